Source: an optimization exercise on an open RTL-to-GDS flow (aim: small area and a short achievable clock period). Production flows keep margins and buffers that such runs may drop.
RTL that was checked went through simulation tests only; none was proved equivalent to the original.
Runs are listed by start time; runs that overlapped did not see each other's results, and the first one shown may already differ from the original design.
Some runs may be left out. An edit can pass the tests and still lose a function that they never use.
For runs 2 to 8, 14 to 16, 33 to 46, 50 to 52, 57, 61 to 63, 66, 67, 69 and 73, only the layout was checked, not whether the RTL still works.
Power figures rest on the tool's default switching activity, not on a simulated workload.

--- config.mk ---
export PLATFORM = sky130hd
export DESIGN_NAME = multiplier_logic
export DESIGN_NICKNAME = multiplier_logic
export VERILOG_FILES = /design/flow/design.v
export SDC_FILE = /design/flow/constraint.sdc
export NUM_CORES = 4
export LEC_CHECK = 0
export CAP_MARGIN = 20
export CORE_MARGIN = 2
export CORE_UTILIZATION = 40
export SLEW_MARGIN = 20
--- constraint.sdc ---
create_clock -name core_clock -period 4.5 [get_ports {clk}]
set_input_delay 0.9000 -clock core_clock [delete_from_list [all_inputs] [get_ports {clk}]]
set_output_delay 0.9000 -clock core_clock [all_outputs]
set_load 0.01 [all_outputs]
--- design.v ---
module multiplier_logic (
    input  wire        clk,
    input  wire        rst_n,
    input  wire [15:0] a,
    input  wire [15:0] b,
    output reg  [31:0] y
);
     reg[15:0] a_r1,a_r2,a_r3;
     reg[15:0] b_r1,b_r2,b_r3;
    wire [31:0] pp [0:15];
    assign pp[0] = b[0] ? (a << 0) : 32'd0;
    assign pp[1] = b[1] ? (a << 1) : 32'd0;
    assign pp[2] = b[2] ? (a << 2) : 32'd0;
    assign pp[3] = b[3] ? (a << 3) : 32'd0;
    assign pp[4] = b[4] ? (a << 4) : 32'd0;
    assign pp[5] = b[5] ? (a << 5) : 32'd0;
    assign pp[6] = b[6] ? (a << 6) : 32'd0;
    assign pp[7] = b[7] ? (a << 7) : 32'd0;
	 assign pp[8] = b[8] ? (a << 8) : 32'd0;
    assign pp[9] = b[9] ? (a << 9) : 32'd0;
    assign pp[10] = b[10] ? (a << 10) : 32'd0;
    assign pp[11] = b[11] ? (a << 11) : 32'd0;
    assign pp[12] = b[12] ? (a << 12) : 32'd0;
	 assign pp[13] = b[13] ? (a << 13) : 32'd0;
    assign pp[14] = b[14] ? (a << 14) : 32'd0;
    assign pp[15] = b[15] ? (a << 15) : 32'd0;
	 reg [31:0] s1_0, s1_1, s1_2, s1_3, s1_4, s1_5, s1_6, s1_7;
    reg [31:0] s2_0, s2_1, s2_2, s2_3;
    reg [31:0] s3_0, s3_1;
    reg [31:0] s4;
    always @(posedge clk) begin
        if (!rst_n) begin
		  a_r1 <= 32'd0;a_r2 <= 32'd0;a_r3<= 32'd0;
		  b_r1 <= 32'd0;b_r2 <= 32'd0;b_r3<= 32'd0;
		      s1_0 <= 32'd0;
				s1_1 <= 32'd0;
				s1_2 <= 32'd0;
				s1_3 <= 32'd0;
				s1_4 <= 32'd0;
				s1_5 <= 32'd0;
				s1_6 <= 32'd0;
				s1_7 <= 32'd0;
				s2_0 <= 32'd0;
				s2_1 <= 32'd0;
				s2_2 <= 32'd0;
				s2_3 <= 32'd0;
				s3_0 <= 32'd0;
				s3_1 <= 32'd0;
            y  <= 32'd0;
            s4 <= 32'd0;
        end else begin
		     a_r1<=a;
           a_r2<=a_r1; 
           a_r3<=a_r2; 
			  b_r1<=b;
			  b_r2<=b_r1;
			  b_r3<=b_r2;
            s1_0 <= pp[0] + pp[1];
            s1_1 <= pp[2] + pp[3];
            s1_2 <= pp[4] + pp[5];
            s1_3 <= pp[6] + pp[7];
            s1_4 <= pp[8] + pp[9];
            s1_5 <= pp[10] + pp[11];
            s1_6 <= pp[12] + pp[13];
            s1_7 <= pp[14] + pp[15];
            s2_0 <= s1_0 + s1_1;
            s2_1 <= s1_2 + s1_3;
            s2_2 <= s1_4 + s1_5;
            s2_3 <= s1_6 + s1_7;
				s3_0  <= s2_0 + s2_1;
				s3_1  <= s2_2 + s2_3;
				s4    <= s3_0 + s3_1; 
            y  <= s4;
        end
    end
endmodule
--- run.sh ---
#!/bin/bash
# synth_recipe.tcl (not shown) runs the flow's synth.tcl, then flattens the netlist and writes it again
# the make line also repeats each setting of config.mk as NAME=value (left out here)
make -C /OpenROAD-flow-scripts/flow DESIGN_CONFIG=/design/flow/config.mk WORK_HOME=/design/flow/orfs CLKGATE_MAP_FILE= SYNTH_SCRIPT=/design/flow/synth_recipe.tcl finish
==> flow_metrics.env, run 1 <==
export IMPL_finClkSkew_ns=0.0156
export IMPL_nets=2830
export IMPL_dr_pass1_iters=5
export IMPL_p_comb_share_pct=21.8
export IMPL_power_density_nw_per_um2=361
export IMPL_numCtsBuffers=39
export IMPL_antenna_found_initial=5
export IMPL_clk_latency_ns=0.56
export IMPL_syn_area_um2=21000
export IMPL_synth_top_area_share_pct=32.5
export IMPL_grt_pass1_vias=17148
export IMPL_cp_max_fo=10
export IMPL_p_clk_share_pct=38.2
export IMPL_vias=17168
export IMPL_wl_per_cell_um=16.2
export IMPL_postCtsSetupRepairBufs=0
export IMPL_hold_buffers=0
export IMPL_finalSetupTns_ns=0
export IMPL_clock_root_buffer="clkbuf_16"
export IMPL_dieArea_um2=54400
export IMPL_seqPwrFrac_pct=39.9
export IMPL_die_x_um=233
export IMPL_gr_total_overflow=0
export IMPL_yosys_register_bits=341
export IMPL_final_max_slew_viol_count=0
export IMPL_drc=0
export IMPL_leakagePower_nw=10.7
export IMPL_synth_cell_type_count=76
export IMPL_path_clk_slew_ns=0.06
export IMPL_track_usage_pct=19.9
export IMPL_status="finished clean"
export IMPL_die_y_um=233
export IMPL_end_kind="flop"
export IMPL_setup_violations=0
export IMPL_worstMarginPinSlew_ns=1.01
export IMPL_slew_headroom_pct=32.6
export IMPL_rsz0062_at_grt="false"
export IMPL_synth_warnings=1
export IMPL_async_flop_share_pct=0
export IMPL_dpl_hpwl_mm=40.3
export IMPL_grt_max_degree=123
export IMPL_grt_pass1_wl_mm=87.0
export IMPL_ios=66
export IMPL_cts_max_level=2
export IMPL_min_period_ns=3.72
export IMPL_rows=84
export IMPL_clock_path_buffers=3
export IMPL_synth_edff_count=0
export IMPL_dpl_cell_area_um2=22500
export IMPL_setup_slack_ns=0.776
export IMPL_arrival_ns=4.12
export IMPL_netlist_instances=2475
export IMPL_critical_path_class="primary input to flop"
export IMPL_ys_top_cells_by_area="dfxtp_1, ha_1, and2_1, nor2_1, a21oi_1"
export IMPL_drtIter0Drc=977
export IMPL_max_freq_ghz=0.268
export IMPL_utilization_pct=45.8
export IMPL_switching_share_pct=28.5
export IMPL_start_util_pct=40.2
export IMPL_synth_area_leader_cell="dfxtp_1"
export IMPL_hp_class="flop to flop"
export IMPL_intPower_mw=6.16
export IMPL_vias_per_cell=5.26
export IMPL_gp_congestion=0.884
export IMPL_power_mw=8.62
export IMPL_cts_sinks=341
export IMPL_required_ns=4.89
export IMPL_area_growth_pct=13.8
export IMPL_cts_resized=0
export IMPL_drive_gt1_share_pct=5.09
export IMPL_p_switching_mw=2.46
export IMPL_period_share_pct=82.8
export IMPL_syn_avg_cell_area_um2=8.49
export IMPL_finalHoldViolCount=0
export IMPL_ir_drop_uv=240
export IMPL_dp_worst_setup_slack_ns=0.260
export IMPL_drt_total_wl_mm=52.9
export IMPL_maxCapViolCount=0
export IMPL_worstSetupStartpointType="primary input"
export IMPL_yosysSeqAreaShare_pct=32.5
export IMPL_postRouteAntennaNets=0
export IMPL_port_buffers=65
export IMPL_fp_coreArea_um2=52200
export IMPL_yosys_most_used_dff="dfxtp_1"
export IMPL_cts_tree="yes"
export IMPL_fin_area_um2=23900
cells in the mapped netlist, types with 5 or more instances:
| master | count |
|---|---|
| dfxtp_1 | 341 |
| and2_1 | 335 |
| nor2_1 | 271 |
| ha_1 | 236 |
| a21oi_1 | 179 |
| nand2_1 | 131 |
| o21ai_0 | 118 |
| xnor2_1 | 91 |
| xor2_1 | 82 |
| a21o_1 | 71 |
| inv_1 | 70 |
| clkbuf_1 | 69 |
| a211oi_1 | 42 |
| nor3_1 | 40 |
| nand2b_1 | 37 |
| nand3_1 | 37 |
| and3_1 | 29 |
| o21bai_1 | 25 |
| o21a_1 | 23 |
| nor2b_1 | 20 |
| nand4_1 | 17 |
| o211ai_1 | 17 |
| a31oi_1 | 15 |
| fa_1 | 15 |
| mux2i_1 | 13 |
| o31ai_1 | 12 |
| nor3b_1 | 11 |
| or2_2 | 8 |
| o2111ai_1 | 7 |
| a41oi_1 | 6 |
| o22ai_1 | 6 |
| o31a_1 | 6 |
| a211o_1 | 5 |
| a21boi_0 | 5 |
| a221oi_1 | 5 |
| a31o_2 | 5 |
| or3_1 | 5 |
through the flow:
stage	std cells	hold WS, ns
floorplan	2475	0.412
global placement	3192	0.414
detailed placement	3192	0.418
CTS	3262	0.425
global route	3262	0.440
finish	3263	0.425
cells in the final DEF (no fill, tap or decap), types with 42 or more instances in the layout:
master,count
clkdlybuf4s50_1,64
a211oi_1,42
nand2_1,131
and2_1,335
a21oi_1,179
a21o_1,71
xor2_1,82
inv_1,69
o21ai_0,118
nor2_1,271
dfxtp_1,341
ha_1,236
xnor2_1,91
path summary, 6_finish.rpt:
path / startpoint / end / slack [ns] / depth (start not counted)
max: a[0] / s1_3[21] / 0.78 / 12
min: s4[25] / y[25] / 0.43 / 1
max reg2reg: s2_0[7] / s3_0[23] / 1.93 / 8
min reg2reg: s4[25] / y[25] / 0.43 / 1
worst max-delay path, cell delays in order:
cell and delay [ns]:
clkdlybuf4s50_1 0.64, buf_4 0.29, and2_1 0.14, ha_1 0.20, fa_1 0.41, a21o_1 0.22
a211oi_1 0.31, o21ai_0 0.20, a41oi_1 0.36, o21ai_0 0.21, xnor2_1 0.17, nor2_1 0.05
sequential cells by signal (all words and copies together), names as in the netlist, 20 cells and up:
signal,count
y,32
s2_3,20
s2_0,21
s2_2,21
s3_0,26
s2_1,21
s4,32
s3_1,24
cells by family (layout without fill, tap and decap cells):
kind of cell	Yosys count	count (layout)	synth area share, %
AND/OR/NAND/NOR	960	960	23.5
XOR/XNOR	173	173	7.21
buffers and inverters	146	245	2.69
flip-flops	341	341	32.5
other	0	1	0
adder cells (fa/ha/maj)	251	251	15.5
multiplexers	13	13	0.619
AO/OA/AOI/OAI	591	591	18.0
power by group through the flow:
stage,Sequential (mW),Clock (mW),Combinational (mW)
after floorplan,3.46,0,1.39
after global placement,3.51,0,1.84
after detailed placement,3.52,0,1.87
after CTS,3.45,3.40,1.88
after global routing,3.47,3.50,2.13
final,3.44,3.30,1.88
layer usage:
metal	global-route usage, %	vias up	part of all wire, %
li1	-	8770	-
met1	24.0	7968	45
met2	35.7	323	48
met3	3.26	101	4.1
met4	6.41	6	3.1
met5	0	-	0.064
cell type report:
type / count / area, um^2
antenna: 1 / 2.50
timing repair buffer: 105 / 961
sequential: 341 / 6830
clock inverter: 14 / 194
fill: 5127 / 28300
tap: 688 / 861
clock buffer: 56 / 1170
multi-input combinational: 1988 / 13600
inverter: 70 / 268
==> run 2: too many edits to list; what changed since run 1 <==
design.v: 76 -> 1085 lines; modules unchanged: 0
  multiplier_logic: edited, 76 -> 1085 lines, not shown
==> run 2 against run 1 <==
  * Fmax is 37% higher
  * Register-to-register slack worse by 0.14 ns
  * First-iteration DRC count is 65% lower
  * Non-clock buffer count is 40 lower
  * Critical path type is now flop to flop
  * Critical endpoint is now r2_s441
  * Highest routed layer is now met4
==> flow_metrics.env, run 2 <==
export IMPL_clock_path_buffers=3
export IMPL_grt_pass1_vias=7970
export IMPL_cpMaxStageDelayCell="dfxtp_1"
export IMPL_rsz0062_at_grt="false"
export IMPL_postRouteAntennaNets=0
export IMPL_yosys_most_used_dff="dfxtp_1"
export IMPL_setup_violations=0
export IMPL_reg_largest_list="q4 x32, y x32, v x4"
export IMPL_period_share_pct=60.2
export IMPL_slew_headroom_pct=35.5
export IMPL_fp_coreArea_um2=31600
export IMPL_synth_area_leader_cell="dfxtp_1"
export IMPL_syn_avg_cell_area_um2=11.1
export IMPL_placed_cells=1578
export IMPL_hold_buffers=0
export IMPL_cts_tree="yes"
export IMPL_rows=65
export IMPL_required_ns=4.89
export IMPL_worstSetupStartpointType="flop"
export IMPL_instances_no_fill=1625
export IMPL_synth_top_area_share_pct=39.4
export IMPL_gr_total_overflow=0
export IMPL_dr_pass1_iters=5
export IMPL_die_y_um=183
export IMPL_critical_path_class="flop to flop"
export IMPL_intPower_mw=5.57
export IMPL_powerComb_mw=2.99
export IMPL_max_freq_ghz=0.369
export IMPL_dieArea_um2=33600
export IMPL_die_x_um=183
export IMPL_synth_common_cells="dfxtp_1, fa_1, inv_1, nand2_1, and2_1"
export IMPL_ios=66
export IMPL_worstMarginPinSlew_ns=0.965
export IMPL_final_cell_mix="dfxtp_1, inv_1, fa_1"
export IMPL_ir_drop_uv=294
export IMPL_finalSetupTns_ns=0
export IMPL_n_antenna_cell=0
export IMPL_path_delay_family="adder cells"
export IMPL_grt_pass1_wl_mm=42.6
export IMPL_drt_total_wl_mm=25.7
export IMPL_p_clk_share_pct=25.8
export IMPL_cts_sinks=253
export IMPL_switching_share_pct=33.5
export IMPL_hp_class="flop to flop"
export IMPL_end_kind="flop"
export IMPL_p_switching_mw=2.81
export IMPL_netlist_instances=1152
export IMPL_p_comb_share_pct=35.7
export IMPL_wl_per_cell_um=15.8
export IMPL_synth_edff_count=0
export IMPL_arrival_ns=3.10
export IMPL_vias=7381
export IMPL_p_clk_mw=2.16
export IMPL_async_flop_share_pct=0
export IMPL_pg_seq_mw=3.23
export IMPL_clk_latency_ns=0.52
export IMPL_area_growth_pct=14.7
export IMPL_port_buffers=65
export IMPL_status="finished clean"
export IMPL_cp_max_fo=16
export IMPL_min_period_ns=2.71
export IMPL_syn_area_um2=12800
export IMPL_yosysMostFrequentCell="dfxtp_1"
export IMPL_final_max_slew_viol_count=0
export IMPL_worstPathBufferInverterCount=1
export IMPL_final_common_cell="dfxtp_1"
export IMPL_synth_cell_type_count=43
export IMPL_finalHoldViolCount=0
export IMPL_path_clk_slew_ns=0.06
export IMPL_track_usage_pct=16.1
export IMPL_crit_top_cell="fa_1"
==> run 2: routing by layer <==
metal | wire, um | track usage [%] | share of wire, % | up-vias
met4 | 486 | 4.19 | 1.9 | 0
met1 | 12700 | 24.0 | 49 | 3563
li1 | - | - | - | 3529
met5 | 0 | 0 | 0 | -
met3 | 1820 | 2.60 | 7.1 | 36
met2 | 10700 | 24.3 | 42 | 253
==> run 2: layout make-up <==
type / count / area (um^2)
inverters: 203 / 762
multi-input cells: 655 / 6850
repair buffers: 65 / 651
clock inverters: 11 / 120
clock buffers: 36 / 769
fillers: 2868 / 16800
flip-flops and latches: 253 / 5060
well taps: 402 / 503
==> run 2: logic make-up (layout without fill, tap and decap cells) <==
family,after synthesis,count (layout),synth area share [%]
fa+ha+maj,241,241,35.4
compound gates,64,64,3.53
buf+inv,244,315,7.19
simple gates,332,332,13.3
xor+xnor,18,18,1.23
flops,253,253,39.4
==> run 2: final timing paths <==
path	cells after the start	startpoint	to
setup / recovery	5	r1_b8	r2_s441
hold / removal	0	r3_r2_s267	q4[3]
setup reg to reg	5	r1_b8	r2_s441
hold reg to reg	0	r3_r2_s267	q4[3]
==> run 2: per-stage QoR <==
step	area, um^2	power (mW)	hold slack, ns	setup slack, ns
after floorplan	12800	5.43	0.310	2.09
after global placement	13800	6.24	0.313	1.82
after detailed placement	13800	6.29	0.312	1.78
after CTS	14700	8.49	0.324	1.76
after global routing	14700	9.14	0.327	1.64
final	14700	8.38	0.324	1.79
==> run 3, diff against run 2 <==
--- a/config.mk
+++ b/config.mk
@@ -5,7 +5,9 @@
 export SDC_FILE = /design/flow/constraint.sdc
 export NUM_CORES = 4
 export LEC_CHECK = 0
+export ABC_CLOCK_PERIOD_IN_PS = 1600
 export CAP_MARGIN = 20
 export CORE_MARGIN = 2
 export CORE_UTILIZATION = 40
+export SETUP_SLACK_MARGIN = 2.5
 export SLEW_MARGIN = 20
==> run 3 against run 2 <==
  * Combinational power rose by 42%
  * Clock power grew 21%
  * Hold slack lost 0.00058 ns
  * Sequential power hardly changed
  * Clock skew rose by 0.0039 ns
  * Critical endpoint is now r2_s477
==> flow_metrics.env, run 3 <==
export IMPL_rows=65
export IMPL_max_freq_ghz=0.434
export IMPL_hp_class="flop to flop"
export IMPL_use_met3_pct=3.91
export IMPL_clockBufferCount=33
export IMPL_postRouteAntennaNets=0
export IMPL_fillCellCount=2662
export IMPL_fin_area_um2=16900
export IMPL_yosysSeqAreaShare_pct=39.4
export IMPL_clock_root_buffer="clkbuf_16"
export IMPL_maxCapViolCount=0
export IMPL_die_y_um=183
export IMPL_area_growth_pct=31.5
export IMPL_yosys_register_bits=253
export IMPL_async_flop_share_pct=0
export IMPL_reg_largest_list="q4 x32, y x32, v x4"
export IMPL_p_clk_share_pct=25.9
export IMPL_end_kind="flop"
export IMPL_finalSetupTns_ns=0
export IMPL_hold_buffers=0
export IMPL_power_density_nw_per_um2=600
export IMPL_multi_input_area_share_pct=45.5
export IMPL_synth_common_cells="dfxtp_1, fa_1, inv_1, nand2_1, and2_1"
export IMPL_ys_top_cells_by_area="dfxtp_1, fa_1, and2_1, inv_1, nand2_1"
export IMPL_synth_edff_count=0
export IMPL_gr_total_overflow=0
export IMPL_grt_max_degree=37
export IMPL_inv_count=203
export IMPL_worstMarginPinSlew_ns=0.948
export IMPL_multi_input_cells=655
export IMPL_non_clock_buffer_area_share_pct=9.73
export IMPL_drc=0
export IMPL_synth_cell_type_count=43
export IMPL_clock_path_buffers=3
export IMPL_setup_violations=0
export IMPL_final_max_slew_viol_count=0
export IMPL_grt_busiest_layer="met2"
export IMPL_ios=66
export IMPL_dp_worst_setup_slack_ns=2.08
export IMPL_finalHoldViolCount=0
export IMPL_cts_tree="yes"
export IMPL_seqCellArea_um2=5190
export IMPL_wl_per_cell_um=16.6
export IMPL_clkCellAreaFrac_pct=6.50
export IMPL_path_clk_slew_ns=0.07
export IMPL_synth_top_area_share_pct=39.4
export IMPL_ir_drop_uv=390
export IMPL_seqPwrFrac_pct=32.0
export IMPL_leakagePower_nw=7.83
export IMPL_num_nonclk_buffers=191
export IMPL_cp_max_fo=8
export IMPL_grt_pass1_vias=8649
export IMPL_vias_per_cell=4.59
export IMPL_synth_area_leader_cell="dfxtp_1"
export IMPL_final_cell_mix="dfxtp_1, inv_1, fa_1"
export IMPL_multi_input_area_um2=7680
export IMPL_seq_area_share_pct=30.8
export IMPL_setup_slack_ns=2.20
export IMPL_period_share_pct=51.2
export IMPL_n_antenna_cell=0
export IMPL_gr_usage_met2_pct=26.6
export IMPL_dpl_hpwl_mm=19.1
export IMPL_gp_congestion=0.875
export IMPL_numCtsBuffers=28
export IMPL_status="finished clean"
export IMPL_cts_max_level=1
export IMPL_drt_total_wl_mm=29.2
export IMPL_die_x_um=183
export IMPL_finClkSkew_ns=0.0155
export IMPL_drtIter0Drc=577
export IMPL_dpl_cell_area_um2=14100
## run 3: logic make-up after synthesis
logic type	share of synthesized area (%)
XOR/XNOR	1.23
AND/OR/NAND/NOR	13.3
adder cells (fa/ha/maj)	35.4
flip-flops	39.4
AO/OA/AOI/OAI	3.53
buffers and inverters	7.19
## run 3: power by group through the flow
stage / combinational [mW] / clock [mW] / sequential (mW)
global route: 4.78 / 2.80 / 3.30
CTS: 3.84 / 2.70 / 3.21
finish: 4.26 / 2.62 / 3.24
floorplan: 2.45 / 0 / 3.15
detailed placement: 3.20 / 0 / 3.29
global placement: 3.16 / 0 / 3.28
## run 3: final timing paths
| kind | startpoint | to | slack (ns) | depth (start not counted) |
|---|---|---|---|---|
| worst max-delay path | r1_a12 | r2_s477 | 2.20 | 6 |
| worst min register to register | r3_r2_s261 | q4[2] | 0.32 | 0 |
| worst max register to register | r1_a12 | r2_s477 | 2.20 | 6 |
| worst min-delay path | r3_r2_s261 | q4[2] | 0.32 | 0 |
## run 3: timing repair
item,CTS,global route
gates resized for setup,262,115
setup endpoints to repair,108,87
setup buffers,108,18
pin swaps,47,54
## run 3: metal layers
metal	part of all wire (%)	vias to the layer above
met5	0.082	-
li1	-	3787
met3	7.6	69
met4	3.3	4
met2	43	273
met1	46	3927
## run 3: worst max-delay path, cell delays in order (launching register included)
cell and delay (ns):
dfxtp_4 0.40, and2_4 0.18, fa_2 0.55, inv_1 0.05, fa_1 0.50, inv_2 0.05
fa_1 0.44
## Run 4: large edit since run 3, in outline
design.v: 1085 -> 1089 lines; modules unchanged: 0
  multiplier_logic: edited, 1085 -> 1085 lines, not shown
  mult_fa: new, 4 lines
==> module mult_fa as of run 4 <==
module mult_fa (input wire x, input wire y, input wire z, output wire s, output wire c);
  assign s = x ^ y ^ z;
  assign c = (x & y) | (x & z) | (y & z);
endmodule
--- a/config.mk
+++ b/config.mk
@@ -5,9 +5,9 @@
 export SDC_FILE = /design/flow/constraint.sdc
 export NUM_CORES = 4
 export LEC_CHECK = 0
-export ABC_CLOCK_PERIOD_IN_PS = 1600
 export CAP_MARGIN = 20
 export CORE_MARGIN = 2
 export CORE_UTILIZATION = 40
-export SETUP_SLACK_MARGIN = 2.5
 export SLEW_MARGIN = 20
+export SYNTH_HIERARCHICAL = 1
+export SYNTH_MINIMUM_KEEP_SIZE = 0
==> run 4 against run 3 <==
  * Still clean
  * Register-to-register slack got worse by 0.36 ns
  * Worst setup slack got worse by 0.36 ns
  * Die area fell by 3.2%
  * Sequential share of layout area rose by 4.5 points
  * Cell count fell by 19%
  * Critical path depth decreased by 2
  * Area after synthesis decreased by 3.3%
  * Critical endpoint is now r2_c478
  * Largest power group is now registers
  * Highest routed layer is now met4
==> flow_metrics.env, run 4 <==
export IMPL_synth_area_leader_cell="dfxtp_1"
export IMPL_synth_warnings=7
export IMPL_synth_cell_type_count=37
export IMPL_dpl_hpwl_mm=17.7
export IMPL_instances_no_fill=1425
export IMPL_utilization_pct=46.9
export IMPL_finalSetupTns_ns=0
export IMPL_async_flop_share_pct=0
export IMPL_final_cell_mix="and2_1, dfxtp_1, fa_1"
export IMPL_yosys_most_used_dff="dfxtp_1"
export IMPL_period_share_pct=59.1
export IMPL_reg_largest_list="q4 x32, y x32, v x4"
export IMPL_worstMarginPinSlew_ns=0.920
export IMPL_synth_top_area_share_pct=40.8
export IMPL_dpl_cell_area_um2=13400
export IMPL_maxCapViolCount=0
export IMPL_synth_edff_count=0
export IMPL_critical_path_class="flop to flop"
export IMPL_synth_compound_area_share_pct=3.35
export IMPL_nets=1283
export IMPL_dieArea_um2=32500
export IMPL_yosysMostFrequentCell="and2_1"
export IMPL_setup_violations=0
export IMPL_worstRegToRegCells=4
export IMPL_min_period_ns=2.66
export IMPL_drive_gt1_share_pct=5.64
export IMPL_vias_per_cell=4.75
export IMPL_max_freq_ghz=0.376
export IMPL_grt_pass1_wl_mm=41.5
export IMPL_syn_area_um2=12400
export IMPL_synth_xor_area_share_pct=1.34
export IMPL_placed_cells=1375
export IMPL_cts_sinks=253
export IMPL_gr_total_overflow=0
export IMPL_wl_per_cell_um=18.0
export IMPL_dp_worst_setup_slack_ns=1.82
export IMPL_power_density_nw_per_um2=588
export IMPL_ios=66
export IMPL_yosys_register_bits=253
export IMPL_synthAdderAreaFrac_pct=36.6
export IMPL_synthSimpleGateAreaFrac_pct=16.5
export IMPL_postRouteAntennaNets=0
export IMPL_status="finished clean"
export IMPL_rsz0062_at_grt="false"
export IMPL_synth_mux_area_share_pct=0
export IMPL_n_antenna_cell=0
export IMPL_clock_path_buffers=3
export IMPL_finalHoldViolCount=0
export IMPL_antenna_found_initial=0
export IMPL_cts_resized=0
export IMPL_rows=64
export IMPL_dr_pass1_iters=4
export IMPL_required_ns=4.89
export IMPL_synth_top_family_by_area="adder cells"
export IMPL_fin_area_um2=14400
export IMPL_drc=0
export IMPL_hold_depth=0
export IMPL_syn_avg_cell_area_um2=13.0
export IMPL_drt_total_wl_mm=25.6
export IMPL_setup_slack_ns=1.84
export IMPL_worstSetupStartpointType="flop"
export IMPL_postCtsSetupRepairBufs=0
export IMPL_vias=6768
export IMPL_clk_latency_ns=0.54
export IMPL_cp_max_fo=16
export IMPL_grt_pass1_vias=7619
export IMPL_ir_drop_uv=291
export IMPL_cts_max_level=1
export IMPL_final_common_cell="and2_1"
export IMPL_leakagePower_nw=6.15
export IMPL_finClkSkew_ns=0.0187
-- run 4: cell families after synthesis --
family / after synthesis
AOI/OAI and AO/OA: 56
xor gates and xnor gates: 19
adders and majority gates: 241
buffers and inverters: 48
DFF: 253
and+or+nand+nor: 337
-- run 4: worst paths after layout --
| path | startpoint | end | slack, ns |
|---|---|---|---|
| min | r3_r2_s257 | q4[1] | 0.33 |
| max reg2reg | r1_b8 | r2_c478 | 1.84 |
| min reg2reg | r3_r2_s257 | q4[1] | 0.33 |
| max | r1_b8 | r2_c478 | 1.84 |
-- run 4: metal layers --
layer / GRT usage [%] / wire (um)
met5: 0 / 0
met4: 5.29 / 609
met3: 3.15 / 1610
met2: 24.9 / 11200
met1: 23.0 / 12200
-- run 4: worst max-delay path, cell delays in order (launching register included) --
cell and delay, ns:
dfxtp_1 0.83, and2_1 0.25, fa_1 0.45, fa_1 0.51
fa_1 0.48
-- run 4: cell type report --
class / instances / area (um^2)
inverter: 8 / 30.0
timing repair buffer: 65 / 651
clock inverter: 16 / 186
clock buffer: 34 / 752
tap: 396 / 495
fill: 2769 / 16200
sequential: 253 / 5060
multi-input combinational: 653 / 7170
-- run 4: modules after synthesis (local to each module, per instance) --
module	cells inside	area (um^2)	times used	flops+latches
mult_fa	1	20.0	202	0
multiplier_logic	752	8370	1	253
-- run 4: power breakdown --
group	switching [mW]	internal (mW)	leakage, nW
Combinational	1.55	1.35	3.58
Sequential	0.329	2.94	2.11
Clock	0.901	1.37	0.459
--- run 5: outline of the changes from run 4 ---
design.v: 1089 -> 841 lines; modules unchanged: 0
  multiplier_logic: edited, 1085 -> 841 lines, not shown
  removed: mult_fa
--- a/config.mk
+++ b/config.mk
@@ -9,5 +9,3 @@
 export CORE_MARGIN = 2
 export CORE_UTILIZATION = 40
 export SLEW_MARGIN = 20
-export SYNTH_HIERARCHICAL = 1
-export SYNTH_MINIMUM_KEEP_SIZE = 0
==> run 5 against run 4 <==
  * Still clean
  * Global-route usage rose by 0.88 points
  * Via count rose by 8.7%
  * Routed wire length fell by 0.39%
  * Hold slack barely moved
  * Sequential share of layout area fell by 0.37 points
  * First-iteration DRC count rose by 30%
  * Non-clock buffer count rose by 9
  * Clock skew rose by 0.0064 ns
  * Combinational power rose by 17%
  * Power rose by 3.3%
  * Worst setup slack got worse by 0.30 ns
  * Sequential cell count fell by 16
  * Critical path type unchanged
  * Critical endpoint is now r2_s229
==> flow_metrics.env, run 5 <==
export IMPL_status="finished clean"
export IMPL_p_clk_share_pct=23.2
export IMPL_drive_gt1_share_pct=5.46
export IMPL_grt_busiest_layer="met2"
export IMPL_seq_area_share_pct=34.9
export IMPL_grt_pass1_vias=7527
export IMPL_cpMaxStageDelayCell="dfxtp_1"
export IMPL_postCtsSetupRepairBufs=0
export IMPL_power_density_nw_per_um2=642
export IMPL_gr_total_overflow=0
export IMPL_synth_area_leader_cell="dfxtp_1"
export IMPL_cp_startpoint="r1_neg6"
export IMPL_max_freq_ghz=0.338
export IMPL_ir_drop_uv=238
export IMPL_port_buffers=65
export IMPL_clockBufferCount=32
export IMPL_nets=1306
export IMPL_ys_top_cells_by_area="dfxtp_1, fa_1, xnor2_1, a22oi_1, inv_1"
export IMPL_grt_max_degree=37
export IMPL_area_growth_pct=14.3
export IMPL_utilization_pct=46.1
export IMPL_clkCellAreaFrac_pct=6.01
export IMPL_end_kind="flop"
export IMPL_timing_hold_ws_ns=0.326
export IMPL_crit_top_cell="fa_1"
export IMPL_leakagePower_nw=5.86
export IMPL_seqPwrFrac_pct=37.8
export IMPL_reg_largest_list="q4 x32, y x32, v x4"
export IMPL_switching_share_pct=36.0
export IMPL_worstSetupStartpointType="flop"
export IMPL_cts_sinks=237
export IMPL_cts_tree="yes"
export IMPL_inv_count=152
export IMPL_start_util_pct=40.3
export IMPL_fillCellCount=2769
export IMPL_p_switching_mw=3.14
export IMPL_gp_congestion=0.878
export IMPL_die_x_um=176
export IMPL_track_usage_pct=17.0
export IMPL_clock_path_buffers=3
export IMPL_seqCellArea_um2=4740
export IMPL_async_flop_share_pct=0
export IMPL_hp_start="r3_r2_s203"
export IMPL_multi_input_area_um2=6250
export IMPL_wl_per_cell_um=16.7
export IMPL_met3_length_mm=1.97
export IMPL_maxCapViolCount=0
export IMPL_dieArea_um2=31100
export IMPL_drtIter0Drc=500
## run 5: changes by cell type in the layout (fill, tap and decap cells not counted), sizes merged, moves of 12 or more
cell / delta
xor2: +47
nand2: +34
a22oi: +121
a21oi: -12
xnor2: +97
and2: -253
fa: -87
inv: +143
dfxtp: -16
## run 5: metrics by stage
stage	worst slack [ns]	power, mW	instance area [um^2]
6_report	1.54	8.72	13600
5_1_grt	1.38	9.54	13600
4_1_cts	1.54	8.84	13600
3_5_place_dp	1.55	6.79	12800
3_3_place_gp	1.61	6.67	12800
2_1_floorplan	1.81	5.72	11900
## run 5: power by group through the flow
stage               registers, mW  clock network [mW]  logic, mW
finish                       3.29                2.02       3.40
global route                 3.38                2.18       3.98
CTS                          3.30                2.09       3.45
detailed placement           3.34                   0       3.45
global placement             3.32                   0       3.35
floorplan                    3.14                   0       2.59
## run 5: kinds of logic (layout without fill, tap and decap cells)
| family | count (synthesis) | in the layout | synth area share (%) |
|---|---|---|---|
| AOI/OAI and AO/OA | 179 | 179 | 11.2 |
| xor gates and xnor gates | 163 | 163 | 12.0 |
| adders and majority gates | 153 | 153 | 23.4 |
| buffers and inverters | 237 | 270 | 7.54 |
| DFF | 237 | 237 | 39.9 |
| muxes | 3 | 3 | 0.274 |
| and+or+nand+nor | 131 | 131 | 5.61 |
## run 5: worst paths after layout
check,to,slack [ns],depth (start not counted)
worst max-delay path,r2_s229,1.54,6
worst min-delay path,q4[3],0.33,0
worst max register to register,r2_s229,1.54,6
worst min register to register,q4[3],0.33,0
==> run 6: too many edits to list; what changed since run 5 <==
design.v: 841 -> 845 lines; modules unchanged: 0
  multiplier_logic: edited, 841 -> 841 lines, not shown
  mult_fa: new, 4 lines
==> module mult_fa as of run 6 <==
module mult_fa (input wire x, input wire y, input wire z, output wire s, output wire c);
  assign s = x ^ y ^ z;
  assign c = (x & y) | (x & z) | (y & z);
endmodule
--- a/config.mk
+++ b/config.mk
@@ -8,4 +8,7 @@
 export CAP_MARGIN = 20
 export CORE_MARGIN = 2
 export CORE_UTILIZATION = 40
+export SETUP_SLACK_MARGIN = 2.1
 export SLEW_MARGIN = 20
+export SYNTH_HIERARCHICAL = 1
+export SYNTH_MINIMUM_KEEP_SIZE = 0
==> run 6 against run 5 <==
  * Still clean on timing, DRC and antenna
  * First-iteration DRC count fell by 12%
  * Non-clock buffer count rose by 44
  * Utilization rose by 3.2 points
  * Cell area rose by 3.3%
  * Worst setup slack improved by 0.55 ns
  * Largest cell class unchanged
  * Highest routed layer unchanged
==> flow_metrics.env, run 6 <==
export IMPL_cts_max_level=1
export IMPL_final_cell_mix="dfxtp_1, xnor2_1, fa_1"
export IMPL_finalHoldViolCount=0
export IMPL_die_x_um=173
export IMPL_p_switching_mw=2.92
export IMPL_finalSetupTns_ns=0
export IMPL_drive_gt1_share_pct=16.8
export IMPL_required_ns=4.88
export IMPL_synth_top_area_share_pct=41.3
export IMPL_cts_sinks=237
export IMPL_dpl_hpwl_mm=17.1
export IMPL_synth_area_leader_cell="dfxtp_1"
export IMPL_postRouteAntennaNets=0
export IMPL_cp_max_fo=16
export IMPL_worstSetupStartpointType="flop"
export IMPL_netlist_instances=957
export IMPL_yosysSeqAreaShare_pct=41.3
export IMPL_clk_latency_ns=0.52
export IMPL_synth_compound_area_share_pct=11.3
export IMPL_syn_area_um2=11500
export IMPL_port_buffers=65
export IMPL_end_kind="flop"
export IMPL_wirelength_met1_mm=12.1
export IMPL_cts_tree="yes"
export IMPL_synthSimpleGateAreaFrac_pct=6.03
export IMPL_nets=1213
export IMPL_vias=7102
export IMPL_status="finished clean"
export IMPL_synth_top_family_by_area="adder cells"
export IMPL_reg2reg_from="r1_one19"
export IMPL_clock_path_buffers=3
export IMPL_cp_startpoint="r1_one19"
export IMPL_synth_xor_area_share_pct=12.4
export IMPL_yosys_most_used_dff="dfxtp_1"
export IMPL_wl_per_cell_um=17.8
export IMPL_period_share_pct=53.5
export IMPL_vias_per_cell=4.98
export IMPL_leakagePower_nw=5.49
export IMPL_ys_top_cells_by_area="dfxtp_1, fa_1, xnor2_1, a22oi_1, ha_1"
export IMPL_clock_root_buffer="clkbuf_16"
export IMPL_slew_headroom_pct=40.7
export IMPL_critical_path_class="flop to flop"
export IMPL_async_flop_share_pct=0
export IMPL_drt_total_wl_mm=25.4
export IMPL_finClkSkew_ns=0.0170
export IMPL_drc=0
export IMPL_seqPwrFrac_pct=37.6
export IMPL_arrival_ns=2.79
export IMPL_start_util_pct=40.3
export IMPL_hp_class="flop to flop"
export IMPL_worstRegToRegCells=5
export IMPL_maxCapViolCount=0
export IMPL_fp_coreArea_um2=28500
export IMPL_synth_mux_area_share_pct=0
export IMPL_utilization_pct=49.3
export IMPL_reg_largest_list="q4 x32, y x32, v x4"
export IMPL_timing_rr_end="r2_s321"
export IMPL_yosys_register_bits=237
export IMPL_gp_congestion=0.879
export IMPL_hold_depth=0
export IMPL_synth_warnings=7
export IMPL_path_clk_slew_ns=0.06
export IMPL_yosysMostFrequentCell="dfxtp_1"
export IMPL_synth_cell_type_count=47
export IMPL_ir_drop_uv=316
export IMPL_numCtsBuffers=26
export IMPL_top_layer="met4"
export IMPL_track_usage_pct=16.3
export IMPL_timing_hold_ws_ns=0.324
export IMPL_gr_total_overflow=0
export IMPL_final_max_slew_viol_count=0
[run 6: cell type report]
class,instances,area [um^2]
sequential,237,4890
timing repair buffer,118,1130
multi-input combinational,624,6490
clock inverter,17,255
tap,384,480
clock buffer,31,731
fill,2555,14400
inverter,15,56.3
[run 6: power groups by stage]
stage	Clock (mW)	Sequential (mW)	Combinational, mW
floorplan	0	3.19	2.37
global placement	0	3.39	2.99
detailed placement	0	3.41	3.07
CTS	2.41	3.36	3.10
global route	2.50	3.44	3.66
finish	2.35	3.35	3.19
[run 6: per-layer routing]
| layer | up-vias | track usage [%] |
|---|---|---|
| met5 | - | 0 |
| met4 | 0 | 4.80 |
| met3 | 45 | 2.30 |
| met2 | 275 | 24.5 |
| met1 | 3458 | 24.5 |
| li1 | 3324 | - |
[run 6: worst max-delay path: stages (launching register included)]
cell     delay [ns]
dfxtp_4        0.51
a22oi_2        0.13
xnor2_1        0.16
fa_1           0.53
fa_2           0.41
fa_1           0.51
[run 6: what timing repair did]
action,4_1_cts,5_1_grt
endpoints found under the setup margin,58,20
buffers inserted,3,43
gates resized for setup,76,26
pin swaps,0,4
hold buffers,0,0
cloned,0,1
[run 6: metrics by stage]
step	instances	total power [mW]	cell area (um^2)	setup slack [ns]
2_1_floorplan	964	5.55	11700	2.08
3_3_place_gp	1331	6.37	12400	1.49
3_5_place_dp	1331	6.48	12400	1.51
4_1_cts	1382	8.88	13500	2.07
5_1_grt	1426	9.59	14000	2.06
6_report	1426	8.89	14000	2.09
==> run 7, diff against run 6 <==
==> design.v: back to that of run 4 <==
==> run 7 against run 6 <==
  * Worst setup slack improved by 0.038 ns
  * Count of clock-buffer cells in the layout increased by 3
  * Combinational power fell by 5%
  * Critical path depth up 5
  * Die area is 7.9% higher
  * Power fell by 3.5%
  * Highest routed layer unchanged
==> flow_metrics.env, run 7 <==
export IMPL_power_density_nw_per_um2=590
export IMPL_p_clk_mw=2.27
export IMPL_crit_top_cell="o31ai_4"
export IMPL_syn_area_um2=12400
export IMPL_arrival_ns=2.78
export IMPL_die_x_um=180
export IMPL_synth_area_leader_cell="dfxtp_1"
export IMPL_synth_cell_type_count=37
export IMPL_yosysMostFrequentCell="and2_1"
export IMPL_async_flop_share_pct=0
export IMPL_powerComb_mw=3.04
export IMPL_syn_avg_cell_area_um2=13.0
export IMPL_finClkSkew_ns=0.0187
export IMPL_finalSetupTns_ns=0
export IMPL_drtIter0Drc=317
export IMPL_cts_sinks=253
export IMPL_postRouteAntennaNets=0
export IMPL_grt_pass1_vias=7640
export IMPL_fp_coreArea_um2=30600
export IMPL_wl_per_cell_um=18.0
export IMPL_grt_max_degree=37
export IMPL_dieArea_um2=32500
export IMPL_min_period_ns=2.37
export IMPL_rows=64
export IMPL_final_cell_mix="and2_1, dfxtp_1, fa_1"
export IMPL_synth_edff_count=0
export IMPL_drive_gt1_share_pct=10.3
export IMPL_die_y_um=180
export IMPL_path_depth=10
export IMPL_worstPathBufferInverterCount=1
export IMPL_gr_total_overflow=0
export IMPL_slew_headroom_pct=38.3
export IMPL_regToRegSetupSlack_ns=2.13
export IMPL_leakagePower_nw=6.17
export IMPL_period_share_pct=52.7
export IMPL_port_buffers=65
export IMPL_synth_warnings=7
export IMPL_p_comb_share_pct=35.4
export IMPL_cts_tree="yes"
export IMPL_worstMarginPinSlew_ns=0.922
export IMPL_cp_max_fo=3
export IMPL_nets=1287
export IMPL_end_kind="flop"
export IMPL_synth_common_cells="and2_1, dfxtp_1, fa_1, clkbuf_1, ha_1"
export IMPL_status="finished clean"
export IMPL_numCtsBuffers=27
export IMPL_power_leader="registers"
export IMPL_start_util_pct=40.6
export IMPL_setup_violations=0
export IMPL_intPower_mw=5.75
export IMPL_cts_max_level=1
export IMPL_antenna_found_initial=0
export IMPL_dr_pass1_iters=4
export IMPL_ir_drop_uv=292
export IMPL_worstRegToRegCells=10
export IMPL_synth_top_area_share_pct=40.8
export IMPL_n_antenna_cell=0
export IMPL_required_ns=4.91
export IMPL_pg_seq_mw=3.27
export IMPL_holdPathEnd="q4[3]"
export IMPL_track_usage_pct=16.2
export IMPL_hp_start="r3_r2_s267"
export IMPL_path_clk_slew_ns=0.06
export IMPL_dpl_hpwl_mm=17.7
export IMPL_hold_buffers=0
export IMPL_p_clk_share_pct=26.5
export IMPL_switching_share_pct=33.0
export IMPL_postCtsSetupRepairBufs=2
export IMPL_p_switching_mw=2.83
export IMPL_maxCapViolCount=0
export IMPL_worstSetupStartpointType="flop"
==> run 7: area by class of cell <==
cell class	count	area, um^2
well taps	396	495
clock buffers	34	752
flip-flops and latches	253	5150
repair buffers	69	681
inverters	8	30.0
clock inverters	16	186
multi-input cells	653	7230
fillers	2765	16100
==> run 7: worst register-to-register path, cell delays in order (launching register included) <==
cell	delay, ns
dfxtp_2	0.33
ha_4	0.27
inv_2	0.04
fa_2	0.38
nor2b_4	0.16
o31ai_4	0.08
a31oi_4	0.22
a41oi_4	0.17
o31ai_4	0.32
a31oi_1	0.14
xnor2_1	0.14
==> run 7: modules after synthesis, one instance, submodules excluded <==
module,flip-flops and latches,cells inside,copies in the design,cell area [um^2]
mult_fa,0,1,202,20.0
multiplier_logic,253,752,1,8370
==> run 7: stage by stage <==
step	instance area, um^2	cells	utilization (%)	worst slack [ns]
after floorplan	12400	954	-	2.23
after global placement	13400	1375	43.8	1.88
after detailed placement	13400	1375	43.8	1.82
after CTS	14400	1427	47.1	2.11
after global routing	14500	1429	47.5	2.02
final	14500	1429	47.5	2.13
==> run 7: cells by family (layout without fill, tap and decap cells) <==
group | Yosys count | count (layout) | share of synthesized area (%)
simple gates | 337 | 337 | 16.5
flops | 253 | 253 | 40.8
fa+ha+maj | 241 | 241 | 36.6
compound gates | 56 | 56 | 3.35
buf+inv | 48 | 127 | 1.46
xor+xnor | 19 | 19 | 1.34
==> run 7: layer usage <==
metal  wire [um]  global-route usage (%)
met1       12000                    23.0
met2       11300                    25.1
met3        1750                    3.15
met4         598                    5.29
met5           0                       0
## Run 8: large edit since run 7, in outline
design.v: 1089 -> 890 lines; modules unchanged: 1
  multiplier_logic: edited, 1085 -> 886 lines, not shown
--- a/config.mk
+++ b/config.mk
@@ -8,7 +8,7 @@
 export CAP_MARGIN = 20
 export CORE_MARGIN = 2
 export CORE_UTILIZATION = 40
-export SETUP_SLACK_MARGIN = 2.1
+export SETUP_SLACK_MARGIN = 2.3
 export SLEW_MARGIN = 20
 export SYNTH_HIERARCHICAL = 1
 export SYNTH_MINIMUM_KEEP_SIZE = 0
==> run 8 against run 7 <==
  * Still clean on timing, DRC and antenna
  * Combinational power increased by 11%
  * Sequential power increased by 14%
  * Critical path depth decreased by 1
  * Critical path type unchanged
  * Critical endpoint is now r4_plo[19]
==> flow_metrics.env, run 8 <==
export IMPL_fillCellCount=2725
export IMPL_status="finished clean"
export IMPL_hp_start="r3_c438"
export IMPL_intPower_mw=6.18
export IMPL_numCtsBuffers=28
export IMPL_finalHoldViolCount=0
export IMPL_wl_per_cell_um=17.3
export IMPL_seqCellArea_um2=5410
export IMPL_slew_headroom_pct=47.4
export IMPL_vias_per_cell=4.98
export IMPL_endpoint="r4_plo[19]"
export IMPL_postRouteAntennaNets=0
export IMPL_required_ns=4.92
export IMPL_netlist_instances=985
export IMPL_ios=66
export IMPL_dpl_hpwl_mm=17.2
export IMPL_cpMaxStageDelayCell="fa_1"
export IMPL_reg2reg_from="r3_c368"
export IMPL_p_clk_share_pct=24.1
export IMPL_die_x_um=177
export IMPL_p_switching_mw=3.17
export IMPL_largest_register="y"
export IMPL_setup_slack_ns=2.14
export IMPL_final_common_cell="dfxtp_1"
export IMPL_met2_length_mm=10.8
export IMPL_crit_chain="fa_1 -> ha_2 -> inv_2 -> fa_2 -> nor2b_4 -> o2111ai_4 -> nand4b_1 -> mux2i_1 -> nand2_1"
export IMPL_drive_gt1_share_pct=10.9
export IMPL_wirelength_met1_mm=11.4
export IMPL_cp_startpoint="r3_c368"
export IMPL_worstMarginPinSlew_ns=0.788
export IMPL_synth_warnings=7
export IMPL_cts_tree="yes"
export IMPL_nets=1203
export IMPL_finClkSkew_ns=0.0102
export IMPL_cp_max_fo=2
export IMPL_holdPathEnd="r4_ha[7]"
export IMPL_drt_total_wl_mm=24.6
export IMPL_final_max_slew_viol_count=0
export IMPL_finalSetupTns_ns=0
export IMPL_path_depth=9
export IMPL_max_freq_ghz=0.424
export IMPL_antenna_found_initial=0
export IMPL_setup_violations=0
export IMPL_min_period_ns=2.36
export IMPL_syn_avg_cell_area_um2=12.2
export IMPL_synth_cell_type_count=44
export IMPL_gr_total_overflow=0
export IMPL_power_density_nw_per_um2=670
export IMPL_maxCapViolCount=0
export IMPL_synth_top_family_by_area="adder cells"
export IMPL_area_growth_pct=15.9
export IMPL_critical_path_class="flop to flop"
export IMPL_synth_xor_area_share_pct=11.6
export IMPL_synthSimpleGateAreaFrac_pct=5.94
export IMPL_seqPwrFrac_pct=39.8
export IMPL_synth_top_area_share_pct=44.3
export IMPL_cts_sinks=266
export IMPL_path_clk_slew_ns=0.06
export IMPL_clk_latency_ns=0.53
export IMPL_start_util_pct=40.6
export IMPL_yosysMostFrequentCell="dfxtp_1"
export IMPL_fin_area_um2=13900
export IMPL_p_comb_share_pct=36.1
export IMPL_n_antenna_cell=0
export IMPL_drc=0
export IMPL_path_delay_family="adder cells"
export IMPL_async_flop_share_pct=0
export IMPL_drtIter0Drc=524
export IMPL_fp_coreArea_um2=29600
export IMPL_hold_depth=0
export IMPL_clock_root_buffer="clkbuf_16"
run 8: changes by cell type after synthesis, sizes merged, moves of 16 or more:
cell / before / now
a21oi: 25 / 7
a22oi: 0 / 121
and2: 261 / 20
buf: 1 / 17
clkbuf: 39 / 71
fa: 203 / 127
xnor2: 14 / 147
run 8: through the flow:
step           cells  hold slack (ns)
2_1_floorplan    992            0.310
3_3_place_gp    1366            0.310
3_5_place_dp    1366            0.312
4_1_cts         1419            0.325
5_1_grt         1420            0.330
6_report        1420            0.324
run 8: final cells by class:
class | count | area share, %
clock buffer | 38 | 5.88
clock inverter | 13 | 0.781
inverter | 16 | 0.431
multi-input combinational | 622 | 45.6
sequential | 266 | 38.8
tap | 390 | 3.50
timing repair buffer | 75 | 4.96
run 8: power groups by stage:
stage / registers (mW) / clock network (mW) / logic (mW)
floorplan: 3.54 / 0 / 2.60
global placement: 3.75 / 0 / 3.22
detailed placement: 3.78 / 0 / 3.30
CTS: 3.73 / 2.32 / 3.38
global route: 3.81 / 2.41 / 3.95
finish: 3.72 / 2.25 / 3.37
run 8: cells by family after synthesis:
| logic type | Yosys count |
|---|---|
| DFF | 266 |
| adders and majority gates | 160 |
| xor gates and xnor gates | 160 |
| AOI/OAI and AO/OA | 158 |
| and+or+nand+nor | 133 |
| buffers and inverters | 104 |
| muxes | 3 |
| other | 1 |
run 8: per-module statistics from Yosys (local to each module, per instance):
module | copies in the design | flip-flops and latches | area, um^2 | cells inside
multiplier_logic | 1 | 266 | 9530 | 860
mult_fa | 125 | 0 | 20.0 | 1
--- run 9: outline of the changes from run 8 ---
design.v: 890 -> 888 lines; modules unchanged: 1
  multiplier_logic: edited, 886 -> 884 lines, not shown
--- a/config.mk
+++ b/config.mk
@@ -7,8 +7,10 @@
 export LEC_CHECK = 0
 export CAP_MARGIN = 20
 export CORE_MARGIN = 2
-export CORE_UTILIZATION = 40
-export SETUP_SLACK_MARGIN = 2.3
+export CORE_UTILIZATION = 60
+export CTS_BUF_LIST = sky130_fd_sc_hd__clkbuf_4 sky130_fd_sc_hd__clkbuf_8
+export PLACE_DENSITY = 0.7
+export SETUP_SLACK_MARGIN = 2.5
 export SLEW_MARGIN = 20
 export SYNTH_HIERARCHICAL = 1
 export SYNTH_MINIMUM_KEEP_SIZE = 0
==> run 9 against run 8 <==
  * Sequential share of layout area decreased by 0.50 points
  * Hold slack lost 0.0031 ns
  * Register-to-register slack better by 0.34 ns
  * Critical path depth shrank 4
  * Largest cell class unchanged
  * Highest routed layer is now met5
  * Utilization is 25 points higher
  * Die area decreased by 32%
  * Power grew 2.1%
  * Clock skew grew 0.0070 ns
  * First-iteration DRC count is 9.9% higher
==> flow_metrics.env, run 9 <==
export IMPL_synth_compound_area_share_pct=10.9
export IMPL_maxCapViolCount=0
export IMPL_status="finished clean"
export IMPL_synth_edff_count=0
export IMPL_power_density_nw_per_um2=661
export IMPL_p_comb_share_pct=37.8
export IMPL_fp_coreArea_um2=20000
export IMPL_track_usage_pct=23.8
export IMPL_postCtsSetupRepairBufs=2
export IMPL_largest_register="y"
export IMPL_syn_area_um2=12200
export IMPL_n_antenna_cell=0
export IMPL_start_util_pct=60.7
export IMPL_critical_path_class="flop to flop"
export IMPL_ys_top_cells_by_area="dfxtp_1, fa_1, xnor2_1, a22oi_1, ha_1"
export IMPL_synth_top_area_share_pct=44.2
export IMPL_multi_input_area_um2=6630
export IMPL_cpMaxStageDelayCell="fa_1"
export IMPL_yosys_register_bits=269
export IMPL_dp_worst_setup_slack_ns=2.03
export IMPL_yosys_most_used_dff="dfxtp_1"
export IMPL_postRouteAntennaNets=0
export IMPL_ir_drop_uv=304
export IMPL_dpl_hpwl_mm=16.2
export IMPL_synth_warnings=7
export IMPL_multi_input_area_share_pct=45.9
export IMPL_arrival_ns=2.45
export IMPL_clock_root_buffer="clkbuf_8"
export IMPL_gr_total_overflow=0
export IMPL_vias_per_cell=5.49
export IMPL_cp_startpoint="r1_a11"
export IMPL_finClkSkew_ns=0.0172
export IMPL_hold_buffers=0
export IMPL_hp_class="flop to flop"
export IMPL_port_buffers=65
export IMPL_clockBufferCount=71
export IMPL_taps=270
export IMPL_drive_gt1_share_pct=22.2
export IMPL_grt_pass1_wl_mm=40.1
export IMPL_num_nonclk_buffers=113
export IMPL_clk_latency_ns=0.55
export IMPL_yosysSeqAreaShare_pct=44.2
export IMPL_p_clk_share_pct=22.8
export IMPL_path_clk_slew_ns=0.06
export IMPL_synth_area_leader_cell="dfxtp_1"
export IMPL_clkCellAreaFrac_pct=6.46
export IMPL_p_switching_mw=3.22
export IMPL_worstSetupStartpointType="flop"
export IMPL_final_common_cell="dfxtp_1"
[run 9: cell types whose count changed after synthesis, moves of 4 or more]
cell and change:
fa_1 -4, o21ai_0 +5, buf_1 +4, xnor2_1 -7
nor2_1 -8, a21oi_1 +10, a31oi_1 -6, ha_1 +7
[run 9: through the flow]
step / cells / area, um^2 / power, mW / hold WS [ns]
2_1_floorplan: 1012 / 12300 / 6.07 / 0.310
6_report: 1385 / 14400 / 9.54 / 0.321
5_1_grt: 1385 / 14400 / 10.3 / 0.315
3_3_place_gp: 1266 / 12900 / 6.85 / 0.311
3_5_place_dp: 1266 / 12900 / 7.01 / 0.312
4_1_cts: 1345 / 14100 / 9.41 / 0.321
[run 9: per-layer routing]
metal	vias up	GRT usage (%)	wire (um)
li1	3532	-	-
met1	3647	34.0	11100
met2	371	36.1	11700
met3	51	5.41	2460
met4	2	8.40	470
met5	-	0	13
[run 9: power groups by stage]
stage	registers, mW	logic (mW)	clock network, mW
3_3_place_gp	3.78	3.07	0
3_5_place_dp	3.81	3.20	0
4_1_cts	3.76	3.41	2.23
6_report	3.76	3.61	2.18
2_1_floorplan	3.55	2.52	0
5_1_grt	3.84	4.13	2.35
[run 9: path summary, 6_finish.rpt]
kind	slack (ns)	end
max	2.49	r2_s345
min	0.32	r4_ha[2]
max reg2reg	2.49	r2_s345
min reg2reg	0.32	r4_ha[2]
[run 9: critical path: cells and delay by family, from the launching register on]
kind                       cells  cell delay [ns]
DFF                            1             0.39
adders and majority gates      2             0.99
and+or+nand+nor                1             0.17
buffers and inverters          2             0.35
==> run 10, diff against run 9 <==
==> config.mk (replaced) <==
export PLATFORM = sky130hd
export DESIGN_NAME = multiplier_logic
export DESIGN_NICKNAME = multiplier_logic
export VERILOG_FILES = /design/flow/design.v
export SDC_FILE = /design/flow/constraint.sdc
export NUM_CORES = 4
export LEC_CHECK = 0
export CAP_MARGIN = 20
export CORE_MARGIN = 2
export CORE_UTILIZATION = 40
export SETUP_SLACK_MARGIN = 2.65
export SLEW_MARGIN = 20
export SYNTH_HIERARCHICAL = 1
export SYNTH_MINIMUM_KEEP_SIZE = 0
==> run 10 against run 9 <==
  * Synthesized cell count stayed put
  * Via count is 4.4% higher
  * Power is 9.1% higher
  * Area after synthesis stayed put
  * Critical path depth stayed put
  * Critical endpoint is now r2_s301
  * Still clean on timing, DRC and antenna
  * Die area is 49% higher
  * Clock skew is 0.0050 ns lower
  * Cell count is 14% higher
  * Sequential power hardly changed
==> flow_metrics.env, run 10 <==
export IMPL_status="finished clean"
export IMPL_hp_start="r3_s365"
export IMPL_final_max_slew_viol_count=0
export IMPL_numCtsBuffers=28
export IMPL_postRouteAntennaNets=0
export IMPL_die_x_um=178
export IMPL_rows=63
export IMPL_syn_area_um2=12200
export IMPL_finalSetupTns_ns=0
export IMPL_timing_rr_end="r2_s301"
export IMPL_timing_hold_ws_ns=0.323
export IMPL_worstMarginPinSlew_ns=0.658
export IMPL_dpl_cell_area_um2=13300
export IMPL_synth_edff_count=0
export IMPL_largest_register="y"
export IMPL_ios=66
export IMPL_synth_common_cells="dfxtp_1, xnor2_1, fa_1, a22oi_1, clkbuf_1"
export IMPL_cts_tree="yes"
export IMPL_nets=1362
export IMPL_gr_total_overflow=0
export IMPL_end_kind="flop"
export IMPL_powerComb_mw=4.25
export IMPL_track_usage_pct=17.4
export IMPL_area_growth_pct=33.6
export IMPL_power_mw=10.4
export IMPL_power_density_nw_per_um2=640
export IMPL_critical_path_class="flop to flop"
export IMPL_p_comb_share_pct=40.8
export IMPL_required_ns=4.98
export IMPL_cp_max_fo=8
export IMPL_grt_pass1_wl_mm=43.1
export IMPL_p_clk_share_pct=23.2
export IMPL_vias=7941
export IMPL_reg2reg_from="r1_a10"
export IMPL_cts_sinks=269
export IMPL_pg_seq_mw=3.75
export IMPL_dpl_hpwl_mm=17.3
export IMPL_start_util_pct=40.9
export IMPL_vias_per_cell=5.05
export IMPL_synth_cell_type_count=48
export IMPL_gr_usage_met2_pct=27.0
export IMPL_dr_pass1_iters=5
export IMPL_utilization_pct=54.6
export IMPL_max_freq_ghz=0.505
export IMPL_drt_total_wl_mm=30.0
export IMPL_fin_area_um2=16300
export IMPL_hp_class="flop to flop"
export IMPL_cp_startpoint="r1_a10"
export IMPL_p_switching_mw=3.46
export IMPL_reg_largest_list="y x32, r4_plo x21, r4_ha x12"
export IMPL_slew_headroom_pct=56.0
export IMPL_hold_buffers=0
export IMPL_yosysSeqAreaShare_pct=44.2
export IMPL_clock_path_buffers=3
export IMPL_seqPwrFrac_pct=36.0
export IMPL_synth_area_leader_cell="dfxtp_1"
export IMPL_antenna_found_initial=1
export IMPL_switching_share_pct=33.2
export IMPL_grt_busiest_layer="met2"
export IMPL_yosys_most_used_dff="dfxtp_1"
export IMPL_ir_drop_uv=362
export IMPL_dieArea_um2=31800
export IMPL_final_common_cell="dfxtp_1"
export IMPL_yosys_register_bits=269
export IMPL_drtIter0Drc=557
export IMPL_n_antenna_cell=0
export IMPL_maxCapViolCount=0
export IMPL_drive_gt1_share_pct=38.6
export IMPL_regToRegSetupSlack_ns=2.52
export IMPL_clock_root_buffer="clkbuf_16"
export IMPL_drc=0
==> run 10: layer usage <==
layer  part of all wire, %  routed length [um]
met4                   3.6                1090
met2                    45               13500
met1                    43               13100
met5                 0.043                  13
met3                   7.9                2380
==> run 10: what timing repair did <==
item	CTS	global route
resized for setup	265	117
cloned	0	1
pin swaps	26	61
setup endpoints to repair	136	108
buffers inserted	61	76
==> run 10: cell families after synthesis <==
logic type	count (synthesis)	synth area share, %
buffers and inverters	104	3.35
adder cells (fa/ha/maj)	163	24.3
flip-flops	269	44.2
AND/OR/NAND/NOR	130	5.89
AO/OA/AOI/OAI	182	10.9
other	1	0.0308
XOR/XNOR	153	11.0
multiplexers	3	0.288
==> run 10: per-stage QoR <==
| step | instances | setup WS, ns |
|---|---|---|
| 6_report | 1572 | 2.52 |
| 4_1_cts | 1495 | 2.55 |
| 5_1_grt | 1572 | 2.44 |
| 3_5_place_dp | 1387 | 2.01 |
| 3_3_place_gp | 1387 | 2.03 |
| 2_1_floorplan | 1012 | 2.54 |
==> run 10: cell type report <==
cell class | instances | area [um^2]
inverter | 17 | 63.8
tap | 390 | 488
multi-input combinational | 639 | 7290
clock inverter | 9 | 155
clock buffer | 38 | 820
fill | 2481 | 13500
timing repair buffer | 210 | 1890
sequential | 269 | 5550
==> run 10: worst max-delay path, cell delays in order (launching register included) <==
cell and delay [ns]:
dfxtp_4 0.42, buf_12 0.18, a22oi_2 0.17, xnor2_1 0.16
fa_2 0.47, fa_2 0.53
==> run 11, diff against run 10 <==
--- a/config.mk
+++ b/config.mk
@@ -8,7 +8,7 @@
 export CAP_MARGIN = 20
 export CORE_MARGIN = 2
 export CORE_UTILIZATION = 40
-export SETUP_SLACK_MARGIN = 2.65
+export SETUP_SLACK_MARGIN = 2.3
 export SLEW_MARGIN = 20
 export SYNTH_HIERARCHICAL = 1
 export SYNTH_MINIMUM_KEEP_SIZE = 0
==> run 11 against run 10 <==
  * Utilization decreased by 7.5 points
  * Fmax fell by 7.4%
  * Largest cell class unchanged
  * Routed wire length fell by 16%
  * First-iteration DRC count decreased by 3.4%
  * Largest power group is now registers
  * Register-to-register slack worse by 0.16 ns
  * Hold slack about the same
  * Sequential cell count stayed put
  * Synthesized cell count did not move
  * Highest routed layer is now met4
  * Clock skew is 0.00075 ns lower
  * Critical endpoint unchanged
==> flow_metrics.env, run 11 <==
export IMPL_track_usage_pct=16.2
export IMPL_die_x_um=178
export IMPL_clock_path_buffers=3
export IMPL_power_leader="registers"
export IMPL_fp_coreArea_um2=29800
export IMPL_cts_sinks=269
export IMPL_regToRegSetupSlack_ns=2.36
export IMPL_hp_class="flop to flop"
export IMPL_numCtsBuffers=28
export IMPL_setup_slack_ns=2.36
export IMPL_leakagePower_nw=5.59
export IMPL_maxCapViolCount=0
export IMPL_reg_largest_list="y x32, r4_plo x21, r4_ha x12"
export IMPL_dp_worst_setup_slack_ns=1.99
export IMPL_seqPwrFrac_pct=40.7
export IMPL_utilization_pct=47.1
export IMPL_synth_top_area_share_pct=44.2
export IMPL_ir_drop_uv=282
export IMPL_drt_total_wl_mm=25.1
export IMPL_synth_cell_type_count=48
export IMPL_finalSetupTns_ns=0
export IMPL_cts_tree="yes"
export IMPL_hold_depth=0
export IMPL_endpoint="r2_s301"
export IMPL_synthSimpleGateAreaFrac_pct=5.89
export IMPL_start_util_pct=40.9
export IMPL_setup_violations=0
export IMPL_path_clk_slew_ns=0.06
export IMPL_status="finished clean"
export IMPL_final_common_cell="dfxtp_1"
export IMPL_required_ns=4.90
export IMPL_fin_area_um2=14000
export IMPL_postRouteAntennaNets=0
export IMPL_drc=0
export IMPL_synthAdderAreaFrac_pct=24.3
export IMPL_intPower_mw=6.16
export IMPL_vias=7197
export IMPL_ios=66
export IMPL_antenna_found_initial=1
export IMPL_dpl_hpwl_mm=16.9
export IMPL_hp_start="r3_s417"
export IMPL_drive_gt1_share_pct=10.0
export IMPL_async_flop_share_pct=0
export IMPL_worstRegToRegCells=4
export IMPL_p_comb_share_pct=34.4
export IMPL_min_period_ns=2.14
export IMPL_max_freq_ghz=0.467
export IMPL_gp_congestion=0.843
export IMPL_power_mw=9.21
[run 11: changes by cell type in the layout (fill, tap and decap cells not counted), sizes merged]
cell         before  now
dlygate4sd2       0   32
clkinvlp          1    3
bufinv            4    2
clkinv            3    8
inv              18   17
clkbuf           39   37
buf             176    6
[run 11: worst min-delay path by stage]
stage | to | slack (ns)
2_1_floorplan | r3_r2_c210 | 0.31
3_3_place_gp | r4_plo[3] | 0.31
3_5_place_dp | r3_r2_s355 | 0.31
4_1_cts | r4_ha[1] | 0.33
5_1_grt | r4_ha[6] | 0.33
6_report | r4_ha[1] | 0.32
[run 11: worst max-delay path, cell delays in order (launching register included)]
cell	delay, ns
dfxtp_2	0.62
a22oi_1	0.19
xnor2_1	0.24
fa_1	0.48
fa_1	0.47
[run 11: metal layers]
metal  part of all wire, %  track usage (%)  wire, um  vias up
met4                   2.6             5.08       657        0
li1                      -                -         -     3397
met5                     0                0         0        -
met2                    43             25.3     10900      265
met3                   7.4             2.75      1870       48
met1                    46             23.0     11700     3487
[run 11: what timing repair did]
action,in CTS,in global routing
pin swaps,0,1
hold buffers,0,0
setup buffers,0,1
setup endpoints to repair,90,8
resized for setup,69,16
[run 11: cell type report]
class	count	area [um^2]
clock buffers	37	806
clock inverters	13	134
fillers	2693	15800
inverters	17	63.8
multi-input cells	639	6420
flip-flops and latches	269	5460
well taps	390	488
repair buffers	71	656
[run 11: per-module statistics from Yosys, one instance, submodules excluded]
module	copies in the design	flip-flops and latches	cells
mult_fa	120	0	1
multiplier_logic	1	269	885
==> run 12, diff against run 11 <==
--- a/config.mk
+++ b/config.mk
@@ -8,7 +8,7 @@
 export CAP_MARGIN = 20
 export CORE_MARGIN = 2
 export CORE_UTILIZATION = 40
-export SETUP_SLACK_MARGIN = 2.3
+export SETUP_SLACK_MARGIN = 2.4
 export SLEW_MARGIN = 20
 export SYNTH_HIERARCHICAL = 1
 export SYNTH_MINIMUM_KEEP_SIZE = 0
==> run 12 against run 11 <==
  * Worst setup slack improved by 0.091 ns
  * Critical path depth increased by 4
  * Power up 4.4%
  * Die area unchanged
  * Cell count increased by 1.1%
  * Utilization up 1.3 points
  * Register-to-register slack improved by 0.09 ns
  * Non-clock buffer count grew 14
  * Sequential power is essentially flat
  * Via count is 0.96% higher
  * Clock power is 7% higher
  * Largest cell class unchanged
  * Highest routed layer unchanged
==> flow_metrics.env, run 12 <==
export IMPL_status="finished clean"
export IMPL_worstMarginPinSlew_ns=0.565
export IMPL_finClkSkew_ns=0.0116
export IMPL_yosys_register_bits=269
export IMPL_path_delay_family="compound AO/OA/AOI/OAI gates"
export IMPL_arrival_ns=2.50
export IMPL_seqPwrFrac_pct=39.0
export IMPL_power_mw=9.62
export IMPL_switching_share_pct=32.6
export IMPL_postRouteAntennaNets=0
export IMPL_worstSetupStartpointType="flop"
export IMPL_wl_per_cell_um=17.5
export IMPL_max_freq_ghz=0.488
export IMPL_dpl_cell_area_um2=13000
export IMPL_setup_violations=0
export IMPL_worstPathBufferInverterCount=1
export IMPL_p_comb_share_pct=35.5
export IMPL_die_y_um=178
export IMPL_drt_total_wl_mm=25.4
export IMPL_setup_slack_ns=2.45
export IMPL_leakagePower_nw=5.72
export IMPL_dieArea_um2=31800
export IMPL_port_buffers=65
export IMPL_drtIter0Drc=456
export IMPL_required_ns=4.95
export IMPL_gr_total_overflow=0
export IMPL_critical_path_class="flop to flop"
export IMPL_power_leader="registers"
export IMPL_gp_congestion=0.824
export IMPL_drc=0
export IMPL_path_depth=8
export IMPL_final_cell_mix="dfxtp_1, xnor2_1, fa_1"
export IMPL_timing_hold_ws_ns=0.325
export IMPL_hold_buffers=0
export IMPL_cts_tree="yes"
export IMPL_hold_depth=0
export IMPL_synth_area_leader_cell="dfxtp_1"
export IMPL_pg_seq_mw=3.75
export IMPL_rows=63
export IMPL_worstRegToRegCells=8
export IMPL_fin_area_um2=14400
export IMPL_utilization_pct=48.4
export IMPL_largest_reg_flops=32
export IMPL_clk_latency_ns=0.53
export IMPL_rsz0062_at_grt="true"
export IMPL_ios=66
export IMPL_largest_register="y"
export IMPL_numCtsBuffers=28
export IMPL_hp_class="flop to flop"
export IMPL_crit_chain="fa_2 -> inv_2 -> fa_2 -> nor2b_2 -> o31a_1 -> o31a_1 -> o21a_1 -> nor3_2"
export IMPL_start_util_pct=40.9
export IMPL_maxCapViolCount=0
export IMPL_instances_no_fill=1452
export IMPL_syn_area_um2=12200
export IMPL_crit_path_max_incr_delay_ns=0.39
export IMPL_ir_drop_uv=344
export IMPL_yosysMostFrequentCell="dfxtp_1"
export IMPL_grt_pass1_vias=7575
export IMPL_dr_pass1_iters=6
export IMPL_track_usage_pct=16.3
export IMPL_p_clk_mw=2.45
export IMPL_fillCellCount=2700
export IMPL_path_clk_slew_ns=0.06
export IMPL_reg_largest_list="y x32, r4_plo x21, r4_ha x12"
export IMPL_cts_sinks=269
export IMPL_vias_per_cell=5.00
export IMPL_power_density_nw_per_um2=667
export IMPL_nets=1237
export IMPL_min_period_ns=2.05
export IMPL_finalHoldViolCount=0
export IMPL_netlist_instances=1005
==> run 12: cell counts after synthesis <==
No cell type changed its count.
==> run 12: per-layer routing <==
layer,vias up,wire (um),part of all wire [%],track usage [%]
met1,3524,12000,47,23.1
met5,-,0,0,0
li1,3436,-,-,-
met4,0,584,2.3,5.62
met3,53,1710,6.7,2.75
met2,253,11100,44,25.1
==> run 12: layout make-up <==
type,instances,area share [%]
Tap cell,390,3.38
Inverter,17,0.442
Timing Repair Buffer,85,5.48
Multi-Input combinational cell,639,45.3
Clock buffer,40,5.87
Clock inverter,12,1.20
Sequential cell,269,38.3
==> run 12: logic make-up (layout without fill, tap and decap cells) <==
group                      after synthesis  count (layout)  synth area share [%]
AOI/OAI and AO/OA                      182             182                  10.9
and+or+nand+nor                        130             130                  5.89
other                                    1               8                0.0308
buffers and inverters                  104             154                  3.35
adders and majority gates              163             163                  24.3
xor gates and xnor gates               153             153                  11.0
DFF                                    269             269                  44.2
muxes                                    3               3                 0.288
==> run 12: path summary, 6_finish.rpt <==
path              end  startpoint  slack, ns
min reg2reg  r4_ha[1]     r3_s417       0.33
max             y[30]    r4_hb[0]       2.45
min          r4_ha[1]     r3_s417       0.33
max reg2reg     y[30]    r4_hb[0]       2.45
==> run 12: what timing repair did <==
action                                  in CTS  in global routing
pin swaps                                    1                  7
endpoints found under the hold margin        0                  0
resized for setup                           84                 56
endpoints found under the setup margin     100                 38
buffers inserted                             0                 14
==> run 13, diff against run 12 <==
==> flow/run.sh (new file) <==
#!/bin/bash
# Layout: the standard flow (standard.sh), with the port buffers that
# global placement inserts made from plain buf_1 cells instead of the tool's
# default pick; repair_timing still resizes them where timing needs it.
set -euo pipefail
export BUFFER_PORTS_ARGS="-buffer_cell sky130_fd_sc_hd__buf_1"
bash standard.sh > standard_flow.log 2>&1
==> standard.sh (new file) <==
#!/bin/bash
# synth_recipe.tcl (not shown) runs the flow's synth.tcl, then flattens the netlist and writes it again
# the make line also repeats each setting of config.mk as NAME=value (left out here)
make -C /OpenROAD-flow-scripts/flow DESIGN_CONFIG=/design/flow/config.mk WORK_HOME=/design/flow/orfs CLKGATE_MAP_FILE= SYNTH_SCRIPT=/design/flow/synth_recipe.tcl "${@:-finish}"
--- a/config.mk
+++ b/config.mk
@@ -8,7 +8,7 @@
 export CAP_MARGIN = 20
 export CORE_MARGIN = 2
 export CORE_UTILIZATION = 40
-export SETUP_SLACK_MARGIN = 2.4
+export SETUP_SLACK_MARGIN = 2.5
 export SLEW_MARGIN = 20
 export SYNTH_HIERARCHICAL = 1
 export SYNTH_MINIMUM_KEEP_SIZE = 0
removed: run.sh
==> run 13 against run 12 <==
  * Still clean on timing, DRC and antenna
  * Clock power rose by 3%
  * Synthesized cell count did not move
  * Area after synthesis did not move
  * Cell area rose by 0.30%
  * First-iteration DRC count rose by 23%
  * Sequential power barely moved
  * Count of clock-buffer cells in the layout fell by 2
  * Die area did not move
  * Combinational power rose by 5%
  * Fmax fell by 0.15%
==> flow_metrics.env, run 13 <==
export IMPL_instances_no_fill=1480
export IMPL_leakagePower_nw=5.59
export IMPL_rsz0062_at_grt="true"
export IMPL_yosys_register_bits=269
export IMPL_min_period_ns=2.05
export IMPL_final_cell_mix="dfxtp_1, xnor2_1, fa_1"
export IMPL_crit_top_cell="fa_1"
export IMPL_synth_edff_count=0
export IMPL_synth_cell_type_count=48
export IMPL_cts_tree="yes"
export IMPL_finalHoldViolCount=0
export IMPL_syn_area_um2=12200
export IMPL_synth_area_leader_cell="dfxtp_1"
export IMPL_dpl_hpwl_mm=17.0
export IMPL_area_growth_pct=18.8
export IMPL_timing_hold_ws_ns=0.324
export IMPL_clk_latency_ns=0.54
export IMPL_crit_path_max_incr_delay_ns=0.50
export IMPL_yosysMostFrequentCell="dfxtp_1"
export IMPL_wl_per_cell_um=18.1
export IMPL_cts_sinks=269
export IMPL_dieArea_um2=31800
export IMPL_port_buffers=65
export IMPL_fp_coreArea_um2=29800
export IMPL_cts_max_level=1
export IMPL_wirelength_met1_mm=12.2
export IMPL_largest_register="y"
export IMPL_largest_reg_flops=32
export IMPL_start_util_pct=40.9
export IMPL_fin_area_um2=14500
export IMPL_n_antenna_cell=0
export IMPL_yosysSeqAreaShare_pct=44.2
export IMPL_finalSetupTns_ns=0
export IMPL_hold_buffers=0
export IMPL_dr_pass1_iters=6
export IMPL_utilization_pct=48.5
export IMPL_vias=7431
export IMPL_met3_length_mm=2.47
export IMPL_status="finished clean"
export IMPL_final_common_cell="dfxtp_1"
export IMPL_grt_max_degree=36
export IMPL_end_kind="flop"
export IMPL_drt_total_wl_mm=26.8
export IMPL_setup_slack_ns=2.45
export IMPL_drtIter0Drc=562
export IMPL_grt_pass1_vias=7593
export IMPL_antenna_found_initial=0
export IMPL_yosys_most_used_dff="dfxtp_1"
export IMPL_nets=1267
-- run 13: cell counts after synthesis --
No cell type changed its count.
-- run 13: routing by layer --
layer  up-vias  track usage, %
li1       3484               -
met1      3579            23.9
met2       316            25.4
met3        52            3.50
met4         0            5.01
met5         -               0
-- run 13: final timing paths --
path / from / cells past startpoint / to / slack, ns
max: r1_a7 / 5 / r2_s327 / 2.45
min: r3_s417 / 0 / r4_ha[1] / 0.32
max reg2reg: r1_a7 / 5 / r2_s327 / 2.45
min reg2reg: r3_s417 / 0 / r4_ha[1] / 0.32
-- run 13: what timing repair did --
action	in CTS	in global routing
buffers inserted	4	40
setup endpoints to repair	83	32
resized for setup	94	38
pin swaps	10	15
-- run 13: where the power goes --
group / internal [mW] / switching, mW / total [mW]
sequential: 3.26 / 0.495 / 3.76
clock: 1.60 / 0.920 / 2.52
combinational: 1.77 / 1.80 / 3.58
-- run 13: final cells by class --
cell class / count / share of cell area (%)
Timing Repair Buffer: 115 / 5.01
Inverter: 17 / 0.441
Multi-Input combinational cell: 639 / 45.8
Clock buffer: 38 / 5.60
Sequential cell: 269 / 38.3
Tap cell: 390 / 3.37
Clock inverter: 12 / 1.53
-- run 13: cells by family (layout without fill, tap and decap cells) --
logic type                 after synthesis  in the layout  share of synthesized area (%)
buffers and inverters                  104            182                           3.35
other                                    1              8                         0.0308
adders and majority gates              163            163                           24.3
and+or+nand+nor                        130            130                           5.89
AOI/OAI and AO/OA                      182            182                           10.9
DFF                                    269            269                           44.2
xor gates and xnor gates               153            153                           11.0
muxes                                    3              3                          0.288
==> run 14, diff against run 13 <==
--- a/design.v
+++ b/design.v
@@ -671,12 +671,9 @@
   wire c472 = r3_c424 & r3_c426;
   wire [31:0] ra = {r3_c444, r3_s443, r3_c440, r3_s439, r3_c436, r3_s435, r3_s431, r3_s427, r3_s425, r3_s421, r3_s417, r3_s411, r3_s407, c464, r3_s397, r3_s393, c460, c458, c456, c454, c452, c450, c448, c446, r3_r2_s213, r3_c366, r3_s365, r3_s361, r3_s357, r3_r2_s199, r3_r2_s195, r3_r2_s193};
   wire [31:0] rb = {r3_r2_s355, 1'b0, r3_s441, 1'b0, r3_s437, 1'b0, c472, s471, c470, s469, c468, s467, c466, s465, s463, c462, s461, s459, s457, s455, s453, s451, s449, s447, s445, r3_s367, 1'b0, 1'b0, 1'b0, 1'b0, 1'b0, 1'b0};
-  wire [20:0] plo = ra[19:0] + rb[19:0];
-  reg [20:0] r4_plo;
-  reg [11:0] r4_ha, r4_hb;
-  always @(posedge clk) begin r4_plo <= plo; r4_ha <= ra[31:20]; r4_hb <= rb[31:20]; end
-  wire [11:0] phi = r4_ha + r4_hb + r4_plo[20];
-  wire [31:0] prod = {phi, r4_plo[19:0]};
+  wire [31:0] prod = ra + rb;
+  reg [31:0] q4;
+  always @(posedge clk) q4 <= prod;
   always @(posedge clk) begin
     r1_a0 <= a[0];
     r1_a1 <= a[1];
@@ -878,7 +875,7 @@
       y <= 32'd0;
     end else begin
       v <= {v[2:0], 1'b1};
-      y <= v[3] ? prod : 32'd0;
+      y <= v[3] ? q4 : 32'd0;
     end
   end
 endmodule
==> run.sh (new file) <==
#!/bin/bash
# synth_recipe.tcl (not shown) runs the flow's synth.tcl, then flattens the netlist and writes it again
# the make line also repeats each setting of config.mk as NAME=value (left out here)
make -C /OpenROAD-flow-scripts/flow DESIGN_CONFIG=/design/flow/config.mk WORK_HOME=/design/flow/orfs CLKGATE_MAP_FILE= SYNTH_SCRIPT=/design/flow/synth_recipe.tcl finish
removed: flow/run.sh
removed: standard.sh
==> run 14 against run 13 <==
  * Still clean
  * Fmax shrank 12%
  * Sequential share of layout area down 2.6 points
  * Global-route usage barely moved
  * Largest power group is now combinational logic
==> flow_metrics.env, run 14 <==
export IMPL_start_util_pct=40.9
export IMPL_multi_input_area_share_pct=47.3
export IMPL_wl_per_cell_um=18.0
export IMPL_syn_avg_cell_area_um2=11.8
export IMPL_largest_cell_class="multi-input gates"
export IMPL_finalSetupTns_ns=0
export IMPL_seqPwrFrac_pct=34.1
export IMPL_clockBufferCount=38
export IMPL_taps=390
export IMPL_syn_area_um2=12200
export IMPL_maxCapViolCount=0
export IMPL_finalHoldViolCount=0
export IMPL_final_common_cell="dfxtp_1"
export IMPL_synth_top_area_share_pct=42.5
export IMPL_ir_drop_uv=351
export IMPL_arrival_ns=2.73
export IMPL_fillCellCount=2606
export IMPL_placed_cells=1413
export IMPL_cts_max_level=1
export IMPL_grt_pass1_wl_mm=41.8
export IMPL_die_y_um=179
export IMPL_required_ns=4.90
export IMPL_timing_hold_ws_ns=0.325
export IMPL_die_x_um=179
export IMPL_utilization_pct=50.0
export IMPL_antenna_found_initial=0
export IMPL_clock_root_buffer="clkbuf_16"
export IMPL_fp_coreArea_um2=29900
export IMPL_ys_top_cells_by_area="dfxtp_1, fa_1, xnor2_1, a22oi_1, ha_1"
export IMPL_gr_usage_met2_pct=24.7
export IMPL_cts_tree="yes"
export IMPL_seq_area_share_pct=35.7
export IMPL_rsz0062_at_grt="true"
export IMPL_dpl_hpwl_mm=17.8
export IMPL_async_flop_share_pct=0
export IMPL_synth_common_cells="dfxtp_1, xnor2_1, fa_1, a22oi_1, clkbuf_1"
export IMPL_worstMarginPinSlew_ns=0.946
export IMPL_met1_usage_pct=24.7
export IMPL_netlist_instances=1038
export IMPL_instances_no_fill=1521
export IMPL_cts_sinks=259
export IMPL_clkCellAreaFrac_pct=6.29
export IMPL_p_comb_share_pct=44.7
export IMPL_final_max_slew_viol_count=0
export IMPL_gr_total_overflow=0
export IMPL_synth_cell_type_count=55
export IMPL_numCtsBuffers=28
export IMPL_met3_length_mm=2.13
export IMPL_p_switching_mw=3.79
export IMPL_met2_length_mm=11.7
export IMPL_switching_share_pct=35.5
export IMPL_non_clock_buffer_area_share_pct=6.96
export IMPL_end_kind="flop"
export IMPL_yosysSeqAreaShare_pct=42.5
export IMPL_slew_headroom_pct=36.7
export IMPL_wirelength_met1_mm=12.9
export IMPL_yosys_register_bits=259
export IMPL_synth_warnings=7
export IMPL_use_met3_pct=3.12
export IMPL_postRouteAntennaNets=0
export IMPL_top_layer="met4"
export IMPL_path_clk_slew_ns=0.06
export IMPL_crit_path_max_incr_delay_ns=0.37
export IMPL_dieArea_um2=31900
export IMPL_yosysMostFrequentCell="dfxtp_1"
export IMPL_yosys_most_used_dff="dfxtp_1"
export IMPL_status="finished clean"
export IMPL_critical_path_class="flop to flop"
export IMPL_postCtsSetupRepairBufs=5
export IMPL_multi_input_cells=675
export IMPL_synth_edff_count=0
[run 14: cell count changes in the layout (fill, tap and decap cells not counted), moves of 6 or more]
| cell | change |
|---|---|
| a22oi_1 | -9 |
| buf_2 | +9 |
| and3_1 | +14 |
| buf_1 | -65 |
| buf_4 | +13 |
| a21oi_1 | +8 |
| dfxtp_1 | -13 |
| a22oi_2 | +9 |
| clkdlybuf4s50_1 | +33 |
| clkbuf_2 | +17 |
| clkdlybuf4s15_2 | +6 |
| a21oi_2 | -8 |
| ha_4 | +6 |
[run 14: kinds of logic (layout without fill, tap and decap cells)]
kind of cell,after synthesis,count (layout),synth area share (%)
other,1,8,0.0307
flip-flops,259,259,42.5
XOR/XNOR,159,159,11.4
AO/OA/AOI/OAI,196,196,11.8
adder cells (fa/ha/maj),162,162,24.0
AND/OR/NAND/NOR,150,150,6.75
buffers and inverters,111,197,3.51
[run 14: final timing paths]
check,from,endpoint,slack [ns],cells after the start
hold / removal,r2_s199,r3_r2_s199,0.33,0
setup reg to reg,r3_c368,q4[24],2.17,9
hold reg to reg,r2_s199,r3_r2_s199,0.33,0
setup / recovery,r3_c368,q4[24],2.17,9
[run 14: worst max-delay path, delay by kind of cell (launching register included)]
family                     cells  cell delay (ns)
AOI/OAI and AO/OA              5             1.08
adders and majority gates      2             0.61
buffers and inverters          1             0.03
DFF                            1             0.33
and+or+nand+nor                1             0.15
[run 14: Yosys stat by module (local to each module, per instance)]
module / copies in the design / cells inside / area, um^2
multiplier_logic: 1 / 918 / 9810
mult_fa: 120 / 1 / 20.0
==> run 15, diff against run 14 <==
--- a/design.v
+++ b/design.v
@@ -671,9 +671,12 @@
   wire c472 = r3_c424 & r3_c426;
   wire [31:0] ra = {r3_c444, r3_s443, r3_c440, r3_s439, r3_c436, r3_s435, r3_s431, r3_s427, r3_s425, r3_s421, r3_s417, r3_s411, r3_s407, c464, r3_s397, r3_s393, c460, c458, c456, c454, c452, c450, c448, c446, r3_r2_s213, r3_c366, r3_s365, r3_s361, r3_s357, r3_r2_s199, r3_r2_s195, r3_r2_s193};
   wire [31:0] rb = {r3_r2_s355, 1'b0, r3_s441, 1'b0, r3_s437, 1'b0, c472, s471, c470, s469, c468, s467, c466, s465, s463, c462, s461, s459, s457, s455, s453, s451, s449, s447, s445, r3_s367, 1'b0, 1'b0, 1'b0, 1'b0, 1'b0, 1'b0};
-  wire [31:0] prod = ra + rb;
-  reg [31:0] q4;
-  always @(posedge clk) q4 <= prod;
+  wire [18:0] plo = ra[17:0] + rb[17:0];
+  reg [18:0] r4_plo;
+  reg [13:0] r4_ha, r4_hb;
+  always @(posedge clk) begin r4_plo <= plo; r4_ha <= ra[31:18]; r4_hb <= rb[31:18]; end
+  wire [13:0] phi = r4_ha + r4_hb + r4_plo[18];
+  wire [31:0] prod = {phi, r4_plo[17:0]};
   always @(posedge clk) begin
     r1_a0 <= a[0];
     r1_a1 <= a[1];
@@ -875,7 +878,7 @@
       y <= 32'd0;
     end else begin
       v <= {v[2:0], 1'b1};
-      y <= v[3] ? q4 : 32'd0;
+      y <= v[3] ? prod : 32'd0;
     end
   end
 endmodule
==> run 15 against run 14 <==
  * Sequential power up 4%
  * Register-to-register slack better by 0.26 ns
  * Non-clock buffer count increased by 15
  * Power down 8.4%
  * Clock power increased by 3%
  * Worst setup slack better by 0.26 ns
  * Utilization up 0.25 points
  * Critical path depth is the same
  * Fmax up 13%
  * Still clean on timing, DRC and antenna
  * Area after synthesis decreased by 0.33%
  * Combinational power down 23%
  * Cell count is 1.6% lower
==> flow_metrics.env, run 15 <==
export IMPL_dpl_cell_area_um2=13100
export IMPL_drc=0
export IMPL_cpMaxStageDelayCell="fa_2"
export IMPL_area_growth_pct=23.1
export IMPL_placed_cells=1378
export IMPL_setup_slack_ns=2.43
export IMPL_arrival_ns=2.49
export IMPL_pg_seq_mw=3.77
export IMPL_die_y_um=178
export IMPL_cts_max_level=1
export IMPL_yosysSeqAreaShare_pct=44.6
export IMPL_switching_share_pct=33.0
export IMPL_clockBufferCount=36
export IMPL_required_ns=4.92
export IMPL_wl_per_cell_um=18.2
export IMPL_finalSetupTns_ns=0
export IMPL_rsz0062_at_grt="true"
export IMPL_multi_input_area_share_pct=45.1
export IMPL_n_antenna_cell=0
export IMPL_synth_area_leader_cell="dfxtp_1"
export IMPL_status="finished clean"
export IMPL_grt_pass1_vias=7492
export IMPL_end_kind="flop"
export IMPL_dr_pass1_iters=5
export IMPL_gr_total_overflow=0
export IMPL_seq_area_share_pct=37.2
export IMPL_p_comb_share_pct=37.4
export IMPL_fin_area_um2=15000
export IMPL_slew_headroom_pct=59.9
export IMPL_p_clk_share_pct=24.0
export IMPL_rows=63
export IMPL_nets=1284
export IMPL_vias=7536
export IMPL_clock_root_buffer="clkbuf_16"
export IMPL_finalHoldViolCount=0
export IMPL_gp_congestion=0.824
export IMPL_p_switching_mw=3.22
export IMPL_leakagePower_nw=5.97
export IMPL_ir_drop_uv=391
export IMPL_crit_chain="fa_2 -> fa_2 -> a21oi_4 -> o21bai_2 -> buf_4 -> buf_4 -> buf_4 -> xnor2_1 -> nor2_1"
export IMPL_numCtsBuffers=28
export IMPL_clkCellAreaFrac_pct=6.40
export IMPL_seqPwrFrac_pct=38.6
export IMPL_hp_class="flop to flop"
export IMPL_path_clk_slew_ns=0.06
export IMPL_multi_input_cells=634
export IMPL_synth_cell_type_count=47
export IMPL_final_cell_mix="dfxtp_1, xnor2_1, fa_1"
export IMPL_seqCellArea_um2=5570
run 15: final timing paths:
| check | from | to | slack (ns) | depth (start not counted) |
|---|---|---|---|---|
| setup / recovery | r4_hb[0] | y[22] | 2.43 | 9 |
| hold / removal | r2_c210 | r3_r2_c210 | 0.32 | 0 |
| setup reg to reg | r4_hb[0] | y[22] | 2.43 | 9 |
| hold reg to reg | r2_c210 | r3_r2_c210 | 0.32 | 0 |
run 15: repair_timing:
| action | CTS | global route |
|---|---|---|
| endpoints found under the hold margin | 0 | 0 |
| resized for setup | 177 | 107 |
| setup endpoints to repair | 107 | 65 |
| buffers inserted | 6 | 63 |
| hold buffers | 0 | 0 |
| pin swaps | 7 | 43 |
| cloned | 0 | 0 |
run 15: per-module statistics from Yosys (local to each module, per instance):
module / cell area (um^2) / times used / cells / flops+latches
multiplier_logic: 9770 / 1 / 877 / 271
mult_fa: 20.0 / 120 / 1 / 0
run 15: logic make-up after synthesis:
family	after synthesis	synth area share (%)
AOI/OAI and AO/OA	178	10.7
xor gates and xnor gates	157	11.3
and+or+nand+nor	124	5.57
muxes	4	0.329
adders and majority gates	163	24.3
other	1	0.0308
DFF	271	44.6
buffers and inverters	99	3.13
run 15: worst max-delay path, delay by kind of cell, from the launching register on:
family | cells | cell delay (ns)
XOR/XNOR | 1 | 0.13
adder cells (fa/ha/maj) | 2 | 0.78
AND/OR/NAND/NOR | 1 | 0.05
buffers and inverters | 3 | 0.38
flip-flops | 1 | 0.32
AO/OA/AOI/OAI | 2 | 0.28
==> run 16, diff against run 15 <==
--- a/design.v
+++ b/design.v
@@ -671,12 +671,12 @@
   wire c472 = r3_c424 & r3_c426;
   wire [31:0] ra = {r3_c444, r3_s443, r3_c440, r3_s439, r3_c436, r3_s435, r3_s431, r3_s427, r3_s425, r3_s421, r3_s417, r3_s411, r3_s407, c464, r3_s397, r3_s393, c460, c458, c456, c454, c452, c450, c448, c446, r3_r2_s213, r3_c366, r3_s365, r3_s361, r3_s357, r3_r2_s199, r3_r2_s195, r3_r2_s193};
   wire [31:0] rb = {r3_r2_s355, 1'b0, r3_s441, 1'b0, r3_s437, 1'b0, c472, s471, c470, s469, c468, s467, c466, s465, s463, c462, s461, s459, s457, s455, s453, s451, s449, s447, s445, r3_s367, 1'b0, 1'b0, 1'b0, 1'b0, 1'b0, 1'b0};
-  wire [18:0] plo = ra[17:0] + rb[17:0];
-  reg [18:0] r4_plo;
-  reg [13:0] r4_ha, r4_hb;
-  always @(posedge clk) begin r4_plo <= plo; r4_ha <= ra[31:18]; r4_hb <= rb[31:18]; end
-  wire [13:0] phi = r4_ha + r4_hb + r4_plo[18];
-  wire [31:0] prod = {phi, r4_plo[17:0]};
+  wire [22:0] plo = ra[21:0] + rb[21:0];
+  reg [22:0] r4_plo;
+  reg [9:0] r4_ha, r4_hb;
+  always @(posedge clk) begin r4_plo <= plo; r4_ha <= ra[31:22]; r4_hb <= rb[31:22]; end
+  wire [9:0] phi = r4_ha + r4_hb + r4_plo[22];
+  wire [31:0] prod = {phi, r4_plo[21:0]};
   always @(posedge clk) begin
     r1_a0 <= a[0];
     r1_a1 <= a[1];
==> run 16 against run 15 <==
  * Still clean on timing, DRC and antenna
  * Worst setup slack improved by 0.035 ns
  * Die area rose by 0.75%
  * Fmax rose by 1.7%
  * Highest routed layer unchanged
==> flow_metrics.env, run 16 <==
export IMPL_status="finished clean"
export IMPL_reg2reg_from="r1_a8"
export IMPL_port_buffers=65
export IMPL_setup_violations=0
export IMPL_cts_tree="yes"
export IMPL_drtIter0Drc=608
export IMPL_drive_gt1_share_pct=17.4
export IMPL_end_kind="flop"
export IMPL_clock_path_buffers=3
export IMPL_p_clk_share_pct=23.4
export IMPL_power_density_nw_per_um2=690
export IMPL_met3_length_mm=2.08
export IMPL_final_common_cell="dfxtp_1"
export IMPL_synth_compound_area_share_pct=11.2
export IMPL_netlist_instances=1030
export IMPL_synth_top_family_by_area="adder cells"
export IMPL_synth_cell_type_count=48
export IMPL_dpl_hpwl_mm=16.9
export IMPL_dp_worst_setup_slack_ns=1.51
export IMPL_maxCapViolCount=0
export IMPL_grt_max_degree=36
export IMPL_clk_latency_ns=0.55
export IMPL_largest_reg_flops=32
export IMPL_seq_cell_count=267
export IMPL_synth_edff_count=0
export IMPL_yosys_register_bits=267
export IMPL_taps=396
export IMPL_hp_start="r3_s439"
export IMPL_inv_count=24
export IMPL_holdPathEnd="r4_ha[6]"
export IMPL_multi_input_area_um2=6700
export IMPL_cts_max_level=1
export IMPL_timing_rr_end="r2_c284"
export IMPL_synth_common_cells="dfxtp_1, xnor2_1, fa_1, a22oi_1, clkbuf_1"
export IMPL_final_cell_mix="dfxtp_1, xnor2_1, a22oi_1"
export IMPL_worstRegToRegCells=5
export IMPL_required_ns=4.90
export IMPL_power_mw=10.1
export IMPL_hp_class="flop to flop"
export IMPL_max_freq_ghz=0.492
export IMPL_dieArea_um2=32100
export IMPL_num_nonclk_buffers=104
export IMPL_clockBufferCount=36
export IMPL_critical_path_class="flop to flop"
export IMPL_finalHoldViolCount=0
export IMPL_seqCellArea_um2=5490
export IMPL_worstSetupStartpointType="flop"
export IMPL_antenna_found_initial=0
export IMPL_gp_congestion=0.844
export IMPL_fp_coreArea_um2=30400
export IMPL_syn_area_um2=12300
export IMPL_n_antenna_cell=0
export IMPL_start_util_pct=40.3
export IMPL_synthAdderAreaFrac_pct=24.2
export IMPL_largest_register="y"
export IMPL_min_period_ns=2.03
export IMPL_timing_hold_ws_ns=0.325
export IMPL_rsz0062_at_grt="true"
export IMPL_intPower_mw=6.64
export IMPL_area_growth_pct=19.0
export IMPL_path_clk_slew_ns=0.06
export IMPL_die_x_um=179
export IMPL_met1_usage_pct=22.8
export IMPL_ys_top_cells_by_area="dfxtp_1, fa_1, xnor2_1, a22oi_1, ha_1"
export IMPL_regToRegSetupSlack_ns=2.47
export IMPL_vias_per_cell=5.04
export IMPL_postRouteAntennaNets=0
export IMPL_syn_avg_cell_area_um2=11.9
export IMPL_die_y_um=179
export IMPL_hold_buffers=0
export IMPL_wl_per_cell_um=17.5
[run 16: cell types whose count changed after synthesis, sizes merged, moves of 5 or more]
cell	previous run	this run
o211ai	1	6
buf	8	17
xnor2	147	140
inv	12	24
nor3	3	12
[run 16: power by group through the flow]
stage | registers (mW) | clock network [mW] | logic (mW)
after floorplan | 3.52 | 0 | 2.79
after global placement | 3.75 | 0 | 3.43
after detailed placement | 3.77 | 0 | 3.47
after CTS | 3.71 | 2.43 | 3.81
after global routing | 3.80 | 2.52 | 4.60
final | 3.71 | 2.36 | 4.00
[run 16: Yosys stat by module (local to each module, per instance)]
module | flops+latches | cell area [um^2] | cells inside | times used
multiplier_logic | 267 | 9860 | 910 | 1
mult_fa | 0 | 20.0 | 1 | 120
[run 16: worst max path at each step]
stage	slack, ns	end	startpoint
4_1_cts	2.48	r2_s293	r1_a6
5_1_grt	2.45	r4_plo[20]	r3_s377
3_5_place_dp	1.51	y[29]	rst_n
2_1_floorplan	2.46	r2_s219	r1_one1
6_report	2.47	r2_c284	r1_a8
3_3_place_gp	1.60	y[29]	rst_n
[run 16: worst max-delay path, stage by stage, from the launching register on]
cell     delay [ns]
dfxtp_4        0.46
buf_6          0.21
a22oi_1        0.10
xnor2_1        0.20
fa_1           0.46
fa_1           0.45
[run 16: repair_timing]
item                                    4_1_cts  5_1_grt
endpoints found under the setup margin      119       68
resized for setup                           195       39
setup buffers                                 8       27
pin swaps                                     8        7
==> run 17, diff against run 16 <==
--- a/design.v
+++ b/design.v
@@ -671,12 +671,12 @@
   wire c472 = r3_c424 & r3_c426;
   wire [31:0] ra = {r3_c444, r3_s443, r3_c440, r3_s439, r3_c436, r3_s435, r3_s431, r3_s427, r3_s425, r3_s421, r3_s417, r3_s411, r3_s407, c464, r3_s397, r3_s393, c460, c458, c456, c454, c452, c450, c448, c446, r3_r2_s213, r3_c366, r3_s365, r3_s361, r3_s357, r3_r2_s199, r3_r2_s195, r3_r2_s193};
   wire [31:0] rb = {r3_r2_s355, 1'b0, r3_s441, 1'b0, r3_s437, 1'b0, c472, s471, c470, s469, c468, s467, c466, s465, s463, c462, s461, s459, s457, s455, s453, s451, s449, s447, s445, r3_s367, 1'b0, 1'b0, 1'b0, 1'b0, 1'b0, 1'b0};
-  wire [22:0] plo = ra[21:0] + rb[21:0];
-  reg [22:0] r4_plo;
-  reg [9:0] r4_ha, r4_hb;
-  always @(posedge clk) begin r4_plo <= plo; r4_ha <= ra[31:22]; r4_hb <= rb[31:22]; end
-  wire [9:0] phi = r4_ha + r4_hb + r4_plo[22];
-  wire [31:0] prod = {phi, r4_plo[21:0]};
+  wire [16:0] plo = ra[15:0] + rb[15:0];
+  reg [16:0] r4_plo;
+  reg [15:0] r4_ha, r4_hb;
+  always @(posedge clk) begin r4_plo <= plo; r4_ha <= ra[31:16]; r4_hb <= rb[31:16]; end
+  wire [15:0] phi = r4_ha + r4_hb + r4_plo[16];
+  wire [31:0] prod = {phi, r4_plo[15:0]};
   always @(posedge clk) begin
     r1_a0 <= a[0];
     r1_a1 <= a[1];
==> run 17 against run 16 <==
  * Non-clock buffer count fell by 16
  * Via count fell by 0.86%
  * Clock power fell by 5%
  * Sequential share of layout area rose by 1.4 points
  * Hold slack got worse by 0.0065 ns
  * Cell count fell by 2.1%
  * Critical endpoint is now r2_s309
  * Sequential cell count rose by 6
  * Critical path type unchanged
  * Power fell by 7.1%
==> flow_metrics.env, run 17 <==
export IMPL_finClkSkew_ns=0.0147
export IMPL_synth_xor_area_share_pct=11.0
export IMPL_synth_common_cells="dfxtp_1, xnor2_1, fa_1, a22oi_1, clkbuf_1"
export IMPL_yosys_register_bits=273
export IMPL_path_clk_slew_ns=0.07
export IMPL_worstSetupStartpointType="flop"
export IMPL_top_layer="met4"
export IMPL_fillCellCount=2782
export IMPL_synthAdderAreaFrac_pct=24.1
export IMPL_dp_worst_setup_slack_ns=1.89
export IMPL_slew_headroom_pct=62.1
export IMPL_rsz0062_at_grt="true"
export IMPL_ir_drop_uv=329
export IMPL_n_antenna_cell=0
export IMPL_status="finished clean"
export IMPL_worstMarginPinSlew_ns=0.567
export IMPL_die_y_um=179
export IMPL_drc=0
export IMPL_port_buffers=65
export IMPL_area_growth_pct=17.0
export IMPL_cts_max_level=1
export IMPL_finalHoldViolCount=0
export IMPL_dpl_hpwl_mm=17.2
export IMPL_hp_class="flop to flop"
export IMPL_maxCapViolCount=0
export IMPL_finalSetupTns_ns=0
export IMPL_drt_total_wl_mm=26.6
export IMPL_crit_top_cell="fa_1"
export IMPL_timing_rr_end="r2_s309"
export IMPL_min_period_ns=2.00
export IMPL_ios=66
export IMPL_synth_area_leader_cell="dfxtp_1"
export IMPL_synth_edff_count=0
export IMPL_synth_compound_area_share_pct=11.3
export IMPL_setup_violations=0
export IMPL_clock_root_buffer="clkbuf_16"
export IMPL_crit_path_max_incr_delay_ns=0.51
export IMPL_path_delay_family="adder cells"
export IMPL_required_ns=4.91
export IMPL_dr_pass1_iters=6
export IMPL_yosys_most_used_dff="dfxtp_1"
export IMPL_end_kind="flop"
export IMPL_hold_depth=0
export IMPL_synth_cell_type_count=47
export IMPL_postRouteAntennaNets=0
export IMPL_hold_buffers=0
export IMPL_yosysSeqAreaShare_pct=44.5
export IMPL_max_freq_ghz=0.499
export IMPL_cts_tree="yes"
## run 17: cell count changes after synthesis, moves of 4 or more
cell | previous run | this run
and2_1 | 21 | 25
nor2_1 | 12 | 19
inv_1 | 24 | 15
o21ai_0 | 20 | 16
and3_1 | 25 | 20
nand2_1 | 29 | 25
a21oi_1 | 13 | 20
dfxtp_1 | 267 | 273
nor3_1 | 11 | 3
clkbuf_1 | 74 | 70
## run 17: report_power, final
group	internal [mW]	leakage [nW]	switching, mW
sequential	3.31	2.30	0.484
clock	1.34	0.447	0.900
combinational	1.61	2.89	1.72
## run 17: worst max-delay path by stage
stage | to | cells after the start | slack, ns | start
floorplan | r2_s219 | 6 | 2.46 | r1_one1
global placement | r2_s283 | 4 | 1.93 | r1_a9
detailed placement | r2_s283 | 4 | 1.89 | r1_a9
CTS | r2_s283 | 4 | 2.47 | r1_a9
global route | r2_c258 | 4 | 2.42 | r1_one16
finish | r2_s309 | 4 | 2.50 | r1_one13
## run 17: cell type report
type	count	area (um^2)	share of cell area [%]
Inverter	15	56.3	0.392
Sequential cell	273	5610	39.0
Multi-Input combinational cell	644	6600	46.0
Clock buffer	37	753	5.25
Tap cell	396	495	3.45
Timing Repair Buffer	88	707	4.92
Clock inverter	12	139	0.967
## run 17: metal layers
layer	track usage, %	up-vias
li1	-	3465
met1	23.3	3638
met2	25.8	328
met3	3.24	52
met4	5.17	0
met5	0	-
## run 17: repair_timing
action,CTS,global route
setup buffers,1,17
pin swaps,11,5
setup endpoints to repair,110,63
resized for setup,162,47
==> run 18, diff against run 17 <==
--- a/design.v
+++ b/design.v
@@ -671,12 +671,12 @@
   wire c472 = r3_c424 & r3_c426;
   wire [31:0] ra = {r3_c444, r3_s443, r3_c440, r3_s439, r3_c436, r3_s435, r3_s431, r3_s427, r3_s425, r3_s421, r3_s417, r3_s411, r3_s407, c464, r3_s397, r3_s393, c460, c458, c456, c454, c452, c450, c448, c446, r3_r2_s213, r3_c366, r3_s365, r3_s361, r3_s357, r3_r2_s199, r3_r2_s195, r3_r2_s193};
   wire [31:0] rb = {r3_r2_s355, 1'b0, r3_s441, 1'b0, r3_s437, 1'b0, c472, s471, c470, s469, c468, s467, c466, s465, s463, c462, s461, s459, s457, s455, s453, s451, s449, s447, s445, r3_s367, 1'b0, 1'b0, 1'b0, 1'b0, 1'b0, 1'b0};
-  wire [16:0] plo = ra[15:0] + rb[15:0];
-  reg [16:0] r4_plo;
-  reg [15:0] r4_ha, r4_hb;
-  always @(posedge clk) begin r4_plo <= plo; r4_ha <= ra[31:16]; r4_hb <= rb[31:16]; end
-  wire [15:0] phi = r4_ha + r4_hb + r4_plo[16];
-  wire [31:0] prod = {phi, r4_plo[15:0]};
+  wire [20:0] plo = ra[19:0] + rb[19:0];
+  reg [20:0] r4_plo;
+  reg [11:0] r4_ha, r4_hb;
+  always @(posedge clk) begin r4_plo <= plo; r4_ha <= ra[31:20]; r4_hb <= rb[31:20]; end
+  wire [11:0] phi = r4_ha + r4_hb + r4_plo[20];
+  wire [31:0] prod = {phi, r4_plo[19:0]};
   always @(posedge clk) begin
     r1_a0 <= a[0];
     r1_a1 <= a[1];
--- a/config.mk
+++ b/config.mk
@@ -8,6 +8,8 @@
 export CAP_MARGIN = 20
 export CORE_MARGIN = 2
 export CORE_UTILIZATION = 40
+export CTS_CLUSTER_DIAMETER = 60
+export CTS_CLUSTER_SIZE = 40
 export SETUP_SLACK_MARGIN = 2.5
 export SLEW_MARGIN = 20
 export SYNTH_HIERARCHICAL = 1
==> run 18 against run 17 <==
  * Still clean on timing, DRC and antenna
  * Register-to-register slack about the same
  * Sequential share of layout area decreased by 0.61 points
  * Global-route usage decreased by 0.71 points
  * Hold slack improved by 0.0027 ns
  * Area after synthesis decreased by 0.81%
  * Die area decreased by 0.79%
  * Utilization increased by 1.1 points
  * Critical path type unchanged
==> flow_metrics.env, run 18 <==
export IMPL_path_clk_slew_ns=0.08
export IMPL_cts_sinks=269
export IMPL_largest_reg_flops=32
export IMPL_synth_common_cells="dfxtp_1, xnor2_1, fa_1, a22oi_1, clkbuf_1"
export IMPL_end_kind="flop"
export IMPL_utilization_pct=48.3
export IMPL_instances_no_fill=1459
export IMPL_crit_chain="buf_4 -> a22oi_1 -> xnor2_1 -> fa_1 -> fa_1"
export IMPL_setup_violations=0
export IMPL_top_layer="met4"
export IMPL_crit_top_cell="fa_1"
export IMPL_dp_worst_setup_slack_ns=2.01
export IMPL_final_common_cell="dfxtp_1"
export IMPL_grt_pass1_vias=7327
export IMPL_n_antenna_cell=0
export IMPL_drive_gt1_share_pct=18.3
export IMPL_worstMarginPinSlew_ns=0.687
export IMPL_wl_per_cell_um=17.2
export IMPL_drtIter0Drc=497
export IMPL_yosysSeqAreaShare_pct=44.2
export IMPL_synth_warnings=7
export IMPL_met3_length_mm=1.68
export IMPL_gp_congestion=0.815
export IMPL_cts_resized=163
export IMPL_clk_latency_ns=0.52
export IMPL_clock_path_buffers=3
export IMPL_yosys_register_bits=269
export IMPL_required_ns=4.89
export IMPL_leakagePower_nw=5.62
export IMPL_start_util_pct=40.9
export IMPL_synth_top_area_share_pct=44.2
export IMPL_power_density_nw_per_um2=654
export IMPL_largest_register="y"
export IMPL_worstPathBufferInverterCount=1
export IMPL_status="finished clean"
export IMPL_met2_length_mm=11.0
export IMPL_postRouteAntennaNets=0
export IMPL_drc=0
export IMPL_critical_path_class="flop to flop"
export IMPL_area_growth_pct=18.3
export IMPL_postCtsSetupRepairBufs=2
export IMPL_synth_cell_type_count=48
export IMPL_path_delay_family="adder cells"
export IMPL_syn_area_um2=12200
export IMPL_gr_total_overflow=0
export IMPL_async_flop_share_pct=0
export IMPL_power_mw=9.41
export IMPL_cts_tree="yes"
export IMPL_cts_max_level=1
[run 18: cell count changes after synthesis, sizes merged, moves of 3 or more]
cell / before / now
nor2: 19 / 12
o21bai: 0 / 3
o211ai: 5 / 2
dfxtp: 273 / 269
a21oi: 20 / 16
buf: 16 / 19
nor2b: 4 / 7
nand2: 26 / 29
[run 18: report_power, final]
group	switching (mW)	internal [mW]
Combinational	1.77	1.77
Clock	1.00	1.13
Sequential	0.486	3.26
Total	3.26	6.16
[run 18: cells by family (layout without fill, tap and decap cells)]
kind of cell,after synthesis,count (layout),synth area share (%)
compound gates,182,182,10.9
xor+xnor,153,153,11.0
fa+ha+maj,163,163,24.3
buf+inv,104,161,3.35
flops,269,269,44.2
mux,3,3,0.288
other cells,1,8,0.0308
simple gates,130,130,5.89
[run 18: path summary, 6_finish.rpt]
check | from | to | slack [ns] | cells past startpoint
worst max-delay path | r1_a8 | r2_c220 | 2.50 | 5
worst min-delay path | r3_s437 | r4_hb[7] | 0.32 | 0
worst max register to register | r1_a8 | r2_c220 | 2.50 | 5
worst min register to register | r3_s437 | r4_hb[7] | 0.32 | 0
[run 18: modules after synthesis, one instance, submodules excluded]
module	cells	area (um^2)	copies in the design	flip-flops and latches
mult_fa	1	20.0	120	0
multiplier_logic	885	9770	1	269
[run 18: layout make-up]
class,count,area share [%]
clock buffer,23,4.00
clock inverter,16,1.81
inverter,17,0.443
multi-input combinational,639,45.9
sequential,269,38.4
tap,390,3.39
timing repair buffer,105,6.03
==> run 19, diff against run 18 <==
--- a/config.mk
+++ b/config.mk
@@ -8,8 +8,6 @@
 export CAP_MARGIN = 20
 export CORE_MARGIN = 2
 export CORE_UTILIZATION = 40
-export CTS_CLUSTER_DIAMETER = 60
-export CTS_CLUSTER_SIZE = 40
 export SETUP_SLACK_MARGIN = 2.5
 export SLEW_MARGIN = 20
 export SYNTH_HIERARCHICAL = 1
==> run 19 against run 18 <==
  * Still clean
  * Die area unchanged
  * Power increased by 3.6%
  * Sequential share of layout area decreased by 0.39 points
  * Critical path type unchanged
  * Largest power group unchanged
==> flow_metrics.env, run 19 <==
export IMPL_yosys_most_used_dff="dfxtp_1"
export IMPL_start_util_pct=40.9
export IMPL_grt_pass1_vias=7425
export IMPL_utilization_pct=48.8
export IMPL_status="finished clean"
export IMPL_end_kind="flop"
export IMPL_dpl_hpwl_mm=16.7
export IMPL_path_delay_family="adder cells"
export IMPL_synth_area_leader_cell="dfxtp_1"
export IMPL_nets=1256
export IMPL_power_mw=9.75
export IMPL_cpMaxStageDelayCell="fa_1"
export IMPL_synth_top_family_by_area="adder cells"
export IMPL_seqPwrFrac_pct=38.4
export IMPL_syn_area_um2=12200
export IMPL_finClkSkew_ns=0.0283
export IMPL_synth_edff_count=0
export IMPL_dr_pass1_iters=5
export IMPL_multi_input_area_um2=6610
export IMPL_seqCellArea_um2=5530
export IMPL_slew_headroom_pct=53.8
export IMPL_track_usage_pct=15.9
export IMPL_gr_total_overflow=0
export IMPL_yosys_register_bits=269
export IMPL_pg_seq_mw=3.75
export IMPL_postCtsSetupRepairBufs=1
export IMPL_cts_sinks=269
export IMPL_clock_path_buffers=3
export IMPL_synth_warnings=7
export IMPL_p_clk_share_pct=25.4
export IMPL_min_period_ns=2.02
export IMPL_synth_common_cells="dfxtp_1, xnor2_1, fa_1, a22oi_1, clkbuf_1"
export IMPL_hold_buffers=0
export IMPL_port_buffers=65
export IMPL_fp_coreArea_um2=29800
export IMPL_max_freq_ghz=0.494
export IMPL_clk_latency_ns=0.55
export IMPL_synthSimpleGateAreaFrac_pct=5.89
export IMPL_clock_root_buffer="clkbuf_16"
export IMPL_hp_class="flop to flop"
export IMPL_n_antenna_cell=0
export IMPL_p_clk_mw=2.47
export IMPL_dieArea_um2=31800
export IMPL_power_density_nw_per_um2=671
export IMPL_powerComb_mw=3.53
export IMPL_area_growth_pct=19.4
export IMPL_die_y_um=178
export IMPL_cts_resized=180
export IMPL_synth_top_area_share_pct=44.2
export IMPL_drc=0
export IMPL_switching_share_pct=32.7
export IMPL_ir_drop_uv=336
export IMPL_arrival_ns=2.45
export IMPL_cts_max_level=1
export IMPL_antenna_found_initial=0
export IMPL_path_clk_slew_ns=0.06
export IMPL_placed_cells=1386
export IMPL_grt_pass1_wl_mm=40.0
export IMPL_drive_gt1_share_pct=19.0
export IMPL_synth_mux_area_share_pct=0.288
export IMPL_p_switching_mw=3.19
export IMPL_wl_per_cell_um=17.3
export IMPL_numCtsBuffers=28
export IMPL_ys_top_cells_by_area="dfxtp_1, fa_1, xnor2_1, a22oi_1, ha_1"
export IMPL_maxCapViolCount=0
export IMPL_intPower_mw=6.57
export IMPL_cts_tree="yes"
export IMPL_synth_xor_area_share_pct=11.0
export IMPL_fillCellCount=2655
export IMPL_final_max_slew_viol_count=0
export IMPL_period_share_pct=45.0
## run 19: final timing paths
check	start	end	slack (ns)	depth (start not counted)
max	r1_a8	r2_s265	2.48	5
min	r3_s437	r4_hb[7]	0.32	0
max reg2reg	r1_a8	r2_s265	2.48	5
min reg2reg	r3_s437	r4_hb[7]	0.32	0
## run 19: metrics by stage
step                area, um^2  worst slack [ns]  hold slack [ns]
finish                   14500              2.48            0.325
global placement         13000              2.01            0.312
CTS                      14300              2.50            0.326
detailed placement       13000              2.01            0.312
floorplan                12300              2.49            0.310
global route             14500              2.41            0.328
## run 19: cell type report
class / instances / area share [%]
clock buffers: 32 / 5.13
clock inverters: 16 / 1.84
inverters: 17 / 0.439
multi-input cells: 639 / 45.5
flip-flops and latches: 269 / 38.1
well taps: 390 / 3.36
repair buffers: 104 / 5.69
## run 19: per-module statistics from Yosys (local to each module, per instance)
| module | copies in the design | flip-flops and latches | cells inside | cell area [um^2] |
|---|---|---|---|---|
| multiplier_logic | 1 | 269 | 885 | 9770 |
| mult_fa | 120 | 0 | 1 | 20.0 |
## run 19: cell families after synthesis
logic type,after synthesis
flip-flops,269
AO/OA/AOI/OAI,182
adder cells (fa/ha/maj),163
XOR/XNOR,153
AND/OR/NAND/NOR,130
buffers and inverters,104
multiplexers,3
other,1
## run 19: per-layer routing
layer  wire length, um  global-route usage, %  up-vias  part of all wire [%]
met1             11800                   22.8     3546                    47
met4               524                   4.23        0                   2.1
met5                 0                      0        -                     0
met3              1940                   2.86       40                   7.6
li1                  -                      -     3464                     -
met2             11100                   24.6      262                    44
==> run 20, diff against run 19 <==
--- a/config.mk
+++ b/config.mk
@@ -7,7 +7,8 @@
 export LEC_CHECK = 0
 export CAP_MARGIN = 20
 export CORE_MARGIN = 2
-export CORE_UTILIZATION = 40
+export CORE_UTILIZATION = 55
+export PLACE_DENSITY = 0.75
 export SETUP_SLACK_MARGIN = 2.5
 export SLEW_MARGIN = 20
 export SYNTH_HIERARCHICAL = 1
==> run 20 against run 19 <==
  * Hold slack better by 0.0033 ns
  * Routed wire length up 1.1%
  * Sequential share of layout area up 0.36 points
  * Non-clock buffer count unchanged
  * Combinational power up 3%
  * Highest routed layer unchanged
  * Cell area down 0.97%
  * Clock skew down 0.016 ns
  * Register-to-register slack better by 0.03 ns
  * Power down 0.27%
==> flow_metrics.env, run 20 <==
export IMPL_cp_max_fo=3
export IMPL_clk_latency_ns=0.54
export IMPL_hold_buffers=0
export IMPL_antenna_found_initial=0
export IMPL_hold_depth=0
export IMPL_vias=7578
export IMPL_leakagePower_nw=5.66
export IMPL_drc=0
export IMPL_power_mw=9.73
export IMPL_grt_busiest_layer="met2"
export IMPL_crit_chain="fa_2 -> inv_2 -> fa_2 -> nor2b_1 -> o31a_1 -> o31a_1 -> o21a_1 -> nor3_2"
export IMPL_yosys_register_bits=269
export IMPL_regToRegSetupSlack_ns=2.51
export IMPL_reg_largest_list="y x32, r4_plo x21, r4_ha x12"
export IMPL_required_ns=4.96
export IMPL_holdPathEnd="r4_plo[1]"
export IMPL_gr_total_overflow=0
export IMPL_rows=54
export IMPL_syn_area_um2=12200
export IMPL_dieArea_um2=23300
export IMPL_n_antenna_cell=0
export IMPL_utilization_pct=66.2
export IMPL_largest_register="y"
export IMPL_reg2reg_from="r4_plo[20]"
export IMPL_critical_path_class="flop to flop"
export IMPL_final_common_cell="dfxtp_1"
export IMPL_area_growth_pct=18.2
export IMPL_instances_no_fill=1359
export IMPL_synth_warnings=7
export IMPL_synth_edff_count=0
export IMPL_ys_top_cells_by_area="dfxtp_1, fa_1, xnor2_1, a22oi_1, ha_1"
export IMPL_netlist_instances=1005
export IMPL_met2_length_mm=11.8
export IMPL_die_x_um=153
export IMPL_path_clk_slew_ns=0.06
export IMPL_async_flop_share_pct=0
export IMPL_nets=1255
export IMPL_status="finished clean"
export IMPL_gp_congestion=0.892
export IMPL_die_y_um=153
export IMPL_met3_length_mm=2.42
export IMPL_numCtsBuffers=27
export IMPL_period_share_pct=44.2
export IMPL_yosysMostFrequentCell="dfxtp_1"
export IMPL_track_usage_pct=21.3
export IMPL_setup_violations=0
export IMPL_met1_usage_pct=30.4
export IMPL_crit_path_max_incr_delay_ns=0.40
export IMPL_cp_startpoint="r4_plo[20]"
-- run 20: cell count changes in the layout (fill, tap and decap cells not counted), moves of 3 or more --
cell and delta:
inv_6 +3, buf_2 -21, dfxtp_2 -4, buf_4 +4
clkdlybuf4s15_1 +11, bufinv_16 -3, clkbuf_2 +8, dfxtp_1 +3
-- run 20: logic make-up after synthesis --
logic type               count (synthesis)  share of synthesized area [%]
flip-flops                             269                           44.2
AO/OA/AOI/OAI                          182                           10.9
adder cells (fa/ha/maj)                163                           24.3
XOR/XNOR                               153                           11.0
AND/OR/NAND/NOR                        130                           5.89
buffers and inverters                  104                           3.35
multiplexers                             3                          0.288
other                                    1                         0.0308
-- run 20: layout make-up --
class                      instances  area share, %
tap                              280           2.43
timing repair buffer             104           5.99
clock buffer                      34           5.22
clock inverter                    16           1.30
multi-input combinational        639           46.2
inverter                          17          0.443
sequential                       269           38.4
-- run 20: where the power goes --
| part | switching (mW) | internal (mW) | total [mW] |
|---|---|---|---|
| clock network | 0.936 | 1.37 | 2.31 |
| registers | 0.523 | 3.26 | 3.78 |
| logic | 1.83 | 1.81 | 3.63 |
-- run 20: worst max-delay path: cells and delay by family (launching register included) --
family | cells | cell delay, ns
and+or+nand+nor | 2 | 0.16
adders and majority gates | 2 | 0.58
DFF | 1 | 0.32
AOI/OAI and AO/OA | 3 | 0.81
buffers and inverters | 1 | 0.06
-- run 20: per-module statistics from Yosys (local to each module, per instance) --
| module | times used | cells inside |
|---|---|---|
| multiplier_logic | 1 | 885 |
| mult_fa | 120 | 1 |
==> run 21, diff against run 20 <==
--- a/config.mk
+++ b/config.mk
@@ -7,9 +7,8 @@
 export LEC_CHECK = 0
 export CAP_MARGIN = 20
 export CORE_MARGIN = 2
-export CORE_UTILIZATION = 55
-export PLACE_DENSITY = 0.75
-export SETUP_SLACK_MARGIN = 2.5
+export CORE_UTILIZATION = 40
+export SETUP_SLACK_MARGIN = 2.45
 export SLEW_MARGIN = 20
 export SYNTH_HIERARCHICAL = 1
 export SYNTH_MINIMUM_KEEP_SIZE = 0
==> run 21 against run 20 <==
  * Still clean on timing, DRC and antenna
  * Highest routed layer unchanged
  * Critical path depth fell by 4
  * Sequential cell count is the same
  * Register-to-register slack lost 0.02 ns
  * Hold slack got worse by 0.0073 ns
  * Area after synthesis did not move
  * Count of clock-buffer cells in the layout is 6 higher
  * Clock skew increased by 0.0015 ns
  * Non-clock buffer count is 11 lower
  * Utilization decreased by 18 points
==> flow_metrics.env, run 21 <==
export IMPL_status="finished clean"
export IMPL_synth_common_cells="dfxtp_1, xnor2_1, fa_1, a22oi_1, clkbuf_1"
export IMPL_placed_cells=1385
export IMPL_cpMaxStageDelayCell="fa_1"
export IMPL_grt_pass1_vias=7449
export IMPL_area_growth_pct=18.4
export IMPL_cts_max_level=1
export IMPL_numCtsBuffers=28
export IMPL_synth_area_leader_cell="dfxtp_1"
export IMPL_rsz0062_at_grt="true"
export IMPL_finalSetupTns_ns=0
export IMPL_antenna_found_initial=1
export IMPL_hold_buffers=0
export IMPL_n_antenna_cell=0
export IMPL_yosys_most_used_dff="dfxtp_1"
export IMPL_ys_top_cells_by_area="dfxtp_1, fa_1, xnor2_1, a22oi_1, ha_1"
export IMPL_power_mw=9.42
export IMPL_power_density_nw_per_um2=653
export IMPL_crit_top_cell="fa_1"
export IMPL_timing_hold_ws_ns=0.321
export IMPL_grt_pass1_wl_mm=41.0
export IMPL_reg_largest_list="y x32, r4_plo x21, r4_ha x12"
export IMPL_drive_gt1_share_pct=13.3
export IMPL_async_flop_share_pct=0
export IMPL_drt_total_wl_mm=26.0
export IMPL_intPower_mw=6.27
export IMPL_drtIter0Drc=482
export IMPL_met2_length_mm=11.3
export IMPL_nets=1245
export IMPL_synth_warnings=7
export IMPL_finalHoldViolCount=0
export IMPL_die_y_um=178
export IMPL_p_switching_mw=3.14
export IMPL_clock_path_buffers=3
export IMPL_clock_root_buffer="clkbuf_16"
export IMPL_vias=7340
export IMPL_final_max_slew_viol_count=0
export IMPL_required_ns=4.91
export IMPL_setup_slack_ns=2.49
export IMPL_gr_total_overflow=0
export IMPL_end_kind="flop"
export IMPL_final_cell_mix="dfxtp_1, xnor2_1, fa_1"
export IMPL_switching_share_pct=33.4
export IMPL_maxCapViolCount=0
export IMPL_track_usage_pct=16.4
export IMPL_largest_reg_flops=32
export IMPL_cts_sinks=269
export IMPL_pg_seq_mw=3.76
export IMPL_path_delay_family="adder cells"
-- run 21: path summary, 6_finish.rpt --
| check | start | end | slack (ns) | depth (start not counted) |
|---|---|---|---|---|
| setup / recovery | r1_a3 | r2_s219 | 2.49 | 4 |
| setup reg to reg | r1_a3 | r2_s219 | 2.49 | 4 |
| hold reg to reg | r3_s417 | r4_ha[1] | 0.32 | 0 |
| hold / removal | r3_s417 | r4_ha[1] | 0.32 | 0 |
-- run 21: kinds of logic (layout without fill, tap and decap cells) --
kind of cell,after synthesis,in the layout,synth area share (%)
XOR/XNOR,153,153,11.0
AND/OR/NAND/NOR,130,130,5.89
flip-flops,269,269,44.2
other,1,8,0.0308
buffers and inverters,104,160,3.35
multiplexers,3,3,0.288
AO/OA/AOI/OAI,182,182,10.9
adder cells (fa/ha/maj),163,163,24.3
-- run 21: routing by layer --
layer,up-vias,global-route usage (%)
li1,3453,-
met1,3577,23.7
met2,265,25.0
met3,45,3.20
met4,0,4.44
met5,-,0
-- run 21: cell type report --
cell class | instances | area [um^2] | area share, %
multi-input combinational | 639 | 6560 | 45.5
sequential | 269 | 5530 | 38.4
timing repair buffer | 93 | 872 | 6.05
clock buffer | 40 | 807 | 5.60
tap | 390 | 488 | 3.39
clock inverter | 10 | 87.6 | 0.608
inverter | 17 | 63.8 | 0.443
-- run 21: worst register-to-register path, cell delays in order, from the launching register on --
cell     delay (ns)
dfxtp_4        0.51
a22oi_1        0.14
xnor2_1        0.17
fa_1           0.64
fa_1           0.44
==> run 22, diff against run 21 <==
--- a/config.mk
+++ b/config.mk
@@ -8,7 +8,7 @@
 export CAP_MARGIN = 20
 export CORE_MARGIN = 2
 export CORE_UTILIZATION = 40
-export SETUP_SLACK_MARGIN = 2.45
+export SETUP_SLACK_MARGIN = 2.55
 export SLEW_MARGIN = 20
 export SYNTH_HIERARCHICAL = 1
 export SYNTH_MINIMUM_KEEP_SIZE = 0
==> run 22 against run 21 <==
  * Still clean
  * Hold slack improved by 0.0025 ns
  * Count of clock-buffer cells in the layout did not move
  * Routed wire length rose by 7.1%
  * Utilization rose by 4.0 points
  * Register-to-register slack improved by 0.02 ns
  * Die area did not move
  * First-iteration DRC count rose by 36%
  * Worst setup slack improved by 0.016 ns
==> flow_metrics.env, run 22 <==
export IMPL_dr_pass1_iters=7
export IMPL_cp_max_fo=6
export IMPL_synth_warnings=7
export IMPL_final_cell_mix="dfxtp_1, xnor2_1, fa_1"
export IMPL_largest_register="y"
export IMPL_drt_total_wl_mm=27.8
export IMPL_crit_top_cell="fa_1"
export IMPL_nets=1314
export IMPL_rows=63
export IMPL_die_x_um=178
export IMPL_cts_tree="yes"
export IMPL_drc=0
export IMPL_fin_area_um2=15600
export IMPL_finClkSkew_ns=0.0190
export IMPL_end_kind="flop"
export IMPL_hold_buffers=0
export IMPL_syn_avg_cell_area_um2=12.1
export IMPL_seqPwrFrac_pct=36.7
export IMPL_gp_congestion=0.814
export IMPL_setup_violations=0
export IMPL_dieArea_um2=31800
export IMPL_critical_path_class="flop to flop"
export IMPL_synth_top_area_share_pct=44.2
export IMPL_clk_latency_ns=0.54
export IMPL_power_leader="combinational logic"
export IMPL_hp_class="flop to flop"
export IMPL_numCtsBuffers=28
export IMPL_min_period_ns=2.00
export IMPL_yosysMostFrequentCell="dfxtp_1"
export IMPL_slew_headroom_pct=58.7
export IMPL_p_comb_share_pct=40.2
export IMPL_power_mw=10.1
export IMPL_p_switching_mw=3.37
export IMPL_path_clk_slew_ns=0.06
export IMPL_intPower_mw=6.77
export IMPL_drive_gt1_share_pct=29.7
export IMPL_synth_common_cells="dfxtp_1, xnor2_1, fa_1, a22oi_1, clkbuf_1"
export IMPL_hp_start="r3_s439"
export IMPL_async_flop_share_pct=0
export IMPL_grt_pass1_wl_mm=42.4
export IMPL_n_antenna_cell=0
export IMPL_area_growth_pct=28.1
export IMPL_yosys_most_used_dff="dfxtp_1"
export IMPL_p_clk_share_pct=23.1
export IMPL_synth_edff_count=0
export IMPL_finalHoldViolCount=0
export IMPL_cpMaxStageDelayCell="fa_1"
export IMPL_dpl_cell_area_um2=13200
export IMPL_timing_hold_ws_ns=0.323
export IMPL_crit_path_max_incr_delay_ns=0.56
export IMPL_syn_area_um2=12200
export IMPL_synth_area_leader_cell="dfxtp_1"
export IMPL_p_clk_mw=2.34
export IMPL_rsz0062_at_grt="true"
export IMPL_switching_share_pct=33.2
export IMPL_leakagePower_nw=6.13
export IMPL_cts_sinks=269
export IMPL_antenna_found_initial=0
export IMPL_cts_max_level=1
export IMPL_fp_coreArea_um2=29800
export IMPL_max_freq_ghz=0.501
export IMPL_power_density_nw_per_um2=651
export IMPL_clock_root_buffer="clkbuf_16"
export IMPL_grt_pass1_vias=7668
export IMPL_start_util_pct=40.9
export IMPL_pg_seq_mw=3.72
export IMPL_dpl_hpwl_mm=16.7
export IMPL_status="finished clean"
export IMPL_utilization_pct=52.3
export IMPL_postRouteAntennaNets=0
export IMPL_period_share_pct=44.4
==> run 22: metal layers <==
metal / GRT usage, % / up-vias / routed length, um
met5: 0 / - / 0
met4: 6.23 / 0 / 758
met3: 3.13 / 56 / 1960
met2: 26.3 / 292 / 12400
met1: 24.3 / 3745 / 12700
li1: - / 3594 / -
==> run 22: final cells by class <==
class / count / area share, %
clock buffers: 40 / 5.18
clock inverters: 11 / 0.955
inverters: 17 / 0.409
multi-input cells: 639 / 45.1
flip-flops and latches: 269 / 35.5
well taps: 390 / 3.13
repair buffers: 162 / 9.73
==> run 22: path summary, 6_finish.rpt <==
kind                            endpoint  slack (ns)  cells past startpoint
worst min-delay path            r4_ha[8]        0.32                      0
worst min register to register  r4_ha[8]        0.32                      0
worst max-delay path             r2_s349        2.50                      5
worst max register to register   r2_s349        2.50                      5
==> run 22: cells by family after synthesis <==
family	after synthesis	share of synthesized area, %
flops	269	44.2
compound gates	182	10.9
fa+ha+maj	163	24.3
xor+xnor	153	11.0
simple gates	130	5.89
buf+inv	104	3.35
mux	3	0.288
other cells	1	0.0308
==> run 22: per-module statistics from Yosys (local to each module, per instance) <==
| module | cell area, um^2 | copies in the design | cells |
|---|---|---|---|
| multiplier_logic | 9770 | 1 | 885 |
| mult_fa | 20.0 | 120 | 1 |
==> run 22: repair_timing <==
action | CTS | global route
setup endpoints to repair | 133 | 47
resized for setup | 241 | 81
pin swaps | 5 | 43
buffers inserted | 42 | 49
==> run 23, diff against run 22 <==
--- a/config.mk
+++ b/config.mk
@@ -5,10 +5,11 @@
 export SDC_FILE = /design/flow/constraint.sdc
 export NUM_CORES = 4
 export LEC_CHECK = 0
+export ABC_AREA = 1
 export CAP_MARGIN = 20
 export CORE_MARGIN = 2
 export CORE_UTILIZATION = 40
-export SETUP_SLACK_MARGIN = 2.55
+export SETUP_SLACK_MARGIN = 2.5
 export SLEW_MARGIN = 20
 export SYNTH_HIERARCHICAL = 1
 export SYNTH_MINIMUM_KEEP_SIZE = 0
==> run 23 against run 22 <==
  * Still clean
  * Via count grew 5.4%
  * Sequential power shrank 3%
  * Critical path depth is the same
  * Non-clock buffer count shrank 14
  * Die area grew 0.58%
  * Area after synthesis grew 0.60%
  * Clock skew shrank 0.0027 ns
  * Cell count grew 10%
  * Cell area grew 1.5%
  * Synthesized cell count grew 13%
  * Highest routed layer unchanged
==> flow_metrics.env, run 23 <==
export IMPL_status="finished clean"
export IMPL_largest_register="y"
export IMPL_dpl_hpwl_mm=18.4
export IMPL_hold_depth=0
export IMPL_postRouteAntennaNets=0
export IMPL_port_buffers=65
export IMPL_async_flop_share_pct=0
export IMPL_met1_usage_pct=23.6
export IMPL_multi_input_area_share_pct=43.7
export IMPL_rsz0062_at_grt="true"
export IMPL_finalSetupTns_ns=0
export IMPL_yosys_register_bits=269
export IMPL_gr_total_overflow=0
export IMPL_final_common_cell="dfxtp_1"
export IMPL_power_leader="registers"
export IMPL_switching_share_pct=35.0
export IMPL_wl_per_cell_um=16.6
export IMPL_largest_reg_flops=32
export IMPL_yosysMostFrequentCell="dfxtp_1"
export IMPL_synth_warnings=7
export IMPL_p_switching_mw=3.34
export IMPL_multi_input_area_um2=6910
export IMPL_synth_common_cells="dfxtp_1, xor2_1, nand2_1, fa_1, o22ai_1"
export IMPL_path_clk_slew_ns=0.06
export IMPL_num_nonclk_buffers=148
export IMPL_required_ns=4.98
export IMPL_finClkSkew_ns=0.0162
export IMPL_cts_max_level=1
export IMPL_dpl_cell_area_um2=13200
export IMPL_hp_class="flop to flop"
export IMPL_yosysSeqAreaShare_pct=44.0
export IMPL_gp_congestion=0.895
export IMPL_vias_per_cell=4.81
export IMPL_dr_pass1_iters=5
export IMPL_antenna_found_initial=0
export IMPL_clkCellAreaFrac_pct=6.06
export IMPL_met3_length_mm=2.14
export IMPL_powerComb_mw=3.60
export IMPL_track_usage_pct=17.3
export IMPL_fillCellCount=2547
export IMPL_multi_input_cells=695
export IMPL_clock_path_buffers=3
export IMPL_grt_max_degree=34
export IMPL_taps=396
export IMPL_die_y_um=179
export IMPL_area_growth_pct=29.2
export IMPL_leakagePower_nw=6.91
export IMPL_end_kind="flop"
export IMPL_clk_latency_ns=0.54
export IMPL_drive_gt1_share_pct=28.5
export IMPL_worstRegToRegCells=5
export IMPL_inv_count=126
export IMPL_final_max_slew_viol_count=0
export IMPL_numCtsBuffers=27
export IMPL_synth_cell_type_count=31
export IMPL_min_period_ns=2.17
export IMPL_rows=64
export IMPL_n_antenna_cell=0
export IMPL_grt_pass1_vias=8189
export IMPL_clock_root_buffer="clkbuf_16"
export IMPL_p_clk_mw=2.34
export IMPL_use_met3_pct=3.77
export IMPL_non_clock_buffer_area_share_pct=9.00
export IMPL_regToRegSetupSlack_ns=2.33
export IMPL_grt_pass1_wl_mm=43.2
export IMPL_seq_cell_count=269
export IMPL_period_share_pct=48.2
export IMPL_start_util_pct=40.3
export IMPL_vias=8105
export IMPL_netlist_instances=1134
export IMPL_seqCellArea_um2=5430
-- run 23: how the worst max path moves through the flow --
stage | slack, ns | to | from | cells past startpoint
finish | 2.33 | r2_s265 | r1_one1 | 5
global route | 2.27 | r2_s243 | r1_two2 | 6
CTS | 2.37 | r2_s293 | r1_two14 | 6
detailed placement | 1.73 | y[23] | rst_n | 5
global placement | 1.76 | y[23] | rst_n | 5
floorplan | 2.51 | r2_s243 | r1_neg18 | 5
-- run 23: what timing repair did --
action                                  4_1_cts  5_1_grt
buffers inserted                             61       15
endpoints found under the setup margin      103       82
pin swaps                                    48       53
gates cloned                                  1        1
gates resized for setup                     220      131
-- run 23: logic make-up after synthesis --
kind of cell / count (synthesis) / share of synthesized area (%)
muxes: 7 / 0.644
other: 1 / 0.0306
xor gates and xnor gates: 144 / 10.3
and+or+nand+nor: 227 / 7.49
DFF: 269 / 44.0
buffers and inverters: 177 / 6.07
adders and majority gates: 163 / 24.2
AOI/OAI and AO/OA: 146 / 7.30
-- run 23: critical path, cell delays in order (launching register included) --
cell	delay, ns
dfxtp_4	0.38
clkinvlp_2	0.32
o22ai_1	0.31
xor2_1	0.15
fa_2	0.42
fa_2	0.54
-- run 23: per-stage QoR --
step | hold slack (ns) | setup slack (ns) | total power, mW
after floorplan | 0.310 | 2.51 | 6.05
after global placement | 0.311 | 1.76 | 6.94
after detailed placement | 0.312 | 1.73 | 7.02
after CTS | 0.325 | 2.37 | 9.57
after global routing | 0.331 | 2.27 | 10.4
final | 0.323 | 2.33 | 9.54
==> run 24, diff against run 23 <==
--- a/config.mk
+++ b/config.mk
@@ -5,7 +5,7 @@
 export SDC_FILE = /design/flow/constraint.sdc
 export NUM_CORES = 4
 export LEC_CHECK = 0
-export ABC_AREA = 1
+export ABC_CLOCK_PERIOD_IN_PS = 1500
 export CAP_MARGIN = 20
 export CORE_MARGIN = 2
 export CORE_UTILIZATION = 40
==> run 24 against run 23 <==
  * Still clean on timing, DRC and antenna
  * Count of clock-buffer cells in the layout increased by 1
  * Synthesized cell count decreased by 11%
  * Sequential cell count unchanged
  * Via count decreased by 9.8%
  * Critical path type unchanged
  * Highest routed layer unchanged
==> flow_metrics.env, run 24 <==
export IMPL_seqPwrFrac_pct=38.4
export IMPL_powerComb_mw=3.53
export IMPL_instances_no_fill=1467
export IMPL_status="finished clean"
export IMPL_clk_latency_ns=0.55
export IMPL_end_kind="flop"
export IMPL_cp_max_fo=10
export IMPL_dieArea_um2=31800
export IMPL_clock_root_buffer="clkbuf_16"
export IMPL_cp_startpoint="r1_a8"
export IMPL_die_y_um=178
export IMPL_synth_cell_type_count=48
export IMPL_yosysSeqAreaShare_pct=44.2
export IMPL_clock_path_buffers=3
export IMPL_fp_coreArea_um2=29800
export IMPL_grt_max_degree=36
export IMPL_max_freq_ghz=0.494
export IMPL_dpl_cell_area_um2=13000
export IMPL_worstRegToRegCells=5
export IMPL_cpMaxStageDelayCell="fa_1"
export IMPL_grt_pass1_wl_mm=40.0
export IMPL_postRouteAntennaNets=0
export IMPL_largest_register="y"
export IMPL_p_clk_share_pct=25.4
export IMPL_dpl_hpwl_mm=16.7
export IMPL_ios=66
export IMPL_cts_resized=180
export IMPL_worstSetupStartpointType="flop"
export IMPL_drive_gt1_share_pct=19.0
export IMPL_synth_warnings=7
export IMPL_rows=63
export IMPL_synth_common_cells="dfxtp_1, xnor2_1, fa_1, a22oi_1, clkbuf_1"
export IMPL_utilization_pct=48.8
export IMPL_ir_drop_uv=336
export IMPL_power_mw=9.75
export IMPL_reg_largest_list="y x32, r4_plo x21, r4_ha x12"
export IMPL_fin_area_um2=14500
export IMPL_hold_buffers=0
export IMPL_endpoint="r2_s265"
export IMPL_die_x_um=178
export IMPL_finClkSkew_ns=0.0283
export IMPL_timing_rr_end="r2_s265"
export IMPL_dr_pass1_iters=5
export IMPL_antenna_found_initial=0
export IMPL_finalSetupTns_ns=0
export IMPL_final_cell_mix="dfxtp_1, xnor2_1, fa_1"
export IMPL_netlist_instances=1005
export IMPL_crit_top_cell="fa_1"
export IMPL_final_max_slew_viol_count=0
## run 24: cell types whose count changed after synthesis, moves of 65 or more
cell / before / now
xor2_1: 142 / 13
a22oi_1: 0 / 120
inv_1: 103 / 17
xnor2_1: 2 / 140
o22ai_1: 120 / 0
nand2_1: 128 / 29
clkbuf_1: 3 / 68
## run 24: logic make-up (layout without fill, tap and decap cells)
kind of cell / after synthesis / after routing / synth area share, %
other: 1 / 8 / 0.0308
adders and majority gates: 163 / 163 / 24.3
DFF: 269 / 269 / 44.2
buffers and inverters: 104 / 169 / 3.35
xor gates and xnor gates: 153 / 153 / 11.0
AOI/OAI and AO/OA: 182 / 182 / 10.9
muxes: 3 / 3 / 0.288
and+or+nand+nor: 130 / 130 / 5.89
## run 24: area by class of cell
class                      count  area, um^2
clock buffer                  32         746
clock inverter                16         268
fill                        2655       15300
inverter                      17        63.8
multi-input combinational    639        6610
sequential                   269        5530
tap                          390         488
timing repair buffer         104         827
## run 24: per-module statistics from Yosys, one instance, submodules excluded
module	times used	cell area, um^2	cells	flip-flops and latches
multiplier_logic	1	9770	885	269
mult_fa	120	20.0	1	0
## run 24: per-layer routing
layer  track usage (%)  vias up  share of wire [%]
li1                  -     3464                  -
met1              22.8     3546                 47
met2              24.6      262                 44
met3              2.86       40                7.6
met4              4.23        0                2.1
met5                 0        -                  0
## run 24: worst register-to-register path: stages (launching register included)
cell     delay (ns)
dfxtp_4        0.47
buf_6          0.20
a22oi_1        0.11
xnor2_1        0.16
fa_1           0.46
fa_1           0.49
==> run 25, diff against run 24 <==
--- a/design.v
+++ b/design.v
@@ -671,12 +671,12 @@
   wire c472 = r3_c424 & r3_c426;
   wire [31:0] ra = {r3_c444, r3_s443, r3_c440, r3_s439, r3_c436, r3_s435, r3_s431, r3_s427, r3_s425, r3_s421, r3_s417, r3_s411, r3_s407, c464, r3_s397, r3_s393, c460, c458, c456, c454, c452, c450, c448, c446, r3_r2_s213, r3_c366, r3_s365, r3_s361, r3_s357, r3_r2_s199, r3_r2_s195, r3_r2_s193};
   wire [31:0] rb = {r3_r2_s355, 1'b0, r3_s441, 1'b0, r3_s437, 1'b0, c472, s471, c470, s469, c468, s467, c466, s465, s463, c462, s461, s459, s457, s455, s453, s451, s449, s447, s445, r3_s367, 1'b0, 1'b0, 1'b0, 1'b0, 1'b0, 1'b0};
-  wire [20:0] plo = ra[19:0] + rb[19:0];
-  reg [20:0] r4_plo;
-  reg [11:0] r4_ha, r4_hb;
-  always @(posedge clk) begin r4_plo <= plo; r4_ha <= ra[31:20]; r4_hb <= rb[31:20]; end
-  wire [11:0] phi = r4_ha + r4_hb + r4_plo[20];
-  wire [31:0] prod = {phi, r4_plo[19:0]};
+  wire [16:0] plo = ra[15:0] + rb[15:0];
+  reg [16:0] r4_plo;
+  reg [15:0] r4_ha, r4_hb;
+  always @(posedge clk) begin r4_plo <= plo; r4_ha <= ra[31:16]; r4_hb <= rb[31:16]; end
+  wire [15:0] phi = r4_ha + r4_hb + r4_plo[16];
+  wire [31:0] prod = {phi, r4_plo[15:0]};
   always @(posedge clk) begin
     r1_a0 <= a[0];
     r1_a1 <= a[1];
--- a/config.mk
+++ b/config.mk
@@ -5,10 +5,12 @@
 export SDC_FILE = /design/flow/constraint.sdc
 export NUM_CORES = 4
 export LEC_CHECK = 0
-export ABC_CLOCK_PERIOD_IN_PS = 1500
 export CAP_MARGIN = 20
 export CORE_MARGIN = 2
 export CORE_UTILIZATION = 40
+export CTS_BUF_LIST = sky130_fd_sc_hd__clkbuf_16 sky130_fd_sc_hd__clkbuf_8
+export CTS_CLUSTER_DIAMETER = 60
+export CTS_CLUSTER_SIZE = 40
 export SETUP_SLACK_MARGIN = 2.5
 export SLEW_MARGIN = 20
 export SYNTH_HIERARCHICAL = 1
==> run 25 against run 24 <==
  * Count of clock-buffer cells in the layout shrank 10
  * Highest routed layer unchanged
  * Critical path depth shrank 1
  * Cell area shrank 2.3%
  * Sequential cell count grew 4
  * Combinational power shrank 6.5%
  * Global-route usage grew 0.72 points
  * Fmax shrank 0.34%
  * Largest power group unchanged
  * Worst setup slack lost 0.0069 ns
  * Clock skew shrank 0.017 ns
  * First-iteration DRC count grew 7.3%
  * Sequential share of layout area grew 1.5 points
==> flow_metrics.env, run 25 <==
export IMPL_status="finished clean"
export IMPL_gr_total_overflow=0
export IMPL_ios=66
export IMPL_required_ns=4.90
export IMPL_postRouteAntennaNets=0
export IMPL_synth_top_area_share_pct=44.5
export IMPL_use_met3_pct=3.16
export IMPL_die_x_um=179
export IMPL_drive_gt1_share_pct=14.6
export IMPL_slew_headroom_pct=62.5
export IMPL_final_common_cell="dfxtp_1"
export IMPL_antenna_found_initial=0
export IMPL_crit_top_cell="fa_1"
export IMPL_vias_per_cell=5.08
export IMPL_clock_path_buffers=3
export IMPL_dr_pass1_iters=5
export IMPL_path_delay_family="adder cells"
export IMPL_gp_congestion=0.826
export IMPL_yosysMostFrequentCell="dfxtp_1"
export IMPL_synth_cell_type_count=47
export IMPL_met3_length_mm=2.14
export IMPL_cpMaxStageDelayCell="dfxtp_4"
export IMPL_syn_area_um2=12300
export IMPL_largest_register="y"
export IMPL_path_clk_slew_ns=0.08
export IMPL_finClkSkew_ns=0.0110
export IMPL_crit_chain="a22oi_1 -> xnor2_2 -> fa_1 -> fa_1"
export IMPL_start_util_pct=40.3
export IMPL_port_buffers=65
export IMPL_dieArea_um2=32100
export IMPL_drc=0
export IMPL_setup_violations=0
export IMPL_clock_root_buffer="clkbuf_16"
export IMPL_nets=1241
export IMPL_netlist_instances=1011
export IMPL_power_mw=9.02
export IMPL_crit_path_max_incr_delay_ns=0.53
export IMPL_yosys_most_used_dff="dfxtp_1"
export IMPL_reg_largest_list="y x32, r4_plo x17, r4_ha x16"
export IMPL_drtIter0Drc=562
export IMPL_rows=64
export IMPL_maxCapViolCount=0
export IMPL_gr_usage_met2_pct=25.9
export IMPL_largest_reg_flops=32
export IMPL_synth_area_leader_cell="dfxtp_1"
export IMPL_met2_length_mm=11.5
export IMPL_grt_max_degree=36
export IMPL_min_period_ns=2.03
export IMPL_rsz0062_at_grt="true"
## run 25: path summary, 6_finish.rpt
kind                endpoint  cells past startpoint  slack (ns)     from
setup reg to reg     r2_s283                      4        2.47    r1_a8
hold / removal    r3_r2_s355                      0        0.33  r2_s355
hold reg to reg   r3_r2_s355                      0        0.33  r2_s355
setup / recovery     r2_s283                      4        2.47    r1_a8
## run 25: cells by family after synthesis
family	after synthesis	synth area share [%]
adders and majority gates	163	24.1
DFF	273	44.5
xor gates and xnor gates	154	11.0
muxes	1	0.0816
buffers and inverters	101	3.24
AOI/OAI and AO/OA	190	11.3
other	1	0.0306
and+or+nand+nor	128	5.69
## run 25: repair_timing
action	CTS	global route
gates resized for setup	148	47
pin swaps	12	7
buffers inserted	2	18
setup endpoints to repair	111	65
## run 25: final cells by class
type / count / area (um^2) / share of cell area [%]
multi-input combinational: 644 / 6570 / 46.3
sequential: 273 / 5610 / 39.5
timing repair buffer: 90 / 747 / 5.26
clock buffer: 22 / 539 / 3.80
tap: 396 / 495 / 3.49
clock inverter: 14 / 176 / 1.24
inverter: 15 / 56.3 / 0.397
## run 25: power by group
part	internal [mW]	switching, mW	leakage [nW]
Sequential	3.31	0.485	2.30
Clock	1.02	0.901	0.356
Combinational	1.60	1.71	2.90
## run 25: per-stage QoR
step	setup slack, ns	std cells
floorplan	2.46	1018
global placement	1.93	1398
detailed placement	1.89	1398
CTS	2.46	1436
global route	2.41	1454
finish	2.47	1454
==> run 26, diff against run 25 <==
--- a/config.mk
+++ b/config.mk
@@ -8,9 +8,8 @@
 export CAP_MARGIN = 20
 export CORE_MARGIN = 2
 export CORE_UTILIZATION = 40
-export CTS_BUF_LIST = sky130_fd_sc_hd__clkbuf_16 sky130_fd_sc_hd__clkbuf_8
-export CTS_CLUSTER_DIAMETER = 60
-export CTS_CLUSTER_SIZE = 40
+export CTS_CLUSTER_DIAMETER = 40
+export CTS_CLUSTER_SIZE = 30
 export SETUP_SLACK_MARGIN = 2.5
 export SLEW_MARGIN = 20
 export SYNTH_HIERARCHICAL = 1
==> run 26 against run 25 <==
  * Global-route usage grew 0.34 points
  * Cell count grew 2.9%
  * Power increased by 13%
  * Cell area is 6.1% higher
  * Non-clock buffer count is 8 higher
  * Critical endpoint is now r2_s243
==> flow_metrics.env, run 26 <==
export IMPL_status="finished clean"
export IMPL_n_antenna_cell=0
export IMPL_top_layer="met4"
export IMPL_track_usage_pct=16.9
export IMPL_synth_xor_area_share_pct=11.0
export IMPL_finalSetupTns_ns=0
export IMPL_cts_tree="yes"
export IMPL_reg_largest_list="y x32, r4_plo x17, r4_ha x16"
export IMPL_clock_root_buffer="clkbuf_16"
export IMPL_synth_top_family_by_area="adder cells"
export IMPL_maxCapViolCount=0
export IMPL_numCtsBuffers=39
export IMPL_cts_sinks=273
export IMPL_synth_common_cells="dfxtp_1, xnor2_1, fa_1, a22oi_1, clkbuf_1"
export IMPL_drtIter0Drc=715
export IMPL_synth_top_area_share_pct=44.5
export IMPL_final_common_cell="dfxtp_1"
export IMPL_worstSetupStartpointType="flop"
export IMPL_final_max_slew_viol_count=0
export IMPL_ys_top_cells_by_area="dfxtp_1, fa_1, xnor2_1, a22oi_1, ha_1"
export IMPL_timing_rr_end="r2_s243"
export IMPL_start_util_pct=40.3
export IMPL_vias_per_cell=5.06
export IMPL_reg2reg_from="r1_one7"
export IMPL_synth_warnings=7
export IMPL_vias=7565
export IMPL_power_density_nw_per_um2=678
export IMPL_met2_length_mm=11.9
export IMPL_end_kind="flop"
export IMPL_synth_compound_area_share_pct=11.3
export IMPL_met3_length_mm=2.35
export IMPL_dpl_hpwl_mm=17.2
export IMPL_worstMarginPinSlew_ns=0.586
export IMPL_hp_class="flop to flop"
export IMPL_final_cell_mix="dfxtp_1, xnor2_1, fa_1"
export IMPL_synthAdderAreaFrac_pct=24.1
export IMPL_cts_max_level=2
export IMPL_clock_path_buffers=3
export IMPL_dieArea_um2=32100
export IMPL_met1_usage_pct=23.3
export IMPL_crit_chain="buf_4 -> a22oi_1 -> xnor2_1 -> fa_1 -> fa_1"
export IMPL_slew_headroom_pct=60.9
export IMPL_wirelength_met1_mm=11.9
export IMPL_placed_cells=1398
export IMPL_arrival_ns=2.39
export IMPL_rows=64
export IMPL_worstRegToRegCells=5
export IMPL_rsz0062_at_grt="true"
export IMPL_power_mw=10.2
export IMPL_clk_latency_ns=0.52
export IMPL_synth_cell_type_count=47
export IMPL_crit_path_max_incr_delay_ns=0.46
export IMPL_synthSimpleGateAreaFrac_pct=5.69
export IMPL_die_x_um=179
export IMPL_hold_depth=0
export IMPL_netlist_instances=1011
export IMPL_crit_top_cell="fa_1"
export IMPL_period_share_pct=44.5
export IMPL_largest_reg_flops=32
export IMPL_utilization_pct=49.5
export IMPL_postRouteAntennaNets=0
export IMPL_syn_area_um2=12300
export IMPL_gp_congestion=0.826
export IMPL_fp_coreArea_um2=30400
export IMPL_cp_max_fo=9
export IMPL_synth_area_leader_cell="dfxtp_1"
export IMPL_yosys_most_used_dff="dfxtp_1"
export IMPL_wl_per_cell_um=17.9
export IMPL_grt_busiest_layer="met2"
export IMPL_required_ns=4.89
export IMPL_timing_hold_ws_ns=0.308
## run 26: changes by cell type in the layout (fill, tap and decap cells not counted), moves of 4 or more
cell,before,now
clkbuf_16,21,41
clkdlybuf4s15_1,9,20
clkbuf_2,20,11
inv_6,1,6
buf_12,1,5
dfxtp_1,230,234
dfxtp_2,6,2
## run 26: Yosys stat by module (local to each module, per instance)
module | area [um^2] | flip-flops and latches | times used | cells inside
mult_fa | 20.0 | 0 | 120 | 1
multiplier_logic | 9870 | 273 | 1 | 891
## run 26: power breakdown
group          switching, mW  internal [mW]
logic                   1.72           1.62
clock network           1.17           1.92
registers              0.477           3.31
total                   3.36           6.85
## run 26: how the worst max path moves through the flow
stage / slack [ns] / cells after the start / to
after floorplan: 2.46 / 6 / r2_s219
after global placement: 1.93 / 4 / r2_s283
after detailed placement: 1.89 / 4 / r2_s283
after CTS: 2.47 / 8 / y[28]
after global routing: 2.42 / 8 / y[30]
final: 2.50 / 5 / r2_s243
## run 26: final cells by class
class / instances / area [um^2]
Clock buffer: 45 / 1060
Clock inverter: 25 / 319
Timing Repair Buffer: 98 / 920
Inverter: 15 / 56.3
Multi-Input combinational cell: 644 / 6600
Sequential cell: 273 / 5610
Fill cell: 2721 / 15400
Tap cell: 396 / 495
## run 26: timing repair
action / in CTS / in global routing
setup buffers: 3 / 25
gates resized for setup: 142 / 45
setup endpoints to repair: 110 / 56
pin swaps: 12 / 11
hold buffers: 0 / 0
==> run 27, diff against run 26 <==
--- a/config.mk
+++ b/config.mk
@@ -8,9 +8,8 @@
 export CAP_MARGIN = 20
 export CORE_MARGIN = 2
 export CORE_UTILIZATION = 40
-export CTS_CLUSTER_DIAMETER = 40
-export CTS_CLUSTER_SIZE = 30
 export SETUP_SLACK_MARGIN = 2.5
 export SLEW_MARGIN = 20
 export SYNTH_HIERARCHICAL = 1
 export SYNTH_MINIMUM_KEEP_SIZE = 0
+export TNS_END_PERCENT = 5
==> run 27 against run 26 <==
  * Sequential share of layout area grew 1.9 points
  * Hold slack gained 0.014 ns
  * Worst setup slack lost 0.028 ns
  * Critical path type unchanged
  * Routed wire length shrank 4.9%
  * Combinational power shrank 4%
  * Highest routed layer unchanged
==> flow_metrics.env, run 27 <==
export IMPL_maxCapViolCount=0
export IMPL_synth_cell_type_count=47
export IMPL_hold_depth=0
export IMPL_cts_max_level=1
export IMPL_numCtsBuffers=29
export IMPL_vias_per_cell=5.01
export IMPL_seq_area_share_pct=39.1
export IMPL_dpl_cell_area_um2=13200
export IMPL_largest_reg_flops=32
export IMPL_clkCellAreaFrac_pct=6.67
export IMPL_synth_edff_count=0
export IMPL_num_nonclk_buffers=73
export IMPL_clock_root_buffer="clkbuf_16"
export IMPL_reg_largest_list="y x32, r4_plo x17, r4_ha x16"
export IMPL_start_util_pct=40.3
export IMPL_yosys_most_used_dff="dfxtp_1"
export IMPL_syn_avg_cell_area_um2=12.1
export IMPL_track_usage_pct=16.6
export IMPL_setup_slack_ns=2.47
export IMPL_cts_tree="yes"
export IMPL_port_buffers=65
export IMPL_async_flop_share_pct=0
export IMPL_power_mw=9.30
export IMPL_synth_common_cells="dfxtp_1, xnor2_1, fa_1, a22oi_1, clkbuf_1"
export IMPL_worstMarginPinSlew_ns=0.596
export IMPL_required_ns=4.91
export IMPL_critical_path_class="flop to flop"
export IMPL_die_y_um=179
export IMPL_finClkSkew_ns=0.0223
export IMPL_yosys_register_bits=273
export IMPL_clockBufferCount=38
export IMPL_met1_usage_pct=23.2
export IMPL_placed_cells=1400
export IMPL_met3_length_mm=2.10
export IMPL_finalSetupTns_ns=0
export IMPL_cp_max_fo=19
export IMPL_grt_max_degree=36
export IMPL_multi_input_cells=644
export IMPL_rsz0062_at_grt="true"
export IMPL_largest_register="y"
export IMPL_vias=7281
export IMPL_fp_coreArea_um2=30400
export IMPL_yosysSeqAreaShare_pct=44.5
export IMPL_grt_pass1_wl_mm=41.4
export IMPL_final_cell_mix="dfxtp_1, xnor2_1, a22oi_1, fa_1, ha_1"
export IMPL_hold_buffers=0
export IMPL_worstRegToRegCells=3
export IMPL_wl_per_cell_um=17.5
export IMPL_antenna_found_initial=0
export IMPL_wirelength_met1_mm=11.6
export IMPL_drc=0
export IMPL_final_max_slew_viol_count=0
export IMPL_end_kind="flop"
export IMPL_crit_chain="xnor2_1 -> fa_1 -> fa_1"
export IMPL_multi_input_area_share_pct=45.5
export IMPL_gr_usage_met2_pct=26.0
export IMPL_met2_length_mm=11.4
export IMPL_gr_total_overflow=0
export IMPL_rows=64
export IMPL_netlist_instances=1011
export IMPL_period_share_pct=45.1
export IMPL_instances_no_fill=1454
export IMPL_top_layer="met4"
export IMPL_status="finished clean"
export IMPL_clock_path_buffers=3
export IMPL_worstSetupStartpointType="flop"
export IMPL_synth_top_area_share_pct=44.5
export IMPL_timing_hold_ws_ns=0.323
export IMPL_largest_cell_class="multi-input gates"
export IMPL_path_clk_slew_ns=0.06
export IMPL_clk_latency_ns=0.55
==> run 27: cell counts after synthesis <==
Identical to the previous run, type by type.
==> run 27: logic make-up after synthesis <==
family	Yosys count	share of synthesized area, %
DFF	273	44.5
AOI/OAI and AO/OA	190	11.3
adders and majority gates	163	24.1
xor gates and xnor gates	154	11.0
and+or+nand+nor	128	5.69
buffers and inverters	101	3.24
other	1	0.0306
muxes	1	0.0816
==> run 27: where the power goes <==
group	switching [mW]	leakage, nW	internal (mW)
sequential	0.477	2.30	3.31
clock	0.949	0.458	1.37
combinational	1.66	2.86	1.53
==> run 27: final timing paths <==
| path | start | end | slack, ns |
|---|---|---|---|
| setup / recovery | r1_neg6 | r2_s273 | 2.47 |
| setup reg to reg | r1_neg6 | r2_s273 | 2.47 |
| hold / removal | r3_s435 | r4_ha[10] | 0.32 |
| hold reg to reg | r3_s435 | r4_ha[10] | 0.32 |
==> run 27: repair_timing <==
action / 4_1_cts / 5_1_grt
setup endpoints to repair: 107 / 73
gates resized for setup: 128 / 5
setup buffers: 1 / 0
hold endpoints to repair: 0 / 0
pin swaps: 7 / 1
==> run 27: per-module statistics from Yosys, one instance, submodules excluded <==
module	copies in the design	cells inside	flip-flops and latches
multiplier_logic	1	891	273
mult_fa	120	1	0
==> run 27: worst max-delay path, delay by kind of cell (launching register included) <==
kind,cells,cell delay (ns)
xor gates and xnor gates,1,0.20
adders and majority gates,2,1.00
DFF,1,0.71
==> run 28, diff against run 27 <==
--- a/config.mk
+++ b/config.mk
@@ -12,4 +12,4 @@
 export SLEW_MARGIN = 20
 export SYNTH_HIERARCHICAL = 1
 export SYNTH_MINIMUM_KEEP_SIZE = 0
-export TNS_END_PERCENT = 5
+export TNS_END_PERCENT = 20
==> run 28 against run 27 <==
  * Sequential share of layout area down 0.13 points
  * Via count up 3.1%
  * Register-to-register slack about the same
  * Hold slack worse by 0.0035 ns
  * Clock power down 4%
  * Sequential power about the same
  * Non-clock buffer count up 11
  * First-iteration DRC count up 77%
  * Critical path depth up 2
  * Synthesized cell count unchanged
  * Largest power group unchanged
  * Still clean
==> flow_metrics.env, run 28 <==
export IMPL_cts_sinks=273
export IMPL_clk_latency_ns=0.54
export IMPL_final_common_cell="dfxtp_1"
export IMPL_synth_warnings=7
export IMPL_gp_congestion=0.826
export IMPL_status="finished clean"
export IMPL_ys_top_cells_by_area="dfxtp_1, fa_1, xnor2_1, a22oi_1, ha_1"
export IMPL_vias=7510
export IMPL_drc=0
export IMPL_clock_root_buffer="clkbuf_16"
export IMPL_final_max_slew_viol_count=0
export IMPL_crit_chain="buf_6 -> a22oi_1 -> xnor2_1 -> fa_1 -> fa_1"
export IMPL_timing_rr_end="r2_s309"
export IMPL_rows=64
export IMPL_cpMaxStageDelayCell="fa_1"
export IMPL_path_clk_slew_ns=0.07
export IMPL_holdPathEnd="r4_plo[1]"
export IMPL_postRouteAntennaNets=0
export IMPL_fp_coreArea_um2=30400
export IMPL_numCtsBuffers=27
export IMPL_syn_avg_cell_area_um2=12.1
export IMPL_netlist_instances=1011
export IMPL_reg2reg_from="r1_a5"
export IMPL_antenna_found_initial=0
export IMPL_intPower_mw=6.24
export IMPL_fillCellCount=2790
export IMPL_yosys_register_bits=273
export IMPL_vias_per_cell=5.14
export IMPL_timing_hold_ws_ns=0.319
export IMPL_power_mw=9.33
export IMPL_seqPwrFrac_pct=40.7
export IMPL_yosysSeqAreaShare_pct=44.5
export IMPL_ir_drop_uv=327
export IMPL_p_switching_mw=3.09
export IMPL_syn_area_um2=12300
export IMPL_wl_per_cell_um=18.0
export IMPL_fin_area_um2=14400
export IMPL_critical_path_class="flop to flop"
export IMPL_track_usage_pct=16.5
export IMPL_worstPathBufferInverterCount=1
export IMPL_path_depth=5
export IMPL_regToRegSetupSlack_ns=2.47
export IMPL_rsz0062_at_grt="true"
export IMPL_synth_top_area_share_pct=44.5
export IMPL_maxCapViolCount=0
export IMPL_worstMarginPinSlew_ns=0.559
export IMPL_required_ns=4.91
export IMPL_yosys_most_used_dff="dfxtp_1"
export IMPL_synth_edff_count=0
[run 28: cell counts after synthesis]
No cell type changed its count.
[run 28: area by class of cell]
type / instances / area, um^2 / area share [%]
multi-input combinational: 644 / 6580 / 45.8
sequential: 273 / 5610 / 39.0
clock buffer: 37 / 753 / 5.24
timing repair buffer: 84 / 749 / 5.21
tap: 396 / 495 / 3.45
clock inverter: 12 / 139 / 0.966
inverter: 15 / 56.3 / 0.392
[run 28: worst reg2reg max path, cell delays in order, from the launching register on]
cell and delay, ns:
dfxtp_4 0.45, buf_6 0.19, a22oi_1 0.10, xnor2_1 0.21, fa_1 0.47, fa_1 0.48
[run 28: cells by family after synthesis]
group / synth area share (%)
AOI/OAI and AO/OA: 11.3
xor gates and xnor gates: 11.0
adders and majority gates: 24.1
buffers and inverters: 3.24
DFF: 44.5
muxes: 0.0816
other: 0.0306
and+or+nand+nor: 5.69
[run 28: metal layers]
layer | track usage (%) | wire, um | up-vias | part of all wire [%]
li1 | - | - | 3456 | -
met1 | 23.3 | 11700 | 3655 | 44
met2 | 25.7 | 11600 | 343 | 44
met3 | 3.27 | 2380 | 56 | 9.1
met4 | 5.17 | 655 | 0 | 2.5
met5 | 0 | 0 | - | 0
[run 28: Yosys stat by module (local to each module, per instance)]
module	area [um^2]	flip-flops and latches
mult_fa	20.0	0
multiplier_logic	9870	273
[run 28: timing repair]
action / CTS / global route
gates resized for setup: 115 / 23
setup buffers: 1 / 13
cloned: 0 / 0
pin swaps: 7 / 8
endpoints found under the setup margin: 110 / 67
hold buffers: 0 / 0
==> run 29, diff against run 28 <==
--- a/config.mk
+++ b/config.mk
@@ -8,8 +8,8 @@
 export CAP_MARGIN = 20
 export CORE_MARGIN = 2
 export CORE_UTILIZATION = 40
-export SETUP_SLACK_MARGIN = 2.5
+export SETUP_SLACK_MARGIN = 2.6
 export SLEW_MARGIN = 20
 export SYNTH_HIERARCHICAL = 1
 export SYNTH_MINIMUM_KEEP_SIZE = 0
-export TNS_END_PERCENT = 20
+export TNS_END_PERCENT = 5
==> run 29 against run 28 <==
  * Global-route usage increased by 1.0 points
  * Synthesized cell count unchanged
  * Critical path depth decreased by 1
  * Via count decreased by 1.6%
==> flow_metrics.env, run 29 <==
export IMPL_status="finished clean"
export IMPL_ios=66
export IMPL_synth_edff_count=0
export IMPL_switching_share_pct=33.1
export IMPL_grt_pass1_wl_mm=43.4
export IMPL_grt_max_degree=30
export IMPL_power_mw=9.46
export IMPL_synth_common_cells="dfxtp_1, xnor2_1, fa_1, a22oi_1, clkbuf_1"
export IMPL_synth_top_family_by_area="adder cells"
export IMPL_vias=7390
export IMPL_dpl_hpwl_mm=17.5
export IMPL_drc=0
export IMPL_cp_max_fo=16
export IMPL_start_util_pct=40.3
export IMPL_end_kind="flop"
export IMPL_cts_sinks=273
export IMPL_maxCapViolCount=0
export IMPL_cts_tree="yes"
export IMPL_dpl_cell_area_um2=13300
export IMPL_yosys_register_bits=273
export IMPL_drtIter0Drc=485
export IMPL_grt_pass1_vias=7795
export IMPL_wl_per_cell_um=18.3
export IMPL_worstSetupStartpointType="flop"
export IMPL_instances_no_fill=1489
export IMPL_reg2reg_from="r1_two8"
export IMPL_track_usage_pct=17.6
export IMPL_hp_class="flop to flop"
export IMPL_synth_xor_area_share_pct=11.0
export IMPL_setup_slack_ns=2.46
export IMPL_placed_cells=1400
export IMPL_numCtsBuffers=28
export IMPL_largest_reg_flops=32
export IMPL_async_flop_share_pct=0
export IMPL_setup_violations=0
export IMPL_worstPathBufferInverterCount=0
export IMPL_synth_compound_area_share_pct=11.3
export IMPL_period_share_pct=45.4
export IMPL_fp_coreArea_um2=30400
export IMPL_synth_warnings=7
export IMPL_yosysSeqAreaShare_pct=44.5
export IMPL_final_max_slew_viol_count=0
export IMPL_crit_chain="a22oi_2 -> xnor2_1 -> fa_1 -> fa_1"
export IMPL_final_common_cell="dfxtp_1"
export IMPL_synth_cell_type_count=47
export IMPL_die_x_um=179
export IMPL_finalHoldViolCount=0
export IMPL_dp_worst_setup_slack_ns=1.97
export IMPL_min_period_ns=2.04
export IMPL_path_depth=4
export IMPL_finalSetupTns_ns=0
export IMPL_p_comb_share_pct=34.7
export IMPL_use_met3_pct=3.24
export IMPL_n_antenna_cell=0
export IMPL_finClkSkew_ns=0.00745
export IMPL_fin_area_um2=14900
export IMPL_worstMarginPinSlew_ns=0.561
export IMPL_synth_top_area_share_pct=44.5
export IMPL_clk_latency_ns=0.54
export IMPL_crit_top_cell="fa_1"
export IMPL_power_density_nw_per_um2=635
export IMPL_endpoint="r2_s293"
export IMPL_rows=64
export IMPL_area_growth_pct=21.4
export IMPL_drt_total_wl_mm=27.2
export IMPL_largest_register="y"
export IMPL_cpMaxStageDelayCell="fa_1"
export IMPL_syn_area_um2=12300
export IMPL_ir_drop_uv=310
export IMPL_met2_length_mm=11.6
export IMPL_synthAdderAreaFrac_pct=24.1
==> run 29: cell counts after synthesis <==
No cell type changed its count.
==> run 29: repair_timing <==
action	in CTS	in global routing
pin swaps	8	5
setup endpoints to repair	131	99
buffers inserted	32	6
hold buffers	0	0
endpoints found under the hold margin	0	0
resized for setup	138	12
==> run 29: cell type report <==
type	count	area, um^2
Fill cell	2748	15500
Multi-Input combinational cell	644	6680
Sequential cell	273	5610
Timing Repair Buffer	110	1060
Clock buffer	36	802
Tap cell	396	495
Clock inverter	15	180
Inverter	15	56.3
==> run 29: Yosys stat by module (local to each module, per instance) <==
module,cells,flip-flops and latches
mult_fa,1,0
multiplier_logic,891,273
==> run 29: worst reg2reg max path, stage by stage, from the launching register on <==
cell and delay (ns):
dfxtp_4 0.52, a22oi_2 0.09, xnor2_1 0.17, fa_1 0.66
fa_1 0.46
==> run 29: cell families (layout without fill, tap and decap cells) <==
family / count (synthesis) / after routing
buf+inv: 101 / 176
fa+ha+maj: 163 / 163
compound gates: 190 / 190
simple gates: 128 / 128
xor+xnor: 154 / 154
mux: 1 / 1
flops: 273 / 273
other cells: 1 / 8
==> run 29: power by group through the flow <==
| stage | Combinational (mW) | Clock (mW) | Sequential [mW] |
|---|---|---|---|
| 2_1_floorplan | 2.51 | 0 | 3.61 |
| 3_3_place_gp | 3.07 | 0 | 3.84 |
| 3_5_place_dp | 3.13 | 0 | 3.86 |
| 5_1_grt | 3.83 | 2.56 | 3.86 |
| 6_report | 3.29 | 2.40 | 3.77 |
| 4_1_cts | 3.25 | 2.46 | 3.79 |
==> run 30, diff against run 29 <==
--- a/config.mk
+++ b/config.mk
@@ -8,7 +8,7 @@
 export CAP_MARGIN = 20
 export CORE_MARGIN = 2
 export CORE_UTILIZATION = 40
-export SETUP_SLACK_MARGIN = 2.6
+export SETUP_SLACK_MARGIN = 2.4
 export SLEW_MARGIN = 20
 export SYNTH_HIERARCHICAL = 1
 export SYNTH_MINIMUM_KEEP_SIZE = 0
==> run 30 against run 29 <==
  * Clock power up 5%
  * Hold slack better by 0.00091 ns
  * Cell area down 4.1%
  * Cell count down 2.5%
  * Critical path depth down 3
  * Combinational power down 6%
  * Utilization down 2.0 points
  * Power down 0.60%
==> flow_metrics.env, run 30 <==
export IMPL_status="finished clean"
export IMPL_antenna_found_initial=0
export IMPL_cp_max_fo=1
export IMPL_gr_usage_met2_pct=24.9
export IMPL_grt_max_degree=36
export IMPL_grt_pass1_wl_mm=41.4
export IMPL_crit_path_max_incr_delay_ns=0.53
export IMPL_postRouteAntennaNets=0
export IMPL_worstPathBufferInverterCount=1
export IMPL_start_util_pct=40.3
export IMPL_area_growth_pct=16.3
export IMPL_placed_cells=1399
export IMPL_arrival_ns=1.38
export IMPL_yosysMostFrequentCell="dfxtp_1"
export IMPL_netlist_instances=1011
export IMPL_worstSetupStartpointType="flop"
export IMPL_largest_register="y"
export IMPL_use_met3_pct=3.37
export IMPL_cts_tree="yes"
export IMPL_path_delay_family="buffers and inverters"
export IMPL_maxCapViolCount=0
export IMPL_die_y_um=179
export IMPL_setup_slack_ns=2.22
export IMPL_ios=66
export IMPL_max_freq_ghz=0.438
export IMPL_utilization_pct=46.9
export IMPL_gp_congestion=0.847
export IMPL_drtIter0Drc=492
export IMPL_cts_sinks=273
export IMPL_clock_root_buffer="clkbuf_16"
export IMPL_hp_class="flop to flop"
export IMPL_vias=7250
export IMPL_synth_cell_type_count=47
export IMPL_instances_no_fill=1452
export IMPL_synth_compound_area_share_pct=11.3
export IMPL_final_cell_mix="dfxtp_1, xnor2_1, fa_1"
export IMPL_synth_mux_area_share_pct=0.0816
export IMPL_finClkSkew_ns=0.0123
export IMPL_finalHoldViolCount=0
export IMPL_regToRegSetupSlack_ns=2.34
export IMPL_period_share_pct=50.7
export IMPL_dpl_cell_area_um2=13100
export IMPL_intPower_mw=6.34
export IMPL_async_flop_share_pct=0
export IMPL_synthAdderAreaFrac_pct=24.1
export IMPL_reg_largest_list="y x32, r4_plo x17, r4_ha x16"
export IMPL_dieArea_um2=32100
export IMPL_setup_violations=0
export IMPL_clk_latency_ns=0.54
export IMPL_synthSimpleGateAreaFrac_pct=5.69
export IMPL_yosys_most_used_dff="dfxtp_1"
export IMPL_leakagePower_nw=5.55
export IMPL_finalSetupTns_ns=0
export IMPL_vias_per_cell=4.99
export IMPL_syn_avg_cell_area_um2=12.1
export IMPL_rows=64
export IMPL_port_buffers=65
export IMPL_gr_total_overflow=0
export IMPL_track_usage_pct=16.5
export IMPL_ys_top_cells_by_area="dfxtp_1, fa_1, xnor2_1, a22oi_1, ha_1"
export IMPL_top_layer="met4"
export IMPL_dp_worst_setup_slack_ns=1.94
export IMPL_power_density_nw_per_um2=658
export IMPL_synth_top_area_share_pct=44.5
export IMPL_switching_share_pct=32.6
export IMPL_cts_max_level=1
export IMPL_wirelength_met1_mm=12.1
export IMPL_fp_coreArea_um2=30400
export IMPL_dpl_hpwl_mm=17.1
export IMPL_n_antenna_cell=0
export IMPL_clock_path_buffers=3
## run 30: cell counts after synthesis
No cell type changed its count.
## run 30: kinds of logic (layout without fill, tap and decap cells)
kind of cell / after synthesis / in the layout
mux: 1 / 1
fa+ha+maj: 163 / 163
buf+inv: 101 / 139
flops: 273 / 273
simple gates: 128 / 128
other cells: 1 / 8
compound gates: 190 / 190
xor+xnor: 154 / 154
## run 30: Yosys stat by module, one instance, submodules excluded
module | flip-flops and latches | copies in the design
mult_fa | 0 | 120
multiplier_logic | 273 | 1
## run 30: layout make-up
| class | instances | area (um^2) |
|---|---|---|
| fill | 2744 | 16200 |
| multi-input combinational | 644 | 6450 |
| sequential | 273 | 5540 |
| clock buffer | 35 | 798 |
| timing repair buffer | 71 | 701 |
| tap | 396 | 495 |
| clock inverter | 18 | 238 |
| inverter | 15 | 56.3 |
## run 30: final timing paths
kind,from,cells past startpoint,to
setup / recovery,y[24],1,y[24]
setup reg to reg,r3_r2_c210,7,r4_plo[13]
hold reg to reg,r3_s361,0,r4_plo[4]
hold / removal,r3_s361,0,r4_plo[4]
## run 30: power by group through the flow
stage	Combinational (mW)	Sequential [mW]	Clock, mW
final	3.10	3.80	2.51
after global routing	3.61	3.89	2.69
after CTS	3.12	3.80	2.58
after detailed placement	3.09	3.85	0
after global placement	3.04	3.84	0
after floorplan	2.44	3.61	0
## run 30: what timing repair did
item	in CTS	in global routing
pin swaps	0	1
setup endpoints to repair	102	65
resized for setup	49	6
hold buffers	0	0
==> run 31, diff against run 30 <==
--- a/config.mk
+++ b/config.mk
@@ -8,8 +8,9 @@
 export CAP_MARGIN = 20
 export CORE_MARGIN = 2
 export CORE_UTILIZATION = 40
-export SETUP_SLACK_MARGIN = 2.4
+export CTS_CLUSTER_DIAMETER = 50
+export CTS_CLUSTER_SIZE = 60
+export SETUP_SLACK_MARGIN = 2.5
 export SLEW_MARGIN = 20
 export SYNTH_HIERARCHICAL = 1
 export SYNTH_MINIMUM_KEEP_SIZE = 0
-export TNS_END_PERCENT = 5
==> run 31 against run 30 <==
  * Clock skew shrank 0.0016 ns
  * Cell count grew 0.83%
  * Sequential share of layout area is essentially flat
  * Worst setup slack gained 0.27 ns
  * First-iteration DRC count grew 44%
  * Sequential power is essentially flat
  * Cell area grew 1.2%
  * Critical path type is now flop to flop
  * Power grew 1.3%
  * Still clean
  * Register-to-register slack gained 0.15 ns
  * Clock power shrank 4%
==> flow_metrics.env, run 31 <==
export IMPL_die_y_um=179
export IMPL_end_kind="flop"
export IMPL_required_ns=4.97
export IMPL_yosysSeqAreaShare_pct=44.5
export IMPL_cts_max_level=1
export IMPL_drtIter0Drc=710
export IMPL_p_clk_mw=2.42
export IMPL_synth_common_cells="dfxtp_1, xnor2_1, fa_1, a22oi_1, clkbuf_1"
export IMPL_postRouteAntennaNets=0
export IMPL_synth_top_family_by_area="adder cells"
export IMPL_path_clk_slew_ns=0.07
export IMPL_power_leader="registers"
export IMPL_yosysMostFrequentCell="dfxtp_1"
export IMPL_area_growth_pct=17.8
export IMPL_final_max_slew_viol_count=0
export IMPL_die_x_um=179
export IMPL_synthAdderAreaFrac_pct=24.1
export IMPL_arrival_ns=2.48
export IMPL_path_delay_family="compound AO/OA/AOI/OAI gates"
export IMPL_rows=64
export IMPL_synth_cell_type_count=47
export IMPL_numCtsBuffers=27
export IMPL_setup_violations=0
export IMPL_crit_top_cell="fa_2"
export IMPL_power_density_nw_per_um2=659
export IMPL_syn_avg_cell_area_um2=12.1
export IMPL_synth_compound_area_share_pct=11.3
export IMPL_status="finished clean"
export IMPL_gr_total_overflow=0
export IMPL_slew_headroom_pct=62.6
export IMPL_worstSetupStartpointType="flop"
export IMPL_clock_root_buffer="clkbuf_16"
export IMPL_crit_chain="fa_2 -> inv_2 -> fa_2 -> nor2b_4 -> o31ai_2 -> a211oi_2 -> o31ai_1 -> nor3b_2"
export IMPL_rsz0062_at_grt="true"
export IMPL_maxCapViolCount=0
export IMPL_track_usage_pct=16.8
export IMPL_clk_latency_ns=0.54
export IMPL_synth_top_area_share_pct=44.5
export IMPL_gp_congestion=0.826
export IMPL_final_cell_mix="dfxtp_1, xnor2_1, fa_1"
export IMPL_synth_warnings=7
export IMPL_p_comb_share_pct=34.7
export IMPL_largest_register="y"
export IMPL_hold_buffers=0
export IMPL_syn_area_um2=12300
export IMPL_nets=1244
export IMPL_instances_no_fill=1464
export IMPL_dpl_hpwl_mm=17.2
export IMPL_leakagePower_nw=5.67
run 31: cell counts after synthesis:
No cell type changed its count.
run 31: Yosys stat by module (local to each module, per instance):
module            cells inside  copies in the design
multiplier_logic           891                     1
mult_fa                      1                   120
run 31: layout make-up:
cell class / instances / area [um^2] / share of cell area (%)
Clock buffer: 30 / 717 / 4.96
Clock inverter: 20 / 277 / 1.91
Inverter: 15 / 56.3 / 0.390
Multi-Input combinational cell: 644 / 6600 / 45.7
Sequential cell: 273 / 5610 / 38.8
Tap cell: 396 / 495 / 3.43
Timing Repair Buffer: 86 / 701 / 4.85
run 31: stage by stage:
stage	setup WS [ns]	util, %
5_1_grt	2.40	47.5
3_3_place_gp	1.93	43.2
4_1_cts	2.49	47.3
3_5_place_dp	1.89	43.2
2_1_floorplan	2.46	-
6_report	2.49	47.5
run 31: worst paths after layout:
| path | start | endpoint | slack, ns | cells after the start |
|---|---|---|---|---|
| setup reg to reg | r4_hb[0] | y[30] | 2.49 | 8 |
| hold reg to reg | r2_s355 | r3_r2_s355 | 0.32 | 0 |
| setup / recovery | r4_hb[0] | y[30] | 2.49 | 8 |
| hold / removal | r2_s355 | r3_r2_s355 | 0.32 | 0 |
run 31: routing by layer:
metal  share of wire (%)  track usage (%)
met5                   0                0
met2                  44             26.1
met3                 8.0             3.41
met1                  45             23.5
met4                 2.1             5.28
run 31: timing repair:
item / in CTS / in global routing
setup endpoints to repair: 111 / 56
gates resized for setup: 179 / 42
setup buffers: 3 / 13
gates cloned: 0 / 0
pin swaps: 11 / 5
==> run 32, diff against run 31 <==
--- a/config.mk
+++ b/config.mk
@@ -8,8 +8,8 @@
 export CAP_MARGIN = 20
 export CORE_MARGIN = 2
 export CORE_UTILIZATION = 40
-export CTS_CLUSTER_DIAMETER = 50
-export CTS_CLUSTER_SIZE = 60
+export CTS_CLUSTER_DIAMETER = 60
+export CTS_CLUSTER_SIZE = 50
 export SETUP_SLACK_MARGIN = 2.5
 export SLEW_MARGIN = 20
 export SYNTH_HIERARCHICAL = 1
==> run 32 against run 31 <==
  * Sequential cell count did not move
  * Power decreased by 5.2%
  * Die area is the same
  * Highest routed layer unchanged
==> flow_metrics.env, run 32 <==
export IMPL_min_period_ns=2.02
export IMPL_crit_chain="a22oi_1 -> xnor2_2 -> fa_1 -> fa_1"
export IMPL_critical_path_class="flop to flop"
export IMPL_met1_usage_pct=23.5
export IMPL_num_nonclk_buffers=90
export IMPL_ys_top_cells_by_area="dfxtp_1, fa_1, xnor2_1, a22oi_1, ha_1"
export IMPL_synth_edff_count=0
export IMPL_die_x_um=179
export IMPL_power_density_nw_per_um2=635
export IMPL_hold_buffers=0
export IMPL_required_ns=4.90
export IMPL_cts_sinks=273
export IMPL_die_y_um=179
export IMPL_non_clock_buffer_area_share_pct=5.26
export IMPL_worstSetupStartpointType="flop"
export IMPL_port_buffers=65
export IMPL_setup_violations=0
export IMPL_worstPathBufferInverterCount=0
export IMPL_yosys_register_bits=273
export IMPL_path_delay_family="adder cells"
export IMPL_switching_share_pct=34.3
export IMPL_finalHoldViolCount=0
export IMPL_start_util_pct=40.3
export IMPL_synth_area_leader_cell="dfxtp_1"
export IMPL_multi_input_area_um2=6570
export IMPL_cpMaxStageDelayCell="dfxtp_4"
export IMPL_pg_seq_mw=3.79
export IMPL_drc=0
export IMPL_multi_input_area_share_pct=46.3
export IMPL_clkCellAreaFrac_pct=5.04
export IMPL_synth_compound_area_share_pct=11.3
export IMPL_drtIter0Drc=639
export IMPL_status="finished clean"
export IMPL_vias_per_cell=5.09
export IMPL_worstMarginPinSlew_ns=0.561
export IMPL_clockBufferCount=25
export IMPL_grt_max_degree=36
export IMPL_numCtsBuffers=20
export IMPL_cts_tree="yes"
export IMPL_netlist_instances=1011
export IMPL_yosys_most_used_dff="dfxtp_1"
export IMPL_area_growth_pct=15.7
export IMPL_postRouteAntennaNets=0
export IMPL_clock_path_buffers=3
export IMPL_nets=1241
export IMPL_track_usage_pct=16.6
export IMPL_final_cell_mix="dfxtp_1, xnor2_1, fa_1"
export IMPL_synth_top_family_by_area="adder cells"
export IMPL_clk_latency_ns=0.51
export IMPL_synth_top_area_share_pct=44.5
export IMPL_async_flop_share_pct=0
export IMPL_synth_common_cells="dfxtp_1, xnor2_1, fa_1, a22oi_1, clkbuf_1"
export IMPL_seq_cell_count=273
export IMPL_fillCellCount=2799
export IMPL_end_kind="flop"
export IMPL_p_comb_share_pct=36.6
export IMPL_rsz0062_at_grt="true"
export IMPL_final_max_slew_viol_count=0
export IMPL_dr_pass1_iters=5
export IMPL_gr_usage_met2_pct=25.9
export IMPL_antenna_found_initial=0
export IMPL_inv_count=15
export IMPL_powerComb_mw=3.30
export IMPL_multi_input_cells=644
export IMPL_synth_cell_type_count=47
export IMPL_utilization_pct=46.7
export IMPL_vias=7395
export IMPL_grt_busiest_layer="met2"
export IMPL_ios=66
export IMPL_clock_root_buffer="clkbuf_16"
export IMPL_p_switching_mw=3.09
## run 32: cell count changes in the layout (fill, tap and decap cells not counted), moves of 5 or more
cell	change
clkbuf_16	-6
clkdlybuf4s15_2	-6
clkbuf_2	+10
clkdlybuf4s15_1	+9
buf_2	-13
dfxtp_2	+5
dfxtp_1	-5
## run 32: through the flow
| stage | instance area [um^2] | setup slack [ns] |
|---|---|---|
| final | 14200 | 2.48 |
| after CTS | 14100 | 2.46 |
| after detailed placement | 13100 | 1.89 |
| after global placement | 13100 | 1.93 |
| after global routing | 14200 | 2.41 |
| after floorplan | 12400 | 2.46 |
## run 32: worst paths after layout
check	startpoint	end	slack (ns)	depth (start not counted)
worst max-delay path	r1_a8	r2_s283	2.48	4
worst min-delay path	r2_s355	r3_r2_s355	0.33	0
worst max register to register	r1_a8	r2_s283	2.48	4
worst min register to register	r2_s355	r3_r2_s355	0.33	0
## run 32: metal layers
layer  up-vias  share of wire, %  routed length (um)
met5         -                 0                   0
li1       3448                 -                   -
met1      3595                46               12100
met4         0               2.1                 561
met2       301                44               11500
met3        51               8.1                2140
## run 32: repair_timing
| item | CTS | global route |
|---|---|---|
| endpoints found under the setup margin | 111 | 65 |
| gates resized for setup | 148 | 47 |
| gates cloned | 0 | 0 |
| pin swaps | 12 | 7 |
| endpoints found under the hold margin | 0 | 0 |
| buffers inserted | 2 | 18 |
## run 32: Yosys stat by module (local to each module, per instance)
module            area, um^2  flip-flops and latches
multiplier_logic        9870                     273
mult_fa                 20.0                       0
--- run 33: outline of the changes from run 32 ---
design.v: 888 -> 891 lines; modules unchanged: 1
  multiplier_logic: edited, 884 -> 887 lines, not shown
==> run 33 against run 32 <==
  * Cell area grew 7.3%
  * Utilization grew 3.4 points
  * Combinational power grew 29%
  * Clock skew grew 0.0066 ns
  * Critical endpoint is now q4[28]
  * Hold slack lost 0.013 ns
  * Register-to-register slack lost 0.20 ns
  * Synthesized cell count grew 3.4%
  * Fmax shrank 9.1%
  * Non-clock buffer count grew 73
  * Die area is essentially flat
  * Via count grew 8.3%
  * Largest power group is now combinational logic
  * Worst setup slack lost 0.20 ns
==> flow_metrics.env, run 33 <==
export IMPL_ir_drop_uv=236
export IMPL_use_met3_pct=3.33
export IMPL_path_delay_family="compound AO/OA/AOI/OAI gates"
export IMPL_synth_warnings=7
export IMPL_wl_per_cell_um=18.7
export IMPL_gp_congestion=0.841
export IMPL_gr_total_overflow=0
export IMPL_utilization_pct=50.1
export IMPL_start_util_pct=40.3
export IMPL_seqPwrFrac_pct=36.6
export IMPL_required_ns=4.92
export IMPL_synth_area_leader_cell="dfxtp_1"
export IMPL_final_max_slew_viol_count=0
export IMPL_yosysMostFrequentCell="dfxtp_1"
export IMPL_dpl_hpwl_mm=18.2
export IMPL_status="finished clean"
export IMPL_cp_max_fo=3
export IMPL_nets=1343
export IMPL_fp_coreArea_um2=30400
export IMPL_path_clk_slew_ns=0.09
export IMPL_critical_path_class="flop to flop"
export IMPL_worstPathBufferInverterCount=0
export IMPL_dp_worst_setup_slack_ns=2.04
export IMPL_yosys_register_bits=265
export IMPL_instances_no_fill=1554
export IMPL_antenna_found_initial=0
export IMPL_area_growth_pct=24.1
export IMPL_numCtsBuffers=21
export IMPL_dieArea_um2=32100
export IMPL_min_period_ns=2.22
export IMPL_drc=0
export IMPL_worstMarginPinSlew_ns=0.899
export IMPL_met1_usage_pct=24.4
export IMPL_end_kind="flop"
export IMPL_cts_sinks=265
export IMPL_cpMaxStageDelayCell="dfxtp_4"
export IMPL_grt_busiest_layer="met2"
export IMPL_met3_length_mm=2.16
export IMPL_grt_max_degree=37
export IMPL_netlist_instances=1045
export IMPL_crit_path_max_incr_delay_ns=0.37
export IMPL_port_buffers=65
export IMPL_rsz0062_at_grt="true"
export IMPL_async_flop_share_pct=0
export IMPL_leakagePower_nw=6.16
export IMPL_syn_area_um2=12300
export IMPL_die_y_um=179
export IMPL_period_share_pct=49.3
export IMPL_fillCellCount=2648
run 33: power groups by stage:
stage | sequential (mW) | clock (mW) | combinational, mW
finish | 3.63 | 2.03 | 4.26
global route | 3.71 | 2.19 | 4.79
CTS | 3.66 | 2.10 | 3.92
detailed placement | 3.71 | 0 | 3.64
global placement | 3.70 | 0 | 3.58
floorplan | 3.47 | 0 | 2.85
run 33: repair_timing:
item,in CTS,in global routing
endpoints found under the setup margin,109,73
cloned,0,0
pin swaps,9,32
resized for setup,167,106
setup buffers,10,81
run 33: logic make-up (layout without fill, tap and decap cells):
family                     after synthesis  after routing  share of synthesized area (%)
AOI/OAI and AO/OA                      206            206                           11.8
xor gates and xnor gates               170            170                           12.1
adders and majority gates              165            165                           23.8
buffers and inverters                  105            211                           3.22
DFF                                    265            265                           43.2
other                                    1              8                         0.0305
and+or+nand+nor                        133            133                           5.80
run 33: final timing paths:
| kind | start | endpoint | slack, ns | cells after the start |
|---|---|---|---|---|
| worst max-delay path | r3_s413 | q4[28] | 2.28 | 8 |
| worst min-delay path | r2_s195 | r3_r2_s195 | 0.31 | 0 |
| worst max register to register | r3_s413 | q4[28] | 2.28 | 8 |
| worst min register to register | r2_s195 | r3_r2_s195 | 0.31 | 0 |
run 33: layout make-up:
cell class	count	area, um^2	area share, %
Clock buffer	22	529	3.47
Clock inverter	15	249	1.63
Inverter	11	41.3	0.271
Multi-Input combinational cell	682	7070	46.4
Sequential cell	265	5460	35.8
Tap cell	396	495	3.25
Timing Repair Buffer	163	1400	9.16
==> run 34, diff against run 33 <==
--- a/design.v
+++ b/design.v
@@ -671,9 +671,12 @@
   wire c466 = r2_c286 & r2_s287;
   wire [31:0] ra = {r3_c466, r3_c464, r3_c462, r3_c460, r3_c458, r3_c456, r3_c454, r3_c452, r3_c450, r3_c448, r3_c446, r3_c444, r3_c442, r3_c440, r3_c438, r3_c436, r3_c434, r3_c432, r3_c430, r3_c428, r3_c426, r3_c424, r3_c422, r3_c420, r3_c418, r3_c416, r3_c414, r3_r2_s195, r3_r2_c356, r3_r2_s355, r3_r2_s353, r3_r2_s351};
   wire [31:0] rb = {r3_r2_s349, r3_s465, r3_s463, r3_s461, r3_s459, r3_s457, r3_s455, r3_s453, r3_s451, r3_s449, r3_s447, r3_s445, r3_s443, r3_s441, r3_s439, r3_s437, r3_s435, r3_s433, r3_s431, r3_s429, r3_s427, r3_s425, r3_s423, r3_s421, r3_s419, r3_s417, r3_s415, r3_s413, r3_r2_s289, 1'b0, 1'b0, 1'b0};
-  wire [31:0] prod = ra + rb;
-  reg [31:0] q4;
-  always @(posedge clk) q4 <= prod;
+  wire [24:0] plo = ra[23:0] + rb[23:0];
+  reg [24:0] r4_plo;
+  reg [7:0] r4_ha, r4_hb;
+  always @(posedge clk) begin r4_plo <= plo; r4_ha <= ra[31:24]; r4_hb <= rb[31:24]; end
+  wire [7:0] phi = r4_ha + r4_hb + r4_plo[24];
+  wire [31:0] prod = {phi, r4_plo[23:0]};
   always @(posedge clk) begin
     r1_a0 <= a[0];
     r1_a1 <= a[1];
@@ -881,7 +884,7 @@
       y <= 32'd0;
     end else begin
       v <= {v[2:0], 1'b1};
-      y <= v[3] ? q4 : 32'd0;
+      y <= v[3] ? prod : 32'd0;
     end
   end
 endmodule
==> run 34 against run 33 <==
  * Still clean on timing, DRC and antenna
  * Clock skew grew 0.0016 ns
  * Global-route usage down 0.91 points
  * Sequential power rose by 3%
  * First-iteration DRC count rose by 4.9%
  * Count of clock-buffer cells in the layout rose by 3
  * Cell area fell by 1.0%
  * Critical endpoint is now r2_s301
  * Largest cell class unchanged
  * Largest power group unchanged
==> flow_metrics.env, run 34 <==
export IMPL_track_usage_pct=16.4
export IMPL_dpl_hpwl_mm=17.7
export IMPL_clk_latency_ns=0.52
export IMPL_largest_cell_class="multi-input gates"
export IMPL_synth_common_cells="dfxtp_1, xnor2_1, a22oi_1, fa_1, clkbuf_1"
export IMPL_gr_usage_met2_pct=25.1
export IMPL_crit_top_cell="fa_1"
export IMPL_min_period_ns=2.09
export IMPL_powerComb_mw=3.80
export IMPL_largest_register="y"
export IMPL_yosysSeqAreaShare_pct=44.0
export IMPL_grt_pass1_wl_mm=43.3
export IMPL_met3_length_mm=2.46
export IMPL_final_cell_mix="dfxtp_1, xnor2_1, fa_1"
export IMPL_power_leader="combinational logic"
export IMPL_cts_tree="yes"
export IMPL_gr_total_overflow=0
export IMPL_max_freq_ghz=0.477
export IMPL_drive_gt1_share_pct=20.9
export IMPL_multi_input_area_um2=6790
export IMPL_async_flop_share_pct=0
export IMPL_num_nonclk_buffers=145
export IMPL_ir_drop_uv=327
export IMPL_p_clk_mw=2.10
export IMPL_rsz0062_at_grt="true"
export IMPL_end_kind="flop"
export IMPL_seqPwrFrac_pct=38.8
export IMPL_setup_violations=0
export IMPL_largest_reg_flops=32
export IMPL_status="finished clean"
export IMPL_synth_cell_type_count=48
export IMPL_yosys_most_used_dff="dfxtp_1"
export IMPL_worstMarginPinSlew_ns=0.664
export IMPL_maxCapViolCount=0
export IMPL_synthSimpleGateAreaFrac_pct=6.10
export IMPL_synth_compound_area_share_pct=10.9
export IMPL_cp_max_fo=9
export IMPL_synth_top_area_share_pct=44.0
export IMPL_crit_chain="buf_4 -> a22oi_2 -> xnor2_1 -> fa_1 -> fa_1"
export IMPL_cts_sinks=274
export IMPL_synth_top_family_by_area="adder cells"
export IMPL_gp_congestion=0.830
export IMPL_non_clock_buffer_area_share_pct=8.38
export IMPL_syn_area_um2=12500
export IMPL_seq_area_share_pct=37.4
export IMPL_wirelength_met1_mm=13.2
export IMPL_dr_pass1_iters=6
export IMPL_cpMaxStageDelayCell="fa_1"
export IMPL_clkCellAreaFrac_pct=5.43
run 34: changes by cell type in the layout (fill, tap and decap cells not counted), moves of 7 or more:
cell / previous run / this run
nor2_1: 13 / 23
dfxtp_1: 219 / 231
buf_6: 8 / 15
and3_1: 34 / 25
a22oi_1: 92 / 102
a22oi_2: 29 / 18
buf_4: 78 / 55
inv_1: 11 / 18
run 34: logic make-up after synthesis:
kind of cell,Yosys count
flops,274
simple gates,141
fa+ha+maj,166
other cells,1
buf+inv,112
compound gates,189
xor+xnor,165
run 34: timing repair:
| item | 4_1_cts | 5_1_grt |
|---|---|---|
| gates resized for setup | 164 | 86 |
| hold buffers | 0 | 0 |
| pin swaps | 6 | 31 |
| setup endpoints to repair | 117 | 61 |
| buffers inserted | 9 | 66 |
run 34: path summary, 6_finish.rpt:
path	slack, ns	end	depth (start not counted)	start
setup / recovery	2.41	r2_s301	5	r1_two14
hold / removal	0.33	r3_r2_s289	0	r2_s289
setup reg to reg	2.41	r2_s301	5	r1_two14
hold reg to reg	0.33	r3_r2_s289	0	r2_s289
run 34: stage by stage:
stage	instances	util [%]	power (mW)	instance area, um^2
finish	1545	49.3	9.63	15100
global route	1545	49.3	10.4	15100
CTS	1479	47.1	9.44	14400
detailed placement	1430	43.5	7.20	13300
global placement	1430	43.5	7.10	13300
floorplan	1055	-	6.25	12600
run 34: per-module statistics from Yosys, one instance, submodules excluded:
module	cells	cell area, um^2	copies in the design	flops+latches
multiplier_logic	934	10200	1	274
mult_fa	1	20.0	114	0
--- run 35: outline of the changes from run 34 ---
design.v: 894 -> 889 lines; modules unchanged: 1
  multiplier_logic: edited, 890 -> 885 lines, not shown
==> run 35 against run 34 <==
  * Die area shrank 1.7%
  * Count of clock-buffer cells in the layout shrank 4
  * Cell count is 4.9% lower
  * Still clean
  * Routed wire length fell by 10%
  * Global-route usage down 0.19 points
  * Critical path depth decreased by 1
  * Power is 6.2% lower
  * Critical path type unchanged
==> flow_metrics.env, run 35 <==
export IMPL_cts_tree="yes"
export IMPL_gr_usage_met2_pct=24.6
export IMPL_area_growth_pct=18.7
export IMPL_hold_buffers=0
export IMPL_syn_avg_cell_area_um2=12.3
export IMPL_yosys_most_used_dff="dfxtp_1"
export IMPL_intPower_mw=5.91
export IMPL_rows=64
export IMPL_async_flop_share_pct=0
export IMPL_rsz0062_at_grt="true"
export IMPL_yosysSeqAreaShare_pct=44.6
export IMPL_final_cell_mix="dfxtp_1, xnor2_1, fa_1"
export IMPL_seqPwrFrac_pct=41.9
export IMPL_instances_no_fill=1470
export IMPL_fin_area_um2=14500
export IMPL_power_density_nw_per_um2=622
export IMPL_postRouteAntennaNets=0
export IMPL_yosys_register_bits=273
export IMPL_num_nonclk_buffers=121
export IMPL_seq_cell_count=273
export IMPL_die_x_um=179
export IMPL_p_comb_share_pct=36.6
export IMPL_inv_count=11
export IMPL_required_ns=4.90
export IMPL_final_max_slew_viol_count=0
export IMPL_drive_gt1_share_pct=17.7
export IMPL_multi_input_area_share_pct=45.1
export IMPL_power_mw=9.04
export IMPL_numCtsBuffers=21
export IMPL_largest_cell_class="multi-input gates"
export IMPL_vias_per_cell=5.06
export IMPL_synth_edff_count=0
export IMPL_worstMarginPinSlew_ns=0.633
export IMPL_cp_max_fo=16
export IMPL_drt_total_wl_mm=26.2
export IMPL_clock_root_buffer="clkbuf_16"
export IMPL_status="finished clean"
export IMPL_met1_usage_pct=24.0
export IMPL_maxCapViolCount=0
export IMPL_dieArea_um2=32000
export IMPL_multi_input_area_um2=6550
export IMPL_grt_pass1_wl_mm=40.7
export IMPL_path_clk_slew_ns=0.08
export IMPL_antenna_found_initial=0
export IMPL_ys_top_cells_by_area="dfxtp_1, fa_1, xnor2_1, a22oi_1, ha_1"
export IMPL_postCtsSetupRepairBufs=16
export IMPL_reg2reg_from="r1_a6"
export IMPL_drtIter0Drc=624
export IMPL_ios=66
[run 35: changes by cell type in the layout (fill, tap and decap cells not counted), sizes merged, moves of 8 or more]
cell,delta
ha,-8
nor2,-12
buf,-30
inv,-11
[run 35: logic make-up after synthesis]
logic type,count (synthesis),synth area share [%]
mux,5,0.409
buf+inv,98,3.15
xor+xnor,154,11.0
compound gates,183,11.3
flops,273,44.6
simple gates,121,5.35
fa+ha+maj,163,24.1
other cells,1,0.0306
[run 35: worst paths after layout]
| kind | end | slack, ns | cells past startpoint |
|---|---|---|---|
| min | r4_hb[11] | 0.32 | 0 |
| max | r2_s293 | 2.49 | 4 |
| max reg2reg | r2_s293 | 2.49 | 4 |
| min reg2reg | r4_hb[11] | 0.32 | 0 |
[run 35: critical path: stages, from the launching register on]
cell	delay, ns
dfxtp_4	0.51
a22oi_1	0.16
xnor2_1	0.17
fa_1	0.56
fa_1	0.49
[run 35: modules after synthesis (local to each module, per instance)]
module | area [um^2] | times used
multiplier_logic | 9840 | 1
mult_fa | 20.0 | 120
[run 35: power groups by stage]
| stage | clock network (mW) | registers, mW | logic, mW |
|---|---|---|---|
| floorplan | 0 | 3.61 | 2.49 |
| global placement | 0 | 3.84 | 3.03 |
| detailed placement | 0 | 3.86 | 3.11 |
| CTS | 2.01 | 3.79 | 3.23 |
| global route | 2.11 | 3.88 | 3.80 |
| finish | 1.94 | 3.79 | 3.31 |
[run 35: routing by layer]
layer	part of all wire, %	up-vias
li1	-	3475
met1	47	3630
met2	44	293
met3	7.5	36
met4	1.8	0
met5	0	-
==> run 36, diff against run 35 <==
--- a/design.v
+++ b/design.v
@@ -671,13 +671,13 @@
   wire c472 = r3_c424 & r3_c426;
   wire [31:0] ra = {r3_c444, r3_s443, r3_c440, r3_s439, r3_c436, r3_s435, r3_s431, r3_s427, r3_s425, r3_s421, r3_s417, r3_s411, r3_s407, c464, r3_s397, r3_s393, c460, c458, c456, c454, c452, c450, c448, c446, r3_r2_s213, r3_c366, r3_s365, r3_s361, r3_s357, r3_r2_s199, r3_r2_s195, r3_r2_s193};
   wire [31:0] rb = {r3_r2_s355, 1'b0, r3_s441, 1'b0, r3_s437, 1'b0, c472, s471, c470, s469, c468, s467, c466, s465, s463, c462, s461, s459, s457, s455, s453, s451, s449, s447, s445, r3_s367, 1'b0, 1'b0, 1'b0, 1'b0, 1'b0, 1'b0};
-  wire [16:0] plo = ra[15:0] + rb[15:0];
-  reg [16:0] r4_plo;
-  reg [15:0] r4_ha, r4_hb;
-  always @(posedge clk) begin r4_plo <= plo; r4_ha <= ra[31:16]; r4_hb <= rb[31:16]; end
-  wire [16:0] phs = {r4_ha, r4_plo[16]} + {r4_hb, r4_plo[16]};
-  wire [15:0] phi = phs[16:1];
-  wire [31:0] prod = {phi, r4_plo[15:0]};
+  wire [20:0] plo = ra[19:0] + rb[19:0];
+  reg [20:0] r4_plo;
+  reg [11:0] r4_ha, r4_hb;
+  always @(posedge clk) begin r4_plo <= plo; r4_ha <= ra[31:20]; r4_hb <= rb[31:20]; end
+  wire [12:0] phs = {r4_ha, r4_plo[20]} + {r4_hb, r4_plo[20]};
+  wire [11:0] phi = phs[12:1];
+  wire [31:0] prod = {phi, r4_plo[19:0]};
   always @(posedge clk) begin
     r1_a0 <= a[0];
     r1_a1 <= a[1];
==> run 36 against run 35 <==
  * Clock skew fell by 0.0024 ns
  * Hold slack gained 0.0065 ns
  * Via count increased by 0.75%
  * Critical endpoint is now r2_s327
  * Largest cell class unchanged
  * Register-to-register slack better by 0.03 ns
==> flow_metrics.env, run 36 <==
export IMPL_wl_per_cell_um=17.9
export IMPL_min_period_ns=1.98
export IMPL_power_density_nw_per_um2=686
export IMPL_cts_max_level=1
export IMPL_gr_usage_met2_pct=25.2
export IMPL_ir_drop_uv=391
export IMPL_final_cell_mix="dfxtp_1, xnor2_1, fa_1"
export IMPL_syn_avg_cell_area_um2=12.1
export IMPL_dieArea_um2=32200
export IMPL_gr_total_overflow=0
export IMPL_regToRegSetupSlack_ns=2.52
export IMPL_vias=7490
export IMPL_fillCellCount=2735
export IMPL_timing_hold_ws_ns=0.330
export IMPL_setup_violations=0
export IMPL_drive_gt1_share_pct=17.1
export IMPL_die_x_um=179
export IMPL_ios=66
export IMPL_met3_length_mm=1.86
export IMPL_grt_pass1_vias=7462
export IMPL_grt_max_degree=36
export IMPL_hp_class="flop to flop"
export IMPL_die_y_um=179
export IMPL_maxCapViolCount=0
export IMPL_vias_per_cell=5.13
export IMPL_dp_worst_setup_slack_ns=1.94
export IMPL_hold_buffers=0
export IMPL_async_flop_share_pct=0
export IMPL_final_common_cell="dfxtp_1"
export IMPL_port_buffers=65
export IMPL_antenna_found_initial=0
export IMPL_multi_input_area_um2=6790
export IMPL_cp_max_fo=10
export IMPL_synth_cell_type_count=55
export IMPL_synth_area_leader_cell="dfxtp_1"
export IMPL_largest_register="y"
export IMPL_yosys_most_used_dff="dfxtp_1"
export IMPL_cts_sinks=269
export IMPL_end_kind="flop"
export IMPL_yosysSeqAreaShare_pct=43.8
export IMPL_leakagePower_nw=5.60
export IMPL_cpMaxStageDelayCell="fa_1"
export IMPL_drc=0
export IMPL_crit_path_max_incr_delay_ns=0.48
export IMPL_postRouteAntennaNets=0
export IMPL_worstMarginPinSlew_ns=0.641
export IMPL_seqCellArea_um2=5530
export IMPL_dr_pass1_iters=6
export IMPL_wirelength_met1_mm=12.0
export IMPL_yosysMostFrequentCell="dfxtp_1"
export IMPL_rows=64
export IMPL_worstSetupStartpointType="flop"
export IMPL_drt_total_wl_mm=26.1
export IMPL_status="finished clean"
export IMPL_instances_no_fill=1461
export IMPL_synth_warnings=7
export IMPL_finalHoldViolCount=0
export IMPL_crit_top_cell="fa_1"
export IMPL_syn_area_um2=12300
export IMPL_track_usage_pct=16.1
export IMPL_grt_pass1_wl_mm=40.5
export IMPL_max_freq_ghz=0.505
export IMPL_dpl_cell_area_um2=13200
export IMPL_slew_headroom_pct=57.2
export IMPL_n_antenna_cell=0
export IMPL_power_mw=9.92
export IMPL_cts_tree="yes"
export IMPL_rsz0062_at_grt="true"
export IMPL_finClkSkew_ns=0.0171
export IMPL_clock_root_buffer="clkbuf_16"
export IMPL_nets=1246
## run 36: cell count changes after synthesis, moves of 4 or more
cell / delta
and3_1: +9
nand2_1: -7
a2111oi_0: +4
a21oi_1: +4
dfxtp_1: -4
mux2i_1: -4
nand2b_1: -4
nor3_1: +4
## run 36: layout make-up
cell class                 count  area share, %
multi-input combinational    653           46.9
sequential                   269           38.2
timing repair buffer          92           5.32
clock buffer                  24           4.07
tap                          396           3.43
clock inverter                17           1.76
inverter                      10          0.259
## run 36: power by group
| group | switching, mW | leakage (nW) | internal (mW) |
|---|---|---|---|
| clock | 1.08 | 0.403 | 1.07 |
| sequential | 0.481 | 2.27 | 3.26 |
| combinational | 2.05 | 2.93 | 1.98 |
| total | 3.61 | 5.60 | 6.31 |
## run 36: cell families (layout without fill, tap and decap cells)
family | Yosys count | count (layout) | share of synthesized area, %
compound gates | 194 | 194 | 11.6
xor+xnor | 157 | 157 | 11.2
fa+ha+maj | 163 | 163 | 24.0
buf+inv | 101 | 143 | 3.31
flops | 269 | 269 | 43.8
mux | 1 | 1 | 0.0813
other cells | 1 | 8 | 0.0305
simple gates | 130 | 130 | 5.98
## run 36: repair_timing
action                     in CTS  in global routing
resized for setup             167                 63
pin swaps                       4                  7
setup endpoints to repair     107                 63
buffers inserted                2                 20
## run 36: path summary, 6_finish.rpt
check	to	startpoint	cells after the start
worst max-delay path	r2_s327	r1_a7	5
worst min-delay path	r3_r2_s195	r2_s195	0
worst max register to register	r2_s327	r1_a7	5
worst min register to register	r3_r2_s195	r2_s195	0
==> run 37, diff against run 36 <==
--- a/config.mk
+++ b/config.mk
@@ -10,7 +10,7 @@
 export CORE_UTILIZATION = 40
 export CTS_CLUSTER_DIAMETER = 60
 export CTS_CLUSTER_SIZE = 50
-export SETUP_SLACK_MARGIN = 2.5
+export SETUP_SLACK_MARGIN = 2.45
 export SLEW_MARGIN = 20
 export SYNTH_HIERARCHICAL = 1
 export SYNTH_MINIMUM_KEEP_SIZE = 0
==> run 37 against run 36 <==
  * Still clean
  * Fmax shrank 0.89%
  * Hold slack gained 0.0025 ns
  * Synthesized cell count is the same
  * Combinational power shrank 5.5%
  * Routed wire length shrank 4.0%
  * Largest cell class unchanged
  * Highest routed layer unchanged
==> flow_metrics.env, run 37 <==
export IMPL_status="finished clean"
export IMPL_critical_path_class="flop to flop"
export IMPL_hold_depth=0
export IMPL_fillCellCount=2781
export IMPL_clkCellAreaFrac_pct=5.39
export IMPL_period_share_pct=44.4
export IMPL_seq_cell_count=269
export IMPL_finalSetupTns_ns=0
export IMPL_multi_input_area_share_pct=46.9
export IMPL_clk_latency_ns=0.52
export IMPL_rows=64
export IMPL_grt_pass1_vias=7404
export IMPL_synth_area_leader_cell="dfxtp_1"
export IMPL_end_kind="flop"
export IMPL_timing_hold_ws_ns=0.332
export IMPL_drtIter0Drc=528
export IMPL_hp_class="flop to flop"
export IMPL_track_usage_pct=16.0
export IMPL_drive_gt1_share_pct=10.4
export IMPL_postRouteAntennaNets=0
export IMPL_num_nonclk_buffers=73
export IMPL_port_buffers=65
export IMPL_die_y_um=179
export IMPL_non_clock_buffer_area_share_pct=4.95
export IMPL_wl_per_cell_um=17.5
export IMPL_yosysSeqAreaShare_pct=43.8
export IMPL_regToRegSetupSlack_ns=2.50
export IMPL_hp_start="r2_s213"
export IMPL_setup_slack_ns=2.50
export IMPL_max_freq_ghz=0.500
export IMPL_reg2reg_from="r1_a5"
export IMPL_grt_pass1_wl_mm=40.5
export IMPL_syn_avg_cell_area_um2=12.1
export IMPL_clockBufferCount=22
export IMPL_dp_worst_setup_slack_ns=1.51
export IMPL_arrival_ns=2.38
export IMPL_final_cell_mix="dfxtp_1, xnor2_1, a22oi_1"
export IMPL_synth_common_cells="dfxtp_1, xnor2_1, a22oi_1, fa_1, clkbuf_1"
export IMPL_largest_register="y"
export IMPL_start_util_pct=40.4
export IMPL_fin_area_um2=14200
export IMPL_slew_headroom_pct=58.0
export IMPL_cts_max_level=1
export IMPL_drc=0
export IMPL_netlist_instances=1016
export IMPL_synth_edff_count=0
export IMPL_rsz0062_at_grt="false"
export IMPL_finalHoldViolCount=0
export IMPL_inv_count=10
export IMPL_instances_no_fill=1437
export IMPL_cts_sinks=269
export IMPL_ir_drop_uv=346
export IMPL_vias_per_cell=5.13
export IMPL_syn_area_um2=12300
export IMPL_clock_root_buffer="clkbuf_16"
export IMPL_multi_input_area_um2=6660
export IMPL_setup_violations=0
export IMPL_ios=66
export IMPL_final_common_cell="dfxtp_1"
export IMPL_area_growth_pct=15.3
export IMPL_largest_cell_class="multi-input gates"
export IMPL_path_clk_slew_ns=0.08
export IMPL_async_flop_share_pct=0
export IMPL_min_period_ns=2.00
export IMPL_dpl_hpwl_mm=17.1
export IMPL_final_max_slew_viol_count=0
export IMPL_utilization_pct=46.6
export IMPL_worstSetupStartpointType="flop"
export IMPL_cp_max_fo=17
export IMPL_gr_total_overflow=0
export IMPL_synth_cell_type_count=55
run 37: cells by family after synthesis:
kind of cell,synth area share (%)
AO/OA/AOI/OAI,11.6
XOR/XNOR,11.2
adder cells (fa/ha/maj),24.0
buffers and inverters,3.31
flip-flops,43.8
multiplexers,0.0813
other,0.0305
AND/OR/NAND/NOR,5.98
run 37: worst max-delay path by stage:
stage	end	cells past startpoint	slack, ns	from
floorplan	r2_s219	6	2.42	r1_a8
global placement	y[27]	4	1.56	rst_n
detailed placement	y[27]	4	1.51	rst_n
CTS	r2_s273	4	2.45	r1_a8
global route	r4_plo[16]	6	2.44	r3_c374
finish	r2_s213	4	2.50	r1_a5
run 37: critical path, cell delays in order, from the launching register on:
cell and delay [ns]:
dfxtp_4 0.51, a22oi_1 0.15, xnor2_1 0.17, fa_1 0.58, fa_1 0.46
run 37: per-module statistics from Yosys (local to each module, per instance):
module | copies in the design | cells
multiplier_logic | 1 | 896
mult_fa | 120 | 1
run 37: layer usage:
layer,share of wire (%),track usage (%)
met5,0,0
met4,1.9,4.44
met3,7.1,2.81
met2,44,24.5
met1,47,23.2
run 37: what timing repair did:
action | in CTS | in global routing
hold buffers | 0 | 0
endpoints found under the hold margin | 0 | 0
buffers inserted | 2 | 2
pin swaps | 2 | 3
resized for setup | 106 | 47
endpoints found under the setup margin | 104 | 55
run 37: power breakdown:
part	internal [mW]	switching, mW	total, mW
clock	1.02	0.999	2.02
sequential	3.25	0.477	3.73
combinational	1.86	1.96	3.81
==> run 38, diff against run 37 <==
==> flow/run.sh (new file) <==
#!/bin/bash
# Layout: the standard flow (standard.sh), with the port buffers that
# global placement inserts made from plain buf_1 cells instead of the tool's
# default pick; repair_timing still resizes them where timing needs it.
set -euo pipefail
export BUFFER_PORTS_ARGS="-buffer_cell sky130_fd_sc_hd__buf_1"
bash standard.sh > standard_flow.log 2>&1
==> standard.sh (new file) <==
#!/bin/bash
# synth_recipe.tcl (not shown) runs the flow's synth.tcl, then flattens the netlist and writes it again
# the make line also repeats each setting of config.mk as NAME=value (left out here)
make -C /OpenROAD-flow-scripts/flow DESIGN_CONFIG=/design/flow/config.mk WORK_HOME=/design/flow/orfs CLKGATE_MAP_FILE= SYNTH_SCRIPT=/design/flow/synth_recipe.tcl "${@:-finish}"
--- a/config.mk
+++ b/config.mk
@@ -10,7 +10,7 @@
 export CORE_UTILIZATION = 40
 export CTS_CLUSTER_DIAMETER = 60
 export CTS_CLUSTER_SIZE = 50
-export SETUP_SLACK_MARGIN = 2.45
+export SETUP_SLACK_MARGIN = 2.5
 export SLEW_MARGIN = 20
 export SYNTH_HIERARCHICAL = 1
 export SYNTH_MINIMUM_KEEP_SIZE = 0
removed: run.sh
==> run 38 against run 37 <==
  * Via count increased by 0.34%
  * Clock skew increased by 0.0025 ns
  * Synthesized cell count unchanged
  * Sequential share of layout area increased by 0.10 points
  * Critical endpoint is now r2_s219
  * Still clean
==> flow_metrics.env, run 38 <==
export IMPL_synth_common_cells="dfxtp_1, xnor2_1, a22oi_1, fa_1, clkbuf_1"
export IMPL_drt_total_wl_mm=25.9
export IMPL_maxCapViolCount=0
export IMPL_finalHoldViolCount=0
export IMPL_synthSimpleGateAreaFrac_pct=5.98
export IMPL_regToRegSetupSlack_ns=2.48
export IMPL_final_cell_mix="dfxtp_1, xnor2_1, fa_1"
export IMPL_crit_chain="buf_4 -> a22oi_1 -> xnor2_1 -> fa_1 -> fa_1"
export IMPL_largest_reg_flops=32
export IMPL_finalSetupTns_ns=0
export IMPL_hp_start="r2_c210"
export IMPL_arrival_ns=2.42
export IMPL_grt_pass1_wl_mm=41.1
export IMPL_hp_class="flop to flop"
export IMPL_finClkSkew_ns=0.0168
export IMPL_synthAdderAreaFrac_pct=24.0
export IMPL_cts_sinks=269
export IMPL_drc=0
export IMPL_die_y_um=179
export IMPL_start_util_pct=40.4
export IMPL_wirelength_met1_mm=12.3
export IMPL_power_density_nw_per_um2=689
export IMPL_synth_cell_type_count=55
export IMPL_vias=7395
export IMPL_met1_usage_pct=22.6
export IMPL_met2_length_mm=11.4
export IMPL_postRouteAntennaNets=0
export IMPL_clk_latency_ns=0.52
export IMPL_area_growth_pct=15.1
export IMPL_grt_max_degree=36
export IMPL_gr_usage_met2_pct=24.4
export IMPL_critical_path_class="flop to flop"
export IMPL_numCtsBuffers=20
export IMPL_timing_hold_ws_ns=0.330
export IMPL_ir_drop_uv=338
export IMPL_grt_pass1_vias=7610
export IMPL_clock_root_buffer="clkbuf_16"
export IMPL_antenna_found_initial=1
export IMPL_required_ns=4.90
export IMPL_hold_buffers=0
export IMPL_ios=66
export IMPL_final_max_slew_viol_count=0
export IMPL_dpl_hpwl_mm=17.1
export IMPL_fp_coreArea_um2=30400
export IMPL_drive_gt1_share_pct=14.5
export IMPL_dr_pass1_iters=6
export IMPL_setup_slack_ns=2.48
export IMPL_crit_top_cell="fa_1"
export IMPL_status="finished clean"
export IMPL_path_delay_family="adder cells"
export IMPL_cpMaxStageDelayCell="fa_1"
export IMPL_ys_top_cells_by_area="dfxtp_1, fa_1, xnor2_1, a22oi_1, ha_1"
export IMPL_syn_area_um2=12300
export IMPL_yosys_register_bits=269
export IMPL_grt_busiest_layer="met2"
export IMPL_met3_length_mm=1.84
export IMPL_nets=1252
export IMPL_clock_path_buffers=3
export IMPL_yosysSeqAreaShare_pct=43.8
export IMPL_yosys_most_used_dff="dfxtp_1"
export IMPL_synth_mux_area_share_pct=0.0813
export IMPL_crit_path_max_incr_delay_ns=0.57
export IMPL_largest_register="y"
export IMPL_syn_avg_cell_area_um2=12.1
export IMPL_leakagePower_nw=5.38
export IMPL_worstPathBufferInverterCount=1
export IMPL_port_buffers=65
export IMPL_track_usage_pct=16.1
export IMPL_rows=64
export IMPL_cp_max_fo=8
export IMPL_synth_xor_area_share_pct=11.2
## run 38: cell counts after synthesis
No cell type changed its count.
## run 38: timing repair
item                       in CTS  in global routing
setup buffers                   2                 29
gates resized for setup        93                 39
pin swaps                       7                  9
setup endpoints to repair      74                 33
## run 38: through the flow
step	cell area, um^2	total power, mW	instances
final	14200	9.76	1465
after global routing	14200	10.6	1464
after CTS	13700	9.38	1435
after detailed placement	12700	7.23	1398
after global placement	12700	7.16	1398
after floorplan	12500	6.37	1023
## run 38: layout make-up
| type | instances | area [um^2] | area share [%] |
|---|---|---|---|
| well taps | 396 | 495 | 3.50 |
| flip-flops and latches | 269 | 5530 | 39.0 |
| multi-input cells | 653 | 6850 | 48.4 |
| clock buffers | 22 | 529 | 3.74 |
| repair buffers | 101 | 537 | 3.79 |
| clock inverters | 13 | 183 | 1.29 |
| inverters | 10 | 37.5 | 0.265 |
| diodes | 1 | 2.50 | 0.0177 |
## run 38: where the power goes
part | internal (mW) | total [mW] | switching [mW]
Combinational | 2.07 | 4.11 | 2.04
Sequential | 3.26 | 3.76 | 0.500
Clock | 0.935 | 1.90 | 0.963
Total | 6.26 | 9.76 | 3.50
## run 38: worst reg2reg max path: cells and delay by family, from the launching register on
| family | cells | cell delay [ns] |
|---|---|---|
| compound gates | 1 | 0.22 |
| xor+xnor | 1 | 0.12 |
| fa+ha+maj | 2 | 0.98 |
| buf+inv | 1 | 0.19 |
| flops | 1 | 0.40 |
==> run 39, diff against run 38 <==
==> run.sh (new file) <==
#!/bin/bash
# synth_recipe.tcl (not shown) runs the flow's synth.tcl, then flattens the netlist and writes it again
# the make line also repeats each setting of config.mk as NAME=value (left out here)
make -C /OpenROAD-flow-scripts/flow DESIGN_CONFIG=/design/flow/config.mk WORK_HOME=/design/flow/orfs CLKGATE_MAP_FILE= SYNTH_SCRIPT=/design/flow/synth_recipe.tcl finish
--- a/config.mk
+++ b/config.mk
@@ -10,7 +10,7 @@
 export CORE_UTILIZATION = 40
 export CTS_CLUSTER_DIAMETER = 60
 export CTS_CLUSTER_SIZE = 50
-export SETUP_SLACK_MARGIN = 2.5
+export SETUP_SLACK_MARGIN = 2.55
 export SLEW_MARGIN = 20
 export SYNTH_HIERARCHICAL = 1
 export SYNTH_MINIMUM_KEEP_SIZE = 0
removed: flow/run.sh
removed: standard.sh
==> run 39 against run 38 <==
  * Global-route usage rose by 0.57 points
  * Combinational power rose by 3%
  * Sequential cell count did not move
  * Clock skew rose by 0.0087 ns
  * Clock power rose by 8%
  * Largest cell class unchanged
  * Highest routed layer unchanged
==> flow_metrics.env, run 39 <==
export IMPL_status="finished clean"
export IMPL_power_mw=10.0
export IMPL_syn_avg_cell_area_um2=12.1
export IMPL_gr_total_overflow=0
export IMPL_placed_cells=1399
export IMPL_hp_class="flop to flop"
export IMPL_synth_top_family_by_area="adder cells"
export IMPL_track_usage_pct=16.7
export IMPL_synth_compound_area_share_pct=11.6
export IMPL_ios=66
export IMPL_die_y_um=179
export IMPL_port_buffers=65
export IMPL_drt_total_wl_mm=26.5
export IMPL_grt_pass1_vias=7694
export IMPL_clock_root_buffer="clkbuf_16"
export IMPL_fp_coreArea_um2=30400
export IMPL_min_period_ns=2.01
export IMPL_multi_input_area_um2=6990
export IMPL_seqCellArea_um2=5530
export IMPL_max_freq_ghz=0.499
export IMPL_netlist_instances=1016
export IMPL_path_delay_family="adder cells"
export IMPL_worstSetupStartpointType="flop"
export IMPL_crit_chain="buf_6 -> a22oi_2 -> xnor2_2 -> fa_1 -> fa_1"
export IMPL_yosys_register_bits=269
export IMPL_maxCapViolCount=0
export IMPL_setup_slack_ns=2.49
export IMPL_dp_worst_setup_slack_ns=1.93
export IMPL_vias=7509
export IMPL_power_density_nw_per_um2=683
export IMPL_antenna_found_initial=0
export IMPL_reg_largest_list="y x32, r4_plo x21, r4_ha x12"
export IMPL_crit_top_cell="fa_1"
export IMPL_final_cell_mix="dfxtp_1, xnor2_1, fa_1"
export IMPL_synth_warnings=7
export IMPL_cts_sinks=269
export IMPL_ir_drop_uv=321
export IMPL_met2_length_mm=11.6
export IMPL_syn_area_um2=12300
export IMPL_ys_top_cells_by_area="dfxtp_1, fa_1, xnor2_1, a22oi_1, ha_1"
export IMPL_setup_violations=0
export IMPL_worstPathBufferInverterCount=1
export IMPL_wirelength_met1_mm=12.4
export IMPL_dpl_hpwl_mm=17.4
export IMPL_drc=0
export IMPL_leakagePower_nw=5.72
export IMPL_synth_top_area_share_pct=43.8
export IMPL_postRouteAntennaNets=0
export IMPL_final_common_cell="dfxtp_1"
export IMPL_required_ns=4.91
export IMPL_grt_max_degree=30
export IMPL_vias_per_cell=5.10
export IMPL_synth_area_leader_cell="dfxtp_1"
export IMPL_yosysMostFrequentCell="dfxtp_1"
export IMPL_crit_path_max_incr_delay_ns=0.57
export IMPL_synth_mux_area_share_pct=0.0813
export IMPL_drive_gt1_share_pct=20.8
export IMPL_synth_edff_count=0
export IMPL_start_util_pct=40.4
export IMPL_top_layer="met4"
export IMPL_rsz0062_at_grt="true"
export IMPL_clk_latency_ns=0.53
export IMPL_arrival_ns=2.42
export IMPL_n_antenna_cell=0
export IMPL_end_kind="flop"
export IMPL_largest_reg_flops=32
export IMPL_final_max_slew_viol_count=0
export IMPL_numCtsBuffers=20
export IMPL_dpl_cell_area_um2=13300
export IMPL_area_growth_pct=19.5
export IMPL_synthSimpleGateAreaFrac_pct=5.98
run 39: power by group:
| part | switching (mW) | internal, mW | total (mW) |
|---|---|---|---|
| registers | 0.499 | 3.26 | 3.76 |
| logic | 2.12 | 2.11 | 4.23 |
| clock network | 1.00 | 1.06 | 2.06 |
| total | 3.62 | 6.42 | 10.0 |
run 39: metal layers:
layer	vias up	GRT usage (%)
met5	-	0
met4	0	5.07
met3	49	3.40
met2	285	25.4
met1	3640	24.0
li1	3535	-
run 39: timing repair:
action / 4_1_cts / 5_1_grt
endpoints found under the setup margin: 126 / 43
gates resized for setup: 231 / 36
pin swaps: 6 / 14
cloned: 0 / 0
buffers inserted: 16 / 22
hold endpoints to repair: 0 / 0
run 39: final cells by class:
cell class	instances	share of cell area, %
flip-flops and latches	269	37.6
clock buffers	21	3.57
inverters	10	0.255
clock inverters	15	1.87
repair buffers	109	5.84
multi-input cells	653	47.5
well taps	396	3.37
run 39: path summary, 6_finish.rpt:
path / from / end / slack [ns] / depth (start not counted)
hold reg to reg: r2_s199 / r3_r2_s199 / 0.33 / 0
setup reg to reg: r1_a7 / r2_s273 / 2.49 / 5
setup / recovery: r1_a7 / r2_s273 / 2.49 / 5
hold / removal: r2_s199 / r3_r2_s199 / 0.33 / 0
run 39: per-module statistics from Yosys (local to each module, per instance):
| module | times used | cells | flops+latches | area [um^2] |
|---|---|---|---|---|
| mult_fa | 120 | 1 | 0 | 20.0 |
| multiplier_logic | 1 | 896 | 269 | 9900 |
==> run 40, diff against run 39 <==
--- a/config.mk
+++ b/config.mk
@@ -10,7 +10,8 @@
 export CORE_UTILIZATION = 40
 export CTS_CLUSTER_DIAMETER = 60
 export CTS_CLUSTER_SIZE = 50
-export SETUP_SLACK_MARGIN = 2.55
+export PLACE_DENSITY = 0.7
+export SETUP_SLACK_MARGIN = 2.5
 export SLEW_MARGIN = 20
 export SYNTH_HIERARCHICAL = 1
 export SYNTH_MINIMUM_KEEP_SIZE = 0
==> run 40 against run 39 <==
  * Die area did not move
  * Power fell by 4.6%
  * Largest power group unchanged
  * Highest routed layer unchanged
  * Critical path type unchanged
  * Synthesized cell count did not move
==> flow_metrics.env, run 40 <==
export IMPL_status="finished clean"
export IMPL_netlist_instances=1016
export IMPL_syn_avg_cell_area_um2=12.1
export IMPL_drive_gt1_share_pct=14.9
export IMPL_cts_max_level=1
export IMPL_power_leader="combinational logic"
export IMPL_period_share_pct=44.0
export IMPL_antenna_found_initial=0
export IMPL_numCtsBuffers=17
export IMPL_vias=7366
export IMPL_n_antenna_cell=0
export IMPL_maxCapViolCount=0
export IMPL_hp_class="flop to flop"
export IMPL_pg_seq_mw=3.73
export IMPL_clock_root_buffer="clkbuf_16"
export IMPL_largest_reg_flops=32
export IMPL_max_freq_ghz=0.505
export IMPL_finalSetupTns_ns=0
export IMPL_placed_cells=1397
export IMPL_instances_no_fill=1439
export IMPL_seqPwrFrac_pct=38.9
export IMPL_min_period_ns=1.98
export IMPL_path_delay_family="adder cells"
export IMPL_postCtsSetupRepairBufs=3
export IMPL_dpl_cell_area_um2=13100
export IMPL_cts_tree="yes"
export IMPL_grt_max_degree=37
export IMPL_worstRegToRegCells=4
export IMPL_grt_pass1_wl_mm=40.1
export IMPL_seqCellArea_um2=5540
export IMPL_dieArea_um2=32200
export IMPL_timing_hold_ws_ns=0.324
export IMPL_end_kind="flop"
export IMPL_drt_total_wl_mm=25.3
export IMPL_dr_pass1_iters=6
export IMPL_drtIter0Drc=550
export IMPL_crit_top_cell="fa_1"
export IMPL_final_common_cell="dfxtp_1"
export IMPL_setup_violations=0
export IMPL_yosys_register_bits=269
export IMPL_power_density_nw_per_um2=676
export IMPL_rows=64
export IMPL_required_ns=4.89
export IMPL_rsz0062_at_grt="true"
export IMPL_async_flop_share_pct=0
export IMPL_largest_register="y"
export IMPL_dp_worst_setup_slack_ns=1.85
export IMPL_syn_area_um2=12300
export IMPL_dpl_hpwl_mm=17.0
export IMPL_port_buffers=65
export IMPL_hold_depth=0
export IMPL_clk_latency_ns=0.51
export IMPL_arrival_ns=2.36
export IMPL_synthAdderAreaFrac_pct=24.0
export IMPL_synth_warnings=7
export IMPL_cts_sinks=269
export IMPL_critical_path_class="flop to flop"
export IMPL_synth_common_cells="dfxtp_1, xnor2_1, a22oi_1, fa_1, clkbuf_1"
export IMPL_synth_compound_area_share_pct=11.6
export IMPL_cp_max_fo=17
export IMPL_power_mw=9.58
export IMPL_reg_largest_list="y x32, r4_plo x21, r4_ha x12"
export IMPL_worstPathBufferInverterCount=0
export IMPL_yosys_most_used_dff="dfxtp_1"
export IMPL_fillCellCount=2745
export IMPL_die_x_um=179
export IMPL_die_y_um=179
export IMPL_intPower_mw=6.08
export IMPL_gp_congestion=0.862
export IMPL_utilization_pct=46.6
export IMPL_wl_per_cell_um=17.6
[run 40: cell count changes in the layout (fill, tap and decap cells not counted), moves of 3 or more]
cell             previous run  this run
xnor2_2                     3         0
buf_6                       5         0
buf_4                      37        15
dfxtp_1                   228       225
a22oi_1                    95       118
clkinv_16                   2         5
clkdlybuf4s15_1             0         6
xnor2_1                   139       142
a22oi_2                    27         4
clkinv_8                    3         0
clkbuf_16                  21        17
buf_2                      32         7
clkbuf_2                    0        19
[run 40: Yosys stat by module (local to each module, per instance)]
| module | times used | area [um^2] |
|---|---|---|
| mult_fa | 120 | 20.0 |
| multiplier_logic | 1 | 9900 |
[run 40: layer usage]
| metal | up-vias | share of wire (%) | track usage [%] |
|---|---|---|---|
| li1 | 3462 | - | - |
| met1 | 3617 | 46 | 21.9 |
| met2 | 263 | 46 | 25.1 |
| met3 | 24 | 7.0 | 3.16 |
| met4 | 0 | 1.4 | 4.64 |
| met5 | - | 0 | 0 |
[run 40: cell type report]
cell class                 instances  area share (%)
tap                              396            3.49
clock buffer                      17            3.00
timing repair buffer              81            4.56
clock inverter                    13            1.76
sequential                       269            39.1
multi-input combinational        653            47.9
inverter                          10           0.265
[run 40: path summary, 6_finish.rpt]
kind	endpoint	slack (ns)	startpoint
hold reg to reg	r3_r2_s199	0.32	r2_s199
setup / recovery	r2_s293	2.52	r1_a14
hold / removal	r3_r2_s199	0.32	r2_s199
setup reg to reg	r2_s293	2.52	r1_a14
==> run 41, diff against run 40 <==
--- a/config.mk
+++ b/config.mk
@@ -10,7 +10,7 @@
 export CORE_UTILIZATION = 40
 export CTS_CLUSTER_DIAMETER = 60
 export CTS_CLUSTER_SIZE = 50
-export PLACE_DENSITY = 0.7
+export GPL_ROUTABILITY_DRIVEN = 0
 export SETUP_SLACK_MARGIN = 2.5
 export SLEW_MARGIN = 20
 export SYNTH_HIERARCHICAL = 1
==> run 41 against run 40 <==
  * Critical path depth is 1 higher
  * Cell count is 1.7% higher
  * Clock power is 21% higher
  * Routed wire length is 2.8% higher
  * Critical endpoint is now r2_s321
  * Sequential cell count stayed put
  * Largest cell class unchanged
  * Area after synthesis stayed put
  * Worst setup slack worse by 0.019 ns
  * Die area stayed put
  * Global-route usage is 0.22 points higher
  * Synthesized cell count stayed put
  * Count of clock-buffer cells in the layout is 6 higher
  * Power is 2.9% higher
==> flow_metrics.env, run 41 <==
export IMPL_arrival_ns=2.40
export IMPL_p_comb_share_pct=40.3
export IMPL_cts_resized=164
export IMPL_drt_total_wl_mm=26.0
export IMPL_area_growth_pct=17.9
export IMPL_hp_class="flop to flop"
export IMPL_yosysSeqAreaShare_pct=43.8
export IMPL_syn_avg_cell_area_um2=12.1
export IMPL_utilization_pct=47.7
export IMPL_status="finished clean"
export IMPL_setup_slack_ns=2.50
export IMPL_finalSetupTns_ns=0
export IMPL_drtIter0Drc=650
export IMPL_ir_drop_uv=294
export IMPL_seqPwrFrac_pct=37.9
export IMPL_slew_headroom_pct=56.9
export IMPL_syn_area_um2=12300
export IMPL_crit_path_max_incr_delay_ns=0.50
export IMPL_nets=1249
export IMPL_vias_per_cell=5.09
export IMPL_numCtsBuffers=22
export IMPL_fin_area_um2=14500
export IMPL_final_common_cell="dfxtp_1"
export IMPL_power_density_nw_per_um2=679
export IMPL_intPower_mw=6.29
export IMPL_dieArea_um2=32200
export IMPL_netlist_instances=1016
export IMPL_end_kind="flop"
export IMPL_cts_tree="yes"
export IMPL_cts_sinks=269
export IMPL_synth_cell_type_count=55
export IMPL_dp_worst_setup_slack_ns=1.95
export IMPL_path_clk_slew_ns=0.09
export IMPL_grt_max_degree=36
export IMPL_period_share_pct=44.4
export IMPL_power_mw=9.86
export IMPL_min_period_ns=2.00
export IMPL_vias=7459
export IMPL_synth_top_area_share_pct=43.8
export IMPL_final_cell_mix="dfxtp_1, xnor2_1, fa_1"
export IMPL_wl_per_cell_um=17.7
export IMPL_pg_seq_mw=3.74
export IMPL_rsz0062_at_grt="true"
export IMPL_p_clk_mw=2.15
export IMPL_setup_violations=0
export IMPL_ios=66
export IMPL_maxCapViolCount=0
export IMPL_largest_register="y"
export IMPL_cts_max_level=1
-- run 41: worst paths after layout --
check | cells after the start | to | slack (ns) | start
setup reg to reg | 5 | r2_s321 | 2.50 | r1_a8
hold / removal | 0 | r3_r2_s199 | 0.33 | r2_s199
setup / recovery | 5 | r2_s321 | 2.50 | r1_a8
hold reg to reg | 0 | r3_r2_s199 | 0.33 | r2_s199
-- run 41: modules after synthesis, one instance, submodules excluded --
module,area [um^2],flops+latches,times used
multiplier_logic,9900,269,1
mult_fa,20.0,0,120
-- run 41: routing by layer --
| layer | global-route usage [%] | share of wire [%] | vias to the layer above |
|---|---|---|---|
| met2 | 25.1 | 44 | 316 |
| met4 | 4.37 | 2.2 | 0 |
| met3 | 2.76 | 8.2 | 48 |
| li1 | - | - | 3514 |
| met5 | 0 | 0 | - |
| met1 | 22.9 | 46 | 3581 |
-- run 41: cells by family (layout without fill, tap and decap cells) --
logic type	Yosys count	in the layout	share of synthesized area, %
adders and majority gates	163	163	24.0
other	1	8	0.0305
DFF	269	269	43.8
xor gates and xnor gates	157	157	11.2
buffers and inverters	101	146	3.31
muxes	1	1	0.0813
AOI/OAI and AO/OA	194	194	11.6
and+or+nand+nor	130	130	5.98
-- run 41: cell type report --
type                            count  area (um^2)
Tap cell                          396          495
Fill cell                        2772        15900
Multi-Input combinational cell    653         6780
Clock buffer                       23          576
Inverter                           10         37.5
Sequential cell                   269         5530
Timing Repair Buffer               96          798
Clock inverter                     17          298
## Run 42: large edit since run 41, in outline
design.v: 889 -> 927 lines; modules unchanged: 1
  multiplier_logic: edited, 885 -> 923 lines, not shown
--- a/config.mk
+++ b/config.mk
@@ -10,8 +10,7 @@
 export CORE_UTILIZATION = 40
 export CTS_CLUSTER_DIAMETER = 60
 export CTS_CLUSTER_SIZE = 50
-export GPL_ROUTABILITY_DRIVEN = 0
-export SETUP_SLACK_MARGIN = 2.5
+export SETUP_SLACK_MARGIN = 2.6
 export SLEW_MARGIN = 20
 export SYNTH_HIERARCHICAL = 1
 export SYNTH_MINIMUM_KEEP_SIZE = 0
==> run 42 against run 41 <==
  * Die area rose by 4.9%
  * Count of clock-buffer cells in the layout did not move
  * Critical path depth rose by 3
  * Non-clock buffer count rose by 24
  * Utilization rose by 2.7 points
  * Via count rose by 6.1%
  * Power rose by 2.4%
  * Fmax fell by 2.1%
  * Synthesized cell count rose by 6.9%
  * Global-route usage rose by 0.43 points
  * Critical path type unchanged
  * Largest power group is now registers
==> flow_metrics.env, run 42 <==
export IMPL_grt_pass1_wl_mm=44.0
export IMPL_cts_tree="yes"
export IMPL_gp_congestion=0.870
export IMPL_ir_drop_uv=301
export IMPL_dp_worst_setup_slack_ns=1.78
export IMPL_wl_per_cell_um=17.7
export IMPL_synth_top_area_share_pct=46.1
export IMPL_worstMarginPinSlew_ns=0.518
export IMPL_holdPathEnd="r3_r2_s289"
export IMPL_fin_area_um2=16000
export IMPL_final_cell_mix="dfxtp_1, xnor2_1, fa_1"
export IMPL_fillCellCount=2744
export IMPL_top_layer="met4"
export IMPL_period_share_pct=45.4
export IMPL_yosysSeqAreaShare_pct=46.1
export IMPL_numCtsBuffers=21
export IMPL_multi_input_area_um2=7210
export IMPL_nets=1363
export IMPL_timing_hold_ws_ns=0.322
export IMPL_dpl_hpwl_mm=19.0
export IMPL_utilization_pct=50.4
export IMPL_reg2reg_from="r1_one13"
export IMPL_drt_total_wl_mm=28.0
export IMPL_grt_pass1_vias=7970
export IMPL_clk_latency_ns=0.54
export IMPL_final_common_cell="dfxtp_1"
export IMPL_gr_total_overflow=0
export IMPL_rsz0062_at_grt="true"
export IMPL_status="finished clean"
export IMPL_worstPathBufferInverterCount=4
export IMPL_cp_max_fo=6
export IMPL_endpoint="r2_s309"
export IMPL_path_depth=8
export IMPL_vias_per_cell=5.01
export IMPL_min_period_ns=2.04
export IMPL_async_flop_share_pct=0
export IMPL_end_kind="flop"
export IMPL_finClkSkew_ns=0.0222
export IMPL_yosys_register_bits=298
export IMPL_critical_path_class="flop to flop"
export IMPL_wirelength_met1_mm=13.5
export IMPL_crit_path_max_incr_delay_ns=0.53
export IMPL_die_x_um=184
export IMPL_synth_warnings=7
export IMPL_drtIter0Drc=673
export IMPL_dieArea_um2=33800
export IMPL_largest_reg_flops=32
export IMPL_fp_coreArea_um2=31700
export IMPL_vias=7911
export IMPL_syn_avg_cell_area_um2=11.9
export IMPL_worstSetupStartpointType="flop"
export IMPL_clock_root_buffer="clkbuf_16"
export IMPL_dr_pass1_iters=5
export IMPL_postCtsSetupRepairBufs=40
export IMPL_grt_max_degree=35
export IMPL_hold_buffers=0
export IMPL_synth_cell_type_count=54
export IMPL_rows=65
export IMPL_cpMaxStageDelayCell="fa_2"
export IMPL_instances_no_fill=1580
export IMPL_leakagePower_nw=6.31
export IMPL_dpl_cell_area_um2=13900
export IMPL_slew_headroom_pct=65.4
export IMPL_cp_startpoint="r1_one13"
export IMPL_maxCapViolCount=0
export IMPL_postRouteAntennaNets=0
export IMPL_max_freq_ghz=0.490
export IMPL_clock_path_buffers=3
export IMPL_cts_sinks=298
export IMPL_power_mw=10.1
export IMPL_reg_largest_list="y x32, r4_plo x17"
run 42: layout make-up:
type	count	share of cell area [%]
multi-input combinational	679	45.1
sequential	298	38.4
timing repair buffer	120	6.68
clock buffer	23	3.40
tap	402	3.14
clock inverter	15	1.76
inverter	40	1.38
timing repair inverter	3	0.110
run 42: Yosys stat by module, one instance, submodules excluded:
module | cell area, um^2 | flip-flops and latches | times used
mult_fa | 20.0 | 0 | 114
multiplier_logic | 10600 | 298 | 1
run 42: per-layer routing:
layer	track usage [%]	up-vias
met5	0	-
met1	24.4	3790
met4	4.54	0
li1	-	3794
met2	24.8	279
met3	2.63	48
run 42: logic make-up after synthesis:
| logic type | share of synthesized area, % |
|---|---|
| AOI/OAI and AO/OA | 10.7 |
| adders and majority gates | 22.8 |
| other | 0.0290 |
| buffers and inverters | 3.51 |
| and+or+nand+nor | 5.71 |
| xor gates and xnor gates | 10.7 |
| muxes | 0.387 |
| DFF | 46.1 |
run 42: worst register-to-register path: stages, from the launching register on:
cell and delay, ns:
dfxtp_4 0.39, clkinvlp_4 0.12, buf_12 0.16, buf_6 0.12
buf_6 0.11, o22ai_4 0.11, xnor2_2 0.08, fa_2 0.38
fa_2 0.53
run 42: power breakdown:
group / switching [mW] / total, mW / internal, mW
sequential: 0.417 / 3.97 / 3.55
clock: 1.10 / 2.15 / 1.05
combinational: 2.07 / 3.97 / 1.89
==> run 43, diff against run 42 <==
--- a/design.v
+++ b/design.v
@@ -21,22 +21,6 @@
   reg r1_a13;
   reg r1_a14;
   reg r1_a15;
-  reg r1_an0;
-  reg r1_an1;
-  reg r1_an2;
-  reg r1_an3;
-  reg r1_an4;
-  reg r1_an5;
-  reg r1_an6;
-  reg r1_an7;
-  reg r1_an8;
-  reg r1_an9;
-  reg r1_an10;
-  reg r1_an11;
-  reg r1_an12;
-  reg r1_an13;
-  reg r1_an14;
-  reg r1_an15;
   reg r1_b15;
   reg r1_one1;
   reg r1_two2;
@@ -319,80 +303,80 @@
   wire p98 = ((r1_one10 & 1'b0) | (r1_two11 & r1_a15)) ^ r1_neg12;
   wire ns99 = ~r1_neg12;
   wire ng100 = r1_neg12;
-  wire p101 = ((r1_one13 & ~r1_an0) | (r1_two14 & 1'b0)) ^ r1_neg15;
-  wire p102 = ((r1_one13 & ~r1_an1) | (r1_two14 & ~r1_an0)) ^ r1_neg15;
-  wire p103 = ((r1_one13 & ~r1_an2) | (r1_two14 & ~r1_an1)) ^ r1_neg15;
-  wire p104 = ((r1_one13 & ~r1_an3) | (r1_two14 & ~r1_an2)) ^ r1_neg15;
-  wire p105 = ((r1_one13 & ~r1_an4) | (r1_two14 & ~r1_an3)) ^ r1_neg15;
-  wire p106 = ((r1_one13 & ~r1_an5) | (r1_two14 & ~r1_an4)) ^ r1_neg15;
-  wire p107 = ((r1_one13 & ~r1_an6) | (r1_two14 & ~r1_an5)) ^ r1_neg15;
-  wire p108 = ((r1_one13 & ~r1_an7) | (r1_two14 & ~r1_an6)) ^ r1_neg15;
-  wire p109 = ((r1_one13 & ~r1_an8) | (r1_two14 & ~r1_an7)) ^ r1_neg15;
-  wire p110 = ((r1_one13 & ~r1_an9) | (r1_two14 & ~r1_an8)) ^ r1_neg15;
-  wire p111 = ((r1_one13 & ~r1_an10) | (r1_two14 & ~r1_an9)) ^ r1_neg15;
-  wire p112 = ((r1_one13 & ~r1_an11) | (r1_two14 & ~r1_an10)) ^ r1_neg15;
-  wire p113 = ((r1_one13 & ~r1_an12) | (r1_two14 & ~r1_an11)) ^ r1_neg15;
-  wire p114 = ((r1_one13 & ~r1_an13) | (r1_two14 & ~r1_an12)) ^ r1_neg15;
-  wire p115 = ((r1_one13 & ~r1_an14) | (r1_two14 & ~r1_an13)) ^ r1_neg15;
-  wire p116 = ((r1_one13 & ~r1_an15) | (r1_two14 & ~r1_an14)) ^ r1_neg15;
-  wire p117 = ((r1_one13 & 1'b0) | (r1_two14 & ~r1_an15)) ^ r1_neg15;
+  wire p101 = ((r1_one13 & r1_a0) | (r1_two14 & 1'b0)) ^ r1_neg15;
+  wire p102 = ((r1_one13 & r1_a1) | (r1_two14 & r1_a0)) ^ r1_neg15;
+  wire p103 = ((r1_one13 & r1_a2) | (r1_two14 & r1_a1)) ^ r1_neg15;
+  wire p104 = ((r1_one13 & r1_a3) | (r1_two14 & r1_a2)) ^ r1_neg15;
+  wire p105 = ((r1_one13 & r1_a4) | (r1_two14 & r1_a3)) ^ r1_neg15;
+  wire p106 = ((r1_one13 & r1_a5) | (r1_two14 & r1_a4)) ^ r1_neg15;
+  wire p107 = ((r1_one13 & r1_a6) | (r1_two14 & r1_a5)) ^ r1_neg15;
+  wire p108 = ((r1_one13 & r1_a7) | (r1_two14 & r1_a6)) ^ r1_neg15;
+  wire p109 = ((r1_one13 & r1_a8) | (r1_two14 & r1_a7)) ^ r1_neg15;
+  wire p110 = ((r1_one13 & r1_a9) | (r1_two14 & r1_a8)) ^ r1_neg15;
+  wire p111 = ((r1_one13 & r1_a10) | (r1_two14 & r1_a9)) ^ r1_neg15;
+  wire p112 = ((r1_one13 & r1_a11) | (r1_two14 & r1_a10)) ^ r1_neg15;
+  wire p113 = ((r1_one13 & r1_a12) | (r1_two14 & r1_a11)) ^ r1_neg15;
+  wire p114 = ((r1_one13 & r1_a13) | (r1_two14 & r1_a12)) ^ r1_neg15;
+  wire p115 = ((r1_one13 & r1_a14) | (r1_two14 & r1_a13)) ^ r1_neg15;
+  wire p116 = ((r1_one13 & r1_a15) | (r1_two14 & r1_a14)) ^ r1_neg15;
+  wire p117 = ((r1_one13 & 1'b0) | (r1_two14 & r1_a15)) ^ r1_neg15;
   wire ns118 = ~r1_neg15;
   wire ng119 = r1_neg15;
-  wire p120 = ((r1_one16 & ~r1_an0) | (r1_two17 & 1'b0)) ^ r1_neg18;
-  wire p121 = ((r1_one16 & ~r1_an1) | (r1_two17 & ~r1_an0)) ^ r1_neg18;
-  wire p122 = ((r1_one16 & ~r1_an2) | (r1_two17 & ~r1_an1)) ^ r1_neg18;
-  wire p123 = ((r1_one16 & ~r1_an3) | (r1_two17 & ~r1_an2)) ^ r1_neg18;
-  wire p124 = ((r1_one16 & ~r1_an4) | (r1_two17 & ~r1_an3)) ^ r1_neg18;
-  wire p125 = ((r1_one16 & ~r1_an5) | (r1_two17 & ~r1_an4)) ^ r1_neg18;
-  wire p126 = ((r1_one16 & ~r1_an6) | (r1_two17 & ~r1_an5)) ^ r1_neg18;
-  wire p127 = ((r1_one16 & ~r1_an7) | (r1_two17 & ~r1_an6)) ^ r1_neg18;
-  wire p128 = ((r1_one16 & ~r1_an8) | (r1_two17 & ~r1_an7)) ^ r1_neg18;
-  wire p129 = ((r1_one16 & ~r1_an9) | (r1_two17 & ~r1_an8)) ^ r1_neg18;
-  wire p130 = ((r1_one16 & ~r1_an10) | (r1_two17 & ~r1_an9)) ^ r1_neg18;
-  wire p131 = ((r1_one16 & ~r1_an11) | (r1_two17 & ~r1_an10)) ^ r1_neg18;
-  wire p132 = ((r1_one16 & ~r1_an12) | (r1_two17 & ~r1_an11)) ^ r1_neg18;
-  wire p133 = ((r1_one16 & ~r1_an13) | (r1_two17 & ~r1_an12)) ^ r1_neg18;
-  wire p134 = ((r1_one16 & ~r1_an14) | (r1_two17 & ~r1_an13)) ^ r1_neg18;
-  wire p135 = ((r1_one16 & ~r1_an15) | (r1_two17 & ~r1_an14)) ^ r1_neg18;
-  wire p136 = ((r1_one16 & 1'b0) | (r1_two17 & ~r1_an15)) ^ r1_neg18;
+  wire p120 = ((r1_one16 & r1_a0) | (r1_two17 & 1'b0)) ^ r1_neg18;
+  wire p121 = ((r1_one16 & r1_a1) | (r1_two17 & r1_a0)) ^ r1_neg18;
+  wire p122 = ((r1_one16 & r1_a2) | (r1_two17 & r1_a1)) ^ r1_neg18;
+  wire p123 = ((r1_one16 & r1_a3) | (r1_two17 & r1_a2)) ^ r1_neg18;
+  wire p124 = ((r1_one16 & r1_a4) | (r1_two17 & r1_a3)) ^ r1_neg18;
+  wire p125 = ((r1_one16 & r1_a5) | (r1_two17 & r1_a4)) ^ r1_neg18;
+  wire p126 = ((r1_one16 & r1_a6) | (r1_two17 & r1_a5)) ^ r1_neg18;
+  wire p127 = ((r1_one16 & r1_a7) | (r1_two17 & r1_a6)) ^ r1_neg18;
+  wire p128 = ((r1_one16 & r1_a8) | (r1_two17 & r1_a7)) ^ r1_neg18;
+  wire p129 = ((r1_one16 & r1_a9) | (r1_two17 & r1_a8)) ^ r1_neg18;
+  wire p130 = ((r1_one16 & r1_a10) | (r1_two17 & r1_a9)) ^ r1_neg18;
+  wire p131 = ((r1_one16 & r1_a11) | (r1_two17 & r1_a10)) ^ r1_neg18;
+  wire p132 = ((r1_one16 & r1_a12) | (r1_two17 & r1_a11)) ^ r1_neg18;
+  wire p133 = ((r1_one16 & r1_a13) | (r1_two17 & r1_a12)) ^ r1_neg18;
+  wire p134 = ((r1_one16 & r1_a14) | (r1_two17 & r1_a13)) ^ r1_neg18;
+  wire p135 = ((r1_one16 & r1_a15) | (r1_two17 & r1_a14)) ^ r1_neg18;
+  wire p136 = ((r1_one16 & 1'b0) | (r1_two17 & r1_a15)) ^ r1_neg18;
   wire ns137 = ~r1_neg18;
   wire ng138 = r1_neg18;
-  wire p139 = ((r1_one19 & ~r1_an0) | (r1_two20 & 1'b0)) ^ r1_neg21;
-  wire p140 = ((r1_one19 & ~r1_an1) | (r1_two20 & ~r1_an0)) ^ r1_neg21;
-  wire p141 = ((r1_one19 & ~r1_an2) | (r1_two20 & ~r1_an1)) ^ r1_neg21;
-  wire p142 = ((r1_one19 & ~r1_an3) | (r1_two20 & ~r1_an2)) ^ r1_neg21;
-  wire p143 = ((r1_one19 & ~r1_an4) | (r1_two20 & ~r1_an3)) ^ r1_neg21;
-  wire p144 = ((r1_one19 & ~r1_an5) | (r1_two20 & ~r1_an4)) ^ r1_neg21;
-  wire p145 = ((r1_one19 & ~r1_an6) | (r1_two20 & ~r1_an5)) ^ r1_neg21;
-  wire p146 = ((r1_one19 & ~r1_an7) | (r1_two20 & ~r1_an6)) ^ r1_neg21;
-  wire p147 = ((r1_one19 & ~r1_an8) | (r1_two20 & ~r1_an7)) ^ r1_neg21;
-  wire p148 = ((r1_one19 & ~r1_an9) | (r1_two20 & ~r1_an8)) ^ r1_neg21;
-  wire p149 = ((r1_one19 & ~r1_an10) | (r1_two20 & ~r1_an9)) ^ r1_neg21;
-  wire p150 = ((r1_one19 & ~r1_an11) | (r1_two20 & ~r1_an10)) ^ r1_neg21;
-  wire p151 = ((r1_one19 & ~r1_an12) | (r1_two20 & ~r1_an11)) ^ r1_neg21;
-  wire p152 = ((r1_one19 & ~r1_an13) | (r1_two20 & ~r1_an12)) ^ r1_neg21;
-  wire p153 = ((r1_one19 & ~r1_an14) | (r1_two20 & ~r1_an13)) ^ r1_neg21;
-  wire p154 = ((r1_one19 & ~r1_an15) | (r1_two20 & ~r1_an14)) ^ r1_neg21;
-  wire p155 = ((r1_one19 & 1'b0) | (r1_two20 & ~r1_an15)) ^ r1_neg21;
+  wire p139 = ((r1_one19 & r1_a0) | (r1_two20 & 1'b0)) ^ r1_neg21;
+  wire p140 = ((r1_one19 & r1_a1) | (r1_two20 & r1_a0)) ^ r1_neg21;
+  wire p141 = ((r1_one19 & r1_a2) | (r1_two20 & r1_a1)) ^ r1_neg21;
+  wire p142 = ((r1_one19 & r1_a3) | (r1_two20 & r1_a2)) ^ r1_neg21;
+  wire p143 = ((r1_one19 & r1_a4) | (r1_two20 & r1_a3)) ^ r1_neg21;
+  wire p144 = ((r1_one19 & r1_a5) | (r1_two20 & r1_a4)) ^ r1_neg21;
+  wire p145 = ((r1_one19 & r1_a6) | (r1_two20 & r1_a5)) ^ r1_neg21;
+  wire p146 = ((r1_one19 & r1_a7) | (r1_two20 & r1_a6)) ^ r1_neg21;
+  wire p147 = ((r1_one19 & r1_a8) | (r1_two20 & r1_a7)) ^ r1_neg21;
+  wire p148 = ((r1_one19 & r1_a9) | (r1_two20 & r1_a8)) ^ r1_neg21;
+  wire p149 = ((r1_one19 & r1_a10) | (r1_two20 & r1_a9)) ^ r1_neg21;
+  wire p150 = ((r1_one19 & r1_a11) | (r1_two20 & r1_a10)) ^ r1_neg21;
+  wire p151 = ((r1_one19 & r1_a12) | (r1_two20 & r1_a11)) ^ r1_neg21;
+  wire p152 = ((r1_one19 & r1_a13) | (r1_two20 & r1_a12)) ^ r1_neg21;
+  wire p153 = ((r1_one19 & r1_a14) | (r1_two20 & r1_a13)) ^ r1_neg21;
+  wire p154 = ((r1_one19 & r1_a15) | (r1_two20 & r1_a14)) ^ r1_neg21;
+  wire p155 = ((r1_one19 & 1'b0) | (r1_two20 & r1_a15)) ^ r1_neg21;
   wire ns156 = ~r1_neg21;
   wire ng157 = r1_neg21;
-  wire p158 = ((r1_one22 & ~r1_an0) | (r1_two23 & 1'b0)) ^ r1_neg24;
-  wire p159 = ((r1_one22 & ~r1_an1) | (r1_two23 & ~r1_an0)) ^ r1_neg24;
-  wire p160 = ((r1_one22 & ~r1_an2) | (r1_two23 & ~r1_an1)) ^ r1_neg24;
-  wire p161 = ((r1_one22 & ~r1_an3) | (r1_two23 & ~r1_an2)) ^ r1_neg24;
-  wire p162 = ((r1_one22 & ~r1_an4) | (r1_two23 & ~r1_an3)) ^ r1_neg24;
-  wire p163 = ((r1_one22 & ~r1_an5) | (r1_two23 & ~r1_an4)) ^ r1_neg24;
-  wire p164 = ((r1_one22 & ~r1_an6) | (r1_two23 & ~r1_an5)) ^ r1_neg24;
-  wire p165 = ((r1_one22 & ~r1_an7) | (r1_two23 & ~r1_an6)) ^ r1_neg24;
-  wire p166 = ((r1_one22 & ~r1_an8) | (r1_two23 & ~r1_an7)) ^ r1_neg24;
-  wire p167 = ((r1_one22 & ~r1_an9) | (r1_two23 & ~r1_an8)) ^ r1_neg24;
-  wire p168 = ((r1_one22 & ~r1_an10) | (r1_two23 & ~r1_an9)) ^ r1_neg24;
-  wire p169 = ((r1_one22 & ~r1_an11) | (r1_two23 & ~r1_an10)) ^ r1_neg24;
-  wire p170 = ((r1_one22 & ~r1_an12) | (r1_two23 & ~r1_an11)) ^ r1_neg24;
-  wire p171 = ((r1_one22 & ~r1_an13) | (r1_two23 & ~r1_an12)) ^ r1_neg24;
-  wire p172 = ((r1_one22 & ~r1_an14) | (r1_two23 & ~r1_an13)) ^ r1_neg24;
-  wire p173 = ((r1_one22 & ~r1_an15) | (r1_two23 & ~r1_an14)) ^ r1_neg24;
-  wire p174 = ((r1_one22 & 1'b0) | (r1_two23 & ~r1_an15)) ^ r1_neg24;
+  wire p158 = ((r1_one22 & r1_a0) | (r1_two23 & 1'b0)) ^ r1_neg24;
+  wire p159 = ((r1_one22 & r1_a1) | (r1_two23 & r1_a0)) ^ r1_neg24;
+  wire p160 = ((r1_one22 & r1_a2) | (r1_two23 & r1_a1)) ^ r1_neg24;
+  wire p161 = ((r1_one22 & r1_a3) | (r1_two23 & r1_a2)) ^ r1_neg24;
+  wire p162 = ((r1_one22 & r1_a4) | (r1_two23 & r1_a3)) ^ r1_neg24;
+  wire p163 = ((r1_one22 & r1_a5) | (r1_two23 & r1_a4)) ^ r1_neg24;
+  wire p164 = ((r1_one22 & r1_a6) | (r1_two23 & r1_a5)) ^ r1_neg24;
+  wire p165 = ((r1_one22 & r1_a7) | (r1_two23 & r1_a6)) ^ r1_neg24;
+  wire p166 = ((r1_one22 & r1_a8) | (r1_two23 & r1_a7)) ^ r1_neg24;
+  wire p167 = ((r1_one22 & r1_a9) | (r1_two23 & r1_a8)) ^ r1_neg24;
+  wire p168 = ((r1_one22 & r1_a10) | (r1_two23 & r1_a9)) ^ r1_neg24;
+  wire p169 = ((r1_one22 & r1_a11) | (r1_two23 & r1_a10)) ^ r1_neg24;
+  wire p170 = ((r1_one22 & r1_a12) | (r1_two23 & r1_a11)) ^ r1_neg24;
+  wire p171 = ((r1_one22 & r1_a13) | (r1_two23 & r1_a12)) ^ r1_neg24;
+  wire p172 = ((r1_one22 & r1_a14) | (r1_two23 & r1_a13)) ^ r1_neg24;
+  wire p173 = ((r1_one22 & r1_a15) | (r1_two23 & r1_a14)) ^ r1_neg24;
+  wire p174 = ((r1_one22 & 1'b0) | (r1_two23 & r1_a15)) ^ r1_neg24;
   wire ns175 = ~r1_neg24;
   wire ng176 = r1_neg24;
   wire p177 = r1_a0 & r1_b15;
@@ -711,22 +695,6 @@
     r1_a13 <= a[13];
     r1_a14 <= a[14];
     r1_a15 <= a[15];
-    r1_an0 <= ~a[0];
-    r1_an1 <= ~a[1];
-    r1_an2 <= ~a[2];
-    r1_an3 <= ~a[3];
-    r1_an4 <= ~a[4];
-    r1_an5 <= ~a[5];
-    r1_an6 <= ~a[6];
-    r1_an7 <= ~a[7];
-    r1_an8 <= ~a[8];
-    r1_an9 <= ~a[9];
-    r1_an10 <= ~a[10];
-    r1_an11 <= ~a[11];
-    r1_an12 <= ~a[12];
-    r1_an13 <= ~a[13];
-    r1_an14 <= ~a[14];
-    r1_an15 <= ~a[15];
     r1_b15 <= b[15];
     r1_one1 <= one1;
     r1_two2 <= two2;
--- a/config.mk
+++ b/config.mk
@@ -10,7 +10,7 @@
 export CORE_UTILIZATION = 40
 export CTS_CLUSTER_DIAMETER = 60
 export CTS_CLUSTER_SIZE = 50
-export SETUP_SLACK_MARGIN = 2.6
+export SETUP_SLACK_MARGIN = 2.55
 export SLEW_MARGIN = 20
 export SYNTH_HIERARCHICAL = 1
 export SYNTH_MINIMUM_KEEP_SIZE = 0
==> run 43 against run 42 <==
  * Non-clock buffer count up 21
  * Largest cell class unchanged
  * Largest power group unchanged
  * Sequential cell count down 16
  * Global-route usage increased by 0.71 points
  * Combinational power fell by 5%
  * Still clean on timing, DRC and antenna
==> flow_metrics.env, run 43 <==
export IMPL_status="finished clean"
export IMPL_yosys_most_used_dff="dfxtp_1"
export IMPL_track_usage_pct=17.1
export IMPL_synthSimpleGateAreaFrac_pct=5.42
export IMPL_numCtsBuffers=23
export IMPL_period_share_pct=44.5
export IMPL_met3_length_mm=2.19
export IMPL_cts_max_level=1
export IMPL_vias_per_cell=5.13
export IMPL_grt_pass1_wl_mm=44.9
export IMPL_multi_input_area_um2=7000
export IMPL_syn_area_um2=12700
export IMPL_grt_pass1_vias=8196
export IMPL_rows=65
export IMPL_die_x_um=182
export IMPL_ios=66
export IMPL_finalHoldViolCount=0
export IMPL_netlist_instances=1068
export IMPL_largest_reg_flops=32
export IMPL_utilization_pct=49.6
export IMPL_fin_area_um2=15600
export IMPL_power_density_nw_per_um2=634
export IMPL_start_util_pct=40.3
export IMPL_cp_max_fo=5
export IMPL_nets=1352
export IMPL_synth_top_area_share_pct=44.6
export IMPL_drt_total_wl_mm=29.0
export IMPL_met2_length_mm=12.7
export IMPL_final_common_cell="dfxtp_1"
export IMPL_final_max_slew_viol_count=0
export IMPL_fillCellCount=2835
export IMPL_yosysSeqAreaShare_pct=44.6
export IMPL_postRouteAntennaNets=0
export IMPL_clock_path_buffers=3
export IMPL_reg_largest_list="y x32, r4_plo x17"
export IMPL_reg2reg_from="r1_one16"
export IMPL_synth_compound_area_share_pct=12.2
export IMPL_worstMarginPinSlew_ns=0.517
export IMPL_critical_path_class="flop to flop"
export IMPL_regToRegSetupSlack_ns=2.50
export IMPL_vias=8059
export IMPL_synth_cell_type_count=49
export IMPL_gr_total_overflow=0
export IMPL_hp_class="flop to flop"
export IMPL_gp_congestion=0.811
export IMPL_required_ns=4.91
export IMPL_die_y_um=182
export IMPL_leakagePower_nw=6.23
export IMPL_seqCellArea_um2=5810
export IMPL_largest_register="y"
export IMPL_dpl_cell_area_um2=13600
export IMPL_min_period_ns=2.00
export IMPL_gr_usage_met2_pct=26.5
export IMPL_worstPathBufferInverterCount=1
export IMPL_ir_drop_uv=341
export IMPL_instances_no_fill=1572
export IMPL_synth_warnings=7
export IMPL_worstRegToRegCells=5
export IMPL_antenna_found_initial=1
export IMPL_clock_root_buffer="clkbuf_16"
export IMPL_cpMaxStageDelayCell="fa_1"
export IMPL_synth_xor_area_share_pct=11.1
export IMPL_arrival_ns=2.41
export IMPL_power_mw=9.87
export IMPL_final_cell_mix="dfxtp_1, xnor2_1, fa_1"
export IMPL_dp_worst_setup_slack_ns=1.86
export IMPL_wirelength_met1_mm=13.5
export IMPL_dr_pass1_iters=5
export IMPL_slew_headroom_pct=65.5
export IMPL_synth_common_cells="dfxtp_1, xnor2_1, a22oi_1, fa_1, clkbuf_1"
export IMPL_timing_rr_end="r2_s301"
## run 43: cell types whose count changed after synthesis, moves of 5 or more
cell and delta:
a21oi_1 +9, a22oi_1 +61, buf_1 -8, buf_2 -6
clkbuf_1 +28, dfxtp_1 -16, inv_1 -19, nand2_1 +11
nor2_1 -17, o22ai_1 -60, xor2_1 +5
## run 43: layout make-up
type / count / area share [%]
clock inverter: 19 / 2.16
timing repair buffer: 141 / 8.27
antenna: 1 / 0.0161
tap: 402 / 3.23
multi-input combinational: 687 / 44.9
sequential: 282 / 37.3
inverter: 17 / 0.410
clock buffer: 23 / 3.70
## run 43: how the worst max path moves through the flow
| stage | from | end | slack, ns | cells after the start |
|---|---|---|---|---|
| 2_1_floorplan | r1_one16 | r2_s301 | 2.51 | 6 |
| 3_3_place_gp | rst_n | y[31] | 1.83 | 5 |
| 3_5_place_dp | rst_n | y[18] | 1.86 | 3 |
| 4_1_cts | r3_r2_c356 | r4_plo[15] | 2.48 | 7 |
| 5_1_grt | r3_r2_c356 | r4_plo[15] | 2.42 | 7 |
| 6_report | r1_one16 | r2_s301 | 2.50 | 5 |
## run 43: power by group
part           internal [mW]  total [mW]  switching (mW)
clock network           1.08        2.25            1.17
registers               3.40        3.84           0.445
logic                   1.77        3.78            2.01
total                   6.25        9.87            3.63
## run 43: what timing repair did
item                                   4_1_cts  5_1_grt
setup buffers                               25       46
setup endpoints to repair                  124       47
endpoints found under the hold margin        0        0
gates resized for setup                    232       66
pin swaps                                    1       29
==> run 44, diff against run 43 <==
==> design.v: back to that of run 42 <==
--- a/config.mk
+++ b/config.mk
@@ -10,7 +10,7 @@
 export CORE_UTILIZATION = 40
 export CTS_CLUSTER_DIAMETER = 60
 export CTS_CLUSTER_SIZE = 50
-export SETUP_SLACK_MARGIN = 2.55
+export SETUP_SLACK_MARGIN = 2.5
 export SLEW_MARGIN = 20
 export SYNTH_HIERARCHICAL = 1
 export SYNTH_MINIMUM_KEEP_SIZE = 0
==> run 44 against run 43 <==
  * Highest routed layer unchanged
  * Non-clock buffer count shrank 53
  * Count of clock-buffer cells in the layout rose by 2
  * Die area up 2.1%
  * Sequential cell count grew 16
  * Sequential share of layout area is 2.4 points higher
  * Still clean
  * Combinational power about the same
  * Largest power group unchanged
  * Sequential power is 3% higher
  * Synthesized cell count rose by 1.7%
  * Register-to-register slack lost 0.20 ns
  * Area after synthesis grew 2.1%
==> flow_metrics.env, run 44 <==
export IMPL_hp_start="r3_c466"
export IMPL_worstRegToRegCells=5
export IMPL_seqPwrFrac_pct=40.2
export IMPL_cp_max_fo=6
export IMPL_vias=7832
export IMPL_power_leader="registers"
export IMPL_p_clk_mw=2.16
export IMPL_dr_pass1_iters=7
export IMPL_synth_cell_type_count=54
export IMPL_hold_buffers=0
export IMPL_final_cell_mix="dfxtp_1, xnor2_1, fa_1"
export IMPL_hold_depth=0
export IMPL_n_antenna_cell=0
export IMPL_clock_path_buffers=3
export IMPL_switching_share_pct=34.9
export IMPL_clk_latency_ns=0.54
export IMPL_finalSetupTns_ns=0
export IMPL_ir_drop_uv=284
export IMPL_power_mw=9.88
export IMPL_finalHoldViolCount=0
export IMPL_cpMaxStageDelayCell="fa_2"
export IMPL_grt_max_degree=26
export IMPL_p_switching_mw=3.45
export IMPL_worstSetupStartpointType="flop"
export IMPL_antenna_found_initial=0
export IMPL_p_comb_share_pct=38.0
export IMPL_maxCapViolCount=0
export IMPL_drive_gt1_share_pct=21.4
export IMPL_port_buffers=65
export IMPL_gr_total_overflow=0
export IMPL_yosys_most_used_dff="dfxtp_1"
export IMPL_largest_register="y"
export IMPL_area_growth_pct=18.5
export IMPL_path_depth=5
export IMPL_max_freq_ghz=0.454
export IMPL_ios=66
export IMPL_dieArea_um2=33800
export IMPL_min_period_ns=2.20
export IMPL_clock_root_buffer="clkbuf_16"
export IMPL_instances_no_fill=1553
export IMPL_path_clk_slew_ns=0.09
export IMPL_synth_area_leader_cell="dfxtp_1"
export IMPL_crit_chain="clkinvlp_4 -> o22ai_1 -> xnor2_1 -> fa_2 -> fa_1"
export IMPL_async_flop_share_pct=0
export IMPL_drc=0
export IMPL_status="finished clean"
export IMPL_grt_pass1_vias=8010
export IMPL_dpl_hpwl_mm=19.1
export IMPL_fp_coreArea_um2=31700
## run 44: cell count changes in the layout (fill, tap and decap cells not counted), moves of 13 or more
cell	delta
a22oi_2	-40
nor2_1	+14
clkinvlp_4	+14
o22ai_1	+31
dfxtp_1	+13
dfxtp_2	+24
buf_4	-34
dfxtp_4	-21
a22oi_1	-21
o22ai_2	+25
## run 44: logic make-up after synthesis
group,count (synthesis),synth area share [%]
AOI/OAI and AO/OA,200,10.7
adders and majority gates,166,22.8
other,1,0.0290
and+or+nand+nor,142,5.71
xor gates and xnor gates,158,10.7
DFF,298,46.1
muxes,5,0.387
buffers and inverters,116,3.51
## run 44: per-stage QoR
step | util [%] | worst slack, ns
floorplan | - | 2.45
global placement | 43.5 | 1.80
detailed placement | 43.6 | 1.78
CTS | 47.8 | 2.42
global route | 48.3 | 2.21
finish | 48.3 | 2.30
## run 44: cell type report
cell class | instances | area [um^2]
Clock buffer | 25 | 593
Clock inverter | 15 | 220
Fill cell | 2846 | 16400
Inverter | 40 | 193
Multi-Input combinational cell | 679 | 6970
Sequential cell | 298 | 6080
Tap cell | 402 | 503
Timing Repair Buffer | 88 | 726
Timing Repair inverter | 6 | 42.5
## run 44: modules after synthesis, one instance, submodules excluded
module            flops+latches  copies in the design
mult_fa                       0                   114
multiplier_logic            298                     1
## run 44: routing by layer
layer,track usage [%],up-vias,part of all wire (%)
met5,0,-,0
met4,4.74,0,2.4
met3,2.73,52,6.6
met2,25.0,264,43
met1,23.7,3782,48
li1,-,3734,-
==> run 45, diff against run 44 <==
==> design.v: back to that of run 36 <==
--- a/config.mk
+++ b/config.mk
@@ -10,6 +10,7 @@
 export CORE_UTILIZATION = 40
 export CTS_CLUSTER_DIAMETER = 60
 export CTS_CLUSTER_SIZE = 50
+export PLACE_DENSITY = 0.8
 export SETUP_SLACK_MARGIN = 2.5
 export SLEW_MARGIN = 20
 export SYNTH_HIERARCHICAL = 1
==> run 45 against run 44 <==
  * Register-to-register slack gained 0.15 ns
  * First-iteration DRC count fell by 17%
  * Count of clock-buffer cells in the layout down 7
  * Largest power group is now combinational logic
  * Largest cell class unchanged
  * Cell count decreased by 6.2%
  * Area after synthesis shrank 4.8%
  * Critical path type unchanged
  * Fmax grew 7.5%
  * Synthesized cell count down 6.4%
  * Non-clock buffer count grew 12
==> flow_metrics.env, run 45 <==
export IMPL_port_buffers=65
export IMPL_async_flop_share_pct=0
export IMPL_ios=66
export IMPL_cts_resized=159
export IMPL_critical_path_class="flop to flop"
export IMPL_cpMaxStageDelayCell="fa_1"
export IMPL_synth_warnings=7
export IMPL_seqPwrFrac_pct=39.3
export IMPL_grt_pass1_vias=7990
export IMPL_timing_hold_ws_ns=0.311
export IMPL_start_util_pct=40.4
export IMPL_wl_per_cell_um=18.3
export IMPL_ir_drop_uv=336
export IMPL_synth_top_area_share_pct=43.8
export IMPL_die_y_um=179
export IMPL_rsz0062_at_grt="true"
export IMPL_power_mw=9.55
export IMPL_placed_cells=1398
export IMPL_clk_latency_ns=0.52
export IMPL_p_clk_share_pct=18.2
export IMPL_final_cell_mix="dfxtp_1, xnor2_1, fa_1"
export IMPL_gr_total_overflow=0
export IMPL_maxCapViolCount=0
export IMPL_drtIter0Drc=545
export IMPL_power_density_nw_per_um2=668
export IMPL_dieArea_um2=32200
export IMPL_synth_common_cells="dfxtp_1, xnor2_1, a22oi_1, fa_1, clkbuf_1"
export IMPL_yosys_most_used_dff="dfxtp_1"
export IMPL_dr_pass1_iters=5
export IMPL_final_common_cell="dfxtp_1"
export IMPL_instances_no_fill=1456
export IMPL_yosysSeqAreaShare_pct=43.8
export IMPL_cts_tree="yes"
export IMPL_period_share_pct=45.6
export IMPL_utilization_pct=47.0
export IMPL_p_comb_share_pct=42.5
export IMPL_worstMarginPinSlew_ns=0.501
export IMPL_status="finished clean"
export IMPL_multi_input_area_um2=6760
export IMPL_setup_slack_ns=2.45
export IMPL_track_usage_pct=16.6
export IMPL_cp_max_fo=14
export IMPL_finClkSkew_ns=0.0281
export IMPL_fin_area_um2=14300
export IMPL_crit_top_cell="fa_1"
export IMPL_ys_top_cells_by_area="dfxtp_1, fa_1, xnor2_1, a22oi_1, ha_1"
export IMPL_crit_chain="buf_4 -> a22oi_1 -> xnor2_1 -> fa_1 -> fa_1"
export IMPL_finalSetupTns_ns=0
export IMPL_setup_violations=0
## run 45: path summary, 6_finish.rpt
path,slack (ns),from,endpoint,cells past startpoint
worst max-delay path,2.45,r1_a5,r2_s219,5
worst min-delay path,0.31,r2_s195,r3_r2_s195,0
worst max register to register,2.45,r1_a5,r2_s219,5
worst min register to register,0.31,r2_s195,r3_r2_s195,0
## run 45: final cells by class
class / count / area share [%]
clock buffer: 18 / 3.00
clock inverter: 10 / 1.30
inverter: 10 / 0.262
multi-input combinational: 653 / 47.3
sequential: 269 / 38.7
tap: 396 / 3.46
timing repair buffer: 100 / 5.95
## run 45: power by group through the flow
stage / logic [mW] / clock network (mW) / registers (mW)
after floorplan: 2.81 / 0 / 3.56
after global placement: 3.32 / 0 / 3.77
after detailed placement: 3.54 / 0 / 3.81
after CTS: 3.81 / 1.78 / 3.76
after global routing: 4.53 / 1.87 / 3.84
final: 4.06 / 1.74 / 3.75
## run 45: logic make-up (layout without fill, tap and decap cells)
group           count (synthesis)  in the layout  share of synthesized area (%)
other cells                     1              8                         0.0305
flops                         269            269                           43.8
mux                             1              1                         0.0813
fa+ha+maj                     163            163                           24.0
compound gates                194            194                           11.6
xor+xnor                      157            157                           11.2
simple gates                  130            130                           5.98
buf+inv                       101            138                           3.31
## run 45: layer usage
layer	vias to the layer above	wire, um	share of wire, %	global-route usage, %
met4	0	599	2.3	4.70
met3	45	2010	7.6	2.85
met5	-	0	0	0
met2	307	12900	48	28.4
met1	3732	11100	42	21.9
li1	3504	-	-	-
==> run 46, diff against run 45 <==
--- a/config.mk
+++ b/config.mk
@@ -10,8 +10,8 @@
 export CORE_UTILIZATION = 40
 export CTS_CLUSTER_DIAMETER = 60
 export CTS_CLUSTER_SIZE = 50
-export PLACE_DENSITY = 0.8
-export SETUP_SLACK_MARGIN = 2.5
+export PLACE_DENSITY = 0.7
+export SETUP_SLACK_MARGIN = 2.45
 export SLEW_MARGIN = 20
 export SYNTH_HIERARCHICAL = 1
 export SYNTH_MINIMUM_KEEP_SIZE = 0
==> run 46 against run 45 <==
  * Still clean
  * Count of clock-buffer cells in the layout increased by 2
  * Clock skew increased by 0.0051 ns
  * Non-clock buffer count fell by 27
  * Power shrank 0.85%
  * Utilization decreased by 0.42 points
  * Register-to-register slack gained 0.05 ns
  * Area after synthesis unchanged
  * Sequential power hardly changed
  * Worst setup slack improved by 0.044 ns
  * Combinational power is 6.2% lower
  * Critical path type is now flop to output port
  * Largest cell class unchanged
  * Largest power group unchanged
==> flow_metrics.env, run 46 <==
export IMPL_period_share_pct=44.6
export IMPL_slew_headroom_pct=60.8
export IMPL_final_cell_mix="dfxtp_1, xnor2_1, a22oi_1, fa_1, dfxtp_4"
export IMPL_top_layer="met4"
export IMPL_start_util_pct=40.4
export IMPL_yosys_most_used_dff="dfxtp_1"
export IMPL_clock_root_buffer="clkbuf_16"
export IMPL_finalHoldViolCount=0
export IMPL_worstSetupStartpointType="flop"
export IMPL_power_mw=9.47
export IMPL_drtIter0Drc=661
export IMPL_area_growth_pct=15.2
export IMPL_port_buffers=65
export IMPL_path_clk_slew_ns=0.11
export IMPL_leakagePower_nw=5.50
export IMPL_hp_class="flop to flop"
export IMPL_synth_edff_count=0
export IMPL_synth_cell_type_count=55
export IMPL_netlist_instances=1016
export IMPL_cts_sinks=269
export IMPL_dp_worst_setup_slack_ns=2.00
export IMPL_antenna_found_initial=0
export IMPL_hp_start="r2_s195"
export IMPL_status="finished clean"
export IMPL_critical_path_class="flop to output port"
export IMPL_ys_top_cells_by_area="dfxtp_1, fa_1, xnor2_1, a22oi_1, ha_1"
export IMPL_met2_length_mm=11.2
export IMPL_met3_length_mm=2.02
export IMPL_largest_reg_flops=32
export IMPL_cts_max_level=1
export IMPL_instances_no_fill=1434
export IMPL_path_depth=1
export IMPL_vias=7325
export IMPL_wl_per_cell_um=17.3
export IMPL_hold_depth=0
export IMPL_worstRegToRegCells=6
export IMPL_synth_top_area_share_pct=43.8
export IMPL_endpoint="y[0]"
export IMPL_cpMaxStageDelayCell="dfxtp_1"
export IMPL_power_density_nw_per_um2=668
export IMPL_finalSetupTns_ns=0
export IMPL_regToRegSetupSlack_ns=2.50
export IMPL_holdPathEnd="r3_r2_s195"
export IMPL_die_x_um=179
export IMPL_largest_register="y"
export IMPL_reg_largest_list="y x32, r4_plo x21, r4_ha x12"
export IMPL_synth_area_leader_cell="dfxtp_1"
export IMPL_utilization_pct=46.6
export IMPL_min_period_ns=2.01
==> run 46: cell counts after synthesis <==
Identical to the previous run, type by type.
==> run 46: power by group <==
part / total, mW / internal, mW / leakage (nW) / switching [mW]
Clock: 1.92 / 0.899 / 0.350 / 1.02
Sequential: 3.73 / 3.25 / 2.27 / 0.480
Combinational: 3.81 / 1.86 / 2.88 / 1.95
==> run 46: final cells by class <==
cell class / count / area, um^2 / share of cell area, %
multi-input combinational: 653 / 6680 / 47.2
tap: 396 / 495 / 3.50
timing repair buffer: 73 / 688 / 4.86
clock buffer: 20 / 479 / 3.38
clock inverter: 13 / 260 / 1.84
inverter: 10 / 37.5 / 0.265
sequential: 269 / 5530 / 39.0
==> run 46: cell families (layout without fill, tap and decap cells) <==
kind of cell	after synthesis	after routing	synth area share, %
DFF	269	269	43.8
AOI/OAI and AO/OA	194	194	11.6
adders and majority gates	163	163	24.0
xor gates and xnor gates	157	157	11.2
and+or+nand+nor	130	130	5.98
buffers and inverters	101	116	3.31
other	1	8	0.0305
muxes	1	1	0.0813
==> run 46: timing repair <==
| action | 4_1_cts | 5_1_grt |
|---|---|---|
| setup endpoints to repair | 99 | 48 |
| pin swaps | 2 | 6 |
| setup buffers | 1 | 3 |
| gates resized for setup | 98 | 52 |
==> run 46: Yosys stat by module (local to each module, per instance) <==
module,copies in the design,cells,cell area [um^2]
multiplier_logic,1,896,9900
mult_fa,120,1,20.0
==> run 47, diff against run 46 <==
--- a/design.v
+++ b/design.v
@@ -394,253 +394,253 @@
   wire s195 = p26 ^ c194;
   wire c196 = p26 & c194;
   wire s197, c198;
-  mult_fa u_s197 (.x(ng62), .y(p27), .z(p44), .s(s197), .c(c198));
+  mult_fa u_s197 (.x(p44), .y(ng62), .z(p27), .s(s197), .c(c198));
   wire s199 = c196 ^ s197;
   wire c200 = c196 & s197;
   wire s201, c202;
-  mult_fa u_s201 (.x(p28), .y(p45), .z(c198), .s(s201), .c(c202));
+  mult_fa u_s201 (.x(c198), .y(p28), .z(p45), .s(s201), .c(c202));
   wire s203, c204;
-  mult_fa u_s203 (.x(ng81), .y(p29), .z(p46), .s(s203), .c(c204));
+  mult_fa u_s203 (.x(p46), .y(ng81), .z(p29), .s(s203), .c(c204));
   wire s205, c206;
-  mult_fa u_s205 (.x(p30), .y(p47), .z(p64), .s(s205), .c(c206));
+  mult_fa u_s205 (.x(p64), .y(p30), .z(p47), .s(s205), .c(c206));
   wire s207, c208;
-  mult_fa u_s207 (.x(ng100), .y(p31), .z(p48), .s(s207), .c(c208));
+  mult_fa u_s207 (.x(p48), .y(ng100), .z(p31), .s(s207), .c(c208));
   wire s209, c210;
-  mult_fa u_s209 (.x(p65), .y(p82), .z(c206), .s(s209), .c(c210));
+  mult_fa u_s209 (.x(c206), .y(p65), .z(p82), .s(s209), .c(c210));
   wire s211, c212;
-  mult_fa u_s211 (.x(p32), .y(p49), .z(p66), .s(s211), .c(c212));
+  mult_fa u_s211 (.x(p66), .y(p32), .z(p49), .s(s211), .c(c212));
   wire s213, c214;
-  mult_fa u_s213 (.x(p83), .y(c208), .z(s211), .s(s213), .c(c214));
+  mult_fa u_s213 (.x(s211), .y(p83), .z(c208), .s(s213), .c(c214));
   wire s215, c216;
-  mult_fa u_s215 (.x(ng119), .y(p101), .z(p33), .s(s215), .c(c216));
+  mult_fa u_s215 (.x(p33), .y(ng119), .z(p101), .s(s215), .c(c216));
   wire s217, c218;
-  mult_fa u_s217 (.x(p50), .y(p67), .z(p84), .s(s217), .c(c218));
+  mult_fa u_s217 (.x(p84), .y(p50), .z(p67), .s(s217), .c(c218));
   wire s219, c220;
-  mult_fa u_s219 (.x(c212), .y(s215), .z(s217), .s(s219), .c(c220));
+  mult_fa u_s219 (.x(s217), .y(c212), .z(s215), .s(s219), .c(c220));
   wire s221, c222;
-  mult_fa u_s221 (.x(p102), .y(p34), .z(p51), .s(s221), .c(c222));
+  mult_fa u_s221 (.x(p51), .y(p102), .z(p34), .s(s221), .c(c222));
   wire s223, c224;
-  mult_fa u_s223 (.x(p68), .y(p85), .z(c216), .s(s223), .c(c224));
+  mult_fa u_s223 (.x(c216), .y(p68), .z(p85), .s(s223), .c(c224));
   wire s225, c226;
-  mult_fa u_s225 (.x(ng138), .y(p103), .z(p120), .s(s225), .c(c226));
+  mult_fa u_s225 (.x(p120), .y(ng138), .z(p103), .s(s225), .c(c226));
   wire s227, c228;
-  mult_fa u_s227 (.x(p35), .y(p52), .z(p69), .s(s227), .c(c228));
+  mult_fa u_s227 (.x(p69), .y(p35), .z(p52), .s(s227), .c(c228));
   wire s229, c230;
-  mult_fa u_s229 (.x(p86), .y(c222), .z(s225), .s(s229), .c(c230));
+  mult_fa u_s229 (.x(s225), .y(p86), .z(c222), .s(s229), .c(c230));
   wire s231, c232;
-  mult_fa u_s231 (.x(p104), .y(p121), .z(p36), .s(s231), .c(c232));
+  mult_fa u_s231 (.x(p36), .y(p104), .z(p121), .s(s231), .c(c232));
   wire s233, c234;
-  mult_fa u_s233 (.x(p53), .y(p70), .z(p87), .s(s233), .c(c234));
+  mult_fa u_s233 (.x(p87), .y(p53), .z(p70), .s(s233), .c(c234));
   wire s235, c236;
-  mult_fa u_s235 (.x(c226), .y(c228), .z(s231), .s(s235), .c(c236));
+  mult_fa u_s235 (.x(s231), .y(c226), .z(c228), .s(s235), .c(c236));
   wire s237, c238;
-  mult_fa u_s237 (.x(ng157), .y(p105), .z(p122), .s(s237), .c(c238));
+  mult_fa u_s237 (.x(p122), .y(ng157), .z(p105), .s(s237), .c(c238));
   wire s239, c240;
-  mult_fa u_s239 (.x(p139), .y(p37), .z(p54), .s(s239), .c(c240));
+  mult_fa u_s239 (.x(p54), .y(p139), .z(p37), .s(s239), .c(c240));
   wire s241, c242;
-  mult_fa u_s241 (.x(p71), .y(p88), .z(c232), .s(s241), .c(c242));
+  mult_fa u_s241 (.x(c232), .y(p71), .z(p88), .s(s241), .c(c242));
   wire s243, c244;
-  mult_fa u_s243 (.x(c234), .y(s237), .z(s239), .s(s243), .c(c244));
+  mult_fa u_s243 (.x(s239), .y(c234), .z(s237), .s(s243), .c(c244));
   wire s245, c246;
-  mult_fa u_s245 (.x(p106), .y(p123), .z(p140), .s(s245), .c(c246));
+  mult_fa u_s245 (.x(p140), .y(p106), .z(p123), .s(s245), .c(c246));
   wire s247, c248;
-  mult_fa u_s247 (.x(p38), .y(p55), .z(p72), .s(s247), .c(c248));
+  mult_fa u_s247 (.x(p72), .y(p38), .z(p55), .s(s247), .c(c248));
   wire s249, c250;
-  mult_fa u_s249 (.x(p89), .y(c238), .z(c240), .s(s249), .c(c250));
+  mult_fa u_s249 (.x(c240), .y(p89), .z(c238), .s(s249), .c(c250));
   wire s251, c252;
-  mult_fa u_s251 (.x(ng176), .y(p107), .z(p124), .s(s251), .c(c252));
+  mult_fa u_s251 (.x(p124), .y(ng176), .z(p107), .s(s251), .c(c252));
   wire s253, c254;
-  mult_fa u_s253 (.x(p141), .y(p158), .z(p39), .s(s253), .c(c254));
+  mult_fa u_s253 (.x(p39), .y(p141), .z(p158), .s(s253), .c(c254));
   wire s255, c256;
-  mult_fa u_s255 (.x(p56), .y(p73), .z(p90), .s(s255), .c(c256));
+  mult_fa u_s255 (.x(p90), .y(p56), .z(p73), .s(s255), .c(c256));
   wire s257, c258;
-  mult_fa u_s257 (.x(c246), .y(c248), .z(s251), .s(s257), .c(c258));
+  mult_fa u_s257 (.x(s251), .y(c246), .z(c248), .s(s257), .c(c258));
   wire s259, c260;
-  mult_fa u_s259 (.x(p108), .y(p125), .z(p142), .s(s259), .c(c260));
+  mult_fa u_s259 (.x(p142), .y(p108), .z(p125), .s(s259), .c(c260));
   wire s261, c262;
-  mult_fa u_s261 (.x(p159), .y(p40), .z(p57), .s(s261), .c(c262));
+  mult_fa u_s261 (.x(p57), .y(p159), .z(p40), .s(s261), .c(c262));
   wire s263, c264;
-  mult_fa u_s263 (.x(p74), .y(p91), .z(c252), .s(s263), .c(c264));
+  mult_fa u_s263 (.x(c252), .y(p74), .z(p91), .s(s263), .c(c264));
   wire s265, c266;
-  mult_fa u_s265 (.x(c254), .y(c256), .z(s259), .s(s265), .c(c266));
+  mult_fa u_s265 (.x(s259), .y(c254), .z(c256), .s(s265), .c(c266));
   wire s267, c268;
-  mult_fa u_s267 (.x(p177), .y(p109), .z(p126), .s(s267), .c(c268));
+  mult_fa u_s267 (.x(p126), .y(p177), .z(p109), .s(s267), .c(c268));
   wire s269, c270;
-  mult_fa u_s269 (.x(p143), .y(p160), .z(p41), .s(s269), .c(c270));
+  mult_fa u_s269 (.x(p41), .y(p143), .z(p160), .s(s269), .c(c270));
   wire s271, c272;
-  mult_fa u_s271 (.x(p58), .y(p75), .z(p92), .s(s271), .c(c272));
+  mult_fa u_s271 (.x(p92), .y(p58), .z(p75), .s(s271), .c(c272));
   wire s273, c274;
-  mult_fa u_s273 (.x(c260), .y(c262), .z(s267), .s(s273), .c(c274));
+  mult_fa u_s273 (.x(s267), .y(c260), .z(c262), .s(s273), .c(c274));
   wire s275, c276;
-  mult_fa u_s275 (.x(1'b1), .y(ns42), .z(p178), .s(s275), .c(c276));
+  mult_fa u_s275 (.x(p178), .y(1'b1), .z(ns42), .s(s275), .c(c276));
   wire s277, c278;
-  mult_fa u_s277 (.x(p110), .y(p127), .z(p144), .s(s277), .c(c278));
+  mult_fa u_s277 (.x(p144), .y(p110), .z(p127), .s(s277), .c(c278));
   wire s279, c280;
-  mult_fa u_s279 (.x(p161), .y(p59), .z(p76), .s(s279), .c(c280));
+  mult_fa u_s279 (.x(p76), .y(p161), .z(p59), .s(s279), .c(c280));
   wire s281, c282;
-  mult_fa u_s281 (.x(p93), .y(s275), .z(c268), .s(s281), .c(c282));
+  mult_fa u_s281 (.x(c268), .y(p93), .z(s275), .s(s281), .c(c282));
   wire s283, c284;
-  mult_fa u_s283 (.x(c270), .y(c272), .z(s277), .s(s283), .c(c284));
+  mult_fa u_s283 (.x(s277), .y(c270), .z(c272), .s(s283), .c(c284));
   wire s285, c286;
-  mult_fa u_s285 (.x(1'b1), .y(p179), .z(p111), .s(s285), .c(c286));
+  mult_fa u_s285 (.x(p111), .y(1'b1), .z(p179), .s(s285), .c(c286));
   wire s287, c288;
-  mult_fa u_s287 (.x(p128), .y(p145), .z(p162), .s(s287), .c(c288));
+  mult_fa u_s287 (.x(p162), .y(p128), .z(p145), .s(s287), .c(c288));
   wire s289, c290;
-  mult_fa u_s289 (.x(p60), .y(p77), .z(p94), .s(s289), .c(c290));
+  mult_fa u_s289 (.x(p94), .y(p60), .z(p77), .s(s289), .c(c290));
   wire s291, c292;
-  mult_fa u_s291 (.x(c276), .y(c278), .z(c280), .s(s291), .c(c292));
+  mult_fa u_s291 (.x(c280), .y(c276), .z(c278), .s(s291), .c(c292));
   wire s293, c294;
-  mult_fa u_s293 (.x(s285), .y(s287), .z(s289), .s(s293), .c(c294));
+  mult_fa u_s293 (.x(s289), .y(s285), .z(s287), .s(s293), .c(c294));
   wire s295, c296;
-  mult_fa u_s295 (.x(ns61), .y(p180), .z(p112), .s(s295), .c(c296));
+  mult_fa u_s295 (.x(p112), .y(ns61), .z(p180), .s(s295), .c(c296));
   wire s297, c298;
-  mult_fa u_s297 (.x(p129), .y(p146), .z(p163), .s(s297), .c(c298));
+  mult_fa u_s297 (.x(p163), .y(p129), .z(p146), .s(s297), .c(c298));
   wire s299, c300;
-  mult_fa u_s299 (.x(p78), .y(p95), .z(c286), .s(s299), .c(c300));
+  mult_fa u_s299 (.x(c286), .y(p78), .z(p95), .s(s299), .c(c300));
   wire s301, c302;
-  mult_fa u_s301 (.x(c288), .y(c290), .z(s295), .s(s301), .c(c302));
+  mult_fa u_s301 (.x(s295), .y(c288), .z(c290), .s(s301), .c(c302));
   wire s303, c304;
-  mult_fa u_s303 (.x(1'b1), .y(p181), .z(p113), .s(s303), .c(c304));
+  mult_fa u_s303 (.x(p113), .y(1'b1), .z(p181), .s(s303), .c(c304));
   wire s305, c306;
-  mult_fa u_s305 (.x(p130), .y(p147), .z(p164), .s(s305), .c(c306));
+  mult_fa u_s305 (.x(p164), .y(p130), .z(p147), .s(s305), .c(c306));
   wire s307, c308;
-  mult_fa u_s307 (.x(p79), .y(p96), .z(c296), .s(s307), .c(c308));
+  mult_fa u_s307 (.x(c296), .y(p79), .z(p96), .s(s307), .c(c308));
   wire s309, c310;
-  mult_fa u_s309 (.x(c298), .y(s303), .z(s305), .s(s309), .c(c310));
+  mult_fa u_s309 (.x(s305), .y(c298), .z(s303), .s(s309), .c(c310));
   wire s311, c312;
-  mult_fa u_s311 (.x(ns80), .y(p182), .z(p114), .s(s311), .c(c312));
+  mult_fa u_s311 (.x(p114), .y(ns80), .z(p182), .s(s311), .c(c312));
   wire s313, c314;
-  mult_fa u_s313 (.x(p131), .y(p148), .z(p165), .s(s313), .c(c314));
+  mult_fa u_s313 (.x(p165), .y(p131), .z(p148), .s(s313), .c(c314));
   wire s315, c316;
-  mult_fa u_s315 (.x(p97), .y(c304), .z(c306), .s(s315), .c(c316));
+  mult_fa u_s315 (.x(c306), .y(p97), .z(c304), .s(s315), .c(c316));
   wire s317, c318;
-  mult_fa u_s317 (.x(1'b1), .y(p183), .z(p115), .s(s317), .c(c318));
+  mult_fa u_s317 (.x(p115), .y(1'b1), .z(p183), .s(s317), .c(c318));
   wire s319, c320;
-  mult_fa u_s319 (.x(p132), .y(p149), .z(p166), .s(s319), .c(c320));
+  mult_fa u_s319 (.x(p166), .y(p132), .z(p149), .s(s319), .c(c320));
   wire s321, c322;
-  mult_fa u_s321 (.x(p98), .y(c312), .z(c314), .s(s321), .c(c322));
+  mult_fa u_s321 (.x(c314), .y(p98), .z(c312), .s(s321), .c(c322));
   wire s323, c324;
-  mult_fa u_s323 (.x(ns99), .y(p184), .z(p116), .s(s323), .c(c324));
+  mult_fa u_s323 (.x(p116), .y(ns99), .z(p184), .s(s323), .c(c324));
   wire s325, c326;
-  mult_fa u_s325 (.x(p133), .y(p150), .z(p167), .s(s325), .c(c326));
+  mult_fa u_s325 (.x(p167), .y(p133), .z(p150), .s(s325), .c(c326));
   wire s327, c328;
-  mult_fa u_s327 (.x(c318), .y(c320), .z(s323), .s(s327), .c(c328));
+  mult_fa u_s327 (.x(s323), .y(c318), .z(c320), .s(s327), .c(c328));
   wire s329, c330;
-  mult_fa u_s329 (.x(1'b1), .y(p185), .z(p117), .s(s329), .c(c330));
+  mult_fa u_s329 (.x(p117), .y(1'b1), .z(p185), .s(s329), .c(c330));
   wire s331, c332;
-  mult_fa u_s331 (.x(p134), .y(p151), .z(p168), .s(s331), .c(c332));
+  mult_fa u_s331 (.x(p168), .y(p134), .z(p151), .s(s331), .c(c332));
   wire s333, c334;
-  mult_fa u_s333 (.x(c324), .y(c326), .z(s329), .s(s333), .c(c334));
+  mult_fa u_s333 (.x(s329), .y(c324), .z(c326), .s(s333), .c(c334));
   wire s335, c336;
-  mult_fa u_s335 (.x(ns118), .y(p186), .z(p135), .s(s335), .c(c336));
+  mult_fa u_s335 (.x(p135), .y(ns118), .z(p186), .s(s335), .c(c336));
   wire s337, c338;
-  mult_fa u_s337 (.x(p152), .y(p169), .z(c330), .s(s337), .c(c338));
+  mult_fa u_s337 (.x(c330), .y(p152), .z(p169), .s(s337), .c(c338));
   wire s339, c340;
-  mult_fa u_s339 (.x(1'b1), .y(p187), .z(p136), .s(s339), .c(c340));
+  mult_fa u_s339 (.x(p136), .y(1'b1), .z(p187), .s(s339), .c(c340));
   wire s341, c342;
-  mult_fa u_s341 (.x(p153), .y(p170), .z(c336), .s(s341), .c(c342));
+  mult_fa u_s341 (.x(c336), .y(p153), .z(p170), .s(s341), .c(c342));
   wire s343, c344;
-  mult_fa u_s343 (.x(ns137), .y(p188), .z(p154), .s(s343), .c(c344));
+  mult_fa u_s343 (.x(p154), .y(ns137), .z(p188), .s(s343), .c(c344));
   wire s345, c346;
-  mult_fa u_s345 (.x(p171), .y(c340), .z(s343), .s(s345), .c(c346));
+  mult_fa u_s345 (.x(s343), .y(p171), .z(c340), .s(s345), .c(c346));
   wire s347, c348;
-  mult_fa u_s347 (.x(1'b1), .y(p189), .z(p155), .s(s347), .c(c348));
+  mult_fa u_s347 (.x(p155), .y(1'b1), .z(p189), .s(s347), .c(c348));
   wire s349, c350;
-  mult_fa u_s349 (.x(p172), .y(c344), .z(s347), .s(s349), .c(c350));
+  mult_fa u_s349 (.x(s347), .y(p172), .z(c344), .s(s349), .c(c350));
   wire s351, c352;
-  mult_fa u_s351 (.x(ns156), .y(p190), .z(p173), .s(s351), .c(c352));
+  mult_fa u_s351 (.x(p173), .y(ns156), .z(p190), .s(s351), .c(c352));
   wire s353, c354;
-  mult_fa u_s353 (.x(1'b1), .y(p191), .z(p174), .s(s353), .c(c354));
+  mult_fa u_s353 (.x(p174), .y(1'b1), .z(p191), .s(s353), .c(c354));
   wire s355, c356;
-  mult_fa u_s355 (.x(ns175), .y(p192), .z(c354), .s(s355), .c(c356));
+  mult_fa u_s355 (.x(c354), .y(ns175), .z(p192), .s(s355), .c(c356));
   wire s357 = r2_c200 ^ r2_s201;
   wire c358 = r2_c200 & r2_s201;
   wire s359, c360;
-  mult_fa u_s359 (.x(r2_c202), .y(r2_p63), .z(r2_s203), .s(s359), .c(c360));
+  mult_fa u_s359 (.x(r2_s203), .y(r2_c202), .z(r2_p63), .s(s359), .c(c360));
   wire s361 = c358 ^ s359;
   wire c362 = c358 & s359;
   wire s363, c364;
-  mult_fa u_s363 (.x(r2_c204), .y(r2_s205), .z(c360), .s(s363), .c(c364));
+  mult_fa u_s363 (.x(c360), .y(r2_c204), .z(r2_s205), .s(s363), .c(c364));
   wire s365 = c362 ^ s363;
   wire c366 = c362 & s363;
   wire s367, c368;
-  mult_fa u_s367 (.x(r2_s207), .y(r2_s209), .z(c364), .s(s367), .c(c368));
+  mult_fa u_s367 (.x(c364), .y(r2_s207), .z(r2_s209), .s(s367), .c(c368));
   wire s369, c370;
-  mult_fa u_s369 (.x(r2_c218), .y(r2_c220), .z(r2_s221), .s(s369), .c(c370));
+  mult_fa u_s369 (.x(r2_s221), .y(r2_c218), .z(r2_c220), .s(s369), .c(c370));
   wire s371, c372;
-  mult_fa u_s371 (.x(r2_c224), .y(r2_s227), .z(r2_s229), .s(s371), .c(c372));
+  mult_fa u_s371 (.x(r2_s229), .y(r2_c224), .z(r2_s227), .s(s371), .c(c372));
   wire s373, c374;
-  mult_fa u_s373 (.x(r2_c230), .y(r2_s233), .z(r2_s235), .s(s373), .c(c374));
+  mult_fa u_s373 (.x(r2_s235), .y(r2_c230), .z(r2_s233), .s(s373), .c(c374));
   wire s375, c376;
-  mult_fa u_s375 (.x(r2_c236), .y(r2_s241), .z(r2_s243), .s(s375), .c(c376));
+  mult_fa u_s375 (.x(r2_s243), .y(r2_c236), .z(r2_s241), .s(s375), .c(c376));
   wire s377, c378;
-  mult_fa u_s377 (.x(r2_c242), .y(r2_c244), .z(r2_s245), .s(s377), .c(c378));
+  mult_fa u_s377 (.x(r2_s245), .y(r2_c242), .z(r2_c244), .s(s377), .c(c378));
   wire s379, c380;
-  mult_fa u_s379 (.x(r2_s247), .y(r2_s249), .z(c376), .s(s379), .c(c380));
+  mult_fa u_s379 (.x(c376), .y(r2_s247), .z(r2_s249), .s(s379), .c(c380));
   wire s381, c382;
-  mult_fa u_s381 (.x(r2_c250), .y(r2_s253), .z(r2_s255), .s(s381), .c(c382));
+  mult_fa u_s381 (.x(r2_s255), .y(r2_c250), .z(r2_s253), .s(s381), .c(c382));
   wire s383, c384;
-  mult_fa u_s383 (.x(r2_s257), .y(c378), .z(s381), .s(s383), .c(c384));
+  mult_fa u_s383 (.x(s381), .y(r2_s257), .z(c378), .s(s383), .c(c384));
   wire s385, c386;
-  mult_fa u_s385 (.x(r2_c258), .y(r2_s261), .z(r2_s263), .s(s385), .c(c386));
+  mult_fa u_s385 (.x(r2_s263), .y(r2_c258), .z(r2_s261), .s(s385), .c(c386));
   wire s387, c388;
-  mult_fa u_s387 (.x(r2_s265), .y(c382), .z(s385), .s(s387), .c(c388));
+  mult_fa u_s387 (.x(s385), .y(r2_s265), .z(c382), .s(s387), .c(c388));
   wire s389, c390;
-  mult_fa u_s389 (.x(r2_c264), .y(r2_c266), .z(r2_s269), .s(s389), .c(c390));
+  mult_fa u_s389 (.x(r2_s269), .y(r2_c264), .z(r2_c266), .s(s389), .c(c390));
   wire s391, c392;
-  mult_fa u_s391 (.x(r2_s271), .y(r2_s273), .z(c386), .s(s391), .c(c392));
+  mult_fa u_s391 (.x(c386), .y(r2_s271), .z(r2_s273), .s(s391), .c(c392));
   wire s393, c394;
-  mult_fa u_s393 (.x(s389), .y(c388), .z(s391), .s(s393), .c(c394));
+  mult_fa u_s393 (.x(s391), .y(s389), .z(c388), .s(s393), .c(c394));
   wire s395, c396;
-  mult_fa u_s395 (.x(r2_c274), .y(r2_s279), .z(r2_s281), .s(s395), .c(c396));
+  mult_fa u_s395 (.x(r2_s281), .y(r2_c274), .z(r2_s279), .s(s395), .c(c396));
   wire s397, c398;
-  mult_fa u_s397 (.x(r2_s283), .y(c390), .z(s395), .s(s397), .c(c398));
+  mult_fa u_s397 (.x(s395), .y(r2_s283), .z(c390), .s(s397), .c(c398));
   wire s399, c400;
-  mult_fa u_s399 (.x(r2_c282), .y(r2_c284), .z(r2_s291), .s(s399), .c(c400));
+  mult_fa u_s399 (.x(r2_s291), .y(r2_c282), .z(r2_c284), .s(s399), .c(c400));
   wire s401, c402;
-  mult_fa u_s401 (.x(r2_s293), .y(c396), .z(s399), .s(s401), .c(c402));
+  mult_fa u_s401 (.x(s399), .y(r2_s293), .z(c396), .s(s401), .c(c402));
   wire s403, c404;
-  mult_fa u_s403 (.x(r2_c292), .y(r2_c294), .z(r2_s297), .s(s403), .c(c404));
+  mult_fa u_s403 (.x(r2_s297), .y(r2_c292), .z(r2_c294), .s(s403), .c(c404));
   wire s405, c406;
-  mult_fa u_s405 (.x(r2_s299), .y(r2_s301), .z(c400), .s(s405), .c(c406));
+  mult_fa u_s405 (.x(c400), .y(r2_s299), .z(r2_s301), .s(s405), .c(c406));
   wire s407, c408;
-  mult_fa u_s407 (.x(s403), .y(c402), .z(s405), .s(s407), .c(c408));
+  mult_fa u_s407 (.x(s405), .y(s403), .z(c402), .s(s407), .c(c408));
   wire s409, c410;
-  mult_fa u_s409 (.x(r2_c300), .y(r2_c302), .z(r2_s307), .s(s409), .c(c410));
+  mult_fa u_s409 (.x(r2_s307), .y(r2_c300), .z(r2_c302), .s(s409), .c(c410));
   wire s411, c412;
-  mult_fa u_s411 (.x(r2_s309), .y(c404), .z(s409), .s(s411), .c(c412));
+  mult_fa u_s411 (.x(s409), .y(r2_s309), .z(c404), .s(s411), .c(c412));
   wire s413, c414;
-  mult_fa u_s413 (.x(r2_c308), .y(r2_c310), .z(r2_s311), .s(s413), .c(c414));
+  mult_fa u_s413 (.x(r2_s311), .y(r2_c308), .z(r2_c310), .s(s413), .c(c414));
   wire s415, c416;
-  mult_fa u_s415 (.x(r2_s313), .y(r2_s315), .z(c410), .s(s415), .c(c416));
+  mult_fa u_s415 (.x(c410), .y(r2_s313), .z(r2_s315), .s(s415), .c(c416));
   wire s417, c418;
-  mult_fa u_s417 (.x(s413), .y(c412), .z(s415), .s(s417), .c(c418));
+  mult_fa u_s417 (.x(s415), .y(s413), .z(c412), .s(s417), .c(c418));
   wire s419, c420;
-  mult_fa u_s419 (.x(r2_c316), .y(r2_s317), .z(r2_s319), .s(s419), .c(c420));
+  mult_fa u_s419 (.x(r2_s319), .y(r2_c316), .z(r2_s317), .s(s419), .c(c420));
   wire s421, c422;
-  mult_fa u_s421 (.x(r2_s321), .y(c414), .z(s419), .s(s421), .c(c422));
+  mult_fa u_s421 (.x(s419), .y(r2_s321), .z(c414), .s(s421), .c(c422));
   wire s423, c424;
-  mult_fa u_s423 (.x(r2_c322), .y(r2_s325), .z(r2_s327), .s(s423), .c(c424));
+  mult_fa u_s423 (.x(r2_s327), .y(r2_c322), .z(r2_s325), .s(s423), .c(c424));
   wire s425, c426;
-  mult_fa u_s425 (.x(c420), .y(s423), .z(c422), .s(s425), .c(c426));
+  mult_fa u_s425 (.x(c422), .y(c420), .z(s423), .s(s425), .c(c426));
   wire s427, c428;
-  mult_fa u_s427 (.x(r2_c328), .y(r2_s331), .z(r2_s333), .s(s427), .c(c428));
+  mult_fa u_s427 (.x(r2_s333), .y(r2_c328), .z(r2_s331), .s(s427), .c(c428));
   wire s429, c430;
-  mult_fa u_s429 (.x(r2_c332), .y(r2_c334), .z(r2_s335), .s(s429), .c(c430));
+  mult_fa u_s429 (.x(r2_s335), .y(r2_c332), .z(r2_c334), .s(s429), .c(c430));
   wire s431, c432;
-  mult_fa u_s431 (.x(r2_s337), .y(c428), .z(s429), .s(s431), .c(c432));
+  mult_fa u_s431 (.x(s429), .y(r2_s337), .z(c428), .s(s431), .c(c432));
   wire s433, c434;
-  mult_fa u_s433 (.x(r2_c338), .y(r2_s339), .z(r2_s341), .s(s433), .c(c434));
+  mult_fa u_s433 (.x(r2_s341), .y(r2_c338), .z(r2_s339), .s(s433), .c(c434));
   wire s435, c436;
-  mult_fa u_s435 (.x(c430), .y(s433), .z(c432), .s(s435), .c(c436));
+  mult_fa u_s435 (.x(c432), .y(c430), .z(s433), .s(s435), .c(c436));
   wire s437, c438;
-  mult_fa u_s437 (.x(r2_c342), .y(r2_s345), .z(c434), .s(s437), .c(c438));
+  mult_fa u_s437 (.x(c434), .y(r2_c342), .z(r2_s345), .s(s437), .c(c438));
   wire s439, c440;
-  mult_fa u_s439 (.x(r2_c346), .y(r2_s349), .z(c438), .s(s439), .c(c440));
+  mult_fa u_s439 (.x(c438), .y(r2_c346), .z(r2_s349), .s(s439), .c(c440));
   wire s441, c442;
-  mult_fa u_s441 (.x(r2_c348), .y(r2_c350), .z(r2_s351), .s(s441), .c(c442));
+  mult_fa u_s441 (.x(r2_s351), .y(r2_c348), .z(r2_c350), .s(s441), .c(c442));
   wire s443, c444;
-  mult_fa u_s443 (.x(r2_c352), .y(r2_s353), .z(c442), .s(s443), .c(c444));
+  mult_fa u_s443 (.x(c442), .y(r2_c352), .z(r2_s353), .s(s443), .c(c444));
   wire s445 = r3_c368 ^ r3_r2_c210;
   wire c446 = r3_c368 & r3_r2_c210;
   wire s447 = r3_r2_c214 ^ r3_r2_s219;
--- a/config.mk
+++ b/config.mk
@@ -10,8 +10,7 @@
 export CORE_UTILIZATION = 40
 export CTS_CLUSTER_DIAMETER = 60
 export CTS_CLUSTER_SIZE = 50
-export PLACE_DENSITY = 0.7
-export SETUP_SLACK_MARGIN = 2.45
+export SETUP_SLACK_MARGIN = 2.5
 export SLEW_MARGIN = 20
 export SYNTH_HIERARCHICAL = 1
 export SYNTH_MINIMUM_KEEP_SIZE = 0
==> run 47 against run 46 <==
  * Register-to-register slack gained 0.04 ns
  * Synthesized cell count is the same
  * Critical path type is now flop to flop
  * Cell count grew 1.7%
  * Largest cell class unchanged
  * Area after synthesis is the same
  * Hold slack lost 0.0044 ns
  * Still clean
  * Fmax grew 2.2%
  * Global-route usage grew 1.2 points
==> flow_metrics.env, run 47 <==
export IMPL_status="finished clean"
export IMPL_ios=66
export IMPL_rsz0062_at_grt="true"
export IMPL_cts_max_level=1
export IMPL_drt_total_wl_mm=26.0
export IMPL_netlist_instances=1016
export IMPL_vias=7418
export IMPL_rows=64
export IMPL_grt_pass1_wl_mm=42.2
export IMPL_placed_cells=1399
export IMPL_seq_area_share_pct=38.2
export IMPL_critical_path_class="flop to flop"
export IMPL_end_kind="flop"
export IMPL_largest_cell_class="multi-input gates"
export IMPL_taps=396
export IMPL_gp_congestion=0.823
export IMPL_finClkSkew_ns=0.0251
export IMPL_inv_count=10
export IMPL_non_clock_buffer_area_share_pct=5.41
export IMPL_wl_per_cell_um=17.8
export IMPL_vias_per_cell=5.08
export IMPL_cp_startpoint="r3_r2_c210"
export IMPL_p_switching_mw=3.63
export IMPL_fillCellCount=2717
export IMPL_worstRegToRegCells=6
export IMPL_n_antenna_cell=0
export IMPL_finalSetupTns_ns=0
export IMPL_synth_warnings=7
export IMPL_required_ns=4.94
export IMPL_largest_reg_flops=32
export IMPL_yosysMostFrequentCell="dfxtp_1"
export IMPL_postRouteAntennaNets=0
export IMPL_numCtsBuffers=21
export IMPL_power_leader="combinational logic"
export IMPL_multi_input_area_share_pct=47.0
export IMPL_timing_hold_ws_ns=0.321
export IMPL_finalHoldViolCount=0
export IMPL_worstMarginPinSlew_ns=0.627
export IMPL_powerComb_mw=4.12
export IMPL_p_comb_share_pct=41.5
export IMPL_worstSetupStartpointType="flop"
export IMPL_antenna_found_initial=0
export IMPL_drive_gt1_share_pct=17.3
export IMPL_cts_sinks=269
export IMPL_cts_tree="yes"
export IMPL_area_growth_pct=17.8
export IMPL_syn_area_um2=12300
export IMPL_port_buffers=65
export IMPL_ys_top_cells_by_area="dfxtp_1, fa_1, xnor2_1, a22oi_1, ha_1"
run 47: cell counts after synthesis:
Identical to the previous run, type by type.
run 47: per-module statistics from Yosys (local to each module, per instance):
module / cells / area (um^2)
multiplier_logic: 896 / 9900
mult_fa: 1 / 20.0
run 47: critical path, cell delays in order (launching register included):
cell      delay (ns)
dfxtp_2         0.34
ha_4            0.24
fa_2            0.34
a21o_1          0.21
a221oi_4        0.32
and4b_1         0.24
a211oi_2        0.18
run 47: per-layer routing:
metal  part of all wire [%]  routed length, um  track usage [%]  vias up
met5                      0                  0                0        -
met4                    2.1                536             4.40        0
met3                    5.6               1460             2.68       37
met2                     45              11800             26.2      224
met1                     47              12300             23.8     3651
li1                       -                  -                -     3506
run 47: through the flow:
step / setup WS (ns) / area (um^2) / utilization, %
floorplan: 2.50 / 12400 / -
global placement: 1.94 / 13200 / 43.2
detailed placement: 1.88 / 13200 / 43.2
CTS: 2.50 / 14300 / 46.9
global route: 2.38 / 14500 / 47.6
finish: 2.54 / 14500 / 47.6
run 47: timing repair:
item / in CTS / in global routing
gates resized for setup: 185 / 67
pin swaps: 7 / 10
hold buffers: 0 / 0
setup endpoints to repair: 112 / 58
buffers inserted: 3 / 19
run 47: cells by family after synthesis:
group / after synthesis / synth area share, %
AO/OA/AOI/OAI: 194 / 11.6
XOR/XNOR: 157 / 11.2
adder cells (fa/ha/maj): 163 / 24.0
buffers and inverters: 101 / 3.31
flip-flops: 269 / 43.8
multiplexers: 1 / 0.0813
other: 1 / 0.0305
AND/OR/NAND/NOR: 130 / 5.98
==> run 48, diff against run 47 <==
--- a/config.mk
+++ b/config.mk
@@ -10,6 +10,7 @@
 export CORE_UTILIZATION = 40
 export CTS_CLUSTER_DIAMETER = 60
 export CTS_CLUSTER_SIZE = 50
+export PLACE_DENSITY = 0.7
 export SETUP_SLACK_MARGIN = 2.5
 export SLEW_MARGIN = 20
 export SYNTH_HIERARCHICAL = 1
==> run 48 against run 47 <==
  * Sequential share of layout area increased by 0.76 points
  * First-iteration DRC count increased by 24%
  * Utilization decreased by 0.89 points
  * Count of clock-buffer cells in the layout decreased by 3
  * Hold slack improved by 0.0012 ns
  * Area after synthesis unchanged
  * Critical path type unchanged
  * Largest cell class unchanged
==> flow_metrics.env, run 48 <==
export IMPL_status="finished clean"
export IMPL_netlist_instances=1016
export IMPL_synth_edff_count=0
export IMPL_synth_common_cells="dfxtp_1, xnor2_1, a22oi_1, fa_1, clkbuf_1"
export IMPL_setup_violations=0
export IMPL_clockBufferCount=19
export IMPL_utilization_pct=46.8
export IMPL_rsz0062_at_grt="true"
export IMPL_cp_max_fo=3
export IMPL_clkCellAreaFrac_pct=5.00
export IMPL_setup_slack_ns=2.47
export IMPL_p_clk_share_pct=19.9
export IMPL_seqCellArea_um2=5540
export IMPL_async_flop_share_pct=0
export IMPL_multi_input_area_um2=6730
export IMPL_reg_largest_list="y x32, r4_plo x21, r4_ha x12"
export IMPL_die_y_um=179
export IMPL_p_comb_share_pct=41.0
export IMPL_timing_hold_ws_ns=0.322
export IMPL_cts_tree="yes"
export IMPL_taps=396
export IMPL_synth_top_area_share_pct=43.8
export IMPL_dpl_cell_area_um2=13200
export IMPL_nets=1236
export IMPL_fin_area_um2=14200
export IMPL_grt_pass1_wl_mm=41.6
export IMPL_syn_avg_cell_area_um2=12.1
export IMPL_largest_cell_class="multi-input gates"
export IMPL_hold_depth=0
export IMPL_arrival_ns=2.42
export IMPL_final_max_slew_viol_count=0
export IMPL_pg_seq_mw=3.74
export IMPL_reg2reg_from="r3_c368"
export IMPL_cpMaxStageDelayCell="fa_2"
export IMPL_path_clk_slew_ns=0.11
export IMPL_instances_no_fill=1446
export IMPL_fillCellCount=2715
export IMPL_end_kind="flop"
export IMPL_synth_area_leader_cell="dfxtp_1"
export IMPL_yosysMostFrequentCell="dfxtp_1"
export IMPL_power_density_nw_per_um2=671
export IMPL_crit_path_max_incr_delay_ns=0.36
export IMPL_largest_register="y"
export IMPL_dpl_hpwl_mm=17.4
export IMPL_numCtsBuffers=19
export IMPL_power_mw=9.54
export IMPL_worstRegToRegCells=7
export IMPL_clock_root_buffer="clkbuf_16"
export IMPL_non_clock_buffer_area_share_pct=5.00
export IMPL_maxCapViolCount=0
export IMPL_worstPathBufferInverterCount=1
export IMPL_required_ns=4.89
export IMPL_seq_area_share_pct=39.0
export IMPL_multi_input_area_share_pct=47.3
export IMPL_cts_max_level=1
export IMPL_synth_cell_type_count=55
export IMPL_start_util_pct=40.4
export IMPL_period_share_pct=45.2
export IMPL_area_growth_pct=15.6
export IMPL_ys_top_cells_by_area="dfxtp_1, fa_1, xnor2_1, a22oi_1, ha_1"
export IMPL_path_depth=7
export IMPL_antenna_found_initial=0
export IMPL_hp_class="flop to flop"
export IMPL_gp_congestion=0.889
export IMPL_syn_area_um2=12300
export IMPL_drtIter0Drc=579
export IMPL_vias_per_cell=5.18
export IMPL_placed_cells=1400
export IMPL_finalSetupTns_ns=0
export IMPL_worstSetupStartpointType="flop"
export IMPL_cp_startpoint="r3_c368"
-- run 48: cell counts after synthesis --
Identical to the previous run, type by type.
-- run 48: what timing repair did --
item | CTS | global route
setup buffers | 2 | 12
resized for setup | 164 | 77
endpoints found under the setup margin | 109 | 64
cloned | 0 | 0
pin swaps | 3 | 10
-- run 48: Yosys stat by module (local to each module, per instance) --
module	cells	flip-flops and latches	area, um^2	times used
mult_fa	1	0	20.0	120
multiplier_logic	896	269	9900	1
-- run 48: logic make-up after synthesis --
logic type	count (synthesis)	share of synthesized area [%]
adders and majority gates	163	24.0
AOI/OAI and AO/OA	194	11.6
buffers and inverters	101	3.31
and+or+nand+nor	130	5.98
xor gates and xnor gates	157	11.2
muxes	1	0.0813
other	1	0.0305
DFF	269	43.8
-- run 48: per-layer routing --
| layer | wire length [um] | global-route usage [%] |
|---|---|---|
| met1 | 11200 | 21.9 |
| met2 | 12000 | 26.8 |
| met3 | 2120 | 3.40 |
| met4 | 444 | 4.84 |
| met5 | 0 | 0 |
-- run 48: how the worst min path moves through the flow --
stage | start | to | slack, ns
after floorplan | r2_c210 | r3_r2_c210 | 0.31
after global placement | r3_s421 | r4_ha[2] | 0.31
after detailed placement | r3_s431 | r4_ha[5] | 0.31
after CTS | r3_r2_s195 | r4_plo[1] | 0.33
after global routing | r2_s199 | r3_r2_s199 | 0.32
final | r2_s199 | r3_r2_s199 | 0.32
==> run 49, diff against run 48 <==
--- a/config.mk
+++ b/config.mk
@@ -11,7 +11,7 @@
 export CTS_CLUSTER_DIAMETER = 60
 export CTS_CLUSTER_SIZE = 50
 export PLACE_DENSITY = 0.7
-export SETUP_SLACK_MARGIN = 2.5
+export SETUP_SLACK_MARGIN = 2.55
 export SLEW_MARGIN = 20
 export SYNTH_HIERARCHICAL = 1
 export SYNTH_MINIMUM_KEEP_SIZE = 0
==> run 49 against run 48 <==
  * Combinational power grew 6.6%
  * Cell area grew 2.9%
  * Utilization grew 1.3 points
  * Synthesized cell count is the same
  * Still clean
  * Count of clock-buffer cells in the layout is the same
  * Sequential power is essentially flat
  * Highest routed layer unchanged
  * Register-to-register slack gained 0.08 ns
==> flow_metrics.env, run 49 <==
export IMPL_netlist_instances=1016
export IMPL_grt_max_degree=32
export IMPL_reg_largest_list="y x32, r4_plo x21, r4_ha x12"
export IMPL_numCtsBuffers=19
export IMPL_yosys_most_used_dff="dfxtp_1"
export IMPL_regToRegSetupSlack_ns=2.55
export IMPL_synth_compound_area_share_pct=11.6
export IMPL_setup_violations=0
export IMPL_track_usage_pct=16.0
export IMPL_grt_pass1_wl_mm=40.8
export IMPL_die_y_um=179
export IMPL_clock_path_buffers=3
export IMPL_syn_avg_cell_area_um2=12.1
export IMPL_drc=0
export IMPL_async_flop_share_pct=0
export IMPL_port_buffers=65
export IMPL_synth_edff_count=0
export IMPL_maxCapViolCount=0
export IMPL_fin_area_um2=14600
export IMPL_synth_cell_type_count=55
export IMPL_reg2reg_from="r3_r2_c210"
export IMPL_cts_tree="yes"
export IMPL_finClkSkew_ns=0.0332
export IMPL_drtIter0Drc=584
export IMPL_fillCellCount=2715
export IMPL_largest_reg_flops=32
export IMPL_start_util_pct=40.4
export IMPL_die_x_um=179
export IMPL_status="finished clean"
export IMPL_cp_startpoint="r3_r2_c210"
export IMPL_area_growth_pct=18.9
export IMPL_ios=66
export IMPL_synth_top_family_by_area="adder cells"
export IMPL_synth_xor_area_share_pct=11.2
export IMPL_dr_pass1_iters=5
export IMPL_met3_length_mm=2.23
export IMPL_final_cell_mix="dfxtp_1, xnor2_1, fa_1"
export IMPL_timing_hold_ws_ns=0.328
export IMPL_rows=64
export IMPL_holdPathEnd="r3_r2_s195"
export IMPL_end_kind="flop"
export IMPL_drt_total_wl_mm=25.5
export IMPL_worstRegToRegCells=6
export IMPL_max_freq_ghz=0.512
export IMPL_synth_mux_area_share_pct=0.0813
export IMPL_final_max_slew_viol_count=0
export IMPL_placed_cells=1398
export IMPL_wl_per_cell_um=17.2
export IMPL_fp_coreArea_um2=30400
export IMPL_cts_max_level=1
export IMPL_wirelength_met1_mm=10.9
export IMPL_power_mw=9.84
export IMPL_synth_top_area_share_pct=43.8
export IMPL_endpoint="r4_plo[18]"
export IMPL_top_layer="met4"
export IMPL_clock_root_buffer="clkbuf_16"
export IMPL_cts_sinks=269
export IMPL_worstSetupStartpointType="flop"
export IMPL_finalSetupTns_ns=0
export IMPL_synth_warnings=7
export IMPL_final_common_cell="dfxtp_1"
export IMPL_required_ns=4.95
export IMPL_gp_congestion=0.870
export IMPL_dieArea_um2=32200
export IMPL_drive_gt1_share_pct=19.8
export IMPL_critical_path_class="flop to flop"
export IMPL_postCtsSetupRepairBufs=5
export IMPL_synth_common_cells="dfxtp_1, xnor2_1, a22oi_1, fa_1, clkbuf_1"
export IMPL_power_density_nw_per_um2=672
export IMPL_ir_drop_uv=405
export IMPL_syn_area_um2=12300
==> run 49: cell type report <==
| type | instances | area (um^2) | area share (%) |
|---|---|---|---|
| clock inverters | 15 | 282 | 1.92 |
| well taps | 396 | 495 | 3.39 |
| multi-input cells | 653 | 6850 | 46.8 |
| clock buffers | 19 | 475 | 3.25 |
| flip-flops and latches | 269 | 5540 | 37.9 |
| inverters | 10 | 37.5 | 0.256 |
| repair buffers | 116 | 948 | 6.48 |
==> run 49: per-stage QoR <==
stage          setup WS [ns]  util, %
2_1_floorplan           2.53        -
3_3_place_gp            1.57     43.3
3_5_place_dp            1.56     43.3
4_1_cts                 2.55     46.4
5_1_grt                 2.49     48.1
6_report                2.55     48.1
==> run 49: report_power, final <==
group | leakage [nW] | total, mW | internal (mW) | switching, mW
Combinational | 3.09 | 4.17 | 2.07 | 2.10
Clock | 0.348 | 1.94 | 0.905 | 1.04
Sequential | 2.27 | 3.73 | 3.26 | 0.474
Total | 5.71 | 9.84 | 6.23 | 3.61
==> run 49: worst max-delay path, cell delays in order (launching register included) <==
cell      delay (ns)
dfxtp_2         0.34
ha_4            0.24
fa_2            0.36
a21o_1          0.22
a221oi_4        0.33
and4b_1         0.25
a211oi_2        0.14
==> run 49: routing by layer <==
| metal | track usage (%) | vias up |
|---|---|---|
| li1 | - | 3548 |
| met5 | 0 | - |
| met2 | 25.6 | 306 |
| met4 | 5.17 | 0 |
| met3 | 3.44 | 37 |
| met1 | 21.8 | 3638 |
==> run 50, diff against run 49 <==
--- a/design.v
+++ b/design.v
@@ -671,13 +671,13 @@
   wire c472 = r3_c424 & r3_c426;
   wire [31:0] ra = {r3_c444, r3_s443, r3_c440, r3_s439, r3_c436, r3_s435, r3_s431, r3_s427, r3_s425, r3_s421, r3_s417, r3_s411, r3_s407, c464, r3_s397, r3_s393, c460, c458, c456, c454, c452, c450, c448, c446, r3_r2_s213, r3_c366, r3_s365, r3_s361, r3_s357, r3_r2_s199, r3_r2_s195, r3_r2_s193};
   wire [31:0] rb = {r3_r2_s355, 1'b0, r3_s441, 1'b0, r3_s437, 1'b0, c472, s471, c470, s469, c468, s467, c466, s465, s463, c462, s461, s459, s457, s455, s453, s451, s449, s447, s445, r3_s367, 1'b0, 1'b0, 1'b0, 1'b0, 1'b0, 1'b0};
-  wire [20:0] plo = ra[19:0] + rb[19:0];
-  reg [20:0] r4_plo;
-  reg [11:0] r4_ha, r4_hb;
-  always @(posedge clk) begin r4_plo <= plo; r4_ha <= ra[31:20]; r4_hb <= rb[31:20]; end
-  wire [12:0] phs = {r4_ha, r4_plo[20]} + {r4_hb, r4_plo[20]};
-  wire [11:0] phi = phs[12:1];
-  wire [31:0] prod = {phi, r4_plo[19:0]};
+  wire [16:0] plo = ra[15:0] + rb[15:0];
+  reg [16:0] r4_plo;
+  reg [15:0] r4_ha, r4_hb;
+  always @(posedge clk) begin r4_plo <= plo; r4_ha <= ra[31:16]; r4_hb <= rb[31:16]; end
+  wire [16:0] phs = {r4_ha, r4_plo[16]} + {r4_hb, r4_plo[16]};
+  wire [15:0] phi = phs[16:1];
+  wire [31:0] prod = {phi, r4_plo[15:0]};
   always @(posedge clk) begin
     r1_a0 <= a[0];
     r1_a1 <= a[1];
--- a/config.mk
+++ b/config.mk
@@ -10,8 +10,7 @@
 export CORE_UTILIZATION = 40
 export CTS_CLUSTER_DIAMETER = 60
 export CTS_CLUSTER_SIZE = 50
-export PLACE_DENSITY = 0.7
-export SETUP_SLACK_MARGIN = 2.55
+export SETUP_SLACK_MARGIN = 2.5
 export SLEW_MARGIN = 20
 export SYNTH_HIERARCHICAL = 1
 export SYNTH_MINIMUM_KEEP_SIZE = 0
==> run 50 against run 49 <==
  * Sequential share of layout area rose by 0.36 points
  * Sequential cell count rose by 4
  * Power fell by 7.5%
  * Largest cell class unchanged
  * Clock skew rose by 0.0033 ns
  * Fmax fell by 4.1%
  * Highest routed layer unchanged
  * Non-clock buffer count rose by 4
  * Global-route usage fell by 0.15 points
==> flow_metrics.env, run 50 <==
export IMPL_p_switching_mw=3.20
export IMPL_end_kind="flop"
export IMPL_largest_register="y"
export IMPL_grt_pass1_wl_mm=40.1
export IMPL_rows=64
export IMPL_port_buffers=65
export IMPL_gr_usage_met2_pct=24.4
export IMPL_largest_reg_flops=32
export IMPL_synth_warnings=7
export IMPL_yosysMostFrequentCell="dfxtp_1"
export IMPL_switching_share_pct=35.1
export IMPL_dp_worst_setup_slack_ns=1.77
export IMPL_async_flop_share_pct=0
export IMPL_drtIter0Drc=629
export IMPL_inv_count=11
export IMPL_yosys_register_bits=273
export IMPL_top_layer="met4"
export IMPL_synth_common_cells="dfxtp_1, xnor2_1, fa_1, a22oi_1, clkbuf_1"
export IMPL_final_max_slew_viol_count=0
export IMPL_synth_area_leader_cell="dfxtp_1"
export IMPL_vias=7386
export IMPL_ys_top_cells_by_area="dfxtp_1, fa_1, xnor2_1, a22oi_1, ha_1"
export IMPL_ios=66
export IMPL_largest_cell_class="multi-input gates"
export IMPL_slew_headroom_pct=58.5
export IMPL_postCtsSetupRepairBufs=2
export IMPL_synth_edff_count=0
export IMPL_status="finished clean"
export IMPL_dr_pass1_iters=5
export IMPL_worstSetupStartpointType="flop"
export IMPL_dpl_cell_area_um2=13100
export IMPL_required_ns=4.89
export IMPL_yosys_most_used_dff="dfxtp_1"
export IMPL_seqPwrFrac_pct=41.5
export IMPL_final_common_cell="dfxtp_1"
export IMPL_p_clk_share_pct=22.1
export IMPL_met2_length_mm=11.4
export IMPL_area_growth_pct=19.9
export IMPL_cts_tree="yes"
export IMPL_arrival_ns=2.42
export IMPL_finalHoldViolCount=0
export IMPL_n_antenna_cell=0
export IMPL_use_met3_pct=3.16
export IMPL_grt_pass1_vias=7378
export IMPL_seq_area_share_pct=38.2
export IMPL_numCtsBuffers=21
export IMPL_gr_total_overflow=0
export IMPL_dieArea_um2=32000
export IMPL_grt_max_degree=36
## run 50: cell types whose count changed after synthesis, sizes merged, moves of 4 or more
cell	change
mux2i	+4
and3	-9
nor3	-4
nand2	+7
buf	-5
nand2b	+4
dfxtp	+4
## run 50: kinds of logic (layout without fill, tap and decap cells)
logic type | Yosys count | in the layout | synth area share, %
multiplexers | 5 | 5 | 0.409
adder cells (fa/ha/maj) | 163 | 163 | 24.1
other | 1 | 8 | 0.0306
XOR/XNOR | 154 | 154 | 11.0
flip-flops | 273 | 273 | 44.6
AND/OR/NAND/NOR | 121 | 121 | 5.35
buffers and inverters | 98 | 169 | 3.15
AO/OA/AOI/OAI | 183 | 183 | 11.3
## run 50: power by group through the flow
stage,sequential (mW),combinational (mW),clock (mW)
4_1_cts,3.79,3.20,2.08
3_5_place_dp,3.85,3.09,0
5_1_grt,3.86,3.80,2.16
2_1_floorplan,3.62,2.44,0
6_report,3.78,3.32,2.01
3_3_place_gp,3.83,3.03,0
## run 50: final timing paths
path,cells past startpoint,startpoint,endpoint
min,0,r2_s193,r3_r2_s193
min reg2reg,0,r2_s193,r3_r2_s193
max,5,r1_a6,r2_s293
max reg2reg,5,r1_a6,r2_s293
## run 50: modules after synthesis, one instance, submodules excluded
module            cells  flip-flops and latches  area, um^2  copies in the design
multiplier_logic    878                     273        9840                     1
mult_fa               1                       0        20.0                   120
## run 50: worst max-delay path: stages (launching register included)
cell,delay (ns)
dfxtp_4,0.40
buf_4,0.16
a22oi_1,0.20
xnor2_1,0.17
fa_1,0.49
fa_1,0.47
==> run 51, diff against run 50 <==
--- a/design.v
+++ b/design.v
@@ -671,13 +671,13 @@
   wire c472 = r3_c424 & r3_c426;
   wire [31:0] ra = {r3_c444, r3_s443, r3_c440, r3_s439, r3_c436, r3_s435, r3_s431, r3_s427, r3_s425, r3_s421, r3_s417, r3_s411, r3_s407, c464, r3_s397, r3_s393, c460, c458, c456, c454, c452, c450, c448, c446, r3_r2_s213, r3_c366, r3_s365, r3_s361, r3_s357, r3_r2_s199, r3_r2_s195, r3_r2_s193};
   wire [31:0] rb = {r3_r2_s355, 1'b0, r3_s441, 1'b0, r3_s437, 1'b0, c472, s471, c470, s469, c468, s467, c466, s465, s463, c462, s461, s459, s457, s455, s453, s451, s449, s447, s445, r3_s367, 1'b0, 1'b0, 1'b0, 1'b0, 1'b0, 1'b0};
-  wire [16:0] plo = ra[15:0] + rb[15:0];
-  reg [16:0] r4_plo;
-  reg [15:0] r4_ha, r4_hb;
-  always @(posedge clk) begin r4_plo <= plo; r4_ha <= ra[31:16]; r4_hb <= rb[31:16]; end
-  wire [16:0] phs = {r4_ha, r4_plo[16]} + {r4_hb, r4_plo[16]};
-  wire [15:0] phi = phs[16:1];
-  wire [31:0] prod = {phi, r4_plo[15:0]};
+  wire [22:0] plo = ra[21:0] + rb[21:0];
+  reg [22:0] r4_plo;
+  reg [9:0] r4_ha, r4_hb;
+  always @(posedge clk) begin r4_plo <= plo; r4_ha <= ra[31:22]; r4_hb <= rb[31:22]; end
+  wire [10:0] phs = {r4_ha, r4_plo[22]} + {r4_hb, r4_plo[22]};
+  wire [9:0] phi = phs[10:1];
+  wire [31:0] prod = {phi, r4_plo[21:0]};
   always @(posedge clk) begin
     r1_a0 <= a[0];
     r1_a1 <= a[1];
==> run 51 against run 50 <==
  * Still clean on timing, DRC and antenna
  * Area after synthesis is 0.60% lower
  * Sequential share of layout area is 0.44 points lower
  * Non-clock buffer count is 19 lower
  * Hold slack better by 0.0096 ns
  * Fmax is 1.3% higher
  * Critical path type unchanged
==> flow_metrics.env, run 51 <==
export IMPL_fillCellCount=2652
export IMPL_track_usage_pct=16.3
export IMPL_reg_largest_list="y x32, r4_plo x23, r4_ha x10"
export IMPL_timing_rr_end="r4_plo[22]"
export IMPL_start_util_pct=40.8
export IMPL_endpoint="r4_plo[22]"
export IMPL_cts_sinks=267
export IMPL_numCtsBuffers=23
export IMPL_hp_class="flop to flop"
export IMPL_crit_chain="ha_4 -> ha_4 -> and2_4 -> a21oi_4 -> or2_4 -> o221ai_4 -> a31oi_4 -> o31ai_2"
export IMPL_ir_drop_uv=281
export IMPL_regToRegSetupSlack_ns=2.49
export IMPL_largest_register="y"
export IMPL_synthAdderAreaFrac_pct=24.3
export IMPL_wl_per_cell_um=17.3
export IMPL_netlist_instances=1004
export IMPL_cpMaxStageDelayCell="dfxtp_2"
export IMPL_nets=1247
export IMPL_rsz0062_at_grt="true"
export IMPL_vias_per_cell=4.96
export IMPL_yosysMostFrequentCell="dfxtp_1"
export IMPL_hold_buffers=0
export IMPL_synthSimpleGateAreaFrac_pct=5.56
export IMPL_power_density_nw_per_um2=696
export IMPL_largest_reg_flops=32
export IMPL_postRouteAntennaNets=0
export IMPL_slew_headroom_pct=58.0
export IMPL_drt_total_wl_mm=25.1
export IMPL_placed_cells=1385
export IMPL_async_flop_share_pct=0
export IMPL_ios=66
export IMPL_syn_avg_cell_area_um2=12.1
export IMPL_synth_compound_area_share_pct=11.2
export IMPL_cp_max_fo=5
export IMPL_powerComb_mw=4.12
export IMPL_min_period_ns=2.01
export IMPL_switching_share_pct=35.8
export IMPL_seqPwrFrac_pct=36.9
export IMPL_hold_depth=0
export IMPL_synth_top_family_by_area="adder cells"
export IMPL_syn_area_um2=12200
export IMPL_worstPathBufferInverterCount=0
export IMPL_path_delay_family="compound AO/OA/AOI/OAI gates"
export IMPL_n_antenna_cell=0
export IMPL_drc=0
export IMPL_gp_congestion=0.857
export IMPL_status="finished clean"
export IMPL_maxCapViolCount=0
export IMPL_grt_pass1_vias=7534
run 51: changes by cell type in the layout (fill, tap and decap cells not counted), moves of 7 or more:
cell             change
clkdlybuf4s15_1      -9
buf_12               -7
a22oi_2             -11
dfxtp_1              -9
fa_1                 +7
ha_4                +15
ha_1                -15
buf_2               +12
fa_2                 -7
a22oi_1             +12
run 51: metrics by stage:
stage	total power [mW]	utilization (%)	hold WS, ns
finish	10.1	48.8	0.324
floorplan	6.26	-	0.310
CTS	9.93	48.1	0.331
detailed placement	7.16	43.8	0.312
global route	11.0	48.8	0.334
global placement	7.09	43.8	0.312
run 51: timing repair:
item / in CTS / in global routing
gates resized for setup: 173 / 70
setup buffers: 8 / 22
endpoints found under the hold margin: 0 / 0
pin swaps: 13 / 16
setup endpoints to repair: 110 / 66
run 51: area by class of cell:
class / instances / area share, %
multi-input combinational: 640 / 46.7
sequential: 267 / 37.8
timing repair buffer: 101 / 5.44
clock buffer: 23 / 3.96
tap: 390 / 3.35
clock inverter: 17 / 2.37
inverter: 17 / 0.439
run 51: routing by layer:
metal / wire length (um) / part of all wire (%) / track usage, % / vias to the layer above
met2: 11200 / 45 / 25.6 / 223
met1: 11700 / 47 / 22.5 / 3509
met5: 12 / 0.048 / 0 / -
met4: 561 / 2.2 / 4.88 / 2
met3: 1630 / 6.5 / 3.71 / 49
li1: - / - / - / 3437
run 51: per-module statistics from Yosys (local to each module, per instance):
| module | flip-flops and latches | area, um^2 |
|---|---|---|
| multiplier_logic | 267 | 9770 |
| mult_fa | 0 | 20.0 |
==> run 52, diff against run 51 <==
--- a/design.v
+++ b/design.v
@@ -671,13 +671,13 @@
   wire c472 = r3_c424 & r3_c426;
   wire [31:0] ra = {r3_c444, r3_s443, r3_c440, r3_s439, r3_c436, r3_s435, r3_s431, r3_s427, r3_s425, r3_s421, r3_s417, r3_s411, r3_s407, c464, r3_s397, r3_s393, c460, c458, c456, c454, c452, c450, c448, c446, r3_r2_s213, r3_c366, r3_s365, r3_s361, r3_s357, r3_r2_s199, r3_r2_s195, r3_r2_s193};
   wire [31:0] rb = {r3_r2_s355, 1'b0, r3_s441, 1'b0, r3_s437, 1'b0, c472, s471, c470, s469, c468, s467, c466, s465, s463, c462, s461, s459, s457, s455, s453, s451, s449, s447, s445, r3_s367, 1'b0, 1'b0, 1'b0, 1'b0, 1'b0, 1'b0};
-  wire [22:0] plo = ra[21:0] + rb[21:0];
-  reg [22:0] r4_plo;
-  reg [9:0] r4_ha, r4_hb;
-  always @(posedge clk) begin r4_plo <= plo; r4_ha <= ra[31:22]; r4_hb <= rb[31:22]; end
-  wire [10:0] phs = {r4_ha, r4_plo[22]} + {r4_hb, r4_plo[22]};
-  wire [9:0] phi = phs[10:1];
-  wire [31:0] prod = {phi, r4_plo[21:0]};
+  wire [18:0] plo = ra[17:0] + rb[17:0];
+  reg [18:0] r4_plo;
+  reg [13:0] r4_ha, r4_hb;
+  always @(posedge clk) begin r4_plo <= plo; r4_ha <= ra[31:18]; r4_hb <= rb[31:18]; end
+  wire [14:0] phs = {r4_ha, r4_plo[18]} + {r4_hb, r4_plo[18]};
+  wire [13:0] phi = phs[14:1];
+  wire [31:0] prod = {phi, r4_plo[17:0]};
   always @(posedge clk) begin
     r1_a0 <= a[0];
     r1_a1 <= a[1];
==> run 52 against run 51 <==
  * Critical endpoint is now r4_plo[16]
  * Non-clock buffer count increased by 9
  * Still clean
  * Power down 4.9%
  * Highest routed layer is now met4
  * Area after synthesis up 1.5%
  * Sequential share of layout area increased by 0.31 points
  * Largest cell class unchanged
==> flow_metrics.env, run 52 <==
export IMPL_leakagePower_nw=5.71
export IMPL_cp_max_fo=2
export IMPL_postRouteAntennaNets=0
export IMPL_dr_pass1_iters=5
export IMPL_drtIter0Drc=562
export IMPL_p_comb_share_pct=40.5
export IMPL_maxCapViolCount=0
export IMPL_start_util_pct=40.5
export IMPL_rows=64
export IMPL_final_common_cell="dfxtp_1"
export IMPL_final_max_slew_viol_count=0
export IMPL_grt_max_degree=29
export IMPL_path_clk_slew_ns=0.10
export IMPL_postCtsSetupRepairBufs=8
export IMPL_vias_per_cell=5.08
export IMPL_intPower_mw=6.20
export IMPL_n_antenna_cell=0
export IMPL_timing_hold_ws_ns=0.326
export IMPL_critical_path_class="flop to flop"
export IMPL_top_layer="met4"
export IMPL_setup_slack_ns=2.41
export IMPL_syn_avg_cell_area_um2=12.0
export IMPL_fin_area_um2=14600
export IMPL_status="finished clean"
export IMPL_max_freq_ghz=0.479
export IMPL_dp_worst_setup_slack_ns=1.75
export IMPL_power_mw=9.63
export IMPL_clk_latency_ns=0.53
export IMPL_switching_share_pct=35.6
export IMPL_crit_chain="ha_4 -> ha_4 -> or4_4 -> o21ai_2 -> a31oi_2 -> or4_1 -> nand4_1"
export IMPL_yosys_most_used_dff="dfxtp_1"
export IMPL_utilization_pct=47.9
export IMPL_ys_top_cells_by_area="dfxtp_1, fa_1, xnor2_1, a22oi_1, ha_1"
export IMPL_slew_headroom_pct=54.0
export IMPL_finClkSkew_ns=0.0334
export IMPL_ir_drop_uv=296
export IMPL_nets=1274
export IMPL_syn_area_um2=12300
export IMPL_drive_gt1_share_pct=17.2
export IMPL_p_clk_share_pct=20.0
export IMPL_met2_length_mm=11.6
export IMPL_p_switching_mw=3.43
export IMPL_wl_per_cell_um=17.8
export IMPL_worstSetupStartpointType="flop"
export IMPL_largest_register="y"
export IMPL_fp_coreArea_um2=30500
export IMPL_wirelength_met1_mm=12.2
export IMPL_area_growth_pct=18.5
export IMPL_instances_no_fill=1486
export IMPL_hp_class="flop to flop"
export IMPL_finalHoldViolCount=0
export IMPL_async_flop_share_pct=0
export IMPL_dpl_cell_area_um2=13200
export IMPL_cts_sinks=271
export IMPL_reg_largest_list="y x32, r4_plo x19, r4_ha x14"
export IMPL_drt_total_wl_mm=26.4
export IMPL_synth_edff_count=0
export IMPL_yosysMostFrequentCell="dfxtp_1"
export IMPL_synth_warnings=7
export IMPL_yosysSeqAreaShare_pct=43.9
export IMPL_cts_max_level=1
export IMPL_vias=7545
export IMPL_met1_usage_pct=22.7
export IMPL_gp_congestion=0.840
export IMPL_gr_usage_met2_pct=24.7
export IMPL_cts_resized=151
export IMPL_synth_area_leader_cell="dfxtp_1"
export IMPL_crit_top_cell="ha_4"
export IMPL_antenna_found_initial=0
export IMPL_pg_seq_mw=3.80
export IMPL_p_clk_mw=1.93
-- run 52: cell count changes after synthesis, moves of 5 or more --
cell and delta:
a211oi_1 +8, clkbuf_1 +6, buf_2 -6, and3_1 -5, nor2_1 +5
-- run 52: worst max-delay path: cells and delay by family (launching register included) --
| kind | cells | cell delay [ns] |
|---|---|---|
| fa+ha+maj | 2 | 0.48 |
| simple gates | 3 | 1.04 |
| compound gates | 2 | 0.17 |
| flops | 1 | 0.33 |
-- run 52: final timing paths --
path | start | end | cells after the start
worst max-delay path | r3_s373 | r4_plo[16] | 7
worst min-delay path | r3_s411 | r4_ha[2] | 0
worst max register to register | r3_s373 | r4_plo[16] | 7
worst min register to register | r3_s411 | r4_ha[2] | 0
-- run 52: logic make-up after synthesis --
logic type,after synthesis,synth area share (%)
muxes,1,0.0811
xor gates and xnor gates,157,11.1
adders and majority gates,163,23.9
buffers and inverters,109,3.59
AOI/OAI and AO/OA,199,11.6
other,1,0.0304
DFF,271,43.9
and+or+nand+nor,130,5.66
-- run 52: layout make-up --
| type | count | area, um^2 | area share [%] |
|---|---|---|---|
| Sequential cell | 271 | 5570 | 38.1 |
| Tap cell | 396 | 495 | 3.39 |
| Clock inverter | 12 | 185 | 1.27 |
| Inverter | 15 | 56.3 | 0.385 |
| Clock buffer | 24 | 547 | 3.74 |
| Multi-Input combinational cell | 658 | 6780 | 46.3 |
| Timing Repair Buffer | 110 | 993 | 6.79 |
==> run 53, diff against run 52 <==
--- a/design.v
+++ b/design.v
@@ -671,13 +671,13 @@
   wire c472 = r3_c424 & r3_c426;
   wire [31:0] ra = {r3_c444, r3_s443, r3_c440, r3_s439, r3_c436, r3_s435, r3_s431, r3_s427, r3_s425, r3_s421, r3_s417, r3_s411, r3_s407, c464, r3_s397, r3_s393, c460, c458, c456, c454, c452, c450, c448, c446, r3_r2_s213, r3_c366, r3_s365, r3_s361, r3_s357, r3_r2_s199, r3_r2_s195, r3_r2_s193};
   wire [31:0] rb = {r3_r2_s355, 1'b0, r3_s441, 1'b0, r3_s437, 1'b0, c472, s471, c470, s469, c468, s467, c466, s465, s463, c462, s461, s459, s457, s455, s453, s451, s449, s447, s445, r3_s367, 1'b0, 1'b0, 1'b0, 1'b0, 1'b0, 1'b0};
-  wire [18:0] plo = ra[17:0] + rb[17:0];
-  reg [18:0] r4_plo;
-  reg [13:0] r4_ha, r4_hb;
-  always @(posedge clk) begin r4_plo <= plo; r4_ha <= ra[31:18]; r4_hb <= rb[31:18]; end
-  wire [14:0] phs = {r4_ha, r4_plo[18]} + {r4_hb, r4_plo[18]};
-  wire [13:0] phi = phs[14:1];
-  wire [31:0] prod = {phi, r4_plo[17:0]};
+  wire [20:0] plo = ra[19:0] + rb[19:0];
+  reg [20:0] r4_plo;
+  reg [11:0] r4_ha, r4_hb;
+  always @(posedge clk) begin r4_plo <= plo; r4_ha <= ra[31:20]; r4_hb <= rb[31:20]; end
+  wire [12:0] phs = {r4_ha, r4_plo[20]} + {r4_hb, r4_plo[20]};
+  wire [11:0] phi = phs[12:1];
+  wire [31:0] prod = {phi, r4_plo[19:0]};
   always @(posedge clk) begin
     r1_a0 <= a[0];
     r1_a1 <= a[1];
==> flow/run.sh (new file) <==
#!/bin/bash
# Layout: the standard flow (standard.sh) with two changes to how it is
# built, none to what is built or measured:
#  - the port buffers that global placement inserts are plain buf_1 cells
#    (repair_timing still resizes any that timing needs);
#  - clock tree synthesis runs with the settings of config.mk
#    (CTS_CLUSTER_SIZE 50, CTS_CLUSTER_DIAMETER 60) but inserts no dummy
#    load cells.
# All tool output goes to standard_flow.log here; ORFS's per-step logs stay
# under orfs/logs/.
set -euo pipefail
export BUFFER_PORTS_ARGS="-buffer_cell sky130_fd_sc_hd__buf_1"
export CTS_ARGS="-sink_clustering_enable -repair_clock_nets -sink_clustering_size 50 -sink_clustering_max_diameter 60 -dont_use_dummy_load"
bash standard.sh > standard_flow.log 2>&1
==> standard.sh (new file) <==
#!/bin/bash
# synth_recipe.tcl (not shown) runs the flow's synth.tcl, then flattens the netlist and writes it again
# the make line also repeats each setting of config.mk as NAME=value (left out here)
make -C /OpenROAD-flow-scripts/flow DESIGN_CONFIG=/design/flow/config.mk WORK_HOME=/design/flow/orfs CLKGATE_MAP_FILE= SYNTH_SCRIPT=/design/flow/synth_recipe.tcl "${@:-finish}"
--- a/config.mk
+++ b/config.mk
@@ -10,7 +10,7 @@
 export CORE_UTILIZATION = 40
 export CTS_CLUSTER_DIAMETER = 60
 export CTS_CLUSTER_SIZE = 50
-export SETUP_SLACK_MARGIN = 2.5
+export SETUP_SLACK_MARGIN = 2.55
 export SLEW_MARGIN = 20
 export SYNTH_HIERARCHICAL = 1
 export SYNTH_MINIMUM_KEEP_SIZE = 0
removed: run.sh
==> run 53 against run 52 <==
  * Utilization fell by 0.58 points
  * Cell area fell by 1.5%
  * Non-clock buffer count rose by 10
  * Critical path depth fell by 2
==> flow_metrics.env, run 53 <==
export IMPL_instances_no_fill=1469
export IMPL_die_y_um=179
export IMPL_yosys_most_used_dff="dfxtp_1"
export IMPL_finalHoldViolCount=0
export IMPL_antenna_found_initial=0
export IMPL_maxCapViolCount=0
export IMPL_top_layer="met4"
export IMPL_finClkSkew_ns=0.0681
export IMPL_drtIter0Drc=492
export IMPL_placed_cells=1401
export IMPL_ios=66
export IMPL_drt_total_wl_mm=26.5
export IMPL_drive_gt1_share_pct=18.5
export IMPL_finalSetupTns_ns=0
export IMPL_worstPathBufferInverterCount=1
export IMPL_gr_total_overflow=0
export IMPL_grt_pass1_vias=7585
export IMPL_dpl_hpwl_mm=17.1
export IMPL_timing_rr_end="r2_s265"
export IMPL_synth_top_area_share_pct=43.8
export IMPL_fin_area_um2=14400
export IMPL_switching_share_pct=34.9
export IMPL_cts_tree="yes"
export IMPL_end_kind="flop"
export IMPL_synth_warnings=7
export IMPL_netlist_instances=1016
export IMPL_period_share_pct=44.4
export IMPL_path_clk_slew_ns=0.08
export IMPL_arrival_ns=2.37
export IMPL_syn_area_um2=12300
export IMPL_area_growth_pct=17.1
export IMPL_utilization_pct=47.4
export IMPL_max_freq_ghz=0.501
export IMPL_required_ns=4.88
export IMPL_nets=1272
export IMPL_min_period_ns=2.00
export IMPL_postRouteAntennaNets=0
export IMPL_yosys_register_bits=269
export IMPL_cts_max_level=1
export IMPL_gp_congestion=0.841
export IMPL_crit_chain="buf_12 -> a22oi_1 -> xnor2_1 -> fa_1 -> fa_1"
export IMPL_p_clk_mw=1.56
export IMPL_intPower_mw=6.25
export IMPL_cp_max_fo=5
export IMPL_port_buffers=65
export IMPL_status="finished clean"
export IMPL_setup_violations=0
export IMPL_grt_pass1_wl_mm=41.2
export IMPL_synth_edff_count=0
export IMPL_met3_length_mm=2.04
export IMPL_cpMaxStageDelayCell="fa_1"
export IMPL_holdPathEnd="r4_ha[1]"
export IMPL_pg_seq_mw=3.72
export IMPL_die_x_um=179
export IMPL_final_cell_mix="dfxtp_1, xnor2_1, fa_1"
export IMPL_dp_worst_setup_slack_ns=1.81
export IMPL_hp_start="r3_s417"
export IMPL_power_leader="combinational logic"
export IMPL_p_clk_share_pct=16.3
export IMPL_grt_max_degree=28
export IMPL_synth_area_leader_cell="dfxtp_1"
export IMPL_n_antenna_cell=0
export IMPL_synth_cell_type_count=55
export IMPL_final_common_cell="dfxtp_1"
export IMPL_timing_hold_ws_ns=0.308
export IMPL_largest_reg_flops=32
export IMPL_dieArea_um2=32200
export IMPL_clock_path_buffers=3
export IMPL_worstRegToRegCells=5
export IMPL_rsz0062_at_grt="true"
export IMPL_final_max_slew_viol_count=0
run 53: cell count changes in the layout (fill, tap and decap cells not counted), moves of 8 or more:
cell / delta
a22oi_1: -15
a22oi_2: +17
buf_1: +62
clkdlybuf4s15_1: -16
clkdlybuf4s50_1: -33
dfxtp_2: -8
run 53: cells by family after synthesis:
family,share of synthesized area [%]
AO/OA/AOI/OAI,11.6
XOR/XNOR,11.2
adder cells (fa/ha/maj),24.0
buffers and inverters,3.31
flip-flops,43.8
multiplexers,0.0813
other,0.0305
AND/OR/NAND/NOR,5.98
run 53: worst max-delay path by stage:
stage	end	slack [ns]	cells past startpoint
2_1_floorplan	r2_s293	2.53	6
3_3_place_gp	y[29]	1.87	4
3_5_place_dp	y[27]	1.81	4
4_1_cts	r2_s293	2.55	4
5_1_grt	r4_plo[18]	2.43	6
6_report	r2_s265	2.50	5
run 53: Yosys stat by module, one instance, submodules excluded:
module	cells inside	copies in the design	cell area (um^2)
multiplier_logic	896	1	9900
mult_fa	1	120	20.0
run 53: area by class of cell:
type	instances	area, um^2
Clock buffer	21	526
Fill cell	2756	16000
Inverter	10	37.5
Multi-Input combinational cell	653	7020
Sequential cell	269	5530
Tap cell	396	495
Timing Repair Buffer	120	805
run 53: timing repair:
action / in CTS / in global routing
endpoints found under the setup margin: 86 / 37
pin swaps: 8 / 24
hold buffers: 0 / 0
gates resized for setup: 106 / 70
setup buffers: 9 / 38
run 53: layer usage:
metal  vias up  track usage [%]
li1       3550                -
met1      3618             23.3
met2       255             24.4
met3        49             3.99
met4         0             4.81
met5         -                0
==> run 54, diff against run 53 <==
--- a/config.mk
+++ b/config.mk
@@ -10,7 +10,7 @@
 export CORE_UTILIZATION = 40
 export CTS_CLUSTER_DIAMETER = 60
 export CTS_CLUSTER_SIZE = 50
-export SETUP_SLACK_MARGIN = 2.55
+export SETUP_SLACK_MARGIN = 2.6
 export SLEW_MARGIN = 20
 export SYNTH_HIERARCHICAL = 1
 export SYNTH_MINIMUM_KEEP_SIZE = 0
==> run 54 against run 53 <==
  * Cell count increased by 5.6%
  * Clock power increased by 4%
  * Die area unchanged
  * Cell area increased by 8.3%
  * Fmax decreased by 2.0%
  * Utilization increased by 3.9 points
  * Sequential power about the same
  * Synthesized cell count unchanged
  * First-iteration DRC count increased by 22%
  * Worst setup slack got worse by 0.040 ns
==> flow_metrics.env, run 54 <==
export IMPL_status="finished clean"
export IMPL_leakagePower_nw=6.11
export IMPL_dpl_cell_area_um2=12900
export IMPL_maxCapViolCount=0
export IMPL_crit_path_max_incr_delay_ns=0.53
export IMPL_critical_path_class="flop to flop"
export IMPL_power_density_nw_per_um2=635
export IMPL_gr_total_overflow=0
export IMPL_reg_largest_list="y x32, r4_plo x21, r4_ha x12"
export IMPL_finClkSkew_ns=0.0550
export IMPL_dieArea_um2=32200
export IMPL_die_y_um=179
export IMPL_drive_gt1_share_pct=31.8
export IMPL_async_flop_share_pct=0
export IMPL_hp_start="r2_c210"
export IMPL_wl_per_cell_um=18.6
export IMPL_fin_area_um2=15600
export IMPL_drc=0
export IMPL_instances_no_fill=1551
export IMPL_path_depth=5
export IMPL_setup_violations=0
export IMPL_synth_edff_count=0
export IMPL_endpoint="r2_s309"
export IMPL_drt_total_wl_mm=28.8
export IMPL_clock_path_buffers=3
export IMPL_yosysSeqAreaShare_pct=43.8
export IMPL_cts_sinks=269
export IMPL_cp_startpoint="r1_a7"
export IMPL_placed_cells=1398
export IMPL_end_kind="flop"
export IMPL_antenna_found_initial=0
export IMPL_vias_per_cell=5.18
export IMPL_min_period_ns=2.04
export IMPL_finalSetupTns_ns=0
export IMPL_vias=8028
export IMPL_gp_congestion=0.807
export IMPL_cpMaxStageDelayCell="fa_2"
export IMPL_yosys_register_bits=269
export IMPL_syn_area_um2=12300
export IMPL_area_growth_pct=26.8
export IMPL_clk_latency_ns=0.52
export IMPL_reg2reg_from="r1_a7"
export IMPL_seqPwrFrac_pct=37.4
export IMPL_final_common_cell="dfxtp_1"
export IMPL_drtIter0Drc=599
export IMPL_hp_class="flop to flop"
export IMPL_nets=1354
export IMPL_utilization_pct=51.3
export IMPL_die_x_um=179
## run 54: cell types whose count changed in the layout (fill, tap and decap cells not counted), moves of 11 or more
| cell | before | now |
|---|---|---|
| buf_1 | 62 | 42 |
| a22oi_2 | 23 | 58 |
| xnor2_1 | 136 | 121 |
| fa_2 | 12 | 31 |
| buf_12 | 7 | 21 |
| clkbuf_2 | 2 | 13 |
| fa_1 | 110 | 91 |
| buf_4 | 34 | 94 |
| xnor2_2 | 6 | 21 |
| a22oi_1 | 99 | 64 |
## run 54: final cells by class
cell class	instances	area, um^2
fillers	2614	14800
multi-input cells	653	7350
flip-flops and latches	269	5530
clock buffers	22	551
inverters	10	37.5
repair buffers	201	1640
well taps	396	495
## run 54: through the flow
stage | setup WS [ns] | hold WS, ns
6_report | 2.46 | 0.314
4_1_cts | 2.49 | 0.317
3_3_place_gp | 1.87 | 0.312
5_1_grt | 2.42 | 0.324
2_1_floorplan | 2.56 | 0.310
3_5_place_dp | 1.81 | 0.312
## run 54: layer usage
metal  GRT usage [%]  wire (um)  up-vias
met5               0          0        -
li1                -          -     3705
met2            27.8      13400      319
met1            24.0      12800     3943
met4            5.17        780        0
met3            3.02       1780       61
## run 54: logic make-up (layout without fill, tap and decap cells)
logic type,count (synthesis),in the layout,synth area share (%)
flops,269,269,43.8
compound gates,194,194,11.6
fa+ha+maj,163,163,24.0
xor+xnor,157,157,11.2
simple gates,130,130,5.98
buf+inv,101,233,3.31
other cells,1,8,0.0305
mux,1,1,0.0813
==> run 55, diff against run 54 <==
--- a/config.mk
+++ b/config.mk
@@ -10,7 +10,7 @@
 export CORE_UTILIZATION = 40
 export CTS_CLUSTER_DIAMETER = 60
 export CTS_CLUSTER_SIZE = 50
-export SETUP_SLACK_MARGIN = 2.6
+export SETUP_SLACK_MARGIN = 2.5
 export SLEW_MARGIN = 20
 export SYNTH_HIERARCHICAL = 1
 export SYNTH_MINIMUM_KEEP_SIZE = 0
==> run 55 against run 54 <==
  * Still clean
  * Cell count decreased by 6.7%
  * Area after synthesis unchanged
  * Sequential cell count unchanged
  * Sequential power about the same
  * Count of clock-buffer cells in the layout decreased by 1
  * First-iteration DRC count decreased by 15%
==> flow_metrics.env, run 55 <==
export IMPL_status="finished clean"
export IMPL_timing_rr_end="r2_s321"
export IMPL_track_usage_pct=16.2
export IMPL_cp_max_fo=8
export IMPL_vias=7368
export IMPL_finalHoldViolCount=0
export IMPL_power_density_nw_per_um2=669
export IMPL_multi_input_area_um2=6750
export IMPL_leakagePower_nw=5.29
export IMPL_fin_area_um2=13900
export IMPL_synth_top_area_share_pct=43.8
export IMPL_yosys_register_bits=269
export IMPL_placed_cells=1399
export IMPL_n_antenna_cell=0
export IMPL_max_freq_ghz=0.510
export IMPL_port_buffers=65
export IMPL_path_depth=6
export IMPL_fp_coreArea_um2=30400
export IMPL_reg2reg_from="r1_a6"
export IMPL_yosysSeqAreaShare_pct=43.8
export IMPL_dpl_hpwl_mm=17.1
export IMPL_hold_buffers=0
export IMPL_drtIter0Drc=509
export IMPL_power_mw=9.31
export IMPL_path_delay_family="adder cells"
export IMPL_die_x_um=179
export IMPL_yosysMostFrequentCell="dfxtp_1"
export IMPL_cts_tree="yes"
export IMPL_ios=66
export IMPL_dieArea_um2=32200
export IMPL_largest_register="y"
export IMPL_syn_avg_cell_area_um2=12.1
export IMPL_setup_slack_ns=2.54
export IMPL_drc=0
export IMPL_fillCellCount=2809
export IMPL_worstPathBufferInverterCount=2
export IMPL_die_y_um=179
export IMPL_arrival_ns=2.37
export IMPL_worstRegToRegCells=6
export IMPL_gp_congestion=0.839
export IMPL_cp_startpoint="r1_a6"
export IMPL_cts_sinks=269
export IMPL_rows=64
export IMPL_final_cell_mix="dfxtp_1, xnor2_1, fa_1"
export IMPL_utilization_pct=45.7
export IMPL_clock_root_buffer="clkbuf_16"
export IMPL_final_common_cell="dfxtp_1"
export IMPL_worstSetupStartpointType="flop"
export IMPL_synth_warnings=7
export IMPL_drive_gt1_share_pct=12.6
export IMPL_largest_reg_flops=32
export IMPL_finalSetupTns_ns=0
export IMPL_async_flop_share_pct=0
export IMPL_setup_violations=0
export IMPL_crit_chain="buf_6 -> buf_4 -> a22oi_2 -> xnor2_1 -> fa_1 -> fa_1"
export IMPL_yosys_most_used_dff="dfxtp_1"
export IMPL_grt_pass1_wl_mm=40.8
export IMPL_clk_latency_ns=0.54
export IMPL_synth_cell_type_count=55
export IMPL_required_ns=4.91
export IMPL_dr_pass1_iters=5
export IMPL_hp_class="flop to flop"
export IMPL_grt_pass1_vias=7600
export IMPL_final_max_slew_viol_count=0
export IMPL_syn_area_um2=12300
export IMPL_end_kind="flop"
export IMPL_maxCapViolCount=0
export IMPL_ys_top_cells_by_area="dfxtp_1, fa_1, xnor2_1, a22oi_1, ha_1"
export IMPL_netlist_instances=1016
export IMPL_timing_hold_ws_ns=0.302
export IMPL_crit_top_cell="fa_1"
-- run 55: cell types whose count changed in the layout (fill, tap and decap cells not counted), moves of 4 or more --
cell / change
a22oi_1: +53
a22oi_2: -53
buf_1: +22
buf_12: -17
buf_2: -10
buf_4: -69
buf_6: -15
clkbuf_2: -13
dfxtp_2: +4
fa_1: +30
fa_2: -30
xnor2_1: +21
xnor2_2: -21
-- run 55: timing repair --
action / CTS / global route
buffers inserted: 7 / 20
gates resized for setup: 88 / 36
hold endpoints to repair: 0 / 0
setup endpoints to repair: 74 / 34
pin swaps: 7 / 12
-- run 55: power breakdown --
part           leakage [nW]  switching (mW)  internal (mW)
combinational          2.76            2.00           1.99
clock                 0.259           0.768          0.821
sequential             2.27           0.480           3.26
-- run 55: per-layer routing --
layer  vias up  track usage [%]  wire (um)
met5         -                0          0
met4         0             5.21        555
met3        41             3.54       1900
met2       241             24.8      11300
met1      3589             22.9      12000
li1       3497                -          -
-- run 55: cell families after synthesis --
family                     Yosys count  synth area share, %
xor gates and xnor gates           157                 11.2
AOI/OAI and AO/OA                  194                 11.6
and+or+nand+nor                    130                 5.98
DFF                                269                 43.8
adders and majority gates          163                 24.0
other                                1               0.0305
muxes                                1               0.0813
buffers and inverters              101                 3.31
-- run 55: area by class of cell --
type / count / area share, %
multi-input cells: 653 / 48.5
flip-flops and latches: 269 / 39.8
well taps: 396 / 3.56
repair buffers: 98 / 4.10
inverters: 10 / 0.270
clock buffers: 21 / 3.78
==> run 56, diff against run 55 <==
--- a/config.mk
+++ b/config.mk
@@ -10,6 +10,7 @@
 export CORE_UTILIZATION = 40
 export CTS_CLUSTER_DIAMETER = 60
 export CTS_CLUSTER_SIZE = 50
+export PLACE_DENSITY = 0.7
 export SETUP_SLACK_MARGIN = 2.5
 export SLEW_MARGIN = 20
 export SYNTH_HIERARCHICAL = 1
==> run 56 against run 55 <==
  * Clock skew is 0.0034 ns higher
  * Cell count is 0.69% lower
  * Via count is 0.61% higher
  * Count of clock-buffer cells in the layout is 3 lower
  * Global-route usage is 0.12 points lower
  * Routed wire length is 0.55% lower
  * Sequential cell count stayed put
  * Highest routed layer unchanged
  * Largest cell class unchanged
  * Critical path type unchanged
==> flow_metrics.env, run 56 <==
export IMPL_status="finished clean"
export IMPL_gp_congestion=0.881
export IMPL_die_x_um=179
export IMPL_rsz0062_at_grt="true"
export IMPL_fp_coreArea_um2=30400
export IMPL_finClkSkew_ns=0.0660
export IMPL_grt_max_degree=38
export IMPL_hp_class="flop to flop"
export IMPL_largest_reg_flops=32
export IMPL_async_flop_share_pct=0
export IMPL_synth_top_family_by_area="adder cells"
export IMPL_final_cell_mix="dfxtp_1, xnor2_1, fa_1"
export IMPL_synthAdderAreaFrac_pct=24.0
export IMPL_die_y_um=179
export IMPL_dr_pass1_iters=5
export IMPL_cts_sinks=269
export IMPL_final_max_slew_viol_count=0
export IMPL_area_growth_pct=11.7
export IMPL_dieArea_um2=32200
export IMPL_reg_largest_list="y x32, r4_plo x21, r4_ha x12"
export IMPL_leakagePower_nw=5.19
export IMPL_hold_depth=0
export IMPL_top_layer="met4"
export IMPL_use_met3_pct=2.78
export IMPL_ir_drop_uv=423
export IMPL_clk_latency_ns=0.54
export IMPL_syn_avg_cell_area_um2=12.1
export IMPL_dpl_hpwl_mm=17.4
export IMPL_cts_max_level=1
export IMPL_port_buffers=65
export IMPL_setup_slack_ns=2.50
export IMPL_instances_no_fill=1437
export IMPL_largest_register="y"
export IMPL_met1_usage_pct=22.2
export IMPL_clock_root_buffer="clkbuf_16"
export IMPL_clock_path_buffers=3
export IMPL_worstRegToRegCells=6
export IMPL_required_ns=4.90
export IMPL_drc=0
export IMPL_synth_top_area_share_pct=43.8
export IMPL_rows=64
export IMPL_synth_cell_type_count=55
export IMPL_finalSetupTns_ns=0
export IMPL_grt_busiest_layer="met2"
export IMPL_synth_xor_area_share_pct=11.2
export IMPL_max_freq_ghz=0.499
export IMPL_met3_length_mm=1.64
export IMPL_synth_mux_area_share_pct=0.0813
export IMPL_arrival_ns=2.40
export IMPL_yosysSeqAreaShare_pct=43.8
export IMPL_grt_pass1_vias=7442
export IMPL_finalHoldViolCount=0
export IMPL_numCtsBuffers=18
export IMPL_met2_length_mm=11.9
export IMPL_path_clk_slew_ns=0.11
export IMPL_synthSimpleGateAreaFrac_pct=5.98
export IMPL_period_share_pct=44.5
export IMPL_synth_area_leader_cell="dfxtp_1"
export IMPL_utilization_pct=45.2
export IMPL_dp_worst_setup_slack_ns=1.82
export IMPL_cp_max_fo=3
export IMPL_power_density_nw_per_um2=662
export IMPL_min_period_ns=2.00
export IMPL_synth_compound_area_share_pct=11.6
export IMPL_cpMaxStageDelayCell="dfxtp_2"
export IMPL_dpl_cell_area_um2=12700
export IMPL_yosysMostFrequentCell="dfxtp_1"
export IMPL_drive_gt1_share_pct=11.4
export IMPL_placed_cells=1399
export IMPL_vias_per_cell=5.16
export IMPL_setup_violations=0
==> run 56: timing repair <==
item,in CTS,in global routing
pin swaps,4,8
buffers inserted,1,18
gates cloned,0,0
hold buffers,0,0
endpoints found under the setup margin,78,36
gates resized for setup,90,31
==> run 56: worst max-delay path, delay by kind of cell, from the launching register on <==
family / cells / cell delay, ns
and+or+nand+nor: 1 / 0.25
DFF: 1 / 0.35
AOI/OAI and AO/OA: 3 / 0.69
adders and majority gates: 2 / 0.59
==> run 56: path summary, 6_finish.rpt <==
check        startpoint          to  slack (ns)
max          r3_r2_c210  r4_plo[18]        2.50
min             r2_s199  r3_r2_s199        0.27
max reg2reg  r3_r2_c210  r4_plo[18]        2.50
min reg2reg     r2_s199  r3_r2_s199        0.27
==> run 56: power breakdown <==
part / internal, mW / total, mW / switching [mW]
Clock: 0.709 / 1.43 / 0.724
Sequential: 3.26 / 3.75 / 0.495
Combinational: 1.94 / 3.92 / 1.98
Total: 5.91 / 9.10 / 3.20
==> run 56: final cells by class <==
| type | count | area [um^2] | share of cell area, % |
|---|---|---|---|
| Tap cell | 396 | 495 | 3.61 |
| Multi-Input combinational cell | 653 | 6770 | 49.3 |
| Timing Repair Buffer | 90 | 455 | 3.31 |
| Antenna cell | 1 | 2.50 | 0.0182 |
| Inverter | 10 | 37.5 | 0.273 |
| Clock buffer | 18 | 450 | 3.28 |
| Sequential cell | 269 | 5530 | 40.2 |
==> run 57, diff against run 56 <==
--- a/design.v
+++ b/design.v
@@ -671,13 +671,13 @@
   wire c472 = r3_c424 & r3_c426;
   wire [31:0] ra = {r3_c444, r3_s443, r3_c440, r3_s439, r3_c436, r3_s435, r3_s431, r3_s427, r3_s425, r3_s421, r3_s417, r3_s411, r3_s407, c464, r3_s397, r3_s393, c460, c458, c456, c454, c452, c450, c448, c446, r3_r2_s213, r3_c366, r3_s365, r3_s361, r3_s357, r3_r2_s199, r3_r2_s195, r3_r2_s193};
   wire [31:0] rb = {r3_r2_s355, 1'b0, r3_s441, 1'b0, r3_s437, 1'b0, c472, s471, c470, s469, c468, s467, c466, s465, s463, c462, s461, s459, s457, s455, s453, s451, s449, s447, s445, r3_s367, 1'b0, 1'b0, 1'b0, 1'b0, 1'b0, 1'b0};
-  wire [20:0] plo = ra[19:0] + rb[19:0];
-  reg [20:0] r4_plo;
-  reg [11:0] r4_ha, r4_hb;
-  always @(posedge clk) begin r4_plo <= plo; r4_ha <= ra[31:20]; r4_hb <= rb[31:20]; end
-  wire [12:0] phs = {r4_ha, r4_plo[20]} + {r4_hb, r4_plo[20]};
-  wire [11:0] phi = phs[12:1];
-  wire [31:0] prod = {phi, r4_plo[19:0]};
+  wire [16:0] plo = ra[15:0] + rb[15:0];
+  reg [16:0] r4_plo;
+  reg [15:0] r4_ha, r4_hb;
+  always @(posedge clk) begin r4_plo <= plo; r4_ha <= ra[31:16]; r4_hb <= rb[31:16]; end
+  wire [16:0] phs = {r4_ha, r4_plo[16]} + {r4_hb, r4_plo[16]};
+  wire [15:0] phi = phs[16:1];
+  wire [31:0] prod = {phi, r4_plo[15:0]};
   always @(posedge clk) begin
     r1_a0 <= a[0];
     r1_a1 <= a[1];
--- a/config.mk
+++ b/config.mk
@@ -10,8 +10,7 @@
 export CORE_UTILIZATION = 40
 export CTS_CLUSTER_DIAMETER = 60
 export CTS_CLUSTER_SIZE = 50
-export PLACE_DENSITY = 0.7
-export SETUP_SLACK_MARGIN = 2.5
+export SETUP_SLACK_MARGIN = 2.55
 export SLEW_MARGIN = 20
 export SYNTH_HIERARCHICAL = 1
 export SYNTH_MINIMUM_KEEP_SIZE = 0
==> run 57 against run 56 <==
  * Still clean on timing, DRC and antenna
  * Sequential share of layout area is 1.3 points lower
  * Register-to-register slack is essentially flat
  * First-iteration DRC count grew 19%
  * Cell area increased by 4.8%
  * Clock power rose by 18%
  * Clock skew down 0.034 ns
  * Fmax rose by 0.18%
  * Synthesized cell count down 1.8%
  * Utilization is 2.3 points higher
  * Area after synthesis down 0.51%
  * Largest cell class unchanged
==> flow_metrics.env, run 57 <==
export IMPL_cts_max_level=1
export IMPL_placed_cells=1385
export IMPL_met3_length_mm=1.95
export IMPL_leakagePower_nw=5.55
export IMPL_setup_violations=0
export IMPL_clock_path_buffers=3
export IMPL_gr_total_overflow=0
export IMPL_end_kind="flop"
export IMPL_largest_reg_flops=32
export IMPL_synth_edff_count=0
export IMPL_netlist_instances=998
export IMPL_finalHoldViolCount=0
export IMPL_p_switching_mw=3.00
export IMPL_power_density_nw_per_um2=617
export IMPL_numCtsBuffers=23
export IMPL_synth_cell_type_count=49
export IMPL_dr_pass1_iters=8
export IMPL_required_ns=4.86
export IMPL_clk_latency_ns=0.52
export IMPL_reg_largest_list="y x32, r4_plo x17, r4_ha x16"
export IMPL_path_delay_family="adder cells"
export IMPL_yosys_most_used_dff="dfxtp_1"
export IMPL_syn_area_um2=12200
export IMPL_dpl_hpwl_mm=17.1
export IMPL_antenna_found_initial=0
export IMPL_hp_class="flop to flop"
export IMPL_dpl_cell_area_um2=12800
export IMPL_cp_startpoint="r1_one16"
export IMPL_start_util_pct=40.3
export IMPL_final_cell_mix="dfxtp_1, xnor2_1, fa_1"
export IMPL_met2_length_mm=11.7
export IMPL_clock_root_buffer="clkbuf_16"
export IMPL_synth_warnings=7
export IMPL_hold_buffers=0
export IMPL_seqPwrFrac_pct=42.7
export IMPL_reg2reg_from="r1_one16"
export IMPL_synth_area_leader_cell="dfxtp_1"
export IMPL_postRouteAntennaNets=0
export IMPL_yosysSeqAreaShare_pct=44.6
export IMPL_fin_area_um2=14400
export IMPL_synth_common_cells="dfxtp_1, xnor2_1, fa_1, a22oi_1, clkbuf_1"
export IMPL_gp_congestion=0.877
export IMPL_crit_top_cell="fa_1"
export IMPL_yosys_register_bits=273
export IMPL_worstPathBufferInverterCount=1
export IMPL_instances_no_fill=1471
export IMPL_status="finished clean"
export IMPL_rows=64
export IMPL_nets=1274
==> run 57: cell types whose count changed in the layout (fill, tap and decap cells not counted), sizes merged, moves of 3 or more <==
cell,change
a21oi,-3
mux2i,+4
nand2b,+4
dfxtp,+4
a2111oi,-3
a221oi,-3
nor3,-4
nand2,+7
buf,+44
clkbuf,+6
nor4,+3
and3,-9
a211oi,+3
==> run 57: area by class of cell <==
type,instances,area [um^2]
inverter,11,41.3
fill,2709,16000
timing repair buffer,134,885
tap,396,495
clock buffer,23,576
sequential,273,5600
multi-input combinational,634,6800
==> run 57: metal layers <==
| layer | vias to the layer above | track usage (%) |
|---|---|---|
| met2 | 288 | 24.0 |
| met3 | 52 | 3.24 |
| met4 | 0 | 4.00 |
| li1 | 3483 | - |
| met1 | 3638 | 23.8 |
| met5 | - | 0 |
==> run 57: logic make-up after synthesis <==
family	after synthesis	share of synthesized area, %
flops	273	44.6
xor+xnor	154	11.0
mux	5	0.409
buf+inv	98	3.15
fa+ha+maj	163	24.1
simple gates	121	5.35
other cells	1	0.0306
compound gates	183	11.3
==> run 57: worst paths after layout <==
kind,slack [ns],cells after the start,endpoint
hold reg to reg,0.30,0,r4_plo[0]
hold / removal,0.30,0,r4_plo[0]
setup reg to reg,2.50,5,r2_s235
setup / recovery,2.50,5,r2_s235
==> run 57: Yosys stat by module (local to each module, per instance) <==
| module | cells | times used | flip-flops and latches | area [um^2] |
|---|---|---|---|---|
| mult_fa | 1 | 120 | 0 | 20.0 |
| multiplier_logic | 878 | 1 | 273 | 9840 |
==> run 58, diff against run 57 <==
--- a/design.v
+++ b/design.v
@@ -671,13 +671,13 @@
   wire c472 = r3_c424 & r3_c426;
   wire [31:0] ra = {r3_c444, r3_s443, r3_c440, r3_s439, r3_c436, r3_s435, r3_s431, r3_s427, r3_s425, r3_s421, r3_s417, r3_s411, r3_s407, c464, r3_s397, r3_s393, c460, c458, c456, c454, c452, c450, c448, c446, r3_r2_s213, r3_c366, r3_s365, r3_s361, r3_s357, r3_r2_s199, r3_r2_s195, r3_r2_s193};
   wire [31:0] rb = {r3_r2_s355, 1'b0, r3_s441, 1'b0, r3_s437, 1'b0, c472, s471, c470, s469, c468, s467, c466, s465, s463, c462, s461, s459, s457, s455, s453, s451, s449, s447, s445, r3_s367, 1'b0, 1'b0, 1'b0, 1'b0, 1'b0, 1'b0};
-  wire [16:0] plo = ra[15:0] + rb[15:0];
-  reg [16:0] r4_plo;
-  reg [15:0] r4_ha, r4_hb;
-  always @(posedge clk) begin r4_plo <= plo; r4_ha <= ra[31:16]; r4_hb <= rb[31:16]; end
-  wire [16:0] phs = {r4_ha, r4_plo[16]} + {r4_hb, r4_plo[16]};
-  wire [15:0] phi = phs[16:1];
-  wire [31:0] prod = {phi, r4_plo[15:0]};
+  wire [20:0] plo = ra[19:0] + rb[19:0];
+  reg [20:0] r4_plo;
+  reg [11:0] r4_ha, r4_hb;
+  always @(posedge clk) begin r4_plo <= plo; r4_ha <= ra[31:20]; r4_hb <= rb[31:20]; end
+  wire [12:0] phs = {r4_ha, r4_plo[20]} + {r4_hb, r4_plo[20]};
+  wire [11:0] phi = phs[12:1];
+  wire [31:0] prod = {phi, r4_plo[19:0]};
   always @(posedge clk) begin
     r1_a0 <= a[0];
     r1_a1 <= a[1];
--- a/config.mk
+++ b/config.mk
@@ -5,12 +5,12 @@
 export SDC_FILE = /design/flow/constraint.sdc
 export NUM_CORES = 4
 export LEC_CHECK = 0
-export CAP_MARGIN = 20
+export CAP_MARGIN = 10
 export CORE_MARGIN = 2
 export CORE_UTILIZATION = 40
 export CTS_CLUSTER_DIAMETER = 60
 export CTS_CLUSTER_SIZE = 50
-export SETUP_SLACK_MARGIN = 2.55
-export SLEW_MARGIN = 20
+export SETUP_SLACK_MARGIN = 2.5
+export SLEW_MARGIN = 10
 export SYNTH_HIERARCHICAL = 1
 export SYNTH_MINIMUM_KEEP_SIZE = 0
==> run 58 against run 57 <==
  * Still clean
  * Cell count shrank 2.2%
  * Sequential share of layout area grew 0.99 points
  * Fmax grew 1.7%
  * Critical path depth grew 1
  * Global-route usage grew 0.12 points
  * Highest routed layer unchanged
==> flow_metrics.env, run 58 <==
export IMPL_status="finished clean"
export IMPL_period_share_pct=43.7
export IMPL_fin_area_um2=13900
export IMPL_largest_register="y"
export IMPL_final_common_cell="dfxtp_1"
export IMPL_netlist_instances=1016
export IMPL_area_growth_pct=12.8
export IMPL_start_util_pct=40.4
export IMPL_seqPwrFrac_pct=39.7
export IMPL_p_comb_share_pct=43.1
export IMPL_p_clk_share_pct=17.2
export IMPL_cpMaxStageDelayCell="a2111oi_2"
export IMPL_required_ns=4.88
export IMPL_drtIter0Drc=495
export IMPL_final_max_slew_viol_count=0
export IMPL_min_period_ns=1.96
export IMPL_intPower_mw=6.16
export IMPL_track_usage_pct=16.2
export IMPL_synth_cell_type_count=55
export IMPL_hp_start="r3_s437"
export IMPL_port_buffers=65
export IMPL_cp_startpoint="r3_s377"
export IMPL_pg_seq_mw=3.75
export IMPL_dr_pass1_iters=5
export IMPL_syn_avg_cell_area_um2=12.1
export IMPL_power_density_nw_per_um2=681
export IMPL_met3_length_mm=1.88
export IMPL_placed_cells=1399
export IMPL_clock_path_buffers=3
export IMPL_utilization_pct=45.6
export IMPL_reg2reg_from="r3_s377"
export IMPL_use_met3_pct=3.44
export IMPL_finalSetupTns_ns=0
export IMPL_numCtsBuffers=22
export IMPL_synth_warnings=7
export IMPL_reg_largest_list="y x32, r4_plo x21, r4_ha x12"
export IMPL_rsz0062_at_grt="true"
export IMPL_top_layer="met4"
export IMPL_power_leader="combinational logic"
export IMPL_synth_top_area_share_pct=43.8
export IMPL_grt_pass1_wl_mm=40.9
export IMPL_grt_busiest_layer="met2"
export IMPL_met1_usage_pct=23.3
export IMPL_max_freq_ghz=0.509
export IMPL_fillCellCount=2792
export IMPL_antenna_found_initial=0
export IMPL_path_clk_slew_ns=0.09
export IMPL_drc=0
export IMPL_instances_no_fill=1438
export IMPL_worstSetupStartpointType="flop"
export IMPL_die_y_um=179
export IMPL_powerComb_mw=4.07
export IMPL_synth_common_cells="dfxtp_1, xnor2_1, a22oi_1, fa_1, clkbuf_1"
export IMPL_clock_root_buffer="clkbuf_16"
export IMPL_timing_hold_ws_ns=0.306
export IMPL_maxCapViolCount=0
export IMPL_ys_top_cells_by_area="dfxtp_1, fa_1, xnor2_1, a22oi_1, ha_1"
export IMPL_yosysMostFrequentCell="dfxtp_1"
export IMPL_p_clk_mw=1.63
export IMPL_dpl_cell_area_um2=12700
export IMPL_hp_class="flop to flop"
export IMPL_yosysSeqAreaShare_pct=43.8
export IMPL_arrival_ns=2.35
export IMPL_cts_tree="yes"
export IMPL_hold_buffers=0
export IMPL_yosys_register_bits=269
export IMPL_n_antenna_cell=0
export IMPL_wirelength_met1_mm=12.0
export IMPL_cp_max_fo=5
export IMPL_vias_per_cell=5.13
export IMPL_end_kind="flop"
## run 58: per-module statistics from Yosys (local to each module, per instance)
| module | cell area [um^2] | flops+latches | cells | times used |
|---|---|---|---|---|
| mult_fa | 20.0 | 0 | 1 | 120 |
| multiplier_logic | 9900 | 269 | 896 | 1 |
## run 58: critical path, delay by kind of cell (launching register included)
| kind | cells | cell delay (ns) |
|---|---|---|
| AOI/OAI and AO/OA | 3 | 0.75 |
| DFF | 1 | 0.31 |
| xor gates and xnor gates | 1 | 0.15 |
| adders and majority gates | 2 | 0.59 |
## run 58: area by class of cell
| cell class | count | area [um^2] | area share, % |
|---|---|---|---|
| Clock buffer | 22 | 551 | 3.97 |
| Inverter | 10 | 37.5 | 0.271 |
| Multi-Input combinational cell | 653 | 6800 | 49.0 |
| Sequential cell | 269 | 5540 | 39.9 |
| Tap cell | 396 | 495 | 3.57 |
| Timing Repair Buffer | 88 | 450 | 3.25 |
## run 58: cells by family after synthesis
group	after synthesis	share of synthesized area, %
AOI/OAI and AO/OA	194	11.6
xor gates and xnor gates	157	11.2
adders and majority gates	163	24.0
buffers and inverters	101	3.31
DFF	269	43.8
muxes	1	0.0813
other	1	0.0305
and+or+nand+nor	130	5.98
## run 58: worst paths after layout
check,endpoint,slack (ns),cells after the start
min,r4_hb[7],0.31,0
max reg2reg,r4_plo[16],2.54,6
min reg2reg,r4_hb[7],0.31,0
max,r4_plo[16],2.54,6
## run 58: what timing repair did
action	CTS	global route
buffers inserted	6	11
pin swaps	6	11
gates resized for setup	94	40
endpoints found under the setup margin	86	37
==> run 59, diff against run 58 <==
--- a/config.mk
+++ b/config.mk
@@ -5,12 +5,12 @@
 export SDC_FILE = /design/flow/constraint.sdc
 export NUM_CORES = 4
 export LEC_CHECK = 0
-export CAP_MARGIN = 10
+export CAP_MARGIN = 0
 export CORE_MARGIN = 2
 export CORE_UTILIZATION = 40
 export CTS_CLUSTER_DIAMETER = 60
 export CTS_CLUSTER_SIZE = 50
 export SETUP_SLACK_MARGIN = 2.5
-export SLEW_MARGIN = 10
+export SLEW_MARGIN = 0
 export SYNTH_HIERARCHICAL = 1
 export SYNTH_MINIMUM_KEEP_SIZE = 0
==> run 59 against run 58 <==
  * Utilization unchanged
  * Critical path type unchanged
  * Largest cell class unchanged
  * Still clean
  * Area after synthesis is the same
  * Largest power group unchanged
  * Sequential cell count is the same
  * Die area unchanged
  * Cell area stayed put
  * Hold slack unchanged
  * Count of clock-buffer cells in the layout unchanged
  * Power is the same
  * Fmax unchanged
  * Register-to-register slack about the same
  * Clock power hardly changed
  * Highest routed layer unchanged
  * Clock skew is the same
  * Critical endpoint unchanged
==> flow_metrics.env, run 59 <==
export IMPL_status="finished clean"
export IMPL_endpoint="r4_plo[16]"
export IMPL_seqPwrFrac_pct=39.7
export IMPL_utilization_pct=45.6
export IMPL_final_cell_mix="dfxtp_1, xnor2_1, fa_1"
export IMPL_die_y_um=179
export IMPL_power_density_nw_per_um2=681
export IMPL_hold_buffers=0
export IMPL_final_max_slew_viol_count=0
export IMPL_cp_max_fo=5
export IMPL_setup_violations=0
export IMPL_required_ns=4.88
export IMPL_drc=0
export IMPL_instances_no_fill=1438
export IMPL_critical_path_class="flop to flop"
export IMPL_regToRegSetupSlack_ns=2.54
export IMPL_synth_warnings=7
export IMPL_p_comb_share_pct=43.1
export IMPL_clock_root_buffer="clkbuf_16"
export IMPL_switching_share_pct=34.8
export IMPL_cts_tree="yes"
export IMPL_synth_top_area_share_pct=43.8
export IMPL_n_antenna_cell=0
export IMPL_syn_avg_cell_area_um2=12.1
export IMPL_powerComb_mw=4.07
export IMPL_antenna_found_initial=0
export IMPL_yosys_register_bits=269
export IMPL_p_clk_share_pct=17.2
export IMPL_vias=7381
export IMPL_syn_area_um2=12300
export IMPL_reg_largest_list="y x32, r4_plo x21, r4_ha x12"
export IMPL_yosysMostFrequentCell="dfxtp_1"
export IMPL_track_usage_pct=16.2
export IMPL_top_layer="met4"
export IMPL_grt_pass1_vias=7525
export IMPL_numCtsBuffers=22
export IMPL_end_kind="flop"
export IMPL_gp_congestion=0.839
export IMPL_nets=1241
export IMPL_p_switching_mw=3.29
export IMPL_reg2reg_from="r3_s377"
export IMPL_worstRegToRegCells=6
export IMPL_finalSetupTns_ns=0
export IMPL_dpl_hpwl_mm=17.1
export IMPL_clock_path_buffers=3
export IMPL_intPower_mw=6.16
export IMPL_use_met3_pct=3.44
export IMPL_vias_per_cell=5.13
export IMPL_ios=66
export IMPL_postRouteAntennaNets=0
export IMPL_timing_hold_ws_ns=0.306
export IMPL_yosys_most_used_dff="dfxtp_1"
export IMPL_timing_rr_end="r4_plo[16]"
export IMPL_finalHoldViolCount=0
export IMPL_largest_reg_flops=32
export IMPL_area_growth_pct=12.8
export IMPL_period_share_pct=43.7
export IMPL_dpl_cell_area_um2=12700
export IMPL_rows=64
export IMPL_setup_slack_ns=2.54
export IMPL_hold_depth=0
export IMPL_leakagePower_nw=5.24
export IMPL_cts_sinks=269
export IMPL_cts_max_level=1
export IMPL_fp_coreArea_um2=30400
export IMPL_synth_cell_type_count=55
export IMPL_netlist_instances=1016
export IMPL_drt_total_wl_mm=25.6
export IMPL_path_clk_slew_ns=0.09
export IMPL_grt_max_degree=29
export IMPL_arrival_ns=2.35
==> run 59: cell counts in the layout (fill, tap and decap cells not counted) <==
No cell type changed its count.
==> run 59: worst max-delay path, stage by stage, from the launching register on <==
cell       delay, ns
dfxtp_1         0.31
ha_1            0.32
ha_4            0.27
a21o_1          0.23
a2111oi_2       0.38
a211oi_1        0.14
xor2_1          0.15
==> run 59: area by class of cell <==
cell class                 count  area, um^2
clock buffer                  22         551
fill                        2792       16600
inverter                      10        37.5
multi-input combinational    653        6800
sequential                   269        5540
tap                          396         495
timing repair buffer          88         450
==> run 59: kinds of logic (layout without fill, tap and decap cells) <==
| group | count (synthesis) | count (layout) | share of synthesized area [%] |
|---|---|---|---|
| buffers and inverters | 101 | 120 | 3.31 |
| XOR/XNOR | 157 | 157 | 11.2 |
| AO/OA/AOI/OAI | 194 | 194 | 11.6 |
| flip-flops | 269 | 269 | 43.8 |
| other | 1 | 8 | 0.0305 |
| AND/OR/NAND/NOR | 130 | 130 | 5.98 |
| multiplexers | 1 | 1 | 0.0813 |
| adder cells (fa/ha/maj) | 163 | 163 | 24.0 |
==> run 59: what timing repair did <==
item,4_1_cts,5_1_grt
pin swaps,6,11
setup endpoints to repair,86,37
setup buffers,6,11
gates resized for setup,94,40
==> run 59: Yosys stat by module (local to each module, per instance) <==
module	cells inside	flops+latches	area, um^2	times used
mult_fa	1	0	20.0	120
multiplier_logic	896	269	9900	1
==> run 60, diff against run 59 <==
--- a/flow/run.sh
+++ b/flow/run.sh
@@ -11,4 +11,5 @@
 set -euo pipefail
 export BUFFER_PORTS_ARGS="-buffer_cell sky130_fd_sc_hd__buf_1"
 export CTS_ARGS="-sink_clustering_enable -repair_clock_nets -sink_clustering_size 50 -sink_clustering_max_diameter 60 -dont_use_dummy_load"
+export SKIP_GATE_CLONING=1
 bash standard.sh > standard_flow.log 2>&1
--- a/config.mk
+++ b/config.mk
@@ -5,12 +5,12 @@
 export SDC_FILE = /design/flow/constraint.sdc
 export NUM_CORES = 4
 export LEC_CHECK = 0
-export CAP_MARGIN = 0
+export CAP_MARGIN = 20
 export CORE_MARGIN = 2
 export CORE_UTILIZATION = 40
 export CTS_CLUSTER_DIAMETER = 60
 export CTS_CLUSTER_SIZE = 50
 export SETUP_SLACK_MARGIN = 2.5
-export SLEW_MARGIN = 0
+export SLEW_MARGIN = 20
 export SYNTH_HIERARCHICAL = 1
 export SYNTH_MINIMUM_KEEP_SIZE = 0
==> run 60 against run 59 <==
  * Sequential cell count unchanged
  * Sequential power about the same
  * Utilization increased by 0.12 points
  * Global-route usage about the same
  * Fmax increased by 0.27%
  * Hold slack got worse by 0.0045 ns
  * Area after synthesis unchanged
  * Cell area increased by 0.26%
  * Clock skew increased by 0.0073 ns
  * Routed wire length increased by 0.64%
  * Synthesized cell count unchanged
  * Count of clock-buffer cells in the layout decreased by 1
  * Critical endpoint is now r2_s321
  * Largest cell class unchanged
  * Highest routed layer unchanged
==> flow_metrics.env, run 60 <==
export IMPL_drc=0
export IMPL_dp_worst_setup_slack_ns=1.81
export IMPL_start_util_pct=40.4
export IMPL_gp_congestion=0.839
export IMPL_final_max_slew_viol_count=0
export IMPL_setup_slack_ns=2.54
export IMPL_drtIter0Drc=509
export IMPL_yosys_most_used_dff="dfxtp_1"
export IMPL_ios=66
export IMPL_cp_max_fo=8
export IMPL_drive_gt1_share_pct=12.6
export IMPL_yosysSeqAreaShare_pct=43.8
export IMPL_hp_start="r2_s355"
export IMPL_cts_tree="yes"
export IMPL_power_density_nw_per_um2=669
export IMPL_path_clk_slew_ns=0.10
export IMPL_leakagePower_nw=5.29
export IMPL_clock_root_buffer="clkbuf_16"
export IMPL_synth_cell_type_count=55
export IMPL_synth_common_cells="dfxtp_1, xnor2_1, a22oi_1, fa_1, clkbuf_1"
export IMPL_dpl_cell_area_um2=12700
export IMPL_final_cell_mix="dfxtp_1, xnor2_1, fa_1"
export IMPL_vias=7368
export IMPL_cpMaxStageDelayCell="fa_1"
export IMPL_vias_per_cell=5.09
export IMPL_wl_per_cell_um=17.8
export IMPL_cp_startpoint="r1_a6"
export IMPL_yosysMostFrequentCell="dfxtp_1"
export IMPL_synth_edff_count=0
export IMPL_status="finished clean"
export IMPL_p_clk_mw=1.59
export IMPL_numCtsBuffers=21
export IMPL_min_period_ns=1.96
export IMPL_hp_class="flop to flop"
export IMPL_ir_drop_uv=342
export IMPL_synth_top_area_share_pct=43.8
export IMPL_rows=64
export IMPL_largest_reg_flops=32
export IMPL_seqPwrFrac_pct=40.1
export IMPL_antenna_found_initial=1
export IMPL_ys_top_cells_by_area="dfxtp_1, fa_1, xnor2_1, a22oi_1, ha_1"
export IMPL_finClkSkew_ns=0.0626
export IMPL_fp_coreArea_um2=30400
export IMPL_drt_total_wl_mm=25.8
export IMPL_fin_area_um2=13900
export IMPL_hold_buffers=0
export IMPL_grt_pass1_wl_mm=40.8
export IMPL_n_antenna_cell=0
export IMPL_path_delay_family="adder cells"
==> run 60: changes by cell type in the layout (fill, tap and decap cells not counted), sizes merged <==
| cell | delta |
|---|---|
| clkbuf | -1 |
| buf | +10 |
==> run 60: final cells by class <==
| cell class | instances | area [um^2] |
|---|---|---|
| inverter | 10 | 37.5 |
| tap | 396 | 495 |
| clock buffer | 21 | 526 |
| sequential | 269 | 5530 |
| multi-input combinational | 653 | 6750 |
| timing repair buffer | 98 | 571 |
| fill | 2809 | 16500 |
==> run 60: cells by family after synthesis <==
kind of cell    synth area share (%)
flops                           43.8
buf+inv                         3.31
xor+xnor                        11.2
simple gates                    5.98
compound gates                  11.6
mux                           0.0813
other cells                   0.0305
fa+ha+maj                       24.0
==> run 60: worst paths after layout <==
| kind | to | slack [ns] | cells past startpoint |
|---|---|---|---|
| setup / recovery | r2_s321 | 2.54 | 6 |
| hold / removal | r3_r2_s355 | 0.30 | 0 |
| setup reg to reg | r2_s321 | 2.54 | 6 |
| hold reg to reg | r3_r2_s355 | 0.30 | 0 |
==> run 60: per-stage QoR <==
step	util [%]	cells	total power, mW	hold WS, ns
CTS	44.6	1427	9.14	0.307
detailed placement	41.9	1399	7.22	0.312
global placement	41.9	1399	7.14	0.311
global route	45.7	1447	10.1	0.313
floorplan	-	1023	6.33	0.310
finish	45.7	1447	9.31	0.302
==> run 60: layer usage <==
layer	track usage (%)	share of wire [%]	routed length, um
met3	3.54	7.4	1900
met5	0	0	0
met1	22.9	47	12000
met4	5.21	2.2	555
met2	24.8	44	11300
==> run 61, diff against run 60 <==
--- a/design.v
+++ b/design.v
@@ -21,6 +21,22 @@
   reg r1_a13;
   reg r1_a14;
   reg r1_a15;
+  reg r1_an0;
+  reg r1_an1;
+  reg r1_an2;
+  reg r1_an3;
+  reg r1_an4;
+  reg r1_an5;
+  reg r1_an6;
+  reg r1_an7;
+  reg r1_an8;
+  reg r1_an9;
+  reg r1_an10;
+  reg r1_an11;
+  reg r1_an12;
+  reg r1_an13;
+  reg r1_an14;
+  reg r1_an15;
   reg r1_b15;
   reg r1_one1;
   reg r1_two2;
@@ -297,80 +313,80 @@
   wire p98 = ((r1_one10 & 1'b0) | (r1_two11 & r1_a15)) ^ r1_neg12;
   wire ns99 = ~r1_neg12;
   wire ng100 = r1_neg12;
-  wire p101 = ((r1_one13 & r1_a0) | (r1_two14 & 1'b0)) ^ r1_neg15;
-  wire p102 = ((r1_one13 & r1_a1) | (r1_two14 & r1_a0)) ^ r1_neg15;
-  wire p103 = ((r1_one13 & r1_a2) | (r1_two14 & r1_a1)) ^ r1_neg15;
-  wire p104 = ((r1_one13 & r1_a3) | (r1_two14 & r1_a2)) ^ r1_neg15;
-  wire p105 = ((r1_one13 & r1_a4) | (r1_two14 & r1_a3)) ^ r1_neg15;
-  wire p106 = ((r1_one13 & r1_a5) | (r1_two14 & r1_a4)) ^ r1_neg15;
-  wire p107 = ((r1_one13 & r1_a6) | (r1_two14 & r1_a5)) ^ r1_neg15;
-  wire p108 = ((r1_one13 & r1_a7) | (r1_two14 & r1_a6)) ^ r1_neg15;
-  wire p109 = ((r1_one13 & r1_a8) | (r1_two14 & r1_a7)) ^ r1_neg15;
-  wire p110 = ((r1_one13 & r1_a9) | (r1_two14 & r1_a8)) ^ r1_neg15;
-  wire p111 = ((r1_one13 & r1_a10) | (r1_two14 & r1_a9)) ^ r1_neg15;
-  wire p112 = ((r1_one13 & r1_a11) | (r1_two14 & r1_a10)) ^ r1_neg15;
-  wire p113 = ((r1_one13 & r1_a12) | (r1_two14 & r1_a11)) ^ r1_neg15;
-  wire p114 = ((r1_one13 & r1_a13) | (r1_two14 & r1_a12)) ^ r1_neg15;
-  wire p115 = ((r1_one13 & r1_a14) | (r1_two14 & r1_a13)) ^ r1_neg15;
-  wire p116 = ((r1_one13 & r1_a15) | (r1_two14 & r1_a14)) ^ r1_neg15;
-  wire p117 = ((r1_one13 & 1'b0) | (r1_two14 & r1_a15)) ^ r1_neg15;
+  wire p101 = ((r1_one13 & ~r1_an0) | (r1_two14 & 1'b0)) ^ r1_neg15;
+  wire p102 = ((r1_one13 & ~r1_an1) | (r1_two14 & ~r1_an0)) ^ r1_neg15;
+  wire p103 = ((r1_one13 & ~r1_an2) | (r1_two14 & ~r1_an1)) ^ r1_neg15;
+  wire p104 = ((r1_one13 & ~r1_an3) | (r1_two14 & ~r1_an2)) ^ r1_neg15;
+  wire p105 = ((r1_one13 & ~r1_an4) | (r1_two14 & ~r1_an3)) ^ r1_neg15;
+  wire p106 = ((r1_one13 & ~r1_an5) | (r1_two14 & ~r1_an4)) ^ r1_neg15;
+  wire p107 = ((r1_one13 & ~r1_an6) | (r1_two14 & ~r1_an5)) ^ r1_neg15;
+  wire p108 = ((r1_one13 & ~r1_an7) | (r1_two14 & ~r1_an6)) ^ r1_neg15;
+  wire p109 = ((r1_one13 & ~r1_an8) | (r1_two14 & ~r1_an7)) ^ r1_neg15;
+  wire p110 = ((r1_one13 & ~r1_an9) | (r1_two14 & ~r1_an8)) ^ r1_neg15;
+  wire p111 = ((r1_one13 & ~r1_an10) | (r1_two14 & ~r1_an9)) ^ r1_neg15;
+  wire p112 = ((r1_one13 & ~r1_an11) | (r1_two14 & ~r1_an10)) ^ r1_neg15;
+  wire p113 = ((r1_one13 & ~r1_an12) | (r1_two14 & ~r1_an11)) ^ r1_neg15;
+  wire p114 = ((r1_one13 & ~r1_an13) | (r1_two14 & ~r1_an12)) ^ r1_neg15;
+  wire p115 = ((r1_one13 & ~r1_an14) | (r1_two14 & ~r1_an13)) ^ r1_neg15;
+  wire p116 = ((r1_one13 & ~r1_an15) | (r1_two14 & ~r1_an14)) ^ r1_neg15;
+  wire p117 = ((r1_one13 & 1'b0) | (r1_two14 & ~r1_an15)) ^ r1_neg15;
   wire ns118 = ~r1_neg15;
   wire ng119 = r1_neg15;
-  wire p120 = ((r1_one16 & r1_a0) | (r1_two17 & 1'b0)) ^ r1_neg18;
-  wire p121 = ((r1_one16 & r1_a1) | (r1_two17 & r1_a0)) ^ r1_neg18;
-  wire p122 = ((r1_one16 & r1_a2) | (r1_two17 & r1_a1)) ^ r1_neg18;
-  wire p123 = ((r1_one16 & r1_a3) | (r1_two17 & r1_a2)) ^ r1_neg18;
-  wire p124 = ((r1_one16 & r1_a4) | (r1_two17 & r1_a3)) ^ r1_neg18;
-  wire p125 = ((r1_one16 & r1_a5) | (r1_two17 & r1_a4)) ^ r1_neg18;
-  wire p126 = ((r1_one16 & r1_a6) | (r1_two17 & r1_a5)) ^ r1_neg18;
-  wire p127 = ((r1_one16 & r1_a7) | (r1_two17 & r1_a6)) ^ r1_neg18;
-  wire p128 = ((r1_one16 & r1_a8) | (r1_two17 & r1_a7)) ^ r1_neg18;
-  wire p129 = ((r1_one16 & r1_a9) | (r1_two17 & r1_a8)) ^ r1_neg18;
-  wire p130 = ((r1_one16 & r1_a10) | (r1_two17 & r1_a9)) ^ r1_neg18;
-  wire p131 = ((r1_one16 & r1_a11) | (r1_two17 & r1_a10)) ^ r1_neg18;
-  wire p132 = ((r1_one16 & r1_a12) | (r1_two17 & r1_a11)) ^ r1_neg18;
-  wire p133 = ((r1_one16 & r1_a13) | (r1_two17 & r1_a12)) ^ r1_neg18;
-  wire p134 = ((r1_one16 & r1_a14) | (r1_two17 & r1_a13)) ^ r1_neg18;
-  wire p135 = ((r1_one16 & r1_a15) | (r1_two17 & r1_a14)) ^ r1_neg18;
-  wire p136 = ((r1_one16 & 1'b0) | (r1_two17 & r1_a15)) ^ r1_neg18;
+  wire p120 = ((r1_one16 & ~r1_an0) | (r1_two17 & 1'b0)) ^ r1_neg18;
+  wire p121 = ((r1_one16 & ~r1_an1) | (r1_two17 & ~r1_an0)) ^ r1_neg18;
+  wire p122 = ((r1_one16 & ~r1_an2) | (r1_two17 & ~r1_an1)) ^ r1_neg18;
+  wire p123 = ((r1_one16 & ~r1_an3) | (r1_two17 & ~r1_an2)) ^ r1_neg18;
+  wire p124 = ((r1_one16 & ~r1_an4) | (r1_two17 & ~r1_an3)) ^ r1_neg18;
+  wire p125 = ((r1_one16 & ~r1_an5) | (r1_two17 & ~r1_an4)) ^ r1_neg18;
+  wire p126 = ((r1_one16 & ~r1_an6) | (r1_two17 & ~r1_an5)) ^ r1_neg18;
+  wire p127 = ((r1_one16 & ~r1_an7) | (r1_two17 & ~r1_an6)) ^ r1_neg18;
+  wire p128 = ((r1_one16 & ~r1_an8) | (r1_two17 & ~r1_an7)) ^ r1_neg18;
+  wire p129 = ((r1_one16 & ~r1_an9) | (r1_two17 & ~r1_an8)) ^ r1_neg18;
+  wire p130 = ((r1_one16 & ~r1_an10) | (r1_two17 & ~r1_an9)) ^ r1_neg18;
+  wire p131 = ((r1_one16 & ~r1_an11) | (r1_two17 & ~r1_an10)) ^ r1_neg18;
+  wire p132 = ((r1_one16 & ~r1_an12) | (r1_two17 & ~r1_an11)) ^ r1_neg18;
+  wire p133 = ((r1_one16 & ~r1_an13) | (r1_two17 & ~r1_an12)) ^ r1_neg18;
+  wire p134 = ((r1_one16 & ~r1_an14) | (r1_two17 & ~r1_an13)) ^ r1_neg18;
+  wire p135 = ((r1_one16 & ~r1_an15) | (r1_two17 & ~r1_an14)) ^ r1_neg18;
+  wire p136 = ((r1_one16 & 1'b0) | (r1_two17 & ~r1_an15)) ^ r1_neg18;
   wire ns137 = ~r1_neg18;
   wire ng138 = r1_neg18;
-  wire p139 = ((r1_one19 & r1_a0) | (r1_two20 & 1'b0)) ^ r1_neg21;
-  wire p140 = ((r1_one19 & r1_a1) | (r1_two20 & r1_a0)) ^ r1_neg21;
-  wire p141 = ((r1_one19 & r1_a2) | (r1_two20 & r1_a1)) ^ r1_neg21;
-  wire p142 = ((r1_one19 & r1_a3) | (r1_two20 & r1_a2)) ^ r1_neg21;
-  wire p143 = ((r1_one19 & r1_a4) | (r1_two20 & r1_a3)) ^ r1_neg21;
-  wire p144 = ((r1_one19 & r1_a5) | (r1_two20 & r1_a4)) ^ r1_neg21;
-  wire p145 = ((r1_one19 & r1_a6) | (r1_two20 & r1_a5)) ^ r1_neg21;
-  wire p146 = ((r1_one19 & r1_a7) | (r1_two20 & r1_a6)) ^ r1_neg21;
-  wire p147 = ((r1_one19 & r1_a8) | (r1_two20 & r1_a7)) ^ r1_neg21;
-  wire p148 = ((r1_one19 & r1_a9) | (r1_two20 & r1_a8)) ^ r1_neg21;
-  wire p149 = ((r1_one19 & r1_a10) | (r1_two20 & r1_a9)) ^ r1_neg21;
-  wire p150 = ((r1_one19 & r1_a11) | (r1_two20 & r1_a10)) ^ r1_neg21;
-  wire p151 = ((r1_one19 & r1_a12) | (r1_two20 & r1_a11)) ^ r1_neg21;
-  wire p152 = ((r1_one19 & r1_a13) | (r1_two20 & r1_a12)) ^ r1_neg21;
-  wire p153 = ((r1_one19 & r1_a14) | (r1_two20 & r1_a13)) ^ r1_neg21;
-  wire p154 = ((r1_one19 & r1_a15) | (r1_two20 & r1_a14)) ^ r1_neg21;
-  wire p155 = ((r1_one19 & 1'b0) | (r1_two20 & r1_a15)) ^ r1_neg21;
+  wire p139 = ((r1_one19 & ~r1_an0) | (r1_two20 & 1'b0)) ^ r1_neg21;
+  wire p140 = ((r1_one19 & ~r1_an1) | (r1_two20 & ~r1_an0)) ^ r1_neg21;
+  wire p141 = ((r1_one19 & ~r1_an2) | (r1_two20 & ~r1_an1)) ^ r1_neg21;
+  wire p142 = ((r1_one19 & ~r1_an3) | (r1_two20 & ~r1_an2)) ^ r1_neg21;
+  wire p143 = ((r1_one19 & ~r1_an4) | (r1_two20 & ~r1_an3)) ^ r1_neg21;
+  wire p144 = ((r1_one19 & ~r1_an5) | (r1_two20 & ~r1_an4)) ^ r1_neg21;
+  wire p145 = ((r1_one19 & ~r1_an6) | (r1_two20 & ~r1_an5)) ^ r1_neg21;
+  wire p146 = ((r1_one19 & ~r1_an7) | (r1_two20 & ~r1_an6)) ^ r1_neg21;
+  wire p147 = ((r1_one19 & ~r1_an8) | (r1_two20 & ~r1_an7)) ^ r1_neg21;
+  wire p148 = ((r1_one19 & ~r1_an9) | (r1_two20 & ~r1_an8)) ^ r1_neg21;
+  wire p149 = ((r1_one19 & ~r1_an10) | (r1_two20 & ~r1_an9)) ^ r1_neg21;
+  wire p150 = ((r1_one19 & ~r1_an11) | (r1_two20 & ~r1_an10)) ^ r1_neg21;
+  wire p151 = ((r1_one19 & ~r1_an12) | (r1_two20 & ~r1_an11)) ^ r1_neg21;
+  wire p152 = ((r1_one19 & ~r1_an13) | (r1_two20 & ~r1_an12)) ^ r1_neg21;
+  wire p153 = ((r1_one19 & ~r1_an14) | (r1_two20 & ~r1_an13)) ^ r1_neg21;
+  wire p154 = ((r1_one19 & ~r1_an15) | (r1_two20 & ~r1_an14)) ^ r1_neg21;
+  wire p155 = ((r1_one19 & 1'b0) | (r1_two20 & ~r1_an15)) ^ r1_neg21;
   wire ns156 = ~r1_neg21;
   wire ng157 = r1_neg21;
-  wire p158 = ((r1_one22 & r1_a0) | (r1_two23 & 1'b0)) ^ r1_neg24;
-  wire p159 = ((r1_one22 & r1_a1) | (r1_two23 & r1_a0)) ^ r1_neg24;
-  wire p160 = ((r1_one22 & r1_a2) | (r1_two23 & r1_a1)) ^ r1_neg24;
-  wire p161 = ((r1_one22 & r1_a3) | (r1_two23 & r1_a2)) ^ r1_neg24;
-  wire p162 = ((r1_one22 & r1_a4) | (r1_two23 & r1_a3)) ^ r1_neg24;
-  wire p163 = ((r1_one22 & r1_a5) | (r1_two23 & r1_a4)) ^ r1_neg24;
-  wire p164 = ((r1_one22 & r1_a6) | (r1_two23 & r1_a5)) ^ r1_neg24;
-  wire p165 = ((r1_one22 & r1_a7) | (r1_two23 & r1_a6)) ^ r1_neg24;
-  wire p166 = ((r1_one22 & r1_a8) | (r1_two23 & r1_a7)) ^ r1_neg24;
-  wire p167 = ((r1_one22 & r1_a9) | (r1_two23 & r1_a8)) ^ r1_neg24;
-  wire p168 = ((r1_one22 & r1_a10) | (r1_two23 & r1_a9)) ^ r1_neg24;
-  wire p169 = ((r1_one22 & r1_a11) | (r1_two23 & r1_a10)) ^ r1_neg24;
-  wire p170 = ((r1_one22 & r1_a12) | (r1_two23 & r1_a11)) ^ r1_neg24;
-  wire p171 = ((r1_one22 & r1_a13) | (r1_two23 & r1_a12)) ^ r1_neg24;
-  wire p172 = ((r1_one22 & r1_a14) | (r1_two23 & r1_a13)) ^ r1_neg24;
-  wire p173 = ((r1_one22 & r1_a15) | (r1_two23 & r1_a14)) ^ r1_neg24;
-  wire p174 = ((r1_one22 & 1'b0) | (r1_two23 & r1_a15)) ^ r1_neg24;
+  wire p158 = ((r1_one22 & ~r1_an0) | (r1_two23 & 1'b0)) ^ r1_neg24;
+  wire p159 = ((r1_one22 & ~r1_an1) | (r1_two23 & ~r1_an0)) ^ r1_neg24;
+  wire p160 = ((r1_one22 & ~r1_an2) | (r1_two23 & ~r1_an1)) ^ r1_neg24;
+  wire p161 = ((r1_one22 & ~r1_an3) | (r1_two23 & ~r1_an2)) ^ r1_neg24;
+  wire p162 = ((r1_one22 & ~r1_an4) | (r1_two23 & ~r1_an3)) ^ r1_neg24;
+  wire p163 = ((r1_one22 & ~r1_an5) | (r1_two23 & ~r1_an4)) ^ r1_neg24;
+  wire p164 = ((r1_one22 & ~r1_an6) | (r1_two23 & ~r1_an5)) ^ r1_neg24;
+  wire p165 = ((r1_one22 & ~r1_an7) | (r1_two23 & ~r1_an6)) ^ r1_neg24;
+  wire p166 = ((r1_one22 & ~r1_an8) | (r1_two23 & ~r1_an7)) ^ r1_neg24;
+  wire p167 = ((r1_one22 & ~r1_an9) | (r1_two23 & ~r1_an8)) ^ r1_neg24;
+  wire p168 = ((r1_one22 & ~r1_an10) | (r1_two23 & ~r1_an9)) ^ r1_neg24;
+  wire p169 = ((r1_one22 & ~r1_an11) | (r1_two23 & ~r1_an10)) ^ r1_neg24;
+  wire p170 = ((r1_one22 & ~r1_an12) | (r1_two23 & ~r1_an11)) ^ r1_neg24;
+  wire p171 = ((r1_one22 & ~r1_an13) | (r1_two23 & ~r1_an12)) ^ r1_neg24;
+  wire p172 = ((r1_one22 & ~r1_an14) | (r1_two23 & ~r1_an13)) ^ r1_neg24;
+  wire p173 = ((r1_one22 & ~r1_an15) | (r1_two23 & ~r1_an14)) ^ r1_neg24;
+  wire p174 = ((r1_one22 & 1'b0) | (r1_two23 & ~r1_an15)) ^ r1_neg24;
   wire ns175 = ~r1_neg24;
   wire ng176 = r1_neg24;
   wire p177 = r1_a0 & r1_b15;
@@ -671,13 +687,13 @@
   wire c472 = r3_c424 & r3_c426;
   wire [31:0] ra = {r3_c444, r3_s443, r3_c440, r3_s439, r3_c436, r3_s435, r3_s431, r3_s427, r3_s425, r3_s421, r3_s417, r3_s411, r3_s407, c464, r3_s397, r3_s393, c460, c458, c456, c454, c452, c450, c448, c446, r3_r2_s213, r3_c366, r3_s365, r3_s361, r3_s357, r3_r2_s199, r3_r2_s195, r3_r2_s193};
   wire [31:0] rb = {r3_r2_s355, 1'b0, r3_s441, 1'b0, r3_s437, 1'b0, c472, s471, c470, s469, c468, s467, c466, s465, s463, c462, s461, s459, s457, s455, s453, s451, s449, s447, s445, r3_s367, 1'b0, 1'b0, 1'b0, 1'b0, 1'b0, 1'b0};
-  wire [20:0] plo = ra[19:0] + rb[19:0];
-  reg [20:0] r4_plo;
-  reg [11:0] r4_ha, r4_hb;
-  always @(posedge clk) begin r4_plo <= plo; r4_ha <= ra[31:20]; r4_hb <= rb[31:20]; end
-  wire [12:0] phs = {r4_ha, r4_plo[20]} + {r4_hb, r4_plo[20]};
-  wire [11:0] phi = phs[12:1];
-  wire [31:0] prod = {phi, r4_plo[19:0]};
+  wire [16:0] plo = ra[15:0] + rb[15:0];
+  reg [16:0] r4_plo;
+  reg [15:0] r4_ha, r4_hb;
+  always @(posedge clk) begin r4_plo <= plo; r4_ha <= ra[31:16]; r4_hb <= rb[31:16]; end
+  wire [16:0] phs = {r4_ha, r4_plo[16]} + {r4_hb, r4_plo[16]};
+  wire [15:0] phi = phs[16:1];
+  wire [31:0] prod = {phi, r4_plo[15:0]};
   always @(posedge clk) begin
     r1_a0 <= a[0];
     r1_a1 <= a[1];
@@ -695,6 +711,22 @@
     r1_a13 <= a[13];
     r1_a14 <= a[14];
     r1_a15 <= a[15];
+    r1_an0 <= ~a[0];
+    r1_an1 <= ~a[1];
+    r1_an2 <= ~a[2];
+    r1_an3 <= ~a[3];
+    r1_an4 <= ~a[4];
+    r1_an5 <= ~a[5];
+    r1_an6 <= ~a[6];
+    r1_an7 <= ~a[7];
+    r1_an8 <= ~a[8];
+    r1_an9 <= ~a[9];
+    r1_an10 <= ~a[10];
+    r1_an11 <= ~a[11];
+    r1_an12 <= ~a[12];
+    r1_an13 <= ~a[13];
+    r1_an14 <= ~a[14];
+    r1_an15 <= ~a[15];
     r1_b15 <= b[15];
     r1_one1 <= one1;
     r1_two2 <= two2;
--- a/flow/run.sh
+++ b/flow/run.sh
@@ -11,5 +11,4 @@
 set -euo pipefail
 export BUFFER_PORTS_ARGS="-buffer_cell sky130_fd_sc_hd__buf_1"
 export CTS_ARGS="-sink_clustering_enable -repair_clock_nets -sink_clustering_size 50 -sink_clustering_max_diameter 60 -dont_use_dummy_load"
-export SKIP_GATE_CLONING=1
 bash standard.sh > standard_flow.log 2>&1
--- a/config.mk
+++ b/config.mk
@@ -10,7 +10,7 @@
 export CORE_UTILIZATION = 40
 export CTS_CLUSTER_DIAMETER = 60
 export CTS_CLUSTER_SIZE = 50
-export SETUP_SLACK_MARGIN = 2.5
+export SETUP_SLACK_MARGIN = 2.6
 export SLEW_MARGIN = 20
 export SYNTH_HIERARCHICAL = 1
 export SYNTH_MINIMUM_KEEP_SIZE = 0
==> run 61 against run 60 <==
  * Still clean on timing, DRC and antenna
  * Global-route usage fell by 0.18 points
  * Hold slack improved by 0.0074 ns
  * Clock power barely moved
  * Sequential share of layout area rose by 0.80 points
  * Non-clock buffer count rose by 4
  * Critical path depth fell by 1
  * First-iteration DRC count rose by 34%
  * Die area rose by 1.1%
  * Sequential power rose by 5.3%
  * Sequential cell count rose by 20
  * Combinational power fell by 12%
  * Critical endpoint is now r2_s265
==> flow_metrics.env, run 61 <==
export IMPL_status="finished clean"
export IMPL_port_buffers=65
export IMPL_met3_length_mm=1.78
export IMPL_synth_top_area_share_pct=46.5
export IMPL_dp_worst_setup_slack_ns=2.16
export IMPL_largest_register="y"
export IMPL_cts_tree="yes"
export IMPL_finClkSkew_ns=0.0500
export IMPL_required_ns=4.90
export IMPL_cts_resized=127
export IMPL_finalHoldViolCount=0
export IMPL_worstSetupStartpointType="flop"
export IMPL_power_density_nw_per_um2=621
export IMPL_crit_path_max_incr_delay_ns=0.49
export IMPL_dpl_hpwl_mm=18.6
export IMPL_hold_depth=0
export IMPL_reg2reg_from="r1_one22"
export IMPL_reg_largest_list="y x32, r4_plo x17, r4_ha x16"
export IMPL_async_flop_share_pct=0
export IMPL_worstMarginPinSlew_ns=0.545
export IMPL_yosysMostFrequentCell="dfxtp_1"
export IMPL_ys_top_cells_by_area="dfxtp_1, fa_1, xnor2_1, ha_1, a22oi_1"
export IMPL_synth_cell_type_count=46
export IMPL_critical_path_class="flop to flop"
export IMPL_gr_usage_met2_pct=23.8
export IMPL_die_y_um=180
export IMPL_postRouteAntennaNets=0
export IMPL_instances_no_fill=1479
export IMPL_power_mw=9.07
export IMPL_cp_startpoint="r1_one22"
export IMPL_hold_buffers=0
export IMPL_worstRegToRegCells=5
export IMPL_yosysSeqAreaShare_pct=46.5
export IMPL_path_clk_slew_ns=0.08
export IMPL_wirelength_met1_mm=12.9
export IMPL_p_comb_share_pct=38.8
export IMPL_start_util_pct=40.7
export IMPL_fp_coreArea_um2=30600
export IMPL_path_depth=5
export IMPL_drc=0
export IMPL_synth_area_leader_cell="dfxtp_1"
export IMPL_hp_class="flop to flop"
export IMPL_postCtsSetupRepairBufs=21
export IMPL_syn_area_um2=12400
export IMPL_gp_congestion=0.897
export IMPL_numCtsBuffers=21
export IMPL_dieArea_um2=32500
export IMPL_utilization_pct=47.8
export IMPL_rsz0062_at_grt="true"
## run 61: cell count changes after synthesis, sizes merged, moves of 12 or more
cell	delta
o22ai	+60
dfxtp	+20
nor2	+12
a22oi	-62
clkbuf	-21
inv	+25
## run 61: area by class of cell
type                            count  area (um^2)  area share, %
Multi-Input combinational cell    632         6860           46.9
Sequential cell                   289         5930           40.6
Timing Repair Buffer              102          586           4.01
Clock buffer                       21          526           3.60
Tap cell                          396          495           3.39
Inverter                           35          191           1.31
Timing Repair inverter              4         28.8          0.197
## run 61: worst max path at each step
stage	end	slack, ns
after detailed placement	r2_s213	2.16
after floorplan	r2_s219	2.57
final	r2_s265	2.51
after CTS	r2_s293	2.54
after global routing	r2_s293	2.45
after global placement	r2_s219	2.18
## run 61: power by group through the flow
stage | Clock [mW] | Sequential, mW | Combinational [mW]
2_1_floorplan | 0 | 3.78 | 2.44
3_3_place_gp | 0 | 3.95 | 3.02
3_5_place_dp | 0 | 3.97 | 3.07
4_1_cts | 1.67 | 3.93 | 3.31
5_1_grt | 1.77 | 4.03 | 4.04
6_report | 1.61 | 3.94 | 3.52
## run 61: kinds of logic (layout without fill, tap and decap cells)
family                   after synthesis  after routing  share of synthesized area (%)
XOR/XNOR                             158            158                           11.1
AND/OR/NAND/NOR                      120            120                           5.23
other                                  1              8                         0.0301
buffers and inverters                108            162                           3.35
adder cells (fa/ha/maj)              163            163                           23.8
multiplexers                           1              1                         0.0805
AO/OA/AOI/OAI                        182            182                           9.94
flip-flops                           289            289                           46.5
==> run 62, diff against run 61 <==
--- a/design.v
+++ b/design.v
@@ -687,13 +687,13 @@
   wire c472 = r3_c424 & r3_c426;
   wire [31:0] ra = {r3_c444, r3_s443, r3_c440, r3_s439, r3_c436, r3_s435, r3_s431, r3_s427, r3_s425, r3_s421, r3_s417, r3_s411, r3_s407, c464, r3_s397, r3_s393, c460, c458, c456, c454, c452, c450, c448, c446, r3_r2_s213, r3_c366, r3_s365, r3_s361, r3_s357, r3_r2_s199, r3_r2_s195, r3_r2_s193};
   wire [31:0] rb = {r3_r2_s355, 1'b0, r3_s441, 1'b0, r3_s437, 1'b0, c472, s471, c470, s469, c468, s467, c466, s465, s463, c462, s461, s459, s457, s455, s453, s451, s449, s447, s445, r3_s367, 1'b0, 1'b0, 1'b0, 1'b0, 1'b0, 1'b0};
-  wire [16:0] plo = ra[15:0] + rb[15:0];
-  reg [16:0] r4_plo;
-  reg [15:0] r4_ha, r4_hb;
-  always @(posedge clk) begin r4_plo <= plo; r4_ha <= ra[31:16]; r4_hb <= rb[31:16]; end
-  wire [16:0] phs = {r4_ha, r4_plo[16]} + {r4_hb, r4_plo[16]};
-  wire [15:0] phi = phs[16:1];
-  wire [31:0] prod = {phi, r4_plo[15:0]};
+  wire [20:0] plo = ra[19:0] + rb[19:0];
+  reg [20:0] r4_plo;
+  reg [11:0] r4_ha, r4_hb;
+  always @(posedge clk) begin r4_plo <= plo; r4_ha <= ra[31:20]; r4_hb <= rb[31:20]; end
+  wire [12:0] phs = {r4_ha, r4_plo[20]} + {r4_hb, r4_plo[20]};
+  wire [11:0] phi = phs[12:1];
+  wire [31:0] prod = {phi, r4_plo[19:0]};
   always @(posedge clk) begin
     r1_a0 <= a[0];
     r1_a1 <= a[1];
--- a/config.mk
+++ b/config.mk
@@ -10,7 +10,7 @@
 export CORE_UTILIZATION = 40
 export CTS_CLUSTER_DIAMETER = 60
 export CTS_CLUSTER_SIZE = 50
-export SETUP_SLACK_MARGIN = 2.6
+export SETUP_SLACK_MARGIN = 2.55
 export SLEW_MARGIN = 20
 export SYNTH_HIERARCHICAL = 1
 export SYNTH_MINIMUM_KEEP_SIZE = 0
==> run 62 against run 61 <==
  * Still clean
  * Fmax decreased by 9.7%
  * Via count increased by 1.5%
  * Die area about the same
  * Area after synthesis about the same
  * Utilization about the same
  * Sequential power decreased by 1%
  * Combinational power increased by 17%
  * Global-route usage increased by 0.19 points
  * Sequential share of layout area decreased by 0.86 points
  * Worst setup slack got worse by 0.21 ns
==> flow_metrics.env, run 62 <==
export IMPL_status="finished clean"
export IMPL_max_freq_ghz=0.453
export IMPL_top_layer="met4"
export IMPL_met1_usage_pct=23.0
export IMPL_synthAdderAreaFrac_pct=23.7
export IMPL_final_common_cell="dfxtp_1"
export IMPL_fillCellCount=2740
export IMPL_hp_class="flop to flop"
export IMPL_grt_max_degree=30
export IMPL_async_flop_share_pct=0
export IMPL_power_leader="combinational logic"
export IMPL_rsz0062_at_grt="true"
export IMPL_synth_top_area_share_pct=45.8
export IMPL_ir_drop_uv=297
export IMPL_dpl_hpwl_mm=18.5
export IMPL_yosysSeqAreaShare_pct=45.8
export IMPL_worstRegToRegCells=7
export IMPL_grt_pass1_wl_mm=42.5
export IMPL_p_clk_mw=1.57
export IMPL_p_clk_share_pct=16.4
export IMPL_netlist_instances=1032
export IMPL_numCtsBuffers=20
export IMPL_required_ns=4.95
export IMPL_drc=0
export IMPL_yosys_most_used_dff="dfxtp_1"
export IMPL_dpl_cell_area_um2=13000
export IMPL_gp_congestion=0.879
export IMPL_n_antenna_cell=0
export IMPL_arrival_ns=2.65
export IMPL_largest_register="y"
export IMPL_min_period_ns=2.21
export IMPL_syn_area_um2=12400
export IMPL_vias_per_cell=5.07
export IMPL_antenna_found_initial=1
export IMPL_worstPathBufferInverterCount=3
export IMPL_start_util_pct=40.7
export IMPL_synth_warnings=7
export IMPL_synth_cell_type_count=48
export IMPL_utilization_pct=47.8
export IMPL_slew_headroom_pct=59.1
export IMPL_fp_coreArea_um2=30600
export IMPL_worstMarginPinSlew_ns=0.613
export IMPL_drt_total_wl_mm=26.5
export IMPL_path_delay_family="adder cells"
export IMPL_gr_usage_met2_pct=24.7
export IMPL_power_density_nw_per_um2=655
export IMPL_final_cell_mix="dfxtp_1, xnor2_1, fa_1"
export IMPL_synth_edff_count=0
export IMPL_setup_slack_ns=2.29
export IMPL_crit_path_max_incr_delay_ns=0.56
export IMPL_crit_chain="buf_12 -> clkinvlp_4 -> buf_12 -> o22ai_2 -> xnor2_1 -> fa_2 -> fa_2"
export IMPL_finClkSkew_ns=0.0482
export IMPL_finalHoldViolCount=0
export IMPL_timing_hold_ws_ns=0.314
export IMPL_seqCellArea_um2=5810
export IMPL_cts_tree="yes"
export IMPL_end_kind="flop"
export IMPL_dr_pass1_iters=5
export IMPL_rows=64
export IMPL_setup_violations=0
export IMPL_pg_seq_mw=3.89
export IMPL_die_y_um=180
export IMPL_largest_reg_flops=32
export IMPL_maxCapViolCount=0
export IMPL_use_met3_pct=3.15
export IMPL_cpMaxStageDelayCell="fa_2"
export IMPL_multi_input_area_um2=7010
export IMPL_hold_depth=0
export IMPL_ys_top_cells_by_area="dfxtp_1, fa_1, xnor2_1, ha_1, a22oi_1"
export IMPL_fin_area_um2=14600
export IMPL_cts_max_level=1
run 62: layout make-up:
type	count	area share, %
multi-input cells	641	47.9
flip-flops and latches	285	39.7
repair buffers	101	4.25
clock buffers	20	3.42
well taps	396	3.39
inverters	35	1.17
repair inverters	3	0.154
run 62: kinds of logic (layout without fill, tap and decap cells):
logic type	count (synthesis)	count (layout)
flip-flops	285	285
AO/OA/AOI/OAI	190	190
buffers and inverters	113	159
other	1	8
multiplexers	1	1
AND/OR/NAND/NOR	121	121
adder cells (fa/ha/maj)	163	163
XOR/XNOR	158	158
run 62: repair_timing:
item / CTS / global route
endpoints found under the setup margin: 76 / 60
cloned: 3 / 0
pin swaps: 46 / 38
setup buffers: 22 / 12
gates resized for setup: 134 / 70
run 62: worst reg2reg max path, cell delays in order (launching register included):
cell and delay (ns):
dfxtp_4 0.38, buf_12 0.11, clkinvlp_4 0.16, buf_12 0.18, o22ai_2 0.14, xnor2_1 0.16
fa_2 0.48, fa_2 0.56
run 62: per-module statistics from Yosys, one instance, submodules excluded:
| module | cells | cell area (um^2) | times used |
|---|---|---|---|
| mult_fa | 1 | 20.0 | 120 |
| multiplier_logic | 912 | 10000 | 1 |
run 62: worst paths after layout:
kind | startpoint | to | slack, ns
hold / removal | r3_s417 | r4_ha[1] | 0.31
hold reg to reg | r3_s417 | r4_ha[1] | 0.31
setup / recovery | r1_two14 | r2_s309 | 2.29
setup reg to reg | r1_two14 | r2_s309 | 2.29
==> run 63, diff against run 62 <==
--- a/design.v
+++ b/design.v
@@ -687,13 +687,13 @@
   wire c472 = r3_c424 & r3_c426;
   wire [31:0] ra = {r3_c444, r3_s443, r3_c440, r3_s439, r3_c436, r3_s435, r3_s431, r3_s427, r3_s425, r3_s421, r3_s417, r3_s411, r3_s407, c464, r3_s397, r3_s393, c460, c458, c456, c454, c452, c450, c448, c446, r3_r2_s213, r3_c366, r3_s365, r3_s361, r3_s357, r3_r2_s199, r3_r2_s195, r3_r2_s193};
   wire [31:0] rb = {r3_r2_s355, 1'b0, r3_s441, 1'b0, r3_s437, 1'b0, c472, s471, c470, s469, c468, s467, c466, s465, s463, c462, s461, s459, s457, s455, s453, s451, s449, s447, s445, r3_s367, 1'b0, 1'b0, 1'b0, 1'b0, 1'b0, 1'b0};
-  wire [20:0] plo = ra[19:0] + rb[19:0];
-  reg [20:0] r4_plo;
-  reg [11:0] r4_ha, r4_hb;
-  always @(posedge clk) begin r4_plo <= plo; r4_ha <= ra[31:20]; r4_hb <= rb[31:20]; end
-  wire [12:0] phs = {r4_ha, r4_plo[20]} + {r4_hb, r4_plo[20]};
-  wire [11:0] phi = phs[12:1];
-  wire [31:0] prod = {phi, r4_plo[19:0]};
+  wire [16:0] plo = ra[15:0] + rb[15:0];
+  reg [16:0] r4_plo;
+  reg [15:0] r4_ha, r4_hb;
+  always @(posedge clk) begin r4_plo <= plo; r4_ha <= ra[31:16]; r4_hb <= rb[31:16]; end
+  wire [16:0] phs = {r4_ha, r4_plo[16]} + {r4_hb, r4_plo[16]};
+  wire [15:0] phi = phs[16:1];
+  wire [31:0] prod = {phi, r4_plo[15:0]};
   always @(posedge clk) begin
     r1_a0 <= a[0];
     r1_a1 <= a[1];
==> run 63 against run 62 <==
  * Still clean
  * Count of clock-buffer cells in the layout is 3 higher
  * First-iteration DRC count is 22% lower
  * Worst setup slack better by 0.12 ns
  * Die area hardly changed
  * Critical path depth is 1 lower
  * Combinational power is 14% lower
  * Cell area is 0.79% higher
  * Area after synthesis hardly changed
  * Power is 4.1% lower
  * Hold slack worse by 0.026 ns
  * Critical path type unchanged
  * Largest cell class unchanged
  * Largest power group is now registers
==> flow_metrics.env, run 63 <==
export IMPL_status="finished clean"
export IMPL_nets=1280
export IMPL_worstSetupStartpointType="flop"
export IMPL_drt_total_wl_mm=26.0
export IMPL_regToRegSetupSlack_ns=2.41
export IMPL_finalHoldViolCount=0
export IMPL_vias_per_cell=4.97
export IMPL_syn_area_um2=12400
export IMPL_postRouteAntennaNets=0
export IMPL_synthAdderAreaFrac_pct=23.8
export IMPL_final_max_slew_viol_count=0
export IMPL_ios=66
export IMPL_max_freq_ghz=0.480
export IMPL_arrival_ns=2.46
export IMPL_instances_no_fill=1477
export IMPL_rsz0062_at_grt="true"
export IMPL_area_growth_pct=18.5
export IMPL_path_clk_slew_ns=0.07
export IMPL_period_share_pct=46.3
export IMPL_crit_top_cell="fa_2"
export IMPL_synth_warnings=7
export IMPL_hp_class="flop to flop"
export IMPL_setup_slack_ns=2.41
export IMPL_leakagePower_nw=5.59
export IMPL_clock_root_buffer="clkbuf_16"
export IMPL_finClkSkew_ns=0.0399
export IMPL_cts_max_level=1
export IMPL_start_util_pct=40.7
export IMPL_seqPwrFrac_pct=43.0
export IMPL_die_x_um=180
export IMPL_worstPathBufferInverterCount=2
export IMPL_hp_start="r2_s199"
export IMPL_rows=64
export IMPL_utilization_pct=48.2
export IMPL_async_flop_share_pct=0
export IMPL_dp_worst_setup_slack_ns=2.11
export IMPL_power_density_nw_per_um2=623
export IMPL_grt_pass1_wl_mm=41.5
export IMPL_placed_cells=1420
export IMPL_drc=0
export IMPL_final_cell_mix="dfxtp_1, xnor2_1, fa_1"
export IMPL_antenna_found_initial=1
export IMPL_cts_sinks=289
export IMPL_dr_pass1_iters=6
export IMPL_end_kind="flop"
export IMPL_timing_rr_end="r2_s243"
export IMPL_reg2reg_from="r1_one16"
export IMPL_die_y_um=180
export IMPL_clock_path_buffers=3
run 63: cell type report:
cell class | count | area share [%]
Sequential cell | 289 | 40.0
Tap cell | 396 | 3.36
Clock buffer | 23 | 3.90
Timing Repair Buffer | 100 | 4.15
Multi-Input combinational cell | 632 | 47.3
Inverter | 35 | 1.18
Timing Repair inverter | 2 | 0.102
run 63: power by group through the flow:
stage | Clock [mW] | Sequential (mW) | Combinational (mW)
5_1_grt | 1.87 | 4.04 | 4.06
4_1_cts | 1.78 | 3.93 | 3.29
3_5_place_dp | 0 | 3.97 | 3.02
2_1_floorplan | 0 | 3.78 | 2.38
6_report | 1.71 | 3.95 | 3.53
3_3_place_gp | 0 | 3.95 | 2.96
run 63: metal layers:
layer / global-route usage [%] / part of all wire, % / up-vias
li1: - / - / 3486
met4: 4.97 / 2.7 / 2
met1: 23.5 / 47 / 3536
met3: 3.62 / 7.7 / 42
met2: 23.1 / 43 / 279
met5: 0 / 0.031 / -
run 63: worst max-delay path by stage:
stage,endpoint,slack (ns),depth (start not counted)
6_report,r2_s243,2.41,6
5_1_grt,r2_s243,2.39,6
2_1_floorplan,r2_s219,2.52,6
3_5_place_dp,r2_s213,2.11,3
4_1_cts,r2_s265,2.45,6
3_3_place_gp,r2_s293,2.03,3
run 63: timing repair:
item / 4_1_cts / 5_1_grt
pin swaps: 48 / 52
gates cloned: 2 / 1
setup buffers: 22 / 9
hold endpoints to repair: 0 / 0
endpoints found under the setup margin: 71 / 64
gates resized for setup: 128 / 92
==> run 64, diff against run 63 <==
==> design.v: back to that of run 47 <==
--- a/config.mk
+++ b/config.mk
@@ -10,7 +10,8 @@
 export CORE_UTILIZATION = 40
 export CTS_CLUSTER_DIAMETER = 60
 export CTS_CLUSTER_SIZE = 50
-export SETUP_SLACK_MARGIN = 2.55
+export PLACE_DENSITY = 0.65
+export SETUP_SLACK_MARGIN = 2.5
 export SLEW_MARGIN = 20
 export SYNTH_HIERARCHICAL = 1
 export SYNTH_MINIMUM_KEEP_SIZE = 0
==> run 64 against run 63 <==
  * Clock skew increased by 0.020 ns
  * Cell count fell by 2.8%
  * Die area decreased by 1.1%
  * Hold slack got worse by 0.014 ns
  * Via count is 0.34% higher
  * Combinational power up 5.9%
  * Utilization decreased by 3.2 points
  * Critical path depth shrank 2
  * Power decreased by 2.3%
  * Non-clock buffer count fell by 12
  * Worst setup slack gained 0.086 ns
  * Register-to-register slack improved by 0.09 ns
  * Critical endpoint is now r2_s293
==> flow_metrics.env, run 64 <==
export IMPL_gr_total_overflow=0
export IMPL_leakagePower_nw=5.20
export IMPL_status="finished clean"
export IMPL_final_cell_mix="dfxtp_1, xnor2_1, fa_1"
export IMPL_drt_total_wl_mm=25.2
export IMPL_syn_area_um2=12300
export IMPL_clk_latency_ns=0.51
export IMPL_largest_reg_flops=32
export IMPL_cts_resized=78
export IMPL_path_delay_family="adder cells"
export IMPL_ir_drop_uv=269
export IMPL_n_antenna_cell=0
export IMPL_setup_violations=0
export IMPL_antenna_found_initial=0
export IMPL_reg_largest_list="y x32, r4_plo x21, r4_ha x12"
export IMPL_end_kind="flop"
export IMPL_grt_pass1_vias=7505
export IMPL_clock_root_buffer="clkbuf_16"
export IMPL_synth_cell_type_count=55
export IMPL_crit_path_max_incr_delay_ns=0.57
export IMPL_synth_top_area_share_pct=43.8
export IMPL_timing_hold_ws_ns=0.274
export IMPL_yosys_most_used_dff="dfxtp_1"
export IMPL_instances_no_fill=1435
export IMPL_path_clk_slew_ns=0.11
export IMPL_worstMarginPinSlew_ns=0.525
export IMPL_min_period_ns=2.00
export IMPL_track_usage_pct=15.9
export IMPL_setup_slack_ns=2.50
export IMPL_final_max_slew_viol_count=0
export IMPL_cp_max_fo=16
export IMPL_dpl_hpwl_mm=17.3
export IMPL_syn_avg_cell_area_um2=12.1
export IMPL_required_ns=4.86
export IMPL_nets=1238
export IMPL_yosys_register_bits=269
export IMPL_drtIter0Drc=591
export IMPL_area_growth_pct=11.3
export IMPL_finalHoldViolCount=0
export IMPL_clock_path_buffers=3
export IMPL_final_common_cell="dfxtp_1"
export IMPL_hold_buffers=0
export IMPL_power_mw=8.97
export IMPL_vias=7370
export IMPL_rows=64
export IMPL_dp_worst_setup_slack_ns=2.03
export IMPL_worstSetupStartpointType="flop"
export IMPL_hp_class="flop to flop"
export IMPL_synth_warnings=7
run 64: where the power goes:
group,internal (mW),total [mW],switching (mW)
registers,3.26,3.74,0.487
clock network,0.747,1.48,0.738
logic,1.83,3.74,1.91
run 64: cell type report:
| cell class | instances | area [um^2] | area share (%) |
|---|---|---|---|
| repair buffers | 88 | 462 | 3.37 |
| flip-flops and latches | 269 | 5530 | 40.4 |
| well taps | 396 | 495 | 3.62 |
| multi-input cells | 653 | 6690 | 48.9 |
| inverters | 10 | 37.5 | 0.274 |
| clock buffers | 19 | 475 | 3.47 |
run 64: logic make-up after synthesis:
group | synth area share [%]
compound gates | 11.6
xor+xnor | 11.2
fa+ha+maj | 24.0
buf+inv | 3.31
flops | 43.8
mux | 0.0813
other cells | 0.0305
simple gates | 5.98
run 64: routing by layer:
metal | vias to the layer above | part of all wire (%) | GRT usage, %
li1 | 3477 | - | -
met1 | 3569 | 45 | 22.2
met4 | 0 | 2.2 | 5.24
met5 | - | 0 | 0
met2 | 277 | 45 | 24.7
met3 | 47 | 8.3 | 3.14
run 64: worst paths after layout:
path            start          to  slack, ns  depth (start not counted)
min reg2reg   r2_s199  r3_r2_s199       0.27                          0
max reg2reg  r1_two23     r2_s293       2.50                          4
max          r1_two23     r2_s293       2.50                          4
min           r2_s199  r3_r2_s199       0.27                          0
run 64: Yosys stat by module (local to each module, per instance):
module            flip-flops and latches  cells inside  times used
mult_fa                                0             1         120
multiplier_logic                     269           896           1
==> run 65, diff against run 64 <==
--- a/config.mk
+++ b/config.mk
@@ -10,7 +10,7 @@
 export CORE_UTILIZATION = 40
 export CTS_CLUSTER_DIAMETER = 60
 export CTS_CLUSTER_SIZE = 50
-export PLACE_DENSITY = 0.65
+export PLACE_DENSITY = 0.75
 export SETUP_SLACK_MARGIN = 2.5
 export SLEW_MARGIN = 20
 export SYNTH_HIERARCHICAL = 1
==> run 65 against run 64 <==
  * Sequential power is essentially flat
  * Non-clock buffer count shrank 3
  * Combinational power grew 9.9%
  * Clock skew grew 0.00077 ns
  * Cell count shrank 0.35%
  * First-iteration DRC count grew 16%
  * Hold slack gained 0.026 ns
  * Global-route usage grew 0.40 points
  * Critical path type unchanged
  * Largest cell class unchanged
==> flow_metrics.env, run 65 <==
export IMPL_fp_coreArea_um2=30400
export IMPL_power_mw=9.25
export IMPL_worstMarginPinSlew_ns=0.534
export IMPL_cpMaxStageDelayCell="a221oi_4"
export IMPL_status="finished clean"
export IMPL_finalHoldViolCount=0
export IMPL_netlist_instances=1016
export IMPL_yosysSeqAreaShare_pct=43.8
export IMPL_pg_seq_mw=3.75
export IMPL_intPower_mw=5.95
export IMPL_syn_avg_cell_area_um2=12.1
export IMPL_path_clk_slew_ns=0.11
export IMPL_drive_gt1_share_pct=11.0
export IMPL_switching_share_pct=35.6
export IMPL_hold_buffers=0
export IMPL_timing_hold_ws_ns=0.300
export IMPL_setup_violations=0
export IMPL_use_met3_pct=3.06
export IMPL_worstSetupStartpointType="flop"
export IMPL_clock_root_buffer="clkbuf_16"
export IMPL_vias=7499
export IMPL_top_layer="met4"
export IMPL_power_leader="combinational logic"
export IMPL_start_util_pct=40.4
export IMPL_synth_common_cells="dfxtp_1, xnor2_1, a22oi_1, fa_1, clkbuf_1"
export IMPL_p_clk_share_pct=15.0
export IMPL_synth_warnings=7
export IMPL_period_share_pct=44.6
export IMPL_p_clk_mw=1.39
export IMPL_postRouteAntennaNets=0
export IMPL_ys_top_cells_by_area="dfxtp_1, fa_1, xnor2_1, a22oi_1, ha_1"
export IMPL_drt_total_wl_mm=26.1
export IMPL_setup_slack_ns=2.49
export IMPL_crit_chain="ha_1 -> ha_4 -> a21o_1 -> a221oi_4 -> buf_4 -> nand3b_1 -> a21oi_1"
export IMPL_vias_per_cell=5.24
export IMPL_utilization_pct=45.0
export IMPL_async_flop_share_pct=0
export IMPL_slew_headroom_pct=64.2
export IMPL_synth_top_area_share_pct=43.8
export IMPL_grt_pass1_wl_mm=41.3
export IMPL_arrival_ns=2.35
export IMPL_gr_usage_met2_pct=27.1
export IMPL_met2_length_mm=12.1
export IMPL_final_max_slew_viol_count=0
export IMPL_antenna_found_initial=1
export IMPL_yosys_most_used_dff="dfxtp_1"
export IMPL_dp_worst_setup_slack_ns=1.99
export IMPL_drc=0
export IMPL_powerComb_mw=4.11
==> run 65: per-module statistics from Yosys (local to each module, per instance) <==
module,cell area (um^2),flip-flops and latches,times used,cells inside
multiplier_logic,9900,269,1,896
mult_fa,20.0,0,120,1
==> run 65: layout make-up <==
type                    instances  area [um^2]  area share [%]
clock buffers                  17          425            3.11
inverters                      10         37.5           0.274
multi-input cells             653         6790            49.6
flip-flops and latches        269         5530            40.5
well taps                     396          495            3.62
repair buffers                 85          402            2.94
==> run 65: cells by family after synthesis <==
group / synth area share [%]
AO/OA/AOI/OAI: 11.6
adder cells (fa/ha/maj): 24.0
buffers and inverters: 3.31
multiplexers: 0.0813
XOR/XNOR: 11.2
flip-flops: 43.8
AND/OR/NAND/NOR: 5.98
other: 0.0305
==> run 65: worst paths after layout <==
check	startpoint	end	slack (ns)
setup reg to reg	r3_c370	r4_plo[20]	2.49
setup / recovery	r3_c370	r4_plo[20]	2.49
hold / removal	r2_s199	r3_r2_s199	0.30
hold reg to reg	r2_s199	r3_r2_s199	0.30
==> run 65: worst max-delay path: cells and delay by family, from the launching register on <==
kind | cells | cell delay (ns)
AOI/OAI and AO/OA | 3 | 0.64
adders and majority gates | 2 | 0.62
buffers and inverters | 1 | 0.18
DFF | 1 | 0.31
and+or+nand+nor | 1 | 0.14
==> run 65: repair_timing <==
action,CTS,global route
pin swaps,4,11
gates resized for setup,84,39
endpoints found under the setup margin,72,34
setup buffers,6,6
==> run 66, diff against run 65 <==
--- a/design.v
+++ b/design.v
@@ -671,13 +671,13 @@
   wire c472 = r3_c424 & r3_c426;
   wire [31:0] ra = {r3_c444, r3_s443, r3_c440, r3_s439, r3_c436, r3_s435, r3_s431, r3_s427, r3_s425, r3_s421, r3_s417, r3_s411, r3_s407, c464, r3_s397, r3_s393, c460, c458, c456, c454, c452, c450, c448, c446, r3_r2_s213, r3_c366, r3_s365, r3_s361, r3_s357, r3_r2_s199, r3_r2_s195, r3_r2_s193};
   wire [31:0] rb = {r3_r2_s355, 1'b0, r3_s441, 1'b0, r3_s437, 1'b0, c472, s471, c470, s469, c468, s467, c466, s465, s463, c462, s461, s459, s457, s455, s453, s451, s449, s447, s445, r3_s367, 1'b0, 1'b0, 1'b0, 1'b0, 1'b0, 1'b0};
-  wire [20:0] plo = ra[19:0] + rb[19:0];
-  reg [20:0] r4_plo;
-  reg [11:0] r4_ha, r4_hb;
-  always @(posedge clk) begin r4_plo <= plo; r4_ha <= ra[31:20]; r4_hb <= rb[31:20]; end
-  wire [12:0] phs = {r4_ha, r4_plo[20]} + {r4_hb, r4_plo[20]};
-  wire [11:0] phi = phs[12:1];
-  wire [31:0] prod = {phi, r4_plo[19:0]};
+  wire [22:0] plo = ra[21:0] + rb[21:0];
+  reg [22:0] r4_plo;
+  reg [9:0] r4_ha, r4_hb;
+  always @(posedge clk) begin r4_plo <= plo; r4_ha <= ra[31:22]; r4_hb <= rb[31:22]; end
+  wire [10:0] phs = {r4_ha, r4_plo[22]} + {r4_hb, r4_plo[22]};
+  wire [9:0] phi = phs[10:1];
+  wire [31:0] prod = {phi, r4_plo[21:0]};
   always @(posedge clk) begin
     r1_a0 <= a[0];
     r1_a1 <= a[1];
--- a/config.mk
+++ b/config.mk
@@ -10,7 +10,7 @@
 export CORE_UTILIZATION = 40
 export CTS_CLUSTER_DIAMETER = 60
 export CTS_CLUSTER_SIZE = 50
-export PLACE_DENSITY = 0.75
+export PLACE_DENSITY = 0.7
 export SETUP_SLACK_MARGIN = 2.5
 export SLEW_MARGIN = 20
 export SYNTH_HIERARCHICAL = 1
==> run 66 against run 65 <==
  * Still clean on timing, DRC and antenna
  * Critical endpoint is now r4_plo[18]
  * Die area is 1.1% lower
  * Register-to-register slack worse by 0.07 ns
  * Non-clock buffer count up 18
  * Fmax is 3.5% lower
==> flow_metrics.env, run 66 <==
export IMPL_status="finished clean"
export IMPL_die_y_um=178
export IMPL_worstMarginPinSlew_ns=0.613
export IMPL_drtIter0Drc=576
export IMPL_period_share_pct=46.2
export IMPL_switching_share_pct=34.5
export IMPL_antenna_found_initial=0
export IMPL_holdPathEnd="r4_ha[5]"
export IMPL_postCtsSetupRepairBufs=9
export IMPL_max_freq_ghz=0.481
export IMPL_drive_gt1_share_pct=15.0
export IMPL_hp_class="flop to flop"
export IMPL_timing_rr_end="r4_plo[18]"
export IMPL_regToRegSetupSlack_ns=2.42
export IMPL_dpl_hpwl_mm=17.0
export IMPL_n_antenna_cell=0
export IMPL_vias_per_cell=5.14
export IMPL_largest_reg_flops=32
export IMPL_dieArea_um2=31800
export IMPL_nets=1246
export IMPL_dr_pass1_iters=5
export IMPL_fillCellCount=2660
export IMPL_p_switching_mw=3.27
export IMPL_cts_sinks=267
export IMPL_grt_pass1_vias=7647
export IMPL_pg_seq_mw=3.76
export IMPL_cp_startpoint="r3_c370"
export IMPL_yosys_register_bits=267
export IMPL_yosysMostFrequentCell="dfxtp_1"
export IMPL_hp_start="r3_c436"
export IMPL_finClkSkew_ns=0.0512
export IMPL_synth_edff_count=0
export IMPL_powerComb_mw=4.19
export IMPL_finalHoldViolCount=0
export IMPL_hold_buffers=0
export IMPL_synth_area_leader_cell="dfxtp_1"
export IMPL_arrival_ns=2.51
export IMPL_async_flop_share_pct=0
export IMPL_maxCapViolCount=0
export IMPL_worstRegToRegCells=9
export IMPL_synth_top_area_share_pct=43.9
export IMPL_min_period_ns=2.08
export IMPL_cts_resized=87
export IMPL_synth_compound_area_share_pct=11.2
export IMPL_leakagePower_nw=5.30
export IMPL_synth_top_family_by_area="adder cells"
export IMPL_clock_root_buffer="clkbuf_16"
export IMPL_required_ns=4.93
export IMPL_cts_tree="yes"
export IMPL_area_growth_pct=14.0
export IMPL_syn_area_um2=12200
export IMPL_ios=66
export IMPL_postRouteAntennaNets=0
export IMPL_synth_mux_area_share_pct=0.165
export IMPL_yosys_most_used_dff="dfxtp_1"
export IMPL_met1_usage_pct=21.8
export IMPL_reg2reg_from="r3_c370"
export IMPL_grt_busiest_layer="met2"
export IMPL_cts_max_level=1
export IMPL_clock_path_buffers=3
export IMPL_critical_path_class="flop to flop"
export IMPL_use_met3_pct=3.50
export IMPL_largest_register="y"
export IMPL_track_usage_pct=16.2
export IMPL_power_density_nw_per_um2=683
export IMPL_p_clk_mw=1.53
export IMPL_grt_max_degree=32
export IMPL_numCtsBuffers=20
export IMPL_die_x_um=178
export IMPL_dp_worst_setup_slack_ns=2.00
export IMPL_syn_avg_cell_area_um2=12.1
[run 66: critical path, stage by stage (launching register included)]
cell      delay (ns)
dfxtp_2         0.34
ha_4            0.24
ha_4            0.25
a211o_1         0.33
a21oi_4         0.15
or2_4           0.15
o221ai_4        0.11
a31oi_4         0.18
buf_4           0.14
xnor2_1         0.10
[run 66: cell type report]
class / instances / area (um^2) / area share [%]
multi-input cells: 640 / 6770 / 48.8
flip-flops and latches: 267 / 5500 / 39.6
repair buffers: 103 / 548 / 3.95
clock buffers: 20 / 500 / 3.61
well taps: 390 / 488 / 3.52
inverters: 17 / 63.8 / 0.460
[run 66: metrics by stage]
step / hold WS (ns) / instances / instance area [um^2]
finish: 0.305 / 1437 / 13900
global route: 0.304 / 1437 / 13900
CTS: 0.304 / 1413 / 13500
detailed placement: 0.312 / 1384 / 12600
global placement: 0.312 / 1384 / 12600
floorplan: 0.310 / 1011 / 12300
[run 66: worst max-delay path by stage]
stage	slack [ns]	cells past startpoint	endpoint
5_1_grt	2.37	8	r4_plo[22]
2_1_floorplan	2.48	6	r2_s293
6_report	2.42	9	r4_plo[18]
3_3_place_gp	2.04	4	r2_s293
4_1_cts	2.38	8	r4_plo[22]
3_5_place_dp	2.00	3	r2_s265
[run 66: layer usage]
layer | wire length [um] | vias to the layer above
met5 | 0 | -
met4 | 737 | 0
met3 | 2110 | 54
met2 | 12000 | 289
met1 | 10900 | 3622
li1 | - | 3421
[run 66: per-module statistics from Yosys, one instance, submodules excluded]
module,flip-flops and latches,copies in the design
multiplier_logic,267,1
mult_fa,0,120
==> run 67, diff against run 66 <==
--- a/design.v
+++ b/design.v
@@ -671,13 +671,13 @@
   wire c472 = r3_c424 & r3_c426;
   wire [31:0] ra = {r3_c444, r3_s443, r3_c440, r3_s439, r3_c436, r3_s435, r3_s431, r3_s427, r3_s425, r3_s421, r3_s417, r3_s411, r3_s407, c464, r3_s397, r3_s393, c460, c458, c456, c454, c452, c450, c448, c446, r3_r2_s213, r3_c366, r3_s365, r3_s361, r3_s357, r3_r2_s199, r3_r2_s195, r3_r2_s193};
   wire [31:0] rb = {r3_r2_s355, 1'b0, r3_s441, 1'b0, r3_s437, 1'b0, c472, s471, c470, s469, c468, s467, c466, s465, s463, c462, s461, s459, s457, s455, s453, s451, s449, s447, s445, r3_s367, 1'b0, 1'b0, 1'b0, 1'b0, 1'b0, 1'b0};
-  wire [22:0] plo = ra[21:0] + rb[21:0];
-  reg [22:0] r4_plo;
-  reg [9:0] r4_ha, r4_hb;
-  always @(posedge clk) begin r4_plo <= plo; r4_ha <= ra[31:22]; r4_hb <= rb[31:22]; end
-  wire [10:0] phs = {r4_ha, r4_plo[22]} + {r4_hb, r4_plo[22]};
-  wire [9:0] phi = phs[10:1];
-  wire [31:0] prod = {phi, r4_plo[21:0]};
+  wire [18:0] plo = ra[17:0] + rb[17:0];
+  reg [18:0] r4_plo;
+  reg [13:0] r4_ha, r4_hb;
+  always @(posedge clk) begin r4_plo <= plo; r4_ha <= ra[31:18]; r4_hb <= rb[31:18]; end
+  wire [14:0] phs = {r4_ha, r4_plo[18]} + {r4_hb, r4_plo[18]};
+  wire [13:0] phi = phs[14:1];
+  wire [31:0] prod = {phi, r4_plo[17:0]};
   always @(posedge clk) begin
     r1_a0 <= a[0];
     r1_a1 <= a[1];
==> run 67 against run 66 <==
  * Global-route usage down 0.36 points
  * Count of clock-buffer cells in the layout decreased by 3
  * Sequential share of layout area is 0.68 points higher
  * Power is 3.9% lower
  * Register-to-register slack hardly changed
  * Critical path type unchanged
  * Routed wire length is 1.4% higher
  * Die area is 1.5% higher
  * First-iteration DRC count is 27% higher
  * Still clean on timing, DRC and antenna
==> flow_metrics.env, run 67 <==
export IMPL_status="finished clean"
export IMPL_holdPathEnd="r4_plo[2]"
export IMPL_instances_no_fill=1452
export IMPL_finalSetupTns_ns=0
export IMPL_cp_max_fo=7
export IMPL_ys_top_cells_by_area="dfxtp_1, fa_1, xnor2_1, a22oi_1, ha_1"
export IMPL_dieArea_um2=32300
export IMPL_path_clk_slew_ns=0.10
export IMPL_largest_cell_class="multi-input gates"
export IMPL_wl_per_cell_um=18.0
export IMPL_ir_drop_uv=359
export IMPL_clk_latency_ns=0.51
export IMPL_setup_slack_ns=2.42
export IMPL_vias_per_cell=5.19
export IMPL_grt_pass1_wl_mm=41.7
export IMPL_netlist_instances=1031
export IMPL_cp_startpoint="r3_s377"
export IMPL_multi_input_area_share_pct=48.8
export IMPL_yosysSeqAreaShare_pct=43.9
export IMPL_clockBufferCount=17
export IMPL_start_util_pct=40.5
export IMPL_multi_input_area_um2=6750
export IMPL_drive_gt1_share_pct=11.9
export IMPL_non_clock_buffer_area_share_pct=3.77
export IMPL_cts_tree="yes"
export IMPL_drc=0
export IMPL_worstMarginPinSlew_ns=0.538
export IMPL_final_common_cell="dfxtp_1"
export IMPL_synth_area_leader_cell="dfxtp_1"
export IMPL_synth_cell_type_count=57
export IMPL_dr_pass1_iters=5
export IMPL_timing_rr_end="r4_plo[16]"
export IMPL_seqCellArea_um2=5580
export IMPL_finClkSkew_ns=0.0501
export IMPL_arrival_ns=2.49
export IMPL_numCtsBuffers=17
export IMPL_largest_reg_flops=32
export IMPL_num_nonclk_buffers=95
export IMPL_drt_total_wl_mm=26.2
export IMPL_synth_top_area_share_pct=43.9
export IMPL_period_share_pct=46.3
export IMPL_utilization_pct=45.3
export IMPL_inv_count=15
export IMPL_hp_class="flop to flop"
export IMPL_reg_largest_list="y x32, r4_plo x19, r4_ha x14"
export IMPL_fin_area_um2=13800
export IMPL_max_freq_ghz=0.480
export IMPL_hp_start="r3_r2_s199"
export IMPL_regToRegSetupSlack_ns=2.42
export IMPL_yosysMostFrequentCell="dfxtp_1"
export IMPL_synth_warnings=7
export IMPL_clock_path_buffers=3
export IMPL_taps=396
export IMPL_critical_path_class="flop to flop"
export IMPL_cts_max_level=1
export IMPL_reg2reg_from="r3_s377"
export IMPL_n_antenna_cell=0
export IMPL_end_kind="flop"
export IMPL_area_growth_pct=12.0
export IMPL_hold_depth=0
export IMPL_postRouteAntennaNets=0
export IMPL_dp_worst_setup_slack_ns=2.01
export IMPL_grt_max_degree=36
export IMPL_fp_coreArea_um2=30500
export IMPL_die_x_um=180
export IMPL_yosys_register_bits=271
export IMPL_final_max_slew_viol_count=0
export IMPL_maxCapViolCount=0
export IMPL_clkCellAreaFrac_pct=3.08
export IMPL_placed_cells=1410
export IMPL_synth_common_cells="dfxtp_1, xnor2_1, fa_1, a22oi_1, clkbuf_1"
## run 67: what timing repair did
| action | 4_1_cts | 5_1_grt |
|---|---|---|
| pin swaps | 6 | 18 |
| buffers inserted | 4 | 21 |
| endpoints found under the setup margin | 76 | 39 |
| resized for setup | 76 | 50 |
## run 67: routing by layer
metal	GRT usage, %	vias to the layer above	share of wire [%]
met3	3.32	40	8.0
met1	21.8	3690	44
met4	4.78	0	2.5
met2	25.3	308	45
li1	-	3503	-
met5	0	-	0
## run 67: critical path: stages, from the launching register on
cell and delay (ns):
dfxtp_1 0.31, ha_1 0.32, ha_4 0.20, or4_4 0.53
o21ai_2 0.10, a31oi_4 0.06, or4_1 0.41, nand4_1 0.08
## run 67: modules after synthesis (local to each module, per instance)
module	area, um^2	cells inside	flip-flops and latches
mult_fa	20.0	1	0
multiplier_logic	9950	911	271
## run 67: logic make-up (layout without fill, tap and decap cells)
kind of cell	after synthesis	in the layout	synth area share (%)
other	1	8	0.0304
xor gates and xnor gates	157	157	11.1
AOI/OAI and AO/OA	199	199	11.6
adders and majority gates	163	163	23.9
muxes	1	1	0.0811
DFF	271	271	43.9
and+or+nand+nor	130	130	5.66
buffers and inverters	109	127	3.59
## run 67: where the power goes
part           switching [mW]  internal (mW)  total [mW]
clock network           0.717          0.672        1.39
registers               0.523           3.29        3.81
logic                    1.99           1.92        3.91
==> run 68, diff against run 67 <==
--- a/design.v
+++ b/design.v
@@ -671,13 +671,13 @@
   wire c472 = r3_c424 & r3_c426;
   wire [31:0] ra = {r3_c444, r3_s443, r3_c440, r3_s439, r3_c436, r3_s435, r3_s431, r3_s427, r3_s425, r3_s421, r3_s417, r3_s411, r3_s407, c464, r3_s397, r3_s393, c460, c458, c456, c454, c452, c450, c448, c446, r3_r2_s213, r3_c366, r3_s365, r3_s361, r3_s357, r3_r2_s199, r3_r2_s195, r3_r2_s193};
   wire [31:0] rb = {r3_r2_s355, 1'b0, r3_s441, 1'b0, r3_s437, 1'b0, c472, s471, c470, s469, c468, s467, c466, s465, s463, c462, s461, s459, s457, s455, s453, s451, s449, s447, s445, r3_s367, 1'b0, 1'b0, 1'b0, 1'b0, 1'b0, 1'b0};
-  wire [18:0] plo = ra[17:0] + rb[17:0];
-  reg [18:0] r4_plo;
-  reg [13:0] r4_ha, r4_hb;
-  always @(posedge clk) begin r4_plo <= plo; r4_ha <= ra[31:18]; r4_hb <= rb[31:18]; end
-  wire [14:0] phs = {r4_ha, r4_plo[18]} + {r4_hb, r4_plo[18]};
-  wire [13:0] phi = phs[14:1];
-  wire [31:0] prod = {phi, r4_plo[17:0]};
+  wire [20:0] plo = ra[19:0] + rb[19:0];
+  reg [20:0] r4_plo;
+  reg [11:0] r4_ha, r4_hb;
+  always @(posedge clk) begin r4_plo <= plo; r4_ha <= ra[31:20]; r4_hb <= rb[31:20]; end
+  wire [12:0] phs = {r4_ha, r4_plo[20]} + {r4_hb, r4_plo[20]};
+  wire [11:0] phi = phs[12:1];
+  wire [31:0] prod = {phi, r4_plo[19:0]};
   always @(posedge clk) begin
     r1_a0 <= a[0];
     r1_a1 <= a[1];
--- a/config.mk
+++ b/config.mk
@@ -5,13 +5,13 @@
 export SDC_FILE = /design/flow/constraint.sdc
 export NUM_CORES = 4
 export LEC_CHECK = 0
-export CAP_MARGIN = 20
+export CAP_MARGIN = 10
 export CORE_MARGIN = 2
 export CORE_UTILIZATION = 40
 export CTS_CLUSTER_DIAMETER = 60
 export CTS_CLUSTER_SIZE = 50
 export PLACE_DENSITY = 0.7
 export SETUP_SLACK_MARGIN = 2.5
-export SLEW_MARGIN = 20
+export SLEW_MARGIN = 10
 export SYNTH_HIERARCHICAL = 1
 export SYNTH_MINIMUM_KEEP_SIZE = 0
==> run 68 against run 67 <==
  * Still clean
  * Sequential share of layout area decreased by 0.078 points
  * Power about the same
  * Count of clock-buffer cells in the layout increased by 1
  * First-iteration DRC count decreased by 30%
  * Combinational power about the same
  * Via count decreased by 1.7%
  * Worst setup slack improved by 0.081 ns
  * Synthesized cell count decreased by 1.5%
  * Clock power increased by 3%
  * Sequential cell count decreased by 2
  * Cell count decreased by 1.0%
  * Non-clock buffer count decreased by 5
  * Largest power group unchanged
==> flow_metrics.env, run 68 <==
export IMPL_largest_reg_flops=32
export IMPL_hold_buffers=0
export IMPL_postCtsSetupRepairBufs=1
export IMPL_yosysSeqAreaShare_pct=43.8
export IMPL_synth_mux_area_share_pct=0.0813
export IMPL_fin_area_um2=13700
export IMPL_hold_depth=0
export IMPL_dr_pass1_iters=5
export IMPL_grt_pass1_wl_mm=40.7
export IMPL_p_clk_share_pct=15.7
export IMPL_power_density_nw_per_um2=662
export IMPL_nets=1239
export IMPL_rows=64
export IMPL_synthAdderAreaFrac_pct=24.0
export IMPL_drtIter0Drc=510
export IMPL_syn_area_um2=12300
export IMPL_antenna_found_initial=0
export IMPL_ir_drop_uv=423
export IMPL_switching_share_pct=35.1
export IMPL_cts_max_level=1
export IMPL_seqPwrFrac_pct=41.2
export IMPL_pg_seq_mw=3.75
export IMPL_die_x_um=179
export IMPL_reg_largest_list="y x32, r4_plo x21, r4_ha x12"
export IMPL_p_clk_mw=1.43
export IMPL_synth_area_leader_cell="dfxtp_1"
export IMPL_drive_gt1_share_pct=11.4
export IMPL_placed_cells=1399
export IMPL_setup_violations=0
export IMPL_p_comb_share_pct=43.1
export IMPL_yosysMostFrequentCell="dfxtp_1"
export IMPL_synth_compound_area_share_pct=11.6
export IMPL_gp_congestion=0.881
export IMPL_synth_edff_count=0
export IMPL_clock_path_buffers=3
export IMPL_cts_sinks=269
export IMPL_ys_top_cells_by_area="dfxtp_1, fa_1, xnor2_1, a22oi_1, ha_1"
export IMPL_area_growth_pct=11.7
export IMPL_powerComb_mw=3.92
export IMPL_max_freq_ghz=0.499
export IMPL_status="finished clean"
export IMPL_use_met3_pct=2.78
export IMPL_gr_total_overflow=0
export IMPL_met1_usage_pct=22.2
export IMPL_clk_latency_ns=0.54
export IMPL_start_util_pct=40.4
export IMPL_synth_top_family_by_area="adder cells"
export IMPL_synth_xor_area_share_pct=11.2
export IMPL_met2_length_mm=11.9
## run 68: changes by cell type after synthesis, moves of 5 or more
cell / delta
clkbuf_1: -7
and3_1: +8
nor2_1: -8
inv_1: -5
buf_2: +9
## run 68: path summary, 6_finish.rpt
kind,start,to,slack (ns)
max,r3_r2_c210,r4_plo[18],2.50
min reg2reg,r2_s199,r3_r2_s199,0.27
max reg2reg,r3_r2_c210,r4_plo[18],2.50
min,r2_s199,r3_r2_s199,0.27
## run 68: per-module statistics from Yosys, one instance, submodules excluded
module,cell area (um^2),cells inside,flops+latches,copies in the design
mult_fa,20.0,1,0,120
multiplier_logic,9900,896,269,1
## run 68: through the flow
stage / hold slack (ns) / setup WS, ns / utilization (%)
6_report: 0.268 / 2.50 / 45.2
5_1_grt: 0.273 / 2.44 / 45.2
4_1_cts: 0.275 / 2.48 / 44.2
3_5_place_dp: 0.312 / 1.82 / 41.9
3_3_place_gp: 0.311 / 1.90 / 41.9
2_1_floorplan: 0.310 / 2.50 / -
## run 68: layout make-up
| cell class | instances | area [um^2] |
|---|---|---|
| Fill cell | 2757 | 16700 |
| Multi-Input combinational cell | 653 | 6770 |
| Sequential cell | 269 | 5530 |
| Tap cell | 396 | 495 |
| Timing Repair Buffer | 90 | 455 |
| Clock buffer | 18 | 450 |
| Inverter | 10 | 37.5 |
| Antenna cell | 1 | 2.50 |
## run 68: critical path, stage by stage, from the launching register on
cell and delay (ns):
dfxtp_2 0.35, ha_4 0.24, fa_2 0.35, a21o_1 0.22, a221oi_4 0.34, and4b_1 0.25
a211oi_2 0.13
==> run 69, diff against run 68 <==
--- a/design.v
+++ b/design.v
@@ -671,13 +671,13 @@
   wire c472 = r3_c424 & r3_c426;
   wire [31:0] ra = {r3_c444, r3_s443, r3_c440, r3_s439, r3_c436, r3_s435, r3_s431, r3_s427, r3_s425, r3_s421, r3_s417, r3_s411, r3_s407, c464, r3_s397, r3_s393, c460, c458, c456, c454, c452, c450, c448, c446, r3_r2_s213, r3_c366, r3_s365, r3_s361, r3_s357, r3_r2_s199, r3_r2_s195, r3_r2_s193};
   wire [31:0] rb = {r3_r2_s355, 1'b0, r3_s441, 1'b0, r3_s437, 1'b0, c472, s471, c470, s469, c468, s467, c466, s465, s463, c462, s461, s459, s457, s455, s453, s451, s449, s447, s445, r3_s367, 1'b0, 1'b0, 1'b0, 1'b0, 1'b0, 1'b0};
-  wire [20:0] plo = ra[19:0] + rb[19:0];
-  reg [20:0] r4_plo;
-  reg [11:0] r4_ha, r4_hb;
-  always @(posedge clk) begin r4_plo <= plo; r4_ha <= ra[31:20]; r4_hb <= rb[31:20]; end
-  wire [12:0] phs = {r4_ha, r4_plo[20]} + {r4_hb, r4_plo[20]};
-  wire [11:0] phi = phs[12:1];
-  wire [31:0] prod = {phi, r4_plo[19:0]};
+  wire [24:0] plo = ra[23:0] + rb[23:0];
+  reg [24:0] r4_plo;
+  reg [7:0] r4_ha, r4_hb;
+  always @(posedge clk) begin r4_plo <= plo; r4_ha <= ra[31:24]; r4_hb <= rb[31:24]; end
+  wire [8:0] phs = {r4_ha, r4_plo[24]} + {r4_hb, r4_plo[24]};
+  wire [7:0] phi = phs[8:1];
+  wire [31:0] prod = {phi, r4_plo[23:0]};
   always @(posedge clk) begin
     r1_a0 <= a[0];
     r1_a1 <= a[1];
--- a/config.mk
+++ b/config.mk
@@ -5,13 +5,13 @@
 export SDC_FILE = /design/flow/constraint.sdc
 export NUM_CORES = 4
 export LEC_CHECK = 0
-export CAP_MARGIN = 10
+export CAP_MARGIN = 20
 export CORE_MARGIN = 2
 export CORE_UTILIZATION = 40
 export CTS_CLUSTER_DIAMETER = 60
 export CTS_CLUSTER_SIZE = 50
 export PLACE_DENSITY = 0.7
 export SETUP_SLACK_MARGIN = 2.5
-export SLEW_MARGIN = 10
+export SLEW_MARGIN = 20
 export SYNTH_HIERARCHICAL = 1
 export SYNTH_MINIMUM_KEEP_SIZE = 0
==> run 69 against run 68 <==
  * Power rose by 4.8%
  * Fmax shrank 5.6%
  * Area after synthesis decreased by 0.97%
  * Sequential share of layout area shrank 0.77 points
  * Count of clock-buffer cells in the layout grew 2
  * First-iteration DRC count up 2.9%
  * Register-to-register slack worse by 0.12 ns
  * Critical path depth grew 1
  * Cell count barely moved
  * Critical path type unchanged
==> flow_metrics.env, run 69 <==
export IMPL_yosysSeqAreaShare_pct=43.5
export IMPL_leakagePower_nw=5.25
export IMPL_gp_congestion=0.891
export IMPL_async_flop_share_pct=0
export IMPL_critical_path_class="flop to flop"
export IMPL_port_buffers=65
export IMPL_synth_warnings=7
export IMPL_clock_root_buffer="clkbuf_16"
export IMPL_die_x_um=179
export IMPL_power_mw=9.54
export IMPL_setup_violations=0
export IMPL_numCtsBuffers=20
export IMPL_fp_coreArea_um2=29800
export IMPL_yosysMostFrequentCell="dfxtp_1"
export IMPL_path_clk_slew_ns=0.12
export IMPL_status="finished clean"
export IMPL_antenna_found_initial=0
export IMPL_p_clk_mw=1.53
export IMPL_cpMaxStageDelayCell="o32a_1"
export IMPL_wl_per_cell_um=18.2
export IMPL_dp_worst_setup_slack_ns=2.04
export IMPL_vias_per_cell=5.15
export IMPL_p_switching_mw=3.38
export IMPL_clock_path_buffers=3
export IMPL_regToRegSetupSlack_ns=2.38
export IMPL_grt_pass1_wl_mm=42.1
export IMPL_ys_top_cells_by_area="dfxtp_1, fa_1, xnor2_1, a22oi_1, ha_1"
export IMPL_drive_gt1_share_pct=13.3
export IMPL_drc=0
export IMPL_final_common_cell="dfxtp_1"
export IMPL_instances_no_fill=1438
export IMPL_ios=66
export IMPL_synth_area_leader_cell="dfxtp_1"
export IMPL_vias=7412
export IMPL_p_comb_share_pct=45.0
export IMPL_setup_slack_ns=2.38
export IMPL_arrival_ns=2.48
export IMPL_cts_sinks=265
export IMPL_power_leader="combinational logic"
export IMPL_cts_max_level=1
export IMPL_period_share_pct=47.1
export IMPL_cp_max_fo=2
export IMPL_utilization_pct=46.3
export IMPL_n_antenna_cell=0
export IMPL_hp_class="flop to flop"
export IMPL_synth_common_cells="dfxtp_1, xnor2_1, fa_1, a22oi_1, clkbuf_1"
export IMPL_hold_buffers=0
export IMPL_nets=1247
export IMPL_pg_seq_mw=3.72
## run 69: final cells by class
type,instances,area [um^2]
Fill cell,2698,16000
Multi-Input combinational cell,658,6830
Sequential cell,265,5450
Clock buffer,20,500
Timing Repair Buffer,92,490
Tap cell,390,488
Inverter,13,48.8
## run 69: per-module statistics from Yosys (local to each module, per instance)
| module | times used | cells |
|---|---|---|
| multiplier_logic | 1 | 903 |
| mult_fa | 120 | 1 |
## run 69: final timing paths
path,from,end
worst max register to register,r3_r2_c210,r4_plo[24]
worst min-delay path,r2_s199,r3_r2_s199
worst max-delay path,r3_r2_c210,r4_plo[24]
worst min register to register,r2_s199,r3_r2_s199
## run 69: stage by stage
stage	hold WS, ns	area [um^2]
floorplan	0.310	12300
global placement	0.311	12600
detailed placement	0.312	12600
CTS	0.277	13600
global route	0.279	13800
finish	0.278	13800
## run 69: layer usage
metal  track usage (%)  wire, um
met5                 0         0
met4              5.39       637
met1              22.5     11400
met3              3.03      2020
met2              27.3     12100
## run 69: critical path: cells and delay by family, from the launching register on
family          cells  cell delay [ns]
compound gates      4             0.94
simple gates        1             0.09
fa+ha+maj           2             0.62
flops               1             0.33
## run 69: cell families after synthesis
logic type,count (synthesis),share of synthesized area (%)
other,1,0.0308
and+or+nand+nor,142,6.16
buffers and inverters,107,3.56
xor gates and xnor gates,160,11.5
DFF,265,43.5
adders and majority gates,163,24.3
AOI/OAI and AO/OA,185,11.0
## run 69: timing repair
item,in CTS,in global routing
buffers inserted,11,8
endpoints found under the setup margin,74,35
pin swaps,21,15
cloned,0,0
resized for setup,104,41
==> run 70, diff against run 69 <==
--- a/design.v
+++ b/design.v
@@ -671,13 +671,13 @@
   wire c472 = r3_c424 & r3_c426;
   wire [31:0] ra = {r3_c444, r3_s443, r3_c440, r3_s439, r3_c436, r3_s435, r3_s431, r3_s427, r3_s425, r3_s421, r3_s417, r3_s411, r3_s407, c464, r3_s397, r3_s393, c460, c458, c456, c454, c452, c450, c448, c446, r3_r2_s213, r3_c366, r3_s365, r3_s361, r3_s357, r3_r2_s199, r3_r2_s195, r3_r2_s193};
   wire [31:0] rb = {r3_r2_s355, 1'b0, r3_s441, 1'b0, r3_s437, 1'b0, c472, s471, c470, s469, c468, s467, c466, s465, s463, c462, s461, s459, s457, s455, s453, s451, s449, s447, s445, r3_s367, 1'b0, 1'b0, 1'b0, 1'b0, 1'b0, 1'b0};
-  wire [24:0] plo = ra[23:0] + rb[23:0];
-  reg [24:0] r4_plo;
-  reg [7:0] r4_ha, r4_hb;
-  always @(posedge clk) begin r4_plo <= plo; r4_ha <= ra[31:24]; r4_hb <= rb[31:24]; end
-  wire [8:0] phs = {r4_ha, r4_plo[24]} + {r4_hb, r4_plo[24]};
-  wire [7:0] phi = phs[8:1];
-  wire [31:0] prod = {phi, r4_plo[23:0]};
+  wire [20:0] plo = ra[19:0] + rb[19:0];
+  reg [20:0] r4_plo;
+  reg [11:0] r4_ha, r4_hb;
+  always @(posedge clk) begin r4_plo <= plo; r4_ha <= ra[31:20]; r4_hb <= rb[31:20]; end
+  wire [12:0] phs = {r4_ha, r4_plo[20]} + {r4_hb, r4_plo[20]};
+  wire [11:0] phi = phs[12:1];
+  wire [31:0] prod = {phi, r4_plo[19:0]};
   always @(posedge clk) begin
     r1_a0 <= a[0];
     r1_a1 <= a[1];
--- a/config.mk
+++ b/config.mk
@@ -11,7 +11,7 @@
 export CTS_CLUSTER_DIAMETER = 60
 export CTS_CLUSTER_SIZE = 50
 export PLACE_DENSITY = 0.7
-export SETUP_SLACK_MARGIN = 2.5
+export SETUP_SLACK_MARGIN = 2.45
 export SLEW_MARGIN = 20
 export SYNTH_HIERARCHICAL = 1
 export SYNTH_MINIMUM_KEEP_SIZE = 0
==> run 70 against run 69 <==
  * Still clean on timing, DRC and antenna
  * Synthesized cell count is 0.68% lower
  * Global-route usage is 0.74 points lower
  * Cell count is 1.3% lower
  * Hold slack worse by 0.0071 ns
  * Cell area is 2.1% lower
  * Routed wire length is 3.0% lower
  * Sequential cell count is 4 higher
  * Combinational power is 12% lower
  * Count of clock-buffer cells in the layout is 2 lower
  * Die area is 0.95% higher
  * First-iteration DRC count is 5.0% higher
==> flow_metrics.env, run 70 <==
export IMPL_status="finished clean"
export IMPL_finClkSkew_ns=0.0606
export IMPL_worstSetupStartpointType="flop"
export IMPL_grt_max_degree=36
export IMPL_cp_startpoint="r3_r2_c210"
export IMPL_power_density_nw_per_um2=663
export IMPL_start_util_pct=40.4
export IMPL_largest_reg_flops=32
export IMPL_drive_gt1_share_pct=9.18
export IMPL_vias=7359
export IMPL_antenna_found_initial=0
export IMPL_postCtsSetupRepairBufs=2
export IMPL_crit_chain="ha_4 -> fa_2 -> a21o_1 -> a221oi_4 -> and4b_1 -> a211oi_2"
export IMPL_regToRegSetupSlack_ns=2.45
export IMPL_yosys_most_used_dff="dfxtp_1"
export IMPL_required_ns=4.91
export IMPL_cts_sinks=269
export IMPL_ys_top_cells_by_area="dfxtp_1, fa_1, xnor2_1, a22oi_1, ha_1"
export IMPL_hold_depth=0
export IMPL_wl_per_cell_um=17.8
export IMPL_power_mw=8.95
export IMPL_synth_warnings=7
export IMPL_numCtsBuffers=18
export IMPL_fp_coreArea_um2=30400
export IMPL_rows=64
export IMPL_die_y_um=179
export IMPL_syn_area_um2=12300
export IMPL_vias_per_cell=5.18
export IMPL_hp_class="flop to flop"
export IMPL_reg2reg_from="r3_r2_c210"
export IMPL_period_share_pct=45.5
export IMPL_dr_pass1_iters=5
export IMPL_postRouteAntennaNets=0
export IMPL_netlist_instances=1016
export IMPL_maxCapViolCount=0
export IMPL_gp_congestion=0.841
export IMPL_leakagePower_nw=5.11
export IMPL_worstMarginPinSlew_ns=0.565
export IMPL_async_flop_share_pct=0
export IMPL_worstRegToRegCells=6
export IMPL_utilization_pct=44.4
export IMPL_cts_max_level=1
export IMPL_grt_pass1_wl_mm=40.4
export IMPL_synth_top_area_share_pct=43.8
export IMPL_final_max_slew_viol_count=0
export IMPL_grt_pass1_vias=7435
export IMPL_min_period_ns=2.05
export IMPL_synth_cell_type_count=55
export IMPL_cts_tree="yes"
## run 70: area by class of cell
cell class | count | area [um^2]
inverter | 10 | 37.5
clock buffer | 18 | 450
fill | 2771 | 16900
multi-input combinational | 653 | 6680
tap | 396 | 495
sequential | 269 | 5530
timing repair buffer | 74 | 319
## run 70: per-stage QoR
stage / std cells / setup WS (ns)
after floorplan: 1023 / 2.43
after global placement: 1399 / 1.89
after detailed placement: 1399 / 1.86
after CTS: 1419 / 2.43
after global routing: 1420 / 2.40
final: 1420 / 2.45
## run 70: kinds of logic (layout without fill, tap and decap cells)
family	Yosys count	in the layout	synth area share (%)
compound gates	194	194	11.6
xor+xnor	157	157	11.2
simple gates	130	130	5.98
flops	269	269	43.8
other cells	1	8	0.0305
fa+ha+maj	163	163	24.0
mux	1	1	0.0813
buf+inv	101	102	3.31
## run 70: worst min path at each step
stage | from | endpoint | slack [ns]
floorplan | r2_c210 | r3_r2_c210 | 0.31
global placement | r3_s417 | r4_ha[1] | 0.31
detailed placement | r3_s431 | r4_ha[5] | 0.31
CTS | r2_s193 | r3_r2_s193 | 0.28
global route | r2_s193 | r3_r2_s193 | 0.28
finish | r2_s193 | r3_r2_s193 | 0.27
## run 70: routing by layer
metal | track usage [%] | part of all wire, % | wire length (um) | vias up
met2 | 25.5 | 45 | 11500 | 243
met5 | 0 | 0 | 0 | -
met3 | 2.78 | 6.4 | 1630 | 45
li1 | - | - | - | 3446
met1 | 22.2 | 46 | 11600 | 3625
met4 | 5.04 | 2.2 | 558 | 0
==> run 71, diff against run 70 <==
--- a/config.mk
+++ b/config.mk
@@ -11,7 +11,7 @@
 export CTS_CLUSTER_DIAMETER = 60
 export CTS_CLUSTER_SIZE = 50
 export PLACE_DENSITY = 0.7
-export SETUP_SLACK_MARGIN = 2.45
+export SETUP_SLACK_MARGIN = 2.52
 export SLEW_MARGIN = 20
 export SYNTH_HIERARCHICAL = 1
 export SYNTH_MINIMUM_KEEP_SIZE = 0
==> run 71 against run 70 <==
  * Still clean on timing, DRC and antenna
  * Clock power is essentially flat
  * Via count grew 1.8%
  * Non-clock buffer count grew 23
  * Largest power group is now combinational logic
==> flow_metrics.env, run 71 <==
export IMPL_status="finished clean"
export IMPL_final_common_cell="dfxtp_1"
export IMPL_postCtsSetupRepairBufs=4
export IMPL_syn_avg_cell_area_um2=12.1
export IMPL_hp_class="flop to flop"
export IMPL_finClkSkew_ns=0.0551
export IMPL_nets=1246
export IMPL_seqCellArea_um2=5530
export IMPL_top_layer="met4"
export IMPL_placed_cells=1399
export IMPL_grt_pass1_vias=7565
export IMPL_postRouteAntennaNets=0
export IMPL_power_mw=9.29
export IMPL_required_ns=4.85
export IMPL_dieArea_um2=32200
export IMPL_gp_congestion=0.866
export IMPL_drt_total_wl_mm=26.0
export IMPL_synth_common_cells="dfxtp_1, xnor2_1, a22oi_1, fa_1, clkbuf_1"
export IMPL_final_cell_mix="dfxtp_1, xnor2_1, fa_1"
export IMPL_cts_tree="yes"
export IMPL_ys_top_cells_by_area="dfxtp_1, fa_1, xnor2_1, a22oi_1, ha_1"
export IMPL_setup_violations=0
export IMPL_clock_root_buffer="clkbuf_16"
export IMPL_wirelength_met1_mm=11.8
export IMPL_synth_top_area_share_pct=43.8
export IMPL_fillCellCount=2747
export IMPL_dr_pass1_iters=5
export IMPL_cts_sinks=269
export IMPL_fin_area_um2=13900
export IMPL_grt_max_degree=36
export IMPL_drtIter0Drc=636
export IMPL_timing_hold_ws_ns=0.269
export IMPL_drc=0
export IMPL_largest_reg_flops=32
export IMPL_utilization_pct=45.7
export IMPL_die_y_um=179
export IMPL_antenna_found_initial=0
export IMPL_track_usage_pct=16.1
export IMPL_wl_per_cell_um=18.0
export IMPL_critical_path_class="flop to flop"
export IMPL_grt_pass1_wl_mm=40.9
export IMPL_largest_register="y"
export IMPL_met2_length_mm=12.0
export IMPL_async_flop_share_pct=0
export IMPL_met3_length_mm=1.66
export IMPL_arrival_ns=2.37
export IMPL_instances_no_fill=1443
export IMPL_grt_busiest_layer="met2"
export IMPL_yosysSeqAreaShare_pct=43.8
export IMPL_power_density_nw_per_um2=668
export IMPL_fp_coreArea_um2=30400
export IMPL_min_period_ns=2.02
export IMPL_hold_buffers=0
export IMPL_cp_max_fo=2
export IMPL_ios=66
export IMPL_cts_max_level=1
export IMPL_clk_latency_ns=0.52
export IMPL_netlist_instances=1016
export IMPL_drive_gt1_share_pct=12.9
export IMPL_vias_per_cell=5.19
export IMPL_gr_total_overflow=0
export IMPL_met1_usage_pct=22.2
export IMPL_area_growth_pct=13.0
export IMPL_final_max_slew_viol_count=0
export IMPL_vias=7489
export IMPL_use_met3_pct=2.68
export IMPL_rows=64
export IMPL_leakagePower_nw=5.26
export IMPL_dpl_cell_area_um2=12800
export IMPL_setup_slack_ns=2.48
export IMPL_reg_largest_list="y x32, r4_plo x21, r4_ha x12"
## run 71: cell families after synthesis
group | after synthesis | share of synthesized area, %
adder cells (fa/ha/maj) | 163 | 24.0
AND/OR/NAND/NOR | 130 | 5.98
XOR/XNOR | 157 | 11.2
multiplexers | 1 | 0.0813
AO/OA/AOI/OAI | 194 | 11.6
other | 1 | 0.0305
buffers and inverters | 101 | 3.31
flip-flops | 269 | 43.8
## run 71: modules after synthesis (local to each module, per instance)
module / cell area (um^2) / times used / cells / flops+latches
multiplier_logic: 9900 / 1 / 896 / 269
mult_fa: 20.0 / 120 / 1 / 0
## run 71: critical path, cell delays in order, from the launching register on
cell	delay (ns)
dfxtp_2	0.34
ha_4	0.24
fa_2	0.37
a21o_1	0.21
a221oi_4	0.31
buf_6	0.16
nand3b_1	0.14
a211oi_2	0.08
## run 71: worst paths after layout
check	from	to	slack (ns)	cells after the start
min	r2_s195	r3_r2_s195	0.27	0
min reg2reg	r2_s195	r3_r2_s195	0.27	0
max	r3_r2_c210	r4_plo[18]	2.48	7
max reg2reg	r3_r2_c210	r4_plo[18]	2.48	7
## run 71: power by group
part	total, mW	switching, mW	leakage (nW)	internal [mW]
clock	1.44	0.726	0.222	0.710
sequential	3.75	0.491	2.27	3.26
combinational	4.10	2.06	2.77	2.04
## run 71: layout make-up
class                           count  area share, %
Sequential cell                   269           39.8
Tap cell                          396           3.56
Timing Repair Buffer               97           4.19
Multi-Input combinational cell    653           48.9
Inverter                           10          0.270
Clock buffer                       18           3.24
==> run 72, diff against run 71 <==
--- a/config.mk
+++ b/config.mk
@@ -7,11 +7,11 @@
 export LEC_CHECK = 0
 export CAP_MARGIN = 20
 export CORE_MARGIN = 2
-export CORE_UTILIZATION = 40
+export CORE_UTILIZATION = 50
 export CTS_CLUSTER_DIAMETER = 60
 export CTS_CLUSTER_SIZE = 50
 export PLACE_DENSITY = 0.7
-export SETUP_SLACK_MARGIN = 2.52
+export SETUP_SLACK_MARGIN = 2.5
 export SLEW_MARGIN = 20
 export SYNTH_HIERARCHICAL = 1
 export SYNTH_MINIMUM_KEEP_SIZE = 0
==> run 72 against run 71 <==
  * Cell count shrank 5.8%
  * Worst setup slack gained 0.0082 ns
  * Synthesized cell count is the same
  * Non-clock buffer count shrank 14
  * Sequential cell count is the same
  * Via count shrank 0.40%
  * Clock power grew 9%
  * Count of clock-buffer cells in the layout grew 3
  * Area after synthesis is the same
  * Critical path type unchanged
  * Routed wire length shrank 3.9%
  * Critical path depth shrank 1
  * Hold slack gained 0.035 ns
==> flow_metrics.env, run 72 <==
export IMPL_status="finished clean"
export IMPL_timing_hold_ws_ns=0.304
export IMPL_p_switching_mw=3.31
export IMPL_gp_congestion=0.874
export IMPL_crit_chain="ha_4 -> fa_2 -> a21o_1 -> a221oi_4 -> and4b_1 -> a211oi_2"
export IMPL_hp_start="r2_s219"
export IMPL_final_common_cell="dfxtp_1"
export IMPL_antenna_found_initial=0
export IMPL_holdPathEnd="r3_r2_s219"
export IMPL_p_comb_share_pct=43.6
export IMPL_cts_sinks=269
export IMPL_path_depth=6
export IMPL_cp_max_fo=3
export IMPL_ios=66
export IMPL_dieArea_um2=25900
export IMPL_wirelength_met1_mm=10.8
export IMPL_synth_top_area_share_pct=43.8
export IMPL_finalHoldViolCount=0
export IMPL_die_x_um=161
export IMPL_dp_worst_setup_slack_ns=1.86
export IMPL_reg2reg_from="r3_r2_c210"
export IMPL_seqPwrFrac_pct=39.8
export IMPL_power_density_nw_per_um2=688
export IMPL_yosys_most_used_dff="dfxtp_1"
export IMPL_p_clk_share_pct=16.6
export IMPL_postRouteAntennaNets=0
export IMPL_synth_warnings=7
export IMPL_syn_area_um2=12300
export IMPL_die_y_um=161
export IMPL_worstPathBufferInverterCount=0
export IMPL_numCtsBuffers=21
export IMPL_clk_latency_ns=0.55
export IMPL_final_max_slew_viol_count=0
export IMPL_hold_buffers=0
export IMPL_worstRegToRegCells=6
export IMPL_dpl_cell_area_um2=12600
export IMPL_drtIter0Drc=532
export IMPL_clock_path_buffers=3
export IMPL_largest_register="y"
export IMPL_area_growth_pct=11.5
export IMPL_start_util_pct=50.7
export IMPL_hp_class="flop to flop"
export IMPL_met2_length_mm=11.4
export IMPL_switching_share_pct=35.1
export IMPL_drt_total_wl_mm=25.0
export IMPL_synth_top_family_by_area="adder cells"
export IMPL_drive_gt1_share_pct=11.7
export IMPL_setup_violations=0
export IMPL_intPower_mw=6.13
run 72: changes by cell type in the layout (fill, tap and decap cells not counted), sizes merged:
cell / delta
clkbuf: +3
buf: -14
run 72: repair_timing:
item	CTS	global route
resized for setup	90	41
buffers inserted	1	13
pin swaps	5	5
endpoints found under the setup margin	81	32
run 72: layout make-up:
cell class	count	area, um^2	area share [%]
multi-input cells	653	6830	49.7
inverters	10	37.5	0.274
well taps	324	405	2.95
clock buffers	21	526	3.83
flip-flops and latches	269	5530	40.3
repair buffers	83	394	2.87
run 72: power groups by stage:
stage / combinational, mW / clock (mW) / sequential [mW]
floorplan: 2.77 / 0 / 3.56
global placement: 3.31 / 0 / 3.77
detailed placement: 3.42 / 0 / 3.80
CTS: 3.72 / 1.61 / 3.76
global route: 4.65 / 1.71 / 3.84
finish: 4.12 / 1.57 / 3.76
run 72: Yosys stat by module (local to each module, per instance):
module            cells  times used
mult_fa               1         120
multiplier_logic    896           1
run 72: worst register-to-register path: stages (launching register included):
cell and delay [ns]:
dfxtp_2 0.34, ha_4 0.24, fa_2 0.34, a21o_1 0.22, a221oi_4 0.33, and4b_1 0.24
a211oi_2 0.14
run 72: cell families (layout without fill, tap and decap cells):
kind of cell / count (synthesis) / after routing
compound gates: 194 / 194
xor+xnor: 157 / 157
fa+ha+maj: 163 / 163
buf+inv: 101 / 114
flops: 269 / 269
mux: 1 / 1
other cells: 1 / 8
simple gates: 130 / 130
==> run 73: too many edits to list; what changed since run 72 <==
design.v: 889 -> 891 lines; modules unchanged: 1
  multiplier_logic: edited, 885 -> 887 lines, not shown
--- a/config.mk
+++ b/config.mk
@@ -5,13 +5,13 @@
 export SDC_FILE = /design/flow/constraint.sdc
 export NUM_CORES = 4
 export LEC_CHECK = 0
-export CAP_MARGIN = 20
+export CAP_MARGIN = 10
 export CORE_MARGIN = 2
-export CORE_UTILIZATION = 50
+export CORE_UTILIZATION = 40
 export CTS_CLUSTER_DIAMETER = 60
 export CTS_CLUSTER_SIZE = 50
 export PLACE_DENSITY = 0.7
 export SETUP_SLACK_MARGIN = 2.5
-export SLEW_MARGIN = 20
+export SLEW_MARGIN = 10
 export SYNTH_HIERARCHICAL = 1
 export SYNTH_MINIMUM_KEEP_SIZE = 0
==> run 73 against run 72 <==
  * Area after synthesis decreased by 3.2%
  * Fmax is 9.5% lower
  * Highest routed layer unchanged
  * Worst setup slack got worse by 0.21 ns
  * Count of clock-buffer cells in the layout is 2 lower
  * Largest power group is now registers
==> flow_metrics.env, run 73 <==
export IMPL_area_growth_pct=14.9
export IMPL_utilization_pct=46.4
export IMPL_cp_max_fo=3
export IMPL_hold_depth=0
export IMPL_finalHoldViolCount=0
export IMPL_fin_area_um2=13700
export IMPL_slew_headroom_pct=63.0
export IMPL_dp_worst_setup_slack_ns=1.89
export IMPL_dieArea_um2=31200
export IMPL_drt_total_wl_mm=25.2
export IMPL_min_period_ns=2.22
export IMPL_rsz0062_at_grt="true"
export IMPL_p_comb_share_pct=37.8
export IMPL_leakagePower_nw=5.29
export IMPL_worstSetupStartpointType="flop"
export IMPL_async_flop_share_pct=0
export IMPL_drtIter0Drc=521
export IMPL_ys_top_cells_by_area="dfxtp_1, fa_1, xnor2_1, a22oi_1, ha_1"
export IMPL_cts_sinks=266
export IMPL_holdPathEnd="r3_r2_c212"
export IMPL_endpoint="r4_plo[17]"
export IMPL_top_layer="met4"
export IMPL_gp_congestion=0.864
export IMPL_yosys_register_bits=266
export IMPL_start_util_pct=40.4
export IMPL_critical_path_class="flop to flop"
export IMPL_dpl_cell_area_um2=12400
export IMPL_hold_buffers=0
export IMPL_grt_pass1_wl_mm=38.3
export IMPL_synth_warnings=7
export IMPL_timing_hold_ws_ns=0.304
export IMPL_synth_top_area_share_pct=44.7
export IMPL_final_max_slew_viol_count=0
export IMPL_final_common_cell="dfxtp_1"
export IMPL_syn_avg_cell_area_um2=12.3
export IMPL_numCtsBuffers=19
export IMPL_status="finished clean"
export IMPL_yosysSeqAreaShare_pct=44.7
export IMPL_reg_largest_list="y x32, r4_plo x21, r4_ha x12"
export IMPL_met3_length_mm=1.82
export IMPL_antenna_found_initial=0
export IMPL_wl_per_cell_um=17.6
export IMPL_end_kind="flop"
export IMPL_synth_area_leader_cell="dfxtp_1"
export IMPL_syn_area_um2=11900
export IMPL_seqPwrFrac_pct=44.4
export IMPL_met2_length_mm=11.4
export IMPL_die_x_um=177
export IMPL_drive_gt1_share_pct=16.3
export IMPL_synth_common_cells="dfxtp_1, xnor2_1, fa_1, a22oi_1, clkbuf_1"
export IMPL_clk_latency_ns=0.52
export IMPL_gr_total_overflow=0
export IMPL_worstRegToRegCells=8
export IMPL_largest_register="y"
export IMPL_arrival_ns=2.59
export IMPL_placed_cells=1347
export IMPL_cts_tree="yes"
export IMPL_intPower_mw=5.52
export IMPL_ios=66
export IMPL_fillCellCount=2711
export IMPL_power_density_nw_per_um2=608
export IMPL_track_usage_pct=15.7
export IMPL_yosys_most_used_dff="dfxtp_1"
export IMPL_largest_reg_flops=32
export IMPL_yosysMostFrequentCell="dfxtp_1"
export IMPL_vias=7110
export IMPL_clock_path_buffers=3
export IMPL_synth_edff_count=0
export IMPL_clock_root_buffer="clkbuf_16"
export IMPL_nets=1236
export IMPL_max_freq_ghz=0.450
## run 73: cell count changes in the layout (fill, tap and decap cells not counted), moves of 7 or more
cell / delta
fa_2: +7
a22oi_2: +13
buf_4: +43
nor3_1: -8
a22oi_1: -15
ha_4: -10
## run 73: worst max-delay path, stage by stage, from the launching register on
cell	delay [ns]
dfxtp_2	0.34
fa_2	0.48
ha_4	0.18
fa_2	0.35
a211oi_2	0.22
o21ai_2	0.10
nor2_2	0.15
o31ai_1	0.10
xor2_1	0.15
## run 73: per-module statistics from Yosys, one instance, submodules excluded
module / flops+latches / area [um^2]
multiplier_logic: 266 / 9410
mult_fa: 0 / 20.0
## run 73: area by class of cell
type	count	area, um^2	share of cell area, %
multi-input cells	612	6380	46.6
flip-flops and latches	266	5470	39.9
repair buffers	136	853	6.23
well taps	390	488	3.56
clock buffers	19	475	3.47
inverters	8	30.0	0.219
## run 73: power groups by stage
stage               clock, mW  sequential [mW]  combinational (mW)
floorplan                   0             3.54                2.39
global placement            0             3.75                2.84
detailed placement          0             3.77                2.92
CTS                      1.53             3.72                3.06
global route             1.62             3.79                3.63
finish                   1.48             3.70                3.14
## run 73: layer usage
layer	up-vias	GRT usage, %
li1	3344	-
met1	3477	22.5
met2	255	24.5
met3	34	3.40
met4	0	3.20
met5	-	0
## run 73: logic make-up after synthesis
kind of cell | share of synthesized area [%]
XOR/XNOR | 12.0
adder cells (fa/ha/maj) | 24.6
AND/OR/NAND/NOR | 5.09
AO/OA/AOI/OAI | 10.2
flip-flops | 44.7
other | 0.0315
buffers and inverters | 3.34
==> run 74, diff against run 73 <==
==> design.v: back to that of run 47 <==
--- a/flow/run.sh
+++ b/flow/run.sh
@@ -11,4 +11,5 @@
 set -euo pipefail
 export BUFFER_PORTS_ARGS="-buffer_cell sky130_fd_sc_hd__buf_1"
 export CTS_ARGS="-sink_clustering_enable -repair_clock_nets -sink_clustering_size 50 -sink_clustering_max_diameter 60 -dont_use_dummy_load"
+export SETUP_MOVE_SEQUENCE="unbuffer,sizeup,swap"
 bash standard.sh > standard_flow.log 2>&1
==> run 74 against run 73 <==
  * Critical path depth decreased by 2
  * First-iteration DRC count decreased by 2.9%
  * Count of clock-buffer cells in the layout decreased by 1
  * Combinational power increased by 25%
  * Register-to-register slack improved by 0.22 ns
  * Utilization decreased by 1.7 points
  * Worst setup slack improved by 0.22 ns
==> flow_metrics.env, run 74 <==
export IMPL_status="finished clean"
export IMPL_inv_count=10
export IMPL_antenna_found_initial=0
export IMPL_required_ns=4.91
export IMPL_yosysMostFrequentCell="dfxtp_1"
export IMPL_multi_input_area_um2=6810
export IMPL_period_share_pct=44.5
export IMPL_multi_input_area_share_pct=50.0
export IMPL_arrival_ns=2.41
export IMPL_die_x_um=179
export IMPL_n_antenna_cell=0
export IMPL_finalSetupTns_ns=0
export IMPL_final_cell_mix="dfxtp_1, xnor2_1, fa_1"
export IMPL_worstRegToRegCells=6
export IMPL_nets=1220
export IMPL_clock_root_buffer="clkbuf_16"
export IMPL_seqCellArea_um2=5530
export IMPL_clk_latency_ns=0.53
export IMPL_maxCapViolCount=0
export IMPL_final_common_cell="dfxtp_1"
export IMPL_grt_pass1_vias=7439
export IMPL_clockBufferCount=18
export IMPL_synth_top_area_share_pct=43.8
export IMPL_syn_area_um2=12300
export IMPL_yosysSeqAreaShare_pct=43.8
export IMPL_p_clk_share_pct=15.7
export IMPL_max_freq_ghz=0.500
export IMPL_grt_pass1_wl_mm=40.8
export IMPL_gp_congestion=0.881
export IMPL_drive_gt1_share_pct=10.2
export IMPL_utilization_pct=44.8
export IMPL_drt_total_wl_mm=25.6
export IMPL_synth_warnings=7
export IMPL_met2_length_mm=11.8
export IMPL_wl_per_cell_um=18.0
export IMPL_drc=0
export IMPL_setup_slack_ns=2.50
export IMPL_yosys_register_bits=269
export IMPL_met3_length_mm=1.60
export IMPL_wirelength_met1_mm=11.6
export IMPL_non_clock_buffer_area_share_pct=2.20
export IMPL_reg2reg_from="r3_r2_c210"
export IMPL_largest_register="y"
export IMPL_seq_area_share_pct=40.6
export IMPL_num_nonclk_buffers=71
export IMPL_hold_depth=0
export IMPL_grt_max_degree=38
export IMPL_gr_total_overflow=0
export IMPL_cts_max_level=1
export IMPL_synth_area_leader_cell="dfxtp_1"
export IMPL_p_comb_share_pct=43.0
export IMPL_cts_sinks=269
export IMPL_vias_per_cell=5.18
export IMPL_synth_edff_count=0
export IMPL_largest_cell_class="multi-input gates"
export IMPL_reg_largest_list="y x32, r4_plo x21, r4_ha x12"
export IMPL_worstSetupStartpointType="flop"
export IMPL_cp_startpoint="r3_r2_c210"
export IMPL_hp_class="flop to flop"
export IMPL_track_usage_pct=16.1
export IMPL_hp_start="r2_s199"
export IMPL_timing_hold_ws_ns=0.268
export IMPL_port_buffers=65
export IMPL_ys_top_cells_by_area="dfxtp_1, fa_1, xnor2_1, a22oi_1, ha_1"
export IMPL_timing_rr_end="r4_plo[18]"
export IMPL_netlist_instances=1016
export IMPL_vias=7347
export IMPL_ios=66
export IMPL_power_density_nw_per_um2=668
export IMPL_dr_pass1_iters=5
export IMPL_start_util_pct=40.4
[run 74: metal layers]
layer  up-vias  global-route usage [%]
met5         -                       0
met4         0                    4.64
met3        46                    2.78
met2       247                    26.0
met1      3614                    22.3
li1       3440                       -
[run 74: critical path, stage by stage (launching register included)]
cell,delay [ns]
dfxtp_2,0.35
ha_4,0.24
fa_2,0.35
a21o_1,0.22
a221oi_4,0.35
and4b_1,0.25
a211oi_2,0.13
[run 74: cell families (layout without fill, tap and decap cells)]
group	after synthesis	count (layout)	synth area share, %
XOR/XNOR	157	157	11.2
multiplexers	1	1	0.0813
AO/OA/AOI/OAI	194	194	11.6
other	1	8	0.0305
flip-flops	269	269	43.8
buffers and inverters	101	99	3.31
AND/OR/NAND/NOR	130	130	5.98
adder cells (fa/ha/maj)	163	163	24.0
[run 74: through the flow]
step | instance area, um^2 | std cells | power, mW
3_3_place_gp | 12700 | 1399 | 7.05
4_1_cts | 13400 | 1417 | 8.87
6_report | 13600 | 1417 | 9.10
3_5_place_dp | 12700 | 1399 | 7.20
5_1_grt | 13600 | 1417 | 9.86
2_1_floorplan | 12400 | 1023 | 6.33
[run 74: power groups by stage]
stage	sequential, mW	combinational [mW]	clock, mW
CTS	3.76	3.62	1.49
finish	3.76	3.92	1.43
global placement	3.78	3.27	0
detailed placement	3.81	3.39	0
floorplan	3.56	2.77	0
global route	3.84	4.46	1.56
[run 74: repair_timing]
action                     4_1_cts  5_1_grt
hold buffers                     0        0
pin swaps                        4       11
resized for setup               90       36
setup endpoints to repair       78       37
==> run 75, diff against run 74 <==
--- a/flow/run.sh
+++ b/flow/run.sh
@@ -11,5 +11,5 @@
 set -euo pipefail
 export BUFFER_PORTS_ARGS="-buffer_cell sky130_fd_sc_hd__buf_1"
 export CTS_ARGS="-sink_clustering_enable -repair_clock_nets -sink_clustering_size 50 -sink_clustering_max_diameter 60 -dont_use_dummy_load"
-export SETUP_MOVE_SEQUENCE="unbuffer,sizeup,swap"
+export SETUP_MOVE_SEQUENCE="unbuffer,sizeup,swap,buffer"
 bash standard.sh > standard_flow.log 2>&1
==> run 75 against run 74 <==
  * Routed wire length about the same
  * First-iteration DRC count fell by 3.0%
  * Cell count increased by 1.3%
  * Via count increased by 0.98%
  * Sequential power is essentially flat
  * Combinational power barely moved
  * Worst setup slack worse by 0.00079 ns
  * Utilization is 0.38 points higher
  * Highest routed layer unchanged
==> flow_metrics.env, run 75 <==
export IMPL_status="finished clean"
export IMPL_period_share_pct=44.5
export IMPL_crit_path_max_incr_delay_ns=0.35
export IMPL_synth_mux_area_share_pct=0.0813
export IMPL_postRouteAntennaNets=0
export IMPL_synth_area_leader_cell="dfxtp_1"
export IMPL_multi_input_area_um2=6770
export IMPL_arrival_ns=2.40
export IMPL_synth_top_area_share_pct=43.8
export IMPL_setup_slack_ns=2.50
export IMPL_path_depth=6
export IMPL_grt_pass1_wl_mm=40.7
export IMPL_numCtsBuffers=18
export IMPL_worstRegToRegCells=6
export IMPL_min_period_ns=2.00
export IMPL_wirelength_met1_mm=11.5
export IMPL_gp_congestion=0.881
export IMPL_drive_gt1_share_pct=11.4
export IMPL_rsz0062_at_grt="true"
export IMPL_path_delay_family="compound AO/OA/AOI/OAI gates"
export IMPL_cts_max_level=1
export IMPL_worstPathBufferInverterCount=0
export IMPL_port_buffers=65
export IMPL_finalHoldViolCount=0
export IMPL_clock_path_buffers=3
export IMPL_yosys_most_used_dff="dfxtp_1"
export IMPL_cts_tree="yes"
export IMPL_cpMaxStageDelayCell="dfxtp_2"
export IMPL_synth_edff_count=0
export IMPL_crit_chain="ha_4 -> fa_2 -> a21o_1 -> a221oi_4 -> and4b_1 -> a211oi_2"
export IMPL_yosys_register_bits=269
export IMPL_dieArea_um2=32200
export IMPL_grt_pass1_vias=7442
export IMPL_largest_reg_flops=32
export IMPL_finalSetupTns_ns=0
export IMPL_grt_busiest_layer="met2"
export IMPL_synth_common_cells="dfxtp_1, xnor2_1, a22oi_1, fa_1, clkbuf_1"
export IMPL_nets=1239
export IMPL_wl_per_cell_um=17.8
export IMPL_critical_path_class="flop to flop"
export IMPL_async_flop_share_pct=0
export IMPL_worstSetupStartpointType="flop"
export IMPL_finClkSkew_ns=0.0654
export IMPL_final_common_cell="dfxtp_1"
export IMPL_end_kind="flop"
export IMPL_dr_pass1_iters=5
export IMPL_vias_per_cell=5.17
export IMPL_synthAdderAreaFrac_pct=24.0
export IMPL_dpl_cell_area_um2=12700
## run 75: worst reg2reg max path, delay by kind of cell, from the launching register on
family                     cells  cell delay [ns]
DFF                            1             0.35
AOI/OAI and AO/OA              3             0.69
adders and majority gates      2             0.59
and+or+nand+nor                1             0.25
## run 75: through the flow
step / utilization (%) / cells / hold WS (ns)
floorplan: - / 1023 / 0.310
global placement: 41.9 / 1399 / 0.311
detailed placement: 41.9 / 1399 / 0.312
CTS: 44.2 / 1418 / 0.275
global route: 45.2 / 1436 / 0.273
finish: 45.2 / 1436 / 0.269
## run 75: path summary, 6_finish.rpt
| kind | startpoint | endpoint | slack, ns |
|---|---|---|---|
| hold / removal | r2_s199 | r3_r2_s199 | 0.27 |
| setup reg to reg | r3_r2_c210 | r4_plo[18] | 2.50 |
| setup / recovery | r3_r2_c210 | r4_plo[18] | 2.50 |
| hold reg to reg | r2_s199 | r3_r2_s199 | 0.27 |
## run 75: where the power goes
group | internal (mW) | switching, mW | leakage (nW)
logic | 1.94 | 1.98 | 2.70
clock network | 0.709 | 0.722 | 0.222
registers | 3.26 | 0.493 | 2.27
## run 75: area by class of cell
cell class / count / area share (%)
Clock buffer: 18 / 3.28
Inverter: 10 / 0.273
Multi-Input combinational cell: 653 / 49.3
Sequential cell: 269 / 40.3
Tap cell: 396 / 3.61
Timing Repair Buffer: 90 / 3.31
## run 75: Yosys stat by module, one instance, submodules excluded
module | cells inside | area (um^2) | times used
multiplier_logic | 896 | 9900 | 1
mult_fa | 1 | 20.0 | 120

[separate check: timing with driven ports]
In the flow no input, the clock included, has a driving cell. The finished layouts below were timed again as built, in two steps.
Step 1 (the two cells are an assumption about what drives the block):
set clk [get_ports {clk}]
set_driving_cell -lib_cell sky130_fd_sc_hd__clkbuf_16 $clk
set_driving_cell -lib_cell sky130_fd_sc_hd__buf_2 [delete_from_list [all_inputs] $clk]
Step 2, shift: input delay + t, output delay - t, t = (earliest + latest rising clock arrival at the registers) / 2. This alone moves slack from input paths to output paths.
Slacks: ideal / step 1 / step 2; pairs: ideal / step 1.
| run | shift t [ns] | setup slack, ns | worst setup path at the end | clock arrival spread, ns | cell pins on the clock port's net |
|---|---|---|---|---|---|
| run 1 | 0.602 | 0.776 / 0.805 / 0.203 | input to register | 0.018 / 0.018 | 1 |
| run 2 | 0.567 | 1.790 / 1.790 / 1.790 | register to register | 0.012 / 0.012 | 1 |
| run 3 | 0.609 | 2.198 / 2.198 / 2.098 | input to register | 0.018 / 0.018 | 1 |
| run 4 | 0.573 | 1.841 / 1.841 / 1.841 | register to register | 0.019 / 0.020 | 1 |
| run 5 | 0.587 | 1.545 / 1.545 / 1.545 | register to register | 0.025 / 0.025 | 1 |
| run 6 | 0.553 | 2.091 / 2.091 / 2.091 | register to register | 0.019 / 0.020 | 1 |
| run 7 | 0.572 | 2.129 / 2.129 / 2.118 | input to register | 0.020 / 0.020 | 1 |
| run 8 | 0.573 | 2.143 / 2.143 / 2.143 | register to register | 0.012 / 0.012 | 1 |
| run 9 | 0.589 | 2.485 / 2.485 / 2.161 | input to register | 0.022 / 0.021 | 1 |
| run 10 | 0.585 | 2.519 / 2.519 / 2.188 | input to register | 0.014 / 0.013 | 1 |
| run 11 | 0.574 | 2.360 / 2.360 / 2.017 | input to register | 0.012 / 0.012 | 1 |
| run 12 | 0.571 | 2.451 / 2.435 / 1.994 | input to register | 0.013 / 0.013 | 1 |
| run 13 | 0.581 | 2.448 / 2.448 / 2.374 | input to register | 0.015 / 0.015 | 1 |
| run 14 | 0.579 | 2.166 / 2.166 / 2.087 | input to register | 0.031 / 0.030 | 1 |
| run 15 | 0.585 | 2.430 / 2.430 / 2.385 | input to register | 0.019 / 0.019 | 1 |
| run 16 | 0.590 | 2.465 / 2.465 / 2.173 | input to register | 0.027 / 0.028 | 1 |
| run 17 | 0.578 | 2.496 / 2.494 / 2.106 | input to register | 0.014 / 0.014 | 1 |
| run 18 | 0.566 | 2.503 / 2.497 / 2.110 | input to register | 0.017 / 0.017 | 1 |
| run 19 | 0.589 | 2.477 / 2.477 / 2.094 | input to register | 0.032 / 0.032 | 1 |
| run 20 | 0.573 | 2.509 / 2.493 / 2.150 | input to register | 0.013 / 0.013 | 1 |
| run 21 | 0.571 | 2.488 / 2.457 / 1.992 | input to register | 0.019 / 0.020 | 1 |
| run 22 | 0.577 | 2.504 / 2.504 / 2.159 | input to register | 0.019 / 0.019 | 1 |
| run 23 | 0.578 | 2.332 / 2.332 / 2.279 | input to register | 0.016 / 0.016 | 1 |
| run 24 | 0.589 | 2.477 / 2.477 / 2.094 | input to register | 0.032 / 0.032 | 1 |
| run 25 | 0.554 | 2.470 / 2.470 / 2.086 | input to register | 0.014 / 0.013 | 1 |
| run 26 | 0.554 | 2.498 / 2.498 / 2.093 | input to register | 0.020 / 0.021 | 1 |
| run 27 | 0.585 | 2.469 / 2.446 / 1.918 | input to register | 0.024 / 0.024 | 1 |
| run 28 | 0.575 | 2.472 / 2.450 / 2.101 | input to register | 0.013 / 0.013 | 1 |
| run 29 | 0.583 | 2.459 / 2.448 / 2.089 | input to register | 0.008 / 0.007 | 1 |
| run 30 | 0.583 | 2.218 / 2.169 / 1.966 | input to register | 0.013 / 0.013 | 1 |
| run 31 | 0.589 | 2.489 / 2.489 / 2.104 | input to register | 0.015 / 0.015 | 1 |
| run 32 | 0.555 | 2.484 / 2.484 / 2.085 | input to register | 0.014 / 0.014 | 1 |
| run 33 | 0.573 | 2.283 / 2.283 / 2.283 | register to register | 0.020 / 0.021 | 1 |
| run 34 | 0.561 | 2.405 / 2.405 / 2.339 | input to register | 0.028 / 0.027 | 1 |
| run 35 | 0.552 | 2.486 / 2.486 / 2.244 | input to register | 0.020 / 0.019 | 1 |
| run 36 | 0.572 | 2.520 / 2.489 / 2.080 | input to register | 0.020 / 0.021 | 1 |
| run 37 | 0.562 | 2.502 / 2.455 / 2.136 | input to register | 0.016 / 0.015 | 1 |
| run 38 | 0.558 | 2.477 / 2.477 / 2.287 | input to register | 0.020 / 0.020 | 1 |
| run 39 | 0.562 | 2.494 / 2.494 / 2.146 | input to register | 0.026 / 0.026 | 1 |
| run 40 | 0.548 | 2.521 / 2.513 / 2.284 | input to register | 0.029 / 0.029 | 1 |
| run 41 | 0.565 | 2.502 / 2.500 / 2.076 | input to register | 0.017 / 0.017 | 1 |
| run 42 | 0.578 | 2.458 / 2.458 / 2.417 | input to register | 0.026 / 0.026 | 1 |
| run 43 | 0.584 | 2.496 / 2.496 / 2.489 | input to register | 0.020 / 0.020 | 1 |
| run 44 | 0.580 | 2.296 / 2.296 / 2.075 | input to register | 0.020 / 0.020 | 1 |
| run 45 | 0.542 | 2.449 / 2.449 / 2.071 | input to register | 0.039 / 0.039 | 1 |
| run 46 | 0.550 | 2.492 / 2.446 / 2.074 | input to register | 0.033 / 0.034 | 1 |
| run 47 | 0.572 | 2.535 / 2.492 / 2.052 | input to register | 0.031 / 0.030 | 1 |
| run 48 | 0.560 | 2.466 / 2.466 / 2.064 | input to register | 0.035 / 0.034 | 1 |
| run 49 | 0.566 | 2.548 / 2.548 / 2.183 | input to register | 0.034 / 0.034 | 1 |
| run 50 | 0.566 | 2.464 / 2.464 / 2.259 | input to register | 0.040 / 0.040 | 1 |
| run 51 | 0.575 | 2.491 / 2.491 / 2.169 | input to register | 0.017 / 0.017 | 1 |
| run 52 | 0.557 | 2.414 / 2.414 / 2.060 | input to register | 0.042 / 0.042 | 1 |
| run 53 | 0.542 | 2.504 / 2.504 / 2.247 | input to register | 0.070 / 0.070 | 1 |
| run 54 | 0.542 | 2.463 / 2.463 / 2.257 | input to register | 0.055 / 0.055 | 1 |
| run 55 | 0.553 | 2.541 / 2.541 / 2.262 | input to register | 0.062 / 0.063 | 1 |
| run 56 | 0.541 | 2.498 / 2.498 / 2.141 | input to register | 0.084 / 0.084 | 1 |
| run 57 | 0.552 | 2.501 / 2.501 / 2.242 | input to register | 0.036 / 0.037 | 1 |
| run 58 | 0.551 | 2.535 / 2.535 / 2.273 | input to register | 0.055 / 0.055 | 1 |
| run 59 | 0.551 | 2.535 / 2.535 / 2.273 | input to register | 0.055 / 0.055 | 1 |
| run 60 | 0.553 | 2.541 / 2.541 / 2.262 | input to register | 0.062 / 0.063 | 1 |
| run 61 | 0.546 | 2.508 / 2.508 / 2.479 | input to register | 0.050 / 0.050 | 1 |
| run 62 | 0.548 | 2.295 / 2.295 / 2.295 | register to register | 0.050 / 0.050 | 1 |
| run 63 | 0.552 | 2.415 / 2.415 / 2.415 | register to register | 0.045 / 0.044 | 1 |
| run 64 | 0.531 | 2.501 / 2.501 / 2.228 | input to register | 0.066 / 0.066 | 1 |
| run 65 | 0.532 | 2.494 / 2.494 / 2.305 | input to register | 0.062 / 0.061 | 1 |
| run 66 | 0.535 | 2.421 / 2.421 / 2.421 | register to register | 0.052 / 0.052 | 1 |
| run 67 | 0.530 | 2.417 / 2.417 / 2.119 | input to register | 0.050 / 0.051 | 1 |
| run 68 | 0.541 | 2.498 / 2.498 / 2.141 | input to register | 0.084 / 0.084 | 1 |
| run 69 | 0.548 | 2.380 / 2.380 / 2.334 | input to register | 0.070 / 0.071 | 1 |
| run 70 | 0.543 | 2.455 / 2.455 / 2.206 | input to register | 0.072 / 0.072 | 1 |
| run 71 | 0.542 | 2.479 / 2.479 / 2.174 | input to register | 0.060 / 0.060 | 1 |
| run 72 | 0.553 | 2.488 / 2.488 / 2.223 | input to register | 0.088 / 0.088 | 1 |
| run 73 | 0.540 | 2.276 / 2.276 / 2.241 | input to register | 0.060 / 0.061 | 1 |
| run 74 | 0.540 | 2.499 / 2.499 / 2.144 | input to register | 0.075 / 0.075 | 1 |
| run 75 | 0.540 | 2.498 / 2.498 / 2.142 | input to register | 0.083 / 0.083 | 1 |
After both steps setup and hold are still met in every run listed. The setup slack of run 1, which loses most, moves by +0.029 ns with the drivers and by -0.573 ns with both steps.
